Background: an optimization exercise with open tools, aiming at small area and a short achievable clock period. Do not read the settings as production practice. In this exercise RTL edits were held to simulation tests only and were not proved equivalent to the original. Runs are listed by start time; runs that overlapped did not see each other's results, and the first one shown may already differ from the original design. The series may have gaps, and a smaller design here may also do less where the tests do not look. Power figures rest on the tool's default switching activity, not on a simulated workload.

==> design.v <==
module RVPLIC (
  input      [31:0]   io_sb_SBaddress,
  input               io_sb_SBvalid,
  input      [31:0]   io_sb_SBwdata,
  input               io_sb_SBwrite,
  input      [3:0]    io_sb_SBsize,
  output              io_sb_SBready,
  output     [31:0]   io_sb_SBrdata,
  input               io_sel,
  output              io_irq_pending,
  input               io_has_pending_irq_0,
  input               io_has_pending_irq_1,
  input               io_has_pending_irq_2,
  input               io_has_pending_irq_3,
  input               io_has_pending_irq_4,
  input               io_has_pending_irq_5,
  input               io_has_pending_irq_6,
  input               io_has_pending_irq_7,
  input               io_has_pending_irq_8,
  input               io_has_pending_irq_9,
  input               io_has_pending_irq_10,
  input               io_has_pending_irq_11,
  input               io_has_pending_irq_12,
  input               io_has_pending_irq_13,
  input               io_has_pending_irq_14,
  input               io_has_pending_irq_15,
  input               io_has_pending_irq_16,
  input               io_has_pending_irq_17,
  input               io_has_pending_irq_18,
  input               io_has_pending_irq_19,
  input               io_has_pending_irq_20,
  input               io_has_pending_irq_21,
  input               io_has_pending_irq_22,
  input               io_has_pending_irq_23,
  input               io_has_pending_irq_24,
  input               io_has_pending_irq_25,
  input               io_has_pending_irq_26,
  input               io_has_pending_irq_27,
  input               io_has_pending_irq_28,
  input               io_has_pending_irq_29,
  input               io_has_pending_irq_30,
  input               io_has_pending_irq_31,
  input               io_has_pending_irq_32,
  input               io_has_pending_irq_33,
  input               io_has_pending_irq_34,
  input               io_has_pending_irq_35,
  input               io_has_pending_irq_36,
  input               io_has_pending_irq_37,
  input               io_has_pending_irq_38,
  input               io_has_pending_irq_39,
  input               io_has_pending_irq_40,
  input               io_has_pending_irq_41,
  input               io_has_pending_irq_42,
  input               io_has_pending_irq_43,
  input               io_has_pending_irq_44,
  input               io_has_pending_irq_45,
  input               io_has_pending_irq_46,
  input               io_has_pending_irq_47,
  input               io_has_pending_irq_48,
  input               io_has_pending_irq_49,
  input               io_has_pending_irq_50,
  input               io_has_pending_irq_51,
  input               io_has_pending_irq_52,
  input               clk,
  input               reset
);
  reg        [2:0]    _zz_263;
  wire       [23:0]   _zz_264;
  wire       [23:0]   _zz_265;
  wire       [23:0]   _zz_266;
  wire       [23:0]   _zz_267;
  wire       [2:0]    _zz_268;
  wire       [21:0]   _zz_269;
  wire       [5:0]    _zz_270;
  wire       [23:0]   _zz_271;
  wire       [23:0]   _zz_272;
  wire       [23:0]   _zz_273;
  wire       [23:0]   _zz_274;
  wire       [63:0]   _zz_275;
  wire       [63:0]   _zz_276;
  wire       [30:0]   _zz_277;
  wire       [62:0]   _zz_278;
  wire       [23:0]   _zz_279;
  wire       [23:0]   _zz_280;
  wire       [31:0]   _zz_281;
  wire       [63:0]   _zz_282;
  wire       [63:0]   _zz_283;
  wire       [20:0]   _zz_284;
  wire       [31:0]   _zz_285;
  wire       [23:0]   _zz_286;
  wire       [23:0]   _zz_287;
  wire       [2:0]    _zz_288;
  wire       [23:0]   _zz_289;
  wire       [23:0]   _zz_290;
  wire       [63:0]   _zz_291;
  wire       [63:0]   _zz_292;
  wire       [31:0]   _zz_293;
  wire       [63:0]   _zz_294;
  wire       [23:0]   _zz_295;
  wire       [23:0]   _zz_296;
  wire       [23:0]   _zz_297;
  wire       [23:0]   _zz_298;
  wire       [2:0]    _zz_299;
  wire       [21:0]   _zz_300;
  wire       [5:0]    _zz_301;
  wire       [23:0]   _zz_302;
  wire       [23:0]   _zz_303;
  wire       [31:0]   _zz_304;
  wire       [52:0]   _zz_305;
  wire       [23:0]   _zz_306;
  wire       [23:0]   _zz_307;
  wire       [20:0]   _zz_308;
  wire       [52:0]   _zz_309;
  wire       [23:0]   _zz_310;
  wire       [23:0]   _zz_311;
  wire       [23:0]   _zz_312;
  wire       [23:0]   _zz_313;
  wire       [31:0]   _zz_314;
  wire       [23:0]   _zz_315;
  wire       [23:0]   _zz_316;
  wire       [2:0]    _zz_317;
  wire       [23:0]   _zz_318;
  wire       [23:0]   _zz_319;
  wire       [31:0]   _zz_320;
  wire       [63:0]   _zz_321;
  wire       [62:0]   _zz_322;
  wire       [61:0]   _zz_323;
  wire       [60:0]   _zz_324;
  wire       [59:0]   _zz_325;
  wire       [58:0]   _zz_326;
  wire       [57:0]   _zz_327;
  wire       [56:0]   _zz_328;
  wire       [55:0]   _zz_329;
  wire       [54:0]   _zz_330;
  wire       [53:0]   _zz_331;
  wire       [52:0]   _zz_332;
  wire       [51:0]   _zz_333;
  wire       [50:0]   _zz_334;
  wire       [49:0]   _zz_335;
  wire       [48:0]   _zz_336;
  wire       [47:0]   _zz_337;
  wire       [46:0]   _zz_338;
  wire       [45:0]   _zz_339;
  wire       [44:0]   _zz_340;
  wire       [43:0]   _zz_341;
  wire       [42:0]   _zz_342;
  wire       [41:0]   _zz_343;
  wire       [40:0]   _zz_344;
  wire       [39:0]   _zz_345;
  wire       [38:0]   _zz_346;
  wire       [37:0]   _zz_347;
  wire       [36:0]   _zz_348;
  wire       [35:0]   _zz_349;
  wire       [34:0]   _zz_350;
  wire       [33:0]   _zz_351;
  wire       [32:0]   _zz_352;
  wire       [31:0]   _zz_353;
  wire       [30:0]   _zz_354;
  wire       [29:0]   _zz_355;
  wire       [28:0]   _zz_356;
  wire       [27:0]   _zz_357;
  wire       [26:0]   _zz_358;
  wire       [25:0]   _zz_359;
  wire       [24:0]   _zz_360;
  wire       [23:0]   _zz_361;
  wire       [22:0]   _zz_362;
  wire       [21:0]   _zz_363;
  wire       [20:0]   _zz_364;
  wire       [19:0]   _zz_365;
  wire       [18:0]   _zz_366;
  wire       [17:0]   _zz_367;
  wire       [16:0]   _zz_368;
  wire       [15:0]   _zz_369;
  wire       [14:0]   _zz_370;
  wire       [13:0]   _zz_371;
  wire       [12:0]   _zz_372;
  wire       [11:0]   _zz_373;
  wire       [0:0]    _zz_374;
  wire       [31:0]   _zz_375;
  wire       [1:0]    _zz_376;
  wire       [31:0]   _zz_377;
  wire       [1:0]    _zz_378;
  wire       [31:0]   _zz_379;
  wire       [2:0]    _zz_380;
  wire       [31:0]   _zz_381;
  wire       [2:0]    _zz_382;
  wire       [31:0]   _zz_383;
  wire       [2:0]    _zz_384;
  wire       [31:0]   _zz_385;
  wire       [2:0]    _zz_386;
  wire       [31:0]   _zz_387;
  wire       [3:0]    _zz_388;
  wire       [31:0]   _zz_389;
  wire       [3:0]    _zz_390;
  wire       [31:0]   _zz_391;
  wire       [3:0]    _zz_392;
  wire       [31:0]   _zz_393;
  wire       [3:0]    _zz_394;
  wire       [31:0]   _zz_395;
  wire       [3:0]    _zz_396;
  wire       [31:0]   _zz_397;
  wire       [3:0]    _zz_398;
  wire       [31:0]   _zz_399;
  wire       [3:0]    _zz_400;
  wire       [31:0]   _zz_401;
  wire       [3:0]    _zz_402;
  wire       [31:0]   _zz_403;
  wire       [4:0]    _zz_404;
  wire       [31:0]   _zz_405;
  wire       [4:0]    _zz_406;
  wire       [31:0]   _zz_407;
  wire       [4:0]    _zz_408;
  wire       [31:0]   _zz_409;
  wire       [4:0]    _zz_410;
  wire       [31:0]   _zz_411;
  wire       [4:0]    _zz_412;
  wire       [31:0]   _zz_413;
  wire       [4:0]    _zz_414;
  wire       [31:0]   _zz_415;
  wire       [4:0]    _zz_416;
  wire       [31:0]   _zz_417;
  wire       [4:0]    _zz_418;
  wire       [31:0]   _zz_419;
  wire       [4:0]    _zz_420;
  wire       [31:0]   _zz_421;
  wire       [4:0]    _zz_422;
  wire       [31:0]   _zz_423;
  wire       [4:0]    _zz_424;
  wire       [31:0]   _zz_425;
  wire       [4:0]    _zz_426;
  wire       [31:0]   _zz_427;
  wire       [4:0]    _zz_428;
  wire       [31:0]   _zz_429;
  wire       [4:0]    _zz_430;
  wire       [31:0]   _zz_431;
  wire       [4:0]    _zz_432;
  wire       [31:0]   _zz_433;
  wire       [4:0]    _zz_434;
  wire       [31:0]   _zz_435;
  wire       [5:0]    _zz_436;
  wire       [31:0]   _zz_437;
  wire       [5:0]    _zz_438;
  wire       [31:0]   _zz_439;
  wire       [5:0]    _zz_440;
  wire       [31:0]   _zz_441;
  wire       [5:0]    _zz_442;
  wire       [31:0]   _zz_443;
  wire       [5:0]    _zz_444;
  wire       [31:0]   _zz_445;
  wire       [5:0]    _zz_446;
  wire       [31:0]   _zz_447;
  wire       [5:0]    _zz_448;
  wire       [31:0]   _zz_449;
  wire       [5:0]    _zz_450;
  wire       [31:0]   _zz_451;
  wire       [5:0]    _zz_452;
  wire       [31:0]   _zz_453;
  wire       [5:0]    _zz_454;
  wire       [31:0]   _zz_455;
  wire       [5:0]    _zz_456;
  wire       [31:0]   _zz_457;
  wire       [5:0]    _zz_458;
  wire       [31:0]   _zz_459;
  wire       [5:0]    _zz_460;
  wire       [31:0]   _zz_461;
  wire       [5:0]    _zz_462;
  wire       [31:0]   _zz_463;
  wire       [5:0]    _zz_464;
  wire       [31:0]   _zz_465;
  wire       [5:0]    _zz_466;
  wire       [31:0]   _zz_467;
  wire       [5:0]    _zz_468;
  wire       [31:0]   _zz_469;
  wire       [5:0]    _zz_470;
  wire       [31:0]   _zz_471;
  wire       [5:0]    _zz_472;
  wire       [31:0]   _zz_473;
  wire       [5:0]    _zz_474;
  wire       [31:0]   _zz_475;
  wire       [5:0]    _zz_476;
  wire       [31:0]   _zz_477;
  wire       [0:0]    _zz_478;
  wire       [41:0]   _zz_479;
  wire       [0:0]    _zz_480;
  wire       [30:0]   _zz_481;
  wire       [0:0]    _zz_482;
  wire       [19:0]   _zz_483;
  wire       [0:0]    _zz_484;
  wire       [8:0]    _zz_485;
  wire       [0:0]    _zz_486;
  wire       [41:0]   _zz_487;
  wire       [0:0]    _zz_488;
  wire       [30:0]   _zz_489;
  wire       [0:0]    _zz_490;
  wire       [19:0]   _zz_491;
  wire       [0:0]    _zz_492;
  wire       [8:0]    _zz_493;
  wire       [31:0]   _zz_494;
  wire       [31:0]   _zz_495;
  wire       [31:0]   _zz_496;
  reg                 rdy;
  wire       [21:0]   intAddr;
  wire                read;
  wire                write;
  wire       [23:0]   SRC_PRIO_BASE;
  wire       [23:0]   SRC_PRIO_END;
  wire       [23:0]   PENDING_ARR_BASE;
  wire       [23:0]   HART0_MMODE_INT_EN_BASE;
  wire       [23:0]   HART0_MMODE_PRIO_THRES_BASE;
  wire       [23:0]   HART0_MMODE_CLAIM_BASE;
  wire       [31:0]   current_irq;
  reg        [31:0]   claim_complete;
  reg        [2:0]    interrupt_priorities_0;
  reg        [2:0]    interrupt_priorities_1;
  reg        [2:0]    interrupt_priorities_2;
  reg        [2:0]    interrupt_priorities_3;
  reg        [2:0]    interrupt_priorities_4;
  reg        [2:0]    interrupt_priorities_5;
  reg        [2:0]    interrupt_priorities_6;
  reg        [2:0]    interrupt_priorities_7;
  reg        [2:0]    interrupt_priorities_8;
  reg        [2:0]    interrupt_priorities_9;
  reg        [2:0]    interrupt_priorities_10;
  reg        [2:0]    interrupt_priorities_11;
  reg        [2:0]    interrupt_priorities_12;
  reg        [2:0]    interrupt_priorities_13;
  reg        [2:0]    interrupt_priorities_14;
  reg        [2:0]    interrupt_priorities_15;
  reg        [2:0]    interrupt_priorities_16;
  reg        [2:0]    interrupt_priorities_17;
  reg        [2:0]    interrupt_priorities_18;
  reg        [2:0]    interrupt_priorities_19;
  reg        [2:0]    interrupt_priorities_20;
  reg        [2:0]    interrupt_priorities_21;
  reg        [2:0]    interrupt_priorities_22;
  reg        [2:0]    interrupt_priorities_23;
  reg        [2:0]    interrupt_priorities_24;
  reg        [2:0]    interrupt_priorities_25;
  reg        [2:0]    interrupt_priorities_26;
  reg        [2:0]    interrupt_priorities_27;
  reg        [2:0]    interrupt_priorities_28;
  reg        [2:0]    interrupt_priorities_29;
  reg        [2:0]    interrupt_priorities_30;
  reg        [2:0]    interrupt_priorities_31;
  reg        [2:0]    interrupt_priorities_32;
  reg        [2:0]    interrupt_priorities_33;
  reg        [2:0]    interrupt_priorities_34;
  reg        [2:0]    interrupt_priorities_35;
  reg        [2:0]    interrupt_priorities_36;
  reg        [2:0]    interrupt_priorities_37;
  reg        [2:0]    interrupt_priorities_38;
  reg        [2:0]    interrupt_priorities_39;
  reg        [2:0]    interrupt_priorities_40;
  reg        [2:0]    interrupt_priorities_41;
  reg        [2:0]    interrupt_priorities_42;
  reg        [2:0]    interrupt_priorities_43;
  reg        [2:0]    interrupt_priorities_44;
  reg        [2:0]    interrupt_priorities_45;
  reg        [2:0]    interrupt_priorities_46;
  reg        [2:0]    interrupt_priorities_47;
  reg        [2:0]    interrupt_priorities_48;
  reg        [2:0]    interrupt_priorities_49;
  reg        [2:0]    interrupt_priorities_50;
  reg        [2:0]    interrupt_priorities_51;
  reg        [2:0]    interrupt_priorities_52;
  reg                 pending_interrupts_0;
  reg                 pending_interrupts_1;
  reg                 pending_interrupts_2;
  reg                 pending_interrupts_3;
  reg                 pending_interrupts_4;
  reg                 pending_interrupts_5;
  reg                 pending_interrupts_6;
  reg                 pending_interrupts_7;
  reg                 pending_interrupts_8;
  reg                 pending_interrupts_9;
  reg                 pending_interrupts_10;
  reg                 pending_interrupts_11;
  reg                 pending_interrupts_12;
  reg                 pending_interrupts_13;
  reg                 pending_interrupts_14;
  reg                 pending_interrupts_15;
  reg                 pending_interrupts_16;
  reg                 pending_interrupts_17;
  reg                 pending_interrupts_18;
  reg                 pending_interrupts_19;
  reg                 pending_interrupts_20;
  reg                 pending_interrupts_21;
  reg                 pending_interrupts_22;
  reg                 pending_interrupts_23;
  reg                 pending_interrupts_24;
  reg                 pending_interrupts_25;
  reg                 pending_interrupts_26;
  reg                 pending_interrupts_27;
  reg                 pending_interrupts_28;
  reg                 pending_interrupts_29;
  reg                 pending_interrupts_30;
  reg                 pending_interrupts_31;
  reg                 pending_interrupts_32;
  reg                 pending_interrupts_33;
  reg                 pending_interrupts_34;
  reg                 pending_interrupts_35;
  reg                 pending_interrupts_36;
  reg                 pending_interrupts_37;
  reg                 pending_interrupts_38;
  reg                 pending_interrupts_39;
  reg                 pending_interrupts_40;
  reg                 pending_interrupts_41;
  reg                 pending_interrupts_42;
  reg                 pending_interrupts_43;
  reg                 pending_interrupts_44;
  reg                 pending_interrupts_45;
  reg                 pending_interrupts_46;
  reg                 pending_interrupts_47;
  reg                 pending_interrupts_48;
  reg                 pending_interrupts_49;
  reg                 pending_interrupts_50;
  reg                 pending_interrupts_51;
  reg                 pending_interrupts_52;
  reg        [63:0]   interrupts_enabled;
  reg        [2:0]    interrupt_threshold;
  reg                 has_interrupt_pending;
  reg        [31:0]   SBPlicLogic_sbDataOutputReg;
  wire       [2:0]    _zz_1;
  wire       [63:0]   _zz_2;
  wire       [63:0]   _zz_3;
  wire       [2:0]    _zz_4;
  wire                _zz_5;
  wire       [2:0]    _zz_6;
  wire                _zz_7;
  wire       [2:0]    _zz_8;
  wire                _zz_9;
  wire       [2:0]    _zz_10;
  wire                _zz_11;
  wire       [2:0]    _zz_12;
  wire                _zz_13;
  wire       [2:0]    _zz_14;
  wire                _zz_15;
  wire       [2:0]    _zz_16;
  wire                _zz_17;
  wire       [2:0]    _zz_18;
  wire                _zz_19;
  wire       [2:0]    _zz_20;
  wire                _zz_21;
  wire       [2:0]    _zz_22;
  wire                _zz_23;
  wire       [2:0]    _zz_24;
  wire                _zz_25;
  wire       [2:0]    _zz_26;
  wire                _zz_27;
  wire       [2:0]    _zz_28;
  wire                _zz_29;
  wire       [2:0]    _zz_30;
  wire                _zz_31;
  wire       [2:0]    _zz_32;
  wire                _zz_33;
  wire       [2:0]    _zz_34;
  wire                _zz_35;
  wire       [2:0]    _zz_36;
  wire                _zz_37;
  wire       [2:0]    _zz_38;
  wire                _zz_39;
  wire       [2:0]    _zz_40;
  wire                _zz_41;
  wire       [2:0]    _zz_42;
  wire                _zz_43;
  wire       [2:0]    _zz_44;
  wire                _zz_45;
  wire       [2:0]    _zz_46;
  wire                _zz_47;
  wire       [2:0]    _zz_48;
  wire                _zz_49;
  wire       [2:0]    _zz_50;
  wire                _zz_51;
  wire       [2:0]    _zz_52;
  wire                _zz_53;
  wire       [2:0]    _zz_54;
  wire                _zz_55;
  wire       [2:0]    _zz_56;
  wire                _zz_57;
  wire       [2:0]    _zz_58;
  wire                _zz_59;
  wire       [2:0]    _zz_60;
  wire                _zz_61;
  wire       [2:0]    _zz_62;
  wire                _zz_63;
  wire       [2:0]    _zz_64;
  wire                _zz_65;
  wire       [2:0]    _zz_66;
  wire                _zz_67;
  wire       [2:0]    _zz_68;
  wire                _zz_69;
  wire       [2:0]    _zz_70;
  wire                _zz_71;
  wire       [2:0]    _zz_72;
  wire                _zz_73;
  wire       [2:0]    _zz_74;
  wire                _zz_75;
  wire       [2:0]    _zz_76;
  wire                _zz_77;
  wire       [2:0]    _zz_78;
  wire                _zz_79;
  wire       [2:0]    _zz_80;
  wire                _zz_81;
  wire       [2:0]    _zz_82;
  wire                _zz_83;
  wire       [2:0]    _zz_84;
  wire                _zz_85;
  wire       [2:0]    _zz_86;
  wire                _zz_87;
  wire       [2:0]    _zz_88;
  wire                _zz_89;
  wire       [2:0]    _zz_90;
  wire                _zz_91;
  wire       [2:0]    _zz_92;
  wire                _zz_93;
  wire       [2:0]    _zz_94;
  wire                _zz_95;
  wire       [2:0]    _zz_96;
  wire                _zz_97;
  wire       [2:0]    _zz_98;
  wire                _zz_99;
  wire       [2:0]    _zz_100;
  wire                _zz_101;
  wire       [2:0]    _zz_102;
  wire                _zz_103;
  wire       [2:0]    _zz_104;
  wire                _zz_105;
  wire       [2:0]    _zz_106;
  wire                _zz_107;
  wire                _zz_108;
  wire                _zz_109;
  wire       [2:0]    _zz_110;
  wire                _zz_111;
  wire                _zz_112;
  wire       [2:0]    _zz_113;
  wire                _zz_114;
  wire                _zz_115;
  wire       [2:0]    _zz_116;
  wire                _zz_117;
  wire                _zz_118;
  wire       [2:0]    _zz_119;
  wire                _zz_120;
  wire                _zz_121;
  wire       [2:0]    _zz_122;
  wire                _zz_123;
  wire                _zz_124;
  wire       [2:0]    _zz_125;
  wire                _zz_126;
  wire                _zz_127;
  wire       [2:0]    _zz_128;
  wire                _zz_129;
  wire                _zz_130;
  wire       [2:0]    _zz_131;
  wire                _zz_132;
  wire                _zz_133;
  wire       [2:0]    _zz_134;
  wire                _zz_135;
  wire                _zz_136;
  wire       [2:0]    _zz_137;
  wire                _zz_138;
  wire                _zz_139;
  wire       [2:0]    _zz_140;
  wire                _zz_141;
  wire                _zz_142;
  wire       [2:0]    _zz_143;
  wire                _zz_144;
  wire                _zz_145;
  wire       [2:0]    _zz_146;
  wire                _zz_147;
  wire                _zz_148;
  wire       [2:0]    _zz_149;
  wire                _zz_150;
  wire                _zz_151;
  wire       [2:0]    _zz_152;
  wire                _zz_153;
  wire                _zz_154;
  wire       [2:0]    _zz_155;
  wire                _zz_156;
  wire                _zz_157;
  wire       [2:0]    _zz_158;
  wire                _zz_159;
  wire                _zz_160;
  wire       [2:0]    _zz_161;
  wire                _zz_162;
  wire                _zz_163;
  wire       [2:0]    _zz_164;
  wire                _zz_165;
  wire                _zz_166;
  wire       [2:0]    _zz_167;
  wire                _zz_168;
  wire                _zz_169;
  wire       [2:0]    _zz_170;
  wire                _zz_171;
  wire                _zz_172;
  wire       [2:0]    _zz_173;
  wire                _zz_174;
  wire                _zz_175;
  wire       [2:0]    _zz_176;
  wire                _zz_177;
  wire                _zz_178;
  wire       [2:0]    _zz_179;
  wire                _zz_180;
  wire                _zz_181;
  wire       [2:0]    _zz_182;
  wire                _zz_183;
  wire                _zz_184;
  wire       [2:0]    _zz_185;
  wire                _zz_186;
  wire                _zz_187;
  wire       [2:0]    _zz_188;
  wire                _zz_189;
  wire                _zz_190;
  wire       [2:0]    _zz_191;
  wire                _zz_192;
  wire                _zz_193;
  wire       [2:0]    _zz_194;
  wire                _zz_195;
  wire                _zz_196;
  wire       [2:0]    _zz_197;
  wire                _zz_198;
  wire                _zz_199;
  wire       [2:0]    _zz_200;
  wire                _zz_201;
  wire                _zz_202;
  wire       [2:0]    _zz_203;
  wire                _zz_204;
  wire                _zz_205;
  wire       [2:0]    _zz_206;
  wire                _zz_207;
  wire                _zz_208;
  wire       [2:0]    _zz_209;
  wire                _zz_210;
  wire                _zz_211;
  wire       [2:0]    _zz_212;
  wire                _zz_213;
  wire                _zz_214;
  wire       [2:0]    _zz_215;
  wire                _zz_216;
  wire                _zz_217;
  wire       [2:0]    _zz_218;
  wire                _zz_219;
  wire                _zz_220;
  wire       [2:0]    _zz_221;
  wire                _zz_222;
  wire                _zz_223;
  wire       [2:0]    _zz_224;
  wire                _zz_225;
  wire                _zz_226;
  wire       [2:0]    _zz_227;
  wire                _zz_228;
  wire                _zz_229;
  wire       [2:0]    _zz_230;
  wire                _zz_231;
  wire                _zz_232;
  wire       [2:0]    _zz_233;
  wire                _zz_234;
  wire                _zz_235;
  wire       [2:0]    _zz_236;
  wire                _zz_237;
  wire                _zz_238;
  wire       [2:0]    _zz_239;
  wire                _zz_240;
  wire                _zz_241;
  wire       [2:0]    _zz_242;
  wire                _zz_243;
  wire                _zz_244;
  wire       [2:0]    _zz_245;
  wire                _zz_246;
  wire                _zz_247;
  wire       [2:0]    _zz_248;
  wire                _zz_249;
  wire                _zz_250;
  wire       [2:0]    _zz_251;
  wire                _zz_252;
  wire                _zz_253;
  wire       [2:0]    _zz_254;
  wire                _zz_255;
  wire                _zz_256;
  wire       [2:0]    _zz_257;
  wire                _zz_258;
  wire                _zz_259;
  wire                _zz_260;
  wire                _zz_261;
  wire       [31:0]   _zz_262;
  assign _zz_264 = (SRC_PRIO_BASE + 24'h0);
  assign _zz_265 = {2'd0, intAddr};
  assign _zz_266 = {2'd0, intAddr};
  assign _zz_267 = (SRC_PRIO_END + 24'h0);
  assign _zz_268 = io_sb_SBwdata[2 : 0];
  assign _zz_269 = (intAddr / 3'b100);
  assign _zz_270 = _zz_269[5:0];
  assign _zz_271 = {2'd0, intAddr};
  assign _zz_272 = (PENDING_ARR_BASE + 24'h0);
  assign _zz_273 = {2'd0, intAddr};
  assign _zz_274 = (HART0_MMODE_INT_EN_BASE + 24'h0);
  assign _zz_275 = ({32'd0,32'hffffffff} <<< 32);
  assign _zz_276 = ({1'd0,_zz_278} <<< 1);
  assign _zz_277 = io_sb_SBwdata[31 : 1];
  assign _zz_278 = {32'd0, _zz_277};
  assign _zz_279 = {2'd0, intAddr};
  assign _zz_280 = (HART0_MMODE_INT_EN_BASE + 24'h000004);
  assign _zz_281 = 32'hffffffff;
  assign _zz_282 = {32'd0, _zz_281};
  assign _zz_283 = ({32'd0,_zz_285} <<< 32);
  assign _zz_284 = io_sb_SBwdata[20 : 0];
  assign _zz_285 = {11'd0, _zz_284};
  assign _zz_286 = {2'd0, intAddr};
  assign _zz_287 = (HART0_MMODE_PRIO_THRES_BASE + 24'h0);
  assign _zz_288 = io_sb_SBwdata[2 : 0];
  assign _zz_289 = {2'd0, intAddr};
  assign _zz_290 = (HART0_MMODE_CLAIM_BASE + 24'h0);
  assign _zz_291 = (_zz_292 & 64'h0000000000000001);
  assign _zz_292 = (interrupts_enabled >>> _zz_294);
  assign _zz_293 = io_sb_SBwdata[31 : 0];
  assign _zz_294 = {32'd0, _zz_293};
  assign _zz_295 = (SRC_PRIO_BASE + 24'h0);
  assign _zz_296 = {2'd0, intAddr};
  assign _zz_297 = {2'd0, intAddr};
  assign _zz_298 = (SRC_PRIO_END + 24'h0);
  assign _zz_299 = _zz_263;
  assign _zz_300 = (intAddr / 3'b100);
  assign _zz_301 = _zz_300[5:0];
  assign _zz_302 = {2'd0, intAddr};
  assign _zz_303 = (PENDING_ARR_BASE + 24'h0);
  assign _zz_304 = _zz_305[31 : 0];
  assign _zz_305 = {pending_interrupts_52,{pending_interrupts_51,{pending_interrupts_50,{pending_interrupts_49,{pending_interrupts_48,{pending_interrupts_47,{pending_interrupts_46,{pending_interrupts_45,{pending_interrupts_44,{pending_interrupts_43,{_zz_478,_zz_479}}}}}}}}}}};
  assign _zz_306 = {2'd0, intAddr};
  assign _zz_307 = (PENDING_ARR_BASE + 24'h000004);
  assign _zz_308 = _zz_309[52 : 32];
  assign _zz_309 = {pending_interrupts_52,{pending_interrupts_51,{pending_interrupts_50,{pending_interrupts_49,{pending_interrupts_48,{pending_interrupts_47,{pending_interrupts_46,{pending_interrupts_45,{pending_interrupts_44,{pending_interrupts_43,{_zz_486,_zz_487}}}}}}}}}}};
  assign _zz_310 = {2'd0, intAddr};
  assign _zz_311 = (HART0_MMODE_INT_EN_BASE + 24'h0);
  assign _zz_312 = {2'd0, intAddr};
  assign _zz_313 = (HART0_MMODE_INT_EN_BASE + 24'h000004);
  assign _zz_314 = (interrupts_enabled >>> 32);
  assign _zz_315 = {2'd0, intAddr};
  assign _zz_316 = (HART0_MMODE_PRIO_THRES_BASE + 24'h0);
  assign _zz_317 = interrupt_threshold;
  assign _zz_318 = {2'd0, intAddr};
  assign _zz_319 = (HART0_MMODE_CLAIM_BASE + 24'h0);
  assign _zz_320 = claim_complete;
  assign _zz_321 = (interrupts_enabled >>> 0);
  assign _zz_322 = (interrupts_enabled >>> 1);
  assign _zz_323 = (interrupts_enabled >>> 2);
  assign _zz_324 = (interrupts_enabled >>> 3);
  assign _zz_325 = (interrupts_enabled >>> 4);
  assign _zz_326 = (interrupts_enabled >>> 5);
  assign _zz_327 = (interrupts_enabled >>> 6);
  assign _zz_328 = (interrupts_enabled >>> 7);
  assign _zz_329 = (interrupts_enabled >>> 8);
  assign _zz_330 = (interrupts_enabled >>> 9);
  assign _zz_331 = (interrupts_enabled >>> 10);
  assign _zz_332 = (interrupts_enabled >>> 11);
  assign _zz_333 = (interrupts_enabled >>> 12);
  assign _zz_334 = (interrupts_enabled >>> 13);
  assign _zz_335 = (interrupts_enabled >>> 14);
  assign _zz_336 = (interrupts_enabled >>> 15);
  assign _zz_337 = (interrupts_enabled >>> 16);
  assign _zz_338 = (interrupts_enabled >>> 17);
  assign _zz_339 = (interrupts_enabled >>> 18);
  assign _zz_340 = (interrupts_enabled >>> 19);
  assign _zz_341 = (interrupts_enabled >>> 20);
  assign _zz_342 = (interrupts_enabled >>> 21);
  assign _zz_343 = (interrupts_enabled >>> 22);
  assign _zz_344 = (interrupts_enabled >>> 23);
  assign _zz_345 = (interrupts_enabled >>> 24);
  assign _zz_346 = (interrupts_enabled >>> 25);
  assign _zz_347 = (interrupts_enabled >>> 26);
  assign _zz_348 = (interrupts_enabled >>> 27);
  assign _zz_349 = (interrupts_enabled >>> 28);
  assign _zz_350 = (interrupts_enabled >>> 29);
  assign _zz_351 = (interrupts_enabled >>> 30);
  assign _zz_352 = (interrupts_enabled >>> 31);
  assign _zz_353 = (interrupts_enabled >>> 32);
  assign _zz_354 = (interrupts_enabled >>> 33);
  assign _zz_355 = (interrupts_enabled >>> 34);
  assign _zz_356 = (interrupts_enabled >>> 35);
  assign _zz_357 = (interrupts_enabled >>> 36);
  assign _zz_358 = (interrupts_enabled >>> 37);
  assign _zz_359 = (interrupts_enabled >>> 38);
  assign _zz_360 = (interrupts_enabled >>> 39);
  assign _zz_361 = (interrupts_enabled >>> 40);
  assign _zz_362 = (interrupts_enabled >>> 41);
  assign _zz_363 = (interrupts_enabled >>> 42);
  assign _zz_364 = (interrupts_enabled >>> 43);
  assign _zz_365 = (interrupts_enabled >>> 44);
  assign _zz_366 = (interrupts_enabled >>> 45);
  assign _zz_367 = (interrupts_enabled >>> 46);
  assign _zz_368 = (interrupts_enabled >>> 47);
  assign _zz_369 = (interrupts_enabled >>> 48);
  assign _zz_370 = (interrupts_enabled >>> 49);
  assign _zz_371 = (interrupts_enabled >>> 50);
  assign _zz_372 = (interrupts_enabled >>> 51);
  assign _zz_373 = (interrupts_enabled >>> 52);
  assign _zz_374 = (1'b0 | 1'b1);
  assign _zz_375 = {31'd0, _zz_374};
  assign _zz_376 = (2'b00 | 2'b10);
  assign _zz_377 = {30'd0, _zz_376};
  assign _zz_378 = (2'b00 | 2'b11);
  assign _zz_379 = {30'd0, _zz_378};
  assign _zz_380 = (3'b000 | 3'b100);
  assign _zz_381 = {29'd0, _zz_380};
  assign _zz_382 = (3'b000 | 3'b101);
  assign _zz_383 = {29'd0, _zz_382};
  assign _zz_384 = (3'b000 | 3'b110);
  assign _zz_385 = {29'd0, _zz_384};
  assign _zz_386 = (3'b000 | 3'b111);
  assign _zz_387 = {29'd0, _zz_386};
  assign _zz_388 = (4'b0000 | 4'b1000);
  assign _zz_389 = {28'd0, _zz_388};
  assign _zz_390 = (4'b0000 | 4'b1001);
  assign _zz_391 = {28'd0, _zz_390};
  assign _zz_392 = (4'b0000 | 4'b1010);
  assign _zz_393 = {28'd0, _zz_392};
  assign _zz_394 = (4'b0000 | 4'b1011);
  assign _zz_395 = {28'd0, _zz_394};
  assign _zz_396 = (4'b0000 | 4'b1100);
  assign _zz_397 = {28'd0, _zz_396};
  assign _zz_398 = (4'b0000 | 4'b1101);
  assign _zz_399 = {28'd0, _zz_398};
  assign _zz_400 = (4'b0000 | 4'b1110);
  assign _zz_401 = {28'd0, _zz_400};
  assign _zz_402 = (4'b0000 | 4'b1111);
  assign _zz_403 = {28'd0, _zz_402};
  assign _zz_404 = (5'h0 | 5'h10);
  assign _zz_405 = {27'd0, _zz_404};
  assign _zz_406 = (5'h0 | 5'h11);
  assign _zz_407 = {27'd0, _zz_406};
  assign _zz_408 = (5'h0 | 5'h12);
  assign _zz_409 = {27'd0, _zz_408};
  assign _zz_410 = (5'h0 | 5'h13);
  assign _zz_411 = {27'd0, _zz_410};
  assign _zz_412 = (5'h0 | 5'h14);
  assign _zz_413 = {27'd0, _zz_412};
  assign _zz_414 = (5'h0 | 5'h15);
  assign _zz_415 = {27'd0, _zz_414};
  assign _zz_416 = (5'h0 | 5'h16);
  assign _zz_417 = {27'd0, _zz_416};
  assign _zz_418 = (5'h0 | 5'h17);
  assign _zz_419 = {27'd0, _zz_418};
  assign _zz_420 = (5'h0 | 5'h18);
  assign _zz_421 = {27'd0, _zz_420};
  assign _zz_422 = (5'h0 | 5'h19);
  assign _zz_423 = {27'd0, _zz_422};
  assign _zz_424 = (5'h0 | 5'h1a);
  assign _zz_425 = {27'd0, _zz_424};
  assign _zz_426 = (5'h0 | 5'h1b);
  assign _zz_427 = {27'd0, _zz_426};
  assign _zz_428 = (5'h0 | 5'h1c);
  assign _zz_429 = {27'd0, _zz_428};
  assign _zz_430 = (5'h0 | 5'h1d);
  assign _zz_431 = {27'd0, _zz_430};
  assign _zz_432 = (5'h0 | 5'h1e);
  assign _zz_433 = {27'd0, _zz_432};
  assign _zz_434 = (5'h0 | 5'h1f);
  assign _zz_435 = {27'd0, _zz_434};
  assign _zz_436 = (6'h0 | 6'h20);
  assign _zz_437 = {26'd0, _zz_436};
  assign _zz_438 = (6'h0 | 6'h21);
  assign _zz_439 = {26'd0, _zz_438};
  assign _zz_440 = (6'h0 | 6'h22);
  assign _zz_441 = {26'd0, _zz_440};
  assign _zz_442 = (6'h0 | 6'h23);
  assign _zz_443 = {26'd0, _zz_442};
  assign _zz_444 = (6'h0 | 6'h24);
  assign _zz_445 = {26'd0, _zz_444};
  assign _zz_446 = (6'h0 | 6'h25);
  assign _zz_447 = {26'd0, _zz_446};
  assign _zz_448 = (6'h0 | 6'h26);
  assign _zz_449 = {26'd0, _zz_448};
  assign _zz_450 = (6'h0 | 6'h27);
  assign _zz_451 = {26'd0, _zz_450};
  assign _zz_452 = (6'h0 | 6'h28);
  assign _zz_453 = {26'd0, _zz_452};
  assign _zz_454 = (6'h0 | 6'h29);
  assign _zz_455 = {26'd0, _zz_454};
  assign _zz_456 = (6'h0 | 6'h2a);
  assign _zz_457 = {26'd0, _zz_456};
  assign _zz_458 = (6'h0 | 6'h2b);
  assign _zz_459 = {26'd0, _zz_458};
  assign _zz_460 = (6'h0 | 6'h2c);
  assign _zz_461 = {26'd0, _zz_460};
  assign _zz_462 = (6'h0 | 6'h2d);
  assign _zz_463 = {26'd0, _zz_462};
  assign _zz_464 = (6'h0 | 6'h2e);
  assign _zz_465 = {26'd0, _zz_464};
  assign _zz_466 = (6'h0 | 6'h2f);
  assign _zz_467 = {26'd0, _zz_466};
  assign _zz_468 = (6'h0 | 6'h30);
  assign _zz_469 = {26'd0, _zz_468};
  assign _zz_470 = (6'h0 | 6'h31);
  assign _zz_471 = {26'd0, _zz_470};
  assign _zz_472 = (6'h0 | 6'h32);
  assign _zz_473 = {26'd0, _zz_472};
  assign _zz_474 = (6'h0 | 6'h33);
  assign _zz_475 = {26'd0, _zz_474};
  assign _zz_476 = (6'h0 | 6'h34);
  assign _zz_477 = {26'd0, _zz_476};
  assign _zz_478 = pending_interrupts_42;
  assign _zz_479 = {pending_interrupts_41,{pending_interrupts_40,{pending_interrupts_39,{pending_interrupts_38,{pending_interrupts_37,{pending_interrupts_36,{pending_interrupts_35,{pending_interrupts_34,{pending_interrupts_33,{pending_interrupts_32,{_zz_480,_zz_481}}}}}}}}}}};
  assign _zz_480 = pending_interrupts_31;
  assign _zz_481 = {pending_interrupts_30,{pending_interrupts_29,{pending_interrupts_28,{pending_interrupts_27,{pending_interrupts_26,{pending_interrupts_25,{pending_interrupts_24,{pending_interrupts_23,{pending_interrupts_22,{pending_interrupts_21,{_zz_482,_zz_483}}}}}}}}}}};
  assign _zz_482 = pending_interrupts_20;
  assign _zz_483 = {pending_interrupts_19,{pending_interrupts_18,{pending_interrupts_17,{pending_interrupts_16,{pending_interrupts_15,{pending_interrupts_14,{pending_interrupts_13,{pending_interrupts_12,{pending_interrupts_11,{pending_interrupts_10,{_zz_484,_zz_485}}}}}}}}}}};
  assign _zz_484 = pending_interrupts_9;
  assign _zz_485 = {pending_interrupts_8,{pending_interrupts_7,{pending_interrupts_6,{pending_interrupts_5,{pending_interrupts_4,{pending_interrupts_3,{pending_interrupts_2,{pending_interrupts_1,pending_interrupts_0}}}}}}}};
  assign _zz_486 = pending_interrupts_42;
  assign _zz_487 = {pending_interrupts_41,{pending_interrupts_40,{pending_interrupts_39,{pending_interrupts_38,{pending_interrupts_37,{pending_interrupts_36,{pending_interrupts_35,{pending_interrupts_34,{pending_interrupts_33,{pending_interrupts_32,{_zz_488,_zz_489}}}}}}}}}}};
  assign _zz_488 = pending_interrupts_31;
  assign _zz_489 = {pending_interrupts_30,{pending_interrupts_29,{pending_interrupts_28,{pending_interrupts_27,{pending_interrupts_26,{pending_interrupts_25,{pending_interrupts_24,{pending_interrupts_23,{pending_interrupts_22,{pending_interrupts_21,{_zz_490,_zz_491}}}}}}}}}}};
  assign _zz_490 = pending_interrupts_20;
  assign _zz_491 = {pending_interrupts_19,{pending_interrupts_18,{pending_interrupts_17,{pending_interrupts_16,{pending_interrupts_15,{pending_interrupts_14,{pending_interrupts_13,{pending_interrupts_12,{pending_interrupts_11,{pending_interrupts_10,{_zz_492,_zz_493}}}}}}}}}}};
  assign _zz_492 = pending_interrupts_9;
  assign _zz_493 = {pending_interrupts_8,{pending_interrupts_7,{pending_interrupts_6,{pending_interrupts_5,{pending_interrupts_4,{pending_interrupts_3,{pending_interrupts_2,{pending_interrupts_1,pending_interrupts_0}}}}}}}};
  assign _zz_494 = (_zz_214 ? (_zz_211 ? (_zz_208 ? (_zz_205 ? (_zz_202 ? (_zz_199 ? (_zz_196 ? (_zz_193 ? (_zz_190 ? (_zz_187 ? (_zz_184 ? (_zz_181 ? (_zz_178 ? (_zz_175 ? (_zz_172 ? (_zz_169 ? _zz_495 : _zz_415) : _zz_417) : _zz_419) : _zz_421) : _zz_423) : _zz_425) : _zz_427) : _zz_429) : _zz_431) : _zz_433) : _zz_435) : _zz_437) : _zz_439) : _zz_441) : _zz_443) : _zz_445);
  assign _zz_495 = (_zz_166 ? (_zz_163 ? (_zz_160 ? (_zz_157 ? (_zz_154 ? (_zz_151 ? (_zz_148 ? (_zz_145 ? (_zz_142 ? (_zz_139 ? (_zz_136 ? (_zz_133 ? (_zz_130 ? (_zz_127 ? (_zz_124 ? (_zz_121 ? _zz_496 : _zz_383) : _zz_385) : _zz_387) : _zz_389) : _zz_391) : _zz_393) : _zz_395) : _zz_397) : _zz_399) : _zz_401) : _zz_403) : _zz_405) : _zz_407) : _zz_409) : _zz_411) : _zz_413);
  assign _zz_496 = (_zz_118 ? (_zz_115 ? (_zz_112 ? (_zz_109 ? 32'h0 : _zz_375) : _zz_377) : _zz_379) : _zz_381);
  always @(*) begin
    case(_zz_301)
      6'b000000 : begin
        _zz_263 = interrupt_priorities_0;
      end
      6'b000001 : begin
        _zz_263 = interrupt_priorities_1;
      end
      6'b000010 : begin
        _zz_263 = interrupt_priorities_2;
      end
      6'b000011 : begin
        _zz_263 = interrupt_priorities_3;
      end
      6'b000100 : begin
        _zz_263 = interrupt_priorities_4;
      end
      6'b000101 : begin
        _zz_263 = interrupt_priorities_5;
      end
      6'b000110 : begin
        _zz_263 = interrupt_priorities_6;
      end
      6'b000111 : begin
        _zz_263 = interrupt_priorities_7;
      end
      6'b001000 : begin
        _zz_263 = interrupt_priorities_8;
      end
      6'b001001 : begin
        _zz_263 = interrupt_priorities_9;
      end
      6'b001010 : begin
        _zz_263 = interrupt_priorities_10;
      end
      6'b001011 : begin
        _zz_263 = interrupt_priorities_11;
      end
      6'b001100 : begin
        _zz_263 = interrupt_priorities_12;
      end
      6'b001101 : begin
        _zz_263 = interrupt_priorities_13;
      end
      6'b001110 : begin
        _zz_263 = interrupt_priorities_14;
      end
      6'b001111 : begin
        _zz_263 = interrupt_priorities_15;
      end
      6'b010000 : begin
        _zz_263 = interrupt_priorities_16;
      end
      6'b010001 : begin
        _zz_263 = interrupt_priorities_17;
      end
      6'b010010 : begin
        _zz_263 = interrupt_priorities_18;
      end
      6'b010011 : begin
        _zz_263 = interrupt_priorities_19;
      end
      6'b010100 : begin
        _zz_263 = interrupt_priorities_20;
      end
      6'b010101 : begin
        _zz_263 = interrupt_priorities_21;
      end
      6'b010110 : begin
        _zz_263 = interrupt_priorities_22;
      end
      6'b010111 : begin
        _zz_263 = interrupt_priorities_23;
      end
      6'b011000 : begin
        _zz_263 = interrupt_priorities_24;
      end
      6'b011001 : begin
        _zz_263 = interrupt_priorities_25;
      end
      6'b011010 : begin
        _zz_263 = interrupt_priorities_26;
      end
      6'b011011 : begin
        _zz_263 = interrupt_priorities_27;
      end
      6'b011100 : begin
        _zz_263 = interrupt_priorities_28;
      end
      6'b011101 : begin
        _zz_263 = interrupt_priorities_29;
      end
      6'b011110 : begin
        _zz_263 = interrupt_priorities_30;
      end
      6'b011111 : begin
        _zz_263 = interrupt_priorities_31;
      end
      6'b100000 : begin
        _zz_263 = interrupt_priorities_32;
      end
      6'b100001 : begin
        _zz_263 = interrupt_priorities_33;
      end
      6'b100010 : begin
        _zz_263 = interrupt_priorities_34;
      end
      6'b100011 : begin
        _zz_263 = interrupt_priorities_35;
      end
      6'b100100 : begin
        _zz_263 = interrupt_priorities_36;
      end
      6'b100101 : begin
        _zz_263 = interrupt_priorities_37;
      end
      6'b100110 : begin
        _zz_263 = interrupt_priorities_38;
      end
      6'b100111 : begin
        _zz_263 = interrupt_priorities_39;
      end
      6'b101000 : begin
        _zz_263 = interrupt_priorities_40;
      end
      6'b101001 : begin
        _zz_263 = interrupt_priorities_41;
      end
      6'b101010 : begin
        _zz_263 = interrupt_priorities_42;
      end
      6'b101011 : begin
        _zz_263 = interrupt_priorities_43;
      end
      6'b101100 : begin
        _zz_263 = interrupt_priorities_44;
      end
      6'b101101 : begin
        _zz_263 = interrupt_priorities_45;
      end
      6'b101110 : begin
        _zz_263 = interrupt_priorities_46;
      end
      6'b101111 : begin
        _zz_263 = interrupt_priorities_47;
      end
      6'b110000 : begin
        _zz_263 = interrupt_priorities_48;
      end
      6'b110001 : begin
        _zz_263 = interrupt_priorities_49;
      end
      6'b110010 : begin
        _zz_263 = interrupt_priorities_50;
      end
      6'b110011 : begin
        _zz_263 = interrupt_priorities_51;
      end
      default : begin
        _zz_263 = interrupt_priorities_52;
      end
    endcase
  end
  assign read = ((io_sb_SBvalid && io_sel) && (! io_sb_SBwrite));
  assign write = ((io_sb_SBvalid && io_sel) && io_sb_SBwrite);
  assign SRC_PRIO_BASE = 24'h000004;
  assign SRC_PRIO_END = 24'h0000d0;
  assign PENDING_ARR_BASE = 24'h001000;
  assign HART0_MMODE_INT_EN_BASE = 24'h002000;
  assign HART0_MMODE_PRIO_THRES_BASE = 24'h200000;
  assign HART0_MMODE_CLAIM_BASE = 24'h200004;
  assign current_irq = 32'h0;
  assign intAddr = io_sb_SBaddress[21 : 0];
  assign _zz_1 = _zz_268;
  assign _zz_2 = ({63'd0,1'b1} <<< _zz_270);
  assign _zz_3 = ({63'd0,1'b1} <<< claim_complete[5 : 0]);
  assign _zz_4 = interrupt_priorities_0;
  assign _zz_5 = (((interrupt_priorities_0 <= interrupt_threshold) && ((_zz_321 & 64'h0000000000000001) == 64'h0000000000000001)) && pending_interrupts_0);
  assign _zz_6 = interrupt_priorities_1;
  assign _zz_7 = (((interrupt_priorities_1 <= interrupt_threshold) && ((_zz_322 & 63'h0000000000000001) == 63'h0000000000000001)) && pending_interrupts_1);
  assign _zz_8 = interrupt_priorities_2;
  assign _zz_9 = (((interrupt_priorities_2 <= interrupt_threshold) && ((_zz_323 & 62'h0000000000000001) == 62'h0000000000000001)) && pending_interrupts_2);
  assign _zz_10 = interrupt_priorities_3;
  assign _zz_11 = (((interrupt_priorities_3 <= interrupt_threshold) && ((_zz_324 & 61'h0000000000000001) == 61'h0000000000000001)) && pending_interrupts_3);
  assign _zz_12 = interrupt_priorities_4;
  assign _zz_13 = (((interrupt_priorities_4 <= interrupt_threshold) && ((_zz_325 & 60'h000000000000001) == 60'h000000000000001)) && pending_interrupts_4);
  assign _zz_14 = interrupt_priorities_5;
  assign _zz_15 = (((interrupt_priorities_5 <= interrupt_threshold) && ((_zz_326 & 59'h000000000000001) == 59'h000000000000001)) && pending_interrupts_5);
  assign _zz_16 = interrupt_priorities_6;
  assign _zz_17 = (((interrupt_priorities_6 <= interrupt_threshold) && ((_zz_327 & 58'h000000000000001) == 58'h000000000000001)) && pending_interrupts_6);
  assign _zz_18 = interrupt_priorities_7;
  assign _zz_19 = (((interrupt_priorities_7 <= interrupt_threshold) && ((_zz_328 & 57'h000000000000001) == 57'h000000000000001)) && pending_interrupts_7);
  assign _zz_20 = interrupt_priorities_8;
  assign _zz_21 = (((interrupt_priorities_8 <= interrupt_threshold) && ((_zz_329 & 56'h00000000000001) == 56'h00000000000001)) && pending_interrupts_8);
  assign _zz_22 = interrupt_priorities_9;
  assign _zz_23 = (((interrupt_priorities_9 <= interrupt_threshold) && ((_zz_330 & 55'h00000000000001) == 55'h00000000000001)) && pending_interrupts_9);
  assign _zz_24 = interrupt_priorities_10;
  assign _zz_25 = (((interrupt_priorities_10 <= interrupt_threshold) && ((_zz_331 & 54'h00000000000001) == 54'h00000000000001)) && pending_interrupts_10);
  assign _zz_26 = interrupt_priorities_11;
  assign _zz_27 = (((interrupt_priorities_11 <= interrupt_threshold) && ((_zz_332 & 53'h00000000000001) == 53'h00000000000001)) && pending_interrupts_11);
  assign _zz_28 = interrupt_priorities_12;
  assign _zz_29 = (((interrupt_priorities_12 <= interrupt_threshold) && ((_zz_333 & 52'h0000000000001) == 52'h0000000000001)) && pending_interrupts_12);
  assign _zz_30 = interrupt_priorities_13;
  assign _zz_31 = (((interrupt_priorities_13 <= interrupt_threshold) && ((_zz_334 & 51'h0000000000001) == 51'h0000000000001)) && pending_interrupts_13);
  assign _zz_32 = interrupt_priorities_14;
  assign _zz_33 = (((interrupt_priorities_14 <= interrupt_threshold) && ((_zz_335 & 50'h0000000000001) == 50'h0000000000001)) && pending_interrupts_14);
  assign _zz_34 = interrupt_priorities_15;
  assign _zz_35 = (((interrupt_priorities_15 <= interrupt_threshold) && ((_zz_336 & 49'h0000000000001) == 49'h0000000000001)) && pending_interrupts_15);
  assign _zz_36 = interrupt_priorities_16;
  assign _zz_37 = (((interrupt_priorities_16 <= interrupt_threshold) && ((_zz_337 & 48'h000000000001) == 48'h000000000001)) && pending_interrupts_16);
  assign _zz_38 = interrupt_priorities_17;
  assign _zz_39 = (((interrupt_priorities_17 <= interrupt_threshold) && ((_zz_338 & 47'h000000000001) == 47'h000000000001)) && pending_interrupts_17);
  assign _zz_40 = interrupt_priorities_18;
  assign _zz_41 = (((interrupt_priorities_18 <= interrupt_threshold) && ((_zz_339 & 46'h000000000001) == 46'h000000000001)) && pending_interrupts_18);
  assign _zz_42 = interrupt_priorities_19;
  assign _zz_43 = (((interrupt_priorities_19 <= interrupt_threshold) && ((_zz_340 & 45'h000000000001) == 45'h000000000001)) && pending_interrupts_19);
  assign _zz_44 = interrupt_priorities_20;
  assign _zz_45 = (((interrupt_priorities_20 <= interrupt_threshold) && ((_zz_341 & 44'h00000000001) == 44'h00000000001)) && pending_interrupts_20);
  assign _zz_46 = interrupt_priorities_21;
  assign _zz_47 = (((interrupt_priorities_21 <= interrupt_threshold) && ((_zz_342 & 43'h00000000001) == 43'h00000000001)) && pending_interrupts_21);
  assign _zz_48 = interrupt_priorities_22;
  assign _zz_49 = (((interrupt_priorities_22 <= interrupt_threshold) && ((_zz_343 & 42'h00000000001) == 42'h00000000001)) && pending_interrupts_22);
  assign _zz_50 = interrupt_priorities_23;
  assign _zz_51 = (((interrupt_priorities_23 <= interrupt_threshold) && ((_zz_344 & 41'h00000000001) == 41'h00000000001)) && pending_interrupts_23);
  assign _zz_52 = interrupt_priorities_24;
  assign _zz_53 = (((interrupt_priorities_24 <= interrupt_threshold) && ((_zz_345 & 40'h0000000001) == 40'h0000000001)) && pending_interrupts_24);
  assign _zz_54 = interrupt_priorities_25;
  assign _zz_55 = (((interrupt_priorities_25 <= interrupt_threshold) && ((_zz_346 & 39'h0000000001) == 39'h0000000001)) && pending_interrupts_25);
  assign _zz_56 = interrupt_priorities_26;
  assign _zz_57 = (((interrupt_priorities_26 <= interrupt_threshold) && ((_zz_347 & 38'h0000000001) == 38'h0000000001)) && pending_interrupts_26);
  assign _zz_58 = interrupt_priorities_27;
  assign _zz_59 = (((interrupt_priorities_27 <= interrupt_threshold) && ((_zz_348 & 37'h0000000001) == 37'h0000000001)) && pending_interrupts_27);
  assign _zz_60 = interrupt_priorities_28;
  assign _zz_61 = (((interrupt_priorities_28 <= interrupt_threshold) && ((_zz_349 & 36'h000000001) == 36'h000000001)) && pending_interrupts_28);
  assign _zz_62 = interrupt_priorities_29;
  assign _zz_63 = (((interrupt_priorities_29 <= interrupt_threshold) && ((_zz_350 & 35'h000000001) == 35'h000000001)) && pending_interrupts_29);
  assign _zz_64 = interrupt_priorities_30;
  assign _zz_65 = (((interrupt_priorities_30 <= interrupt_threshold) && ((_zz_351 & 34'h000000001) == 34'h000000001)) && pending_interrupts_30);
  assign _zz_66 = interrupt_priorities_31;
  assign _zz_67 = (((interrupt_priorities_31 <= interrupt_threshold) && ((_zz_352 & 33'h000000001) == 33'h000000001)) && pending_interrupts_31);
  assign _zz_68 = interrupt_priorities_32;
  assign _zz_69 = (((interrupt_priorities_32 <= interrupt_threshold) && ((_zz_353 & 32'h00000001) == 32'h00000001)) && pending_interrupts_32);
  assign _zz_70 = interrupt_priorities_33;
  assign _zz_71 = (((interrupt_priorities_33 <= interrupt_threshold) && ((_zz_354 & 31'h00000001) == 31'h00000001)) && pending_interrupts_33);
  assign _zz_72 = interrupt_priorities_34;
  assign _zz_73 = (((interrupt_priorities_34 <= interrupt_threshold) && ((_zz_355 & 30'h00000001) == 30'h00000001)) && pending_interrupts_34);
  assign _zz_74 = interrupt_priorities_35;
  assign _zz_75 = (((interrupt_priorities_35 <= interrupt_threshold) && ((_zz_356 & 29'h00000001) == 29'h00000001)) && pending_interrupts_35);
  assign _zz_76 = interrupt_priorities_36;
  assign _zz_77 = (((interrupt_priorities_36 <= interrupt_threshold) && ((_zz_357 & 28'h0000001) == 28'h0000001)) && pending_interrupts_36);
  assign _zz_78 = interrupt_priorities_37;
  assign _zz_79 = (((interrupt_priorities_37 <= interrupt_threshold) && ((_zz_358 & 27'h0000001) == 27'h0000001)) && pending_interrupts_37);
  assign _zz_80 = interrupt_priorities_38;
  assign _zz_81 = (((interrupt_priorities_38 <= interrupt_threshold) && ((_zz_359 & 26'h0000001) == 26'h0000001)) && pending_interrupts_38);
  assign _zz_82 = interrupt_priorities_39;
  assign _zz_83 = (((interrupt_priorities_39 <= interrupt_threshold) && ((_zz_360 & 25'h0000001) == 25'h0000001)) && pending_interrupts_39);
  assign _zz_84 = interrupt_priorities_40;
  assign _zz_85 = (((interrupt_priorities_40 <= interrupt_threshold) && ((_zz_361 & 24'h000001) == 24'h000001)) && pending_interrupts_40);
  assign _zz_86 = interrupt_priorities_41;
  assign _zz_87 = (((interrupt_priorities_41 <= interrupt_threshold) && ((_zz_362 & 23'h000001) == 23'h000001)) && pending_interrupts_41);
  assign _zz_88 = interrupt_priorities_42;
  assign _zz_89 = (((interrupt_priorities_42 <= interrupt_threshold) && ((_zz_363 & 22'h000001) == 22'h000001)) && pending_interrupts_42);
  assign _zz_90 = interrupt_priorities_43;
  assign _zz_91 = (((interrupt_priorities_43 <= interrupt_threshold) && ((_zz_364 & 21'h000001) == 21'h000001)) && pending_interrupts_43);
  assign _zz_92 = interrupt_priorities_44;
  assign _zz_93 = (((interrupt_priorities_44 <= interrupt_threshold) && ((_zz_365 & 20'h00001) == 20'h00001)) && pending_interrupts_44);
  assign _zz_94 = interrupt_priorities_45;
  assign _zz_95 = (((interrupt_priorities_45 <= interrupt_threshold) && ((_zz_366 & 19'h00001) == 19'h00001)) && pending_interrupts_45);
  assign _zz_96 = interrupt_priorities_46;
  assign _zz_97 = (((interrupt_priorities_46 <= interrupt_threshold) && ((_zz_367 & 18'h00001) == 18'h00001)) && pending_interrupts_46);
  assign _zz_98 = interrupt_priorities_47;
  assign _zz_99 = (((interrupt_priorities_47 <= interrupt_threshold) && ((_zz_368 & 17'h00001) == 17'h00001)) && pending_interrupts_47);
  assign _zz_100 = interrupt_priorities_48;
  assign _zz_101 = (((interrupt_priorities_48 <= interrupt_threshold) && ((_zz_369 & 16'h0001) == 16'h0001)) && pending_interrupts_48);
  assign _zz_102 = interrupt_priorities_49;
  assign _zz_103 = (((interrupt_priorities_49 <= interrupt_threshold) && ((_zz_370 & 15'h0001) == 15'h0001)) && pending_interrupts_49);
  assign _zz_104 = interrupt_priorities_50;
  assign _zz_105 = (((interrupt_priorities_50 <= interrupt_threshold) && ((_zz_371 & 14'h0001) == 14'h0001)) && pending_interrupts_50);
  assign _zz_106 = interrupt_priorities_51;
  assign _zz_107 = (((interrupt_priorities_51 <= interrupt_threshold) && ((_zz_372 & 13'h0001) == 13'h0001)) && pending_interrupts_51);
  assign _zz_108 = (((interrupt_priorities_52 <= interrupt_threshold) && ((_zz_373 & 12'h001) == 12'h001)) && pending_interrupts_52);
  assign _zz_109 = ((! _zz_7) || (_zz_5 && (_zz_6 <= _zz_4)));
  assign _zz_110 = (_zz_109 ? _zz_4 : _zz_6);
  assign _zz_111 = (_zz_109 ? _zz_5 : _zz_7);
  assign _zz_112 = ((! _zz_9) || (_zz_111 && (_zz_8 <= _zz_110)));
  assign _zz_113 = (_zz_112 ? _zz_110 : _zz_8);
  assign _zz_114 = (_zz_112 ? _zz_111 : _zz_9);
  assign _zz_115 = ((! _zz_11) || (_zz_114 && (_zz_10 <= _zz_113)));
  assign _zz_116 = (_zz_115 ? _zz_113 : _zz_10);
  assign _zz_117 = (_zz_115 ? _zz_114 : _zz_11);
  assign _zz_118 = ((! _zz_13) || (_zz_117 && (_zz_12 <= _zz_116)));
  assign _zz_119 = (_zz_118 ? _zz_116 : _zz_12);
  assign _zz_120 = (_zz_118 ? _zz_117 : _zz_13);
  assign _zz_121 = ((! _zz_15) || (_zz_120 && (_zz_14 <= _zz_119)));
  assign _zz_122 = (_zz_121 ? _zz_119 : _zz_14);
  assign _zz_123 = (_zz_121 ? _zz_120 : _zz_15);
  assign _zz_124 = ((! _zz_17) || (_zz_123 && (_zz_16 <= _zz_122)));
  assign _zz_125 = (_zz_124 ? _zz_122 : _zz_16);
  assign _zz_126 = (_zz_124 ? _zz_123 : _zz_17);
  assign _zz_127 = ((! _zz_19) || (_zz_126 && (_zz_18 <= _zz_125)));
  assign _zz_128 = (_zz_127 ? _zz_125 : _zz_18);
  assign _zz_129 = (_zz_127 ? _zz_126 : _zz_19);
  assign _zz_130 = ((! _zz_21) || (_zz_129 && (_zz_20 <= _zz_128)));
  assign _zz_131 = (_zz_130 ? _zz_128 : _zz_20);
  assign _zz_132 = (_zz_130 ? _zz_129 : _zz_21);
  assign _zz_133 = ((! _zz_23) || (_zz_132 && (_zz_22 <= _zz_131)));
  assign _zz_134 = (_zz_133 ? _zz_131 : _zz_22);
  assign _zz_135 = (_zz_133 ? _zz_132 : _zz_23);
  assign _zz_136 = ((! _zz_25) || (_zz_135 && (_zz_24 <= _zz_134)));
  assign _zz_137 = (_zz_136 ? _zz_134 : _zz_24);
  assign _zz_138 = (_zz_136 ? _zz_135 : _zz_25);
  assign _zz_139 = ((! _zz_27) || (_zz_138 && (_zz_26 <= _zz_137)));
  assign _zz_140 = (_zz_139 ? _zz_137 : _zz_26);
  assign _zz_141 = (_zz_139 ? _zz_138 : _zz_27);
  assign _zz_142 = ((! _zz_29) || (_zz_141 && (_zz_28 <= _zz_140)));
  assign _zz_143 = (_zz_142 ? _zz_140 : _zz_28);
  assign _zz_144 = (_zz_142 ? _zz_141 : _zz_29);
  assign _zz_145 = ((! _zz_31) || (_zz_144 && (_zz_30 <= _zz_143)));
  assign _zz_146 = (_zz_145 ? _zz_143 : _zz_30);
  assign _zz_147 = (_zz_145 ? _zz_144 : _zz_31);
  assign _zz_148 = ((! _zz_33) || (_zz_147 && (_zz_32 <= _zz_146)));
  assign _zz_149 = (_zz_148 ? _zz_146 : _zz_32);
  assign _zz_150 = (_zz_148 ? _zz_147 : _zz_33);
  assign _zz_151 = ((! _zz_35) || (_zz_150 && (_zz_34 <= _zz_149)));
  assign _zz_152 = (_zz_151 ? _zz_149 : _zz_34);
  assign _zz_153 = (_zz_151 ? _zz_150 : _zz_35);
  assign _zz_154 = ((! _zz_37) || (_zz_153 && (_zz_36 <= _zz_152)));
  assign _zz_155 = (_zz_154 ? _zz_152 : _zz_36);
  assign _zz_156 = (_zz_154 ? _zz_153 : _zz_37);
  assign _zz_157 = ((! _zz_39) || (_zz_156 && (_zz_38 <= _zz_155)));
  assign _zz_158 = (_zz_157 ? _zz_155 : _zz_38);
  assign _zz_159 = (_zz_157 ? _zz_156 : _zz_39);
  assign _zz_160 = ((! _zz_41) || (_zz_159 && (_zz_40 <= _zz_158)));
  assign _zz_161 = (_zz_160 ? _zz_158 : _zz_40);
  assign _zz_162 = (_zz_160 ? _zz_159 : _zz_41);
  assign _zz_163 = ((! _zz_43) || (_zz_162 && (_zz_42 <= _zz_161)));
  assign _zz_164 = (_zz_163 ? _zz_161 : _zz_42);
  assign _zz_165 = (_zz_163 ? _zz_162 : _zz_43);
  assign _zz_166 = ((! _zz_45) || (_zz_165 && (_zz_44 <= _zz_164)));
  assign _zz_167 = (_zz_166 ? _zz_164 : _zz_44);
  assign _zz_168 = (_zz_166 ? _zz_165 : _zz_45);
  assign _zz_169 = ((! _zz_47) || (_zz_168 && (_zz_46 <= _zz_167)));
  assign _zz_170 = (_zz_169 ? _zz_167 : _zz_46);
  assign _zz_171 = (_zz_169 ? _zz_168 : _zz_47);
  assign _zz_172 = ((! _zz_49) || (_zz_171 && (_zz_48 <= _zz_170)));
  assign _zz_173 = (_zz_172 ? _zz_170 : _zz_48);
  assign _zz_174 = (_zz_172 ? _zz_171 : _zz_49);
  assign _zz_175 = ((! _zz_51) || (_zz_174 && (_zz_50 <= _zz_173)));
  assign _zz_176 = (_zz_175 ? _zz_173 : _zz_50);
  assign _zz_177 = (_zz_175 ? _zz_174 : _zz_51);
  assign _zz_178 = ((! _zz_53) || (_zz_177 && (_zz_52 <= _zz_176)));
  assign _zz_179 = (_zz_178 ? _zz_176 : _zz_52);
  assign _zz_180 = (_zz_178 ? _zz_177 : _zz_53);
  assign _zz_181 = ((! _zz_55) || (_zz_180 && (_zz_54 <= _zz_179)));
  assign _zz_182 = (_zz_181 ? _zz_179 : _zz_54);
  assign _zz_183 = (_zz_181 ? _zz_180 : _zz_55);
  assign _zz_184 = ((! _zz_57) || (_zz_183 && (_zz_56 <= _zz_182)));
  assign _zz_185 = (_zz_184 ? _zz_182 : _zz_56);
  assign _zz_186 = (_zz_184 ? _zz_183 : _zz_57);
  assign _zz_187 = ((! _zz_59) || (_zz_186 && (_zz_58 <= _zz_185)));
  assign _zz_188 = (_zz_187 ? _zz_185 : _zz_58);
  assign _zz_189 = (_zz_187 ? _zz_186 : _zz_59);
  assign _zz_190 = ((! _zz_61) || (_zz_189 && (_zz_60 <= _zz_188)));
  assign _zz_191 = (_zz_190 ? _zz_188 : _zz_60);
  assign _zz_192 = (_zz_190 ? _zz_189 : _zz_61);
  assign _zz_193 = ((! _zz_63) || (_zz_192 && (_zz_62 <= _zz_191)));
  assign _zz_194 = (_zz_193 ? _zz_191 : _zz_62);
  assign _zz_195 = (_zz_193 ? _zz_192 : _zz_63);
  assign _zz_196 = ((! _zz_65) || (_zz_195 && (_zz_64 <= _zz_194)));
  assign _zz_197 = (_zz_196 ? _zz_194 : _zz_64);
  assign _zz_198 = (_zz_196 ? _zz_195 : _zz_65);
  assign _zz_199 = ((! _zz_67) || (_zz_198 && (_zz_66 <= _zz_197)));
  assign _zz_200 = (_zz_199 ? _zz_197 : _zz_66);
  assign _zz_201 = (_zz_199 ? _zz_198 : _zz_67);
  assign _zz_202 = ((! _zz_69) || (_zz_201 && (_zz_68 <= _zz_200)));
  assign _zz_203 = (_zz_202 ? _zz_200 : _zz_68);
  assign _zz_204 = (_zz_202 ? _zz_201 : _zz_69);
  assign _zz_205 = ((! _zz_71) || (_zz_204 && (_zz_70 <= _zz_203)));
  assign _zz_206 = (_zz_205 ? _zz_203 : _zz_70);
  assign _zz_207 = (_zz_205 ? _zz_204 : _zz_71);
  assign _zz_208 = ((! _zz_73) || (_zz_207 && (_zz_72 <= _zz_206)));
  assign _zz_209 = (_zz_208 ? _zz_206 : _zz_72);
  assign _zz_210 = (_zz_208 ? _zz_207 : _zz_73);
  assign _zz_211 = ((! _zz_75) || (_zz_210 && (_zz_74 <= _zz_209)));
  assign _zz_212 = (_zz_211 ? _zz_209 : _zz_74);
  assign _zz_213 = (_zz_211 ? _zz_210 : _zz_75);
  assign _zz_214 = ((! _zz_77) || (_zz_213 && (_zz_76 <= _zz_212)));
  assign _zz_215 = (_zz_214 ? _zz_212 : _zz_76);
  assign _zz_216 = (_zz_214 ? _zz_213 : _zz_77);
  assign _zz_217 = ((! _zz_79) || (_zz_216 && (_zz_78 <= _zz_215)));
  assign _zz_218 = (_zz_217 ? _zz_215 : _zz_78);
  assign _zz_219 = (_zz_217 ? _zz_216 : _zz_79);
  assign _zz_220 = ((! _zz_81) || (_zz_219 && (_zz_80 <= _zz_218)));
  assign _zz_221 = (_zz_220 ? _zz_218 : _zz_80);
  assign _zz_222 = (_zz_220 ? _zz_219 : _zz_81);
  assign _zz_223 = ((! _zz_83) || (_zz_222 && (_zz_82 <= _zz_221)));
  assign _zz_224 = (_zz_223 ? _zz_221 : _zz_82);
  assign _zz_225 = (_zz_223 ? _zz_222 : _zz_83);
  assign _zz_226 = ((! _zz_85) || (_zz_225 && (_zz_84 <= _zz_224)));
  assign _zz_227 = (_zz_226 ? _zz_224 : _zz_84);
  assign _zz_228 = (_zz_226 ? _zz_225 : _zz_85);
  assign _zz_229 = ((! _zz_87) || (_zz_228 && (_zz_86 <= _zz_227)));
  assign _zz_230 = (_zz_229 ? _zz_227 : _zz_86);
  assign _zz_231 = (_zz_229 ? _zz_228 : _zz_87);
  assign _zz_232 = ((! _zz_89) || (_zz_231 && (_zz_88 <= _zz_230)));
  assign _zz_233 = (_zz_232 ? _zz_230 : _zz_88);
  assign _zz_234 = (_zz_232 ? _zz_231 : _zz_89);
  assign _zz_235 = ((! _zz_91) || (_zz_234 && (_zz_90 <= _zz_233)));
  assign _zz_236 = (_zz_235 ? _zz_233 : _zz_90);
  assign _zz_237 = (_zz_235 ? _zz_234 : _zz_91);
  assign _zz_238 = ((! _zz_93) || (_zz_237 && (_zz_92 <= _zz_236)));
  assign _zz_239 = (_zz_238 ? _zz_236 : _zz_92);
  assign _zz_240 = (_zz_238 ? _zz_237 : _zz_93);
  assign _zz_241 = ((! _zz_95) || (_zz_240 && (_zz_94 <= _zz_239)));
  assign _zz_242 = (_zz_241 ? _zz_239 : _zz_94);
  assign _zz_243 = (_zz_241 ? _zz_240 : _zz_95);
  assign _zz_244 = ((! _zz_97) || (_zz_243 && (_zz_96 <= _zz_242)));
  assign _zz_245 = (_zz_244 ? _zz_242 : _zz_96);
  assign _zz_246 = (_zz_244 ? _zz_243 : _zz_97);
  assign _zz_247 = ((! _zz_99) || (_zz_246 && (_zz_98 <= _zz_245)));
  assign _zz_248 = (_zz_247 ? _zz_245 : _zz_98);
  assign _zz_249 = (_zz_247 ? _zz_246 : _zz_99);
  assign _zz_250 = ((! _zz_101) || (_zz_249 && (_zz_100 <= _zz_248)));
  assign _zz_251 = (_zz_250 ? _zz_248 : _zz_100);
  assign _zz_252 = (_zz_250 ? _zz_249 : _zz_101);
  assign _zz_253 = ((! _zz_103) || (_zz_252 && (_zz_102 <= _zz_251)));
  assign _zz_254 = (_zz_253 ? _zz_251 : _zz_102);
  assign _zz_255 = (_zz_253 ? _zz_252 : _zz_103);
  assign _zz_256 = ((! _zz_105) || (_zz_255 && (_zz_104 <= _zz_254)));
  assign _zz_257 = (_zz_256 ? _zz_254 : _zz_104);
  assign _zz_258 = (_zz_256 ? _zz_255 : _zz_105);
  assign _zz_259 = ((! _zz_107) || (_zz_258 && (_zz_106 <= _zz_257)));
  assign _zz_260 = (_zz_259 ? _zz_258 : _zz_107);
  assign _zz_261 = ((! _zz_108) || (_zz_260 && (interrupt_priorities_52 <= (_zz_259 ? _zz_257 : _zz_106))));
  assign _zz_262 = (_zz_261 ? (_zz_259 ? (_zz_256 ? (_zz_253 ? (_zz_250 ? (_zz_247 ? (_zz_244 ? (_zz_241 ? (_zz_238 ? (_zz_235 ? (_zz_232 ? (_zz_229 ? (_zz_226 ? (_zz_223 ? (_zz_220 ? (_zz_217 ? _zz_494 : _zz_447) : _zz_449) : _zz_451) : _zz_453) : _zz_455) : _zz_457) : _zz_459) : _zz_461) : _zz_463) : _zz_465) : _zz_467) : _zz_469) : _zz_471) : _zz_473) : _zz_475) : _zz_477);
  assign io_sb_SBready = rdy;
  assign io_sb_SBrdata = SBPlicLogic_sbDataOutputReg;
  assign io_irq_pending = has_interrupt_pending;
  always @ (posedge clk or posedge reset) begin
    if (reset) begin
      rdy <= 1'b0;
      claim_complete <= 32'h0;
      interrupt_priorities_0 <= 3'b000;
      interrupt_priorities_1 <= 3'b000;
      interrupt_priorities_2 <= 3'b000;
      interrupt_priorities_3 <= 3'b000;
      interrupt_priorities_4 <= 3'b000;
      interrupt_priorities_5 <= 3'b000;
      interrupt_priorities_6 <= 3'b000;
      interrupt_priorities_7 <= 3'b000;
      interrupt_priorities_8 <= 3'b000;
      interrupt_priorities_9 <= 3'b000;
      interrupt_priorities_10 <= 3'b000;
      interrupt_priorities_11 <= 3'b000;
      interrupt_priorities_12 <= 3'b000;
      interrupt_priorities_13 <= 3'b000;
      interrupt_priorities_14 <= 3'b000;
      interrupt_priorities_15 <= 3'b000;
      interrupt_priorities_16 <= 3'b000;
      interrupt_priorities_17 <= 3'b000;
      interrupt_priorities_18 <= 3'b000;
      interrupt_priorities_19 <= 3'b000;
      interrupt_priorities_20 <= 3'b000;
      interrupt_priorities_21 <= 3'b000;
      interrupt_priorities_22 <= 3'b000;
      interrupt_priorities_23 <= 3'b000;
      interrupt_priorities_24 <= 3'b000;
      interrupt_priorities_25 <= 3'b000;
      interrupt_priorities_26 <= 3'b000;
      interrupt_priorities_27 <= 3'b000;
      interrupt_priorities_28 <= 3'b000;
      interrupt_priorities_29 <= 3'b000;
      interrupt_priorities_30 <= 3'b000;
      interrupt_priorities_31 <= 3'b000;
      interrupt_priorities_32 <= 3'b000;
      interrupt_priorities_33 <= 3'b000;
      interrupt_priorities_34 <= 3'b000;
      interrupt_priorities_35 <= 3'b000;
      interrupt_priorities_36 <= 3'b000;
      interrupt_priorities_37 <= 3'b000;
      interrupt_priorities_38 <= 3'b000;
      interrupt_priorities_39 <= 3'b000;
      interrupt_priorities_40 <= 3'b000;
      interrupt_priorities_41 <= 3'b000;
      interrupt_priorities_42 <= 3'b000;
      interrupt_priorities_43 <= 3'b000;
      interrupt_priorities_44 <= 3'b000;
      interrupt_priorities_45 <= 3'b000;
      interrupt_priorities_46 <= 3'b000;
      interrupt_priorities_47 <= 3'b000;
      interrupt_priorities_48 <= 3'b000;
      interrupt_priorities_49 <= 3'b000;
      interrupt_priorities_50 <= 3'b000;
      interrupt_priorities_51 <= 3'b000;
      interrupt_priorities_52 <= 3'b000;
      pending_interrupts_0 <= 1'b0;
      pending_interrupts_1 <= 1'b0;
      pending_interrupts_2 <= 1'b0;
      pending_interrupts_3 <= 1'b0;
      pending_interrupts_4 <= 1'b0;
      pending_interrupts_5 <= 1'b0;
      pending_interrupts_6 <= 1'b0;
      pending_interrupts_7 <= 1'b0;
      pending_interrupts_8 <= 1'b0;
      pending_interrupts_9 <= 1'b0;
      pending_interrupts_10 <= 1'b0;
      pending_interrupts_11 <= 1'b0;
      pending_interrupts_12 <= 1'b0;
      pending_interrupts_13 <= 1'b0;
      pending_interrupts_14 <= 1'b0;
      pending_interrupts_15 <= 1'b0;
      pending_interrupts_16 <= 1'b0;
      pending_interrupts_17 <= 1'b0;
      pending_interrupts_18 <= 1'b0;
      pending_interrupts_19 <= 1'b0;
      pending_interrupts_20 <= 1'b0;
      pending_interrupts_21 <= 1'b0;
      pending_interrupts_22 <= 1'b0;
      pending_interrupts_23 <= 1'b0;
      pending_interrupts_24 <= 1'b0;
      pending_interrupts_25 <= 1'b0;
      pending_interrupts_26 <= 1'b0;
      pending_interrupts_27 <= 1'b0;
      pending_interrupts_28 <= 1'b0;
      pending_interrupts_29 <= 1'b0;
      pending_interrupts_30 <= 1'b0;
      pending_interrupts_31 <= 1'b0;
      pending_interrupts_32 <= 1'b0;
      pending_interrupts_33 <= 1'b0;
      pending_interrupts_34 <= 1'b0;
      pending_interrupts_35 <= 1'b0;
      pending_interrupts_36 <= 1'b0;
      pending_interrupts_37 <= 1'b0;
      pending_interrupts_38 <= 1'b0;
      pending_interrupts_39 <= 1'b0;
      pending_interrupts_40 <= 1'b0;
      pending_interrupts_41 <= 1'b0;
      pending_interrupts_42 <= 1'b0;
      pending_interrupts_43 <= 1'b0;
      pending_interrupts_44 <= 1'b0;
      pending_interrupts_45 <= 1'b0;
      pending_interrupts_46 <= 1'b0;
      pending_interrupts_47 <= 1'b0;
      pending_interrupts_48 <= 1'b0;
      pending_interrupts_49 <= 1'b0;
      pending_interrupts_50 <= 1'b0;
      pending_interrupts_51 <= 1'b0;
      pending_interrupts_52 <= 1'b0;
      interrupts_enabled <= 64'h0;
      interrupt_threshold <= 3'b111;
      has_interrupt_pending <= 1'b0;
      SBPlicLogic_sbDataOutputReg <= 32'h0;
    end else begin
      if(io_has_pending_irq_0)begin
        pending_interrupts_0 <= 1'b1;
      end
      if(io_has_pending_irq_1)begin
        pending_interrupts_1 <= 1'b1;
      end
      if(io_has_pending_irq_2)begin
        pending_interrupts_2 <= 1'b1;
      end
      if(io_has_pending_irq_3)begin
        pending_interrupts_3 <= 1'b1;
      end
      if(io_has_pending_irq_4)begin
        pending_interrupts_4 <= 1'b1;
      end
      if(io_has_pending_irq_5)begin
        pending_interrupts_5 <= 1'b1;
      end
      if(io_has_pending_irq_6)begin
        pending_interrupts_6 <= 1'b1;
      end
      if(io_has_pending_irq_7)begin
        pending_interrupts_7 <= 1'b1;
      end
      if(io_has_pending_irq_8)begin
        pending_interrupts_8 <= 1'b1;
      end
      if(io_has_pending_irq_9)begin
        pending_interrupts_9 <= 1'b1;
      end
      if(io_has_pending_irq_10)begin
        pending_interrupts_10 <= 1'b1;
      end
      if(io_has_pending_irq_11)begin
        pending_interrupts_11 <= 1'b1;
      end
      if(io_has_pending_irq_12)begin
        pending_interrupts_12 <= 1'b1;
      end
      if(io_has_pending_irq_13)begin
        pending_interrupts_13 <= 1'b1;
      end
      if(io_has_pending_irq_14)begin
        pending_interrupts_14 <= 1'b1;
      end
      if(io_has_pending_irq_15)begin
        pending_interrupts_15 <= 1'b1;
      end
      if(io_has_pending_irq_16)begin
        pending_interrupts_16 <= 1'b1;
      end
      if(io_has_pending_irq_17)begin
        pending_interrupts_17 <= 1'b1;
      end
      if(io_has_pending_irq_18)begin
        pending_interrupts_18 <= 1'b1;
      end
      if(io_has_pending_irq_19)begin
        pending_interrupts_19 <= 1'b1;
      end
      if(io_has_pending_irq_20)begin
        pending_interrupts_20 <= 1'b1;
      end
      if(io_has_pending_irq_21)begin
        pending_interrupts_21 <= 1'b1;
      end
      if(io_has_pending_irq_22)begin
        pending_interrupts_22 <= 1'b1;
      end
      if(io_has_pending_irq_23)begin
        pending_interrupts_23 <= 1'b1;
      end
      if(io_has_pending_irq_24)begin
        pending_interrupts_24 <= 1'b1;
      end
      if(io_has_pending_irq_25)begin
        pending_interrupts_25 <= 1'b1;
      end
      if(io_has_pending_irq_26)begin
        pending_interrupts_26 <= 1'b1;
      end
      if(io_has_pending_irq_27)begin
        pending_interrupts_27 <= 1'b1;
      end
      if(io_has_pending_irq_28)begin
        pending_interrupts_28 <= 1'b1;
      end
      if(io_has_pending_irq_29)begin
        pending_interrupts_29 <= 1'b1;
      end
      if(io_has_pending_irq_30)begin
        pending_interrupts_30 <= 1'b1;
      end
      if(io_has_pending_irq_31)begin
        pending_interrupts_31 <= 1'b1;
      end
      if(io_has_pending_irq_32)begin
        pending_interrupts_32 <= 1'b1;
      end
      if(io_has_pending_irq_33)begin
        pending_interrupts_33 <= 1'b1;
      end
      if(io_has_pending_irq_34)begin
        pending_interrupts_34 <= 1'b1;
      end
      if(io_has_pending_irq_35)begin
        pending_interrupts_35 <= 1'b1;
      end
      if(io_has_pending_irq_36)begin
        pending_interrupts_36 <= 1'b1;
      end
      if(io_has_pending_irq_37)begin
        pending_interrupts_37 <= 1'b1;
      end
      if(io_has_pending_irq_38)begin
        pending_interrupts_38 <= 1'b1;
      end
      if(io_has_pending_irq_39)begin
        pending_interrupts_39 <= 1'b1;
      end
      if(io_has_pending_irq_40)begin
        pending_interrupts_40 <= 1'b1;
      end
      if(io_has_pending_irq_41)begin
        pending_interrupts_41 <= 1'b1;
      end
      if(io_has_pending_irq_42)begin
        pending_interrupts_42 <= 1'b1;
      end
      if(io_has_pending_irq_43)begin
        pending_interrupts_43 <= 1'b1;
      end
      if(io_has_pending_irq_44)begin
        pending_interrupts_44 <= 1'b1;
      end
      if(io_has_pending_irq_45)begin
        pending_interrupts_45 <= 1'b1;
      end
      if(io_has_pending_irq_46)begin
        pending_interrupts_46 <= 1'b1;
      end
      if(io_has_pending_irq_47)begin
        pending_interrupts_47 <= 1'b1;
      end
      if(io_has_pending_irq_48)begin
        pending_interrupts_48 <= 1'b1;
      end
      if(io_has_pending_irq_49)begin
        pending_interrupts_49 <= 1'b1;
      end
      if(io_has_pending_irq_50)begin
        pending_interrupts_50 <= 1'b1;
      end
      if(io_has_pending_irq_51)begin
        pending_interrupts_51 <= 1'b1;
      end
      if(io_has_pending_irq_52)begin
        pending_interrupts_52 <= 1'b1;
      end
      if(write)begin
        if(((_zz_264 <= _zz_265) && (_zz_266 <= _zz_267)))begin
          if(_zz_2[0])begin
            interrupt_priorities_0 <= _zz_1;
          end
          if(_zz_2[1])begin
            interrupt_priorities_1 <= _zz_1;
          end
          if(_zz_2[2])begin
            interrupt_priorities_2 <= _zz_1;
          end
          if(_zz_2[3])begin
            interrupt_priorities_3 <= _zz_1;
          end
          if(_zz_2[4])begin
            interrupt_priorities_4 <= _zz_1;
          end
          if(_zz_2[5])begin
            interrupt_priorities_5 <= _zz_1;
          end
          if(_zz_2[6])begin
            interrupt_priorities_6 <= _zz_1;
          end
          if(_zz_2[7])begin
            interrupt_priorities_7 <= _zz_1;
          end
          if(_zz_2[8])begin
            interrupt_priorities_8 <= _zz_1;
          end
          if(_zz_2[9])begin
            interrupt_priorities_9 <= _zz_1;
          end
          if(_zz_2[10])begin
            interrupt_priorities_10 <= _zz_1;
          end
          if(_zz_2[11])begin
            interrupt_priorities_11 <= _zz_1;
          end
          if(_zz_2[12])begin
            interrupt_priorities_12 <= _zz_1;
          end
          if(_zz_2[13])begin
            interrupt_priorities_13 <= _zz_1;
          end
          if(_zz_2[14])begin
            interrupt_priorities_14 <= _zz_1;
          end
          if(_zz_2[15])begin
            interrupt_priorities_15 <= _zz_1;
          end
          if(_zz_2[16])begin
            interrupt_priorities_16 <= _zz_1;
          end
          if(_zz_2[17])begin
            interrupt_priorities_17 <= _zz_1;
          end
          if(_zz_2[18])begin
            interrupt_priorities_18 <= _zz_1;
          end
          if(_zz_2[19])begin
            interrupt_priorities_19 <= _zz_1;
          end
          if(_zz_2[20])begin
            interrupt_priorities_20 <= _zz_1;
          end
          if(_zz_2[21])begin
            interrupt_priorities_21 <= _zz_1;
          end
          if(_zz_2[22])begin
            interrupt_priorities_22 <= _zz_1;
          end
          if(_zz_2[23])begin
            interrupt_priorities_23 <= _zz_1;
          end
          if(_zz_2[24])begin
            interrupt_priorities_24 <= _zz_1;
          end
          if(_zz_2[25])begin
            interrupt_priorities_25 <= _zz_1;
          end
          if(_zz_2[26])begin
            interrupt_priorities_26 <= _zz_1;
          end
          if(_zz_2[27])begin
            interrupt_priorities_27 <= _zz_1;
          end
          if(_zz_2[28])begin
            interrupt_priorities_28 <= _zz_1;
          end
          if(_zz_2[29])begin
            interrupt_priorities_29 <= _zz_1;
          end
          if(_zz_2[30])begin
            interrupt_priorities_30 <= _zz_1;
          end
          if(_zz_2[31])begin
            interrupt_priorities_31 <= _zz_1;
          end
          if(_zz_2[32])begin
            interrupt_priorities_32 <= _zz_1;
          end
          if(_zz_2[33])begin
            interrupt_priorities_33 <= _zz_1;
          end
          if(_zz_2[34])begin
            interrupt_priorities_34 <= _zz_1;
          end
          if(_zz_2[35])begin
            interrupt_priorities_35 <= _zz_1;
          end
          if(_zz_2[36])begin
            interrupt_priorities_36 <= _zz_1;
          end
          if(_zz_2[37])begin
            interrupt_priorities_37 <= _zz_1;
          end
          if(_zz_2[38])begin
            interrupt_priorities_38 <= _zz_1;
          end
          if(_zz_2[39])begin
            interrupt_priorities_39 <= _zz_1;
          end
          if(_zz_2[40])begin
            interrupt_priorities_40 <= _zz_1;
          end
          if(_zz_2[41])begin
            interrupt_priorities_41 <= _zz_1;
          end
          if(_zz_2[42])begin
            interrupt_priorities_42 <= _zz_1;
          end
          if(_zz_2[43])begin
            interrupt_priorities_43 <= _zz_1;
          end
          if(_zz_2[44])begin
            interrupt_priorities_44 <= _zz_1;
          end
          if(_zz_2[45])begin
            interrupt_priorities_45 <= _zz_1;
          end
          if(_zz_2[46])begin
            interrupt_priorities_46 <= _zz_1;
          end
          if(_zz_2[47])begin
            interrupt_priorities_47 <= _zz_1;
          end
          if(_zz_2[48])begin
            interrupt_priorities_48 <= _zz_1;
          end
          if(_zz_2[49])begin
            interrupt_priorities_49 <= _zz_1;
          end
          if(_zz_2[50])begin
            interrupt_priorities_50 <= _zz_1;
          end
          if(_zz_2[51])begin
            interrupt_priorities_51 <= _zz_1;
          end
          if(_zz_2[52])begin
            interrupt_priorities_52 <= _zz_1;
          end
        end else begin
          if(! (_zz_271 == _zz_272)) begin
            if((_zz_273 == _zz_274))begin
              interrupts_enabled <= ((interrupts_enabled & _zz_275) | _zz_276);
            end else begin
              if((_zz_279 == _zz_280))begin
                interrupts_enabled <= ((interrupts_enabled & _zz_282) | _zz_283);
              end else begin
                if((_zz_286 == _zz_287))begin
                  interrupt_threshold <= _zz_288;
                end else begin
                  if((_zz_289 == _zz_290))begin
                    if(_zz_291[0])begin
                      claim_complete <= 32'h0;
                      has_interrupt_pending <= 1'b0;
                    end
                  end
                end
              end
            end
          end
        end
      end else begin
        if(read)begin
          if(((_zz_295 <= _zz_296) && (_zz_297 <= _zz_298)))begin
            SBPlicLogic_sbDataOutputReg <= {29'd0, _zz_299};
          end else begin
            if((_zz_302 == _zz_303))begin
              SBPlicLogic_sbDataOutputReg <= _zz_304;
            end else begin
              if((_zz_306 == _zz_307))begin
                SBPlicLogic_sbDataOutputReg <= {11'd0, _zz_308};
              end else begin
                if((_zz_310 == _zz_311))begin
                  SBPlicLogic_sbDataOutputReg <= interrupts_enabled[31:0];
                end else begin
                  if((_zz_312 == _zz_313))begin
                    SBPlicLogic_sbDataOutputReg <= _zz_314;
                  end else begin
                    if((_zz_315 == _zz_316))begin
                      SBPlicLogic_sbDataOutputReg <= {29'd0, _zz_317};
                    end else begin
                      if((_zz_318 == _zz_319))begin
                        if((! (claim_complete == 32'h0)))begin
                          if(_zz_3[0])begin
                            pending_interrupts_0 <= 1'b0;
                          end
                          if(_zz_3[1])begin
                            pending_interrupts_1 <= 1'b0;
                          end
                          if(_zz_3[2])begin
                            pending_interrupts_2 <= 1'b0;
                          end
                          if(_zz_3[3])begin
                            pending_interrupts_3 <= 1'b0;
                          end
                          if(_zz_3[4])begin
                            pending_interrupts_4 <= 1'b0;
                          end
                          if(_zz_3[5])begin
                            pending_interrupts_5 <= 1'b0;
                          end
                          if(_zz_3[6])begin
                            pending_interrupts_6 <= 1'b0;
                          end
                          if(_zz_3[7])begin
                            pending_interrupts_7 <= 1'b0;
                          end
                          if(_zz_3[8])begin
                            pending_interrupts_8 <= 1'b0;
                          end
                          if(_zz_3[9])begin
                            pending_interrupts_9 <= 1'b0;
                          end
                          if(_zz_3[10])begin
                            pending_interrupts_10 <= 1'b0;
                          end
                          if(_zz_3[11])begin
                            pending_interrupts_11 <= 1'b0;
                          end
                          if(_zz_3[12])begin
                            pending_interrupts_12 <= 1'b0;
                          end
                          if(_zz_3[13])begin
                            pending_interrupts_13 <= 1'b0;
                          end
                          if(_zz_3[14])begin
                            pending_interrupts_14 <= 1'b0;
                          end
                          if(_zz_3[15])begin
                            pending_interrupts_15 <= 1'b0;
                          end
                          if(_zz_3[16])begin
                            pending_interrupts_16 <= 1'b0;
                          end
                          if(_zz_3[17])begin
                            pending_interrupts_17 <= 1'b0;
                          end
                          if(_zz_3[18])begin
                            pending_interrupts_18 <= 1'b0;
                          end
                          if(_zz_3[19])begin
                            pending_interrupts_19 <= 1'b0;
                          end
                          if(_zz_3[20])begin
                            pending_interrupts_20 <= 1'b0;
                          end
                          if(_zz_3[21])begin
                            pending_interrupts_21 <= 1'b0;
                          end
                          if(_zz_3[22])begin
                            pending_interrupts_22 <= 1'b0;
                          end
                          if(_zz_3[23])begin
                            pending_interrupts_23 <= 1'b0;
                          end
                          if(_zz_3[24])begin
                            pending_interrupts_24 <= 1'b0;
                          end
                          if(_zz_3[25])begin
                            pending_interrupts_25 <= 1'b0;
                          end
                          if(_zz_3[26])begin
                            pending_interrupts_26 <= 1'b0;
                          end
                          if(_zz_3[27])begin
                            pending_interrupts_27 <= 1'b0;
                          end
                          if(_zz_3[28])begin
                            pending_interrupts_28 <= 1'b0;
                          end
                          if(_zz_3[29])begin
                            pending_interrupts_29 <= 1'b0;
                          end
                          if(_zz_3[30])begin
                            pending_interrupts_30 <= 1'b0;
                          end
                          if(_zz_3[31])begin
                            pending_interrupts_31 <= 1'b0;
                          end
                          if(_zz_3[32])begin
                            pending_interrupts_32 <= 1'b0;
                          end
                          if(_zz_3[33])begin
                            pending_interrupts_33 <= 1'b0;
                          end
                          if(_zz_3[34])begin
                            pending_interrupts_34 <= 1'b0;
                          end
                          if(_zz_3[35])begin
                            pending_interrupts_35 <= 1'b0;
                          end
                          if(_zz_3[36])begin
                            pending_interrupts_36 <= 1'b0;
                          end
                          if(_zz_3[37])begin
                            pending_interrupts_37 <= 1'b0;
                          end
                          if(_zz_3[38])begin
                            pending_interrupts_38 <= 1'b0;
                          end
                          if(_zz_3[39])begin
                            pending_interrupts_39 <= 1'b0;
                          end
                          if(_zz_3[40])begin
                            pending_interrupts_40 <= 1'b0;
                          end
                          if(_zz_3[41])begin
                            pending_interrupts_41 <= 1'b0;
                          end
                          if(_zz_3[42])begin
                            pending_interrupts_42 <= 1'b0;
                          end
                          if(_zz_3[43])begin
                            pending_interrupts_43 <= 1'b0;
                          end
                          if(_zz_3[44])begin
                            pending_interrupts_44 <= 1'b0;
                          end
                          if(_zz_3[45])begin
                            pending_interrupts_45 <= 1'b0;
                          end
                          if(_zz_3[46])begin
                            pending_interrupts_46 <= 1'b0;
                          end
                          if(_zz_3[47])begin
                            pending_interrupts_47 <= 1'b0;
                          end
                          if(_zz_3[48])begin
                            pending_interrupts_48 <= 1'b0;
                          end
                          if(_zz_3[49])begin
                            pending_interrupts_49 <= 1'b0;
                          end
                          if(_zz_3[50])begin
                            pending_interrupts_50 <= 1'b0;
                          end
                          if(_zz_3[51])begin
                            pending_interrupts_51 <= 1'b0;
                          end
                          if(_zz_3[52])begin
                            pending_interrupts_52 <= 1'b0;
                          end
                        end
                        SBPlicLogic_sbDataOutputReg <= _zz_320;
                      end
                    end
                  end
                end
              end
            end
          end
        end
      end
      if((claim_complete == 32'h0))begin
        if(((_zz_262 != 32'h0) && (_zz_261 ? _zz_260 : _zz_108)))begin
          claim_complete <= _zz_262;
          has_interrupt_pending <= 1'b1;
        end
      end
      rdy <= 1'b0;
      if(((read || write) && io_sel))begin
        rdy <= 1'b1;
      end
    end
  end
endmodule
==> run.sh <==
#!/bin/bash
# synth_recipe.tcl (not shown) runs the flow's synth.tcl, then flattens the netlist and writes it again
# the make line also repeats each setting of config.mk as NAME=value (left out here)
make -C /OpenROAD-flow-scripts/flow DESIGN_CONFIG=/design/flow/config.mk WORK_HOME=/design/flow/orfs CLKGATE_MAP_FILE= SYNTH_SCRIPT=/design/flow/synth_recipe.tcl finish
==> config.mk <==
export PLATFORM = sky130hd
export DESIGN_NAME = RVPLIC
export DESIGN_NICKNAME = RVPLIC
export VERILOG_FILES = /design/flow/design.v
export SDC_FILE = /design/flow/constraint.sdc
export NUM_CORES = 4
export LEC_CHECK = 0
export CAP_MARGIN = 20
export CORE_MARGIN = 2
export CORE_UTILIZATION = 40
export SLEW_MARGIN = 20
==> constraint.sdc <==
create_clock -name core_clock -period 80.0 [get_ports {clk}]
set_input_delay 16.0000 -clock core_clock [delete_from_list [all_inputs] [get_ports {clk}]]
set_output_delay 16.0000 -clock core_clock [all_outputs]
set_load 0.01 [all_outputs]
==> metrics.cfg, run 1 <==
[grt]
busiest_layer=met2
grt_usage_pct=33.24
antenna_found_initial=5
grt.overflow.total=0
grtUsageMet2_pct=52.48
grt_use_met1_pct=43.42
first_global_vias=25527
grt_pass1_wl_um=168700
grt_max_degree=114
met3_usage_pct=6.514

[layout]
layout-drive-gt1-share_pct=12.15
largestRegisters=interrupts_enabled (52), SBPlicLogic_sbDataOutputReg (32), claim_complete (32)
stdcell_count=4142
layout_commonest_cell=dfrtp_1
seq_area_sq_mm=0.008337
nets=3677
final_core_util_pct=47.06
final_cell_mix=dfrtp_1, ha_1, nor2_1, nand2_1, o21ai_0
regMostFlops=interrupts_enabled
multi_input_area_sq_mm=0.01728
syn_to_final_growth_pct=16.72
largest_reg_flops=52
fill_cells=6289

[routing]
viasPerCell=6.331
drt-total-wl_um=114100
ant_nets=0
drt_pass1_iterations=8
via_count=26224
drt_iter0_markers=2801
wire_per_inst_um=27.54
drc=0

[synthesis]
syn_nets=3523
synth_top_area_share_pct=31.21
yosysWarnings=1
synth_area_leaders=dfrtp_1, ha_1, mux2_2
synthArstFlopShare_pct=100.0
yosysTopAreaCell=dfrtp_1
synth_area_sq_mm=0.02646
postSynthAreaPerCell_sq_um=8.568
seq_area_frac_synth_pct=31.51
synth-seq-cells=333
synth_edf_count=0
syn_inst=3088
synth_top_flop_cell=dfrtp_1
ys_types=89

[sta]
post-route-min-period_ps=74460
setup_violations=0
drv_slew=0
slew_headroom_pct=21.77
timing.fmax_mhz=13.43
finalHoldViolations=0
hold_ws_ps=413.0
fin_skew_ps=45.65
finalSetupTns_ps=0
worstMarginPinSlew_ps=1169
fin_crit_sh_pct=93.07

[critical_path]
end_kind=register
critPathMaxFanout=12
cpPeakStageDelay_ps=550
start_kind=register
arrival_ps=74960
slowest_stage=dfstp_2
criticalPathCategory=register to register
required_ps=80500
cpMostUsedCell=ha_1

[placed_design]
port_buffers=145
finalWeightedCongestion=0.9998
placed_cells=4044
hpwlAfterDp_um=88190

[pwr]
finalPower_mw=0.3897
leakage_nw=14.19
irDropWorstVdd_uv=14.96
powerDensity_mw_per_mm2=12.62

[die]
dieArea_sq_mm=0.06822
die_h_um=261.2
rows=94
core_area_sq_mm=0.06563
initial_core_util_pct=40.32
chipWidth_um=261.2
ios=160

[cts]
cts.sinks=333
numCtsBuffers=41
clock_latency_ps=610
cts_buffer_depth=3
path_clk_slew_ps=60
clock-root-buffer=clkbuf_16
cts_tree=yes
ctsHtreeMaxLevel=2
hold_buffers=0

[outcome]
status=complete, no violations

[worst_hold_path]
min_path_type=register to register

[job]
maxCapViolations=0

metrics by stage:
stage,worst slack (ps),cell area (sq um)
6_report,5543,30880
5_1_grt,-140.2,30880
4_1_cts,934.7,30460
3_5_place_dp,1154,28980
3_3_place_gp,3042,28980
2_1_floorplan,9747,26460
layout make-up:
cell class                 instances  area share [%]
timing repair buffer             212           6.304
inverter                         199           2.443
multi-input combinational       2455           55.97
tap                              864           3.500
antenna                            3         0.02431
clock inverter                    18          0.9156
clock buffer                      58           3.853
sequential                       333           26.99
cells by family (layout without fill, tap and decap cells):
logic type | after synthesis | count (layout) | synth area share, %
AOI/OAI and AO/OA | 929 | 929 | 22.85
other | 0 | 3 | 0
muxes | 186 | 186 | 8.427
buffers and inverters | 300 | 487 | 4.298
adders and majority gates | 309 | 309 | 14.61
and+or+nand+nor | 1031 | 1031 | 18.31
DFF | 333 | 333 | 31.51
metal layers:
layer  share of wire (%)  vias to the layer above  wire length (um)
met5               0.047                        -                54
met2                  44                     1254             50500
li1                    -                    11727                 -
met3                 8.6                      286              9755
met4                 6.0                        8              6897
met1                  41                    12949             46870
cell usage after synthesis, drive strengths merged (10+ instances only):
cell      n
a211oi   18
a21boi   13
a21o     62
a21oi   205
a221oi   29
a22o     25
a22oi    49
a31oi    70
a32oi    13
and2     52
and3     18
buf      12
clkbuf   89
dfrtp   330
ha      309
inv     198
mux2    141
mux2i    30
mux4     15
nand2   287
nand2b   21
nand3    79
nand4    26
nor2    310
nor2b    55
nor3     92
nor4     44
o211ai   24
o21a     46
o21ai   251
o22ai    23
o31ai    15
or2      13
or3      10
worst paths after layout:
path,from,end,slack (ps),cells after the start
worst max-delay path,interrupt_threshold[1]$_DFFE_PP1P_,claim_complete[4]$_DFF_PP0_,5540,401
worst min-delay path,interrupt_priorities_0[1]$_DFFE_PP0P_,interrupt_priorities_0[1]$_DFFE_PP0P_,410,0
worst max register to register,interrupt_threshold[1]$_DFFE_PP1P_,claim_complete[4]$_DFF_PP0_,5540,401
worst min register to register,interrupt_priorities_0[1]$_DFFE_PP0P_,interrupt_priorities_0[1]$_DFFE_PP0P_,410,0
max in group asynchronous,reset,pending_interrupts_28$_DFF_PP0_,61930,4
min in group asynchronous,reset,interrupt_priorities_39[2]$_DFFE_PP0P_,15910,2
worst max-delay path, delay by kind of cell (launching register included):
family                   cells  cell delay, ps
AO/OA/AOI/OAI              234           40710
adder cells (fa/ha/maj)     52           13990
buffers and inverters       34            3890
flip-flops                   1             550
multiplexers                13            4230
AND/OR/NAND/NOR             68           10910
timing repair:
| item | CTS | global route |
|---|---|---|
| resized for setup | 0 | 61 |
| setup buffers | 0 | 18 |
| endpoints found under the setup margin | 0 | 6 |
where the power goes:
part / total [mW] / switching [mW] / internal (mW) / leakage (nW)
clock network: 0.203 / 0.0841 / 0.118 / 0.705
registers: 0.169 / 0.000138 / 0.168 / 3.97
logic: 0.0185 / 0.0119 / 0.00654 / 9.52
total: 0.390 / 0.0962 / 0.294 / 14.2
==> run 2: changes to the inputs <==
==> design.v (replaced) <==
module RVPLIC (
  input      [31:0]   io_sb_SBaddress,
  input               io_sb_SBvalid,
  input      [31:0]   io_sb_SBwdata,
  input               io_sb_SBwrite,
  input      [3:0]    io_sb_SBsize,
  output              io_sb_SBready,
  output     [31:0]   io_sb_SBrdata,
  input               io_sel,
  output              io_irq_pending,
  input               io_has_pending_irq_0,
  input               io_has_pending_irq_1,
  input               io_has_pending_irq_2,
  input               io_has_pending_irq_3,
  input               io_has_pending_irq_4,
  input               io_has_pending_irq_5,
  input               io_has_pending_irq_6,
  input               io_has_pending_irq_7,
  input               io_has_pending_irq_8,
  input               io_has_pending_irq_9,
  input               io_has_pending_irq_10,
  input               io_has_pending_irq_11,
  input               io_has_pending_irq_12,
  input               io_has_pending_irq_13,
  input               io_has_pending_irq_14,
  input               io_has_pending_irq_15,
  input               io_has_pending_irq_16,
  input               io_has_pending_irq_17,
  input               io_has_pending_irq_18,
  input               io_has_pending_irq_19,
  input               io_has_pending_irq_20,
  input               io_has_pending_irq_21,
  input               io_has_pending_irq_22,
  input               io_has_pending_irq_23,
  input               io_has_pending_irq_24,
  input               io_has_pending_irq_25,
  input               io_has_pending_irq_26,
  input               io_has_pending_irq_27,
  input               io_has_pending_irq_28,
  input               io_has_pending_irq_29,
  input               io_has_pending_irq_30,
  input               io_has_pending_irq_31,
  input               io_has_pending_irq_32,
  input               io_has_pending_irq_33,
  input               io_has_pending_irq_34,
  input               io_has_pending_irq_35,
  input               io_has_pending_irq_36,
  input               io_has_pending_irq_37,
  input               io_has_pending_irq_38,
  input               io_has_pending_irq_39,
  input               io_has_pending_irq_40,
  input               io_has_pending_irq_41,
  input               io_has_pending_irq_42,
  input               io_has_pending_irq_43,
  input               io_has_pending_irq_44,
  input               io_has_pending_irq_45,
  input               io_has_pending_irq_46,
  input               io_has_pending_irq_47,
  input               io_has_pending_irq_48,
  input               io_has_pending_irq_49,
  input               io_has_pending_irq_50,
  input               io_has_pending_irq_51,
  input               io_has_pending_irq_52,
  input               clk,
  input               reset
);
  wire [52:0] irq_in = {io_has_pending_irq_52, io_has_pending_irq_51, io_has_pending_irq_50, io_has_pending_irq_49, io_has_pending_irq_48, io_has_pending_irq_47, io_has_pending_irq_46, io_has_pending_irq_45, io_has_pending_irq_44, io_has_pending_irq_43, io_has_pending_irq_42, io_has_pending_irq_41, io_has_pending_irq_40, io_has_pending_irq_39, io_has_pending_irq_38, io_has_pending_irq_37, io_has_pending_irq_36, io_has_pending_irq_35, io_has_pending_irq_34, io_has_pending_irq_33, io_has_pending_irq_32, io_has_pending_irq_31, io_has_pending_irq_30, io_has_pending_irq_29, io_has_pending_irq_28, io_has_pending_irq_27, io_has_pending_irq_26, io_has_pending_irq_25, io_has_pending_irq_24, io_has_pending_irq_23, io_has_pending_irq_22, io_has_pending_irq_21, io_has_pending_irq_20, io_has_pending_irq_19, io_has_pending_irq_18, io_has_pending_irq_17, io_has_pending_irq_16, io_has_pending_irq_15, io_has_pending_irq_14, io_has_pending_irq_13, io_has_pending_irq_12, io_has_pending_irq_11, io_has_pending_irq_10, io_has_pending_irq_9, io_has_pending_irq_8, io_has_pending_irq_7, io_has_pending_irq_6, io_has_pending_irq_5, io_has_pending_irq_4, io_has_pending_irq_3, io_has_pending_irq_2, io_has_pending_irq_1, io_has_pending_irq_0};
  reg          rdy;
  reg  [5:0]   claim;
  reg          irq_pend;
  reg  [158:3] prio;       
  reg  [52:0]  pend;
  reg  [52:1]  en;
  reg  [2:0]   thr;
  reg  [31:0]  rdata;
  assign io_sb_SBready  = rdy;
  assign io_sb_SBrdata  = rdata;
  assign io_irq_pending = irq_pend;
  wire [21:0] A   = io_sb_SBaddress[21:0];
  wire        acc = io_sb_SBvalid & io_sel;
  wire        wr  = acc & io_sb_SBwrite;
  wire        rd  = acc & ~io_sb_SBwrite;
  wire [5:0]  idx = A[7:2];
  wire        hi0 = ~|A[21:8];
  wire        low0 = ~|A[7:0];
  wire        prio_hit = hi0 & (idx != 6'd0) & ((idx < 6'd52) | ((idx == 6'd52) & (A[1:0] == 2'd0)));
  wire        mid_1000 = (A[21:12] == 10'h001) & ~|A[11:3] & (A[1:0] == 2'd0);
  wire        mid_2000 = (A[21:12] == 10'h002) & ~|A[11:3] & (A[1:0] == 2'd0);
  wire        mid_2000_ = (A[21:12] == 10'h200) & ~|A[11:3] & (A[1:0] == 2'd0);
  wire        pend0_hit = mid_1000  & ~A[2];
  wire        pend1_hit = mid_1000  &  A[2];
  wire        en0_hit   = mid_2000  & ~A[2];
  wire        en1_hit   = mid_2000  &  A[2];
  wire        thr_hit   = mid_2000_ & ~A[2];
  wire        claim_hit = mid_2000_ &  A[2];
  wire [52:1] p2, p1, p0, le;
  genvar gi;
  generate for (gi = 1; gi <= 52; gi = gi + 1) begin : g_src
    assign p2[gi] = prio[3*gi+2];
    assign p1[gi] = prio[3*gi+1];
    assign p0[gi] = prio[3*gi];
    wire x0 = ~prio[3*gi] | thr[0];
    wire x1 = (~prio[3*gi+1] & thr[1]) | (~prio[3*gi+1] & x0) | (thr[1] & x0);
    assign le[gi] = (~prio[3*gi+2] & thr[2]) | (~prio[3*gi+2] & x1) | (thr[2] & x1);
  end endgenerate
  wire [52:1] e  = pend[52:1] & en & le;
  wire        any = |e;
  wire        M2 = |(e & p2);
  wire [52:1] c1 = e & (p2 | {52{~M2}});
  wire        M1 = |(c1 & p1);
  wire [52:1] c2 = c1 & (p1 | {52{~M1}});
  wire        M0 = |(c2 & p0);
  wire [52:1] f  = c2 & (p0 | {52{~M0}});
  wire [63:0] fl = {11'd0, f, 1'b0};
  wire [31:0] v1;  wire [31:0] i1;
  wire [15:0] v2;  wire [31:0] i2;
  wire [7:0]  v3;  wire [23:0] i3;
  wire [3:0]  v4;  wire [15:0] i4;
  wire [1:0]  v5;  wire [9:0]  i5;
  wire [5:0]  best;
  generate
    for (gi = 0; gi < 32; gi = gi + 1) begin : l1
      assign v1[gi] = fl[2*gi] | fl[2*gi+1];
      assign i1[gi] = ~fl[2*gi];
    end
    for (gi = 0; gi < 16; gi = gi + 1) begin : l2
      assign v2[gi] = v1[2*gi] | v1[2*gi+1];
      assign i2[2*gi+1:2*gi] = v1[2*gi] ? {1'b0, i1[2*gi]} : {1'b1, i1[2*gi+1]};
    end
    for (gi = 0; gi < 8; gi = gi + 1) begin : l3
      assign v3[gi] = v2[2*gi] | v2[2*gi+1];
      assign i3[3*gi+2:3*gi] = v2[2*gi] ? {1'b0, i2[4*gi+1:4*gi]} : {1'b1, i2[4*gi+3:4*gi+2]};
    end
    for (gi = 0; gi < 4; gi = gi + 1) begin : l4
      assign v4[gi] = v3[2*gi] | v3[2*gi+1];
      assign i4[4*gi+3:4*gi] = v3[2*gi] ? {1'b0, i3[6*gi+2:6*gi]} : {1'b1, i3[6*gi+5:6*gi+3]};
    end
    for (gi = 0; gi < 2; gi = gi + 1) begin : l5
      assign v5[gi] = v4[2*gi] | v4[2*gi+1];
      assign i5[5*gi+4:5*gi] = v4[2*gi] ? {1'b0, i4[8*gi+3:8*gi]} : {1'b1, i4[8*gi+7:8*gi+4]};
    end
  endgenerate
  assign best = v5[0] ? {1'b0, i5[4:0]} : {1'b1, i5[9:5]};
  wire [63:0] en_ext = {11'd0, en, 1'b0};
  wire        cmp = wr & claim_hit & ~|io_sb_SBwdata[31:6] & en_ext[io_sb_SBwdata[5:0]];
  wire        claim_z = (claim == 6'd0);
  reg  [2:0]  prio_rd;
  integer k;
  always @(*) begin
    prio_rd = 3'd0;
    for (k = 1; k <= 52; k = k + 1)
      if (idx == k) prio_rd = prio[3*k +: 3];
  end
  wire [31:0] rd_val = ({32{prio_hit}}  & {29'd0, prio_rd})
                     | ({32{pend0_hit}} & pend[31:0])
                     | ({32{pend1_hit}} & {11'd0, pend[52:32]})
                     | ({32{en0_hit}}   & {en[31:1], 1'b0})
                     | ({32{en1_hit}}   & {11'd0, en[52:32]})
                     | ({32{thr_hit}}   & {29'd0, thr})
                     | ({32{claim_hit}} & {26'd0, claim});
  wire rd_hit = rd & (prio_hit | pend0_hit | pend1_hit | en0_hit | en1_hit | thr_hit | claim_hit);
  wire clr_en = rd & claim_hit;
  always @(posedge clk or posedge reset) begin
    if (reset) begin
      rdy      <= 1'b0;
      claim    <= 6'd0;
      irq_pend <= 1'b0;
      prio     <= {156{1'b0}};
      pend     <= 53'd0;
      en       <= 52'd0;
      thr      <= 3'b111;
      rdata    <= 32'd0;
    end else begin
      rdy <= acc;
      for (k = 1; k <= 52; k = k + 1)
        if (wr & prio_hit & (idx == k)) prio[3*k +: 3] <= io_sb_SBwdata[2:0];
      if (wr & en0_hit) en[31:1]  <= io_sb_SBwdata[31:1];
      if (wr & en1_hit) en[52:32] <= io_sb_SBwdata[20:0];
      if (wr & thr_hit) thr <= io_sb_SBwdata[2:0];
      pend[0] <= pend[0] | irq_in[0];
      for (k = 1; k <= 52; k = k + 1)
        pend[k] <= (pend[k] | irq_in[k]) & ~(clr_en & (claim == k));
      if (rd_hit) rdata <= rd_val;
      if (claim_z) begin
        if (any) begin
          claim    <= best;
          irq_pend <= 1'b1;
        end
      end else if (cmp) begin
        claim    <= 6'd0;
        irq_pend <= 1'b0;
      end
    end
  end
endmodule
==> run 2 against run 1 <==
  * Utilization fell by 0.50 points
  * Total power decreased by 9.1%
  * Setup slack better by 53000 ps
  * Synthesized cell count decreased by 15%
  * Critical path type is now primary input to register
  * Still clean
  * Clock skew fell by 28 ps
  * First-iteration DRC count grew 42%
  * Cell count shrank 16%
  * Sequential power is 9% lower
  * Non-clock buffer count shrank 17
  * Largest cell class unchanged
  * Synthesized area down 16%
==> metrics.cfg, run 2 <==
[critical_path]
required_ps=80440  ; -60 ps
critPathMaxFanout=14  ; +2
critPathLaunch=io_sb_SBaddress[4]
criticalPathCategory=primary input to register
end_kind=register
start_kind=primary input
arrival_ps=21500  ; -53,460 ps
rr_startpoint=thr[2]$_DFFE_PP1P_

[sta]
worstMarginPinSlew_ps=1271  ; +101.7 ps
fin_skew_ps=17.77  ; -27.87 ps
finalHoldViolations=0  ; unchanged
hold_ws_ps=484.6  ; +71.62 ps
setup_violations=0  ; unchanged
rsz0062_at_grt=false
fin_crit_sh_pct=26.33  ; -67 points
post-route-min-period_ps=21060  ; -53,390 ps
timing.fmax_mhz=47.47  ; +250%
finalSetupTns_ps=0  ; unchanged
slew_headroom_pct=14.50  ; -7.3 points
drv_slew=0  ; unchanged

[grt]
grt_pass1_wl_um=179500  ; +6.4%
antenna_found_initial=8  ; +3
grt_max_degree=120  ; +5.3%
grt_usage_pct=45.15  ; +12 points
grt.overflow.total=0  ; unchanged
first_global_vias=22557  ; -12%

[cts]
cts_buffer_depth=3  ; unchanged
clock-root-buffer=clkbuf_16
clock_latency_ps=580  ; -30 ps
ctsResizeCount=0  ; unchanged
cts_tree=yes
cts.sinks=304  ; -8.7%
path_clk_slew_ps=60  ; about the same
numCtsBuffers=39  ; -4.9%
hold_buffers=0  ; unchanged
post_cts_buffers=0  ; unchanged
ctsHtreeMaxLevel=2  ; unchanged

[routing]
wl_met1_um=50420  ; +7.6%
highest_layer=met5
drt_iter0_markers=3968  ; +42%
drc=0  ; unchanged
via_count=24680  ; -5.9%
wl_met2_um=54150  ; +7.2%
viasPerCell=7.094  ; +12%
wl_met3_um=16900  ; +73%
wire_per_inst_um=37.76  ; +37%
drt_pass1_iterations=6  ; -2
drt-total-wl_um=131400  ; +15%
ant_nets=0  ; unchanged

[synthesis]
postSynthAreaPerCell_sq_um=8.466  ; -1.2%
syn_inst=2621  ; -15%
yosysMostFrequentCell=nand2_1
ys_types=100  ; +12%
yosysTopAreaCell=dfrtp_1
seq_area_frac_synth_pct=34.30  ; +2.8 points
synthTopCellsByCount=nand2_1, dfrtp_1, nor2_1, o21ai_0, mux2_2
synth_edf_count=0  ; unchanged
syn_nets=2747  ; -22%
yosysWarnings=1  ; unchanged
synth_top_flop_cell=dfrtp_1
synthArstFlopShare_pct=100.0  ; unchanged
synth_area_sq_mm=0.02219  ; -16%
synth_top_area_share_pct=33.94  ; +2.7 points
synth-seq-cells=304  ; -8.7%
synth_area_leaders=dfrtp_1, mux2_2, nand2_1

[die]
core_area_sq_mm=0.05499  ; -16%
dieArea_sq_mm=0.05737  ; -16%
initial_core_util_pct=40.36  ; about the same
die_h_um=239.5  ; -8.3%
chipWidth_um=239.5  ; -8.3%
ios=160  ; unchanged
rows=86  ; -8.5%

[outcome]
status=complete, no violations

[pwr]
leakage_nw=9.900  ; -30%
irDropWorstVdd_uv=16.65  ; +11%
powerDensity_mw_per_mm2=13.84  ; +9.7%

[layout]
syn_to_final_growth_pct=15.37
layout_commonest_cell=nand2_1
largestRegisters=prio (156), pend (53), en (52)
layout-drive-gt1-share_pct=13.30  ; +1.1 points
nets=2825  ; -23%
regMostFlops=prio
final_cell_mix=nand2_1, dfrtp_1, nor2_1, o21ai_0, mux2_2
largest_reg_flops=156  ; +200%

[placed_design]
hpwlAfterDp_um=102400  ; +16%
finalWeightedCongestion=1.097  ; +9.8%
port_buffers=145  ; unchanged

[worst_hold_path]
holdCritStartpoint=rdata[30]$_DFFE_PP0P_
min_path_type=register to register

[job]
maxCapViolations=0  ; unchanged

## run 2: cell types whose count changed in the layout (fill, tap and decap cells not counted), moves of 27 or more
cell      change
ha_1        -309
maj3_1       +51
nand2b_1     +58
a21oi_1      -57
nand4_1      +53
nor2_1      -112
and2_1       -30
a31oi_1      -54
a21o_1       -51
nand2_1      +27
o21ai_0      -42
dfrtp_1      -29
inv_1       -123
## run 2: cells by family after synthesis
group	after synthesis	synth area share, %
multiplexers	181	9.845
AO/OA/AOI/OAI	777	24.22
flip-flops	304	34.30
AND/OR/NAND/NOR	1069	24.52
buffers and inverters	233	4.516
adder cells (fa/ha/maj)	57	2.605
## run 2: final cells by class
class                           instances  area (sq um)
Tap cell                              748         935.9
Inverter                               75         289.0
Clock buffer                           48          1040
Multi-Input combinational cell       2084         13650
Clock inverter                         23         260.3
Antenna cell                            2         5.005
Timing Repair Buffer                  195          1809
Fill cell                            5355         29380
Sequential cell                       304          7615
## run 2: power breakdown
part           switching, mW  internal [mW]  leakage (nW)
combinational         0.0112        0.00620          5.37
sequential         0.0000138          0.154          3.89
clock                 0.0764          0.107         0.633
## run 2: path summary, 6_finish.rpt
| path | slack, ps | cells after the start | endpoint |
|---|---|---|---|
| setup / recovery | 58940 | 18 | rdata[1]$_DFFE_PP0P_ |
| hold / removal | 480 | 2 | rdata[30]$_DFFE_PP0P_ |
| setup reg to reg | 70620 | 20 | claim[0]$_DFFE_PP0P_ |
| hold reg to reg | 480 | 2 | rdata[30]$_DFFE_PP0P_ |
| max in group asynchronous | 62100 | 4 | en[39]$_DFFE_PP0P_ |
| min in group asynchronous | 15980 | 2 | prio[6]$_DFFE_PP0P_ |
## run 2: worst max-delay path, cell delays in order
cell and delay [ps]:
clkdlybuf4s50_1 720, nor2b_1 330, nand2_1 510, nor2_1 250, a222oi_1 440, nand3_1 140
o221ai_1 790, nand2_1 110, mux2i_1 150, nand3_1 80, o21ai_0 120, a41oi_1 230
a221o_1 330, mux2i_1 340, and4b_1 250, o31ai_1 180, a211oi_1 430, a21oi_1 70
## run 2: layer usage
layer,vias up,track usage (%)
met5,-,0
met4,6,26.36
met3,453,14.20
met2,1926,64.83
met1,12215,59.45
li1,10080,-
## run 2: per-stage QoR
| step | utilization (%) | power (mW) | instances | worst slack (ps) | cell area, sq um |
|---|---|---|---|---|---|
| 4_1_cts | 46.53 | 0.3560 | 3476 | 59310 | 25580 |
| 3_3_place_gp | 44.15 | 0.1735 | 3405 | 58740 | 24270 |
| 6_report | 46.56 | 0.3543 | 3479 | 58940 | 25600 |
| 5_1_grt | 46.55 | 0.3634 | 3477 | 59070 | 25600 |
| 2_1_floorplan | - | 0.1629 | 2621 | 55600 | 22190 |
| 3_5_place_dp | 44.16 | 0.1737 | 3405 | 58720 | 24280 |
==> run 3: changes to the inputs <==
==> design.v (replaced) <==
module RVPLIC (
  input      [31:0]   io_sb_SBaddress,
  input               io_sb_SBvalid,
  input      [31:0]   io_sb_SBwdata,
  input               io_sb_SBwrite,
  input      [3:0]    io_sb_SBsize,
  output              io_sb_SBready,
  output     [31:0]   io_sb_SBrdata,
  input               io_sel,
  output              io_irq_pending,
  input               io_has_pending_irq_0,
  input               io_has_pending_irq_1,
  input               io_has_pending_irq_2,
  input               io_has_pending_irq_3,
  input               io_has_pending_irq_4,
  input               io_has_pending_irq_5,
  input               io_has_pending_irq_6,
  input               io_has_pending_irq_7,
  input               io_has_pending_irq_8,
  input               io_has_pending_irq_9,
  input               io_has_pending_irq_10,
  input               io_has_pending_irq_11,
  input               io_has_pending_irq_12,
  input               io_has_pending_irq_13,
  input               io_has_pending_irq_14,
  input               io_has_pending_irq_15,
  input               io_has_pending_irq_16,
  input               io_has_pending_irq_17,
  input               io_has_pending_irq_18,
  input               io_has_pending_irq_19,
  input               io_has_pending_irq_20,
  input               io_has_pending_irq_21,
  input               io_has_pending_irq_22,
  input               io_has_pending_irq_23,
  input               io_has_pending_irq_24,
  input               io_has_pending_irq_25,
  input               io_has_pending_irq_26,
  input               io_has_pending_irq_27,
  input               io_has_pending_irq_28,
  input               io_has_pending_irq_29,
  input               io_has_pending_irq_30,
  input               io_has_pending_irq_31,
  input               io_has_pending_irq_32,
  input               io_has_pending_irq_33,
  input               io_has_pending_irq_34,
  input               io_has_pending_irq_35,
  input               io_has_pending_irq_36,
  input               io_has_pending_irq_37,
  input               io_has_pending_irq_38,
  input               io_has_pending_irq_39,
  input               io_has_pending_irq_40,
  input               io_has_pending_irq_41,
  input               io_has_pending_irq_42,
  input               io_has_pending_irq_43,
  input               io_has_pending_irq_44,
  input               io_has_pending_irq_45,
  input               io_has_pending_irq_46,
  input               io_has_pending_irq_47,
  input               io_has_pending_irq_48,
  input               io_has_pending_irq_49,
  input               io_has_pending_irq_50,
  input               io_has_pending_irq_51,
  input               io_has_pending_irq_52,
  input               clk,
  input               reset
);
  wire [52:0] irq_in = {io_has_pending_irq_52, io_has_pending_irq_51, io_has_pending_irq_50, io_has_pending_irq_49, io_has_pending_irq_48, io_has_pending_irq_47, io_has_pending_irq_46, io_has_pending_irq_45, io_has_pending_irq_44, io_has_pending_irq_43, io_has_pending_irq_42, io_has_pending_irq_41, io_has_pending_irq_40, io_has_pending_irq_39, io_has_pending_irq_38, io_has_pending_irq_37, io_has_pending_irq_36, io_has_pending_irq_35, io_has_pending_irq_34, io_has_pending_irq_33, io_has_pending_irq_32, io_has_pending_irq_31, io_has_pending_irq_30, io_has_pending_irq_29, io_has_pending_irq_28, io_has_pending_irq_27, io_has_pending_irq_26, io_has_pending_irq_25, io_has_pending_irq_24, io_has_pending_irq_23, io_has_pending_irq_22, io_has_pending_irq_21, io_has_pending_irq_20, io_has_pending_irq_19, io_has_pending_irq_18, io_has_pending_irq_17, io_has_pending_irq_16, io_has_pending_irq_15, io_has_pending_irq_14, io_has_pending_irq_13, io_has_pending_irq_12, io_has_pending_irq_11, io_has_pending_irq_10, io_has_pending_irq_9, io_has_pending_irq_8, io_has_pending_irq_7, io_has_pending_irq_6, io_has_pending_irq_5, io_has_pending_irq_4, io_has_pending_irq_3, io_has_pending_irq_2, io_has_pending_irq_1, io_has_pending_irq_0};
  reg          rdy;
  reg  [5:0]   claim;
  reg          irq_pend;
  reg  [158:3] prio;       
  reg  [52:0]  pend;
  reg  [52:1]  en;
  reg  [2:0]   thr;
  reg  [31:0]  rdata;
  assign io_sb_SBready  = rdy;
  assign io_sb_SBrdata  = rdata;
  assign io_irq_pending = irq_pend;
  wire [21:0] A    = io_sb_SBaddress[21:0];
  wire [31:0] wd   = io_sb_SBwdata;
  wire        acc  = io_sb_SBvalid & io_sel;
  wire        wr   = acc & io_sb_SBwrite;
  wire        rd   = acc & ~io_sb_SBwrite;
  wire        hi0  = ~|A[21:8];
  wire        a10z = ~|A[1:0];
  wire [5:0]  idx  = A[7:2];
  wire        prio_hit = hi0 & (idx != 6'd0) & ((idx < 6'd52) | ((idx == 6'd52) & a10z));
  wire        m1000 = (A[21:12] == 10'h001) & ~|A[11:3] & a10z;
  wire        m2000 = (A[21:12] == 10'h002) & ~|A[11:3] & a10z;
  wire        m2000h = (A[21:12] == 10'h200) & ~|A[11:3] & a10z;
  wire        pend0_hit = m1000  & ~A[2];
  wire        pend1_hit = m1000  &  A[2];
  wire        en0_hit   = m2000  & ~A[2];
  wire        en1_hit   = m2000  &  A[2];
  wire        thr_hit   = m2000h & ~A[2];
  wire        claim_hit = m2000h &  A[2];
  wire [6:0]  rw;      
  wire [6:0]  rr;      
  wire [7:0]  cc;      
  wire [7:0]  cw0, cw1, cw2;
  genvar gi;
  generate
    for (gi = 0; gi < 7; gi = gi + 1) begin : g_row
      assign rw[gi] = wr & hi0 & (idx[5:3] == gi);
      assign rr[gi] = rd & hi0 & (idx[5:3] == gi);
    end
    for (gi = 0; gi < 8; gi = gi + 1) begin : g_col
      assign cc[gi]  = (idx[2:0] == gi);
      assign cw0[gi] = cc[gi] & wd[0];
      assign cw1[gi] = cc[gi] & wd[1];
      assign cw2[gi] = cc[gi] & wd[2];
    end
  endgenerate
  wire       c52 = cc[4] & a10z;
  wire [2:0] cw52 = {3{c52}} & wd[2:0];
  wire [158:3] prio_d;
  generate
    for (gi = 1; gi <= 51; gi = gi + 1) begin : g_pw
      pri_wr u_pw (.q(prio[3*gi+2:3*gi]), .r(rw[gi/8]), .c(cc[gi%8]),
                   .cw({cw2[gi%8], cw1[gi%8], cw0[gi%8]}), .d(prio_d[3*gi+2:3*gi]));
    end
  endgenerate
  pri_wr u_pw52 (.q(prio[158:156]), .r(rw[6]), .c(c52), .cw(cw52), .d(prio_d[158:156]));
  wire [2:0] prio_rd;
  wire [20:0] row_rd;    
  generate
    for (gi = 0; gi < 7; gi = gi + 1) begin : g_rrow
      wire [23:0] rowq;
      wire [7:0]  csel;
      if (gi == 0) begin : r0
        assign rowq = {prio[23:3], 3'b000};
        assign csel = {cc[7:1], 1'b0};
      end else if (gi == 6) begin : r6
        assign rowq = {9'd0, prio[158:144]};
        assign csel = {3'b000, c52, cc[3:0]};
      end else begin : rn
        assign rowq = prio[24*gi+23:24*gi];
        assign csel = cc;
      end
      assign row_rd[3*gi+0] = rr[gi] & |(csel & {rowq[21], rowq[18], rowq[15], rowq[12], rowq[9], rowq[6], rowq[3], rowq[0]});
      assign row_rd[3*gi+1] = rr[gi] & |(csel & {rowq[22], rowq[19], rowq[16], rowq[13], rowq[10], rowq[7], rowq[4], rowq[1]});
      assign row_rd[3*gi+2] = rr[gi] & |(csel & {rowq[23], rowq[20], rowq[17], rowq[14], rowq[11], rowq[8], rowq[5], rowq[2]});
    end
  endgenerate
  assign prio_rd[0] = row_rd[0] | row_rd[3] | row_rd[6] | row_rd[9]  | row_rd[12] | row_rd[15] | row_rd[18];
  assign prio_rd[1] = row_rd[1] | row_rd[4] | row_rd[7] | row_rd[10] | row_rd[13] | row_rd[16] | row_rd[19];
  assign prio_rd[2] = row_rd[2] | row_rd[5] | row_rd[8] | row_rd[11] | row_rd[14] | row_rd[17] | row_rd[20];
  wire [2:0]  tn = ~thr;
  wire        M2, M1, M0;
  wire [52:1] g2, g1, g0, f;
  generate for (gi = 1; gi <= 52; gi = gi + 1) begin : g_arb
    arb_src u_as (.pend(pend[gi]), .en(en[gi]), .p(prio[3*gi+2:3*gi]), .tn(tn),
                  .M2n(~M2), .M1n(~M1), .M0n(~M0),
                  .g2(g2[gi]), .g1(g1[gi]), .g0(g0[gi]), .f(f[gi]));
  end endgenerate
  assign M2 = |g2;
  assign M1 = |g1;
  assign M0 = |g0;
  wire [5:0] best;
  pri_enc u_pe (.f(f), .id(best));
  wire any = |best;
  wire [63:0] en_ext = {11'd0, en, 1'b0};
  wire        cmp = wr & claim_hit & ~|wd[31:6] & en_ext[wd[5:0]];
  wire        claim_z = ~|claim;
  wire pend0_r = rd & pend0_hit, pend1_r = rd & pend1_hit;
  wire en0_r = rd & en0_hit, en1_r = rd & en1_hit;
  wire thr_r = rd & thr_hit, claim_r = rd & claim_hit;
  wire rd_hit = (rd & prio_hit) | pend0_r | pend1_r | en0_r | en1_r | thr_r | claim_r;
  wire [31:0] rd_val = {29'd0, prio_rd}
                     | ({32{pend0_r}} & pend[31:0])
                     | ({32{pend1_r}} & {11'd0, pend[52:32]})
                     | ({32{en0_r}}   & {en[31:1], 1'b0})
                     | ({32{en1_r}}   & {11'd0, en[52:32]})
                     | ({32{thr_r}}   & {29'd0, thr})
                     | ({32{claim_r}} & {26'd0, claim});
  wire [31:0] rdata_d = (rdata & {32{~rd_hit}}) | rd_val;
  wire [6:0] ch;
  wire [7:0] cl;
  generate
    for (gi = 0; gi < 7; gi = gi + 1) begin : g_ch
      assign ch[gi] = claim_r & (claim[5:3] == gi);
    end
    for (gi = 0; gi < 8; gi = gi + 1) begin : g_cl
      assign cl[gi] = (claim[2:0] == gi);
    end
  endgenerate
  wire [52:0] pend_d;
  assign pend_d[0] = pend[0] | irq_in[0];
  generate for (gi = 1; gi <= 52; gi = gi + 1) begin : g_pd
    pend_upd u_pu (.q(pend[gi]), .s(irq_in[gi]), .r(ch[gi/8]), .c(cl[gi%8]), .d(pend_d[gi]));
  end endgenerate
  wire en0_w = wr & en0_hit, en1_w = wr & en1_hit;
  wire [52:1] en_d;
  generate for (gi = 1; gi <= 52; gi = gi + 1) begin : g_en
    if (gi < 32) begin : lo
      ao22 u_e (.a(en[gi]), .b(~en0_w), .c(en0_w), .d(wd[gi]), .y(en_d[gi]));
    end else begin : hi
      ao22 u_e (.a(en[gi]), .b(~en1_w), .c(en1_w), .d(wd[gi-32]), .y(en_d[gi]));
    end
  end endgenerate
  integer k;
  always @(posedge clk or posedge reset) begin
    if (reset) begin
      rdy      <= 1'b0;
      claim    <= 6'd0;
      irq_pend <= 1'b0;
      prio     <= {156{1'b0}};
      pend     <= 53'd0;
      en       <= 52'd0;
      thr      <= 3'b111;
      rdata    <= 32'd0;
    end else begin
      rdy   <= acc;
      prio  <= prio_d;
      en    <= en_d;
      pend  <= pend_d;
      rdata <= rdata_d;
      if (wr & thr_hit) thr <= wd[2:0];
      if (claim_z) begin
        claim    <= best;
        irq_pend <= any;
      end else if (cmp) begin
        claim    <= 6'd0;
        irq_pend <= 1'b0;
      end
    end
  end
endmodule
module pri_wr (input [2:0] q, input r, input c, input [2:0] cw, output [2:0] d);
  wire wen = ~(r & c);
  assign d = (q & {3{wen}}) | ({3{r}} & cw);
endmodule
module ao22 (input a, input b, input c, input d, output y);
  assign y = (a & b) | (c & d);
endmodule
module pend_upd (input q, input s, input r, input c, output d);
  assign d = (q | s) & ~(r & c);
endmodule
module arb_src (input pend, input en, input [2:0] p, input [2:0] tn,
                input M2n, input M1n, input M0n,
                output g2, output g1, output g0, output f);
  wire gt0 = p[0] & tn[0];
  wire gt1 = (p[1] & tn[1]) | (p[1] & gt0) | (tn[1] & gt0);
  wire gt  = (p[2] & tn[2]) | (p[2] & gt1) | (tn[2] & gt1);
  wire e   = pend & en & ~gt;
  assign g2 = e & p[2];
  wire c1  = e & (p[2] | M2n);
  assign g1 = c1 & p[1];
  wire c2  = c1 & (p[1] | M1n);
  assign g0 = c2 & p[0];
  assign f  = c2 & (p[0] | M0n);
endmodule
module pri_enc (input [52:1] f, output [5:0] id);
  reg [5:0] b;
  integer k;
  always @(*) begin
    b = 6'd0;
    for (k = 52; k >= 1; k = k - 1)
      if (f[k]) b = k;
  end
  assign id = b;
endmodule
--- a/config.mk
+++ b/config.mk
@@ -9,3 +9,4 @@
 export CORE_MARGIN = 2
 export CORE_UTILIZATION = 40
 export SLEW_MARGIN = 20
+export SYNTH_HIERARCHICAL = 1
==> run 3 against run 2 <==
  * Synthesized cell count down 26%
  * Cell count down 19%
  * Wire length down 31%
  * Die area down 8.5%
  * Fmax up 7.1%
  * Clock skew down 3.2 ps
  * Cell area down 5.9%
  * Global-route usage down 11 points
==> metrics.cfg, run 3 <==
[outcome]
status=complete, no violations

[critical_path]
critPathMaxFanout=14  ; unchanged
required_ps=80410  ; -30 ps
start_kind=primary input
cpPeakStageDelay_ps=920  ; +130 ps
slowest_stage=nor2_1
end_kind=register
crit_chain=clkdlybuf4s50_1 > or3_1 > or4_1 > nor4_2 > nand2_1 > nor2_1 > a2bb2oi_2
criticalPathCategory=primary input to register
arrival_ps=20070  ; -1430 ps

[placed_design]
port_buffers=145  ; unchanged
finalWeightedCongestion=0.9982  ; -9.0%
placed_cells=2744  ; -19%
hpwlAfterDp_um=64360  ; -37%
post-place-ws_ps=59890  ; +1170 ps
post_dp_cell_area_sq_mm=0.02289  ; -5.8%

[synthesis]
synth_edf_count=0  ; unchanged
yosysWarnings=8  ; +7
synth_area_sq_mm=0.02027  ; -8.6%
seq_area_frac_synth_pct=37.54  ; +3.2 points
synthTopCellsByCount=dfrtp_1, a22o_1, nor4_1, nand2_1, o22ai_1
yosysMostFrequentCell=dfrtp_1
syn_nets=2054  ; -25%
synthArstFlopShare_pct=100.0  ; unchanged
synth-seq-cells=304  ; unchanged
synth_top_flop_cell=dfrtp_1
synth_area_leaders=dfrtp_1, a22o_1, nor4b_2
synth_top_area_share_pct=37.15  ; +3.2 points
syn_inst=1928  ; -26%
yosysTopAreaCell=dfrtp_1
postSynthAreaPerCell_sq_um=10.52  ; +24%
ys_types=77  ; -23%

[die]
rows=82  ; -4.7%
ios=160  ; unchanged
initial_core_util_pct=40.49  ; +0.14 points
dieArea_sq_mm=0.05250  ; -8.5%
die_h_um=229.1  ; -4.3%
chipWidth_um=229.1  ; -4.3%
core_area_sq_mm=0.05007  ; -8.9%

[grt]
grt_usage_pct=33.88  ; -11 points
grt_pass1_wl_um=131000  ; -27%
grt_max_degree=98  ; -18%
grt.overflow.total=0  ; unchanged
first_global_vias=18842  ; -16%
antenna_found_initial=1  ; -7

[routing]
drc=0  ; unchanged
drt_pass1_iterations=5  ; -1
wire_per_inst_um=32.24  ; -15%
drt-total-wl_um=90630  ; -31%
ant_nets=0  ; unchanged
via_count=19723  ; -20%
drt_iter0_markers=2255  ; -43%
viasPerCell=7.016  ; -1.1%

[layout]
syn_to_final_growth_pct=18.78
final_cell_mix=dfrtp_1, a22o_1, nor4_1, clkdlybuf4s50_1, nand2_1
fill_cells=4620  ; -14%
layout_commonest_cell=dfrtp_1
regMostFlops=prio
final_cell_area_sq_mm=0.02408  ; -5.9%
nets=2239  ; -21%
multi_input_area_sq_mm=0.01230  ; -9.8%
final_core_util_pct=48.10  ; +1.5 points
seq_area_sq_mm=0.007611  ; about the same
stdcell_count=2811  ; -19%
largestRegisters=prio (156), pend (53), en (52)
layout-drive-gt1-share_pct=24.42  ; +11 points
largest_reg_flops=156  ; unchanged

[sta]
fin_crit_sh_pct=24.58  ; -1.8 points
slew_headroom_pct=16.97  ; +2.5 points
finalWorstSetupSlack_ps=60340  ; +1402 ps
setup_violations=0  ; unchanged
post-route-min-period_ps=19660  ; -1402 ps
hold_ws_ps=483.2  ; -1.395 ps
timing.fmax_mhz=50.86  ; +7.1%
rsz0062_at_grt=false
finalSetupTns_ps=0  ; unchanged
finalHoldViolations=0  ; unchanged
drv_slew=0  ; unchanged
worstMarginPinSlew_ps=1239  ; -32.13 ps
fin_skew_ps=14.54  ; -3.235 ps

[cts]
clock-root-buffer=clkbuf_16
clock_latency_ps=580  ; about the same
cts_tree=yes
cts.sinks=304  ; unchanged
numCtsBuffers=37  ; -5.1%
cts_buffer_depth=3  ; unchanged
ctsResizeCount=0  ; unchanged
hold_buffers=0  ; unchanged
ctsHtreeMaxLevel=2  ; unchanged
post_cts_buffers=0  ; unchanged
path_clk_slew_ps=60  ; about the same

[pwr]
irDropWorstVdd_uv=13.99  ; -16%
finalPower_mw=0.3448  ; -2.7%
powerDensity_mw_per_mm2=14.32  ; +3.4%
leakage_nw=8.375  ; -15%

[job]
maxCapViolations=0  ; unchanged

[worst_hold_path]
min_path_type=register to register

==> run 3: cell types whose count changed after synthesis, moves of 87 or more <==
cell and delta:
nor4b_2 +103, o21ai_0 -120, nor4_1 +127, a21oi_1 -110
nand2_1 -195, nor2_1 -131, o22ai_1 +87, a22o_1 +203
mux2_2 -130
==> run 3: worst paths after layout <==
check	depth (start not counted)	endpoint	slack, ps	from
max	7	pend[30]$_DFF_PP0_	60340	io_sb_SBaddress[5]
min in group asynchronous	2	en[25]$_DFF_PP0_	15970	reset
min reg2reg	2	rdata[5]$_DFF_PP0_	480	rdata[5]$_DFF_PP0_
max reg2reg	31	irq_pend$_DFFE_PP0P_	68190	thr[2]$_DFFE_PP1P_
min	2	rdata[5]$_DFF_PP0_	480	rdata[5]$_DFF_PP0_
max in group asynchronous	3	en[48]$_DFF_PP0_	62540	reset
==> run 3: area by class of cell <==
class	instances	share of cell area, %
clock inverter	5	0.1455
multi-input combinational	1492	51.09
tap	672	3.491
inverter	77	1.263
clock buffer	59	4.645
antenna	1	0.01039
timing repair buffer	201	7.747
sequential	304	31.60
==> run 3: cells by family (layout without fill, tap and decap cells) <==
logic type	Yosys count	in the layout	synth area share (%)
simple gates	697	697	24.11
mux	123	123	7.418
compound gates	672	672	28.35
flops	304	304	37.54
buf+inv	132	342	2.580
other cells	0	1	0
==> run 3: modules after synthesis (local to each module, per instance) <==
| module | copies in the design | cells | flip-flops and latches |
|---|---|---|---|
| pri_wr | 52 | 4 | 0 |
| arb_src | 52 | 12 | 0 |
| pri_enc | 1 | 117 | 0 |
| pend_upd | 52 | 1 | 0 |
| RVPLIC | 1 | 875 | 304 |
| ao22 | 52 | 1 | 0 |
==> run 3: routing by layer <==
layer | global-route usage, % | routed length (um) | vias up
met5 | 0 | 0 | -
met4 | 19.42 | 5555 | 0
met3 | 8.603 | 9433 | 254
met2 | 50.88 | 39830 | 1184
met1 | 44.34 | 35810 | 9968
li1 | - | - | 8317
==> run 3: worst max-delay path: cells and delay by family <==
family                 cells  cell delay (ps)
AND/OR/NAND/NOR            5             3090
buffers and inverters      1              870
AO/OA/AOI/OAI              1              100
==> run 3: power breakdown <==
| part | internal (mW) | switching (mW) | leakage, nW |
|---|---|---|---|
| sequential | 0.154 | 0.0000165 | 3.88 |
| clock | 0.0955 | 0.0704 | 0.565 |
| combinational | 0.00904 | 0.0160 | 3.93 |
| total | 0.258 | 0.0864 | 8.37 |
==> run 4: too many edits to list; what changed since run 3 <==
design.v: 262 -> 2530 lines; modules unchanged: 1
  RVPLIC: edited, 228 -> 2500 lines, shown in part
  c_inv: new, 1 line
  c_buf: new, 1 line
  c_nand2: new, 1 line
  c_nand3: new, 1 line
  c_nand4: new, 1 line
  c_nor2: new, 1 line
  c_nor3: new, 1 line
  c_nor4: new, 1 line
  c_and2: new, 1 line
  c_and3: new, 1 line
  c_and4: new, 1 line
  c_or2: new, 1 line
  c_or3: new, 1 line
  c_or4: new, 1 line
  c_a21oi: new, 1 line
  c_o21ai: new, 1 line
  c_a22o: new, 1 line
  c_a22oi: new, 1 line
  c_a222oi: new, 1 line
  c_maj3: new, 1 line
  removed: pri_wr, ao22, pend_upd, arb_src
==> module RVPLIC as of run 4, first 42 of 2500 lines <==
module RVPLIC (
  input      [31:0]   io_sb_SBaddress,
  input               io_sb_SBvalid,
  input      [31:0]   io_sb_SBwdata,
  input               io_sb_SBwrite,
  input      [3:0]    io_sb_SBsize,
  output              io_sb_SBready,
  output     [31:0]   io_sb_SBrdata,
  input               io_sel,
  output              io_irq_pending,
  input               io_has_pending_irq_0,
  input               io_has_pending_irq_1,
  input               io_has_pending_irq_2,
  input               io_has_pending_irq_3,
  input               io_has_pending_irq_4,
  input               io_has_pending_irq_5,
  input               io_has_pending_irq_6,
  input               io_has_pending_irq_7,
  input               io_has_pending_irq_8,
  input               io_has_pending_irq_9,
  input               io_has_pending_irq_10,
  input               io_has_pending_irq_11,
  input               io_has_pending_irq_12,
  input               io_has_pending_irq_13,
  input               io_has_pending_irq_14,
  input               io_has_pending_irq_15,
  input               io_has_pending_irq_16,
  input               io_has_pending_irq_17,
  input               io_has_pending_irq_18,
  input               io_has_pending_irq_19,
  input               io_has_pending_irq_20,
  input               io_has_pending_irq_21,
  input               io_has_pending_irq_22,
  input               io_has_pending_irq_23,
  input               io_has_pending_irq_24,
  input               io_has_pending_irq_25,
  input               io_has_pending_irq_26,
  input               io_has_pending_irq_27,
  input               io_has_pending_irq_28,
  input               io_has_pending_irq_29,
  input               io_has_pending_irq_30,
  input               io_has_pending_irq_31,
==> module c_inv as of run 4 <==
module c_inv    (input a, output y); assign y = ~a; endmodule
==> module c_buf as of run 4 <==
module c_buf    (input a, output y); assign y = a; endmodule
==> module c_nand2 as of run 4 <==
module c_nand2  (input a, b, output y); assign y = ~(a & b); endmodule
==> module c_nand3 as of run 4 <==
module c_nand3  (input a, b, c, output y); assign y = ~(a & b & c); endmodule
==> module c_nand4 as of run 4 <==
module c_nand4  (input a, b, c, d, output y); assign y = ~(a & b & c & d); endmodule
==> module c_nor2 as of run 4 <==
module c_nor2   (input a, b, output y); assign y = ~(a | b); endmodule
==> module c_nor3 as of run 4 <==
module c_nor3   (input a, b, c, output y); assign y = ~(a | b | c); endmodule
==> module c_nor4 as of run 4 <==
module c_nor4   (input a, b, c, d, output y); assign y = ~(a | b | c | d); endmodule
==> module c_and2 as of run 4 <==
module c_and2   (input a, b, output y); assign y = a & b; endmodule
==> module c_and3 as of run 4 <==
module c_and3   (input a, b, c, output y); assign y = a & b & c; endmodule
==> module c_and4 as of run 4 <==
module c_and4   (input a, b, c, d, output y); assign y = a & b & c & d; endmodule
==> module c_or2 as of run 4 <==
module c_or2    (input a, b, output y); assign y = a | b; endmodule
==> module c_or3 as of run 4 <==
module c_or3    (input a, b, c, output y); assign y = a | b | c; endmodule
==> module c_or4 as of run 4 <==
module c_or4    (input a, b, c, d, output y); assign y = a | b | c | d; endmodule
==> module c_a21oi as of run 4 <==
module c_a21oi  (input a, b, c, output y); assign y = ~((a & b) | c); endmodule
==> module c_o21ai as of run 4 <==
module c_o21ai  (input a, b, c, output y); assign y = ~((a | b) & c); endmodule
==> module c_a22o as of run 4 <==
module c_a22o   (input a, b, c, d, output y); assign y = (a & b) | (c & d); endmodule
==> module c_a22oi as of run 4 <==
module c_a22oi  (input a, b, c, d, output y); assign y = ~((a & b) | (c & d)); endmodule
==> module c_a222oi as of run 4 <==
module c_a222oi (input a, b, c, d, e, f, output y); assign y = ~((a & b) | (c & d) | (e & f)); endmodule
==> module c_maj3 as of run 4 <==
module c_maj3   (input a, b, c, output y); assign y = (a & b) | (a & c) | (b & c); endmodule
==> run 4 against run 3 <==
  * Worst hold slack improved by 31 ps
  * Clock skew shrank 1.2 ps
  * Critical endpoint is now claim[3]$_DFFE_PP0P_
  * Largest power group unchanged
  * Clock power is 6% higher
  * Critical path depth rose by 4
==> metrics.cfg, run 4 <==
[synthesis]
muxShareOfSynthArea_pct=0.5180  ; -6.9 points
synth_top_flop_cell=dfrtp_1
synth_compound_area_share_pct=27.85  ; -0.51 points
synth-seq-cells=304  ; unchanged
synth-xor-area-share_pct=0.04834  ; +0.048 points
yosysTopAreaCell=dfrtp_1
synthArstFlopShare_pct=100.0  ; unchanged
ys_types=62  ; -19%
syn_inst=1861  ; -3.5%
yosys.area_share.simple_pct=19.77  ; -4.3 points
synthTopCellsByCount=nand2_1, dfrtp_1, a22o_1, nor2_1, inv_1
synth_area_sq_mm=0.01812  ; -11%
synth_area_leaders=dfrtp_1, a22o_1, dfstp_2
synth_fa_ha_area_share_pct=6.464  ; +6.5 points
synth_top_family_by_area=compound AO/OA/AOI/OAI gates
postSynthAreaPerCell_sq_um=9.735  ; -7.4%
seq_area_frac_synth_pct=42.37  ; +4.8 points
synth_edf_count=0  ; unchanged
synth_top_area_share_pct=34.39  ; -2.8 points
syn_nets=1987  ; -3.3%
yosysWarnings=8  ; unchanged
yosysMostFrequentCell=nand2_1

[placed_design]
post_dp_cell_area_sq_mm=0.02081  ; -9.1%
hpwlAfterDp_um=60410  ; -6.1%
placed_cells=2638  ; -3.9%
port_buffers=145  ; unchanged
finalWeightedCongestion=0.9966  ; -0.16%
post-place-ws_ps=60010  ; +119.7 ps

[pwr]
p_sw_mw=0.08263  ; -4.3%
power_frac_comb_pct=5.2  ; -2.1 points
irDropWorstVdd_uv=14.91  ; +6.6%
share_seq_of_total_power_pct=44.2  ; -0.4 points
leakage_nw=9.428  ; +13%
powerDensity_mw_per_mm2=15.76  ; +10%
p_sw_share_pct=23.71  ; -1.3 points
internal_power_mw=0.2658  ; +2.9%
finalPower_mw=0.3485  ; +1.1%
power.share.clock_pct=50.6  ; +2.5 points

[grt]
antenna_found_initial=5  ; +4
grt_max_degree=184  ; +88%
grt_pass1_wl_um=118500  ; -9.5%
grt_usage_pct=34.68  ; +0.79 points
grt.overflow.total=0  ; unchanged
first_global_vias=17036  ; -9.6%

[critical_path]
end_kind=register
required_ps=80420  ; about the same
critPathMaxFanout=20  ; +6
arrival_ps=19940  ; -130 ps
start_kind=primary input
criticalPathCategory=primary input to register

[routing]
drt-total-wl_um=83040  ; -8.4%
drt_iter0_markers=2628  ; +17%
drt_pass1_iterations=9  ; +4
viasPerCell=6.556  ; -6.6%
drc=0  ; unchanged
wire_per_inst_um=30.64  ; -5.0%
ant_nets=0  ; unchanged
via_count=17768  ; -9.9%

[sta]
rsz0062_at_grt=false
setup_violations=0  ; unchanged
worstMarginPinSlew_ps=1278  ; +39.57 ps
fin_crit_sh_pct=24.40  ; -0.17 points
timing.fmax_mhz=51.22  ; +0.71%
finalSetupTns_ps=0  ; unchanged
drv_slew=0  ; unchanged
finalWorstSetupSlack_ps=60480  ; +138.1 ps
finalHoldViolations=0  ; unchanged
post-route-min-period_ps=19520  ; -138.1 ps
slew_headroom_pct=14.13  ; -2.8 points
fin_skew_ps=13.36  ; -1.176 ps

[worst_hold_path]
min_path_type=register to register

[layout]
regMostFlops=pend
layout_commonest_cell=nand2_1
final_cell_mix=nand2_1, dfrtp_1, a22o_1, nor2_1, clkdlybuf4s50_1
stdcell_count=2710  ; -3.6%
nets=2212  ; -1.2%
largest_reg_flops=53  ; -66%
final_cell_area_sq_mm=0.02211  ; -8.2%
syn_to_final_growth_pct=22.04
layout-drive-gt1-share_pct=22.87  ; -1.5 points

[cts]
ctsHtreeMaxLevel=2  ; unchanged
post_cts_buffers=0  ; unchanged
clock-root-buffer=clkbuf_16
cts_tree=yes
cts_buffer_depth=3  ; unchanged
ctsResizeCount=0  ; unchanged
cts.sinks=304  ; unchanged
path_clk_slew_ps=60  ; about the same
numCtsBuffers=38  ; +2.7%
hold_buffers=0  ; unchanged
clock_latency_ps=570  ; about the same

[die]
ios=160  ; unchanged
rows=77  ; -6.1%
die_h_um=216.8  ; -5.4%
initial_core_util_pct=40.70  ; +0.21 points
chipWidth_um=216.8  ; -5.4%
dieArea_sq_mm=0.04701  ; -10%
core_area_sq_mm=0.04451  ; -11%

[outcome]
status=complete, no violations

[job]
maxCapViolations=0  ; unchanged

## run 4: cell count changes in the layout (fill, tap and decap cells not counted), moves of 101 or more
cell / before / now
nor4_1: 161 / 19
o21ai_1: 3 / 107
a21oi_2: 1 / 105
nor4b_2: 104 / 3
o22ai_1: 107 / 0
maj3_2: 0 / 104
nand2_1: 117 / 258
## run 4: power groups by stage
stage | clock, mW | sequential (mW) | combinational [mW]
CTS | 0.179 | 0.154 | 0.0178
global placement | 0 | 0.157 | 0.0176
finish | 0.176 | 0.154 | 0.0180
global route | 0.186 | 0.154 | 0.0189
detailed placement | 0 | 0.157 | 0.0177
floorplan | 0 | 0.157 | 0.00547
## run 4: worst paths after layout
path                                    startpoint  cells after the start              endpoint  slack [ps]
min in group asynchronous                    reset                      2    pend[27]$_DFF_PP0_       16000
worst min register to register  pend[31]$_DFF_PP0_                      2   rdata[31]$_DFF_PP0_         510
worst min-delay path            pend[31]$_DFF_PP0_                      2   rdata[31]$_DFF_PP0_         510
worst max register to register  thr[0]$_DFFE_PP1P_                     32    irq_pend$_DFF_PP0_       70270
worst max-delay path              io_sb_SBwdata[1]                     11  claim[3]$_DFFE_PP0P_       60480
max in group asynchronous                    reset                      3     pr0[47]$_DFF_PP0_       62440
## run 4: through the flow
step	hold slack, ps	utilization [%]
floorplan	437.0	-
detailed placement	501.1	46.75
global placement	484.4	46.74
finish	514.1	49.67
global route	526.3	49.66
CTS	514.0	49.64
## run 4: per-module statistics from Yosys (local to each module, per instance), excerpt
module   cells  flops+latches  copies in the design  area (sq um)
c_o21ai      1              0                   104         5.005
c_nand2      1              0                   238         3.754
c_nor4       1              0                    19         12.51
c_or4        1              0                     1         7.507
c_nand3      1              0                    19         5.005
c_a22o       1              0                   208         8.758
pri_enc    117              0                     1         645.6
c_and2       1              0                     1         6.256
c_a22oi      1              0                    41         12.51
RVPLIC     545            304                     1          9087
c_inv        1              0                    66         3.754
## run 4: cells by family (layout without fill, tap and decap cells)
kind of cell | count (synthesis) | count (layout)
and+or+nand+nor | 701 | 701
buffers and inverters | 144 | 399
DFF | 304 | 304
other | 0 | 2
xor gates and xnor gates | 1 | 1
AOI/OAI and AO/OA | 598 | 598
adders and majority gates | 104 | 104
muxes | 9 | 9
## run 4: routing by layer
metal  up-vias  share of wire (%)  GRT usage [%]
met4         2                6.0          19.25
met1      8901                 40          46.26
li1       7639                  -              -
met3       204                 11          9.727
met2      1022                 43          50.72
met5         -              0.018              0
## run 4: layout make-up
class                           count  area [sq um]
Fill cell                        4221         22400
Sequential cell                   304          7684
Clock buffer                       53          1089
Tap cell                          592         740.7
Multi-Input combinational cell   1413         10050
Timing Repair Buffer              195          1839
Clock inverter                     17         196.4
Inverter                          134         510.5
Antenna cell                        2         5.005
## run 4: critical path, cell delays in order
cell and delay (ps):
clkdlybuf4s50_1 400, buf_4 250, nor3_1 1060, a222oi_1 300
nand3_1 280, a222oi_1 150, nand3_1 150, and4b_1 260
nand4_1 230, nor4_2 730, nor2_1 120
==> run 5: changes to the inputs <==
==> flow/run.sh (new file) <==
#!/bin/bash
# Own layout flow: the standard flow (standard.sh), with
#  - logic cells of the synthesized netlist set to their smallest drive strength
#    (registers untouched; the resizer upsizes again where slew or load needs it),
#  - port buffers of type buf_2 instead of the resizer's default pick.
set -euo pipefail
cd "$(dirname "$0")/.."
R=orfs/results/${FLOW_PLATFORM}/RVPLIC/base
bash standard.sh "$PWD/$R/1_2_yosys.v" > synth.log 2>&1
cp "$R/1_2_yosys.v" yosys_orig.v
bash flow/downsize.sh "$R/1_2_yosys.v" > downsize.log 2>&1
export BUFFER_PORTS_ARGS="-buffer_cell sky130_fd_sc_hd__buf_2"
bash standard.sh finish > layout.log 2>&1
==> flow/downsize.sh (new file) <==
#!/bin/bash
# Replace sky130_fd_sc_hd__<logic>_{2,4} cells by their _1 variant when one exists.
set -euo pipefail
f=$1
for c in a21oi a22oi a222oi nor4 nor3 nor2 nand4 nand3 nand2 maj3 a22o o21ai and2 and3 and4 or2 or3 or4 inv a21o o21a a211oi a31oi o211ai a221oi o221ai a32oi a2111oi nor4b nand4b nand2b nor2b o22ai mux2i a21boi o21bai; do
  sed -i -E "s/\bsky130_fd_sc_hd__${c}_[248]\b/sky130_fd_sc_hd__${c}_1/g" "$f"
done
grep -c "sky130_fd_sc_hd__" "$f"
==> standard.sh (new file) <==
#!/bin/bash
# synth_recipe.tcl (not shown) runs the flow's synth.tcl, then flattens the netlist and writes it again
# the make line also repeats each setting of config.mk as NAME=value (left out here)
make -C /OpenROAD-flow-scripts/flow DESIGN_CONFIG=/design/flow/config.mk WORK_HOME=/design/flow/orfs CLKGATE_MAP_FILE= SYNTH_SCRIPT=/design/flow/synth_recipe.tcl "${@:-finish}"
--- a/config.mk
+++ b/config.mk
@@ -8,5 +8,7 @@
 export CAP_MARGIN = 20
 export CORE_MARGIN = 2
 export CORE_UTILIZATION = 40
+export CTS_BUF_LIST = sky130_fd_sc_hd__clkbuf_8
+export CTS_CLUSTER_SIZE = 20
 export SLEW_MARGIN = 20
 export SYNTH_HIERARCHICAL = 1
removed: run.sh
==> run 5 against run 4 <==
  * Still clean on timing, DRC and antenna
  * Clock skew rose by 11 ps
  * Non-clock buffer count shrank 8
  * Synthesized area down 5.3%
  * First-iteration DRC count up 6.8%
  * Die area fell by 5.2%
  * Via count is 0.33% higher
  * Utilization fell by 1.9 points
  * Total power fell by 7.4%
  * Register-to-register slack lost 750 ps
  * Flip-flop and latch count unchanged
  * Largest power group unchanged
==> metrics.cfg, run 5 <==
[die]
ios=160  ; unchanged
core_area_sq_mm=0.04213  ; -5.3%
initial_core_util_pct=40.72  ; about the same
dieArea_sq_mm=0.04457  ; -5.2%
rows=75  ; -2.6%
die_h_um=211.1  ; -2.6%
chipWidth_um=211.1  ; -2.6%

[critical_path]
arrival_ps=19640  ; -300 ps
start_kind=primary input
required_ps=80510  ; +90 ps
end_kind=register
critPathMaxFanout=20  ; unchanged
r2r_slack_ps=69520  ; -750 ps
criticalPathCategory=primary input to register

[cts]
cts_buffer_depth=3  ; unchanged
cts.sinks=304  ; unchanged
numCtsBuffers=55  ; +45%
ctsHtreeMaxLevel=2  ; unchanged
hold_buffers=0  ; unchanged
clock_latency_ps=670  ; +100 ps
ctsResizeCount=0  ; unchanged
path_clk_slew_ps=60  ; about the same
cts_tree=yes
clock-root-buffer=clkbuf_8
post_cts_buffers=0  ; unchanged

[synthesis]
postSynthAreaPerCell_sq_um=9.220  ; -5.3%
synth_area_sq_mm=0.01716  ; -5.3%
syn_nets=1987  ; unchanged
syn_inst=1861  ; unchanged
yosysWarnings=8  ; unchanged

[sta]
finalSetupTns_ps=0  ; unchanged
slew_headroom_pct=22.70  ; +8.6 points
fin_skew_ps=23.91  ; +10.54 ps
timing.fmax_mhz=52.28  ; +2.1%
worstMarginPinSlew_ps=1157  ; -121.2 ps
fin_crit_sh_pct=23.91  ; -0.49 points
drv_slew=0  ; unchanged
post-route-min-period_ps=19130  ; -395.5 ps
setup_violations=0  ; unchanged
rsz0062_at_grt=false
finalHoldViolations=0  ; unchanged

[routing]
drc=0  ; unchanged
drt_pass1_iterations=13  ; +4
ant_nets=0  ; unchanged
via_count=17826  ; +0.33%
wire_per_inst_um=30.08  ; -1.8%
viasPerCell=6.649  ; +1.4%
drt-total-wl_um=80640  ; -2.9%
drt_iter0_markers=2807  ; +6.8%

[grt]
grt.overflow.total=0  ; unchanged
grt_usage_pct=36.07  ; +1.4 points
grt_pass1_wl_um=116600  ; -1.6%
grt_max_degree=128  ; -30%
first_global_vias=16959  ; -0.45%
antenna_found_initial=2  ; -3

[pwr]
finalPower_mw=0.3226  ; -7.4%
irDropWorstVdd_uv=10.75  ; -28%
powerDensity_mw_per_mm2=16.03  ; +1.7%
leakage_nw=9.267  ; -1.7%

[layout]
final_cell_mix=nand2_1, dfrtp_1, a22o_1, inv_1, nor2_1
nets=2221  ; +0.41%
final_cell_area_sq_mm=0.02012  ; -9.0%
stdcell_count=2681  ; -1.1%
regMostFlops=pend
layout_commonest_cell=nand2_1
largest_reg_flops=53  ; unchanged
syn_to_final_growth_pct=17.24
layout-drive-gt1-share_pct=16.31  ; -6.6 points

[placed_design]
port_buffers=145  ; unchanged
post_dp_cell_area_sq_mm=0.01896  ; -8.9%
hpwlAfterDp_um=58740  ; -2.8%
placed_cells=2577  ; -2.3%
finalWeightedCongestion=0.9836  ; -1.3%

[job]
maxCapViolations=0  ; unchanged

[worst_hold_path]
min_path_type=register to register

[outcome]
status=complete, no violations

## run 5: worst paths after layout
path                                          from                    to  depth (start not counted)
worst min register to register   pend[0]$_DFF_PP0_     pend[0]$_DFF_PP0_                          1
worst max-delay path              io_sb_SBwdata[1]  claim[4]$_DFFE_PP0P_                         10
max in group asynchronous                    reset     pr0[52]$_DFF_PP0_                          4
worst max register to register  thr[0]$_DFFE_PP1P_    irq_pend$_DFF_PP0_                         32
min in group asynchronous                    reset      en[22]$_DFF_PP0_                          2
worst min-delay path             pend[0]$_DFF_PP0_     pend[0]$_DFF_PP0_                          1
## run 5: final cells by class
type                    instances  area, sq um
clock inverters                30        156.4
clock buffers                  72        991.0
fillers                      4120        22020
diodes                          2        5.005
multi-input cells            1413         9064
well taps                     539        674.4
repair buffers                187         1041
flip-flops and latches        304         7676
inverters                     134        510.5
## run 5: per-layer routing
layer	global-route usage [%]	wire [um]	part of all wire, %	vias to the layer above
met5	0	0	0	-
met4	17.97	4425	5.5	0
met3	9.679	9498	12	190
met2	52.61	34230	42	1146
met1	49.31	32490	40	8839
li1	-	-	-	7651
## run 5: per-stage QoR
stage,worst slack (ps),utilization [%],hold slack (ps)
2_1_floorplan,55690,-,431.6
3_3_place_gp,60490,44.99,485.7
3_5_place_dp,60350,45.00,482.9
4_1_cts,61050,47.72,496.0
5_1_grt,60680,47.74,514.7
6_report,60870,47.75,500.3
## run 5: report_power, final
group / switching (mW) / internal, mW
Combinational: 0.0105 / 0.00324
Clock: 0.0712 / 0.0836
Sequential: 0.00000834 / 0.154
Total: 0.0817 / 0.241
## run 5: critical path, stage by stage
cell and delay, ps:
buf_2 470, nor3b_1 890, a222oi_1 330, nand3_1 180
a222oi_1 100, nand3_1 110, and4b_1 240, nand4_1 230
nor4_1 930, nor2_1 130
==> run 6: changes to the inputs <==
--- a/flow/run.sh
+++ b/flow/run.sh
@@ -2,6 +2,7 @@
 # Own layout flow: the standard flow (standard.sh), with
 #  - logic cells of the synthesized netlist set to their smallest drive strength
 #    (registers untouched; the resizer upsizes again where slew or load needs it),
+#  - repair_timing asked for a setup margin, so that the paths from the inputs get sized up,
 #  - port buffers of type buf_2 instead of the resizer's default pick.
 set -euo pipefail
 cd "$(dirname "$0")/.."
@@ -10,4 +11,5 @@
 cp "$R/1_2_yosys.v" yosys_orig.v
 bash flow/downsize.sh "$R/1_2_yosys.v" > downsize.log 2>&1
 export BUFFER_PORTS_ARGS="-buffer_cell sky130_fd_sc_hd__buf_2"
+export SETUP_SLACK_MARGIN=62.5
 bash standard.sh finish > layout.log 2>&1
==> run 6 against run 5 <==
  * Still clean on timing, DRC and antenna
  * Synthesized cell count did not move
  * Cell area increased by 7.3%
  * Global-route usage increased by 0.42 points
  * Cell count grew 2.2%
  * Flip-flop and latch count did not move
  * First-iteration DRC count is 26% higher
  * Largest power group unchanged
==> metrics.cfg, run 6 <==
[outcome]
status=complete, no violations

[layout]
stdcell_count=2739  ; +2.2%
final_cell_mix=dfrtp_1, a22o_1, nand2_1, inv_1, nor2_1
regMostFlops=pend
seq_area_sq_mm=0.007677  ; about the same
layout-drive-gt1-share_pct=22.80  ; +6.5 points
fill_cells=3938  ; -4.4%
layout_commonest_cell=dfrtp_1
syn_to_final_growth_pct=25.76
nets=2272  ; +2.3%
largest_reg_flops=53  ; unchanged
multi_input_area_sq_mm=0.009722  ; +7.3%
final_cell_area_sq_mm=0.02158  ; +7.3%

[cts]
clock_latency_ps=680  ; about the same
numCtsBuffers=55  ; unchanged
hold_buffers=0  ; unchanged
ctsHtreeMaxLevel=2  ; unchanged
clock-root-buffer=clkbuf_8
cts.sinks=304  ; unchanged
path_clk_slew_ps=60  ; about the same
cts_buffer_depth=3  ; unchanged
cts_tree=yes

[grt]
antenna_found_initial=5  ; +3
grt_max_degree=78  ; -39%
grt_usage_pct=36.50  ; +0.42 points
grt.overflow.total=0  ; unchanged
first_global_vias=17218  ; +1.5%
grt_pass1_wl_um=118000  ; +1.2%

[sta]
fin_crit_sh_pct=22.19  ; -1.7 points
worstMarginPinSlew_ps=1180  ; +22.46 ps
setup_violations=0  ; unchanged
slew_headroom_pct=21.36  ; -1.3 points
rsz0062_at_grt=true
post-route-min-period_ps=17750  ; -1379 ps
timing.fmax_mhz=56.34  ; +7.8%
finalSetupTns_ps=0  ; unchanged
drv_slew=0  ; unchanged
finalHoldViolations=0  ; unchanged
fin_skew_ps=33.04  ; +9.139 ps

[die]
rows=75  ; unchanged
chipWidth_um=211.1  ; unchanged
initial_core_util_pct=40.72  ; unchanged
dieArea_sq_mm=0.04457  ; unchanged
die_h_um=211.1  ; unchanged
core_area_sq_mm=0.04213  ; unchanged
ios=160  ; unchanged

[synthesis]
synth_area_sq_mm=0.01716  ; unchanged
yosysWarnings=8  ; unchanged
syn_inst=1861  ; unchanged
syn_nets=1987  ; unchanged
postSynthAreaPerCell_sq_um=9.220  ; unchanged

[critical_path]
critPathMaxFanout=10  ; -50%
cp-endpoint=claim[2]$_DFFE_PP0P_
r2r_slack_ps=69320  ; -200 ps
end_kind=register
criticalPathCategory=primary input to register
r2r_end=irq_pend$_DFF_PP0_
required_ps=80600  ; +90 ps
start_kind=primary input
critPathLaunch=io_sb_SBwdata[0]
rr_startpoint=thr[0]$_DFFE_PP1P_
arrival_ps=18350  ; -1290 ps
reg2reg_depth=31  ; -3.1%

[placed_design]
finalWeightedCongestion=0.9930  ; +0.96%
port_buffers=145  ; unchanged
placed_cells=2559  ; -0.70%
hpwlAfterDp_um=58250  ; -0.85%
post_dp_cell_area_sq_mm=0.01933  ; +2.0%

[routing]
via_count=18801  ; +5.5%
viasPerCell=6.864  ; +3.2%
drt_iter0_markers=3543  ; +26%
wire_per_inst_um=30.90  ; +2.7%
ant_nets=0  ; unchanged
drt_pass1_iterations=11  ; -2
drt-total-wl_um=84630  ; +4.9%
drc=0  ; unchanged

[job]
maxCapViolations=0  ; unchanged

[pwr]
irDropWorstVdd_uv=12.42  ; +16%
powerDensity_mw_per_mm2=15.45  ; -3.6%
leakage_nw=9.922  ; +7.1%

[worst_hold_path]
min_path_type=register to register

## run 6: worst max-delay path: stages
cell      delay (ps)
buf_16           130
nor3b_4          170
buf_12           130
a222oi_1         620
nand3_1          160
a222oi_1         300
nand3_1          140
and4b_1          200
nand4_1          180
nor4_4            50
buf_6            140
nor2_2            90
## run 6: timing repair
item	in CTS	in global routing
resized for setup	39	24
gates cloned	7	5
buffers inserted	21	35
endpoints found under the setup margin	296	141
pin swaps	25	27
## run 6: area by class of cell
type                    instances  area share, %
clock inverters                28         0.7422
well taps                     539          3.125
flip-flops and latches        304          35.58
diodes                          7        0.08117
clock buffers                  76          4.847
inverters                     134          2.400
multi-input cells            1421          45.05
repair buffers                230          8.175
## run 6: stage by stage
step	util (%)	power (mW)	setup slack, ps	hold WS [ps]
3_3_place_gp	45.88	0.1710	60910	494.6
5_1_grt	51.17	0.3423	62220	558.4
4_1_cts	49.85	0.3319	62320	519.6
3_5_place_dp	45.88	0.1712	60840	505.8
2_1_floorplan	-	0.1635	60000	431.6
6_report	51.22	0.3335	62250	523.7
## run 6: how the worst min path moves through the flow
stage	from	endpoint	slack, ps	depth (start not counted)
floorplan	pend[0]$_DFF_PP0_	pend[0]$_DFF_PP0_	430	1
global placement	pend[22]$_DFF_PP0_	rdata[22]$_DFF_PP0_	490	2
detailed placement	pend[22]$_DFF_PP0_	rdata[22]$_DFF_PP0_	510	2
CTS	pend[22]$_DFF_PP0_	rdata[22]$_DFF_PP0_	520	2
global route	rdata[28]$_DFF_PP0_	rdata[28]$_DFF_PP0_	560	2
finish	rdata[22]$_DFF_PP0_	rdata[22]$_DFF_PP0_	520	2
## run 6: per-layer routing
metal  track usage (%)  vias to the layer above  part of all wire [%]
met4             21.66                        2                   6.8
met2             51.50                     1502                    41
li1                  -                     7803                     -
met5                 0                        -                  0.11
met3             10.35                      314                    14
met1             49.66                     9180                    38
## run 6: report_power, final
group          total [mW]  switching [mW]  internal [mW]
Combinational      0.0192          0.0129        0.00631
Sequential          0.154      0.00000564          0.154
Clock               0.160          0.0725         0.0878
Total               0.334          0.0854          0.248
==> run 7: changes to the inputs <==
==> flow/run.sh (replaced) <==
#!/bin/bash
# Own layout flow: the standard flow (standard.sh), with
#  - logic cells of the synthesized netlist set to their smallest drive strength
#    (registers untouched; the resizer upsizes again where slew or load needs it),
#  - port buffers of type buf_2 instead of the resizer's default pick,
#  - clock tree of clkbuf_8 with sink clusters of at most 12 and no dummy loads,
#  - repair_timing asked for a setup margin of 61.6 ns.
set -euo pipefail
cd "$(dirname "$0")/.."
R=orfs/results/${FLOW_PLATFORM}/RVPLIC/base
bash standard.sh "$PWD/$R/1_2_yosys.v" > synth.log 2>&1
cp "$R/1_2_yosys.v" yosys_orig.v
bash flow/downsize.sh "$R/1_2_yosys.v" > downsize.log 2>&1
export BUFFER_PORTS_ARGS="-buffer_cell sky130_fd_sc_hd__buf_2"
export CTS_ARGS="-sink_clustering_enable -repair_clock_nets -dont_use_dummy_load -buf_list sky130_fd_sc_hd__clkbuf_8 -sink_clustering_size 12 -sink_clustering_max_diameter 50"
export SETUP_SLACK_MARGIN=61.6
bash standard.sh finish > layout.log 2>&1
--- a/config.mk
+++ b/config.mk
@@ -8,7 +8,5 @@
 export CAP_MARGIN = 20
 export CORE_MARGIN = 2
 export CORE_UTILIZATION = 40
-export CTS_BUF_LIST = sky130_fd_sc_hd__clkbuf_8
-export CTS_CLUSTER_SIZE = 20
 export SLEW_MARGIN = 20
 export SYNTH_HIERARCHICAL = 1
==> run 7 against run 6 <==
  * Register-to-register slack gained 180 ps
  * Highest routed layer unchanged
  * Utilization shrank 4.5 points
  * Non-clock buffer count shrank 38
  * Fmax shrank 3.3%
  * Cell count shrank 4.2%
  * Still clean on timing, DRC and antenna
  * Setup slack lost 600 ps
  * Combinational power shrank 26%
  * Via count shrank 5.0%
  * Die area is the same
  * Clock power shrank 36%
  * Critical path type unchanged
  * Count of clock-buffer cells in the layout shrank 36
  * Worst hold slack lost 20 ps
==> metrics.cfg, run 7 <==
[outcome]
status=complete, no violations

[routing]
via_count=17863  ; -5.0%
ant_nets=0  ; unchanged
drt_iter0_markers=3126  ; -12%
drt_pass1_iterations=12  ; +1
drt-total-wl_um=80350  ; -5.1%
viasPerCell=6.805  ; -0.86%
wire_per_inst_um=30.61  ; -0.93%
drc=0  ; unchanged

[sta]
finalSetupTns_ps=0  ; unchanged
setup_violations=0  ; unchanged
fin_crit_sh_pct=22.94  ; +0.75 points
rsz0062_at_grt=true
drv_slew=0  ; unchanged
timing.fmax_mhz=54.50  ; -3.3%
slew_headroom_pct=22.19  ; +0.82 points
finalHoldViolations=0  ; unchanged
fin_skew_ps=41.03  ; +7.989 ps
worstMarginPinSlew_ps=1167  ; -12.36 ps
post-route-min-period_ps=18350  ; +599.6 ps
finalWorstSetupSlack_ps=61650  ; -599.6 ps

[layout]
seq_area_sq_mm=0.007676  ; about the same
stdcell_count=2625  ; -4.2%
fill_cells=4155  ; +5.5%
syn_to_final_growth_pct=14.76
largest_reg_flops=53  ; unchanged
final_cell_mix=nand2_1, dfrtp_1, a22o_1, nor2_1, buf_2
nets=2211  ; -2.7%
regMostFlops=pend
layout_commonest_cell=nand2_1
layout-drive-gt1-share_pct=15.46  ; -7.3 points
multi_input_area_sq_mm=0.009184  ; -5.5%

[grt]
grt_pass1_wl_um=115500  ; -2.1%
first_global_vias=16748  ; -2.7%
grt_usage_pct=35.70  ; -0.79 points
grt.overflow.total=0  ; unchanged
grt_max_degree=76  ; -2.6%
antenna_found_initial=4  ; -1

[placed_design]
finalWeightedCongestion=1.036  ; +4.3%
hpwlAfterDp_um=58400  ; +0.27%
port_buffers=145  ; unchanged
post-place-ws_ps=60400  ; -448.9 ps
placed_cells=2577  ; +0.70%

[synthesis]
syn_nets=1987  ; unchanged
yosysWarnings=8  ; unchanged
syn_inst=1861  ; unchanged
postSynthAreaPerCell_sq_um=9.220  ; unchanged
synth_area_sq_mm=0.01716  ; unchanged

[cts]
cts_buffer_depth=3  ; unchanged
cts_tree=yes
path_clk_slew_ps=60  ; about the same
ctsHtreeMaxLevel=2  ; unchanged
cts.sinks=304  ; unchanged
numCtsBuffers=40  ; -27%
clock-root-buffer=clkbuf_8
clock_latency_ps=630  ; -50 ps

[job]
maxCapViolations=0  ; unchanged

[critical_path]
r2r_slack_ps=69500  ; +180 ps
crit_chain=buf_2 > nor3b_2 > a222oi_1 > nand3_1 > a222oi_1 > nand3_1 > and4b_1 > nand4_1 > nor4_4 > nor2_1
criticalPathCategory=primary input to register
arrival_ps=18810  ; +460 ps
slowest_stage=nor3b_2
required_ps=80460  ; -140 ps
cpPeakStageDelay_ps=610  ; about the same
end_kind=register
critPathMaxFanout=19  ; +9
start_kind=primary input

[worst_hold_path]
min_path_type=register to register

[die]
chipWidth_um=211.1  ; unchanged
core_area_sq_mm=0.04213  ; unchanged
die_h_um=211.1  ; unchanged
ios=160  ; unchanged
initial_core_util_pct=40.72  ; unchanged
rows=75  ; unchanged
dieArea_sq_mm=0.04457  ; unchanged

[pwr]
irDropWorstVdd_uv=10.94  ; -12%
finalPower_mw=0.2705  ; -19%
powerDensity_mw_per_mm2=13.74  ; -11%
leakage_nw=8.972  ; -9.6%

run 7: routing by layer:
layer  routed length [um]  global-route usage, %
met1                32390                  49.63
met2                33710                  50.74
met3                 9837                  9.649
met4                 4409                  18.43
met5                    8                      0
run 7: cell type report:
class                   instances  share of cell area [%]
flip-flops and latches        304                   38.98
inverters                     134                   2.573
well taps                     539                   3.425
repair buffers                192                   5.547
multi-input cells            1413                   46.64
clock buffers                  40                   2.796
diodes                          3                 0.03812
run 7: timing repair:
item	in CTS	in global routing
endpoints found under the setup margin	66	86
setup buffers	0	5
pin swaps	0	3
endpoints found under the hold margin	0	0
hold buffers	0	0
gates resized for setup	7	11
run 7: path summary, 6_finish.rpt:
path | startpoint | endpoint | depth (start not counted)
setup reg to reg | thr[0]$_DFFE_PP1P_ | irq_pend$_DFF_PP0_ | 32
setup / recovery | io_sb_SBwdata[0] | claim[0]$_DFFE_PP0P_ | 10
hold / removal | pend[0]$_DFF_PP0_ | pend[0]$_DFF_PP0_ | 1
hold reg to reg | pend[0]$_DFF_PP0_ | pend[0]$_DFF_PP0_ | 1
max in group asynchronous | reset | pr1n[42]$_DFF_PP1_ | 5
min in group asynchronous | reset | pend[45]$_DFF_PP0_ | 2
run 7: power breakdown:
| group | total [mW] | switching (mW) | internal (mW) | leakage, nW |
|---|---|---|---|---|
| clock network | 0.102 | 0.0580 | 0.0443 | 0.288 |
| registers | 0.154 | 0.00000596 | 0.154 | 3.73 |
| logic | 0.0143 | 0.0109 | 0.00339 | 4.95 |
| total | 0.271 | 0.0689 | 0.202 | 8.97 |
run 7: stage by stage:
step	hold WS [ps]	utilization, %	area [sq um]
after global routing	528.2	46.72	19680
after floorplan	431.6	-	17250
after detailed placement	489.1	45.07	18990
final	503.7	46.74	19690
after global placement	476.3	45.07	18990
after CTS	501.9	46.47	19580
run 7: worst max-delay path: cells and delay by family:
| family | cells | cell delay [ps] |
|---|---|---|
| buffers and inverters | 1 | 460 |
| AOI/OAI and AO/OA | 2 | 350 |
| and+or+nand+nor | 7 | 1980 |
==> run 8: changes to the inputs <==
==> flow/run.sh (replaced) <==
#!/bin/bash
# Own layout flow: the standard flow (standard.sh), with
#  - logic cells of the synthesized netlist set to their smallest drive strength
#    (registers untouched; the resizer upsizes again where slew or load needs it),
#  - port buffers of type buf_2 instead of the resizer's default pick,
#  - clock tree of clkbuf_16 with sink clusters of at most 20 and no dummy loads,
#  - repair_timing asked for a setup margin of 61.6 ns.
set -euo pipefail
cd "$(dirname "$0")/.."
R=orfs/results/${FLOW_PLATFORM}/RVPLIC/base
bash standard.sh "$PWD/$R/1_2_yosys.v" > synth.log 2>&1
cp "$R/1_2_yosys.v" yosys_orig.v
bash flow/downsize.sh "$R/1_2_yosys.v" > downsize.log 2>&1
export BUFFER_PORTS_ARGS="-buffer_cell sky130_fd_sc_hd__buf_2"
export CTS_ARGS="-sink_clustering_enable -repair_clock_nets -dont_use_dummy_load -buf_list sky130_fd_sc_hd__clkbuf_16 -sink_clustering_size 20 -sink_clustering_max_diameter 60"
export SETUP_SLACK_MARGIN=61.6
bash standard.sh finish > layout.log 2>&1
==> run 8 against run 7 <==
  * Critical endpoint is now irq_pend$_DFF_PP0_
  * Critical path type unchanged
  * Combinational power about the same
  * Largest power group unchanged
  * Cell count decreased by 0.38%
  * Worst hold slack improved by 0.87 ps
  * Cell area increased by 1.5%
  * Global-route usage about the same
  * Largest cell class unchanged
  * Clock power increased by 33%
==> metrics.cfg, run 8 <==
[outcome]
status=complete, no violations

[job]
maxCapViolations=0  ; unchanged

[cts]
cts_tree=yes
numCtsBuffers=34  ; -15%
ctsHtreeMaxLevel=2  ; unchanged
cts.sinks=304  ; unchanged
path_clk_slew_ps=50  ; about the same
clock-root-buffer=clkbuf_16
cts_buffer_depth=3  ; unchanged
clock_latency_ps=560  ; -70 ps

[critical_path]
arrival_ps=18770  ; -40 ps
r2r_end=irq_pend$_DFF_PP0_
slowest_stage=a222oi_1
cp_num_buf_inv=1  ; unchanged
cp.depth=10  ; unchanged
critPathMaxFanout=20  ; +1
start_kind=primary input
rr_startpoint=thr[0]$_DFFE_PP1P_
r2r_slack_ps=69520  ; +20 ps
path_delay_family=compound AO/OA/AOI/OAI gates
end_kind=register
cpPeakStageDelay_ps=620  ; about the same
reg2reg_depth=32  ; unchanged
criticalPathCategory=primary input to register
crit_chain=buf_2 > nor3_2 > a222oi_1 > nand3_1 > a222oi_1 > nand3_1 > and4b_1 > nand4_1 > nor4_4 > a21oi_1
required_ps=80450  ; about the same

[routing]
wl_met3_um=9840  ; about the same
drt-total-wl_um=80620  ; +0.33%
drt_iter0_markers=3429  ; +9.7%
ant_nets=0  ; unchanged
wl_met1_um=32400  ; about the same
drt_pass1_iterations=13  ; +1
drc=0  ; unchanged
highest_layer=met5
viasPerCell=6.817  ; +0.17%
wire_per_inst_um=30.83  ; +0.71%
via_count=17826  ; -0.21%
wl_met2_um=33550  ; -0.47%

[layout]
layout_commonest_cell=nand2_1
layout-drive-gt1-share_pct=15.22  ; -0.24 points
seq_area_sq_mm=0.007676  ; unchanged
largest_reg_flops=53  ; unchanged
num_antenna_cells=0  ; -3
multi_input_area_sq_mm=0.009199  ; +0.16%
syn_to_final_growth_pct=16.51
nets=2204  ; -0.32%
final_cell_mix=nand2_1, dfrtp_1, a22o_1, nor2_1, buf_2
regMostFlops=pend
fill_cells=4125  ; -0.72%

[die]
core_area_sq_mm=0.04213  ; unchanged
ios=160  ; unchanged
die_h_um=211.1  ; unchanged
initial_core_util_pct=40.72  ; unchanged
dieArea_sq_mm=0.04457  ; unchanged
chipWidth_um=211.1  ; unchanged
rows=75  ; unchanged

[sta]
post-route-min-period_ps=18320  ; -30.80 ps
setup_violations=0  ; unchanged
drv_slew=0  ; unchanged
fin_skew_ps=38.55  ; -2.483 ps
slew_headroom_pct=20.91  ; -1.3 points
rsz0062_at_grt=false
worstMarginPinSlew_ps=1184  ; +16.64 ps
fin_crit_sh_pct=22.90  ; -0.038 points
timing.fmax_mhz=54.59  ; +0.17%
finalHoldViolations=0  ; unchanged
finalSetupTns_ps=0  ; unchanged

[synthesis]
postSynthAreaPerCell_sq_um=9.220  ; unchanged
synth_area_sq_mm=0.01716  ; unchanged
syn_inst=1861  ; unchanged
syn_nets=1987  ; unchanged
yosysWarnings=8  ; unchanged

[grt]
first_global_vias=16777  ; +0.17%
grt_max_degree=76  ; unchanged
grt.overflow.total=0  ; unchanged
grt_pass1_wl_um=115700  ; +0.19%
antenna_found_initial=4  ; unchanged
grt_usage_pct=35.75  ; +0.049 points

[pwr]
p_sw_mw=0.07211  ; +4.6%
power_frac_comb_pct=4.7  ; -0.6 points
leakage_nw=9.104  ; +1.5%
share_seq_of_total_power_pct=50.6  ; -6.3 points
finalPower_mw=0.3041  ; +12%
p_sw_share_pct=23.71  ; -1.8 points
powerDensity_mw_per_mm2=15.21  ; +11%
irDropWorstVdd_uv=10.57  ; -3.4%
power.share.clock_pct=44.6  ; +6.8 points
internal_power_mw=0.2320  ; +15%

[worst_hold_path]
min_path_cells=1  ; unchanged
holdCritStartpoint=pend[0]$_DFF_PP0_
min_path_type=register to register
min_to=pend[0]$_DFF_PP0_

[placed_design]
port_buffers=145  ; unchanged
finalWeightedCongestion=1.036  ; unchanged
hpwlAfterDp_um=58400  ; unchanged

run 8: power groups by stage:
stage               Combinational [mW]  Sequential (mW)  Clock [mW]
finish                          0.0144            0.154       0.136
global route                    0.0153            0.154       0.143
CTS                             0.0139            0.154       0.137
detailed placement              0.0138            0.157           0
global placement                0.0135            0.157           0
floorplan                      0.00544            0.157           0
run 8: worst register-to-register path, delay by kind of cell (launching register included):
| kind | cells | cell delay (ps) |
|---|---|---|
| compound gates | 8 | 1860 |
| fa+ha+maj | 2 | 840 |
| buf+inv | 6 | 2370 |
| flops | 1 | 390 |
| simple gates | 16 | 4860 |
run 8: through the flow:
stage | instance area (sq um) | hold WS (ps) | worst slack, ps | std cells | util [%]
2_1_floorplan | 17250 | 431.6 | 60000 | 1861 | -
3_3_place_gp | 18990 | 476.3 | 60470 | 2577 | 45.07
3_5_place_dp | 18990 | 489.1 | 60400 | 2577 | 45.07
4_1_cts | 19890 | 500.0 | 61510 | 2611 | 47.21
5_1_grt | 19990 | 525.2 | 61620 | 2615 | 47.45
6_report | 19990 | 504.6 | 61680 | 2615 | 47.45
run 8: how the worst max path moves through the flow:
stage	end	from	slack, ps
after floorplan	claim[0]$_DFFE_PP0P_	reset	60000
after global placement	claim[4]$_DFFE_PP0P_	io_sb_SBwdata[1]	60470
after detailed placement	claim[0]$_DFFE_PP0P_	io_sb_SBwdata[1]	60400
after CTS	pend[44]$_DFF_PP0_	io_sb_SBaddress[4]	61510
after global routing	claim[0]$_DFFE_PP0P_	io_sb_SBwdata[1]	61620
final	irq_pend$_DFF_PP0_	io_sb_SBwdata[1]	61680
run 8: layout make-up:
| class | instances | share of cell area [%] |
|---|---|---|
| clock buffer | 34 | 4.256 |
| tap | 539 | 3.373 |
| inverter | 134 | 2.535 |
| timing repair buffer | 191 | 5.426 |
| multi-input combinational | 1413 | 46.01 |
| sequential | 304 | 38.40 |
run 8: layer usage:
layer / vias up / global-route usage (%)
met5: - / 0
met4: 2 / 18.99
met3: 198 / 8.861
met2: 1261 / 50.39
met1: 8764 / 50.36
li1: 7601 / -
run 8: what timing repair did:
action,in CTS,in global routing
setup endpoints to repair,84,86
endpoints found under the hold margin,0,0
hold buffers,0,0
resized for setup,9,12
setup buffers,0,4
pin swaps,0,3
==> run 9: changes to the inputs <==
==> flow/run.sh (replaced) <==
#!/bin/bash
# Own layout flow: the standard flow (standard.sh), with
#  - logic cells of the synthesized netlist set to their smallest drive strength
#    (registers untouched; the resizer upsizes again where slew or load needs it),
#  - port buffers of type buf_2 instead of the resizer's default pick,
#  - clock tree of clkbuf_8 with sink clusters of at most 12 and no dummy loads,
#  - repair_timing asked for a setup margin of 61.6 ns.
set -euo pipefail
cd "$(dirname "$0")/.."
R=orfs/results/${FLOW_PLATFORM}/RVPLIC/base
bash standard.sh "$PWD/$R/1_2_yosys.v" > synth.log 2>&1
cp "$R/1_2_yosys.v" yosys_orig.v
bash flow/downsize.sh "$R/1_2_yosys.v" > downsize.log 2>&1
export BUFFER_PORTS_ARGS="-buffer_cell sky130_fd_sc_hd__buf_2"
export CTS_ARGS="-sink_clustering_enable -repair_clock_nets -dont_use_dummy_load -buf_list sky130_fd_sc_hd__clkbuf_8 -sink_clustering_size 12 -sink_clustering_max_diameter 50"
export SETUP_SLACK_MARGIN=61.6
bash standard.sh finish > layout.log 2>&1
--- a/config.mk
+++ b/config.mk
@@ -7,6 +7,6 @@
 export LEC_CHECK = 0
 export CAP_MARGIN = 20
 export CORE_MARGIN = 2
-export CORE_UTILIZATION = 40
+export CORE_UTILIZATION = 65
 export SLEW_MARGIN = 20
 export SYNTH_HIERARCHICAL = 1
==> run 9 against run 8 <==
  * Still clean on timing, DRC and antenna
  * Critical path depth increased by 1
  * Wire length decreased by 5.6%
  * Worst hold slack got worse by 14 ps
  * Fmax decreased by 0.71%
  * Global-route usage increased by 18 points
  * Register-to-register slack improved by 30 ps
  * Via count increased by 6.1%
  * Setup slack got worse by 130 ps
  * Clock power decreased by 31%
  * Total power decreased by 14%
  * Sequential power about the same
  * Largest power group unchanged
  * Highest routed layer unchanged
==> metrics.cfg, run 9 <==
[sta]
drv_slew=0  ; unchanged
fin_crit_sh_pct=23.06  ; +0.16 points
worstMarginPinSlew_ps=1279  ; +95.37 ps
finalSetupTns_ps=0  ; unchanged
timing.fmax_mhz=54.20  ; -0.71%
setup_violations=0  ; unchanged
rsz0062_at_grt=false
post-route-min-period_ps=18450  ; +131.7 ps
fin_skew_ps=81.39  ; +42.84 ps
finalHoldViolations=0  ; unchanged
slew_headroom_pct=14.25  ; -6.7 points
finalWorstSetupSlack_ps=61550  ; -131.7 ps

[cts]
cts.sinks=304  ; unchanged
clock_latency_ps=560  ; about the same
path_clk_slew_ps=70  ; +20 ps
clock-root-buffer=clkbuf_8
ctsHtreeMaxLevel=2  ; unchanged
hold_buffers=0  ; unchanged
numCtsBuffers=36  ; +5.9%
cts_buffer_depth=3  ; unchanged
cts_tree=yes

[die]
ios=160  ; unchanged
core_area_sq_mm=0.02598  ; -38%
rows=59  ; -21%
dieArea_sq_mm=0.02771  ; -38%
chipWidth_um=166.5  ; -21%
die_h_um=166.5  ; -21%
initial_core_util_pct=66.03  ; +25 points

[critical_path]
crit_chain=buf_2 > nor3b_4 > a222oi_1 > nand3_1 > a222oi_1 > nand3_1 > and4b_1 > nand4_1 > nor4_1 > buf_4 > nor2_1
rr_startpoint=thr[1]$_DFFE_PP1P_
critPathMaxFanout=20  ; unchanged
required_ps=80450  ; about the same
criticalPathCategory=primary input to register
r2r_end=irq_pend$_DFF_PP0_
cpPeakStageDelay_ps=570  ; -50 ps
r2r_slack_ps=69550  ; +30 ps
arrival_ps=18900  ; +130 ps
path_delay_family=simple AND/OR/NAND/NOR gates
reg2reg_depth=29  ; -9.4%
cp.depth=11  ; +1
slowest_stage=nor3b_4
start_kind=primary input
cp_num_buf_inv=2  ; +1
end_kind=register

[worst_hold_path]
min_to=pend[0]$_DFF_PP0_
min_path_type=register to register
holdCritStartpoint=pend[0]$_DFF_PP0_
min_path_cells=1  ; unchanged

[layout]
syn_to_final_growth_pct=12.29
multi_input_area_sq_mm=0.009145  ; -0.58%
final_core_util_pct=74.15  ; +27 points
layout_commonest_cell=nand2_1
num_antenna_cells=0  ; unchanged
nets=2200  ; -0.18%
fill_cells=1867  ; -55%
seq_area_sq_mm=0.007676  ; unchanged
largest_reg_flops=53  ; unchanged
final_cell_mix=nand2_1, dfrtp_1, a22o_1, nor2_1, buf_2
layout-drive-gt1-share_pct=14.82  ; -0.40 points
regMostFlops=pend

[routing]
viasPerCell=7.860  ; +15%
drt_iter0_markers=4702  ; +37%
via_count=18920  ; +6.1%
wire_per_inst_um=31.60  ; +2.5%
drt-total-wl_um=76060  ; -5.6%
drc=0  ; unchanged
ant_nets=0  ; unchanged
drt_pass1_iterations=13  ; unchanged

[grt]
grtUsageMet2_pct=74.96  ; +25 points
grt_usage_pct=53.68  ; +18 points
grt_max_degree=81  ; +6.6%
grt.overflow.total=0  ; unchanged
grt_pass1_wl_um=111400  ; -3.8%
antenna_found_initial=3  ; -1
busiest_layer=met2
first_global_vias=17612  ; +5.0%
met3_usage_pct=23.10  ; +14 points
grt_use_met1_pct=68.78  ; +18 points

[synthesis]
postSynthAreaPerCell_sq_um=9.220  ; unchanged
synth_area_sq_mm=0.01716  ; unchanged
yosysWarnings=8  ; unchanged
syn_inst=1861  ; unchanged
syn_nets=1987  ; unchanged

[pwr]
p_sw_mw=0.06444  ; -11%
share_seq_of_total_power_pct=58.8  ; +8.2 points
power_frac_comb_pct=5.3  ; +0.6 points
irDropWorstVdd_uv=18.82  ; +78%
p_sw_share_pct=24.63  ; +0.91 points
powerDensity_mw_per_mm2=13.58  ; -11%
internal_power_mw=0.1972  ; -15%
leakage_nw=8.875  ; -2.5%
power.share.clock_pct=35.9  ; -8.7 points

[placed_design]
hpwlAfterDp_um=53990  ; -7.6%
port_buffers=145  ; unchanged
finalWeightedCongestion=1.096  ; +5.8%
post-place-ws_ps=60850  ; +451.2 ps

[job]
maxCapViolations=0  ; unchanged

[outcome]
status=complete, no violations

-- run 9: through the flow --
stage               cell area (sq um)  total power, mW  hold slack [ps]  cells
detailed placement              18700           0.1696            461.4   2371
floorplan                       17250           0.1622            431.6   1861
CTS                             19220           0.2600            492.8   2407
global placement                18700           0.1693            453.4   2371
global route                    19270           0.2673            521.5   2407
finish                          19270           0.2616            490.3   2407
-- run 9: area by class of cell --
class / count / share of cell area, %
clock buffers: 36 / 2.571
multi-input cells: 1413 / 47.46
inverters: 134 / 2.630
well taps: 335 / 2.175
repair buffers: 185 / 5.325
flip-flops and latches: 304 / 39.84
-- run 9: how the worst max path moves through the flow --
stage	start	to	slack [ps]
global route	io_sb_SBwdata[1]	claim[3]$_DFFE_PP0P_	61620
finish	io_sb_SBwdata[1]	claim[3]$_DFFE_PP0P_	61550
CTS	io_sb_SBwdata[1]	irq_pend$_DFF_PP0_	61670
floorplan	reset	claim[0]$_DFFE_PP0P_	60000
detailed placement	io_sb_SBwdata[1]	irq_pend$_DFF_PP0_	60850
global placement	io_sb_SBaddress[4]	rdata[0]$_DFF_PP0_	61080
-- run 9: worst register-to-register path, delay by kind of cell (launching register included) --
family / cells / cell delay, ps
AND/OR/NAND/NOR: 15 / 4640
adder cells (fa/ha/maj): 2 / 770
flip-flops: 1 / 890
buffers and inverters: 5 / 1830
AO/OA/AOI/OAI: 7 / 2220
-- run 9: power groups by stage --
stage | registers, mW | logic [mW] | clock network [mW]
finish | 0.154 | 0.0140 | 0.0938
global route | 0.154 | 0.0146 | 0.0990
CTS | 0.154 | 0.0132 | 0.0930
detailed placement | 0.157 | 0.0130 | 0
global placement | 0.157 | 0.0126 | 0
floorplan | 0.157 | 0.00544 | 0
-- run 9: per-layer routing --
layer  routed length, um  vias up
met2               30390     1988
li1                    -     7585
met1               25300     8866
met3               13620      477
met5                  22        -
met4                6725        4
-- run 9: repair_timing --
action | in CTS | in global routing
setup endpoints to repair | 8 | 12
resized for setup | 4 | 7
pin swaps | 0 | 0
buffers inserted | 0 | 0
hold endpoints to repair | 0 | 0
==> run 10: changes to the inputs <==
--- a/flow/run.sh
+++ b/flow/run.sh
@@ -4,7 +4,7 @@
 #    (registers untouched; the resizer upsizes again where slew or load needs it),
 #  - port buffers of type buf_2 instead of the resizer's default pick,
 #  - clock tree of clkbuf_8 with sink clusters of at most 12 and no dummy loads,
-#  - repair_timing asked for a setup margin of 61.6 ns.
+#  - repair_timing asked for a setup margin of 62.2 ns.
 set -euo pipefail
 cd "$(dirname "$0")/.."
 R=orfs/results/${FLOW_PLATFORM}/RVPLIC/base
@@ -13,5 +13,5 @@
 bash flow/downsize.sh "$R/1_2_yosys.v" > downsize.log 2>&1
 export BUFFER_PORTS_ARGS="-buffer_cell sky130_fd_sc_hd__buf_2"
 export CTS_ARGS="-sink_clustering_enable -repair_clock_nets -dont_use_dummy_load -buf_list sky130_fd_sc_hd__clkbuf_8 -sink_clustering_size 12 -sink_clustering_max_diameter 50"
-export SETUP_SLACK_MARGIN=61.6
+export SETUP_SLACK_MARGIN=62.2
 bash standard.sh finish > layout.log 2>&1
==> run 10 against run 9 <==
  * Clock skew is 48 ps lower
  * Cell count is 0.33% lower
  * Synthesized area unchanged
  * Utilization rose by 1.0 points
  * Global-route usage fell by 1.1 points
  * Critical endpoint is now rdata[0]$_DFF_PP0_
  * Largest cell class unchanged
==> metrics.cfg, run 10 <==
[sta]
fin_crit_sh_pct=22.36  ; -0.71 points
slew_headroom_pct=17.01  ; +2.8 points
hold_ws_ps=506.7  ; +16.35 ps
finalHoldViolations=0  ; unchanged
fin_skew_ps=33.57  ; -47.82 ps
finalSetupTns_ps=0  ; unchanged
setup_violations=0  ; unchanged
rsz0062_at_grt=true
timing.fmax_mhz=55.91  ; +3.2%
drv_slew=0  ; unchanged
post-route-min-period_ps=17890  ; -564.3 ps
worstMarginPinSlew_ps=1242  ; -37.01 ps

[cts]
path_clk_slew_ps=80  ; about the same
cts_buffer_depth=3  ; unchanged
clock_latency_ps=630  ; +70 ps
ctsHtreeMaxLevel=1  ; -1
cts.sinks=304  ; unchanged
numCtsBuffers=30  ; -17%
cts_tree=yes
clock-root-buffer=clkbuf_8

[grt]
grt_pass1_wl_um=109400  ; -1.8%
grt.overflow.total=0  ; unchanged
first_global_vias=17376  ; -1.3%
grt_max_degree=84  ; +3.7%
grt_usage_pct=52.59  ; -1.1 points
antenna_found_initial=2  ; -1

[critical_path]
end_kind=register
critPathMaxFanout=20  ; unchanged
reg2reg_depth=32  ; +10%
critPathLaunch=io_sb_SBaddress[2]
criticalPathCategory=primary input to register
rr_startpoint=thr[0]$_DFFE_PP1P_
arrival_ps=18400  ; -500 ps
start_kind=primary input
required_ps=80520  ; +70 ps

[die]
initial_core_util_pct=66.03  ; unchanged
chipWidth_um=166.5  ; unchanged
core_area_sq_mm=0.02598  ; unchanged
rows=59  ; unchanged
dieArea_sq_mm=0.02771  ; unchanged
ios=160  ; unchanged
die_h_um=166.5  ; unchanged

[pwr]
leakage_nw=8.982  ; +1.2%
internal_power_mw=0.1910  ; -3.2%
share_seq_of_total_power_pct=60.6  ; +1.8 points
finalPower_mw=0.2537  ; -3.0%
p_sw_share_pct=24.72  ; +0.087 points
power_frac_comb_pct=5.9  ; +0.6 points
powerDensity_mw_per_mm2=12.99  ; -4.4%
irDropWorstVdd_uv=16.58  ; -12%
power.share.clock_pct=33.5  ; -2.4 points
p_sw_mw=0.06270  ; -2.7%

[layout]
layout_commonest_cell=nand2_1
final_core_util_pct=75.18  ; +1.0 points
largest_reg_flops=53  ; unchanged
regMostFlops=pend
layout-drive-gt1-share_pct=15.91  ; +1.1 points
fill_cells=1869  ; +0.11%
stdcell_count=2399  ; -0.33%
final_cell_mix=nand2_1, dfrtp_1, a22o_1, nor2_1, buf_2
nets=2189  ; -0.50%
syn_to_final_growth_pct=13.85

[placed_design]
placed_cells=2357  ; -0.59%
finalWeightedCongestion=1.104  ; +0.76%
port_buffers=145  ; unchanged
hpwlAfterDp_um=53930  ; -0.11%

[synthesis]
synth_area_sq_mm=0.01716  ; unchanged
syn_nets=1987  ; unchanged
syn_inst=1861  ; unchanged
yosysWarnings=8  ; unchanged
postSynthAreaPerCell_sq_um=9.220  ; unchanged

[job]
maxCapViolations=0  ; unchanged

[worst_hold_path]
min_path_cells=1  ; unchanged
holdCritStartpoint=pend[0]$_DFF_PP0_
min_path_type=register to register

[routing]
drc=0  ; unchanged
drt_pass1_iterations=14  ; +1
drt-total-wl_um=75450  ; -0.81%
wire_per_inst_um=31.45  ; -0.48%
via_count=18803  ; -0.62%
ant_nets=0  ; unchanged
drt_iter0_markers=4476  ; -4.8%
viasPerCell=7.838  ; -0.29%

[outcome]
status=complete, no violations

==> run 10: power groups by stage <==
stage	clock network, mW	registers, mW	logic [mW]
CTS	0.0833	0.154	0.0137
global route	0.0890	0.154	0.0158
detailed placement	0	0.157	0.0133
global placement	0	0.157	0.0130
floorplan	0	0.157	0.00598
finish	0.0849	0.154	0.0150
==> run 10: final timing paths <==
path | to | slack (ps)
setup reg to reg | irq_pend$_DFF_PP0_ | 69020
min in group asynchronous | rdata[29]$_DFF_PP0_ | 15670
hold / removal | pend[0]$_DFF_PP0_ | 510
hold reg to reg | pend[0]$_DFF_PP0_ | 510
max in group asynchronous | pr2[37]$_DFF_PP0_ | 62760
setup / recovery | rdata[0]$_DFF_PP0_ | 62110
==> run 10: per-stage QoR <==
stage / cell area [sq um] / setup WS, ps
floorplan: 17520 / 60000
global placement: 18810 / 61180
detailed placement: 18810 / 61020
CTS: 19360 / 62230
global route: 19530 / 62190
finish: 19540 / 62110
==> run 10: what timing repair did <==
item / CTS / global route
cloned: 0 / 1
setup endpoints to repair: 62 / 14
pin swaps: 6 / 16
gates resized for setup: 20 / 27
buffers inserted: 4 / 3
hold buffers: 0 / 0
==> run 10: metal layers <==
| layer | GRT usage (%) | vias to the layer above | share of wire, % |
|---|---|---|---|
| li1 | - | 7571 | - |
| met3 | 19.94 | 471 | 17 |
| met5 | 0 | - | 0 |
| met2 | 73.18 | 1985 | 40 |
| met1 | 68.50 | 8776 | 33 |
| met4 | 35.16 | 0 | 9.5 |
==> run 10: layout make-up <==
class	count	area, sq um	area share, %
clock buffer	30	412.9	2.113
antenna	3	7.507	0.03843
timing repair buffer	180	1101	5.636
multi-input combinational	1413	9409	48.16
inverter	134	510.5	2.613
tap	335	419.2	2.146
sequential	304	7676	39.29
==> run 10: worst max-delay path, cell delays in order <==
cell	delay, ps
buf_12	140
clkinvlp_4	150
nor3_4	90
buf_6	190
a222oi_1	540
nand3_1	300
a222oi_1	600
and4_1	290
nand2_1	50
==> run 11: changes to the inputs <==
--- a/design.v
+++ b/design.v
@@ -1032,101 +1032,131 @@
   wire rv0_0_n0;
   wire rv0_0_n1;
   wire rv0_0_n2;
+  wire rv0_0_n3;
   wire rv0_1;
   wire rv0_1_n0;
   wire rv0_1_n1;
   wire rv0_1_n2;
+  wire rv0_1_n3;
   wire rv0_2;
   wire rv0_2_n0;
   wire rv0_2_n1;
   wire rv0_2_n2;
+  wire rv0_2_n3;
   wire rv0_3;
   wire rv0_3_n0;
   wire rv0_3_n1;
   wire rv0_3_n2;
+  wire rv0_3_n3;
   wire rv0_4;
   wire rv0_4_n0;
   wire rv0_4_n1;
   wire rv0_4_n2;
+  wire rv0_4_n3;
   wire rv0_5;
   wire rv0_5_n0;
   wire rv0_5_n1;
   wire rv0_5_n2;
+  wire rv0_5_n3;
   wire rv0_6;
   wire rv0_6_n0;
   wire rv0_6_n1;
+  wire rv0_6_n2;
   wire rv1_0;
   wire rv1_0_n0;
   wire rv1_0_n1;
   wire rv1_0_n2;
+  wire rv1_0_n3;
   wire rv1_1;
   wire rv1_1_n0;
   wire rv1_1_n1;
   wire rv1_1_n2;
+  wire rv1_1_n3;
   wire rv1_2;
   wire rv1_2_n0;
   wire rv1_2_n1;
   wire rv1_2_n2;
+  wire rv1_2_n3;
   wire rv1_3;
   wire rv1_3_n0;
   wire rv1_3_n1;
   wire rv1_3_n2;
+  wire rv1_3_n3;
   wire rv1_4;
   wire rv1_4_n0;
   wire rv1_4_n1;
   wire rv1_4_n2;
+  wire rv1_4_n3;
   wire rv1_5;
   wire rv1_5_n0;
   wire rv1_5_n1;
   wire rv1_5_n2;
+  wire rv1_5_n3;
   wire rv1_6;
   wire rv1_6_n0;
   wire rv1_6_n1;
+  wire rv1_6_n2;
   wire rv2_0;
   wire rv2_0_n0;
   wire rv2_0_n1;
   wire rv2_0_n2;
+  wire rv2_0_n3;
   wire rv2_1;
   wire rv2_1_n0;
   wire rv2_1_n1;
   wire rv2_1_n2;
+  wire rv2_1_n3;
   wire rv2_2;
   wire rv2_2_n0;
   wire rv2_2_n1;
   wire rv2_2_n2;
+  wire rv2_2_n3;
   wire rv2_3;
   wire rv2_3_n0;
   wire rv2_3_n1;
   wire rv2_3_n2;
+  wire rv2_3_n3;
   wire rv2_4;
   wire rv2_4_n0;
   wire rv2_4_n1;
   wire rv2_4_n2;
+  wire rv2_4_n3;
   wire rv2_5;
   wire rv2_5_n0;
   wire rv2_5_n1;
   wire rv2_5_n2;
+  wire rv2_5_n3;
   wire rv2_6;
   wire rv2_6_n0;
   wire rv2_6_n1;
+  wire rv2_6_n2;
   wire rd0_n0;
   wire rd0_n1;
   wire rd0_n2;
   wire rd0_n3;
   wire rd0_n4;
+  wire rd0_n5;
+  wire rd0_n6;
   wire rd0_a0;
+  wire rd0_a4;
   wire rd1_n0;
   wire rd1_n1;
   wire rd1_n2;
   wire rd1_n3;
   wire rd1_n4;
+  wire rd1_n5;
+  wire rd1_n6;
   wire rd1_a0;
+  wire rd1_a4;
   wire rd2_n0;
   wire rd2_n1;
   wire rd2_n2;
   wire rd2_n3;
   wire rd2_n4;
+  wire rd2_n5;
+  wire rd2_n6;
   wire rd2_a0;
+  wire rd2_a4;
   wire rd3_n0;
   wire rd3_n1;
   wire rd4_n0;
@@ -1178,33 +1208,41 @@
   wire cv0_n0;
   wire cv0_n1;
   wire cv0_n2;
+  wire cv0_n3;
   wire cv_1;
   wire cv1_n0;
   wire cv1_n1;
   wire cv1_n2;
+  wire cv1_n3;
   wire cv_2;
   wire cv2_n0;
   wire cv2_n1;
   wire cv2_n2;
+  wire cv2_n3;
   wire cv_3;
   wire cv3_n0;
   wire cv3_n1;
   wire cv3_n2;
+  wire cv3_n3;
   wire cv_4;
   wire cv4_n0;
   wire cv4_n1;
   wire cv4_n2;
+  wire cv4_n3;
   wire cv_5;
   wire cv5_n0;
   wire cv5_n1;
   wire cv5_n2;
+  wire cv5_n3;
   wire cv_6;
   wire cv6_n0;
   wire cv6_n1;
+  wire cv6_n2;
   wire cen;
   wire cen_n0;
   wire cen_n1;
   wire cen_n2;
+  wire cen_n3;
   wire [52:0] pend_d;
   wire [52:1] en_d;
   wire [31:0] rdata_d;
@@ -2199,215 +2237,253 @@
   c_nor4 u988 (.a(t0_l0_32), .b(t0_l0_36), .c(t0_l0_40), .d(t0_l0_44), .y(t0_l1_8));
   c_inv u989 (.a(t0_l0_48), .y(t0_l1_12));
   c_and4 u990 (.a(t0_l1_0), .b(t0_l1_4), .c(t0_l1_8), .d(t0_l1_12), .y(M0n));
-  c_a222oi u991 (.a(cc[1]), .b(pr0[1]), .c(cc[2]), .d(pr0[2]), .e(cc[3]), .f(pr0[3]), .y(rv0_0_n0));
-  c_a222oi u992 (.a(cc[4]), .b(pr0[4]), .c(cc[5]), .d(pr0[5]), .e(cc[6]), .f(pr0[6]), .y(rv0_0_n1));
-  c_nand2 u993 (.a(cc[7]), .b(pr0[7]), .y(rv0_0_n2));
-  c_nand3 u994 (.a(rv0_0_n0), .b(rv0_0_n1), .c(rv0_0_n2), .y(rv0_0));
-  c_a222oi u995 (.a(cc[0]), .b(pr0[8]), .c(cc[1]), .d(pr0[9]), .e(cc[2]), .f(pr0[10]), .y(rv0_1_n0));
-  c_a222oi u996 (.a(cc[3]), .b(pr0[11]), .c(cc[4]), .d(pr0[12]), .e(cc[5]), .f(pr0[13]), .y(rv0_1_n1));
-  c_a22oi u997 (.a(cc[6]), .b(pr0[14]), .c(cc[7]), .d(pr0[15]), .y(rv0_1_n2));
-  c_nand3 u998 (.a(rv0_1_n0), .b(rv0_1_n1), .c(rv0_1_n2), .y(rv0_1));
-  c_a222oi u999 (.a(cc[0]), .b(pr0[16]), .c(cc[1]), .d(pr0[17]), .e(cc[2]), .f(pr0[18]), .y(rv0_2_n0));
-  c_a222oi u1000 (.a(cc[3]), .b(pr0[19]), .c(cc[4]), .d(pr0[20]), .e(cc[5]), .f(pr0[21]), .y(rv0_2_n1));
-  c_a22oi u1001 (.a(cc[6]), .b(pr0[22]), .c(cc[7]), .d(pr0[23]), .y(rv0_2_n2));
-  c_nand3 u1002 (.a(rv0_2_n0), .b(rv0_2_n1), .c(rv0_2_n2), .y(rv0_2));
-  c_a222oi u1003 (.a(cc[0]), .b(pr0[24]), .c(cc[1]), .d(pr0[25]), .e(cc[2]), .f(pr0[26]), .y(rv0_3_n0));
-  c_a222oi u1004 (.a(cc[3]), .b(pr0[27]), .c(cc[4]), .d(pr0[28]), .e(cc[5]), .f(pr0[29]), .y(rv0_3_n1));
-  c_a22oi u1005 (.a(cc[6]), .b(pr0[30]), .c(cc[7]), .d(pr0[31]), .y(rv0_3_n2));
-  c_nand3 u1006 (.a(rv0_3_n0), .b(rv0_3_n1), .c(rv0_3_n2), .y(rv0_3));
-  c_a222oi u1007 (.a(cc[0]), .b(pr0[32]), .c(cc[1]), .d(pr0[33]), .e(cc[2]), .f(pr0[34]), .y(rv0_4_n0));
-  c_a222oi u1008 (.a(cc[3]), .b(pr0[35]), .c(cc[4]), .d(pr0[36]), .e(cc[5]), .f(pr0[37]), .y(rv0_4_n1));
-  c_a22oi u1009 (.a(cc[6]), .b(pr0[38]), .c(cc[7]), .d(pr0[39]), .y(rv0_4_n2));
-  c_nand3 u1010 (.a(rv0_4_n0), .b(rv0_4_n1), .c(rv0_4_n2), .y(rv0_4));
-  c_a222oi u1011 (.a(cc[0]), .b(pr0[40]), .c(cc[1]), .d(pr0[41]), .e(cc[2]), .f(pr0[42]), .y(rv0_5_n0));
-  c_a222oi u1012 (.a(cc[3]), .b(pr0[43]), .c(cc[4]), .d(pr0[44]), .e(cc[5]), .f(pr0[45]), .y(rv0_5_n1));
-  c_a22oi u1013 (.a(cc[6]), .b(pr0[46]), .c(cc[7]), .d(pr0[47]), .y(rv0_5_n2));
-  c_nand3 u1014 (.a(rv0_5_n0), .b(rv0_5_n1), .c(rv0_5_n2), .y(rv0_5));
-  c_a222oi u1015 (.a(cc[0]), .b(pr0[48]), .c(cc[1]), .d(pr0[49]), .e(cc[2]), .f(pr0[50]), .y(rv0_6_n0));
-  c_a22oi u1016 (.a(cc[3]), .b(pr0[51]), .c(c52), .d(pr0[52]), .y(rv0_6_n1));
-  c_nand2 u1017 (.a(rv0_6_n0), .b(rv0_6_n1), .y(rv0_6));
-  c_a222oi u1018 (.a(cc[1]), .b(pr1n[1]), .c(cc[2]), .d(pr1n[2]), .e(cc[3]), .f(pr1n[3]), .y(rv1_0_n0));
-  c_a222oi u1019 (.a(cc[4]), .b(pr1n[4]), .c(cc[5]), .d(pr1n[5]), .e(cc[6]), .f(pr1n[6]), .y(rv1_0_n1));
-  c_nand2 u1020 (.a(cc[7]), .b(pr1n[7]), .y(rv1_0_n2));
-  c_and3 u1021 (.a(rv1_0_n0), .b(rv1_0_n1), .c(rv1_0_n2), .y(rv1_0));
-  c_a222oi u1022 (.a(cc[0]), .b(pr1n[8]), .c(cc[1]), .d(pr1n[9]), .e(cc[2]), .f(pr1n[10]), .y(rv1_1_n0));
-  c_a222oi u1023 (.a(cc[3]), .b(pr1n[11]), .c(cc[4]), .d(pr1n[12]), .e(cc[5]), .f(pr1n[13]), .y(rv1_1_n1));
-  c_a22oi u1024 (.a(cc[6]), .b(pr1n[14]), .c(cc[7]), .d(pr1n[15]), .y(rv1_1_n2));
-  c_and3 u1025 (.a(rv1_1_n0), .b(rv1_1_n1), .c(rv1_1_n2), .y(rv1_1));
-  c_a222oi u1026 (.a(cc[0]), .b(pr1n[16]), .c(cc[1]), .d(pr1n[17]), .e(cc[2]), .f(pr1n[18]), .y(rv1_2_n0));
-  c_a222oi u1027 (.a(cc[3]), .b(pr1n[19]), .c(cc[4]), .d(pr1n[20]), .e(cc[5]), .f(pr1n[21]), .y(rv1_2_n1));
-  c_a22oi u1028 (.a(cc[6]), .b(pr1n[22]), .c(cc[7]), .d(pr1n[23]), .y(rv1_2_n2));
-  c_and3 u1029 (.a(rv1_2_n0), .b(rv1_2_n1), .c(rv1_2_n2), .y(rv1_2));
-  c_a222oi u1030 (.a(cc[0]), .b(pr1n[24]), .c(cc[1]), .d(pr1n[25]), .e(cc[2]), .f(pr1n[26]), .y(rv1_3_n0));
-  c_a222oi u1031 (.a(cc[3]), .b(pr1n[27]), .c(cc[4]), .d(pr1n[28]), .e(cc[5]), .f(pr1n[29]), .y(rv1_3_n1));
-  c_a22oi u1032 (.a(cc[6]), .b(pr1n[30]), .c(cc[7]), .d(pr1n[31]), .y(rv1_3_n2));
-  c_and3 u1033 (.a(rv1_3_n0), .b(rv1_3_n1), .c(rv1_3_n2), .y(rv1_3));
-  c_a222oi u1034 (.a(cc[0]), .b(pr1n[32]), .c(cc[1]), .d(pr1n[33]), .e(cc[2]), .f(pr1n[34]), .y(rv1_4_n0));
-  c_a222oi u1035 (.a(cc[3]), .b(pr1n[35]), .c(cc[4]), .d(pr1n[36]), .e(cc[5]), .f(pr1n[37]), .y(rv1_4_n1));
-  c_a22oi u1036 (.a(cc[6]), .b(pr1n[38]), .c(cc[7]), .d(pr1n[39]), .y(rv1_4_n2));
-  c_and3 u1037 (.a(rv1_4_n0), .b(rv1_4_n1), .c(rv1_4_n2), .y(rv1_4));
-  c_a222oi u1038 (.a(cc[0]), .b(pr1n[40]), .c(cc[1]), .d(pr1n[41]), .e(cc[2]), .f(pr1n[42]), .y(rv1_5_n0));
-  c_a222oi u1039 (.a(cc[3]), .b(pr1n[43]), .c(cc[4]), .d(pr1n[44]), .e(cc[5]), .f(pr1n[45]), .y(rv1_5_n1));
-  c_a22oi u1040 (.a(cc[6]), .b(pr1n[46]), .c(cc[7]), .d(pr1n[47]), .y(rv1_5_n2));
-  c_and3 u1041 (.a(rv1_5_n0), .b(rv1_5_n1), .c(rv1_5_n2), .y(rv1_5));
-  c_a222oi u1042 (.a(cc[0]), .b(pr1n[48]), .c(cc[1]), .d(pr1n[49]), .e(cc[2]), .f(pr1n[50]), .y(rv1_6_n0));
-  c_a22oi u1043 (.a(cc[3]), .b(pr1n[51]), .c(c52), .d(pr1n[52]), .y(rv1_6_n1));
-  c_and2 u1044 (.a(rv1_6_n0), .b(rv1_6_n1), .y(rv1_6));
-  c_a222oi u1045 (.a(cc[1]), .b(pr2[1]), .c(cc[2]), .d(pr2[2]), .e(cc[3]), .f(pr2[3]), .y(rv2_0_n0));
-  c_a222oi u1046 (.a(cc[4]), .b(pr2[4]), .c(cc[5]), .d(pr2[5]), .e(cc[6]), .f(pr2[6]), .y(rv2_0_n1));
-  c_nand2 u1047 (.a(cc[7]), .b(pr2[7]), .y(rv2_0_n2));
-  c_nand3 u1048 (.a(rv2_0_n0), .b(rv2_0_n1), .c(rv2_0_n2), .y(rv2_0));
-  c_a222oi u1049 (.a(cc[0]), .b(pr2[8]), .c(cc[1]), .d(pr2[9]), .e(cc[2]), .f(pr2[10]), .y(rv2_1_n0));
-  c_a222oi u1050 (.a(cc[3]), .b(pr2[11]), .c(cc[4]), .d(pr2[12]), .e(cc[5]), .f(pr2[13]), .y(rv2_1_n1));
-  c_a22oi u1051 (.a(cc[6]), .b(pr2[14]), .c(cc[7]), .d(pr2[15]), .y(rv2_1_n2));
-  c_nand3 u1052 (.a(rv2_1_n0), .b(rv2_1_n1), .c(rv2_1_n2), .y(rv2_1));
-  c_a222oi u1053 (.a(cc[0]), .b(pr2[16]), .c(cc[1]), .d(pr2[17]), .e(cc[2]), .f(pr2[18]), .y(rv2_2_n0));
-  c_a222oi u1054 (.a(cc[3]), .b(pr2[19]), .c(cc[4]), .d(pr2[20]), .e(cc[5]), .f(pr2[21]), .y(rv2_2_n1));
-  c_a22oi u1055 (.a(cc[6]), .b(pr2[22]), .c(cc[7]), .d(pr2[23]), .y(rv2_2_n2));
-  c_nand3 u1056 (.a(rv2_2_n0), .b(rv2_2_n1), .c(rv2_2_n2), .y(rv2_2));
-  c_a222oi u1057 (.a(cc[0]), .b(pr2[24]), .c(cc[1]), .d(pr2[25]), .e(cc[2]), .f(pr2[26]), .y(rv2_3_n0));
-  c_a222oi u1058 (.a(cc[3]), .b(pr2[27]), .c(cc[4]), .d(pr2[28]), .e(cc[5]), .f(pr2[29]), .y(rv2_3_n1));
-  c_a22oi u1059 (.a(cc[6]), .b(pr2[30]), .c(cc[7]), .d(pr2[31]), .y(rv2_3_n2));
-  c_nand3 u1060 (.a(rv2_3_n0), .b(rv2_3_n1), .c(rv2_3_n2), .y(rv2_3));
-  c_a222oi u1061 (.a(cc[0]), .b(pr2[32]), .c(cc[1]), .d(pr2[33]), .e(cc[2]), .f(pr2[34]), .y(rv2_4_n0));
-  c_a222oi u1062 (.a(cc[3]), .b(pr2[35]), .c(cc[4]), .d(pr2[36]), .e(cc[5]), .f(pr2[37]), .y(rv2_4_n1));
-  c_a22oi u1063 (.a(cc[6]), .b(pr2[38]), .c(cc[7]), .d(pr2[39]), .y(rv2_4_n2));
-  c_nand3 u1064 (.a(rv2_4_n0), .b(rv2_4_n1), .c(rv2_4_n2), .y(rv2_4));
-  c_a222oi u1065 (.a(cc[0]), .b(pr2[40]), .c(cc[1]), .d(pr2[41]), .e(cc[2]), .f(pr2[42]), .y(rv2_5_n0));
-  c_a222oi u1066 (.a(cc[3]), .b(pr2[43]), .c(cc[4]), .d(pr2[44]), .e(cc[5]), .f(pr2[45]), .y(rv2_5_n1));
-  c_a22oi u1067 (.a(cc[6]), .b(pr2[46]), .c(cc[7]), .d(pr2[47]), .y(rv2_5_n2));
-  c_nand3 u1068 (.a(rv2_5_n0), .b(rv2_5_n1), .c(rv2_5_n2), .y(rv2_5));
-  c_a222oi u1069 (.a(cc[0]), .b(pr2[48]), .c(cc[1]), .d(pr2[49]), .e(cc[2]), .f(pr2[50]), .y(rv2_6_n0));
-  c_a22oi u1070 (.a(cc[3]), .b(pr2[51]), .c(c52), .d(pr2[52]), .y(rv2_6_n1));
-  c_nand2 u1071 (.a(rv2_6_n0), .b(rv2_6_n1), .y(rv2_6));
-  c_a222oi u1072 (.a(rdhn), .b(rdata[0]), .c(pend0_r), .d(pend[0]), .e(pend1_r), .f(pend[32]), .y(rd0_n0));
-  c_a222oi u1073 (.a(en1_r), .b(en[32]), .c(thr_r), .d(thr[0]), .e(claim_r), .f(claim[0]), .y(rd0_n1));
-  c_a222oi u1074 (.a(rrv[0]), .b(rv0_0), .c(rrv[1]), .d(rv0_1), .e(rrv[2]), .f(rv0_2), .y(rd0_n2));
-  c_a222oi u1075 (.a(rrv[3]), .b(rv0_3), .c(rrv[4]), .d(rv0_4), .e(rrv[5]), .f(rv0_5), .y(rd0_n3));
-  c_nand2 u1076 (.a(rrv[6]), .b(rv0_6), .y(rd0_n4));
-  c_and4 u1077 (.a(rd0_n0), .b(rd0_n1), .c(rd0_n2), .d(rd0_n3), .y(rd0_a0));
-  c_nand2 u1078 (.a(rd0_a0), .b(rd0_n4), .y(rdata_d[0]));
-  c_a222oi u1079 (.a(rdhn), .b(rdata[1]), .c(pend0_r), .d(pend[1]), .e(pend1_r), .f(pend[33]), .y(rd1_n0));
-  c_a222oi u1080 (.a(en0_r), .b(en[1]), .c(en1_r), .d(en[33]), .e(thr_r), .f(thr[1]), .y(rd1_n1));
-  c_a222oi u1081 (.a(claim_r), .b(claim[1]), .c(rrv[0]), .d(rv1_0), .e(rrv[1]), .f(rv1_1), .y(rd1_n2));
-  c_a222oi u1082 (.a(rrv[2]), .b(rv1_2), .c(rrv[3]), .d(rv1_3), .e(rrv[4]), .f(rv1_4), .y(rd1_n3));
-  c_a22oi u1083 (.a(rrv[5]), .b(rv1_5), .c(rrv[6]), .d(rv1_6), .y(rd1_n4));
-  c_and4 u1084 (.a(rd1_n0), .b(rd1_n1), .c(rd1_n2), .d(rd1_n3), .y(rd1_a0));
-  c_nand2 u1085 (.a(rd1_a0), .b(rd1_n4), .y(rdata_d[1]));
-  c_a222oi u1086 (.a(rdhn), .b(rdata[2]), .c(pend0_r), .d(pend[2]), .e(pend1_r), .f(pend[34]), .y(rd2_n0));
-  c_a222oi u1087 (.a(en0_r), .b(en[2]), .c(en1_r), .d(en[34]), .e(thr_r), .f(thr[2]), .y(rd2_n1));
-  c_a222oi u1088 (.a(claim_r), .b(claim[2]), .c(rrv[0]), .d(rv2_0), .e(rrv[1]), .f(rv2_1), .y(rd2_n2));
-  c_a222oi u1089 (.a(rrv[2]), .b(rv2_2), .c(rrv[3]), .d(rv2_3), .e(rrv[4]), .f(rv2_4), .y(rd2_n3));
-  c_a22oi u1090 (.a(rrv[5]), .b(rv2_5), .c(rrv[6]), .d(rv2_6), .y(rd2_n4));
-  c_and4 u1091 (.a(rd2_n0), .b(rd2_n1), .c(rd2_n2), .d(rd2_n3), .y(rd2_a0));
-  c_nand2 u1092 (.a(rd2_a0), .b(rd2_n4), .y(rdata_d[2]));
-  c_a222oi u1093 (.a(rdhn), .b(rdata[3]), .c(pend0_r), .d(pend[3]), .e(pend1_r), .f(pend[35]), .y(rd3_n0));
-  c_a222oi u1094 (.a(en0_r), .b(en[3]), .c(en1_r), .d(en[35]), .e(claim_r), .f(claim[3]), .y(rd3_n1));
-  c_nand2 u1095 (.a(rd3_n0), .b(rd3_n1), .y(rdata_d[3]));
-  c_a222oi u1096 (.a(rdhn), .b(rdata[4]), .c(pend0_r), .d(pend[4]), .e(pend1_r), .f(pend[36]), .y(rd4_n0));
-  c_a222oi u1097 (.a(en0_r), .b(en[4]), .c(en1_r), .d(en[36]), .e(claim_r), .f(claim[4]), .y(rd4_n1));
-  c_nand2 u1098 (.a(rd4_n0), .b(rd4_n1), .y(rdata_d[4]));
-  c_a222oi u1099 (.a(rdhn), .b(rdata[5]), .c(pend0_r), .d(pend[5]), .e(pend1_r), .f(pend[37]), .y(rd5_n0));
-  c_a222oi u1100 (.a(en0_r), .b(en[5]), .c(en1_r), .d(en[37]), .e(claim_r), .f(claim[5]), .y(rd5_n1));
-  c_nand2 u1101 (.a(rd5_n0), .b(rd5_n1), .y(rdata_d[5]));
-  c_a222oi u1102 (.a(rdhn), .b(rdata[6]), .c(pend0_r), .d(pend[6]), .e(pend1_r), .f(pend[38]), .y(rd6_n0));
-  c_a22oi u1103 (.a(en0_r), .b(en[6]), .c(en1_r), .d(en[38]), .y(rd6_n1));
-  c_nand2 u1104 (.a(rd6_n0), .b(rd6_n1), .y(rdata_d[6]));
-  c_a222oi u1105 (.a(rdhn), .b(rdata[7]), .c(pend0_r), .d(pend[7]), .e(pend1_r), .f(pend[39]), .y(rd7_n0));
-  c_a22oi u1106 (.a(en0_r), .b(en[7]), .c(en1_r), .d(en[39]), .y(rd7_n1));
-  c_nand2 u1107 (.a(rd7_n0), .b(rd7_n1), .y(rdata_d[7]));
-  c_a222oi u1108 (.a(rdhn), .b(rdata[8]), .c(pend0_r), .d(pend[8]), .e(pend1_r), .f(pend[40]), .y(rd8_n0));
-  c_a22oi u1109 (.a(en0_r), .b(en[8]), .c(en1_r), .d(en[40]), .y(rd8_n1));
-  c_nand2 u1110 (.a(rd8_n0), .b(rd8_n1), .y(rdata_d[8]));
-  c_a222oi u1111 (.a(rdhn), .b(rdata[9]), .c(pend0_r), .d(pend[9]), .e(pend1_r), .f(pend[41]), .y(rd9_n0));
-  c_a22oi u1112 (.a(en0_r), .b(en[9]), .c(en1_r), .d(en[41]), .y(rd9_n1));
-  c_nand2 u1113 (.a(rd9_n0), .b(rd9_n1), .y(rdata_d[9]));
-  c_a222oi u1114 (.a(rdhn), .b(rdata[10]), .c(pend0_r), .d(pend[10]), .e(pend1_r), .f(pend[42]), .y(rd10_n0));
-  c_a22oi u1115 (.a(en0_r), .b(en[10]), .c(en1_r), .d(en[42]), .y(rd10_n1));
-  c_nand2 u1116 (.a(rd10_n0), .b(rd10_n1), .y(rdata_d[10]));
-  c_a222oi u1117 (.a(rdhn), .b(rdata[11]), .c(pend0_r), .d(pend[11]), .e(pend1_r), .f(pend[43]), .y(rd11_n0));
-  c_a22oi u1118 (.a(en0_r), .b(en[11]), .c(en1_r), .d(en[43]), .y(rd11_n1));
-  c_nand2 u1119 (.a(rd11_n0), .b(rd11_n1), .y(rdata_d[11]));
-  c_a222oi u1120 (.a(rdhn), .b(rdata[12]), .c(pend0_r), .d(pend[12]), .e(pend1_r), .f(pend[44]), .y(rd12_n0));
-  c_a22oi u1121 (.a(en0_r), .b(en[12]), .c(en1_r), .d(en[44]), .y(rd12_n1));
-  c_nand2 u1122 (.a(rd12_n0), .b(rd12_n1), .y(rdata_d[12]));
-  c_a222oi u1123 (.a(rdhn), .b(rdata[13]), .c(pend0_r), .d(pend[13]), .e(pend1_r), .f(pend[45]), .y(rd13_n0));
-  c_a22oi u1124 (.a(en0_r), .b(en[13]), .c(en1_r), .d(en[45]), .y(rd13_n1));
-  c_nand2 u1125 (.a(rd13_n0), .b(rd13_n1), .y(rdata_d[13]));
-  c_a222oi u1126 (.a(rdhn), .b(rdata[14]), .c(pend0_r), .d(pend[14]), .e(pend1_r), .f(pend[46]), .y(rd14_n0));
-  c_a22oi u1127 (.a(en0_r), .b(en[14]), .c(en1_r), .d(en[46]), .y(rd14_n1));
-  c_nand2 u1128 (.a(rd14_n0), .b(rd14_n1), .y(rdata_d[14]));
-  c_a222oi u1129 (.a(rdhn), .b(rdata[15]), .c(pend0_r), .d(pend[15]), .e(pend1_r), .f(pend[47]), .y(rd15_n0));
-  c_a22oi u1130 (.a(en0_r), .b(en[15]), .c(en1_r), .d(en[47]), .y(rd15_n1));
-  c_nand2 u1131 (.a(rd15_n0), .b(rd15_n1), .y(rdata_d[15]));
-  c_a222oi u1132 (.a(rdhn), .b(rdata[16]), .c(pend0_r), .d(pend[16]), .e(pend1_r), .f(pend[48]), .y(rd16_n0));
-  c_a22oi u1133 (.a(en0_r), .b(en[16]), .c(en1_r), .d(en[48]), .y(rd16_n1));
-  c_nand2 u1134 (.a(rd16_n0), .b(rd16_n1), .y(rdata_d[16]));
-  c_a222oi u1135 (.a(rdhn), .b(rdata[17]), .c(pend0_r), .d(pend[17]), .e(pend1_r), .f(pend[49]), .y(rd17_n0));
-  c_a22oi u1136 (.a(en0_r), .b(en[17]), .c(en1_r), .d(en[49]), .y(rd17_n1));
-  c_nand2 u1137 (.a(rd17_n0), .b(rd17_n1), .y(rdata_d[17]));
-  c_a222oi u1138 (.a(rdhn), .b(rdata[18]), .c(pend0_r), .d(pend[18]), .e(pend1_r), .f(pend[50]), .y(rd18_n0));
-  c_a22oi u1139 (.a(en0_r), .b(en[18]), .c(en1_r), .d(en[50]), .y(rd18_n1));
-  c_nand2 u1140 (.a(rd18_n0), .b(rd18_n1), .y(rdata_d[18]));
-  c_a222oi u1141 (.a(rdhn), .b(rdata[19]), .c(pend0_r), .d(pend[19]), .e(pend1_r), .f(pend[51]), .y(rd19_n0));
-  c_a22oi u1142 (.a(en0_r), .b(en[19]), .c(en1_r), .d(en[51]), .y(rd19_n1));
-  c_nand2 u1143 (.a(rd19_n0), .b(rd19_n1), .y(rdata_d[19]));
-  c_a222oi u1144 (.a(rdhn), .b(rdata[20]), .c(pend0_r), .d(pend[20]), .e(pend1_r), .f(pend[52]), .y(rd20_n0));
-  c_a22oi u1145 (.a(en0_r), .b(en[20]), .c(en1_r), .d(en[52]), .y(rd20_n1));
-  c_nand2 u1146 (.a(rd20_n0), .b(rd20_n1), .y(rdata_d[20]));
-  c_a222oi u1147 (.a(rdhn), .b(rdata[21]), .c(pend0_r), .d(pend[21]), .e(en0_r), .f(en[21]), .y(rd21_n0));
-  c_inv u1148 (.a(rd21_n0), .y(rdata_d[21]));
-  c_a222oi u1149 (.a(rdhn), .b(rdata[22]), .c(pend0_r), .d(pend[22]), .e(en0_r), .f(en[22]), .y(rd22_n0));
-  c_inv u1150 (.a(rd22_n0), .y(rdata_d[22]));
-  c_a222oi u1151 (.a(rdhn), .b(rdata[23]), .c(pend0_r), .d(pend[23]), .e(en0_r), .f(en[23]), .y(rd23_n0));
-  c_inv u1152 (.a(rd23_n0), .y(rdata_d[23]));
-  c_a222oi u1153 (.a(rdhn), .b(rdata[24]), .c(pend0_r), .d(pend[24]), .e(en0_r), .f(en[24]), .y(rd24_n0));
-  c_inv u1154 (.a(rd24_n0), .y(rdata_d[24]));
-  c_a222oi u1155 (.a(rdhn), .b(rdata[25]), .c(pend0_r), .d(pend[25]), .e(en0_r), .f(en[25]), .y(rd25_n0));
-  c_inv u1156 (.a(rd25_n0), .y(rdata_d[25]));
-  c_a222oi u1157 (.a(rdhn), .b(rdata[26]), .c(pend0_r), .d(pend[26]), .e(en0_r), .f(en[26]), .y(rd26_n0));
-  c_inv u1158 (.a(rd26_n0), .y(rdata_d[26]));
-  c_a222oi u1159 (.a(rdhn), .b(rdata[27]), .c(pend0_r), .d(pend[27]), .e(en0_r), .f(en[27]), .y(rd27_n0));
-  c_inv u1160 (.a(rd27_n0), .y(rdata_d[27]));
-  c_a222oi u1161 (.a(rdhn), .b(rdata[28]), .c(pend0_r), .d(pend[28]), .e(en0_r), .f(en[28]), .y(rd28_n0));
-  c_inv u1162 (.a(rd28_n0), .y(rdata_d[28]));
-  c_a222oi u1163 (.a(rdhn), .b(rdata[29]), .c(pend0_r), .d(pend[29]), .e(en0_r), .f(en[29]), .y(rd29_n0));
-  c_inv u1164 (.a(rd29_n0), .y(rdata_d[29]));
-  c_a222oi u1165 (.a(rdhn), .b(rdata[30]), .c(pend0_r), .d(pend[30]), .e(en0_r), .f(en[30]), .y(rd30_n0));
-  c_inv u1166 (.a(rd30_n0), .y(rdata_d[30]));
-  c_a222oi u1167 (.a(rdhn), .b(rdata[31]), .c(pend0_r), .d(pend[31]), .e(en0_r), .f(en[31]), .y(rd31_n0));
-  c_inv u1168 (.a(rd31_n0), .y(rdata_d[31]));
-  c_a222oi u1169 (.a(vc[1]), .b(en[1]), .c(vc[2]), .d(en[2]), .e(vc[3]), .f(en[3]), .y(cv0_n0));
-  c_a222oi u1170 (.a(vc[4]), .b(en[4]), .c(vc[5]), .d(en[5]), .e(vc[6]), .f(en[6]), .y(cv0_n1));
-  c_nand2 u1171 (.a(vc[7]), .b(en[7]), .y(cv0_n2));
-  c_nand3 u1172 (.a(cv0_n0), .b(cv0_n1), .c(cv0_n2), .y(cv_0));
-  c_a222oi u1173 (.a(vc[0]), .b(en[8]), .c(vc[1]), .d(en[9]), .e(vc[2]), .f(en[10]), .y(cv1_n0));
-  c_a222oi u1174 (.a(vc[3]), .b(en[11]), .c(vc[4]), .d(en[12]), .e(vc[5]), .f(en[13]), .y(cv1_n1));
-  c_a22oi u1175 (.a(vc[6]), .b(en[14]), .c(vc[7]), .d(en[15]), .y(cv1_n2));
-  c_nand3 u1176 (.a(cv1_n0), .b(cv1_n1), .c(cv1_n2), .y(cv_1));
-  c_a222oi u1177 (.a(vc[0]), .b(en[16]), .c(vc[1]), .d(en[17]), .e(vc[2]), .f(en[18]), .y(cv2_n0));
-  c_a222oi u1178 (.a(vc[3]), .b(en[19]), .c(vc[4]), .d(en[20]), .e(vc[5]), .f(en[21]), .y(cv2_n1));
-  c_a22oi u1179 (.a(vc[6]), .b(en[22]), .c(vc[7]), .d(en[23]), .y(cv2_n2));
-  c_nand3 u1180 (.a(cv2_n0), .b(cv2_n1), .c(cv2_n2), .y(cv_2));
-  c_a222oi u1181 (.a(vc[0]), .b(en[24]), .c(vc[1]), .d(en[25]), .e(vc[2]), .f(en[26]), .y(cv3_n0));
-  c_a222oi u1182 (.a(vc[3]), .b(en[27]), .c(vc[4]), .d(en[28]), .e(vc[5]), .f(en[29]), .y(cv3_n1));
-  c_a22oi u1183 (.a(vc[6]), .b(en[30]), .c(vc[7]), .d(en[31]), .y(cv3_n2));
-  c_nand3 u1184 (.a(cv3_n0), .b(cv3_n1), .c(cv3_n2), .y(cv_3));
-  c_a222oi u1185 (.a(vc[0]), .b(en[32]), .c(vc[1]), .d(en[33]), .e(vc[2]), .f(en[34]), .y(cv4_n0));
-  c_a222oi u1186 (.a(vc[3]), .b(en[35]), .c(vc[4]), .d(en[36]), .e(vc[5]), .f(en[37]), .y(cv4_n1));
-  c_a22oi u1187 (.a(vc[6]), .b(en[38]), .c(vc[7]), .d(en[39]), .y(cv4_n2));
-  c_nand3 u1188 (.a(cv4_n0), .b(cv4_n1), .c(cv4_n2), .y(cv_4));
-  c_a222oi u1189 (.a(vc[0]), .b(en[40]), .c(vc[1]), .d(en[41]), .e(vc[2]), .f(en[42]), .y(cv5_n0));
-  c_a222oi u1190 (.a(vc[3]), .b(en[43]), .c(vc[4]), .d(en[44]), .e(vc[5]), .f(en[45]), .y(cv5_n1));
-  c_a22oi u1191 (.a(vc[6]), .b(en[46]), .c(vc[7]), .d(en[47]), .y(cv5_n2));
-  c_nand3 u1192 (.a(cv5_n0), .b(cv5_n1), .c(cv5_n2), .y(cv_5));
-  c_a222oi u1193 (.a(vc[0]), .b(en[48]), .c(vc[1]), .d(en[49]), .e(vc[2]), .f(en[50]), .y(cv6_n0));
-  c_a22oi u1194 (.a(vc[3]), .b(en[51]), .c(vc[4]), .d(en[52]), .y(cv6_n1));
-  c_nand2 u1195 (.a(cv6_n0), .b(cv6_n1), .y(cv_6));
-  c_a222oi u1196 (.a(vr[0]), .b(cv_0), .c(vr[1]), .d(cv_1), .e(vr[2]), .f(cv_2), .y(cen_n0));
-  c_a222oi u1197 (.a(vr[3]), .b(cv_3), .c(vr[4]), .d(cv_4), .e(vr[5]), .f(cv_5), .y(cen_n1));
-  c_nand2 u1198 (.a(vr[6]), .b(cv_6), .y(cen_n2));
-  c_nand3 u1199 (.a(cen_n0), .b(cen_n1), .c(cen_n2), .y(cen));
+  c_a22oi u991 (.a(cc[1]), .b(pr0[1]), .c(cc[2]), .d(pr0[2]), .y(rv0_0_n0));
+  c_a22oi u992 (.a(cc[3]), .b(pr0[3]), .c(cc[4]), .d(pr0[4]), .y(rv0_0_n1));
+  c_a22oi u993 (.a(cc[5]), .b(pr0[5]), .c(cc[6]), .d(pr0[6]), .y(rv0_0_n2));
+  c_nand2 u994 (.a(cc[7]), .b(pr0[7]), .y(rv0_0_n3));
+  c_nand4 u995 (.a(rv0_0_n0), .b(rv0_0_n1), .c(rv0_0_n2), .d(rv0_0_n3), .y(rv0_0));
+  c_a22oi u996 (.a(cc[0]), .b(pr0[8]), .c(cc[1]), .d(pr0[9]), .y(rv0_1_n0));
+  c_a22oi u997 (.a(cc[2]), .b(pr0[10]), .c(cc[3]), .d(pr0[11]), .y(rv0_1_n1));
+  c_a22oi u998 (.a(cc[4]), .b(pr0[12]), .c(cc[5]), .d(pr0[13]), .y(rv0_1_n2));
+  c_a22oi u999 (.a(cc[6]), .b(pr0[14]), .c(cc[7]), .d(pr0[15]), .y(rv0_1_n3));
+  c_nand4 u1000 (.a(rv0_1_n0), .b(rv0_1_n1), .c(rv0_1_n2), .d(rv0_1_n3), .y(rv0_1));
+  c_a22oi u1001 (.a(cc[0]), .b(pr0[16]), .c(cc[1]), .d(pr0[17]), .y(rv0_2_n0));
+  c_a22oi u1002 (.a(cc[2]), .b(pr0[18]), .c(cc[3]), .d(pr0[19]), .y(rv0_2_n1));
+  c_a22oi u1003 (.a(cc[4]), .b(pr0[20]), .c(cc[5]), .d(pr0[21]), .y(rv0_2_n2));
+  c_a22oi u1004 (.a(cc[6]), .b(pr0[22]), .c(cc[7]), .d(pr0[23]), .y(rv0_2_n3));
+  c_nand4 u1005 (.a(rv0_2_n0), .b(rv0_2_n1), .c(rv0_2_n2), .d(rv0_2_n3), .y(rv0_2));
+  c_a22oi u1006 (.a(cc[0]), .b(pr0[24]), .c(cc[1]), .d(pr0[25]), .y(rv0_3_n0));
+  c_a22oi u1007 (.a(cc[2]), .b(pr0[26]), .c(cc[3]), .d(pr0[27]), .y(rv0_3_n1));
+  c_a22oi u1008 (.a(cc[4]), .b(pr0[28]), .c(cc[5]), .d(pr0[29]), .y(rv0_3_n2));
+  c_a22oi u1009 (.a(cc[6]), .b(pr0[30]), .c(cc[7]), .d(pr0[31]), .y(rv0_3_n3));
+  c_nand4 u1010 (.a(rv0_3_n0), .b(rv0_3_n1), .c(rv0_3_n2), .d(rv0_3_n3), .y(rv0_3));
+  c_a22oi u1011 (.a(cc[0]), .b(pr0[32]), .c(cc[1]), .d(pr0[33]), .y(rv0_4_n0));
+  c_a22oi u1012 (.a(cc[2]), .b(pr0[34]), .c(cc[3]), .d(pr0[35]), .y(rv0_4_n1));
+  c_a22oi u1013 (.a(cc[4]), .b(pr0[36]), .c(cc[5]), .d(pr0[37]), .y(rv0_4_n2));
+  c_a22oi u1014 (.a(cc[6]), .b(pr0[38]), .c(cc[7]), .d(pr0[39]), .y(rv0_4_n3));
+  c_nand4 u1015 (.a(rv0_4_n0), .b(rv0_4_n1), .c(rv0_4_n2), .d(rv0_4_n3), .y(rv0_4));
+  c_a22oi u1016 (.a(cc[0]), .b(pr0[40]), .c(cc[1]), .d(pr0[41]), .y(rv0_5_n0));
+  c_a22oi u1017 (.a(cc[2]), .b(pr0[42]), .c(cc[3]), .d(pr0[43]), .y(rv0_5_n1));
+  c_a22oi u1018 (.a(cc[4]), .b(pr0[44]), .c(cc[5]), .d(pr0[45]), .y(rv0_5_n2));
+  c_a22oi u1019 (.a(cc[6]), .b(pr0[46]), .c(cc[7]), .d(pr0[47]), .y(rv0_5_n3));
+  c_nand4 u1020 (.a(rv0_5_n0), .b(rv0_5_n1), .c(rv0_5_n2), .d(rv0_5_n3), .y(rv0_5));
+  c_a22oi u1021 (.a(cc[0]), .b(pr0[48]), .c(cc[1]), .d(pr0[49]), .y(rv0_6_n0));
+  c_a22oi u1022 (.a(cc[2]), .b(pr0[50]), .c(cc[3]), .d(pr0[51]), .y(rv0_6_n1));
+  c_nand2 u1023 (.a(c52), .b(pr0[52]), .y(rv0_6_n2));
+  c_nand3 u1024 (.a(rv0_6_n0), .b(rv0_6_n1), .c(rv0_6_n2), .y(rv0_6));
+  c_a22oi u1025 (.a(cc[1]), .b(pr1n[1]), .c(cc[2]), .d(pr1n[2]), .y(rv1_0_n0));
+  c_a22oi u1026 (.a(cc[3]), .b(pr1n[3]), .c(cc[4]), .d(pr1n[4]), .y(rv1_0_n1));
+  c_a22oi u1027 (.a(cc[5]), .b(pr1n[5]), .c(cc[6]), .d(pr1n[6]), .y(rv1_0_n2));
+  c_nand2 u1028 (.a(cc[7]), .b(pr1n[7]), .y(rv1_0_n3));
+  c_and4 u1029 (.a(rv1_0_n0), .b(rv1_0_n1), .c(rv1_0_n2), .d(rv1_0_n3), .y(rv1_0));
+  c_a22oi u1030 (.a(cc[0]), .b(pr1n[8]), .c(cc[1]), .d(pr1n[9]), .y(rv1_1_n0));
+  c_a22oi u1031 (.a(cc[2]), .b(pr1n[10]), .c(cc[3]), .d(pr1n[11]), .y(rv1_1_n1));
+  c_a22oi u1032 (.a(cc[4]), .b(pr1n[12]), .c(cc[5]), .d(pr1n[13]), .y(rv1_1_n2));
+  c_a22oi u1033 (.a(cc[6]), .b(pr1n[14]), .c(cc[7]), .d(pr1n[15]), .y(rv1_1_n3));
+  c_and4 u1034 (.a(rv1_1_n0), .b(rv1_1_n1), .c(rv1_1_n2), .d(rv1_1_n3), .y(rv1_1));
+  c_a22oi u1035 (.a(cc[0]), .b(pr1n[16]), .c(cc[1]), .d(pr1n[17]), .y(rv1_2_n0));
+  c_a22oi u1036 (.a(cc[2]), .b(pr1n[18]), .c(cc[3]), .d(pr1n[19]), .y(rv1_2_n1));
+  c_a22oi u1037 (.a(cc[4]), .b(pr1n[20]), .c(cc[5]), .d(pr1n[21]), .y(rv1_2_n2));
+  c_a22oi u1038 (.a(cc[6]), .b(pr1n[22]), .c(cc[7]), .d(pr1n[23]), .y(rv1_2_n3));
+  c_and4 u1039 (.a(rv1_2_n0), .b(rv1_2_n1), .c(rv1_2_n2), .d(rv1_2_n3), .y(rv1_2));
+  c_a22oi u1040 (.a(cc[0]), .b(pr1n[24]), .c(cc[1]), .d(pr1n[25]), .y(rv1_3_n0));
+  c_a22oi u1041 (.a(cc[2]), .b(pr1n[26]), .c(cc[3]), .d(pr1n[27]), .y(rv1_3_n1));
+  c_a22oi u1042 (.a(cc[4]), .b(pr1n[28]), .c(cc[5]), .d(pr1n[29]), .y(rv1_3_n2));
+  c_a22oi u1043 (.a(cc[6]), .b(pr1n[30]), .c(cc[7]), .d(pr1n[31]), .y(rv1_3_n3));
+  c_and4 u1044 (.a(rv1_3_n0), .b(rv1_3_n1), .c(rv1_3_n2), .d(rv1_3_n3), .y(rv1_3));
+  c_a22oi u1045 (.a(cc[0]), .b(pr1n[32]), .c(cc[1]), .d(pr1n[33]), .y(rv1_4_n0));
+  c_a22oi u1046 (.a(cc[2]), .b(pr1n[34]), .c(cc[3]), .d(pr1n[35]), .y(rv1_4_n1));
+  c_a22oi u1047 (.a(cc[4]), .b(pr1n[36]), .c(cc[5]), .d(pr1n[37]), .y(rv1_4_n2));
+  c_a22oi u1048 (.a(cc[6]), .b(pr1n[38]), .c(cc[7]), .d(pr1n[39]), .y(rv1_4_n3));
+  c_and4 u1049 (.a(rv1_4_n0), .b(rv1_4_n1), .c(rv1_4_n2), .d(rv1_4_n3), .y(rv1_4));
+  c_a22oi u1050 (.a(cc[0]), .b(pr1n[40]), .c(cc[1]), .d(pr1n[41]), .y(rv1_5_n0));
+  c_a22oi u1051 (.a(cc[2]), .b(pr1n[42]), .c(cc[3]), .d(pr1n[43]), .y(rv1_5_n1));
+  c_a22oi u1052 (.a(cc[4]), .b(pr1n[44]), .c(cc[5]), .d(pr1n[45]), .y(rv1_5_n2));
+  c_a22oi u1053 (.a(cc[6]), .b(pr1n[46]), .c(cc[7]), .d(pr1n[47]), .y(rv1_5_n3));
+  c_and4 u1054 (.a(rv1_5_n0), .b(rv1_5_n1), .c(rv1_5_n2), .d(rv1_5_n3), .y(rv1_5));
+  c_a22oi u1055 (.a(cc[0]), .b(pr1n[48]), .c(cc[1]), .d(pr1n[49]), .y(rv1_6_n0));
+  c_a22oi u1056 (.a(cc[2]), .b(pr1n[50]), .c(cc[3]), .d(pr1n[51]), .y(rv1_6_n1));
+  c_nand2 u1057 (.a(c52), .b(pr1n[52]), .y(rv1_6_n2));
+  c_and3 u1058 (.a(rv1_6_n0), .b(rv1_6_n1), .c(rv1_6_n2), .y(rv1_6));
+  c_a22oi u1059 (.a(cc[1]), .b(pr2[1]), .c(cc[2]), .d(pr2[2]), .y(rv2_0_n0));
+  c_a22oi u1060 (.a(cc[3]), .b(pr2[3]), .c(cc[4]), .d(pr2[4]), .y(rv2_0_n1));
+  c_a22oi u1061 (.a(cc[5]), .b(pr2[5]), .c(cc[6]), .d(pr2[6]), .y(rv2_0_n2));
+  c_nand2 u1062 (.a(cc[7]), .b(pr2[7]), .y(rv2_0_n3));
+  c_nand4 u1063 (.a(rv2_0_n0), .b(rv2_0_n1), .c(rv2_0_n2), .d(rv2_0_n3), .y(rv2_0));
+  c_a22oi u1064 (.a(cc[0]), .b(pr2[8]), .c(cc[1]), .d(pr2[9]), .y(rv2_1_n0));
+  c_a22oi u1065 (.a(cc[2]), .b(pr2[10]), .c(cc[3]), .d(pr2[11]), .y(rv2_1_n1));
+  c_a22oi u1066 (.a(cc[4]), .b(pr2[12]), .c(cc[5]), .d(pr2[13]), .y(rv2_1_n2));
+  c_a22oi u1067 (.a(cc[6]), .b(pr2[14]), .c(cc[7]), .d(pr2[15]), .y(rv2_1_n3));
+  c_nand4 u1068 (.a(rv2_1_n0), .b(rv2_1_n1), .c(rv2_1_n2), .d(rv2_1_n3), .y(rv2_1));
+  c_a22oi u1069 (.a(cc[0]), .b(pr2[16]), .c(cc[1]), .d(pr2[17]), .y(rv2_2_n0));
+  c_a22oi u1070 (.a(cc[2]), .b(pr2[18]), .c(cc[3]), .d(pr2[19]), .y(rv2_2_n1));
+  c_a22oi u1071 (.a(cc[4]), .b(pr2[20]), .c(cc[5]), .d(pr2[21]), .y(rv2_2_n2));
+  c_a22oi u1072 (.a(cc[6]), .b(pr2[22]), .c(cc[7]), .d(pr2[23]), .y(rv2_2_n3));
+  c_nand4 u1073 (.a(rv2_2_n0), .b(rv2_2_n1), .c(rv2_2_n2), .d(rv2_2_n3), .y(rv2_2));
+  c_a22oi u1074 (.a(cc[0]), .b(pr2[24]), .c(cc[1]), .d(pr2[25]), .y(rv2_3_n0));
+  c_a22oi u1075 (.a(cc[2]), .b(pr2[26]), .c(cc[3]), .d(pr2[27]), .y(rv2_3_n1));
+  c_a22oi u1076 (.a(cc[4]), .b(pr2[28]), .c(cc[5]), .d(pr2[29]), .y(rv2_3_n2));
+  c_a22oi u1077 (.a(cc[6]), .b(pr2[30]), .c(cc[7]), .d(pr2[31]), .y(rv2_3_n3));
+  c_nand4 u1078 (.a(rv2_3_n0), .b(rv2_3_n1), .c(rv2_3_n2), .d(rv2_3_n3), .y(rv2_3));
+  c_a22oi u1079 (.a(cc[0]), .b(pr2[32]), .c(cc[1]), .d(pr2[33]), .y(rv2_4_n0));
+  c_a22oi u1080 (.a(cc[2]), .b(pr2[34]), .c(cc[3]), .d(pr2[35]), .y(rv2_4_n1));
+  c_a22oi u1081 (.a(cc[4]), .b(pr2[36]), .c(cc[5]), .d(pr2[37]), .y(rv2_4_n2));
+  c_a22oi u1082 (.a(cc[6]), .b(pr2[38]), .c(cc[7]), .d(pr2[39]), .y(rv2_4_n3));
+  c_nand4 u1083 (.a(rv2_4_n0), .b(rv2_4_n1), .c(rv2_4_n2), .d(rv2_4_n3), .y(rv2_4));
+  c_a22oi u1084 (.a(cc[0]), .b(pr2[40]), .c(cc[1]), .d(pr2[41]), .y(rv2_5_n0));
+  c_a22oi u1085 (.a(cc[2]), .b(pr2[42]), .c(cc[3]), .d(pr2[43]), .y(rv2_5_n1));
+  c_a22oi u1086 (.a(cc[4]), .b(pr2[44]), .c(cc[5]), .d(pr2[45]), .y(rv2_5_n2));
+  c_a22oi u1087 (.a(cc[6]), .b(pr2[46]), .c(cc[7]), .d(pr2[47]), .y(rv2_5_n3));
+  c_nand4 u1088 (.a(rv2_5_n0), .b(rv2_5_n1), .c(rv2_5_n2), .d(rv2_5_n3), .y(rv2_5));
+  c_a22oi u1089 (.a(cc[0]), .b(pr2[48]), .c(cc[1]), .d(pr2[49]), .y(rv2_6_n0));
+  c_a22oi u1090 (.a(cc[2]), .b(pr2[50]), .c(cc[3]), .d(pr2[51]), .y(rv2_6_n1));
+  c_nand2 u1091 (.a(c52), .b(pr2[52]), .y(rv2_6_n2));
+  c_nand3 u1092 (.a(rv2_6_n0), .b(rv2_6_n1), .c(rv2_6_n2), .y(rv2_6));
+  c_a22oi u1093 (.a(rdhn), .b(rdata[0]), .c(pend0_r), .d(pend[0]), .y(rd0_n0));
+  c_a22oi u1094 (.a(pend1_r), .b(pend[32]), .c(en1_r), .d(en[32]), .y(rd0_n1));
+  c_a22oi u1095 (.a(thr_r), .b(thr[0]), .c(claim_r), .d(claim[0]), .y(rd0_n2));
+  c_a22oi u1096 (.a(rrv[0]), .b(rv0_0), .c(rrv[1]), .d(rv0_1), .y(rd0_n3));
+  c_a22oi u1097 (.a(rrv[2]), .b(rv0_2), .c(rrv[3]), .d(rv0_3), .y(rd0_n4));
+  c_a22oi u1098 (.a(rrv[4]), .b(rv0_4), .c(rrv[5]), .d(rv0_5), .y(rd0_n5));
+  c_nand2 u1099 (.a(rrv[6]), .b(rv0_6), .y(rd0_n6));
+  c_and4 u1100 (.a(rd0_n0), .b(rd0_n1), .c(rd0_n2), .d(rd0_n3), .y(rd0_a0));
+  c_and3 u1101 (.a(rd0_n4), .b(rd0_n5), .c(rd0_n6), .y(rd0_a4));
+  c_nand2 u1102 (.a(rd0_a0), .b(rd0_a4), .y(rdata_d[0]));
+  c_a22oi u1103 (.a(rdhn), .b(rdata[1]), .c(pend0_r), .d(pend[1]), .y(rd1_n0));
+  c_a22oi u1104 (.a(pend1_r), .b(pend[33]), .c(en0_r), .d(en[1]), .y(rd1_n1));
+  c_a22oi u1105 (.a(en1_r), .b(en[33]), .c(thr_r), .d(thr[1]), .y(rd1_n2));
+  c_a22oi u1106 (.a(claim_r), .b(claim[1]), .c(rrv[0]), .d(rv1_0), .y(rd1_n3));
+  c_a22oi u1107 (.a(rrv[1]), .b(rv1_1), .c(rrv[2]), .d(rv1_2), .y(rd1_n4));
+  c_a22oi u1108 (.a(rrv[3]), .b(rv1_3), .c(rrv[4]), .d(rv1_4), .y(rd1_n5));
+  c_a22oi u1109 (.a(rrv[5]), .b(rv1_5), .c(rrv[6]), .d(rv1_6), .y(rd1_n6));
+  c_and4 u1110 (.a(rd1_n0), .b(rd1_n1), .c(rd1_n2), .d(rd1_n3), .y(rd1_a0));
+  c_and3 u1111 (.a(rd1_n4), .b(rd1_n5), .c(rd1_n6), .y(rd1_a4));
+  c_nand2 u1112 (.a(rd1_a0), .b(rd1_a4), .y(rdata_d[1]));
+  c_a22oi u1113 (.a(rdhn), .b(rdata[2]), .c(pend0_r), .d(pend[2]), .y(rd2_n0));
+  c_a22oi u1114 (.a(pend1_r), .b(pend[34]), .c(en0_r), .d(en[2]), .y(rd2_n1));
+  c_a22oi u1115 (.a(en1_r), .b(en[34]), .c(thr_r), .d(thr[2]), .y(rd2_n2));
+  c_a22oi u1116 (.a(claim_r), .b(claim[2]), .c(rrv[0]), .d(rv2_0), .y(rd2_n3));
+  c_a22oi u1117 (.a(rrv[1]), .b(rv2_1), .c(rrv[2]), .d(rv2_2), .y(rd2_n4));
+  c_a22oi u1118 (.a(rrv[3]), .b(rv2_3), .c(rrv[4]), .d(rv2_4), .y(rd2_n5));
+  c_a22oi u1119 (.a(rrv[5]), .b(rv2_5), .c(rrv[6]), .d(rv2_6), .y(rd2_n6));
+  c_and4 u1120 (.a(rd2_n0), .b(rd2_n1), .c(rd2_n2), .d(rd2_n3), .y(rd2_a0));
+  c_and3 u1121 (.a(rd2_n4), .b(rd2_n5), .c(rd2_n6), .y(rd2_a4));
+  c_nand2 u1122 (.a(rd2_a0), .b(rd2_a4), .y(rdata_d[2]));
+  c_a222oi u1123 (.a(rdhn), .b(rdata[3]), .c(pend0_r), .d(pend[3]), .e(pend1_r), .f(pend[35]), .y(rd3_n0));
+  c_a222oi u1124 (.a(en0_r), .b(en[3]), .c(en1_r), .d(en[35]), .e(claim_r), .f(claim[3]), .y(rd3_n1));
+  c_nand2 u1125 (.a(rd3_n0), .b(rd3_n1), .y(rdata_d[3]));
+  c_a222oi u1126 (.a(rdhn), .b(rdata[4]), .c(pend0_r), .d(pend[4]), .e(pend1_r), .f(pend[36]), .y(rd4_n0));
+  c_a222oi u1127 (.a(en0_r), .b(en[4]), .c(en1_r), .d(en[36]), .e(claim_r), .f(claim[4]), .y(rd4_n1));
+  c_nand2 u1128 (.a(rd4_n0), .b(rd4_n1), .y(rdata_d[4]));
+  c_a222oi u1129 (.a(rdhn), .b(rdata[5]), .c(pend0_r), .d(pend[5]), .e(pend1_r), .f(pend[37]), .y(rd5_n0));
+  c_a222oi u1130 (.a(en0_r), .b(en[5]), .c(en1_r), .d(en[37]), .e(claim_r), .f(claim[5]), .y(rd5_n1));
+  c_nand2 u1131 (.a(rd5_n0), .b(rd5_n1), .y(rdata_d[5]));
+  c_a222oi u1132 (.a(rdhn), .b(rdata[6]), .c(pend0_r), .d(pend[6]), .e(pend1_r), .f(pend[38]), .y(rd6_n0));
+  c_a22oi u1133 (.a(en0_r), .b(en[6]), .c(en1_r), .d(en[38]), .y(rd6_n1));
+  c_nand2 u1134 (.a(rd6_n0), .b(rd6_n1), .y(rdata_d[6]));
+  c_a222oi u1135 (.a(rdhn), .b(rdata[7]), .c(pend0_r), .d(pend[7]), .e(pend1_r), .f(pend[39]), .y(rd7_n0));
+  c_a22oi u1136 (.a(en0_r), .b(en[7]), .c(en1_r), .d(en[39]), .y(rd7_n1));
+  c_nand2 u1137 (.a(rd7_n0), .b(rd7_n1), .y(rdata_d[7]));
+  c_a222oi u1138 (.a(rdhn), .b(rdata[8]), .c(pend0_r), .d(pend[8]), .e(pend1_r), .f(pend[40]), .y(rd8_n0));
+  c_a22oi u1139 (.a(en0_r), .b(en[8]), .c(en1_r), .d(en[40]), .y(rd8_n1));
+  c_nand2 u1140 (.a(rd8_n0), .b(rd8_n1), .y(rdata_d[8]));
+  c_a222oi u1141 (.a(rdhn), .b(rdata[9]), .c(pend0_r), .d(pend[9]), .e(pend1_r), .f(pend[41]), .y(rd9_n0));
+  c_a22oi u1142 (.a(en0_r), .b(en[9]), .c(en1_r), .d(en[41]), .y(rd9_n1));
+  c_nand2 u1143 (.a(rd9_n0), .b(rd9_n1), .y(rdata_d[9]));
+  c_a222oi u1144 (.a(rdhn), .b(rdata[10]), .c(pend0_r), .d(pend[10]), .e(pend1_r), .f(pend[42]), .y(rd10_n0));
+  c_a22oi u1145 (.a(en0_r), .b(en[10]), .c(en1_r), .d(en[42]), .y(rd10_n1));
+  c_nand2 u1146 (.a(rd10_n0), .b(rd10_n1), .y(rdata_d[10]));
+  c_a222oi u1147 (.a(rdhn), .b(rdata[11]), .c(pend0_r), .d(pend[11]), .e(pend1_r), .f(pend[43]), .y(rd11_n0));
+  c_a22oi u1148 (.a(en0_r), .b(en[11]), .c(en1_r), .d(en[43]), .y(rd11_n1));
+  c_nand2 u1149 (.a(rd11_n0), .b(rd11_n1), .y(rdata_d[11]));
+  c_a222oi u1150 (.a(rdhn), .b(rdata[12]), .c(pend0_r), .d(pend[12]), .e(pend1_r), .f(pend[44]), .y(rd12_n0));
+  c_a22oi u1151 (.a(en0_r), .b(en[12]), .c(en1_r), .d(en[44]), .y(rd12_n1));
+  c_nand2 u1152 (.a(rd12_n0), .b(rd12_n1), .y(rdata_d[12]));
+  c_a222oi u1153 (.a(rdhn), .b(rdata[13]), .c(pend0_r), .d(pend[13]), .e(pend1_r), .f(pend[45]), .y(rd13_n0));
+  c_a22oi u1154 (.a(en0_r), .b(en[13]), .c(en1_r), .d(en[45]), .y(rd13_n1));
+  c_nand2 u1155 (.a(rd13_n0), .b(rd13_n1), .y(rdata_d[13]));
+  c_a222oi u1156 (.a(rdhn), .b(rdata[14]), .c(pend0_r), .d(pend[14]), .e(pend1_r), .f(pend[46]), .y(rd14_n0));
+  c_a22oi u1157 (.a(en0_r), .b(en[14]), .c(en1_r), .d(en[46]), .y(rd14_n1));
+  c_nand2 u1158 (.a(rd14_n0), .b(rd14_n1), .y(rdata_d[14]));
+  c_a222oi u1159 (.a(rdhn), .b(rdata[15]), .c(pend0_r), .d(pend[15]), .e(pend1_r), .f(pend[47]), .y(rd15_n0));
+  c_a22oi u1160 (.a(en0_r), .b(en[15]), .c(en1_r), .d(en[47]), .y(rd15_n1));
+  c_nand2 u1161 (.a(rd15_n0), .b(rd15_n1), .y(rdata_d[15]));
+  c_a222oi u1162 (.a(rdhn), .b(rdata[16]), .c(pend0_r), .d(pend[16]), .e(pend1_r), .f(pend[48]), .y(rd16_n0));
+  c_a22oi u1163 (.a(en0_r), .b(en[16]), .c(en1_r), .d(en[48]), .y(rd16_n1));
+  c_nand2 u1164 (.a(rd16_n0), .b(rd16_n1), .y(rdata_d[16]));
+  c_a222oi u1165 (.a(rdhn), .b(rdata[17]), .c(pend0_r), .d(pend[17]), .e(pend1_r), .f(pend[49]), .y(rd17_n0));
+  c_a22oi u1166 (.a(en0_r), .b(en[17]), .c(en1_r), .d(en[49]), .y(rd17_n1));
+  c_nand2 u1167 (.a(rd17_n0), .b(rd17_n1), .y(rdata_d[17]));
+  c_a222oi u1168 (.a(rdhn), .b(rdata[18]), .c(pend0_r), .d(pend[18]), .e(pend1_r), .f(pend[50]), .y(rd18_n0));
+  c_a22oi u1169 (.a(en0_r), .b(en[18]), .c(en1_r), .d(en[50]), .y(rd18_n1));
+  c_nand2 u1170 (.a(rd18_n0), .b(rd18_n1), .y(rdata_d[18]));
+  c_a222oi u1171 (.a(rdhn), .b(rdata[19]), .c(pend0_r), .d(pend[19]), .e(pend1_r), .f(pend[51]), .y(rd19_n0));
+  c_a22oi u1172 (.a(en0_r), .b(en[19]), .c(en1_r), .d(en[51]), .y(rd19_n1));
+  c_nand2 u1173 (.a(rd19_n0), .b(rd19_n1), .y(rdata_d[19]));
+  c_a222oi u1174 (.a(rdhn), .b(rdata[20]), .c(pend0_r), .d(pend[20]), .e(pend1_r), .f(pend[52]), .y(rd20_n0));
+  c_a22oi u1175 (.a(en0_r), .b(en[20]), .c(en1_r), .d(en[52]), .y(rd20_n1));
+  c_nand2 u1176 (.a(rd20_n0), .b(rd20_n1), .y(rdata_d[20]));
+  c_a222oi u1177 (.a(rdhn), .b(rdata[21]), .c(pend0_r), .d(pend[21]), .e(en0_r), .f(en[21]), .y(rd21_n0));
+  c_inv u1178 (.a(rd21_n0), .y(rdata_d[21]));
+  c_a222oi u1179 (.a(rdhn), .b(rdata[22]), .c(pend0_r), .d(pend[22]), .e(en0_r), .f(en[22]), .y(rd22_n0));
+  c_inv u1180 (.a(rd22_n0), .y(rdata_d[22]));
+  c_a222oi u1181 (.a(rdhn), .b(rdata[23]), .c(pend0_r), .d(pend[23]), .e(en0_r), .f(en[23]), .y(rd23_n0));
+  c_inv u1182 (.a(rd23_n0), .y(rdata_d[23]));
+  c_a222oi u1183 (.a(rdhn), .b(rdata[24]), .c(pend0_r), .d(pend[24]), .e(en0_r), .f(en[24]), .y(rd24_n0));
+  c_inv u1184 (.a(rd24_n0), .y(rdata_d[24]));
+  c_a222oi u1185 (.a(rdhn), .b(rdata[25]), .c(pend0_r), .d(pend[25]), .e(en0_r), .f(en[25]), .y(rd25_n0));
+  c_inv u1186 (.a(rd25_n0), .y(rdata_d[25]));
+  c_a222oi u1187 (.a(rdhn), .b(rdata[26]), .c(pend0_r), .d(pend[26]), .e(en0_r), .f(en[26]), .y(rd26_n0));
+  c_inv u1188 (.a(rd26_n0), .y(rdata_d[26]));
+  c_a222oi u1189 (.a(rdhn), .b(rdata[27]), .c(pend0_r), .d(pend[27]), .e(en0_r), .f(en[27]), .y(rd27_n0));
+  c_inv u1190 (.a(rd27_n0), .y(rdata_d[27]));
+  c_a222oi u1191 (.a(rdhn), .b(rdata[28]), .c(pend0_r), .d(pend[28]), .e(en0_r), .f(en[28]), .y(rd28_n0));
+  c_inv u1192 (.a(rd28_n0), .y(rdata_d[28]));
+  c_a222oi u1193 (.a(rdhn), .b(rdata[29]), .c(pend0_r), .d(pend[29]), .e(en0_r), .f(en[29]), .y(rd29_n0));
+  c_inv u1194 (.a(rd29_n0), .y(rdata_d[29]));
+  c_a222oi u1195 (.a(rdhn), .b(rdata[30]), .c(pend0_r), .d(pend[30]), .e(en0_r), .f(en[30]), .y(rd30_n0));
+  c_inv u1196 (.a(rd30_n0), .y(rdata_d[30]));
+  c_a222oi u1197 (.a(rdhn), .b(rdata[31]), .c(pend0_r), .d(pend[31]), .e(en0_r), .f(en[31]), .y(rd31_n0));
+  c_inv u1198 (.a(rd31_n0), .y(rdata_d[31]));
+  c_a22oi u1199 (.a(vc[1]), .b(en[1]), .c(vc[2]), .d(en[2]), .y(cv0_n0));
+  c_a22oi u1200 (.a(vc[3]), .b(en[3]), .c(vc[4]), .d(en[4]), .y(cv0_n1));
+  c_a22oi u1201 (.a(vc[5]), .b(en[5]), .c(vc[6]), .d(en[6]), .y(cv0_n2));
+  c_nand2 u1202 (.a(vc[7]), .b(en[7]), .y(cv0_n3));
+  c_nand4 u1203 (.a(cv0_n0), .b(cv0_n1), .c(cv0_n2), .d(cv0_n3), .y(cv_0));
+  c_a22oi u1204 (.a(vc[0]), .b(en[8]), .c(vc[1]), .d(en[9]), .y(cv1_n0));
+  c_a22oi u1205 (.a(vc[2]), .b(en[10]), .c(vc[3]), .d(en[11]), .y(cv1_n1));
+  c_a22oi u1206 (.a(vc[4]), .b(en[12]), .c(vc[5]), .d(en[13]), .y(cv1_n2));
+  c_a22oi u1207 (.a(vc[6]), .b(en[14]), .c(vc[7]), .d(en[15]), .y(cv1_n3));
+  c_nand4 u1208 (.a(cv1_n0), .b(cv1_n1), .c(cv1_n2), .d(cv1_n3), .y(cv_1));
+  c_a22oi u1209 (.a(vc[0]), .b(en[16]), .c(vc[1]), .d(en[17]), .y(cv2_n0));
+  c_a22oi u1210 (.a(vc[2]), .b(en[18]), .c(vc[3]), .d(en[19]), .y(cv2_n1));
+  c_a22oi u1211 (.a(vc[4]), .b(en[20]), .c(vc[5]), .d(en[21]), .y(cv2_n2));
+  c_a22oi u1212 (.a(vc[6]), .b(en[22]), .c(vc[7]), .d(en[23]), .y(cv2_n3));
+  c_nand4 u1213 (.a(cv2_n0), .b(cv2_n1), .c(cv2_n2), .d(cv2_n3), .y(cv_2));
+  c_a22oi u1214 (.a(vc[0]), .b(en[24]), .c(vc[1]), .d(en[25]), .y(cv3_n0));
+  c_a22oi u1215 (.a(vc[2]), .b(en[26]), .c(vc[3]), .d(en[27]), .y(cv3_n1));
+  c_a22oi u1216 (.a(vc[4]), .b(en[28]), .c(vc[5]), .d(en[29]), .y(cv3_n2));
+  c_a22oi u1217 (.a(vc[6]), .b(en[30]), .c(vc[7]), .d(en[31]), .y(cv3_n3));
+  c_nand4 u1218 (.a(cv3_n0), .b(cv3_n1), .c(cv3_n2), .d(cv3_n3), .y(cv_3));
+  c_a22oi u1219 (.a(vc[0]), .b(en[32]), .c(vc[1]), .d(en[33]), .y(cv4_n0));
+  c_a22oi u1220 (.a(vc[2]), .b(en[34]), .c(vc[3]), .d(en[35]), .y(cv4_n1));
+  c_a22oi u1221 (.a(vc[4]), .b(en[36]), .c(vc[5]), .d(en[37]), .y(cv4_n2));
+  c_a22oi u1222 (.a(vc[6]), .b(en[38]), .c(vc[7]), .d(en[39]), .y(cv4_n3));
+  c_nand4 u1223 (.a(cv4_n0), .b(cv4_n1), .c(cv4_n2), .d(cv4_n3), .y(cv_4));
+  c_a22oi u1224 (.a(vc[0]), .b(en[40]), .c(vc[1]), .d(en[41]), .y(cv5_n0));
+  c_a22oi u1225 (.a(vc[2]), .b(en[42]), .c(vc[3]), .d(en[43]), .y(cv5_n1));
+  c_a22oi u1226 (.a(vc[4]), .b(en[44]), .c(vc[5]), .d(en[45]), .y(cv5_n2));
+  c_a22oi u1227 (.a(vc[6]), .b(en[46]), .c(vc[7]), .d(en[47]), .y(cv5_n3));
+  c_nand4 u1228 (.a(cv5_n0), .b(cv5_n1), .c(cv5_n2), .d(cv5_n3), .y(cv_5));
+  c_a22oi u1229 (.a(vc[0]), .b(en[48]), .c(vc[1]), .d(en[49]), .y(cv6_n0));
+  c_a22oi u1230 (.a(vc[2]), .b(en[50]), .c(vc[3]), .d(en[51]), .y(cv6_n1));
+  c_nand2 u1231 (.a(vc[4]), .b(en[52]), .y(cv6_n2));
+  c_nand3 u1232 (.a(cv6_n0), .b(cv6_n1), .c(cv6_n2), .y(cv_6));
+  c_a22oi u1233 (.a(vr[0]), .b(cv_0), .c(vr[1]), .d(cv_1), .y(cen_n0));
+  c_a22oi u1234 (.a(vr[2]), .b(cv_2), .c(vr[3]), .d(cv_3), .y(cen_n1));
+  c_a22oi u1235 (.a(vr[4]), .b(cv_4), .c(vr[5]), .d(cv_5), .y(cen_n2));
+  c_nand2 u1236 (.a(vr[6]), .b(cv_6), .y(cen_n3));
+  c_nand4 u1237 (.a(cen_n0), .b(cen_n1), .c(cen_n2), .d(cen_n3), .y(cen));
   wire [52:1] f = ~{fn_52, fn_51, fn_50, fn_49, fn_48, fn_47, fn_46, fn_45, fn_44, fn_43, fn_42, fn_41, fn_40, fn_39, fn_38, fn_37, fn_36, fn_35, fn_34, fn_33, fn_32, fn_31, fn_30, fn_29, fn_28, fn_27, fn_26, fn_25, fn_24, fn_23, fn_22, fn_21, fn_20, fn_19, fn_18, fn_17, fn_16, fn_15, fn_14, fn_13, fn_12, fn_11, fn_10, fn_9, fn_8, fn_7, fn_6, fn_5, fn_4, fn_3, fn_2, fn_1};
   wire [5:0]  best;
   pri_enc u_pe (.f(f), .id(best));
==> run 11 against run 10 <==
  * Setup slack lost 35 ps
  * First-iteration DRC count shrank 5.1%
  * Wire length grew 2.5%
  * Register-to-register slack gained 300 ps
  * Sequential power is essentially flat
  * Still clean on timing, DRC and antenna
  * Utilization grew 1.9 points
  * Critical path depth is the same
  * Fmax shrank 0.20%
  * Global-route usage shrank 0.75 points
  * Die area grew 0.82%
  * Via count grew 4.4%
  * Cell area grew 3.1%
==> metrics.cfg, run 11 <==
[outcome]
status=complete, no violations

[routing]
via_count=19624  ; +4.4%
wire_per_inst_um=31.19  ; -0.81%
viasPerCell=7.916  ; +1.0%
ant_nets=0  ; unchanged
drt-total-wl_um=77330  ; +2.5%
drt_iter0_markers=4248  ; -5.1%
drt_pass1_iterations=22  ; +8
drc=0  ; unchanged

[cts]
cts.sinks=304  ; unchanged
hold_buffers=0  ; unchanged
numCtsBuffers=37  ; +23%
clock_latency_ps=570  ; -60 ps
cts_buffer_depth=3  ; unchanged
ctsHtreeMaxLevel=2  ; +1
path_clk_slew_ps=80  ; about the same
cts_tree=yes
clock-root-buffer=clkbuf_8

[critical_path]
end_kind=register
cp_num_buf_inv=3  ; unchanged
cp.depth=9  ; unchanged
criticalPathCategory=primary input to register
required_ps=80450  ; -70 ps
rr_startpoint=thr[0]$_DFFE_PP1P_
start_kind=primary input
slowest_stage=a22oi_1
reg2reg_depth=32  ; unchanged
arrival_ps=18370  ; -30 ps
crit_chain=buf_4 > inv_1 > and3_1 > buf_4 > a22oi_1 > nand4_1 > a22oi_1 > and3_1 > nand2_1
r2r_end=irq_pend$_DFF_PP0_
r2r_slack_ps=69320  ; +300 ps
cpPeakStageDelay_ps=400  ; -200 ps
critPathMaxFanout=27  ; +35%
path_delay_family=buffers and inverters

[placed_design]
finalWeightedCongestion=1.080  ; -2.1%
post_dp_cell_area_sq_mm=0.01894  ; +0.66%
port_buffers=145  ; unchanged
hpwlAfterDp_um=52690  ; -2.3%

[sta]
timing.fmax_mhz=55.80  ; -0.20%
setup_violations=0  ; unchanged
worstMarginPinSlew_ps=1215  ; -27.06 ps
rsz0062_at_grt=true
post-route-min-period_ps=17920  ; +35.30 ps
slew_headroom_pct=18.82  ; +1.8 points
fin_skew_ps=62.07  ; +28.50 ps
fin_crit_sh_pct=22.40  ; +0.044 points
finalSetupTns_ps=0  ; unchanged
finalHoldViolations=0  ; unchanged
drv_slew=0  ; unchanged

[synthesis]
syn_inst=1899  ; +2.0%
yosysWarnings=8  ; unchanged
syn_nets=2025  ; +1.9%
postSynthAreaPerCell_sq_um=9.112  ; -1.2%
synth_area_sq_mm=0.01730  ; +0.84%

[grt]
first_global_vias=17667  ; +1.7%
antenna_found_initial=1  ; -1
grt.overflow.total=0  ; unchanged
grt_pass1_wl_um=108500  ; -0.79%
grt_max_degree=184  ; +120%
grt_usage_pct=51.84  ; -0.75 points

[layout]
regMostFlops=pend
largest_reg_flops=53  ; unchanged
fill_cells=1854  ; -0.80%
final_cell_mix=nand2_1, dfrtp_1, a22o_1, nor2_1, buf_2
nets=2270  ; +3.7%
syn_to_final_growth_pct=16.40
layout_commonest_cell=nand2_1
final_cell_area_sq_mm=0.02014  ; +3.1%
layout-drive-gt1-share_pct=17.13  ; +1.2 points

[die]
chipWidth_um=167.2  ; +0.41%
dieArea_sq_mm=0.02794  ; +0.82%
rows=59  ; unchanged
core_area_sq_mm=0.02613  ; +0.57%
ios=160  ; unchanged
initial_core_util_pct=66.21  ; +0.18 points
die_h_um=167.2  ; +0.41%

[worst_hold_path]
holdCritStartpoint=rdata[23]$_DFF_PP0_
min_to=rdata[23]$_DFF_PP0_
min_path_cells=2  ; +1
min_path_type=register to register

[job]
maxCapViolations=0  ; unchanged

[pwr]
irDropWorstVdd_uv=16.43  ; -0.93%
powerDensity_mw_per_mm2=13.18  ; +1.5%
leakage_nw=9.163  ; +2.0%

==> run 11: cell count changes in the layout (fill, tap and decap cells not counted), moves of 5 or more <==
cell and change:
a222oi_1 -66, a22oi_1 +93, and4_1 +7, buf_12 +6
buf_4 +24, clkbuf_8 +7, nand3_1 -16, nand4_1 +19
nor2_4 +5
==> run 11: per-layer routing <==
layer	track usage, %	wire (um)
met1	67.67	25350
met2	72.97	30200
met5	0	135
met3	19.17	14240
met4	33.38	7408
==> run 11: cell type report <==
type,count,area [sq um],share of cell area (%)
multi-input combinational,1458,9647,47.90
sequential,304,7676,38.11
timing repair buffer,208,1366,6.784
inverter,134,510.5,2.535
clock buffer,37,509.2,2.528
tap,335,419.2,2.081
timing repair inverter,1,7.507,0.03727
antenna,2,5.005,0.02485
==> run 11: repair_timing <==
action / 4_1_cts / 5_1_grt
gates resized for setup: 25 / 13
buffers inserted: 19 / 18
setup endpoints to repair: 171 / 257
gates cloned: 2 / 7
pin swaps: 10 / 11
==> run 11: power by group <==
part | leakage, nW | internal, mW | switching (mW)
Clock | 0.266 | 0.0411 | 0.0549
Combinational | 5.16 | 0.00398 | 0.0116
Sequential | 3.73 | 0.154 | 0.00000971
==> run 11: tightest hold or removal path, delay by kind of cell, from the launching register on <==
family	cells	cell delay, ps
buffers and inverters	1	50
flip-flops	1	350
AO/OA/AOI/OAI	1	100
==> run 11: worst max path at each step <==
| stage | startpoint | endpoint | slack [ps] |
|---|---|---|---|
| floorplan | reset | claim[0]$_DFFE_PP0P_ | 60000 |
| global placement | io_sb_SBaddress[4] | pend[2]$_DFF_PP0_ | 61250 |
| detailed placement | io_sb_SBaddress[4] | pend[18]$_DFF_PP0_ | 61150 |
| CTS | io_sb_SBaddress[15] | pr0[46]$_DFF_PP0_ | 62170 |
| global route | io_sb_SBaddress[15] | pr2[27]$_DFF_PP0_ | 62090 |
| finish | io_sb_SBaddress[2] | rdata[2]$_DFF_PP0_ | 62080 |
==> run 11: metrics by stage <==
stage               util [%]  total power, mW  std cells  hold WS (ps)  setup WS [ps]
floorplan                  -           0.1626       1899         432.1          60000
global placement       72.44           0.1695       2394         491.6          61250
detailed placement     72.47           0.1698       2394         507.1          61150
CTS                    75.64           0.2622       2452         525.3          62170
global route           77.05           0.2704       2477         549.8          62090
finish                 77.07           0.2654       2479         528.5          62080
==> run 12: changes to the inputs <==
==> design.v: back to that of run 4 <==
==> flow/run.sh (replaced) <==
#!/bin/bash
# Own layout flow: the standard flow (standard.sh), with
#  - logic cells of the synthesized netlist set to their smallest drive strength
#    (registers untouched; the resizer upsizes again where slew or load needs it),
#  - port buffers of type buf_1 instead of the resizer's default pick,
#  - clock tree of clkbuf_8 with sink clusters of at most 12 and no dummy loads,
#  - repair_timing asked for a setup margin of 62.2 ns.
set -euo pipefail
cd "$(dirname "$0")/.."
R=orfs/results/${FLOW_PLATFORM}/RVPLIC/base
bash standard.sh "$PWD/$R/1_2_yosys.v" > synth.log 2>&1
cp "$R/1_2_yosys.v" yosys_orig.v
bash flow/downsize.sh "$R/1_2_yosys.v" > downsize.log 2>&1
export BUFFER_PORTS_ARGS="-buffer_cell sky130_fd_sc_hd__buf_1"
export CTS_ARGS="-sink_clustering_enable -repair_clock_nets -dont_use_dummy_load -buf_list sky130_fd_sc_hd__clkbuf_8 -sink_clustering_size 12 -sink_clustering_max_diameter 50"
export SETUP_SLACK_MARGIN=62.2
bash standard.sh finish > layout.log 2>&1
==> run 12 against run 11 <==
  * Setup slack got worse by 240 ps
  * Register-to-register slack got worse by 760 ps
  * Synthesized cell count decreased by 2.0%
  * Synthesized area decreased by 0.83%
  * Via count about the same
  * Sequential share of layout area increased by 0.38 points
  * Clock skew increased by 5.6 ps
  * Utilization decreased by 0.32 points
  * Non-clock buffer count increased by 5
  * Die area decreased by 0.81%
  * Critical endpoint is now claim[2]$_DFFE_PP0P_
==> metrics.cfg, run 12 <==
[sta]
fin_crit_sh_pct=22.70  ; +0.30 points
rsz0062_at_grt=true
worstMarginPinSlew_ps=1206  ; -9.367 ps
setup_violations=0  ; unchanged
fin_skew_ps=67.69  ; +5.622 ps
post-route-min-period_ps=18160  ; +241.9 ps
hold_ws_ps=534.4  ; +5.948 ps
finalHoldViolations=0  ; unchanged
timing.fmax_mhz=55.06  ; -1.3%
drv_slew=0  ; unchanged
finalSetupTns_ps=0  ; unchanged
slew_headroom_pct=19.32  ; +0.50 points
finalWorstSetupSlack_ps=61840  ; -241.9 ps

[routing]
drt-total-wl_um=81060  ; +4.8%
drt_pass1_iterations=14  ; -36%
drt_iter0_markers=5439  ; +28%
wire_per_inst_um=33.16  ; +6.3%
ant_nets=0  ; unchanged
viasPerCell=8.030  ; +1.4%
drc=0  ; unchanged
via_count=19626  ; +0.010%

[critical_path]
slowest_stage=a222oi_1
cpMostUsedCell=nand3_1
start_kind=primary input
criticalPathCategory=primary input to register
cp_num_buf_inv=4  ; +1
crit_chain=clkbuf_4 > buf_12 > buf_4 > and3_1 > a22oi_1 > nand3_1 > a222oi_1 > nand3_1 > and4b_1 > nand4_1 > nor4_4 > buf_6 > nor2_4
required_ps=80470  ; +20 ps
cpPeakStageDelay_ps=450  ; +50 ps
end_kind=register
path_delay_family=simple AND/OR/NAND/NOR gates
r2r_slack_ps=68560  ; -760 ps
critPathMaxFanout=10  ; -63%
arrival_ps=18630  ; +260 ps
cp.depth=13  ; +4
reg2reg_depth=32  ; unchanged

[die]
core_area_sq_mm=0.02598  ; -0.57%
dieArea_sq_mm=0.02771  ; -0.81%
ios=160  ; unchanged
initial_core_util_pct=66.03  ; -0.18 points
rows=59  ; unchanged
chipWidth_um=166.5  ; -0.41%
die_h_um=166.5  ; -0.41%

[layout]
regMostFlops=pend
layout-drive-gt1-share_pct=11.38  ; -5.8 points
seq_area_sq_mm=0.007676  ; unchanged
num_antenna_cells=0  ; -2
layout_commonest_cell=nand2_1
syn_to_final_growth_pct=16.23
nets=2237  ; -1.5%
fill_cells=1792  ; -3.3%
final_cell_mix=nand2_1, dfrtp_1, a22o_1, nor2_1, buf_1
final_core_util_pct=76.75  ; -0.32 points
final_cell_area_sq_mm=0.01994  ; -0.98%
largest_reg_flops=53  ; unchanged
stdcell_count=2444  ; -1.4%
multi_input_area_sq_mm=0.009534  ; -1.2%

[grt]
grt_usage_pct=54.02  ; +2.2 points
first_global_vias=17730  ; +0.36%
grt_max_degree=86  ; -53%
grt_pass1_wl_um=111700  ; +3.0%
antenna_found_initial=1  ; unchanged
grt.overflow.total=0  ; unchanged

[worst_hold_path]
min_path_cells=1  ; -1
min_path_type=register to register

[pwr]
finalPower_mw=0.2656  ; about the same
power.share.clock_pct=35.7  ; -0.5 points
share_seq_of_total_power_pct=57.9  ; about the same
p_sw_mw=0.06723  ; +1.1%
powerDensity_mw_per_mm2=13.32  ; +1.1%
internal_power_mw=0.1984  ; -0.26%
irDropWorstVdd_uv=16.66  ; +1.4%
leakage_nw=8.803  ; -3.9%
p_sw_share_pct=25.31  ; +0.25 points
power_frac_comb_pct=6.4  ; +0.5 points

[synthesis]
syn_nets=1987  ; -1.9%
synth_area_sq_mm=0.01716  ; -0.83%
yosysWarnings=8  ; unchanged
syn_inst=1861  ; -2.0%
postSynthAreaPerCell_sq_um=9.220  ; +1.2%

[cts]
path_clk_slew_ps=60  ; -20 ps
ctsHtreeMaxLevel=2  ; unchanged
cts_buffer_depth=3  ; unchanged
clock_latency_ps=580  ; about the same
hold_buffers=0  ; unchanged
cts_tree=yes
cts.sinks=304  ; unchanged
clock-root-buffer=clkbuf_8
numCtsBuffers=36  ; -2.7%

[placed_design]
port_buffers=145  ; unchanged
post_dp_cell_area_sq_mm=0.01866  ; -1.5%
hpwlAfterDp_um=53270  ; +1.1%
post-place-ws_ps=60850  ; -298.9 ps
finalWeightedCongestion=1.070  ; -0.94%
placed_cells=2360  ; -1.4%

[job]
maxCapViolations=0  ; unchanged

[outcome]
status=complete, no violations

## run 12: changes by cell type in the layout (fill, tap and decap cells not counted), sizes merged, moves of 4 or more
cell,delta
clkbuf,+4
a22oi,-97
nand4,-19
and4,-6
a222oi,+66
nand3,+16
## run 12: worst paths after layout
path                                    start                   end
setup reg to reg           thr[0]$_DFFE_PP1P_  claim[0]$_DFFE_PP0P_
max in group asynchronous               reset     pr2[52]$_DFF_PP0_
hold / removal              pend[0]$_DFF_PP0_     pend[0]$_DFF_PP0_
hold reg to reg             pend[0]$_DFF_PP0_     pend[0]$_DFF_PP0_
min in group asynchronous               reset   rdata[30]$_DFF_PP0_
setup / recovery             io_sb_SBwdata[2]  claim[2]$_DFFE_PP0P_
## run 12: power groups by stage
stage               sequential (mW)  clock, mW  combinational, mW
global placement              0.157          0             0.0123
global route                  0.154     0.0990             0.0175
finish                        0.154     0.0948             0.0170
CTS                           0.154     0.0929             0.0137
detailed placement            0.157          0             0.0127
floorplan                     0.157          0            0.00598
## run 12: layer usage
layer / track usage, % / part of all wire (%)
met1: 70.25 / 31
met2: 74.70 / 38
met3: 21.06 / 20
met4: 36.51 / 11
met5: 0 / 0.020
## run 12: cell type report
| cell class | instances | area share, % |
|---|---|---|
| timing repair inverter | 1 | 0.03764 |
| multi-input combinational | 1421 | 47.80 |
| inverter | 134 | 2.578 |
| timing repair buffer | 213 | 6.506 |
| tap | 335 | 2.102 |
| clock buffer | 36 | 2.484 |
| sequential | 304 | 38.49 |
## run 12: timing repair
item                                    CTS  global route
setup buffers                            16            19
cloned                                    3             9
pin swaps                                12            23
gates resized for setup                  36            44
endpoints found under the setup margin  135           213
## Run 13: large edit since run 12, in outline
design.v: 2530 -> 2762 lines; modules unchanged: 21
  RVPLIC: edited, 2500 -> 2732 lines, shown in part
==> module RVPLIC, changes in run 13, first 109 of 2748 lines <==
@@ -145,6 +145,16 @@
   wire M2n;
   wire M1;
   wire M0n;
+  wire rw_0_fn;
+  wire rw_0_f0;
+  wire rw_0_f1;
+  wire rw_0_f2;
+  wire rw_0_f3;
+  wire cc_1_fn;
+  wire cc_1_f0;
+  wire cc_1_f1;
+  wire cc_1_f2;
+  wire cc_1_f3;
   wire wen_1;
   wire pd2_1;
   wire pd1_1;
@@ -161,6 +171,21 @@
   wire g0n_1;
   wire fn_1;
   wire pt_1;
+  wire en0_wn_fn;
+  wire en0_wn_f0;
+  wire en0_wn_f1;
+  wire en0_wn_f2;
+  wire en0_wn_f3;
+  wire en0_w_fn;
+  wire en0_w_f0;
+  wire en0_w_f1;
+  wire en0_w_f2;
+  wire en0_w_f3;
+  wire cc_2_fn;
+  wire cc_2_f0;
+  wire cc_2_f1;
+  wire cc_2_f2;
+  wire cc_2_f3;
   wire wen_2;
   wire pd2_2;
   wire pd1_2;
@@ -177,6 +202,11 @@
   wire g0n_2;
   wire fn_2;
   wire pt_2;
+  wire cc_3_fn;
+  wire cc_3_f0;
+  wire cc_3_f1;
+  wire cc_3_f2;
+  wire cc_3_f3;
   wire wen_3;
   wire pd2_3;
   wire pd1_3;
@@ -193,6 +223,11 @@
   wire g0n_3;
   wire fn_3;
   wire pt_3;
+  wire cc_4_fn;
+  wire cc_4_f0;
+  wire cc_4_f1;
+  wire cc_4_f2;
+  wire cc_4_f3;
   wire wen_4;
   wire pd2_4;
   wire pd1_4;
@@ -209,6 +244,11 @@
   wire g0n_4;
   wire fn_4;
   wire pt_4;
+  wire cc_5_fn;
+  wire cc_5_f0;
+  wire cc_5_f1;
+  wire cc_5_f2;
+  wire cc_5_f3;
   wire wen_5;
   wire pd2_5;
   wire pd1_5;
@@ -225,6 +265,11 @@
   wire g0n_5;
   wire fn_5;
   wire pt_5;
+  wire cc_6_fn;
+  wire cc_6_f0;
+  wire cc_6_f1;
+  wire cc_6_f2;
+  wire cc_6_f3;
   wire wen_6;
   wire pd2_6;
   wire pd1_6;
@@ -241,6 +286,11 @@
   wire g0n_6;
   wire fn_6;
   wire pt_6;
+  wire cc_7_fn;
+  wire cc_7_f0;
+  wire cc_7_f1;
+  wire cc_7_f2;
+  wire cc_7_f3;
   wire wen_7;
   wire pd2_7;
   wire pd1_7;
@@ -257,6 +307,16 @@
   wire g0n_7;
   wire fn_7;
   wire pt_7;
+  wire rw_1_fn;
+  wire rw_1_f0;
+  wire rw_1_f1;
+  wire rw_1_f2;
+  wire rw_1_f3;
+  wire cc_0_fn;
==> flow/run.sh (replaced) <==
#!/bin/bash
# Own layout flow: the standard flow (standard.sh), with
#  - logic cells of the synthesized netlist set to their smallest drive strength
#    (registers untouched; the resizer upsizes again where slew or load needs it),
#  - port buffers of type buf_2 instead of the resizer's default pick,
#  - clock tree of clkbuf_8 with sink clusters of at most 12 and no dummy loads,
#  - repair_timing asked for a setup margin of 62.4 ns.
set -euo pipefail
cd "$(dirname "$0")/.."
R=orfs/results/${FLOW_PLATFORM}/RVPLIC/base
bash standard.sh "$PWD/$R/1_2_yosys.v" > synth.log 2>&1
cp "$R/1_2_yosys.v" yosys_orig.v
bash flow/downsize.sh "$R/1_2_yosys.v" > downsize.log 2>&1
export BUFFER_PORTS_ARGS="-buffer_cell sky130_fd_sc_hd__buf_2"
export CTS_ARGS="-sink_clustering_enable -repair_clock_nets -dont_use_dummy_load -buf_list sky130_fd_sc_hd__clkbuf_8 -sink_clustering_size 12 -sink_clustering_max_diameter 50"
export SETUP_SLACK_MARGIN=62.4
bash standard.sh finish > layout.log 2>&1
--- a/config.mk
+++ b/config.mk
@@ -7,6 +7,6 @@
 export LEC_CHECK = 0
 export CAP_MARGIN = 20
 export CORE_MARGIN = 2
-export CORE_UTILIZATION = 65
+export CORE_UTILIZATION = 55
 export SLEW_MARGIN = 20
 export SYNTH_HIERARCHICAL = 1
==> run 13 against run 12 <==
  * Non-clock buffer count is 4 higher
  * Combinational power rose by 4%
  * Total power increased by 1.6%
  * Synthesized area increased by 2.5%
  * Flip-flop and latch count unchanged
  * Cell area is 2.6% higher
  * Utilization decreased by 12 points
  * Via count fell by 0.98%
  * Largest cell class unchanged
  * Largest power group unchanged
  * Highest routed layer unchanged
==> metrics.cfg, run 13 <==
[placed_design]
port_buffers=145  ; unchanged
finalWeightedCongestion=1.180  ; +10%
hpwlAfterDp_um=63380  ; +19%

[grt]
grt.overflow.total=0  ; unchanged
grt_max_degree=76  ; -12%
first_global_vias=17768  ; +0.21%
grt_pass1_wl_um=119300  ; +6.8%
grt_usage_pct=49.61  ; -4.4 points
antenna_found_initial=3  ; +2

[routing]
drt_pass1_iterations=17  ; +3
wire_per_inst_um=32.65  ; -1.5%
ant_nets=0  ; unchanged
drt_iter0_markers=4418  ; -19%
drt-total-wl_um=85750  ; +5.8%
viasPerCell=7.401  ; -7.8%
via_count=19434  ; -0.98%
drc=0  ; unchanged

[synthesis]
yosysWarnings=8  ; unchanged
synth_area_sq_mm=0.01759  ; +2.5%
syn_inst=1976  ; +6.2%
syn_nets=2102  ; +5.8%
postSynthAreaPerCell_sq_um=8.902  ; -3.5%

[critical_path]
crit_chain=buf_16 > clkinvlp_4 > nor3_2 > inv_2 > clkinvlp_4 > a222oi_1 > nand3_1 > a222oi_1 > and4_1 > nand2_1
cpPeakStageDelay_ps=650  ; +200 ps
slowest_stage=a222oi_1
required_ps=80450  ; -20 ps
criticalPathCategory=primary input to register
arrival_ps=18430  ; -200 ps
end_kind=register
start_kind=primary input
critPathMaxFanout=8  ; -2

[layout]
syn_to_final_growth_pct=16.32  ; about the same
final_core_util_pct=64.84  ; -12 points
seq_area_sq_mm=0.007676  ; unchanged
largest_reg_flops=53  ; unchanged
multi_input_area_sq_mm=0.009241  ; -3.1%
final_cell_mix=nand2_1, dfrtp_1, inv_1, a22o_1, nor2_1
nets=2350  ; +5.1%
regMostFlops=pend
fill_cells=2683  ; +50%
layout-drive-gt1-share_pct=16.88  ; +5.5 points
layout_commonest_cell=nand2_1

[sta]
timing.fmax_mhz=55.62  ; +1.0%
drv_slew=0  ; unchanged
fin_crit_sh_pct=22.47  ; -0.23 points
fin_skew_ps=73.17  ; +5.481 ps
rsz0062_at_grt=true
worstMarginPinSlew_ps=1263  ; +57.20 ps
finalHoldViolations=0  ; unchanged
setup_violations=0  ; unchanged
post-route-min-period_ps=17980  ; -184.0 ps
finalSetupTns_ps=0  ; unchanged
slew_headroom_pct=15.02  ; -4.3 points

[pwr]
powerDensity_mw_per_mm2=13.19  ; -0.97%
irDropWorstVdd_uv=13.38  ; -20%
leakage_nw=10.01  ; +14%
finalPower_mw=0.2699  ; +1.6%

[cts]
clock_latency_ps=600  ; +20 ps
clock-root-buffer=clkbuf_8
path_clk_slew_ps=80  ; +20 ps
numCtsBuffers=38  ; +5.6%
cts.sinks=304  ; unchanged
cts_tree=yes
ctsHtreeMaxLevel=2  ; unchanged
cts_buffer_depth=3  ; unchanged

[die]
die_h_um=182.8  ; +9.8%
initial_core_util_pct=55.75  ; -10 points
ios=160  ; unchanged
chipWidth_um=182.8  ; +9.8%
dieArea_sq_mm=0.03343  ; +21%
rows=65  ; +10%
core_area_sq_mm=0.03156  ; +21%

[job]
maxCapViolations=0  ; unchanged

[worst_hold_path]
min_path_type=register to register

[outcome]
status=complete, no violations

## run 13: per-stage QoR
step | cell area, sq um | instances | hold slack [ps] | setup slack (ps)
global placement | 19100 | 2525 | 498.5 | 60790
global route | 20460 | 2625 | 553.1 | 62050
floorplan | 17840 | 1976 | 431.6 | 60000
CTS | 20210 | 2611 | 527.9 | 62210
finish | 20460 | 2626 | 534.3 | 62020
detailed placement | 19100 | 2525 | 509.6 | 60690
## run 13: critical path: cells and delay by family
kind | cells | cell delay, ps
AOI/OAI and AO/OA | 2 | 1100
buffers and inverters | 4 | 610
and+or+nand+nor | 4 | 720
## run 13: report_power, final
part | switching [mW] | leakage [nW] | internal, mW
Sequential | 0.00000924 | 3.73 | 0.154
Clock | 0.0561 | 0.273 | 0.0422
Combinational | 0.0119 | 6.01 | 0.00584
## run 13: cell type report
type                            instances  share of cell area (%)
Antenna cell                            2                 0.02446
Clock buffer                           38                   2.556
Inverter                              249                   4.843
Multi-Input combinational cell       1413                   45.17
Sequential cell                       304                   37.52
Tap cell                              402                   2.458
Timing Repair Buffer                  217                   7.399
Timing Repair inverter                  1                 0.03669
## run 13: what timing repair did
| action | in CTS | in global routing |
|---|---|---|
| setup endpoints to repair | 217 | 130 |
| endpoints found under the hold margin | 0 | 0 |
| buffers inserted | 46 | 11 |
| hold buffers | 0 | 0 |
| gates cloned | 2 | 2 |
| pin swaps | 39 | 26 |
| gates resized for setup | 63 | 27 |
## run 13: worst paths after layout
kind | from | endpoint | slack (ps) | depth (start not counted)
worst max-delay path | io_sb_SBaddress[2] | rdata[0]$_DFF_PP0_ | 62020 | 10
worst min-delay path | rdata[31]$_DFF_PP0_ | rdata[31]$_DFF_PP0_ | 530 | 2
worst max register to register | thr[0]$_DFFE_PP1P_ | irq_pend$_DFF_PP0_ | 69120 | 32
worst min register to register | rdata[31]$_DFF_PP0_ | rdata[31]$_DFF_PP0_ | 530 | 2
max in group asynchronous | reset | pr1n[30]$_DFF_PP1_ | 62680 | 5
min in group asynchronous | reset | pend[9]$_DFF_PP0_ | 15500 | 2
## run 13: metal layers
layer,global-route usage [%],routed length [um],up-vias
li1,-,-,7889
met1,64.40,30200,9129
met2,68.09,33530,1952
met3,20.25,14770,458
met4,31.84,7115,6
met5,2.222,134,-
==> run 14: changes to the inputs <==
==> design.v: back to that of run 4 <==
--- a/config.mk
+++ b/config.mk
@@ -7,6 +7,6 @@
 export LEC_CHECK = 0
 export CAP_MARGIN = 20
 export CORE_MARGIN = 2
-export CORE_UTILIZATION = 55
+export CORE_UTILIZATION = 65
 export SLEW_MARGIN = 20
 export SYNTH_HIERARCHICAL = 1
==> run 14 against run 13 <==
  * Setup slack better by 210 ps
  * First-iteration DRC count rose by 36%
  * Synthesized area is 2.5% lower
  * Utilization up 15 points
  * Flip-flop and latch count did not move
  * Total power shrank 0.51%
  * Critical path depth rose by 1
  * Synthesized cell count down 5.8%
  * Critical endpoint is now claim[3]$_DFFE_PP0P_
==> metrics.cfg, run 14 <==
[placed_design]
placed_cells=2352  ; -6.9%
port_buffers=145  ; unchanged
finalWeightedCongestion=1.151  ; -2.4%
hpwlAfterDp_um=52290  ; -17%

[layout]
fill_cells=1642  ; -39%
regMostFlops=pend
nets=2250  ; -4.3%
layout-drive-gt1-share_pct=21.11  ; +4.2 points
stdcell_count=2461  ; -6.3%
largest_reg_flops=53  ; unchanged
layout_commonest_cell=dfrtp_1
final_cell_mix=dfrtp_1, a22o_1, nand2_1, nor2_1, buf_2
syn_to_final_growth_pct=20.24

[die]
core_area_sq_mm=0.02598  ; -18%
chipWidth_um=166.5  ; -8.9%
die_h_um=166.5  ; -8.9%
initial_core_util_pct=66.03  ; +10 points
ios=160  ; unchanged
rows=59  ; -9.2%
dieArea_sq_mm=0.02771  ; -17%

[sta]
post-route-min-period_ps=17770  ; -206.7 ps
fin_skew_ps=65.61  ; -7.564 ps
finalSetupTns_ps=0  ; unchanged
finalHoldViolations=0  ; unchanged
worstMarginPinSlew_ps=1375  ; +112.2 ps
rsz0062_at_grt=true
drv_slew=0  ; unchanged
timing.fmax_mhz=56.27  ; +1.2%
setup_violations=0  ; unchanged
slew_headroom_pct=8.123  ; -6.9 points
fin_crit_sh_pct=22.21  ; -0.26 points

[critical_path]
cp_num_buf_inv=2  ; -2
r2r_slack_ps=68170  ; -950 ps
reg2reg_depth=32  ; unchanged
path_delay_family=simple AND/OR/NAND/NOR gates
r2r_end=claim[0]$_DFFE_PP0P_
arrival_ps=18280  ; -150 ps
end_kind=register
slowest_stage=a222oi_1
critPathMaxFanout=10  ; +2
crit_chain=buf_16 > nor3b_4 > a222oi_1 > nand3_1 > a222oi_1 > nand3_1 > and4b_1 > nand4_1 > nor4_4 > buf_6 > nor2_1
criticalPathCategory=primary input to register
cpPeakStageDelay_ps=520  ; -130 ps
rr_startpoint=thr[0]$_DFFE_PP1P_
required_ps=80510  ; +60 ps
start_kind=primary input

[cts]
path_clk_slew_ps=80  ; about the same
ctsHtreeMaxLevel=2  ; unchanged
numCtsBuffers=36  ; -5.3%
clock_latency_ps=580  ; -20 ps
clock-root-buffer=clkbuf_8
cts.sinks=304  ; unchanged
cts_tree=yes
cts_buffer_depth=3  ; unchanged

[synthesis]
syn_nets=1987  ; -5.5%
synth_area_sq_mm=0.01716  ; -2.5%
syn_inst=1861  ; -5.8%
postSynthAreaPerCell_sq_um=9.220  ; +3.6%
yosysWarnings=8  ; unchanged

[grt]
grt_usage_pct=54.78  ; +5.2 points
grt_max_degree=86  ; +13%
antenna_found_initial=8  ; +5
grt.overflow.total=0  ; unchanged
grt_pass1_wl_um=113900  ; -4.5%
first_global_vias=18186  ; +2.4%

[routing]
ant_nets=0  ; unchanged
drt-total-wl_um=83330  ; -2.8%
via_count=20272  ; +4.3%
drt_pass1_iterations=23  ; +6
drc=0  ; unchanged
viasPerCell=8.237  ; +11%
drt_iter0_markers=5988  ; +36%
wire_per_inst_um=33.86  ; +3.7%

[pwr]
leakage_nw=9.446  ; -5.7%
irDropWorstVdd_uv=16.94  ; +27%
powerDensity_mw_per_mm2=13.01  ; -1.3%

[outcome]
status=complete, no violations

[worst_hold_path]
holdCritStartpoint=rdata[30]$_DFF_PP0_
min_path_cells=2  ; unchanged
min_path_type=register to register
min_to=rdata[30]$_DFF_PP0_

[job]
maxCapViolations=0  ; unchanged

[run 14: final cells by class]
cell class,instances,area (sq um),share of cell area [%]
Inverter,134,510.5,2.474
Tap cell,335,419.2,2.032
Timing Repair Buffer,225,1758,8.520
Antenna cell,4,10.01,0.04851
Sequential cell,304,7676,37.20
Clock buffer,36,495.5,2.401
Multi-Input combinational cell,1423,9763,47.32
[run 14: power by group]
group | total, mW | switching, mW | internal (mW) | leakage, nW
sequential | 0.154 | 0.0000123 | 0.154 | 3.73
combinational | 0.0192 | 0.0133 | 0.00592 | 5.45
clock | 0.0955 | 0.0554 | 0.0401 | 0.259
total | 0.269 | 0.0687 | 0.200 | 9.45
[run 14: how the worst max path moves through the flow]
stage,start,slack (ps),depth (start not counted),end
floorplan,reset,60000,1,claim[0]$_DFFE_PP0P_
global placement,io_sb_SBaddress[3],61170,6,pend[10]$_DFF_PP0_
detailed placement,io_sb_SBaddress[3],61110,6,pend[10]$_DFF_PP0_
CTS,io_sb_SBaddress[3],62380,9,rdata[0]$_DFF_PP0_
global route,io_sb_SBwdata[2],62180,11,claim[3]$_DFFE_PP0P_
finish,io_sb_SBwdata[0],62230,11,claim[3]$_DFFE_PP0P_
[run 14: per-layer routing]
metal | wire length, um | GRT usage (%) | part of all wire (%)
met3 | 16150 | 24.03 | 19
met1 | 25920 | 69.50 | 31
met5 | 239 | 0 | 0.29
met2 | 32020 | 75.60 | 38
met4 | 9005 | 37.11 | 11
[run 14: worst reg2reg max path, delay by kind of cell, from the launching register on]
kind / cells / cell delay, ps
compound gates: 6 / 1840
buf+inv: 6 / 2450
fa+ha+maj: 2 / 890
mux: 1 / 290
simple gates: 17 / 5900
flops: 1 / 410
[run 14: per-stage QoR]
stage	power (mW)	hold slack, ps	area, sq um	worst slack, ps	util, %
after floorplan	0.1632	431.6	17790	60000	-
after global placement	0.1701	493.1	19030	61170	73.22
after detailed placement	0.1704	500.7	19030	61110	73.22
after CTS	0.2628	519.0	19990	62380	76.94
after global routing	0.2723	539.2	20630	62180	79.38
final	0.2685	526.3	20630	62230	79.40
[run 14: what timing repair did]
item,in CTS,in global routing
pin swaps,26,42
gates resized for setup,47,37
hold buffers,0,0
setup buffers,24,29
gates cloned,5,11
endpoints found under the setup margin,193,241
==> run 15: changes to the inputs <==
==> flow/run.sh (replaced) <==
#!/bin/bash
# Own layout flow: the standard flow (standard.sh), with
#  - logic cells of the synthesized netlist set to their smallest drive strength
#    (registers untouched; the resizer upsizes again where slew or load needs it),
#  - port buffers of type buf_2 instead of the resizer's default pick,
#  - clock tree of clkbuf_8 with sink clusters of at most 16 and no dummy loads,
#  - repair_timing asked for a setup margin of 62.2 ns.
set -euo pipefail
cd "$(dirname "$0")/.."
R=orfs/results/${FLOW_PLATFORM}/RVPLIC/base
bash standard.sh "$PWD/$R/1_2_yosys.v" > synth.log 2>&1
cp "$R/1_2_yosys.v" yosys_orig.v
bash flow/downsize.sh "$R/1_2_yosys.v" > downsize.log 2>&1
export BUFFER_PORTS_ARGS="-buffer_cell sky130_fd_sc_hd__buf_2"
export CTS_ARGS="-sink_clustering_enable -repair_clock_nets -dont_use_dummy_load -buf_list sky130_fd_sc_hd__clkbuf_8 -sink_clustering_size 16 -sink_clustering_max_diameter 60"
export SETUP_SLACK_MARGIN=62.2
bash standard.sh finish > layout.log 2>&1
==> run 15 against run 14 <==
  * Via count decreased by 7.0%
  * First-iteration DRC count decreased by 23%
  * Clock power decreased by 17%
  * Synthesized area unchanged
  * Synthesized cell count unchanged
  * Cell area decreased by 5.5%
  * Non-clock buffer count decreased by 43
  * Setup slack got worse by 110 ps
  * Wire length decreased by 8.9%
==> metrics.cfg, run 15 <==
[cts]
path_clk_slew_ps=110  ; +30 ps
ctsHtreeMaxLevel=1  ; -1
numCtsBuffers=26  ; -28%
cts_tree=yes
cts.sinks=304  ; unchanged
cts_buffer_depth=3  ; unchanged
hold_buffers=0  ; unchanged
clock_latency_ps=630  ; +50 ps
clock-root-buffer=clkbuf_8

[layout]
nets=2190  ; -2.7%
largest_reg_flops=53  ; unchanged
stdcell_count=2398  ; -2.6%
final_cell_mix=nand2_1, dfrtp_1, a22o_1, nor2_1, buf_2
syn_to_final_growth_pct=13.69
layout_commonest_cell=nand2_1
layout-drive-gt1-share_pct=16.00  ; -5.1 points
regMostFlops=pend

[worst_hold_path]
holdCritStartpoint=pend[0]$_DFF_PP0_
min_path_cells=1  ; -1
min_to=pend[0]$_DFF_PP0_
min_path_type=register to register

[placed_design]
hpwlAfterDp_um=53930  ; +3.1%
finalWeightedCongestion=1.104  ; -4.1%
post-place-ws_ps=61020  ; -91.40 ps
placed_cells=2357  ; +0.21%
port_buffers=145  ; unchanged

[critical_path]
criticalPathCategory=primary input to register
cp_num_buf_inv=2  ; unchanged
crit_chain=buf_4 > nand2_1 > nor2_4 > buf_4 > a222oi_1 > nand3_1 > a222oi_1 > and4_1 > nand2_1
start_kind=primary input
rr_startpoint=thr[0]$_DFFE_PP1P_
path_delay_family=compound AO/OA/AOI/OAI gates
required_ps=80530  ; +20 ps
arrival_ps=18410  ; +130 ps
r2r_slack_ps=69140  ; +970 ps
r2r_end=irq_pend$_DFF_PP0_
end_kind=register
critPathMaxFanout=20  ; +10
slowest_stage=a222oi_1
cpPeakStageDelay_ps=540  ; +20 ps
reg2reg_depth=32  ; unchanged

[sta]
fin_skew_ps=61.32  ; -4.287 ps
fin_crit_sh_pct=22.35  ; +0.13 points
hold_ws_ps=515.7  ; -10.64 ps
finalHoldViolations=0  ; unchanged
post-route-min-period_ps=17880  ; +107.7 ps
setup_violations=0  ; unchanged
slew_headroom_pct=20.98  ; +13 points
timing.fmax_mhz=55.93  ; -0.60%
finalSetupTns_ps=0  ; unchanged
rsz0062_at_grt=true
drv_slew=0  ; unchanged
finalWorstSetupSlack_ps=62120  ; -107.7 ps
worstMarginPinSlew_ps=1174  ; -200.7 ps

[routing]
drt_iter0_markers=4595  ; -23%
drt-total-wl_um=75900  ; -8.9%
drc=0  ; unchanged
wire_per_inst_um=31.65  ; -6.5%
ant_nets=0  ; unchanged
drt_pass1_iterations=12  ; -48%
via_count=18849  ; -7.0%
viasPerCell=7.860  ; -4.6%

[grt]
grt_usage_pct=52.12  ; -2.7 points
grt.overflow.total=0  ; unchanged
grt_max_degree=84  ; -2.3%
grt_pass1_wl_um=108300  ; -4.9%
met3_usage_pct=17.73  ; -6.3 points
first_global_vias=17160  ; -5.6%
grt_use_met1_pct=69.11  ; -0.39 points
antenna_found_initial=1  ; -7
busiest_layer=met2
grtUsageMet2_pct=72.89  ; -2.7 points

[die]
dieArea_sq_mm=0.02771  ; unchanged
initial_core_util_pct=66.03  ; unchanged
rows=59  ; unchanged
die_h_um=166.5  ; unchanged
core_area_sq_mm=0.02598  ; unchanged
ios=160  ; unchanged
chipWidth_um=166.5  ; unchanged

[job]
maxCapViolations=0  ; unchanged

[pwr]
finalPower_mw=0.2485  ; -7.5%
irDropWorstVdd_uv=16.02  ; -5.4%
powerDensity_mw_per_mm2=12.74  ; -2.1%
leakage_nw=8.969  ; -5.0%

[synthesis]
postSynthAreaPerCell_sq_um=9.220  ; unchanged
syn_inst=1861  ; unchanged
yosysWarnings=8  ; unchanged
syn_nets=1987  ; unchanged
synth_area_sq_mm=0.01716  ; unchanged

[outcome]
status=complete, no violations

run 15: layout make-up:
class | instances | area (sq um)
Multi-Input combinational cell | 1416 | 9442
Sequential cell | 304 | 7676
Fill cell | 1885 | 6477
Timing Repair Buffer | 182 | 1100
Inverter | 134 | 510.5
Tap cell | 335 | 419.2
Clock buffer | 26 | 357.8
Antenna cell | 1 | 2.502
run 15: worst max-delay path by stage:
stage                            start  depth (start not counted)                   end
floorplan                        reset                          1  claim[0]$_DFFE_PP0P_
global placement    io_sb_SBaddress[4]                          7     pend[5]$_DFF_PP0_
detailed placement  io_sb_SBaddress[4]                          6    pend[16]$_DFF_PP0_
CTS                   io_sb_SBwdata[2]                         11    irq_pend$_DFF_PP0_
global route        io_sb_SBaddress[3]                          9    rdata[0]$_DFF_PP0_
finish              io_sb_SBaddress[3]                          9    rdata[0]$_DFF_PP0_
run 15: what timing repair did:
| action | 4_1_cts | 5_1_grt |
|---|---|---|
| pin swaps | 6 | 17 |
| endpoints found under the setup margin | 59 | 18 |
| buffers inserted | 5 | 4 |
| gates cloned | 0 | 4 |
| resized for setup | 22 | 22 |
run 15: per-layer routing:
layer	vias to the layer above	part of all wire, %
met3	453	17
met4	0	9.2
met1	8868	33
met5	-	0
met2	1960	40
li1	7568	-
run 15: power breakdown:
| group | internal (mW) | switching (mW) |
|---|---|---|
| registers | 0.154 | 0.00000975 |
| clock network | 0.0289 | 0.0508 |
| logic | 0.00411 | 0.0109 |
| total | 0.187 | 0.0617 |
run 15: metrics by stage:
stage / instance area [sq um] / utilization [%]
floorplan: 17520 / -
global placement: 18810 / 72.40
detailed placement: 18810 / 72.40
CTS: 19320 / 74.36
global route: 19510 / 75.06
finish: 19510 / 75.07
==> run 16: changes to the inputs <==
--- a/flow/run.sh
+++ b/flow/run.sh
@@ -4,7 +4,7 @@
 #    (registers untouched; the resizer upsizes again where slew or load needs it),
 #  - port buffers of type buf_2 instead of the resizer's default pick,
 #  - clock tree of clkbuf_8 with sink clusters of at most 16 and no dummy loads,
-#  - repair_timing asked for a setup margin of 62.2 ns.
+#  - repair_timing asked for a setup margin of 62.4 ns.
 set -euo pipefail
 cd "$(dirname "$0")/.."
 R=orfs/results/${FLOW_PLATFORM}/RVPLIC/base
@@ -13,5 +13,5 @@
 bash flow/downsize.sh "$R/1_2_yosys.v" > downsize.log 2>&1
 export BUFFER_PORTS_ARGS="-buffer_cell sky130_fd_sc_hd__buf_2"
 export CTS_ARGS="-sink_clustering_enable -repair_clock_nets -dont_use_dummy_load -buf_list sky130_fd_sc_hd__clkbuf_8 -sink_clustering_size 16 -sink_clustering_max_diameter 60"
-export SETUP_SLACK_MARGIN=62.2
+export SETUP_SLACK_MARGIN=62.4
 bash standard.sh finish > layout.log 2>&1
==> run 16 against run 15 <==
  * Still clean
  * Utilization rose by 3.0 points
  * First-iteration DRC count grew 21%
  * Synthesized area stayed put
  * Clock power increased by 7.2%
  * Via count is 4.1% higher
  * Largest cell class unchanged
  * Largest power group unchanged
  * Highest routed layer unchanged
==> metrics.cfg, run 16 <==
[outcome]
status=complete, no violations

[routing]
wire_per_inst_um=32.78  ; +3.6%
drc=0  ; unchanged
drt-total-wl_um=79920  ; +5.3%
ant_nets=0  ; unchanged
viasPerCell=8.046  ; +2.4%
drt_iter0_markers=5566  ; +21%
via_count=19616  ; +4.1%
drt_pass1_iterations=17  ; +5

[die]
ios=160  ; unchanged
rows=59  ; unchanged
die_h_um=166.5  ; unchanged
dieArea_sq_mm=0.02771  ; unchanged
chipWidth_um=166.5  ; unchanged
core_area_sq_mm=0.02598  ; unchanged
initial_core_util_pct=66.03  ; unchanged

[layout]
layout-drive-gt1-share_pct=19.90  ; +3.9 points
nets=2229  ; +1.8%
layout_commonest_cell=dfrtp_1
largest_reg_flops=53  ; unchanged
final_cell_mix=dfrtp_1, a22o_1, nand2_1, nor2_1, buf_2
regMostFlops=pend
fill_cells=1719  ; -8.8%
syn_to_final_growth_pct=18.23

[cts]
numCtsBuffers=29  ; +12%
ctsHtreeMaxLevel=1  ; unchanged
path_clk_slew_ps=90  ; -20 ps
cts_tree=yes
clock-root-buffer=clkbuf_8
hold_buffers=0  ; unchanged
cts.sinks=304  ; unchanged
cts_buffer_depth=3  ; unchanged
clock_latency_ps=640  ; about the same

[sta]
worstMarginPinSlew_ps=1230  ; +55.79 ps
rsz0062_at_grt=true
timing.fmax_mhz=56.21  ; +0.50%
fin_skew_ps=80.76  ; +19.44 ps
setup_violations=0  ; unchanged
slew_headroom_pct=17.81  ; -3.2 points
post-route-min-period_ps=17790  ; -88.70 ps
finalSetupTns_ps=0  ; unchanged
finalHoldViolations=0  ; unchanged
hold_ws_ps=520.2  ; +4.492 ps
fin_crit_sh_pct=22.24  ; -0.11 points
drv_slew=0  ; unchanged

[synthesis]
synth_area_sq_mm=0.01716  ; unchanged
syn_nets=1987  ; unchanged
yosysWarnings=8  ; unchanged
syn_inst=1861  ; unchanged
postSynthAreaPerCell_sq_um=9.220  ; unchanged

[pwr]
leakage_nw=9.303  ; +3.7%
p_sw_mw=0.06604  ; +7.0%
irDropWorstVdd_uv=17.35  ; +8.3%
powerDensity_mw_per_mm2=12.71  ; -0.25%
power.share.clock_pct=33.1  ; +1.0 points
share_seq_of_total_power_pct=59.7  ; -2.2 points
internal_power_mw=0.1917  ; +2.7%
p_sw_share_pct=25.62  ; +0.77 points
power_frac_comb_pct=7.2  ; +1.1 points

[critical_path]
end_kind=register
start_kind=primary input
criticalPathCategory=primary input to register
critPathMaxFanout=8  ; -60%
required_ps=80500  ; -30 ps
arrival_ps=18290  ; -120 ps

[grt]
grt.overflow.total=0  ; unchanged
grt_usage_pct=53.49  ; +1.4 points
first_global_vias=17763  ; +3.5%
grt_max_degree=86  ; +2.4%
grt_pass1_wl_um=111500  ; +3.0%
antenna_found_initial=3  ; +2

[job]
maxCapViolations=0  ; unchanged

[placed_design]
port_buffers=145  ; unchanged
finalWeightedCongestion=1.151  ; +4.3%
hpwlAfterDp_um=52290  ; -3.0%

[worst_hold_path]
min_path_type=register to register

[run 16: repair_timing]
item / in CTS / in global routing
cloned: 4 / 11
setup endpoints to repair: 171 / 185
resized for setup: 42 / 23
pin swaps: 19 / 30
endpoints found under the hold margin: 0 / 0
setup buffers: 12 / 28
[run 16: metal layers]
| metal | vias up | part of all wire [%] | GRT usage [%] |
|---|---|---|---|
| li1 | 7655 | - | - |
| met1 | 9113 | 32 | 68.22 |
| met2 | 2244 | 39 | 74.15 |
| met3 | 604 | 20 | 23.29 |
| met4 | 0 | 10 | 34.97 |
| met5 | - | 0 | 0 |
[run 16: final timing paths]
kind / startpoint / endpoint / slack, ps / cells past startpoint
min in group asynchronous: reset / rdata[23]$_DFF_PP0_ / 15500 / 3
min: rdata[31]$_DFF_PP0_ / rdata[31]$_DFF_PP0_ / 520 / 2
max in group asynchronous: reset / pr2[2]$_DFF_PP0_ / 62800 / 5
max reg2reg: thr[0]$_DFFE_PP1P_ / irq_pend$_DFF_PP0_ / 68430 / 32
max: io_sb_SBaddress[2] / rdata[0]$_DFF_PP0_ / 62210 / 10
min reg2reg: rdata[31]$_DFF_PP0_ / rdata[31]$_DFF_PP0_ / 520 / 2
[run 16: cell type report]
class / count / area (sq um) / area share, %
antenna: 2 / 5.005 / 0.02467
clock buffer: 29 / 399.1 / 1.967
timing repair buffer: 212 / 1582 / 7.796
inverter: 134 / 513.0 / 2.529
tap: 335 / 419.2 / 2.066
sequential: 304 / 7676 / 37.84
multi-input combinational: 1422 / 9693 / 47.78
[run 16: worst max-delay path: stages]
cell	delay, ps
buf_16	120
clkinvlp_4	210
nand3_4	200
inv_4	50
buf_12	130
a222oi_1	340
nand3_1	270
a222oi_1	580
and4_1	290
nand2_1	70
[run 16: power groups by stage]
stage / logic, mW / clock network [mW] / registers (mW)
6_report: 0.0187 / 0.0854 / 0.154
5_1_grt: 0.0192 / 0.0886 / 0.154
4_1_cts: 0.0154 / 0.0828 / 0.154
3_5_place_dp: 0.0138 / 0 / 0.157
3_3_place_gp: 0.0135 / 0 / 0.157
2_1_floorplan: 0.00645 / 0 / 0.157
[run 16: stage by stage]
step                utilization (%)  worst slack [ps]  instances  instance area (sq um)  total power [mW]
global placement              73.22             61170       2352                  19030            0.1701
floorplan                         -             60000       1861                  17790            0.1632
CTS                           76.11             62370       2397                  19780            0.2520
finish                        78.07             62210       2438                  20290            0.2578
detailed placement            73.22             61110       2352                  19030            0.1704
global route                  78.05             62180       2436                  20280            0.2616

-- static timing again, ports no longer ideal --
The results above use ideal ports. As a check the final layouts listed here were re-extracted and re-timed, cells and wires unchanged. Step 1, drivers: a clkbuf_16 drives clk and a buf_2 each remaining input, both assumed. Step 2 adds t to the input delays and takes it off the output delays; t is the mean of the earliest and latest rising clock arrival at the registers after step 1. Input paths then give back, and output paths get back, about the clock's delay inside the block. Three values: ideal, step 1, step 2; two values: the first two.
run | shift t [ns] | slack for setup (ns) | worst setup path at the end | clock arrival spread, ns | slew at the worst register clock pin (ns)
run 1 | 0.649 | 5.543 / 5.543 / 5.543 | register to register | 0.046 / 0.046 | 0.07 / 0.07
run 2 | 0.627 | 58.936 / 58.972 / 58.345 | input to register | 0.018 / 0.018 | 0.07 / 0.07
run 3 | 0.629 | 60.338 / 60.367 / 59.739 | input to register | 0.014 / 0.015 | 0.06 / 0.06
run 4 | 0.620 | 60.476 / 60.512 / 59.892 | input to register | 0.018 / 0.018 | 0.06 / 0.06
run 5 | 0.714 | 60.872 / 60.904 / 60.189 | input to register | 0.029 / 0.029 | 0.07 / 0.07
run 6 | 0.722 | 62.251 / 62.152 / 61.430 | input to register | 0.034 / 0.034 | 0.07 / 0.07
run 7 | 0.653 | 61.651 / 61.674 / 61.021 | input to register | 0.056 / 0.055 | 0.08 / 0.08
run 8 | 0.595 | 61.682 / 61.716 / 61.121 | input to register | 0.050 / 0.050 | 0.08 / 0.08
run 9 | 0.575 | 61.550 / 61.579 / 61.004 | input to register | 0.083 / 0.083 | 0.09 / 0.09
run 10 | 0.663 | 62.115 / 62.115 / 61.452 | input to register | 0.034 / 0.034 | 0.09 / 0.09
run 11 | 0.598 | 62.079 / 62.106 / 61.508 | input to register | 0.077 / 0.078 | 0.08 / 0.08
run 12 | 0.595 | 61.838 / 61.856 / 61.261 | input to register | 0.069 / 0.069 | 0.08 / 0.08
run 13 | 0.619 | 62.022 / 61.992 / 61.373 | input to register | 0.073 / 0.074 | 0.09 / 0.09
run 14 | 0.599 | 62.228 / 62.090 / 61.490 | input to register | 0.068 / 0.069 | 0.09 / 0.09
run 15 | 0.637 | 62.121 / 62.136 / 61.500 | input to register | 0.082 / 0.081 | 0.11 / 0.11
run 16 | 0.663 | 62.209 / 62.041 / 61.378 | input to register | 0.104 / 0.104 | 0.11 / 0.11
After both steps setup and hold are still met in every run listed. For run 16, which loses most, drivers alone change the setup slack by -0.168 ns; drivers and shift together by -0.831 ns.
